What follows belongs to an exercise in optimizing a design on an open flow for small area, a short achievable clock period and few clock cycles per item; a production flow would make more cautious choices.
Where RTL was checked, it was by simulation tests only, not by an equivalence proof against the original.
The runs stand in the order in which they began. Some may have run side by side, so a run need not build on the results above it, and the first need not be the original design.
The series may have gaps, and a smaller design here may also do less where the tests do not look.
Only the layout flow was run in runs 4, 5, 12 to 14, 20, 21, 24 and 27; the RTL was not checked for function there.

### design/flow/config.mk
export PLATFORM = sky130hd
export DESIGN_NAME = EC_TOP
export DESIGN_NICKNAME = EC_TOP
export VERILOG_FILES = /design/flow/design.v
export SDC_FILE = /design/flow/constraint.sdc
export NUM_CORES = 4
export LEC_CHECK = 0
export CAP_MARGIN = 20
export CORE_MARGIN = 2
export CORE_UTILIZATION = 40
export SLEW_MARGIN = 20
### design/flow/constraint.sdc
create_clock -name core_clock -period 44.0 [get_ports {clk}]
set_input_delay 8.8000 -clock core_clock [delete_from_list [all_inputs] [get_ports {clk}]]
set_output_delay 8.8000 -clock core_clock [all_outputs]
set_load 0.01 [all_outputs]
### design/flow/design.v
module INV_IP #(parameter IP_WIDTH = 6) (
    IN_1, IN_2,
    OUT_INV
);
	input  [IP_WIDTH-1:0] IN_1, IN_2;
	output reg [IP_WIDTH-1:0] OUT_INV;
		parameter LAYERS = (IP_WIDTH==7)? 9 : IP_WIDTH+1;
		parameter Q_LEN = IP_WIDTH-1;
		parameter T_LEN = IP_WIDTH;
		parameter NT_LEN = IP_WIDTH;
		parameter R_LEN = IP_WIDTH;
		parameter NR_LEN = IP_WIDTH-1;
	reg [IP_WIDTH-1 : 0] in_a, in_n;
	always@(*)begin
		if(IN_2 > IN_1)begin
			in_a = IN_1;
			in_n = IN_2;
		end else begin
			in_a = IN_2;
			in_n = IN_1;
		end
	end
	genvar layer_idx;
	genvar layer_idx2;
	generate
	if(IP_WIDTH == 6)begin:ii
			for(layer_idx = 1; layer_idx <= LAYERS-1; layer_idx = layer_idx+1)begin:gen_layer
				if(layer_idx == 1)begin:if_1
					wire [5-1 : 0] 			quotient;  
					wire 					t;
					wire signed [6-1 : 0] 	new_t;  
					wire [6-1 : 0] 			r;  
					wire [5-1 : 0]			new_r;  
					assign quotient = in_n / in_a;
					assign new_t = $signed({1'b0,quotient}) * -1;
					assign t = 1;
					assign new_r = in_n - quotient*in_a;
					assign r = in_a;
				end
				if(layer_idx == 2)begin:if_2
					wire 					l_t = ii.gen_layer[layer_idx-1].if_1.t;
					wire signed [6-1 : 0] 	l_new_t = ii.gen_layer[layer_idx-1].if_1.new_t;
					wire [6-1 : 0] 			l_r = ii.gen_layer[layer_idx-1].if_1.r;
					wire [5-1 : 0]			l_new_r = ii.gen_layer[layer_idx-1].if_1.new_r;
					wire [5-1 : 0] 			quotient;  
					wire signed [6-1 : 0] 	t;  
					wire [5-1 : 0] 			new_t;  
					wire [5-1 : 0] 			r;  
					wire [5-1 : 0] 			new_r;  
					assign quotient = l_r/l_new_r;
					assign new_t = $signed({1'd0, l_t}) -  $signed({1'b0, quotient}) * l_new_t;
					assign t = (l_new_r == 0)? {5'b0, l_t} : l_new_t;
					assign new_r = (l_new_r == 0)? l_new_r : ($signed({1'b0, l_r}) - $signed({1'b0, quotient}) * $signed({1'b0, l_new_r}));
					assign r = l_new_r;
				end
				if(layer_idx == 3)begin:if_3
					wire signed [6-1 : 0]	l_t = ii.gen_layer[layer_idx-1].if_2.t;
					wire [5-1 : 0] 			l_new_t = ii.gen_layer[layer_idx-1].if_2.new_t;
					wire [5-1 : 0] 			l_r = ii.gen_layer[layer_idx-1].if_2.r;
					wire [5-1 : 0]			l_new_r = ii.gen_layer[layer_idx-1].if_2.new_r;
					wire [4-1 : 0] 			quotient;  
					wire signed [6-1 : 0] 	t;  
					wire signed [6-1 : 0] 	new_t;  
					wire [5-1 : 0] 			r;  
					wire [4-1 : 0] 			new_r;  
					assign quotient = l_r/l_new_r;
					assign new_t = l_t - $signed({1'b0, quotient}) * $signed({1'b0,l_new_t});
					assign t = (l_new_r == 0)? l_t : {1'b0, l_new_t};
					assign new_r = (l_new_r == 0)? l_new_r : ($signed({1'b0, l_r}) - $signed({1'b0, quotient}) * $signed({1'b0, l_new_r}));
					assign r = l_new_r;
				end
				if(layer_idx == 4)begin:if_4
					wire signed [6-1 : 0]	l_t = ii.gen_layer[layer_idx-1].if_3.t;
					wire signed [6-1 : 0] 	l_new_t = ii.gen_layer[layer_idx-1].if_3.new_t;
					wire [5-1 : 0] 			l_r = ii.gen_layer[layer_idx-1].if_3.r;
					wire [5-1 : 0]			l_new_r = ii.gen_layer[layer_idx-1].if_3.new_r;
					wire [4-1 : 0] quotient;  
					wire signed [6-1 : 0] t;  
					wire [5-1 : 0] new_t;  
					wire [4-1 : 0] r;  
					wire [3-1 : 0] new_r;  
					assign quotient = l_r/l_new_r;
					assign new_t = l_t - $signed({1'b0, quotient}) * l_new_t;
					assign t = (l_new_r == 0)? l_t : l_new_t;
					assign new_r = (l_new_r == 0)? l_new_r : ($signed({1'b0, l_r}) - $signed({1'b0, quotient}) * $signed({1'b0, l_new_r}));
					assign r = l_new_r;
				end
				if(layer_idx == 5)begin:if_5
					wire signed [6-1 : 0]	l_t = ii.gen_layer[layer_idx-1].if_4.t;
					wire [5-1 : 0] 			l_new_t = ii.gen_layer[layer_idx-1].if_4.new_t;
					wire [4-1 : 0] 			l_r = ii.gen_layer[layer_idx-1].if_4.r;
					wire [3-1 : 0]			l_new_r = ii.gen_layer[layer_idx-1].if_4.new_r;
					wire [3-1 : 0] quotient;  
					wire signed [6-1 : 0] t;  
					wire signed [6-1 : 0] new_t;  
					wire [3-1 : 0] r;  
					wire [2-1 : 0] new_r;  
					assign quotient = l_r/l_new_r;
					assign new_t = l_t - $signed({1'b0, quotient}) * $signed({1'b0, l_new_t});
					assign t = (l_new_r == 0)? l_t : {1'b0,l_new_t};
					assign new_r = (l_new_r == 0)? l_new_r : ($signed({1'b0, l_r}) - $signed({1'b0, quotient}) * $signed({1'b0, l_new_r}));
					assign r = l_new_r;
				end
				if(layer_idx == 6)begin:if_6
					wire signed [6-1 : 0]	l_t = ii.gen_layer[layer_idx-1].if_5.t;
					wire signed [6-1 : 0] 	l_new_t = ii.gen_layer[layer_idx-1].if_5.new_t;
					wire [3-1 : 0] 			l_r = ii.gen_layer[layer_idx-1].if_5.r;
					wire [2-1 : 0]			l_new_r = ii.gen_layer[layer_idx-1].if_5.new_r;
					wire [2-1 : 0]quotient;  
					wire signed [6-1 : 0] t;  
					wire [5-1 : 0] new_t;  
					wire [2-1 : 0] r;  
					wire new_r;
					assign quotient = l_r/l_new_r;
					assign new_t = l_t - $signed({1'b0, quotient}) * $signed({1'b0, l_new_t});
					assign t = (l_new_r == 0)? l_t : l_new_t;
					assign new_r = (l_new_r == 0)? l_new_r : ($signed({1'b0, l_r}) - $signed({1'b0, quotient}) * $signed({1'b0, l_new_r}));
				end
			end
			wire signed [6-1 : 0] last_t = (ii.gen_layer[LAYERS-1].if_6.new_r == 0)? ii.gen_layer[LAYERS-1].if_6.t : {1'b0, ii.gen_layer[LAYERS-1].if_6.new_t}; 
			always @(*)begin
				if(in_a == 1)begin
					OUT_INV = 1;
				end
				else if(last_t < 0)begin
					OUT_INV = last_t + $signed({1'b0,in_n});
				end else begin
					OUT_INV = last_t;
				end
			end
	end 
	if (IP_WIDTH == 5 || IP_WIDTH == 7)begin:im
			for(layer_idx = 1; layer_idx <= LAYERS-1; layer_idx = layer_idx+1)begin:gen_layer
				wire [Q_LEN-1 : 0] quotient;
				wire signed [T_LEN-1 : 0] t;
				wire signed [NT_LEN-1 :0] new_t;
				wire [R_LEN-1 : 0] r;
				wire [NR_LEN-1 :0] new_r; 
				if(layer_idx == 1)begin
					assign quotient = in_n / in_a;
					assign new_t = $signed({1'b0, quotient})* -1;
					assign t = 1;
					assign new_r = $signed({1'b0, in_n}) - $signed({1'b0, quotient}) * $signed({1'b0, in_a});	
					assign r = in_a; 
				end else begin
					wire signed [T_LEN-1 : 0] l_t = im.gen_layer[layer_idx-1].t;
					wire signed [NT_LEN-1 :0] l_new_t = im.gen_layer[layer_idx-1].new_t;
					wire [R_LEN-1 : 0] l_r = im.gen_layer[layer_idx-1].r;
					wire [NR_LEN-1 :0] l_new_r = im.gen_layer[layer_idx-1].new_r; 
					assign quotient = l_r / l_new_r;				
					assign new_t = l_t - $signed({1'b0, quotient}) * l_new_t;
					assign t = (l_new_r == 0)? l_t : l_new_t;
					assign new_r = (l_new_r == 0)? l_new_r : $signed({1'b0, l_r}) - $signed({1'b0, quotient}) * $signed({1'b0, l_new_r});
					assign r = l_new_r;
				end 
		end
		wire signed [T_LEN-1 : 0] last_t = (im.gen_layer[LAYERS-1].new_r == 0)? im.gen_layer[LAYERS-1].t : im.gen_layer[LAYERS-1].new_t; 
		always @(*)begin
			if(in_a == 1)begin
				OUT_INV = 1;
			end
			else if(last_t < 0)begin
				OUT_INV = last_t + $signed({1'b0,in_n});
			end else begin
				OUT_INV = last_t;
			end
		end
	end
	endgenerate
endmodule
module EC_TOP(
    clk, rst_n, in_valid,
    in_Px, in_Py, in_Qx, in_Qy, in_prime, in_a,
    out_valid, out_Rx, out_Ry
);
	input clk, rst_n, in_valid;
	input [6-1:0] in_Px, in_Py, in_Qx, in_Qy, in_prime, in_a;
	output reg out_valid;
	output reg [6-1:0] out_Rx, out_Ry;
	reg [6-1 : 0] px, py;	
	reg [6-1 : 0] qx, qy;	
	reg [6-1 : 0] prime, a;	
	reg [6-1 : 0] s_down;
	reg [8-1 : 0] s_up; 
	wire [6-1 : 0] inv0_out;
	INV_IP #(.IP_WIDTH(6)) inv0 (.IN_1(s_down), .IN_2(prime), .OUT_INV(inv0_out));
	reg [8-1 : 0] Cmult_0;
	reg [6-1 : 0] Cmult_1;
	wire [14-1 : 0] Cmult_out;
	assign Cmult_out = Cmult_0 * Cmult_1;
	reg [14-1 : 0] Cas_add0;  
	reg [7-1 : 0] Cas_add1;
	reg [6-1 : 0] Cas_sub0;
	reg [6-1 : 0] Cas_sub1;
	wire [6-1 : 0] C_out;
	assign C_out = (Cas_add0 + Cas_add1 - Cas_sub0 - Cas_sub1) % prime;
	localparam S_INIT = 'd0;
	localparam S_DOWN = 'd1;
	localparam S_EEA  = 'd2;
	localparam S_ADJ  = 'd3;
	localparam S_P1   = 'd4;
	localparam S_P2   = 'd5;
	localparam S_OUTPUT = 'd6;
	reg [2 : 0] current_state, next_state;
	always@(posedge clk or negedge rst_n)begin
		if(!rst_n) current_state <= S_INIT;
		else current_state <= next_state;
	end
	always@(*)begin
		case(current_state)
			S_INIT: next_state = (in_valid)? S_DOWN : S_INIT;
			S_DOWN: next_state = S_EEA;
			S_EEA:  next_state = S_ADJ; 
			S_ADJ:  next_state = S_P1; 
			S_P1: next_state = S_P2;
			S_P2: next_state = S_OUTPUT;
			S_OUTPUT: next_state = S_INIT;
			default: next_state = S_INIT;
		endcase	
	end
	always@(posedge clk or negedge rst_n)begin
		if(!rst_n)begin
			px <= 0;
			py <= 0;
			qx <= 0;
			qy <= 0;
			prime <= 0;
			a <= 0;
		end else if(current_state == S_INIT && in_valid)begin
			px <= in_Px;
			py <= in_Py;
			qx <= in_Qx;
			qy <= in_Qy;
			prime <= in_prime;
			a <= in_a;
		end
	end
	always@(*)begin
		case(current_state)
			S_DOWN: begin
					Cmult_0 = px;
					Cmult_1 = 3;
				end
			S_EEA:  begin
					Cmult_0 = s_up;
					Cmult_1 = px;
				end
			S_ADJ:  begin
					Cmult_0 = s_up;
					Cmult_1 = s_down;
				end
			S_P1 :  begin
					Cmult_0 = s_down;
					Cmult_1 = s_down;
				end
			S_P2 :  begin
					Cmult_0 = (px > s_up[5:0])? (px - s_up[5:0]) : ((px + prime) - s_up[5:0]);
					Cmult_1 = s_down;
				end
			default:begin
					Cmult_0 = 0;
					Cmult_1 = 0;
				end
		endcase
	end
	always@(*)begin
		case(current_state)
		S_DOWN: begin
					if((px == qx) && (py == qy))begin
						Cas_add0 = {7'd0, py, 1'd0};
						Cas_add1 = 0;
						Cas_sub0 = 0;
						Cas_sub1 = 0;
					end else begin
						Cas_add0 = qx;
						Cas_add1 = prime;
						Cas_sub0 = px;
						Cas_sub1 = 0;
					end
				end
		S_EEA:  begin
					if((px == qx) && (py == qy))begin
						Cas_add0 = Cmult_out;
						Cas_add1 = a;
						Cas_sub0 = 0;
						Cas_sub1 = 0;
					end else begin
						Cas_add0 = qy;
						Cas_add1 = prime;
						Cas_sub0 = py;
						Cas_sub1 = 0;
					end
				end
		S_ADJ:  begin
					Cas_add0 = Cmult_out;
					Cas_add1 = 0;  
					Cas_sub0 = 0;
					Cas_sub1 = 0;
				end
		S_P1 :  begin
					Cas_add0 = Cmult_out;
					Cas_add1 = {prime,1'd0};
					Cas_sub0 = px;
					Cas_sub1 = qx;
				end
		S_P2 :  begin
					Cas_add0 = Cmult_out;
					Cas_add1 = prime;
					Cas_sub0 = py;
					Cas_sub1 = 0;
				end
		default:begin
				Cas_add0 = 0;
				Cas_add1 = 0;
				Cas_sub0 = 0;
				Cas_sub1 = 0;
			end
		endcase
	end	
	always@(posedge clk or negedge rst_n)begin
		if(!rst_n) s_up <= 0;
		else begin
			case (current_state)
				S_DOWN: s_up <= Cmult_out;
				S_EEA:  s_up <= C_out;
				S_P1:	s_up <= C_out;
			endcase
		end
	end
	always@(posedge clk or negedge rst_n)begin
		if(!rst_n) s_down <= 0;
		else begin
			case(current_state)
				S_DOWN: s_down <= C_out;
				S_EEA: s_down <= inv0_out;
				S_ADJ: s_down <= C_out;
			endcase
		end
	end
	always@(posedge clk or negedge rst_n)begin
		if(!rst_n)begin
			out_valid <= 0;
			out_Rx <= 0;
			out_Ry <= 0;
		end else if(current_state == S_P2)begin
			out_valid <= 1;
			out_Rx <= s_up[5:0];
			out_Ry <= C_out;
		end else begin
			out_valid <= 0;
			out_Rx <= 0;
			out_Ry <= 0;
		end
	end
endmodule
### design/flow/run.sh
#!/bin/bash
# synth_recipe.tcl (not shown) runs the flow's synth.tcl, then flattens the netlist and writes it again
# the make line also repeats each setting of config.mk as NAME=value (left out here)
make -C /OpenROAD-flow-scripts/flow DESIGN_CONFIG=/design/flow/config.mk WORK_HOME=/design/flow/orfs CLKGATE_MAP_FILE= SYNTH_SCRIPT=/design/flow/synth_recipe.tcl finish
==> summary.txt, run 1 <==
synthesized area per cell=7.667 um2; TritonCTS clock tree=done; fraction of registers with async set/reset=100.0%; total CTS buffers=9; largest delay contributor family on the critical path=compound AO/OA/AOI/OAI gates; WL per Instance=18.59 um; GPL Wtd Cong=between 0.9 and 1; Largest stage delay, worst path=about 0.67 ns; leading cell type in the layout, fill and taps excluded=ha_1; Setup crit start kind=flop; Ports=52; WL final=roughly 60 mm; first-pass GRT wire length=between 90 and 100 mm; Max FO, Critical Path=8; Ant. Diodes=0; most frequent cells in the layout=240 x ha_1, 235 x nor2_1, 228 x nand2_1, 219 x inv_1, 159 x buf_4; remaining antenna violation count after routing=0; syn nets=about 2800; CP bufs+invs=14; DR pass1 iterations=6; I/O Buffers=between 50 and 60; DP Worst Slack=-1.630 ns; CTS H-Tree Depth=3; Req. time, crit path=44.23 ns; Die Area=about 50000 um2; Slew Limit Fails=0; Hold Crit Class=flop to flop; post-synthesis sequential area ratio=8.753%; worst skew pair latency=about 0.34 ns; yosys synthesis warning count=2; Area growth syn-to-layout=19.12%; largest net degree at the start of global routing=67; Clock transition at path regs=approximately 0.07 ns; Remaining DRCs=0; grt met3 use=under 10%; chip width=roughly 220 um; Worst Tran Pin Value=approximately 1.2 ns; WP data arrival=between 40 and 50 ns; antenna violations before repair=0; Yosys cell types=108; vias in the first global route=between 15000 and 20000; clock root buffer=clkbuf_16; core footprint=46560 um2; clk sinks=66; Final Setup Violations=0; Synth Cell Area=18870 um2; Crit Path Category=flop to flop; GRT Total Usage=23.33%; Critical Path Sink Type=flop; vias post-DR=roughly 19000; Via density=a little under 6; Worst Slack Setup Final=between 1.5 and 2 ns; die height=~220 um; standard-cell rows=just under 80; GRT Max-Usage Layer=met2; Primary FF master, synth=dfrtp_1; Rel. slew slack=20.98%; share of cells above drive strength 1=between 10% and 20%; Mapped Cells=2461; initial detailed-routing violation count=1389; M1 GR Usage=about 33%; Post-synth EDFFs=0; clock skew=0.01147 ns; crit share post-route=between 90% and 100%; initial core utilization=40.53%; clock buffer depth=2; met2 usage=between 30% and 40%; status=timing/DRC/antenna clean; Final Hold Violating Endpoints=0; Final #Nets=a little over 3000; Top cell by count, worst path=ha_1; Worst path slowest cell=or4b_2; detailed-placement wirelength estimate=48.10 mm; Peak Freq=0.02363 GHz; max-cap viol count=0; #FFs+latches synth=66; fin crit period=42.32 ns; grt total ovfl=0
==> area by class of cell <==
cell class	instances	area, um2
clock buffer	9	225.2
clock inverter	7	53.80
fill	4570	24080
inverter	228	862.1
multi-input combinational	2109	17150
sequential	66	1653
tap	607	759.5
timing repair buffer	216	1775
==> through the flow <==
stage | setup TNS (ns) | cell area, um2 | instances | utilization, % | hold WS (ns)
finish | 0 | 22480 | 3242 | 48.28 | 0.5102
global route | -1.531 | 22480 | 3242 | 48.28 | 0.5351
CTS | 0 | 21340 | 3189 | 45.85 | 0.5038
detailed placement | -7.135 | 20750 | 3155 | 44.58 | 0.4875
global placement | -0.5390 | 20750 | 3155 | 44.58 | 0.4898
floorplan | 0 | 19020 | 2461 | - | 0.4657
==> registers in the layout, indices dropped and copies added (netlist names) <==
| signal | flops |
|---|---|
| a | 6 |
| current_state | 3 |
| out_Rx | 6 |
| out_Ry | 6 |
| out_valid | 1 |
| prime | 6 |
| px | 6 |
| py | 6 |
| qx | 6 |
| qy | 6 |
| s_down | 6 |
| s_up | 8 |
==> cell usage after synthesis, types with 7 or more instances <==
cell / n / share of area (%)
o31ai_1: 25 / 0.99
a211oi_1: 10 / 0.40
nand3_1: 34 / 0.90
xnor2_1: 127 / 5.9
nand4_1: 12 / 0.40
dfrtp_1: 66 / 8.8
and2_1: 29 / 0.96
o221ai_1: 12 / 0.56
nor4_1: 7 / 0.23
inv_1: 225 / 4.5
a21boi_0: 10 / 0.40
nor3_1: 84 / 2.2
o21ai_1: 11 / 0.29
nor2b_1: 33 / 1.1
clkbuf_1: 46 / 0.92
fa_1: 83 / 8.8
o21a_1: 60 / 2.4
o211ai_1: 21 / 0.84
mux2_2: 52 / 3.1
a31oi_1: 21 / 0.70
a221oi_1: 7 / 0.32
mux2i_1: 50 / 2.7
xor2_1: 49 / 2.3
nor2_1: 249 / 5.0
nand2b_1: 41 / 1.4
a21oi_1: 140 / 3.7
o22ai_1: 11 / 0.36
or3_1: 15 / 0.50
ha_1: 266 / 18
and3_1: 20 / 0.66
o21bai_1: 12 / 0.48
a22oi_1: 24 / 0.95
nand2_1: 240 / 4.8
or2_2: 15 / 0.50
a21o_1: 66 / 2.6
o21ai_0: 129 / 3.4
==> worst reg2reg max path: cells and delay by family, from the launching register on <==
kind | cells | cell delay, ns
XOR/XNOR | 19 | 2.93
AND/OR/NAND/NOR | 57 | 8.40
flip-flops | 1 | 0.39
buffers and inverters | 14 | 1.33
multiplexers | 7 | 1.40
AO/OA/AOI/OAI | 92 | 15.77
adder cells (fa/ha/maj) | 39 | 11.96
==> path summary, 6_finish.rpt <==
| path | from | depth (start not counted) | slack, ns | end |
|---|---|---|---|---|
| max in group asynchronous | rst_n | 2 | 34.76 | prime[0] |
| max reg2reg | s_down[1] | 228 | 1.68 | s_down[5] |
| min | s_up[6] | 1 | 0.51 | s_up[6] |
| min reg2reg | s_up[6] | 1 | 0.51 | s_up[6] |
| min in group asynchronous | rst_n | 2 | 8.65 | out_Ry[5] |
| max | s_down[1] | 228 | 1.68 | s_down[5] |
==> cells by family (layout without fill, tap and decap cells) <==
| logic type | Yosys count | in the layout | share of synthesized area [%] |
|---|---|---|---|
| compound gates | 659 | 659 | 24.08 |
| mux | 105 | 105 | 6.008 |
| flops | 66 | 66 | 8.753 |
| fa+ha+maj | 349 | 349 | 26.44 |
| xor+xnor | 179 | 179 | 8.521 |
| buf+inv | 286 | 460 | 5.789 |
| simple gates | 817 | 817 | 20.41 |
==> per-layer routing <==
metal,vias to the layer above,part of all wire [%]
met5,-,0
met4,0,2.4
met3,111,6.0
met2,595,46
met1,9055,46
li1,9121,-
==> repair_timing <==
item,in CTS,in global routing
pin swaps,17,133
setup endpoints to repair,6,6
setup buffers,18,53
gates resized for setup,43,151
hold buffers,0,0
Testbench counts, summed over its fixed seeds: cycles 111,992, items 16,000.
Power of run 1 is left out: the tool's default activity adds up to more than one toggle a clock period on the data nets, which glitch-free logic cannot reach.
==> inputs of run 2 (changes only) <==
==> design/flow/design.v (replaced) <==
module INV_IP(p, x, y);
  input [5:0] p;
  wire [5:0] p;
  input [4:0] x;
  wire [4:0] x;
  output [5:0] y;
  wire [5:0] y;
  wire _0000_;
  wire _0001_;
  wire _0002_;
  wire _0003_;
  wire _0004_;
  wire _0005_;
  wire _0006_;
  wire _0007_;
  wire _0008_;
  wire _0009_;
  wire _0010_;
  wire _0011_;
  wire _0012_;
  wire _0013_;
  wire _0014_;
  wire _0015_;
  wire _0016_;
  wire _0017_;
  wire _0018_;
  wire _0019_;
  wire _0020_;
  wire _0021_;
  wire _0022_;
  wire _0023_;
  wire _0024_;
  wire _0025_;
  wire _0026_;
  wire _0027_;
  wire _0028_;
  wire _0029_;
  wire _0030_;
  wire _0031_;
  wire _0032_;
  wire _0033_;
  wire _0034_;
  wire _0035_;
  wire _0036_;
  wire _0037_;
  wire _0038_;
  wire _0039_;
  wire _0040_;
  wire _0041_;
  wire _0042_;
  wire _0043_;
  wire _0044_;
  wire _0045_;
  wire _0046_;
  wire _0047_;
  wire _0048_;
  wire _0049_;
  wire _0050_;
  wire _0051_;
  wire _0052_;
  wire _0053_;
  wire _0054_;
  wire _0055_;
  wire _0056_;
  wire _0057_;
  wire _0058_;
  wire _0059_;
  wire _0060_;
  wire _0061_;
  wire _0062_;
  wire _0063_;
  wire _0064_;
  wire _0065_;
  wire _0066_;
  wire _0067_;
  wire _0068_;
  wire _0069_;
  wire _0070_;
  wire _0071_;
  wire _0072_;
  wire _0073_;
  wire _0074_;
  wire _0075_;
  wire _0076_;
  wire _0077_;
  wire _0078_;
  wire _0079_;
  wire _0080_;
  wire _0081_;
  wire _0082_;
  wire _0083_;
  wire _0084_;
  wire _0085_;
  wire _0086_;
  wire _0087_;
  wire _0088_;
  wire _0089_;
  wire _0090_;
  wire _0091_;
  wire _0092_;
  wire _0093_;
  wire _0094_;
  wire _0095_;
  wire _0096_;
  wire _0097_;
  wire _0098_;
  wire _0099_;
  wire _0100_;
  wire _0101_;
  wire _0102_;
  wire _0103_;
  wire _0104_;
  wire _0105_;
  wire _0106_;
  wire _0107_;
  wire _0108_;
  wire _0109_;
  wire _0110_;
  wire _0111_;
  wire _0112_;
  wire _0113_;
  wire _0114_;
  wire _0115_;
  wire _0116_;
  wire _0117_;
  wire _0118_;
  wire _0119_;
  wire _0120_;
  wire _0121_;
  wire _0122_;
  wire _0123_;
  wire _0124_;
  wire _0125_;
  wire _0126_;
  wire _0127_;
  wire _0128_;
  wire _0129_;
  wire _0130_;
  wire _0131_;
  wire _0132_;
  wire _0133_;
  wire _0134_;
  wire _0135_;
  wire _0136_;
  wire _0137_;
  wire _0138_;
  wire _0139_;
  wire _0140_;
  wire _0141_;
  wire _0142_;
  wire _0143_;
  wire _0144_;
  wire _0145_;
  wire _0146_;
  wire _0147_;
  wire _0148_;
  wire _0149_;
  wire _0150_;
  wire _0151_;
  wire _0152_;
  wire _0153_;
  wire _0154_;
  wire _0155_;
  wire _0156_;
  wire _0157_;
  wire _0158_;
  wire _0159_;
  wire _0160_;
  wire _0161_;
  wire _0162_;
  wire _0163_;
  wire _0164_;
  wire _0165_;
  wire _0166_;
  wire _0167_;
  wire _0168_;
  wire _0169_;
  wire _0170_;
  wire _0171_;
  wire _0172_;
  wire _0173_;
  wire _0174_;
  wire _0175_;
  wire _0176_;
  wire _0177_;
  wire _0178_;
  wire _0179_;
  wire _0180_;
  wire _0181_;
  wire _0182_;
  wire _0183_;
  wire _0184_;
  wire _0185_;
  wire _0186_;
  wire _0187_;
  wire _0188_;
  wire _0189_;
  wire _0190_;
  wire _0191_;
  wire _0192_;
  wire _0193_;
  wire _0194_;
  wire _0195_;
  wire _0196_;
  wire _0197_;
  wire _0198_;
  wire _0199_;
  wire _0200_;
  wire _0201_;
  wire _0202_;
  wire _0203_;
  wire _0204_;
  wire _0205_;
  wire _0206_;
  wire _0207_;
  wire _0208_;
  wire _0209_;
  wire _0210_;
  wire _0211_;
  wire _0212_;
  wire _0213_;
  wire _0214_;
  wire _0215_;
  wire _0216_;
  wire _0217_;
  wire _0218_;
  wire _0219_;
  wire _0220_;
  wire _0221_;
  wire _0222_;
  wire _0223_;
  wire _0224_;
  wire _0225_;
  wire _0226_;
  wire _0227_;
  wire _0228_;
  wire _0229_;
  wire _0230_;
  wire _0231_;
  wire _0232_;
  wire _0233_;
  wire _0234_;
  wire _0235_;
  wire _0236_;
  wire _0237_;
  wire _0238_;
  wire _0239_;
  wire _0240_;
  wire _0241_;
  wire _0242_;
  wire _0243_;
  wire _0244_;
  wire _0245_;
  wire _0246_;
  wire _0247_;
  wire _0248_;
  wire _0249_;
  wire _0250_;
  wire _0251_;
  wire _0252_;
  wire _0253_;
  wire _0254_;
  wire _0255_;
  wire _0256_;
  wire _0257_;
  wire _0258_;
  wire _0259_;
  wire _0260_;
  wire _0261_;
  wire _0262_;
  wire _0263_;
  wire _0264_;
  wire _0265_;
  wire _0266_;
  wire _0267_;
  wire _0268_;
  wire _0269_;
  wire _0270_;
  wire _0271_;
  wire _0272_;
  wire _0273_;
  wire _0274_;
  wire _0275_;
  wire _0276_;
  wire _0277_;
  wire _0278_;
  wire _0279_;
  wire _0280_;
  wire _0281_;
  wire _0282_;
  wire _0283_;
  wire _0284_;
  wire _0285_;
  wire _0286_;
  wire _0287_;
  wire _0288_;
  wire _0289_;
  wire _0290_;
  wire _0291_;
  wire _0292_;
  wire _0293_;
  wire _0294_;
  wire _0295_;
  wire _0296_;
  wire _0297_;
  wire _0298_;
  wire _0299_;
  wire _0300_;
  wire _0301_;
  wire _0302_;
  wire _0303_;
  wire _0304_;
  wire _0305_;
  wire _0306_;
  wire _0307_;
  wire _0308_;
  wire _0309_;
  wire _0310_;
  wire _0311_;
  wire _0312_;
  wire _0313_;
  wire _0314_;
  wire _0315_;
  wire _0316_;
  wire _0317_;
  wire _0318_;
  wire _0319_;
  wire _0320_;
  wire _0321_;
  wire _0322_;
  wire _0323_;
  wire _0324_;
  wire _0325_;
  wire _0326_;
  wire _0327_;
  wire _0328_;
  wire _0329_;
  wire _0330_;
  wire _0331_;
  wire _0332_;
  wire _0333_;
  wire _0334_;
  wire _0335_;
  wire _0336_;
  wire _0337_;
  wire _0338_;
  wire _0339_;
  wire _0340_;
  wire _0341_;
  wire _0342_;
  wire _0343_;
  wire _0344_;
  wire _0345_;
  wire _0346_;
  wire _0347_;
  wire _0348_;
  wire _0349_;
  wire _0350_;
  wire _0351_;
  wire _0352_;
  wire _0353_;
  wire _0354_;
  wire _0355_;
  wire _0356_;
  wire _0357_;
  wire _0358_;
  wire _0359_;
  wire _0360_;
  wire _0361_;
  wire _0362_;
  wire _0363_;
  wire _0364_;
  wire _0365_;
  wire _0366_;
  wire _0367_;
  wire _0368_;
  wire _0369_;
  wire _0370_;
  wire _0371_;
  wire _0372_;
  wire _0373_;
  wire _0374_;
  wire _0375_;
  wire _0376_;
  wire _0377_;
  wire _0378_;
  wire _0379_;
  wire _0380_;
  wire _0381_;
  wire _0382_;
  wire _0383_;
  wire _0384_;
  wire _0385_;
  wire _0386_;
  wire _0387_;
  wire _0388_;
  wire _0389_;
  wire _0390_;
  wire _0391_;
  wire _0392_;
  wire _0393_;
  wire _0394_;
  wire _0395_;
  wire _0396_;
  wire _0397_;
  wire _0398_;
  wire _0399_;
  wire _0400_;
  wire _0401_;
  wire _0402_;
  wire _0403_;
  wire _0404_;
  wire _0405_;
  wire _0406_;
  wire _0407_;
  wire _0408_;
  wire _0409_;
  wire _0410_;
  wire _0411_;
  wire _0412_;
  wire _0413_;
  wire _0414_;
  wire _0415_;
  wire _0416_;
  wire _0417_;
  wire _0418_;
  wire _0419_;
  wire _0420_;
  wire _0421_;
  wire _0422_;
  wire _0423_;
  wire _0424_;
  wire _0425_;
  wire _0426_;
  wire _0427_;
  wire _0428_;
  wire _0429_;
  wire _0430_;
  wire _0431_;
  wire _0432_;
  wire _0433_;
  wire _0434_;
  wire _0435_;
  wire _0436_;
  wire _0437_;
  wire _0438_;
  wire _0439_;
  wire _0440_;
  wire _0441_;
  wire _0442_;
  wire _0443_;
  wire _0444_;
  wire _0445_;
  wire _0446_;
  wire _0447_;
  wire _0448_;
  wire _0449_;
  wire _0450_;
  wire _0451_;
  wire _0452_;
  wire _0453_;
  wire _0454_;
  wire _0455_;
  wire _0456_;
  wire _0457_;
  wire _0458_;
  wire _0459_;
  wire _0460_;
  wire _0461_;
  wire _0462_;
  wire _0463_;
  wire _0464_;
  wire _0465_;
  wire _0466_;
  wire _0467_;
  wire _0468_;
  wire _0469_;
  wire _0470_;
  wire _0471_;
  wire _0472_;
  wire _0473_;
  wire _0474_;
  wire _0475_;
  wire _0476_;
  wire _0477_;
  wire _0478_;
  wire _0479_;
  wire _0480_;
  wire _0481_;
  wire _0482_;
  wire _0483_;
  wire _0484_;
  wire _0485_;
  wire _0486_;
  wire _0487_;
  wire _0488_;
  wire _0489_;
  wire _0490_;
  wire _0491_;
  wire _0492_;
  wire _0493_;
  wire _0494_;
  wire _0495_;
  wire _0496_;
  wire _0497_;
  wire _0498_;
  wire _0499_;
  wire _0500_;
  wire _0501_;
  wire _0502_;
  wire _0503_;
  wire _0504_;
  wire _0505_;
  wire _0506_;
  wire _0507_;
  wire _0508_;
  wire _0509_;
  wire _0510_;
  wire _0511_;
  wire _0512_;
  wire _0513_;
  wire _0514_;
  wire _0515_;
  wire _0516_;
  wire _0517_;
  wire _0518_;
  wire _0519_;
  wire _0520_;
  wire _0521_;
  wire _0522_;
  wire _0523_;
  wire _0524_;
  wire _0525_;
  wire _0526_;
  wire _0527_;
  wire _0528_;
  wire _0529_;
  wire _0530_;
  wire _0531_;
  wire _0532_;
  wire _0533_;
  wire _0534_;
  wire _0535_;
  wire _0536_;
  wire _0537_;
  wire _0538_;
  wire _0539_;
  wire _0540_;
  wire _0541_;
  wire _0542_;
  wire _0543_;
  wire _0544_;
  wire _0545_;
  wire _0546_;
  wire _0547_;
  wire _0548_;
  assign _0079_ = ~x[3];
  assign _0090_ = ~x[4];
  assign _0101_ = p[1] & p[0];
  assign _0112_ = _0101_ & ~(p[2]);
  assign _0123_ = p[3] & ~(p[2]);
  assign _0134_ = _0101_ & _0123_;
  assign _0145_ = x[2] | x[1];
  assign _0156_ = ~(x[2] | x[0]);
  assign _0167_ = x[0] | _0145_;
  assign _0178_ = x[2] & ~(x[0]);
  assign _0188_ = x[3] & ~(_0178_);
  assign _0199_ = ~(_0167_ & _0188_);
  assign _0210_ = x[1] & ~(x[0]);
  assign _0221_ = x[0] | ~(x[1]);
  assign _0232_ = _0079_ & _0221_;
  assign _0243_ = x[2] | ~(x[1]);
  assign _0254_ = ~(_0079_ & _0243_);
  assign _0265_ = _0210_ | _0254_;
  assign _0276_ = x[4] & _0199_;
  assign _0286_ = ~(_0265_ & _0276_);
  assign _0297_ = x[2] & x[0];
  assign _0308_ = x[2] ? x[0] : x[1];
  assign _0319_ = ~(_0079_ & _0308_);
  assign _0330_ = x[1] & x[0];
  assign _0341_ = _0090_ & ~(_0330_);
  assign _0352_ = ~(_0319_ & _0341_);
  assign _0363_ = ~(_0286_ & _0352_);
  assign _0374_ = ~(_0134_ & _0363_);
  assign _0384_ = p[4] & _0374_;
  assign _0395_ = x[0] & ~(x[1]);
  assign _0406_ = x[2] | ~(x[0]);
  assign _0417_ = x[2] | _0210_;
  assign _0428_ = x[1] ^ x[0];
  assign _0439_ = x[2] | _0428_;
  assign _0450_ = _0079_ | _0439_;
  assign _0461_ = ~(x[2] & x[1]);
  assign _0471_ = _0395_ | ~(x[2]);
  assign _0482_ = x[2] & x[3];
  assign _0493_ = _0395_ | ~(_0482_);
  assign _0504_ = ~(_0450_ & _0493_);
  assign _0507_ = ~(x[4] & _0504_);
  assign _0508_ = ~(x[1] & _0297_);
  assign _0509_ = x[4] & _0508_;
  assign _0510_ = x[4] & ~(x[3]);
  assign _0511_ = ~(_0508_ & _0510_);
  assign _0512_ = p[0] & ~(p[1]);
  assign _0513_ = p[2] & p[0];
  assign _0514_ = p[2] & _0512_;
  assign _0515_ = _0514_ & ~(p[3]);
  assign _0516_ = x[2] & ~(x[3]);
  assign _0517_ = ~(x[0] & x[3]);
  assign _0518_ = x[3] ? x[0] : x[2];
  assign _0519_ = _0330_ | ~(_0518_);
  assign _0520_ = ~(_0090_ & _0519_);
  assign _0521_ = _0515_ & _0520_;
  assign _0522_ = _0511_ & _0521_;
  assign _0523_ = ~(_0507_ & _0522_);
  assign _0524_ = x[3] & _0406_;
  assign _0525_ = x[1] | ~(x[2]);
  assign _0526_ = x[1] | ~(_0178_);
  assign _0527_ = ~(_0524_ & _0526_);
  assign _0528_ = _0210_ | _0471_;
  assign _0529_ = _0527_ | ~(_0508_);
  assign _0530_ = x[2] | _0221_;
  assign _0531_ = x[3] & ~(_0297_);
  assign _0532_ = ~(_0530_ & _0531_);
  assign _0533_ = _0090_ ? _0532_ : _0529_;
  assign _0534_ = _0079_ & ~(_0330_);
  assign _0535_ = _0090_ & _0525_;
  assign _0536_ = ~(_0534_ & _0535_);
  assign _0537_ = _0471_ & _0510_;
  assign _0538_ = p[3] & _0514_;
  assign _0539_ = _0538_ & ~(_0537_);
  assign _0540_ = _0536_ & _0539_;
  assign _0541_ = ~(_0533_ & _0540_);
  assign _0542_ = _0523_ & _0541_;
  assign _0543_ = ~(_0384_ & _0542_);
  assign _0544_ = x[1] | ~(_0297_);
  assign _0545_ = x[3] & _0544_;
  assign _0546_ = ~(x[3] & _0544_);
  assign _0547_ = ~(_0417_ & _0545_);
  assign _0548_ = _0510_ & ~(_0156_);
  assign _0000_ = ~(_0528_ & _0548_);
  assign _0001_ = p[2] & _0101_;
  assign _0002_ = p[2] & p[3];
  assign _0003_ = _0101_ & _0002_;
  assign _0004_ = ~(x[3] | x[4]);
  assign _0005_ = _0090_ & _0221_;
  assign _0006_ = _0221_ & _0004_;
  assign _0007_ = ~(_0544_ & _0006_);
  assign _0008_ = _0546_ & _0007_;
  assign _0009_ = _0003_ & _0008_;
  assign _0010_ = ~(_0000_ & _0009_);
  assign _0011_ = _0510_ & ~(x[1]);
  assign _0012_ = ~(_0516_ | _0011_);
  assign _0013_ = _0515_ & _0012_;
  assign _0014_ = x[4] & ~(_0395_);
  assign _0015_ = x[2] | _0395_;
  assign _0016_ = _0090_ | _0015_;
  assign _0017_ = ~(_0090_ & _0178_);
  assign _0018_ = ~(_0079_ & _0461_);
  assign _0019_ = _0017_ & ~(_0018_);
  assign _0020_ = ~(_0016_ & _0019_);
  assign _0021_ = ~(_0530_ & _0545_);
  assign _0022_ = _0134_ & _0021_;
  assign _0023_ = ~(_0020_ & _0022_);
  assign _0024_ = ~(x[4] & _0178_);
  assign _0025_ = ~(_0232_ & _0024_);
  assign _0026_ = _0512_ & ~(p[2]);
  assign _0027_ = _0123_ & _0512_;
  assign _0028_ = x[3] & _0461_;
  assign _0029_ = _0027_ & ~(_0028_);
  assign _0030_ = ~(_0025_ & _0029_);
  assign _0031_ = ~(_0547_ & _0013_);
  assign _0032_ = _0030_ & _0031_;
  assign _0033_ = _0023_ & _0032_;
  assign _0034_ = ~(_0010_ & _0033_);
  assign _0035_ = p[4] | _0034_;
  assign _0036_ = p[5] & _0543_;
  assign _0037_ = ~(_0035_ & _0036_);
  assign _0038_ = p[4] & ~(p[5]);
  assign _0039_ = ~(_0526_ & _0534_);
  assign _0040_ = _0145_ & _0461_;
  assign _0041_ = ~(x[3] & _0040_);
  assign _0042_ = x[0] | ~(_0145_);
  assign _0043_ = x[0] | _0041_;
  assign _0044_ = ~(_0039_ & _0043_);
  assign _0045_ = ~(_0514_ & _0044_);
  assign _0046_ = x[3] & ~(x[1]);
  assign _0047_ = _0428_ | ~(_0516_);
  assign _0048_ = _0079_ ? _0528_ : x[1];
  assign _0049_ = _0145_ & _0001_;
  assign _0050_ = ~(_0048_ & _0049_);
  assign _0051_ = ~(_0045_ & _0050_);
  assign _0052_ = _0079_ & ~(_0395_);
  assign _0053_ = ~(x[1] | _0178_);
  assign _0054_ = ~(_0040_ & _0052_);
  assign _0055_ = ~(_0221_ & _0531_);
  assign _0056_ = _0001_ & _0055_;
  assign _0057_ = ~(_0054_ & _0056_);
  assign _0058_ = _0156_ & _0046_;
  assign _0059_ = ~(_0026_ & _0058_);
  assign _0060_ = ~(x[1] & _0112_);
  assign _0061_ = _0112_ & ~(_0508_);
  assign _0062_ = _0059_ & ~(_0061_);
  assign _0063_ = ~(_0057_ & _0062_);
  assign _0064_ = p[3] ? _0051_ : _0063_;
  assign _0065_ = ~(_0038_ & _0064_);
  assign y[4] = ~(_0037_ & _0065_);
  assign _0066_ = ~(_0090_ & _0145_);
  assign _0067_ = _0145_ & _0004_;
  assign _0068_ = ~(x[1] & _0178_);
  assign _0069_ = x[0] ? x[2] : _0461_;
  assign _0070_ = ~(_0067_ & _0069_);
  assign _0071_ = ~(x[2] | x[3]);
  assign _0072_ = ~(_0014_ & _0071_);
  assign _0073_ = x[0] ? x[1] : x[2];
  assign _0074_ = x[3] & _0073_;
  assign _0075_ = ~(_0005_ & _0074_);
  assign _0076_ = _0072_ & _0075_;
  assign _0077_ = x[2] | ~(_0330_);
  assign _0078_ = _0243_ | _0517_;
  assign _0080_ = x[1] & ~(x[3]);
  assign _0081_ = ~(_0406_ & _0080_);
  assign _0082_ = ~(_0078_ & _0081_);
  assign _0083_ = ~(_0090_ & _0082_);
  assign _0084_ = x[3] & _0015_;
  assign _0085_ = ~(x[4] & _0221_);
  assign _0086_ = _0084_ | _0085_;
  assign _0087_ = x[1] | x[0];
  assign _0088_ = ~(x[2] & _0087_);
  assign _0089_ = ~(x[2] & _0428_);
  assign _0091_ = _0428_ & _0482_;
  assign _0092_ = p[3] & _0070_;
  assign _0093_ = _0076_ & _0092_;
  assign _0094_ = ~(_0507_ & _0093_);
  assign _0095_ = ~(p[3] | _0091_);
  assign _0096_ = _0086_ & _0095_;
  assign _0097_ = ~(_0083_ & _0096_);
  assign _0098_ = ~(_0094_ & _0097_);
  assign _0099_ = ~(p[4] & _0098_);
  assign _0100_ = ~(x[3] & _0439_);
  assign _0102_ = _0330_ | ~(x[2]);
  assign _0103_ = ~(_0548_ & _0102_);
  assign _0104_ = ~(_0232_ & _0535_);
  assign _0105_ = ~(p[3] | p[4]);
  assign _0106_ = _0104_ & _0105_;
  assign _0107_ = _0103_ & _0106_;
  assign _0108_ = ~(_0100_ & _0107_);
  assign _0109_ = ~(_0099_ & _0108_);
  assign _0110_ = ~(_0514_ & _0109_);
  assign _0111_ = p[3] & ~(p[4]);
  assign _0113_ = _0003_ & ~(p[4]);
  assign _0114_ = _0532_ & _0113_;
  assign _0115_ = ~(_0330_ & _0071_);
  assign _0116_ = x[3] | ~(x[0]);
  assign _0117_ = ~(_0395_ & _0516_);
  assign _0118_ = x[4] ? _0117_ : _0115_;
  assign _0119_ = ~(_0114_ & _0118_);
  assign _0120_ = ~(_0090_ & _0156_);
  assign _0121_ = _0052_ & ~(_0297_);
  assign _0122_ = ~(_0120_ & _0121_);
  assign _0124_ = ~(_0188_ & _0077_);
  assign _0125_ = _0512_ & _0124_;
  assign _0126_ = ~(_0122_ & _0125_);
  assign _0127_ = _0079_ & _0077_;
  assign _0128_ = ~(_0088_ & _0127_);
  assign _0129_ = _0090_ & _0101_;
  assign _0130_ = _0129_ & ~(_0084_);
  assign _0131_ = ~(_0128_ & _0130_);
  assign _0132_ = _0101_ & ~(_0482_);
  assign _0133_ = ~(_0014_ & _0132_);
  assign _0135_ = _0126_ & _0133_;
  assign _0136_ = _0131_ & _0135_;
  assign _0137_ = p[4] | _0136_;
  assign _0138_ = _0254_ | ~(_0544_);
  assign _0139_ = x[3] & _0525_;
  assign _0140_ = ~(_0439_ & _0139_);
  assign _0141_ = ~(_0138_ & _0140_);
  assign _0142_ = ~(_0090_ & _0141_);
  assign _0143_ = x[2] | _0330_;
  assign _0144_ = x[1] | ~(_0116_);
  assign _0146_ = _0143_ & _0144_;
  assign _0147_ = ~(x[4] & _0146_);
  assign _0148_ = p[4] & _0101_;
  assign _0149_ = _0147_ & _0148_;
  assign _0150_ = ~(_0142_ & _0149_);
  assign _0151_ = ~(_0137_ & _0150_);
  assign _0152_ = ~(_0123_ & _0151_);
  assign _0153_ = _0110_ & _0152_;
  assign _0154_ = ~(_0119_ & _0153_);
  assign _0155_ = ~(p[5] & _0154_);
  assign _0157_ = _0079_ ? _0077_ : _0439_;
  assign _0158_ = ~(_0026_ & _0157_);
  assign _0159_ = ~(_0112_ & _0053_);
  assign _0160_ = x[3] ? x[0] : x[1];
  assign _0161_ = _0001_ & ~(_0524_);
  assign _0162_ = ~(_0254_ & _0161_);
  assign _0163_ = _0158_ & _0162_;
  assign _0164_ = _0159_ & _0163_;
  assign _0165_ = p[3] | _0164_;
  assign _0166_ = _0330_ | ~(_0139_);
  assign _0168_ = ~(_0428_ & _0516_);
  assign _0169_ = _0512_ & _0168_;
  assign _0170_ = _0166_ & _0169_;
  assign _0171_ = ~(_0002_ & _0170_);
  assign _0172_ = x[3] & _0068_;
  assign _0173_ = ~(_0417_ & _0172_);
  assign _0174_ = _0516_ | ~(_0173_);
  assign _0175_ = ~(_0003_ & _0174_);
  assign _0176_ = _0171_ & _0175_;
  assign _0177_ = ~(_0165_ & _0176_);
  assign _0179_ = ~(_0038_ & _0177_);
  assign _0180_ = ~(x[1] | _0297_);
  assign _0181_ = ~(_0112_ & _0180_);
  assign _0182_ = _0053_ | ~(_0068_);
  assign _0183_ = ~(_0514_ & _0182_);
  assign _0184_ = ~(_0181_ & _0183_);
  assign _0185_ = _0111_ & ~(p[5]);
  assign _0186_ = ~(_0184_ & _0185_);
  assign _0187_ = _0179_ & _0186_;
  assign y[3] = ~(_0155_ & _0187_);
  assign _0189_ = x[2] | ~(_0395_);
  assign _0190_ = ~(_0471_ & _0189_);
  assign _0191_ = ~(x[3] & _0190_);
  assign _0192_ = ~(_0068_ & _0127_);
  assign _0193_ = x[4] & _0192_;
  assign _0194_ = ~(_0191_ & _0193_);
  assign _0195_ = _0079_ & _0530_;
  assign _0196_ = ~(_0535_ & _0195_);
  assign _0197_ = _0090_ & _0087_;
  assign _0198_ = ~(_0028_ & _0197_);
  assign _0200_ = _0196_ & _0198_;
  assign _0201_ = ~(_0194_ & _0200_);
  assign _0202_ = ~(_0134_ & _0201_);
  assign _0203_ = x[4] & _0102_;
  assign _0204_ = ~(_0127_ & _0203_);
  assign _0205_ = x[3] & _0167_;
  assign _0206_ = ~(x[4] & _0205_);
  assign _0207_ = ~(x[0] | _0482_);
  assign _0208_ = _0066_ | _0207_;
  assign _0209_ = _0515_ & _0208_;
  assign _0211_ = _0206_ & _0209_;
  assign _0212_ = ~(_0204_ & _0211_);
  assign _0213_ = _0145_ | ~(_0116_);
  assign _0214_ = ~(_0509_ & _0213_);
  assign _0215_ = x[3] ? _0525_ : _0221_;
  assign _0216_ = x[4] | _0215_;
  assign _0217_ = ~(_0214_ & _0216_);
  assign _0218_ = ~(_0538_ & _0217_);
  assign _0219_ = _0212_ & _0218_;
  assign _0220_ = ~(_0202_ & _0219_);
  assign _0222_ = x[2] ? _0395_ : _0330_;
  assign _0223_ = ~(_0510_ & _0222_);
  assign _0224_ = x[4] | _0018_;
  assign _0225_ = _0512_ & _0224_;
  assign _0226_ = _0191_ & _0225_;
  assign _0227_ = ~(_0223_ & _0226_);
  assign _0228_ = _0395_ | ~(_0188_);
  assign _0229_ = _0073_ | ~(_0004_);
  assign _0230_ = ~(x[4] & _0071_);
  assign _0231_ = _0228_ & _0230_;
  assign _0233_ = _0101_ & _0231_;
  assign _0234_ = ~(_0229_ & _0233_);
  assign _0235_ = ~(_0227_ & _0234_);
  assign _0236_ = ~(_0123_ & _0235_);
  assign _0237_ = ~(_0510_ & _0087_);
  assign _0238_ = _0040_ | _0237_;
  assign _0239_ = _0461_ | ~(_0004_);
  assign _0240_ = _0178_ | ~(_0046_);
  assign _0241_ = _0239_ & _0240_;
  assign _0242_ = _0238_ & _0241_;
  assign _0244_ = ~(_0515_ & _0242_);
  assign _0245_ = _0090_ | _0039_;
  assign _0246_ = _0517_ & _0003_;
  assign _0247_ = _0245_ & _0246_;
  assign _0248_ = ~(_0196_ & _0247_);
  assign _0249_ = _0244_ & _0248_;
  assign _0250_ = ~(_0236_ & _0249_);
  assign _0251_ = p[4] ? _0220_ : _0250_;
  assign _0252_ = ~(_0058_ | _0091_);
  assign _0253_ = _0001_ & _0252_;
  assign _0255_ = ~(_0039_ & _0253_);
  assign _0256_ = x[2] | ~(_0087_);
  assign _0257_ = _0071_ | ~(_0256_);
  assign _0258_ = ~(_0112_ & _0257_);
  assign _0259_ = _0026_ & _0040_;
  assign _0260_ = ~(_0406_ & _0259_);
  assign _0261_ = _0258_ & _0260_;
  assign _0262_ = _0255_ & _0261_;
  assign _0263_ = p[3] | _0262_;
  assign _0264_ = ~(_0068_ & _0084_);
  assign _0266_ = x[3] | _0040_;
  assign _0267_ = _0538_ & _0116_;
  assign _0268_ = _0266_ & _0267_;
  assign _0269_ = ~(_0264_ & _0268_);
  assign _0270_ = ~(_0003_ & _0078_);
  assign _0271_ = _0127_ | _0270_;
  assign _0272_ = _0269_ & _0271_;
  assign _0273_ = ~(_0263_ & _0272_);
  assign _0274_ = ~(p[4] & _0273_);
  assign _0275_ = p[1] | ~(x[0]);
  assign _0277_ = x[1] & _0275_;
  assign _0278_ = _0513_ & _0105_;
  assign _0279_ = ~(_0277_ & _0278_);
  assign _0280_ = ~(_0308_ & _0514_);
  assign _0281_ = ~(_0060_ & _0280_);
  assign _0282_ = ~(_0111_ & _0281_);
  assign _0283_ = _0279_ & _0282_;
  assign _0284_ = ~(_0274_ & _0283_);
  assign y[2] = p[5] ? _0251_ : _0284_;
  assign _0285_ = ~(_0450_ & _0461_);
  assign _0287_ = ~(_0001_ & _0285_);
  assign _0288_ = x[3] | _0145_;
  assign _0289_ = _0112_ & _0288_;
  assign _0290_ = ~(_0077_ & _0289_);
  assign _0291_ = ~(_0026_ & _0073_);
  assign _0292_ = _0290_ & _0291_;
  assign _0293_ = _0287_ & _0292_;
  assign _0294_ = p[3] | _0293_;
  assign _0295_ = ~(x[3] & _0189_);
  assign _0296_ = _0101_ & _0116_;
  assign _0298_ = _0018_ & _0296_;
  assign _0299_ = ~(_0295_ & _0298_);
  assign _0300_ = ~(_0319_ & _0512_);
  assign _0301_ = _0074_ | _0300_;
  assign _0302_ = ~(_0299_ & _0301_);
  assign _0303_ = ~(_0002_ & _0302_);
  assign _0304_ = ~(_0294_ & _0303_);
  assign _0305_ = ~(p[4] & _0304_);
  assign _0306_ = _0221_ & _0514_;
  assign _0307_ = _0112_ | _0306_;
  assign _0309_ = ~(_0105_ & _0307_);
  assign _0310_ = _0079_ & ~(_0042_);
  assign _0311_ = ~(_0461_ & _0310_);
  assign _0312_ = x[4] & _0311_;
  assign _0313_ = ~(_0173_ & _0312_);
  assign _0314_ = ~(_0178_ & _0046_);
  assign _0315_ = ~(_0265_ & _0314_);
  assign _0316_ = ~(_0090_ & _0315_);
  assign _0317_ = p[3] & _0316_;
  assign _0318_ = ~(_0313_ & _0317_);
  assign _0320_ = _0079_ & ~(_0156_);
  assign _0321_ = ~(_0087_ & _0320_);
  assign _0322_ = ~(_0524_ & _0525_);
  assign _0323_ = _0321_ & _0322_;
  assign _0324_ = ~(x[4] & _0323_);
  assign _0325_ = _0004_ & _0077_;
  assign _0326_ = ~(_0089_ & _0325_);
  assign _0327_ = _0005_ & _0028_;
  assign _0328_ = ~(p[3] | _0327_);
  assign _0329_ = _0326_ & _0328_;
  assign _0331_ = ~(_0324_ & _0329_);
  assign _0332_ = _0514_ & _0318_;
  assign _0333_ = ~(_0331_ & _0332_);
  assign _0334_ = _0090_ ? _0189_ : _0077_;
  assign _0335_ = ~(x[3] & _0334_);
  assign _0336_ = x[0] ? x[2] : x[1];
  assign _0337_ = ~(_0079_ & _0336_);
  assign _0338_ = _0134_ & _0337_;
  assign _0339_ = ~(_0335_ & _0338_);
  assign _0340_ = p[4] & _0339_;
  assign _0342_ = ~(_0333_ & _0340_);
  assign _0343_ = ~(_0510_ & _0256_);
  assign _0344_ = _0322_ & _0343_;
  assign _0345_ = _0178_ | _0344_;
  assign _0346_ = ~(_0007_ & _0345_);
  assign _0347_ = ~(_0134_ & _0346_);
  assign _0348_ = ~(_0188_ & _0535_);
  assign _0349_ = _0027_ & _0348_;
  assign _0350_ = x[2] | ~(_0232_);
  assign _0351_ = ~(_0203_ & _0350_);
  assign _0353_ = _0349_ & _0351_;
  assign _0354_ = ~(_0326_ & _0353_);
  assign _0355_ = ~(_0537_ & _0189_);
  assign _0356_ = ~(_0004_ & _0222_);
  assign _0357_ = ~(x[3] & _0143_);
  assign _0358_ = _0515_ & _0357_;
  assign _0359_ = _0356_ & _0358_;
  assign _0360_ = ~(_0355_ & _0359_);
  assign _0361_ = _0354_ & _0360_;
  assign _0362_ = ~(_0535_ & _0127_);
  assign _0364_ = ~(_0531_ & _0015_);
  assign _0365_ = ~(x[1] & _0510_);
  assign _0366_ = _0003_ & _0365_;
  assign _0367_ = _0364_ & _0366_;
  assign _0368_ = _0362_ & _0367_;
  assign _0369_ = ~(p[4] | _0368_);
  assign _0370_ = _0361_ & _0369_;
  assign _0371_ = ~(_0347_ & _0370_);
  assign _0372_ = p[5] & _0342_;
  assign _0373_ = ~(_0371_ & _0372_);
  assign _0375_ = ~(_0112_ & _0042_);
  assign _0376_ = ~(_0514_ & _0073_);
  assign _0377_ = ~(_0375_ & _0376_);
  assign _0378_ = ~(_0111_ & _0377_);
  assign _0379_ = _0309_ & _0378_;
  assign _0380_ = _0305_ & _0379_;
  assign _0381_ = p[5] | _0380_;
  assign y[1] = ~(_0373_ & _0381_);
  assign _0382_ = _0297_ | ~(_0288_);
  assign _0383_ = _0382_ | ~(_0450_);
  assign _0385_ = ~(_0090_ & _0383_);
  assign _0386_ = ~(_0312_ & _0314_);
  assign _0387_ = p[3] & _0386_;
  assign _0388_ = ~(_0385_ & _0387_);
  assign _0389_ = _0090_ & ~(_0195_);
  assign _0390_ = ~(_0173_ & _0389_);
  assign _0391_ = x[4] & ~(_0534_);
  assign _0392_ = ~(_0264_ & _0391_);
  assign _0393_ = _0390_ & _0392_;
  assign _0394_ = p[3] | ~(_0393_);
  assign _0396_ = _0514_ & _0394_;
  assign _0397_ = ~(_0388_ & _0396_);
  assign _0398_ = _0534_ | ~(_0297_);
  assign _0399_ = ~(_0428_ & _0071_);
  assign _0400_ = x[4] & _0399_;
  assign _0401_ = ~(_0398_ & _0400_);
  assign _0402_ = _0066_ | _0160_;
  assign _0403_ = _0134_ & _0402_;
  assign _0404_ = ~(_0401_ & _0403_);
  assign _0405_ = p[4] & _0404_;
  assign _0407_ = ~(_0397_ & _0405_);
  assign _0408_ = ~(_0210_ & _0071_);
  assign _0409_ = _0090_ | _0408_;
  assign _0410_ = _0041_ & _0409_;
  assign _0411_ = _0101_ & ~(_0004_);
  assign _0412_ = _0101_ & ~(_0180_);
  assign _0413_ = _0411_ | _0412_;
  assign _0414_ = ~(_0410_ & _0413_);
  assign _0415_ = ~(_0078_ & _0169_);
  assign _0416_ = ~(_0414_ & _0415_);
  assign _0418_ = ~(_0123_ & _0416_);
  assign _0419_ = ~(_0439_ & _0510_);
  assign _0420_ = ~(_0439_ & _0537_);
  assign _0421_ = _0003_ & ~(_0482_);
  assign _0422_ = _0070_ & _0421_;
  assign _0423_ = ~(_0420_ & _0422_);
  assign _0424_ = ~(_0528_ & _0067_);
  assign _0425_ = _0508_ & ~(_0237_);
  assign _0426_ = _0515_ & ~(_0425_);
  assign _0427_ = _0424_ & _0426_;
  assign _0429_ = _0527_ & _0427_;
  assign _0430_ = ~(p[4] | _0429_);
  assign _0431_ = _0423_ & _0430_;
  assign _0432_ = ~(_0418_ & _0431_);
  assign _0433_ = p[5] & _0432_;
  assign _0434_ = ~(_0407_ & _0433_);
  assign _0435_ = ~(_0330_ & _0514_);
  assign _0436_ = ~(_0060_ & _0435_);
  assign _0437_ = ~(_0111_ & _0436_);
  assign _0438_ = ~(_0221_ & _0278_);
  assign _0440_ = _0437_ & _0438_;
  assign _0441_ = p[5] | _0440_;
  assign _0442_ = _0026_ & _0168_;
  assign _0443_ = ~(_0252_ & _0442_);
  assign _0444_ = ~(_0071_ | _0087_);
  assign _0445_ = ~(_0112_ & _0444_);
  assign _0446_ = ~(_0544_ & _0115_);
  assign _0447_ = ~(_0001_ & _0446_);
  assign _0448_ = _0443_ & _0447_;
  assign _0449_ = _0445_ & _0448_;
  assign _0451_ = p[3] | _0449_;
  assign _0452_ = _0101_ & ~(_0310_);
  assign _0453_ = ~(_0529_ & _0452_);
  assign _0454_ = _0493_ & _0408_;
  assign _0455_ = _0512_ & _0047_;
  assign _0456_ = ~(_0454_ & _0455_);
  assign _0457_ = ~(_0453_ & _0456_);
  assign _0458_ = ~(_0002_ & _0457_);
  assign _0459_ = ~(_0451_ & _0458_);
  assign _0460_ = ~(_0038_ & _0459_);
  assign _0462_ = _0441_ & _0460_;
  assign y[0] = ~(_0434_ & _0462_);
  assign _0463_ = _0090_ | _0189_;
  assign _0464_ = _0079_ & _0508_;
  assign _0465_ = ~(_0463_ & _0464_);
  assign _0466_ = ~(_0105_ & _0465_);
  assign _0467_ = _0172_ | _0466_;
  assign _0468_ = x[0] ? _0525_ : _0145_;
  assign _0469_ = ~(_0510_ & _0468_);
  assign _0470_ = _0516_ ? _0395_ : _0210_;
  assign _0472_ = _0210_ | _0295_;
  assign _0473_ = x[4] ? _0472_ : _0470_;
  assign _0474_ = ~(_0469_ & _0473_);
  assign _0475_ = ~(p[3] & _0474_);
  assign _0476_ = _0079_ | _0222_;
  assign _0477_ = _0510_ & ~(_0526_);
  assign _0478_ = ~(_0325_ | _0477_);
  assign _0479_ = _0476_ & _0478_;
  assign _0480_ = p[3] | _0479_;
  assign _0481_ = p[4] & _0480_;
  assign _0483_ = ~(_0475_ & _0481_);
  assign _0484_ = ~(_0467_ & _0483_);
  assign _0485_ = ~(_0514_ & _0484_);
  assign _0486_ = _0524_ | ~(_0288_);
  assign _0487_ = ~(_0493_ & _0486_);
  assign _0488_ = _0090_ ? _0487_ : _0048_;
  assign _0489_ = ~(_0148_ & _0488_);
  assign _0490_ = _0512_ & ~(_0205_);
  assign _0491_ = ~(_0419_ & _0490_);
  assign _0492_ = _0079_ ? _0395_ : _0178_;
  assign _0494_ = ~(_0411_ & _0492_);
  assign _0495_ = ~(_0491_ & _0494_);
  assign _0496_ = _0526_ & _0004_;
  assign _0497_ = ~(p[4] | _0496_);
  assign _0498_ = ~(_0495_ & _0497_);
  assign _0499_ = ~(_0489_ & _0498_);
  assign _0500_ = ~(_0123_ & _0499_);
  assign _0501_ = _0357_ | ~(_0088_);
  assign _0502_ = ~(_0000_ & _0501_);
  assign _0503_ = ~(_0113_ & _0502_);
  assign _0505_ = _0500_ & _0503_;
  assign _0506_ = ~(_0485_ & _0505_);
  assign y[5] = p[5] & _0506_;
endmodule
module EC_TOP(
    clk, rst_n, in_valid,
    in_Px, in_Py, in_Qx, in_Qy, in_prime, in_a,
    out_valid, out_Rx, out_Ry
);
    input clk, rst_n, in_valid;
    input [6-1:0] in_Px, in_Py, in_Qx, in_Qy, in_prime, in_a;
    output reg out_valid;
    output reg [6-1:0] out_Rx, out_Ry;
    reg c1, c2, c3, c4;
    always @(posedge clk or negedge rst_n) begin
        if (!rst_n) begin
            c1 <= 1'b0; c2 <= 1'b0; c3 <= 1'b0; c4 <= 1'b0; out_valid <= 1'b0;
        end else begin
            c1 <= in_valid;
            c2 <= c1;
            c3 <= c2;
            c4 <= c3;
            out_valid <= c4;
        end
    end
    reg [5:0] p, px, py, qx, qy, ca;
    always @(posedge clk) begin
        if (in_valid) begin
            p  <= in_prime;
            px <= in_Px;
            py <= in_Py;
            qx <= in_Qx;
            qy <= in_Qy;
            ca <= in_a;
        end
    end
    wire dbl = (px == qx);
    wire [7:0] d    = dbl ? ({1'b0, py, 1'b0} - {2'b0, p}) : ({2'b0, qx} - {2'b0, px});
    wire       dneg = d[7];
    wire [5:0] dabs = dneg ? (6'd0 - d[5:0]) : d[5:0];
    wire [6:0] dcmp = {1'b0, p} - {dabs, 1'b0};         
    wire       fold = dcmp[6];
    wire [5:0] xh   = fold ? (p - dabs) : dabs;
    wire [5:0] jh;
    INV_IP u_inv (.p(p), .x(xh[4:0]), .y(jh));
    wire [5:0] jv   = (dneg ^ fold) ? (p - jh) : jh;
    reg  [5:0] ra, rb;           
    reg  [7:0] mx;
    reg  [5:0] my;
    reg  [6:0] mc;
    reg  [6:0] mk;
    always @(*) begin
        mx = 8'd0; my = 6'd0; mc = 7'd0; mk = 7'd0;
        if (c1) begin
            mx = dbl ? ({2'b0, px} + {1'b0, px, 1'b0}) : 8'd0;
            my = px;
            mc = dbl ? {1'b0, ca} : ({1'b0, qy} + {1'b0, p} - {1'b0, py});
        end
        if (c2) begin
            mx = {2'b0, ra};
            my = rb;
        end
        if (c3) begin
            mx = {2'b0, ra};
            my = ra;
            mk = {p, 1'b0} - {1'b0, px} - {1'b0, qx};
        end
        if (c4) begin
            mx = {2'b0, px} + {2'b0, p} - {2'b0, out_Rx};
            my = rb;
            mk = {1'b0, p} - {1'b0, py};
        end
    end
    wire [8:0] sa [0:6];
    wire [8:0] sb [0:6];
    assign sa[0] = {2'b0, mc};
    assign sb[0] = 9'd0;
    genvar i;
    generate
        for (i = 0; i < 6; i = i + 1) begin : it
            wire [8:0] v3 = my[i] ? {1'b0, mx} : 9'd0;
            wire       m  = sa[i][0] ^ sb[i][0] ^ v3[0];
            wire [8:0] v4 = m ? {3'b0, p} : 9'd0;
            wire [8:0] s1 = sa[i] ^ sb[i] ^ v3;
            wire [8:0] k1 = (sa[i] & sb[i]) | (sa[i] & v3) | (sb[i] & v3);
            wire [8:0] c1s = {k1[7:0], 1'b0};
            wire [8:0] s2 = s1 ^ c1s ^ v4;
            wire [8:0] k2 = (s1 & c1s) | (s1 & v4) | (c1s & v4);
            assign sa[i+1] = {1'b0, s2[8:1]};
            assign sb[i+1] = k2;
        end
    endgenerate
    wire [8:0] r   = sa[6] + sb[6] + {2'b0, mk};           
    wire [8:0] r1  = r - {3'b0, p};
    wire [8:0] r2  = r - {2'b0, p, 1'b0};
    wire [8:0] r3  = r - ({3'b0, p} + {2'b0, p, 1'b0});
    wire [5:0] res = !r3[8] ? r3[5:0] : !r2[8] ? r2[5:0] : !r1[8] ? r1[5:0] : r[5:0];
    wire [6:0] e1 = {ra, 1'b0};
    wire [5:0] f1 = (e1 >= {1'b0, p}) ? (e1 - {1'b0, p}) : e1[5:0];
    wire [6:0] e2 = {f1, 1'b0};
    wire [5:0] f2 = (e2 >= {1'b0, p}) ? (e2 - {1'b0, p}) : e2[5:0];
    wire [6:0] e3 = {f2, 1'b0};
    wire [5:0] f3 = (e3 >= {1'b0, p}) ? (e3 - {1'b0, p}) : e3[5:0];
    always @(posedge clk) begin
        if (c1) begin
            ra <= res;
            rb <= jv;
        end
        if (c2) ra <= res;
        if (c3) begin
            rb <= f3;
            out_Rx <= res;
        end
        if (c4) out_Ry <= res;
    end
endmodule
==> run 2 against run 1 <==
Against the previous run: still clean on timing, DRC and antenna; die area is 32% lower; design area is 38% lower; global-route usage is 2.6 points higher; via count is 39% lower; synthesized cell count is 40% lower; critical endpoint is now out_Rx[1].
==> summary.txt, run 2 <==
Hold Crit Class=flop to flop; Final #Nets=about 1800; Req. time, crit path=44.10 ns; Primary FF master, synth=edfxtp_1; Setup crit start kind=flop; first-pass GRT wire length=66.40 mm; I/O Buffers=51; status=timing/DRC/antenna clean; chip width=about 180 um; Clock transition at path regs=about 0.06 ns; Top cell by count, worst path=fa_1; Final TNS setup=0 ns; synthesized area per cell=8.656 um2; Critical Path Sink Type=flop; CTS H-Tree Depth=3; initial core utilization=roughly two fifths; number of fill cells=3105; yosys synthesis warning count=1; DR pass1 iterations=6; Gates resized, CTS repair=0; detailed-placement wirelength estimate=roughly 33 mm; Final Setup Violations=0; top cell type's share of synthesized area=17.12%; Ant. Diodes=0; Post-synth EDFFs=60; total CTS buffers=9; Yosys cell types=between 90 and 100; max-cap viol count=0; most frequent cells in the layout=176 x inv_1, 149 x ha_1, 129 x nand2_1, 109 x fa_1, 89 x a21oi_1; largest net degree at the start of global routing=46; antenna violations before repair=0; initial detailed-routing violation count=~1000; Ports=52; Worst Tran Pin Value=between 1 and 1.5 ns; Worst path slowest cell=o21ai_0; leading cell type in the layout, fill and taps excluded=inv_1; worst skew pair latency=0.35 ns; fin crit period=approximately 15 ns; top cell type by total area after synthesis=fa_1; Setup Fix Bufs, Post-CTS=0; Final Hold Violating Endpoints=0; most common cell in the netlist=inv_1; Via density=slightly above 6; syn nets=1769; vias post-DR=11570; Synth Cell Area=~13000 um2; crit share post-route=roughly a third; TritonCTS clock tree=done; dominant cells by area after synthesis=fa_1 17%, ha_1 15%, edfxtp_1 14%; share of cells above drive strength 1=approximately 5.9%; fraction of registers with async set/reset=just under 8%; #FFs+latches synth=between 60 and 70; clk sinks=between 60 and 70; vias in the first global route=between 10000 and 15000; Rel. slew slack=between 30% and 40%; Crit Path Category=flop to flop; Mapped Cells=around 1500; largest delay contributor family on the critical path=adder cells; Die Area=33300 um2; WL per Instance=about 22 um; post-synthesis sequential area ratio=between 10% and 20%; die height=between 150 and 200 um; WL final=about 43 mm; GPL Wtd Cong=between 1 and 1.5; RSZ-0062 raised after global routing=no; Peak Freq=0.06684 GHz; Remaining DRCs=0; Synth top cells by count=176 x inv_1, 149 x ha_1, 129 x nand2_1, 109 x fa_1, 89 x a21oi_1; core footprint=between 30000 and 40000 um2; remaining antenna violation count after routing=0; Largest stage delay, worst path=between 0.6 and 0.7 ns; Max FO, Critical Path=11; clock buffer depth=2; clock root buffer=clkbuf_16; WP data arrival=around 15 ns; Slew Limit Fails=0; Area growth syn-to-layout=10.03%; GRT Total Usage=about a quarter; Hold-fix buffers, CTS=0; clock skew=about 0.006 ns; grt total ovfl=0; standard-cell rows=between 60 and 70; CP bufs+invs=7
## run 2: cell count changes after synthesis, moves of 60 or more
| cell | before | now |
|---|---|---|
| dfrtp_1 | 66 | 5 |
| edfxtp_1 | 0 | 60 |
| ha_1 | 266 | 149 |
| nand2_1 | 240 | 129 |
| nor2_1 | 249 | 85 |
| o21ai_0 | 129 | 62 |
| xnor2_1 | 127 | 53 |
## run 2: kinds of logic (layout without fill, tap and decap cells)
kind of cell	after synthesis	after routing	share of synthesized area, %
AOI/OAI and AO/OA	406	406	22.37
xor gates and xnor gates	76	76	5.224
adders and majority gates	258	258	31.76
buffers and inverters	235	274	7.345
DFF	65	65	15.12
muxes	32	32	2.740
and+or+nand+nor	400	400	15.45
## run 2: worst reg2reg max path: cells and delay by family (launching register included)
| family | cells | cell delay [ns] |
|---|---|---|
| mux | 1 | 0.42 |
| fa+ha+maj | 18 | 8.64 |
| compound gates | 6 | 1.40 |
| buf+inv | 7 | 0.49 |
| simple gates | 14 | 2.75 |
| flops | 1 | 0.46 |
| xor+xnor | 1 | 0.53 |
## run 2: final cells by class
class	instances	area, um2	share of cell area (%)
clock inverter	6	91.34	0.6514
inverter	180	675.6	4.819
multi-input combinational	1172	9887	70.52
sequential	65	1927	13.74
timing repair buffer	78	708.2	5.051
clock buffer	10	229.0	1.633
tap	402	503.0	3.587
## run 2: through the flow
stage                     instances  utilization, %  hold slack, ns  cell area, um2  setup slack (ns)
final                          1913           44.55          0.5520           14020             29.04
after global routing           1913           44.55          0.5514           14020             28.10
after CTS                      1913           44.55          0.5389           14020             29.09
after detailed placement       1897           43.53          0.5215           13700             29.18
after global placement         1897           43.53          0.5224           13700             29.52
after floorplan                1472               -          0.3929           12740             30.40
## run 2: path summary, 6_finish.rpt
check                      cells after the start   endpoint   from  slack, ns
min                                            0         c3     c2       0.55
min in group asynchronous                      1  out_valid  rst_n       8.71
max in group asynchronous                      1         c4  rst_n      35.04
max reg2reg                                   47  out_Rx[1]  px[1]      29.04
max                                           47  out_Rx[1]  px[1]      29.04
min reg2reg                                    0         c3     c2       0.55
## run 2: layer usage
metal | global-route usage (%) | part of all wire (%)
met5 | 0 | 0
met4 | 8.097 | 3.1
met3 | 5.568 | 8.7
met2 | 40.33 | 44
met1 | 35.93 | 45
Testbench counts for the RTL of run 2, summed over its fixed seeds: cycles 95,992, items 16,000.
Power of run 2 is left out for the same reason.
==> inputs of run 3 (changes only) <==
==> design/flow/design.v (replaced) <==
module INV_IP (
    input  [5:0] p,
    input  [4:0] x,
    output [5:0] y
);
    wire n0;
    wire n1;
    wire n2;
    wire n3;
    wire n4;
    wire n5;
    wire n6;
    wire n7;
    wire n8;
    wire n9;
    wire n10;
    wire n11;
    wire n12;
    wire n13;
    wire n14;
    wire n15;
    wire n16;
    wire n17;
    wire n18;
    wire n19;
    wire n20;
    wire n21;
    wire n22;
    wire n23;
    wire n24;
    wire n25;
    wire n26;
    wire n27;
    wire n28;
    wire n29;
    wire n30;
    wire n31;
    wire n32;
    wire n33;
    wire n34;
    wire n35;
    wire n36;
    wire n37;
    wire n38;
    wire n39;
    wire n40;
    wire n41;
    wire n42;
    wire n43;
    wire n44;
    wire n45;
    wire n46;
    wire n47;
    wire n48;
    wire n49;
    wire n50;
    wire n51;
    wire n52;
    wire n53;
    wire n54;
    wire n55;
    wire n56;
    wire n57;
    wire n58;
    wire n59;
    wire n60;
    wire n61;
    wire n62;
    wire n63;
    wire n64;
    wire n65;
    wire n66;
    wire n67;
    wire n68;
    wire n69;
    wire n70;
    wire n71;
    wire n72;
    wire n73;
    wire n74;
    wire n75;
    wire n76;
    wire n77;
    wire n78;
    wire n79;
    wire n80;
    wire n81;
    wire n82;
    wire n83;
    wire n84;
    wire n85;
    wire n86;
    wire n87;
    wire n88;
    wire n89;
    wire n90;
    wire n91;
    wire n92;
    wire n93;
    wire n94;
    wire n95;
    wire n96;
    wire n97;
    wire n98;
    wire n99;
    wire n100;
    wire n101;
    wire n102;
    wire n103;
    wire n104;
    wire n105;
    wire n106;
    wire n107;
    wire n108;
    wire n109;
    wire n110;
    wire n111;
    wire n112;
    wire n113;
    wire n114;
    wire n115;
    wire n116;
    wire n117;
    wire n118;
    wire n119;
    wire n120;
    wire n121;
    wire n122;
    wire n123;
    wire n124;
    wire n125;
    wire n126;
    wire n127;
    wire n128;
    wire n129;
    wire n130;
    wire n131;
    wire n132;
    wire n133;
    wire n134;
    wire n135;
    wire n136;
    wire n137;
    wire n138;
    wire n139;
    wire n140;
    wire n141;
    wire n142;
    wire n143;
    wire n144;
    wire n145;
    wire n146;
    wire n147;
    wire n148;
    wire n149;
    wire n150;
    wire n151;
    wire n152;
    wire n153;
    wire n154;
    wire n155;
    wire n156;
    wire n157;
    wire n158;
    wire n159;
    wire n160;
    wire n161;
    wire n162;
    wire n163;
    wire n164;
    wire n165;
    wire n166;
    wire n167;
    wire n168;
    wire n169;
    wire n170;
    wire n171;
    wire n172;
    wire n173;
    wire n174;
    wire n175;
    wire n176;
    wire n177;
    wire n178;
    wire n179;
    wire n180;
    wire n181;
    wire n182;
    wire n183;
    wire n184;
    wire n185;
    wire n186;
    wire n187;
    wire n188;
    wire n189;
    wire n190;
    wire n191;
    wire n192;
    wire n193;
    wire n194;
    wire n195;
    wire n196;
    wire n197;
    wire n198;
    wire n199;
    wire n200;
    wire n201;
    wire n202;
    wire n203;
    wire n204;
    wire n205;
    wire n206;
    wire n207;
    wire n208;
    wire n209;
    wire n210;
    wire n211;
    wire n212;
    wire n213;
    wire n214;
    wire n215;
    wire n216;
    wire n217;
    wire n218;
    wire n219;
    wire n220;
    wire n221;
    wire n222;
    wire n223;
    wire n224;
    wire n225;
    wire n226;
    wire n227;
    wire n228;
    wire n229;
    wire n230;
    wire n231;
    wire n232;
    wire n233;
    wire n234;
    wire n235;
    wire n236;
    wire n237;
    wire n238;
    wire n239;
    wire n240;
    wire n241;
    wire n242;
    wire n243;
    wire n244;
    wire n245;
    wire n246;
    wire n247;
    wire n248;
    wire n249;
    wire n250;
    wire n251;
    wire n252;
    wire n253;
    wire n254;
    wire n255;
    wire n256;
    wire n257;
    wire n258;
    wire n259;
    wire n260;
    wire n261;
    wire n262;
    wire n263;
    wire n264;
    wire n265;
    wire n266;
    wire n267;
    wire n268;
    wire n269;
    wire n270;
    wire n271;
    wire n272;
    wire n273;
    wire n274;
    wire n275;
    wire n276;
    wire n277;
    wire n278;
    wire n279;
    wire n280;
    wire n281;
    wire n282;
    wire n283;
    wire n284;
    wire n285;
    wire n286;
    wire n287;
    wire n288;
    wire n289;
    wire n290;
    wire n291;
    wire n292;
    wire n293;
    wire n294;
    wire n295;
    wire n296;
    wire n297;
    wire n298;
    wire n299;
    wire n300;
    wire n301;
    wire n302;
    wire n303;
    wire n304;
    wire n305;
    wire n306;
    wire n307;
    wire n308;
    wire n309;
    wire n310;
    wire n311;
    wire n312;
    wire n313;
    wire n314;
    wire n315;
    wire n316;
    wire n317;
    wire n318;
    wire n319;
    wire n320;
    wire n321;
    wire n322;
    wire n323;
    wire n324;
    wire n325;
    wire n326;
    wire n327;
    wire n328;
    wire n329;
    wire n330;
    wire n331;
    wire n332;
    wire n333;
    wire n334;
    wire n335;
    wire n336;
    wire n337;
    wire n338;
    wire n339;
    wire n340;
    wire n341;
    wire n342;
    wire n343;
    wire n344;
    wire n345;
    wire n346;
    wire n347;
    wire n348;
    wire n349;
    wire n350;
    wire n351;
    wire n352;
    wire n353;
    wire n354;
    wire n355;
    wire n356;
    wire n357;
    wire n358;
    wire n359;
    wire n360;
    wire n361;
    wire n362;
    wire n363;
    wire n364;
    wire n365;
    wire n366;
    wire n367;
    wire n368;
    wire n369;
    wire n370;
    wire n371;
    wire n372;
    wire n373;
    wire n374;
    wire n375;
    wire n376;
    wire n377;
    wire n378;
    wire n379;
    wire n380;
    wire n381;
    wire n382;
    wire n383;
    wire n384;
    wire n385;
    wire n386;
    wire n387;
    wire n388;
    wire n389;
    wire n390;
    wire n391;
    wire n392;
    wire n393;
    wire n394;
    wire n395;
    wire n396;
    wire n397;
    wire n398;
    wire n399;
    wire n400;
    wire n401;
    wire n402;
    wire n403;
    wire n404;
    wire n405;
    wire n406;
    wire n407;
    wire n408;
    wire n409;
    wire n410;
    wire n411;
    wire n412;
    wire n413;
    wire n414;
    wire n415;
    wire n416;
    wire n417;
    wire n418;
    wire n419;
    wire n420;
    wire n421;
    wire n422;
    wire n423;
    wire n424;
    wire n425;
    wire n426;
    wire n427;
    wire n428;
    wire n429;
    wire n430;
    wire n431;
    wire n432;
    wire n433;
    wire n434;
    wire n435;
    wire n436;
    wire n437;
    wire n438;
    wire n439;
    wire n440;
    wire n441;
    wire n442;
    wire n443;
    wire n444;
    wire n445;
    wire n446;
    wire n447;
    wire n448;
    wire n449;
    wire n450;
    wire n451;
    wire n452;
    wire n453;
    wire n454;
    wire n455;
    wire n456;
    wire n457;
    wire n458;
    wire n459;
    wire n460;
    wire n461;
    wire n462;
    wire n463;
    wire n464;
    wire n465;
    wire n466;
    wire n467;
    wire n468;
    wire n469;
    wire n470;
    wire n471;
    wire n472;
    wire n473;
    wire n474;
    wire n475;
    wire n476;
    wire n477;
    wire n478;
    wire n479;
    wire n480;
    wire n481;
    wire n482;
    wire n483;
    wire n484;
    wire n485;
    wire n486;
    wire n487;
    wire n488;
    wire n489;
    wire n490;
    wire n491;
    wire n492;
    wire n493;
    wire n494;
    wire n495;
    wire n496;
    wire n497;
    wire n498;
    wire n499;
    wire n500;
    wire n501;
    wire n502;
    wire n503;
    assign n0 = (p[0] & p[1]);
    assign n1 = (~p[3] & n0);
    assign n2 = (~x[2] & ~x[3]);
    assign n3 = (~p[2] & ~n2);
    assign n4 = (~p[2] & x[1]);
    assign n5 = (~n3 & ~n4);
    assign n6 = (n1 & ~n5);
    assign n7 = (~x[0] & n6);
    assign n8 = (p[0] & p[2]);
    assign n9 = (p[3] & n8);
    assign n10 = (~x[0] & ~x[1]);
    assign n11 = (x[2] & n10);
    assign n12 = (n9 & n11);
    assign n13 = (x[0] & x[1]);
    assign n14 = (~x[0] & x[2]);
    assign n15 = (~n13 & ~n14);
    assign n16 = (~p[2] & n0);
    assign n17 = (~x[0] & x[1]);
    assign n18 = (~p[3] & ~n17);
    assign n19 = (n16 & n18);
    assign n20 = (n15 & n19);
    assign n21 = (~n12 & ~n20);
    assign n22 = (x[0] & x[2]);
    assign n23 = (n1 & n22);
    assign n24 = (n21 & n23);
    assign n25 = (~n7 & ~n24);
    assign n26 = (~x[1] & ~n25);
    assign n27 = (~p[1] & n9);
    assign n28 = (x[0] & ~x[2]);
    assign n29 = (~x[3] & n17);
    assign n30 = (x[2] & n29);
    assign n31 = (~n28 & ~n30);
    assign n32 = (x[0] & ~x[1]);
    assign n33 = (~x[2] & x[3]);
    assign n34 = (~n32 & ~n33);
    assign n35 = (n31 & n34);
    assign n36 = (n27 & ~n35);
    assign n37 = (~x[1] & ~x[3]);
    assign n38 = (~n14 & n37);
    assign n39 = (n9 & n38);
    assign n40 = (~n36 & ~n39);
    assign n41 = (p[4] & ~p[5]);
    assign n42 = (p[2] & n0);
    assign n43 = (n2 & n13);
    assign n44 = (n42 & n43);
    assign n45 = (n41 & ~n44);
    assign n46 = (p[0] & ~p[2]);
    assign n47 = (~p[1] & ~p[3]);
    assign n48 = (n46 & n47);
    assign n49 = (p[3] & n42);
    assign n50 = (~n48 & ~n49);
    assign n51 = (x[1] & x[2]);
    assign n52 = (x[0] & ~x[3]);
    assign n53 = (~n51 & ~n52);
    assign n54 = (x[2] & ~x[3]);
    assign n55 = (~x[1] & ~n54);
    assign n56 = (n53 & ~n55);
    assign n57 = (~n2 & ~n56);
    assign n58 = (~n9 & ~n57);
    assign n59 = (x[0] & x[3]);
    assign n60 = (~x[2] & n59);
    assign n61 = (n13 & n54);
    assign n62 = (~n60 & ~n61);
    assign n63 = (~n17 & ~n32);
    assign n64 = (x[2] & x[3]);
    assign n65 = (n63 & n64);
    assign n66 = (n62 & ~n65);
    assign n67 = (~n58 & n66);
    assign n68 = (~n50 & ~n67);
    assign n69 = (n45 & ~n68);
    assign n70 = (n40 & n69);
    assign n71 = (~n26 & n70);
    assign n72 = (~p[1] & n8);
    assign n73 = (~p[3] & n72);
    assign n74 = (~x[3] & x[4]);
    assign n75 = (~x[3] & ~x[4]);
    assign n76 = (x[2] & n75);
    assign n77 = (~x[2] & ~n75);
    assign n78 = (~n76 & ~n77);
    assign n79 = (~n74 & n78);
    assign n80 = (n17 & n79);
    assign n81 = (n13 & n74);
    assign n82 = (~x[4] & n17);
    assign n83 = (x[4] & n32);
    assign n84 = (n33 & ~n83);
    assign n85 = (~n82 & n84);
    assign n86 = (~n81 & ~n85);
    assign n87 = (~n80 & n86);
    assign n88 = (n73 & ~n87);
    assign n89 = (~x[2] & n17);
    assign n90 = (~x[3] & n89);
    assign n91 = (n27 & ~n90);
    assign n92 = (~x[4] & n32);
    assign n93 = (n33 & n92);
    assign n94 = (x[1] & ~x[4]);
    assign n95 = (n2 & n94);
    assign n96 = (~n11 & ~n82);
    assign n97 = (~n95 & n96);
    assign n98 = (~n93 & n97);
    assign n99 = (n91 & n98);
    assign n100 = (p[4] & p[5]);
    assign n101 = (p[3] & n16);
    assign n102 = (~n13 & n54);
    assign n103 = (~n43 & ~n102);
    assign n104 = (x[3] & ~n22);
    assign n105 = (~n10 & ~n104);
    assign n106 = (n103 & n105);
    assign n107 = (~x[1] & ~x[2]);
    assign n108 = (~n59 & ~n107);
    assign n109 = (~x[4] & ~n108);
    assign n110 = (x[1] & n75);
    assign n111 = (~n109 & ~n110);
    assign n112 = (~n106 & n111);
    assign n113 = (n101 & ~n112);
    assign n114 = (n100 & ~n113);
    assign n115 = (~n99 & n114);
    assign n116 = (~n88 & n115);
    assign n117 = (~x[3] & n83);
    assign n118 = (p[3] & ~n117);
    assign n119 = (x[2] & ~n74);
    assign n120 = (~n29 & n119);
    assign n121 = (n42 & ~n120);
    assign n122 = (~n90 & n121);
    assign n123 = (n118 & n122);
    assign n124 = (~p[4] & p[5]);
    assign n125 = (~n123 & n124);
    assign n126 = (~x[1] & n75);
    assign n127 = (~n22 & n126);
    assign n128 = (p[1] & ~n127);
    assign n129 = (x[4] & n89);
    assign n130 = (x[1] & n33);
    assign n131 = (p[3] & n46);
    assign n132 = (~x[1] & x[3]);
    assign n133 = (x[2] & n132);
    assign n134 = (n131 & ~n133);
    assign n135 = (~n130 & n134);
    assign n136 = (~n129 & n135);
    assign n137 = (n128 & n136);
    assign n138 = (~p[1] & n131);
    assign n139 = (n33 & n63);
    assign n140 = (~n102 & ~n139);
    assign n141 = (~n10 & ~n140);
    assign n142 = (n138 & ~n141);
    assign n143 = (n10 & ~n33);
    assign n144 = (n62 & ~n143);
    assign n145 = (~x[4] & n107);
    assign n146 = (~x[3] & n145);
    assign n147 = (n144 & ~n146);
    assign n148 = (n73 & ~n147);
    assign n149 = (~n142 & ~n148);
    assign n150 = (~n137 & n149);
    assign n151 = (n125 & n150);
    assign n152 = (~p[4] & ~p[5]);
    assign n153 = (p[3] & x[1]);
    assign n154 = (n16 & n153);
    assign n155 = (~n27 & ~n154);
    assign n156 = (p[2] & ~n13);
    assign n157 = (~n155 & ~n156);
    assign n158 = (n152 & ~n157);
    assign n159 = (n8 & n18);
    assign n160 = (n158 & ~n159);
    assign n161 = (~n151 & ~n160);
    assign n162 = (~n116 & n161);
    assign y[0] = (~n71 & n162);
    assign n163 = (p[3] & ~x[0]);
    assign n164 = (n13 & n49);
    assign n165 = (~n163 & ~n164);
    assign n166 = (n33 & ~n165);
    assign n167 = (~n138 & ~n166);
    assign n168 = (~n0 & n33);
    assign n169 = (x[2] & n13);
    assign n170 = (~n168 & ~n169);
    assign n171 = (~n90 & n170);
    assign n172 = (~n127 & n171);
    assign n173 = (~n167 & n172);
    assign n174 = (~x[0] & n74);
    assign n175 = (~x[2] & n174);
    assign n176 = (~x[2] & n13);
    assign n177 = (x[2] & n32);
    assign n178 = (~n64 & ~n177);
    assign n179 = (~n176 & n178);
    assign n180 = (n73 & n179);
    assign n181 = (~n175 & n180);
    assign n182 = (n124 & ~n181);
    assign n183 = (~x[4] & n176);
    assign n184 = (x[3] & n22);
    assign n185 = (~n54 & ~n74);
    assign n186 = (~x[1] & ~n185);
    assign n187 = (~n184 & ~n186);
    assign n188 = (~n183 & n187);
    assign n189 = (n49 & ~n188);
    assign n190 = (n54 & n83);
    assign n191 = (x[2] & ~n75);
    assign n192 = (n10 & ~n191);
    assign n193 = (n28 & n75);
    assign n194 = (~n169 & ~n193);
    assign n195 = (~n192 & n194);
    assign n196 = (~n190 & n195);
    assign n197 = (n101 & ~n196);
    assign n198 = (~n189 & ~n197);
    assign n199 = (n182 & n198);
    assign n200 = (~n173 & n199);
    assign n201 = (x[4] & ~n155);
    assign n202 = (n27 & n37);
    assign n203 = (x[3] & ~n92);
    assign n204 = (n101 & ~n203);
    assign n205 = (~n202 & ~n204);
    assign n206 = (~n201 & n205);
    assign n207 = (~x[2] & ~n17);
    assign n208 = (~n206 & n207);
    assign n209 = (x[2] & n72);
    assign n210 = (x[4] & n17);
    assign n211 = (~x[4] & n10);
    assign n212 = (~n52 & ~n211);
    assign n213 = (~n210 & n212);
    assign n214 = (p[3] & ~n213);
    assign n215 = (n13 & n75);
    assign n216 = (~n214 & ~n215);
    assign n217 = (n209 & ~n216);
    assign n218 = (n37 & n101);
    assign n219 = (~n73 & ~n218);
    assign n220 = (~x[0] & n33);
    assign n221 = (n53 & ~n220);
    assign n222 = (~n145 & ~n221);
    assign n223 = (~n219 & ~n222);
    assign n224 = (n100 & ~n223);
    assign n225 = (~n217 & n224);
    assign n226 = (~n208 & n225);
    assign n227 = (~n153 & ~n163);
    assign n228 = (~n18 & n227);
    assign n229 = (n72 & ~n228);
    assign n230 = (~n16 & ~n229);
    assign n231 = (n163 & ~n209);
    assign n232 = (~n230 & ~n231);
    assign n233 = (n101 & n107);
    assign n234 = (n152 & ~n233);
    assign n235 = (~n232 & n234);
    assign n236 = (~x[3] & n22);
    assign n237 = (~x[0] & n64);
    assign n238 = (~n236 & ~n237);
    assign n239 = (n91 & n238);
    assign n240 = (x[1] & n54);
    assign n241 = (~n60 & ~n240);
    assign n242 = (n9 & ~n241);
    assign n243 = (~n6 & ~n242);
    assign n244 = (~n239 & n243);
    assign n245 = (~n13 & ~n244);
    assign n246 = (p[2] & n139);
    assign n247 = (~n51 & ~n246);
    assign n248 = (n1 & ~n247);
    assign n249 = (~n15 & n48);
    assign n250 = (n41 & ~n249);
    assign n251 = (~n248 & n250);
    assign n252 = (~n245 & n251);
    assign n253 = (~n235 & ~n252);
    assign n254 = (~n226 & n253);
    assign y[1] = (~n200 & n254);
    assign n255 = (~n22 & n153);
    assign n256 = (n103 & ~n255);
    assign n257 = (~x[4] & ~n29);
    assign n258 = (~n256 & ~n257);
    assign n259 = (n118 & ~n133);
    assign n260 = (~x[1] & x[2]);
    assign n261 = (~n74 & ~n176);
    assign n262 = (~n260 & ~n261);
    assign n263 = (x[4] & n130);
    assign n264 = (~n83 & ~n236);
    assign n265 = (~n263 & n264);
    assign n266 = (~n191 & n265);
    assign n267 = (~n262 & n266);
    assign n268 = (~p[3] & ~n267);
    assign n269 = (~n259 & ~n268);
    assign n270 = (~n258 & ~n269);
    assign n271 = (n72 & ~n270);
    assign n272 = (~n31 & ~n83);
    assign n273 = (n32 & n64);
    assign n274 = (~n146 & ~n273);
    assign n275 = (~x[4] & n240);
    assign n276 = (n84 & ~n145);
    assign n277 = (~n275 & ~n276);
    assign n278 = (n274 & n277);
    assign n279 = (~n272 & n278);
    assign n280 = (n101 & ~n279);
    assign n281 = (n100 & ~n280);
    assign n282 = (~n271 & n281);
    assign n283 = (~n83 & ~n132);
    assign n284 = (~n108 & ~n283);
    assign n285 = (n73 & ~n284);
    assign n286 = (x[3] & n32);
    assign n287 = (x[2] & n74);
    assign n288 = (~n286 & ~n287);
    assign n289 = (~n2 & ~n13);
    assign n290 = (n288 & n289);
    assign n291 = (n96 & ~n290);
    assign n292 = (n49 & ~n291);
    assign n293 = (~n285 & ~n292);
    assign n294 = (~n240 & ~n293);
    assign n295 = (~n138 & ~n164);
    assign n296 = (~n54 & ~n130);
    assign n297 = (n4 & ~n296);
    assign n298 = (n5 & n74);
    assign n299 = (~n174 & ~n220);
    assign n300 = (~n273 & n299);
    assign n301 = (~n298 & n300);
    assign n302 = (~n297 & n301);
    assign n303 = (~n295 & ~n302);
    assign n304 = (~n14 & ~n215);
    assign n305 = (n288 & n304);
    assign n306 = (n101 & ~n305);
    assign n307 = (n124 & ~n306);
    assign n308 = (~n303 & n307);
    assign n309 = (~n294 & n308);
    assign n310 = (x[1] & n1);
    assign n311 = (n72 & ~n107);
    assign n312 = (~n310 & ~n311);
    assign n313 = (~n232 & ~n312);
    assign n314 = (n158 & ~n313);
    assign n315 = (~n64 & ~n132);
    assign n316 = (p[1] & ~n315);
    assign n317 = (n104 & n144);
    assign n318 = (~n316 & ~n317);
    assign n319 = (n9 & ~n318);
    assign n320 = (~n10 & n33);
    assign n321 = (~n11 & n156);
    assign n322 = (~n3 & ~n321);
    assign n323 = (~n320 & ~n322);
    assign n324 = (n1 & ~n323);
    assign n325 = (n27 & n56);
    assign n326 = (n48 & ~n51);
    assign n327 = (~n207 & n326);
    assign n328 = (n45 & ~n327);
    assign n329 = (~n325 & n328);
    assign n330 = (~n324 & n329);
    assign n331 = (~n319 & n330);
    assign n332 = (~n314 & ~n331);
    assign n333 = (~n309 & n332);
    assign y[2] = (~n282 & n333);
    assign n334 = (n128 & ~n190);
    assign n335 = (~x[0] & ~n79);
    assign n336 = (~p[4] & ~n43);
    assign n337 = (~n335 & n336);
    assign n338 = (~n334 & ~n337);
    assign n339 = (p[4] & x[4]);
    assign n340 = (n13 & n339);
    assign n341 = (n131 & ~n340);
    assign n342 = (~n338 & n341);
    assign n343 = (n33 & ~n63);
    assign n344 = (~x[4] & n343);
    assign n345 = (~n51 & ~n344);
    assign n346 = (n342 & n345);
    assign n347 = (~n65 & ~n126);
    assign n348 = (~p[3] & ~n347);
    assign n349 = (~n59 & ~n74);
    assign n350 = (n228 & ~n349);
    assign n351 = (~n74 & ~n82);
    assign n352 = (p[3] & x[2]);
    assign n353 = (~n351 & n352);
    assign n354 = (~n145 & ~n193);
    assign n355 = (~n343 & n354);
    assign n356 = (~n353 & n355);
    assign n357 = (~n350 & n356);
    assign n358 = (~n348 & n357);
    assign n359 = (n72 & ~n358);
    assign n360 = (n100 & ~n359);
    assign n361 = (~n346 & n360);
    assign n362 = (n79 & ~n176);
    assign n363 = (~n83 & ~n362);
    assign n364 = (p[1] & ~n363);
    assign n365 = (~n184 & ~n286);
    assign n366 = (~n364 & n365);
    assign n367 = (n342 & n366);
    assign n368 = (~n29 & ~n174);
    assign n369 = (n140 & n368);
    assign n370 = (n73 & ~n369);
    assign n371 = (n49 & ~n183);
    assign n372 = (~n89 & n104);
    assign n373 = (~n190 & ~n372);
    assign n374 = (n371 & n373);
    assign n375 = (n124 & ~n374);
    assign n376 = (~n370 & n375);
    assign n377 = (~n367 & n376);
    assign n378 = (~n48 & n296);
    assign n379 = (n10 & n33);
    assign n380 = (~n176 & ~n379);
    assign n381 = (~n50 & n380);
    assign n382 = (~n378 & n381);
    assign n383 = (x[1] & n2);
    assign n384 = (~n60 & ~n383);
    assign n385 = (~n49 & ~n384);
    assign n386 = (n42 & n385);
    assign n387 = (n27 & ~n289);
    assign n388 = (n9 & n184);
    assign n389 = (n41 & ~n388);
    assign n390 = (~n387 & n389);
    assign n391 = (n21 & n390);
    assign n392 = (~n386 & n391);
    assign n393 = (~n382 & n392);
    assign n394 = (~n89 & n321);
    assign n395 = (n27 & n394);
    assign n396 = (n10 & n101);
    assign n397 = (n234 & ~n396);
    assign n398 = (~n395 & n397);
    assign n399 = (~n393 & ~n398);
    assign n400 = (~n377 & n399);
    assign y[3] = (~n361 & n400);
    assign n401 = (n40 & ~n42);
    assign n402 = (~n61 & ~n132);
    assign n403 = (~n11 & n402);
    assign n404 = (n49 & n107);
    assign n405 = (~n385 & ~n404);
    assign n406 = (n403 & n405);
    assign n407 = (~n401 & n406);
    assign n408 = (~x[0] & ~n54);
    assign n409 = (n27 & n408);
    assign n410 = (~n394 & n409);
    assign n411 = (n48 & n379);
    assign n412 = (~p[5] & ~n411);
    assign n413 = (~n410 & n412);
    assign n414 = (~n24 & n413);
    assign n415 = (~n407 & n414);
    assign n416 = (~x[1] & ~n74);
    assign n417 = (x[1] & n74);
    assign n418 = (~n416 & ~n417);
    assign n419 = (n22 & ~n418);
    assign n420 = (~n132 & ~n417);
    assign n421 = (n14 & ~n420);
    assign n422 = (~n368 & ~n421);
    assign n423 = (~n419 & ~n422);
    assign n424 = (p[5] & n49);
    assign n425 = (~n423 & n424);
    assign n426 = (~x[0] & n76);
    assign n427 = (n17 & n33);
    assign n428 = (~n273 & ~n427);
    assign n429 = (~n175 & n428);
    assign n430 = (~n426 & n429);
    assign n431 = (n101 & ~n430);
    assign n432 = (~n33 & ~n55);
    assign n433 = (n138 & n432);
    assign n434 = (n212 & n433);
    assign n435 = (~n108 & n416);
    assign n436 = (n384 & ~n435);
    assign n437 = (n73 & ~n436);
    assign n438 = (n154 & ~n185);
    assign n439 = (~p[4] & ~n438);
    assign n440 = (~n437 & n439);
    assign n441 = (~n434 & n440);
    assign n442 = (~n431 & n441);
    assign n443 = (~n425 & n442);
    assign n444 = (~n11 & ~n240);
    assign n445 = (x[4] & ~n444);
    assign n446 = (~n215 & ~n445);
    assign n447 = (p[3] & ~n446);
    assign n448 = (~x[4] & ~n163);
    assign n449 = (x[4] & n163);
    assign n450 = (n320 & ~n449);
    assign n451 = (~n448 & n450);
    assign n452 = (n76 & ~n153);
    assign n453 = (~p[3] & n59);
    assign n454 = (n22 & ~n83);
    assign n455 = (~n453 & ~n454);
    assign n456 = (~n452 & n455);
    assign n457 = (~n451 & n456);
    assign n458 = (~n447 & n457);
    assign n459 = (n13 & ~n74);
    assign n460 = (~p[3] & n459);
    assign n461 = (n72 & ~n460);
    assign n462 = (~n458 & n461);
    assign n463 = (n63 & n418);
    assign n464 = (~n95 & n101);
    assign n465 = (n265 & n464);
    assign n466 = (~n463 & n465);
    assign n467 = (n100 & ~n466);
    assign n468 = (~n462 & n467);
    assign n469 = (~n443 & ~n468);
    assign y[4] = (~n415 & n469);
    assign n470 = (n408 & n418);
    assign n471 = (~n64 & n289);
    assign n472 = (~n264 & n471);
    assign n473 = (p[3] & ~n472);
    assign n474 = (~n470 & n473);
    assign n475 = (~p[3] & ~n273);
    assign n476 = (~n262 & n475);
    assign n477 = (~n474 & ~n476);
    assign n478 = (~n190 & ~n477);
    assign n479 = (n72 & ~n478);
    assign n480 = (x[4] & ~n403);
    assign n481 = (~x[4] & n220);
    assign n482 = (n101 & ~n481);
    assign n483 = (n274 & n482);
    assign n484 = (~n480 & n483);
    assign n485 = (p[4] & ~n484);
    assign n486 = (~n479 & n485);
    assign n487 = (~n88 & ~n101);
    assign n488 = (~n117 & ~n237);
    assign n489 = (~n487 & ~n488);
    assign n490 = (x[1] & ~n77);
    assign n491 = (n49 & ~n490);
    assign n492 = (~n180 & ~n491);
    assign n493 = (x[0] & ~n416);
    assign n494 = (~n492 & n493);
    assign n495 = (n63 & ~n459);
    assign n496 = (n138 & n495);
    assign n497 = (~n78 & n496);
    assign n498 = (n49 & n421);
    assign n499 = (~p[4] & ~n498);
    assign n500 = (~n497 & n499);
    assign n501 = (~n494 & n500);
    assign n502 = (~n489 & n501);
    assign n503 = (p[5] & ~n502);
    assign y[5] = (~n486 & n503);
endmodule
module EC_TOP(
    clk, rst_n, in_valid,
    in_Px, in_Py, in_Qx, in_Qy, in_prime, in_a,
    out_valid, out_Rx, out_Ry
);
    input clk, rst_n, in_valid;
    input [6-1:0] in_Px, in_Py, in_Qx, in_Qy, in_prime, in_a;
    output reg out_valid;
    output reg [6-1:0] out_Rx, out_Ry;
    reg c1, c2, c3, c4;
    always @(posedge clk or negedge rst_n) begin
        if (!rst_n) begin
            c1 <= 1'b0; c2 <= 1'b0; c3 <= 1'b0; c4 <= 1'b0; out_valid <= 1'b0;
        end else begin
            c1 <= in_valid;
            c2 <= c1;
            c3 <= c2;
            c4 <= c3;
            out_valid <= c4;
        end
    end
    wire      in_dbl = (in_Px == in_Qx);
    reg [5:0] p, px, qx, npy;
    always @(posedge clk) begin
        if (in_valid) begin
            p   <= in_prime;
            px  <= in_Px;
            qx  <= in_Qx;
            npy <= in_prime - in_Py;
        end
    end
    reg [5:0] cq;                
    reg       dbl, cadd;         
    always @(posedge clk) begin
        cq   <= !in_valid ? 6'd0 : in_dbl ? in_a : in_Qy;
        dbl  <= in_dbl;
        cadd <= in_valid & !in_dbl;
    end
    wire [7:0] d    = dbl ? ({2'b0, p} - {1'b0, npy, 1'b0}) : ({2'b0, qx} - {2'b0, px});
    wire       dneg = d[7];
    wire [5:0] dabs = dneg ? (6'd0 - d[5:0]) : d[5:0];
    wire [6:0] dcmp = {1'b0, p} - {dabs, 1'b0};         
    wire       fold = dcmp[6];
    wire [5:0] xh   = fold ? (p - dabs) : dabs;
    wire [5:0] jh;
    INV_IP u_inv (.p(p), .x(xh[4:0]), .y(jh));
    wire [5:0] jv   = (dneg ^ fold) ? (p - jh) : jh;
    reg  [7:0] ra;               
    reg  [5:0] rb;               
    wire [6:0] k3  = {p, 1'b0} - {1'b0, px} - {1'b0, qx};
    wire [6:0] mk  = c3 ? k3 : c4 ? {1'b0, npy} : 7'd0;
    wire [8:0] sa [0:6];
    wire [8:0] sb [0:6];
    assign sa[0] = {3'b0, cq};
    assign sb[0] = {3'b0, cadd ? npy : 6'd0};
    genvar i;
    generate
        for (i = 0; i < 6; i = i + 1) begin : it
            wire [8:0] v3 = rb[i] ? {1'b0, ra} : 9'd0;
            wire       m  = sa[i][0] ^ sb[i][0] ^ v3[0];
            wire [8:0] v4 = m ? {3'b0, p} : 9'd0;
            wire [8:0] s1 = sa[i] ^ sb[i] ^ v3;
            wire [8:0] k1 = (sa[i] & sb[i]) | (sa[i] & v3) | (sb[i] & v3);
            wire [8:0] c1s = {k1[7:0], 1'b0};
            wire [8:0] s2 = s1 ^ c1s ^ v4;
            wire [8:0] k2 = (s1 & c1s) | (s1 & v4) | (c1s & v4);
            assign sa[i+1] = {1'b0, s2[8:1]};
            assign sb[i+1] = k2;
        end
    endgenerate
    wire [8:0] u   = sa[6] + sb[6];
    wire [8:0] r   = sa[6] + sb[6] + {2'b0, mk};           
    wire [8:0] r1  = r - {3'b0, p};
    wire [8:0] r2  = r - {2'b0, p, 1'b0};
    wire [8:0] r3  = r - ({3'b0, p} + {2'b0, p, 1'b0});
    wire [5:0] res = !r3[8] ? r3[5:0] : !r2[8] ? r2[5:0] : !r1[8] ? r1[5:0] : r[5:0];
    wire [7:0] w0  = {1'b0, px, 1'b0} + {2'b0, qx};        
    wire [7:0] w1  = w0 - {2'b0, p};
    wire [7:0] w2  = w0 - {1'b0, p, 1'b0};
    wire [5:0] w   = !w2[7] ? w2[5:0] : !w1[7] ? w1[5:0] : w0[5:0];
    wire [8:0] x4a = {3'b0, w} + {2'b0, p, 1'b0} - u;      
    wire [8:0] x4b = x4a - {3'b0, p};
    wire [7:0] x4  = x4b[8] ? x4a[7:0] : x4b[7:0];         
    wire [6:0] e1 = {ra[5:0], 1'b0};
    wire [5:0] f1 = (e1 >= {1'b0, p}) ? (e1 - {1'b0, p}) : e1[5:0];
    wire [6:0] e2 = {f1, 1'b0};
    wire [5:0] f2 = (e2 >= {1'b0, p}) ? (e2 - {1'b0, p}) : e2[5:0];
    wire [6:0] e3 = {f2, 1'b0};
    wire [5:0] f3 = (e3 >= {1'b0, p}) ? (e3 - {1'b0, p}) : e3[5:0];
    wire [7:0] ra_o = in_valid ? ({2'b0, in_Px} + {1'b0, in_Px, 1'b0}) : x4;
    wire [5:0] rb_o = in_valid ? (in_dbl ? in_Px : 6'd0) : c1 ? jv : f3;
    always @(posedge clk) begin
        ra <= (c1 | c2) ? {2'b0, res} : ra_o;
        rb <= c2 ? res : rb_o;
        out_Ry <= res;
        if (c3) out_Rx <= res;
    end
endmodule
--- a/design/flow/config.mk
+++ b/design/flow/config.mk
@@ -6,4 +6,5 @@
 export NUM_CORES = 4
 export LEC_CHECK = 0
+export ABC_AREA = 1
 export CAP_MARGIN = 20
 export CORE_MARGIN = 2
==> run 3 against run 2 <==
Against the previous run: still clean; non-clock buffer count is 13 lower; utilization is 0.13 points higher; synthesized cell count grew 27%; maximum frequency rose by 14%; via count up 6.9%; cell count increased by 22%; count of clock-buffer cells in the layout is 2 higher; first-iteration DRC count grew 2.2%.
==> summary.txt, run 3 <==
Req. time, crit path=44.23 ns; total CTS buffers=9; vias in the first global route=approximately 12000; clk sinks=63; largest net degree at the start of global routing=42; I/O Buffers=between 50 and 60; fin crit period=approximately 13 ns; Top cell by count, worst path=fa_1; Rel. slew slack=between 30% and 40%; clock buffer depth=2; top cell type's share of synthesized area=16.31%; Hold Crit Class=flop to flop; CP bufs+invs=11; post-placement cell count=about 2300; GRT Total Usage=a little over a quarter; vias post-DR=12370; Slew Limit Fails=0; initial core utilization=40.74%; first-pass GRT wire length=between 60 and 70 mm; largest delay contributor family on the critical path=adder cells; Worst path slowest cell=clkinv_1; Remaining DRCs=0; Die Area=33670 um2; RSZ-0062 raised after global routing=no; standard-cell rows=65; yosys synthesis warning count=1; Crit Path Category=flop to flop; Via density=around 5.3; Hold-fix buffers, CTS=0; remaining antenna violation count after routing=0; Worst Tran Pin Value=between 1 and 1.5 ns; Post-synth EDFFs=30; die height=roughly 180 um; syn nets=roughly 2200; Final Hold Violating Endpoints=0; clock skew=between 0.01 and 0.015 ns; max reg flops=8; WP data arrival=between 10 and 15 ns; Final #Nets=about 2200; fraction of registers with async set/reset=just under 8%; Synth Cell Area=between 10000 and 15000 um2; Final TNS setup=0 ns; Critical Path Sink Type=flop; status=timing/DRC/antenna clean; crit share post-route=about 30%; max-cap viol count=0; number of fill cells=around 3200; Primary FF master, synth=edfxtp_1; post-synthesis sequential area ratio=about an eighth; Synth top cells by count=469 x nand2_1, 342 x inv_1, 160 x ha_1, 143 x nor2_1, 109 x nand3_1; Peak Freq=between 0.07 and 0.08 GHz; Top reg by flops=ra; Ports=52; TritonCTS clock tree=done; initial detailed-routing violation count=about 1000; Ant. Diodes=0; r2r setup slk=30.85 ns; dominant cells by area after synthesis=fa_1 16%, ha_1 16%, nand2_1 14%; Area growth syn-to-layout=9.679%; share of cells above drive strength 1=5.867%; Setup crit start kind=flop; core footprint=between 30000 and 40000 um2; Setup Fix Bufs, Post-CTS=0; Clock transition at path regs=0.06 ns; antenna violations before repair=0; chip width=roughly 180 um; CTS H-Tree Depth=3; WL per Instance=~18 um; synthesized area per cell=6.870 um2; most common cell in the netlist=nand2_1; grt total ovfl=0; DR pass1 iterations=6; detailed-placement wirelength estimate=34.16 mm; Yosys cell types=57; Largest stage delay, worst path=between 0.6 and 0.7 ns; Gates resized, CTS repair=0; most frequent cells in the layout=469 x nand2_1, 342 x inv_1, 160 x ha_1, 143 x nor2_1, 109 x nand3_1; clock root buffer=clkbuf_16; #FFs+latches synth=63; Max FO, Critical Path=19; leading cell type in the layout, fill and taps excluded=nand2_1; GPL Wtd Cong=0.9559; WL final=between 40 and 50 mm; top cell type by total area after synthesis=fa_1; Final Setup Violations=0; Mapped Cells=~1900; Non-Filler Instances=2328; worst skew pair latency=roughly 0.36 ns
## run 3: worst paths after layout
path                            startpoint         to  cells after the start
worst max-delay path                  p[2]      ra[5]                     46
worst min-delay path                    c2         c3                      0
worst max register to register        p[2]      ra[5]                     46
worst min register to register          c2         c3                      0
max in group asynchronous            rst_n  out_valid                      1
min in group asynchronous            rst_n         c1                      1
## run 3: logic make-up after synthesis
group / share of synthesized area [%]
flops: 12.31
mux: 0.08736
fa+ha+maj: 31.84
xor+xnor: 4.873
simple gates: 27.07
compound gates: 11.71
buf+inv: 12.12
## run 3: layout make-up
| class | instances | area, um2 | area share (%) |
|---|---|---|---|
| sequential | 63 | 1587 | 11.22 |
| multi-input combinational | 1415 | 9741 | 68.91 |
| tap | 402 | 503.0 | 3.558 |
| inverter | 367 | 1378 | 9.745 |
| timing repair buffer | 65 | 610.6 | 4.319 |
| clock buffer | 12 | 267.8 | 1.894 |
| clock inverter | 4 | 50.05 | 0.3540 |
## run 3: per-layer routing
layer  global-route usage, %  vias to the layer above  routed length (um)
met5                       0                        -                   0
met4                   8.768                        0                1374
met3                   3.823                      111                2837
met2                   45.09                      462               20210
met1                   33.71                     5784               18550
li1                        -                     6011                   -
## run 3: stage by stage
| step | util [%] | cell area, um2 | setup slack [ns] | hold slack, ns |
|---|---|---|---|---|
| 5_1_grt | 44.68 | 14140 | 29.95 | 0.5501 |
| 6_report | 44.68 | 14140 | 30.85 | 0.5468 |
| 3_3_place_gp | 43.68 | 13820 | 31.15 | 0.5279 |
| 2_1_floorplan | - | 12890 | 32.09 | 0.3904 |
| 3_5_place_dp | 43.68 | 13820 | 30.83 | 0.5334 |
| 4_1_cts | 44.68 | 14140 | 30.82 | 0.5430 |
Testbench counts for the RTL of run 3, summed over its fixed seeds: cycles 95,992, items 16,000.
Power of run 3 is left out for the same reason.
==> inputs of run 4 (changes only) <==
--- a/design/flow/design.v
+++ b/design/flow/design.v
@@ -1068,5 +1068,11 @@
     reg  [7:0] ra;               
     reg  [5:0] rb;               
-    wire [6:0] k3  = {p, 1'b0} - {1'b0, px} - {1'b0, qx};
+    wire [7:0] k3a = {1'b0, p, 1'b0};
+    wire [7:0] k3b = {2'b11, ~px};
+    wire [7:0] k3c = {2'b11, ~qx};
+    wire [7:0] k3s;
+    EC_RCA #(8) u_k3 (.a(k3a ^ k3b ^ k3c), .b({((k3a & k3b) | (k3a & k3c) | (k3b & k3c)), 1'b0}),
+                      .ci(1'b1), .s(k3s));
+    wire [6:0] k3  = k3s[6:0] + 7'd1;
     wire [6:0] mk  = c3 ? k3 : c4 ? {1'b0, npy} : 7'd0;
     wire [8:0] sa [0:6];
@@ -1089,23 +1095,36 @@
         end
     endgenerate
-    wire [8:0] u   = sa[6] + sb[6];
-    wire [8:0] r   = sa[6] + sb[6] + {2'b0, mk};           
-    wire [8:0] r1  = r - {3'b0, p};
-    wire [8:0] r2  = r - {2'b0, p, 1'b0};
-    wire [8:0] r3  = r - ({3'b0, p} + {2'b0, p, 1'b0});
-    wire [5:0] res = !r3[8] ? r3[5:0] : !r2[8] ? r2[5:0] : !r1[8] ? r1[5:0] : r[5:0];
+    wire [9:0] ua  = {1'b0, sa[6]};
+    wire [9:0] ub  = {1'b0, sb[6]};
+    wire [9:0] uk  = {3'b0, mk};
+    wire [9:0] np1, np3;                                    
+    EC_RCA #(10) u_np1 (.a(~{4'b0, p}), .b(10'd0), .ci(1'b1), .s(np1));
+    EC_RCA #(10) u_np3 (.a(np1), .b({np1[8:0], 1'b0}), .ci(1'b0), .s(np3));
+    wire [9:0] np2 = {np1[8:0], 1'b0};
+    wire [9:0] a1  = ua ^ ub ^ uk;
+    wire [9:0] b1  = {((ua & ub) | (ua & uk) | (ub & uk)), 1'b0};
+    wire [9:0] r0  = a1 + b1;
+    wire [9:0] r1  = (a1 ^ b1 ^ np1) + {((a1 & b1) | (a1 & np1) | (b1 & np1)), 1'b0};
+    wire [9:0] r2  = (a1 ^ b1 ^ np2) + {((a1 & b1) | (a1 & np2) | (b1 & np2)), 1'b0};
+    wire [9:0] r3  = (a1 ^ b1 ^ np3) + {((a1 & b1) | (a1 & np3) | (b1 & np3)), 1'b0};
+    wire [5:0] res = !r3[9] ? r3[5:0] : !r2[9] ? r2[5:0] : !r1[9] ? r1[5:0] : r0[5:0];
     wire [7:0] w0  = {1'b0, px, 1'b0} + {2'b0, qx};        
     wire [7:0] w1  = w0 - {2'b0, p};
     wire [7:0] w2  = w0 - {1'b0, p, 1'b0};
     wire [5:0] w   = !w2[7] ? w2[5:0] : !w1[7] ? w1[5:0] : w0[5:0];
-    wire [8:0] x4a = {3'b0, w} + {2'b0, p, 1'b0} - u;      
-    wire [8:0] x4b = x4a - {3'b0, p};
-    wire [7:0] x4  = x4b[8] ? x4a[7:0] : x4b[7:0];         
-    wire [6:0] e1 = {ra[5:0], 1'b0};
-    wire [5:0] f1 = (e1 >= {1'b0, p}) ? (e1 - {1'b0, p}) : e1[5:0];
-    wire [6:0] e2 = {f1, 1'b0};
-    wire [5:0] f2 = (e2 >= {1'b0, p}) ? (e2 - {1'b0, p}) : e2[5:0];
-    wire [6:0] e3 = {f2, 1'b0};
-    wire [5:0] f3 = (e3 >= {1'b0, p}) ? (e3 - {1'b0, p}) : e3[5:0];
+    wire [9:0] wc0 = {4'b0, w} + {3'b0, p, 1'b0} + 10'd2;   
+    wire [9:0] wc1 = {4'b0, w} + {4'b0, p} + 10'd2;         
+    wire [9:0] na  = ~ua;
+    wire [9:0] nb  = ~ub;
+    wire [9:0] x40 = (na ^ nb ^ wc0) + {((na & nb) | (na & wc0) | (nb & wc0)), 1'b0};
+    wire [9:0] x41 = (na ^ nb ^ wc1) + {((na & nb) | (na & wc1) | (nb & wc1)), 1'b0};
+    wire [7:0] x4  = x41[9] ? x40[7:0] : x41[7:0];         
+    wire [6:0] e1 = {1'b0, ra[5:0]};
+    wire [7:0] g1 = {e1, 1'b0} - {2'b0, p};
+    wire [5:0] f1 = g1[7] ? {e1[4:0], 1'b0} : g1[5:0];
+    wire [7:0] g2 = {1'b0, f1, 1'b0} - {2'b0, p};
+    wire [5:0] f2 = g2[7] ? {f1[4:0], 1'b0} : g2[5:0];
+    wire [7:0] g3 = {1'b0, f2, 1'b0} - {2'b0, p};
+    wire [5:0] f3 = g3[7] ? {f2[4:0], 1'b0} : g3[5:0];
     wire [7:0] ra_o = in_valid ? ({2'b0, in_Px} + {1'b0, in_Px, 1'b0}) : x4;
     wire [5:0] rb_o = in_valid ? (in_dbl ? in_Px : 6'd0) : c1 ? jv : f3;
@@ -1117,2 +1136,18 @@
     end
 endmodule
+module EC_RCA #(parameter W = 8) (
+    input  [W-1:0] a,
+    input  [W-1:0] b,
+    input          ci,
+    output [W-1:0] s
+);
+    wire [W:0] c;
+    assign c[0] = ci;
+    genvar k;
+    generate
+        for (k = 0; k < W; k = k + 1) begin : bit_
+            assign s[k]   = a[k] ^ b[k] ^ c[k];
+            assign c[k+1] = (a[k] & b[k]) | (a[k] & c[k]) | (b[k] & c[k]);
+        end
+    endgenerate
+endmodule
--- a/design/flow/config.mk
+++ b/design/flow/config.mk
@@ -9,4 +9,5 @@
 export CAP_MARGIN = 20
 export CORE_MARGIN = 2
-export CORE_UTILIZATION = 40
+export CORE_UTILIZATION = 70
+export PLACE_DENSITY = 0.85
 export SLEW_MARGIN = 20
==> run 4 against run 3 <==
Against the previous run: critical path type unchanged; sequential share of layout area is 0.56 points lower; design area is 5.3% higher; synthesized cell count is 2.6% higher; non-clock buffer count is 2 lower; register-to-register slack better by 0.99 ns; flip-flop and latch count stayed put.
==> summary.txt, run 4 <==
top cell type's share of synthesized area=between 20 and 25%; clk sinks=63; Final #Nets=roughly 2300; Setup Fix Bufs, Post-CTS=0; Hold Crit Class=flop to flop; Synth Area in Compound Gates=11.12%; clock root buffer=clkbuf_16; core footprint=between 15000 and 20000 um2; Slew Limit Fails=0; remaining antenna violation count after routing=0; standard-cell rows=a little over 50; hold_sp=c4; Final Hold Violating Endpoints=0; Clock transition at path regs=approximately 0.06 ns; CTS H-Tree Depth=3; Yosys cell types=62; largest net degree at the start of global routing=46; final core occ=between 70% and 80%; Peak Freq=about 0.082 GHz; Setup crit start kind=flop; dominant cells by area after synthesis=fa_1 21%, ha_1 15%, nand2_1 11%; Crit Path Category=flop to flop; Primary FF master, synth=edfxtp_1; Worst path slowest cell=fa_1; clock buffer depth=2; detailed-placement wirelength estimate=about 38 mm; FF-to-FF End=rb[2]; status=timing/DRC/antenna clean; Worst Tran Pin Value=between 0.9 and 1 ns; Req. time, crit path=approximately 44 ns; Critical Path Sink Type=flop; GPL Wtd Cong=1.022; synthesized area per cell=about 7.2 um2; max reg flops=8; Final Setup Violations=0; top cell type by total area after synthesis=fa_1; TritonCTS clock tree=done; Max FO, Critical Path=9; initial core utilization=approximately 71%; total CTS buffers=9; clock skew=between 0.01 and 0.015 ns; most common cell in the netlist=nand2_1; WP data arrival=12.44 ns; Die Area=between 20000 and 25000 um2; share of cells above drive strength 1=5.010%; Post-synth EDFFs=30; Rel. slew slack=about 35%; WL final=slightly below 50 mm; Top reg by flops=ra; R2R Path Start=ra[0]; RSZ-0062 raised after global routing=no; hold endpoint=out_valid; Remaining DRCs=0; DR pass1 iterations=6; Mapped Cells=~1900; vias in the first global route=approximately 14000; hold depth=0; grt total ovfl=0; first-pass GRT wire length=roughly 76 mm; GRT Total Usage=around half; max-cap viol count=0; die height=144.6 um; vias post-DR=14350; syn nets=2278; Synth top cells by count=421 x nand2_1, 389 x inv_1, 171 x ha_1, 168 x nor2_1, 143 x fa_1; number of fill cells=1308; I/O Buffers=51; mux share of post-synthesis cell area=less than 1%; chip width=144.6 um; Reg2Reg Depth=42; Synth Cell Area=13830 um2; simple-gate area share of the yosys netlist=24.12%; post-synthesis xor/xnor area fraction=between 4 and 5%; leading cell type in the layout, fill and taps excluded=nand2_1; worst skew pair latency=~0.36 ns; initial detailed-routing violation count=~1900; Area growth syn-to-layout=7.571%; most frequent cells in the layout=421 x nand2_1, 389 x inv_1, 171 x ha_1, 168 x nor2_1, 143 x fa_1; WHS=between 0.4 and 0.5 ns; Largest stage delay, worst path=between 0.6 and 0.7 ns; r2r setup slk=31.84 ns; WL per Instance=22.10 um; #FFs+latches synth=63; yosys synthesis warning count=2; largest family of logic cells by synthesized area=adder cells; Via density=approximately 6.4; Hold-fix buffers, CTS=0; adder-cell share of the synthesized area=between 30% and 40%; Final TNS setup=0 ns; Gates resized, CTS repair=0; post-synthesis sequential area ratio=about 11%; antenna violations before repair=0; fraction of registers with async set/reset=7.937%; crit share post-route=between 20% and 30%; Ant. Diodes=0; Top cell by count, worst path=fa_1; fin crit period=12.16 ns; Ports=52
-- run 4: cell type report --
class / instances / area (um2) / share of cell area, %
clock buffers: 10 / 239.0 / 1.606
clock inverters: 6 / 43.79 / 0.2943
inverters: 407 / 1531 / 10.29
multi-input cells: 1427 / 10550 / 70.91
flip-flops and latches: 63 / 1587 / 10.66
well taps: 265 / 331.6 / 2.228
repair buffers: 63 / 595.6 / 4.003
-- run 4: worst max path at each step --
stage                     startpoint   endpoint  slack, ns
after floorplan                ra[0]  out_Rx[0]      33.07
after global placement         ra[0]      rb[0]      32.58
after detailed placement       ra[0]      rb[0]      32.11
after CTS                      ra[0]      rb[0]      32.00
after global routing           ra[0]      rb[5]      31.27
final                          ra[0]      rb[2]      31.84
-- run 4: cell families (layout without fill, tap and decap cells) --
logic type | count (synthesis) | after routing
xor+xnor | 76 | 76
flops | 63 | 63
simple gates | 770 | 770
compound gates | 266 | 266
fa+ha+maj | 314 | 314
buf+inv | 435 | 486
mux | 1 | 1
-- run 4: metrics by stage --
stage	instances	setup WS [ns]	cell area, um2
after global placement	2225	32.58	14600
after CTS	2241	32.00	14880
after global routing	2241	31.27	14880
after floorplan	1925	33.07	13830
after detailed placement	2225	32.11	14600
final	2241	31.84	14880
-- run 4: routing by layer --
layer  routed length (um)  GRT usage, %  vias up
met1                16860         58.32     6519
met3                 7186         14.97      368
met4                 4095         33.73        0
met2                21380         74.46     1311
met5                    0             0        -
li1                     -             -     6152
-- run 4: critical path: cells and delay by family, from the launching register on --
| kind | cells | cell delay, ns |
|---|---|---|
| and+or+nand+nor | 14 | 1.63 |
| buffers and inverters | 8 | 0.98 |
| AOI/OAI and AO/OA | 4 | 0.82 |
| DFF | 1 | 0.52 |
| adders and majority gates | 16 | 8.12 |
Power of run 4 is left out for the same reason.
==> inputs of run 5 (changes only) <==
--- a/design/flow/config.mk
+++ b/design/flow/config.mk
@@ -9,5 +9,4 @@
 export CAP_MARGIN = 20
 export CORE_MARGIN = 2
-export CORE_UTILIZATION = 70
-export PLACE_DENSITY = 0.85
+export CORE_UTILIZATION = 40
 export SLEW_MARGIN = 20
==> run 5 against run 4 <==
Against the previous run: first-iteration DRC count is 42% lower; cell count is 8.4% higher; area after synthesis stayed put; utilization is 32 points lower; worst setup slack better by 0.28 ns; die area is 73% higher; global-route usage is 23 points lower; hold slack better by 0.022 ns.
==> summary.txt, run 5 <==
status=timing/DRC/antenna clean; Rel. slew slack=30.97%; worst skew pair latency=0.35 ns; leading cell type in the layout, fill and taps excluded=nand2_1; Worst Tran Pin Value=a little over 1 ns; clock buffer depth=2; syn nets=2278; Crit Path Category=flop to flop; I/O Buffers=slightly above 50; clk sinks=63; GRT Max-Usage Layer=met2; Hold-fix buffers, CTS=0; WL final=44.84 mm; GPL Wtd Cong=0.9683; Top cell by count, worst path=fa_1; Synth top cells by count=421 x nand2_1, 389 x inv_1, 171 x ha_1, 168 x nor2_1, 143 x fa_1; Mapped Cells=1925; CTS H-Tree Depth=3; Post-synth EDFFs=30; most common cell in the netlist=nand2_1; initial core utilization=between 40% and 50%; fin crit period=11.88 ns; max-cap viol count=0; met2 usage=a little over two fifths; DR pass1 iterations=6; fraction of registers with async set/reset=between 7 and 8%; first-pass GRT wire length=~70 mm; yosys synthesis warning count=2; Via density=roughly 5.2; Top reg by flops=ra; Final #Nets=2322; RSZ-0062 raised after global routing=no; Setup crit start kind=flop; dominant cells by area after synthesis=fa_1 21%, ha_1 15%, nand2_1 11%; Peak Freq=between 0.08 and 0.09 GHz; Final Hold Violating Endpoints=0; post-synthesis sequential area ratio=between 10% and 20%; Area growth syn-to-layout=9.688%; total CTS buffers=9; Setup Fix Bufs, Post-CTS=0; Clock transition at path regs=~0.06 ns; Die Area=about 36000 um2; WL per Instance=about 18 um; detailed-placement wirelength estimate=36.37 mm; chip width=190.0 um; core footprint=roughly 34000 um2; vias in the first global route=between 10000 and 15000; TritonCTS clock tree=done; #FFs+latches synth=63; die height=between 150 and 200 um; most frequent cells in the layout=421 x nand2_1, 389 x inv_1, 171 x ha_1, 168 x nor2_1, 143 x fa_1; remaining antenna violation count after routing=0; M1 GR Usage=about a third; grt met3 use=between 2 and 3%; clock root buffer=clkbuf_16; clock skew=0.01069 ns; Yosys cell types=62; crit share post-route=between 20 and 30%; synthesized area per cell=roughly 7 um2; top cell type's share of synthesized area=20.70%; GRT Total Usage=approximately a quarter; Primary FF master, synth=edfxtp_1; Remaining DRCs=0; Synth Cell Area=about 14000 um2; Largest stage delay, worst path=around 0.65 ns; top cell type by total area after synthesis=fa_1; Max FO, Critical Path=10; Gates resized, CTS repair=0; Final TNS setup=0 ns; Final Setup Violations=0; share of cells above drive strength 1=around 4.9%; antenna violations before repair=0; Req. time, crit path=~44 ns; Critical Path Sink Type=flop; WP data arrival=between 10 and 15 ns; standard-cell rows=roughly 70; Ports=52; initial detailed-routing violation count=roughly 1100; Slew Limit Fails=0; grt total ovfl=0; Ant. Diodes=0; Worst path slowest cell=fa_1; vias post-DR=12730; max reg flops=8; largest net degree at the start of global routing=between 40 and 50; Hold Crit Class=flop to flop
[run 5: worst max-delay path, delay by kind of cell, from the launching register on]
kind | cells | cell delay, ns
xor+xnor | 1 | 0.19
compound gates | 4 | 0.46
fa+ha+maj | 16 | 8.01
mux | 1 | 0.27
buf+inv | 10 | 1.22
simple gates | 11 | 1.09
flops | 1 | 0.51
[run 5: area by class of cell]
class / count / area (um2)
fill: 3491 / 19120
multi-input combinational: 1427 / 10550
sequential: 63 / 1587
inverter: 407 / 1531
timing repair buffer: 61 / 580.6
tap: 455 / 569.3
clock buffer: 9 / 225.2
clock inverter: 7 / 127.6
[run 5: worst paths after layout]
| kind | cells past startpoint | start | slack [ns] | end |
|---|---|---|---|---|
| setup / recovery | 43 | rb[0] | 32.12 | rb[0] |
| hold / removal | 0 | c4 | 0.43 | out_valid |
| setup reg to reg | 43 | rb[0] | 32.12 | rb[0] |
| hold reg to reg | 0 | c4 | 0.43 | out_valid |
| max in group asynchronous | 1 | rst_n | 35.08 | c2 |
| min in group asynchronous | 1 | rst_n | 8.70 | out_valid |
[run 5: per-layer routing]
| metal | routed length, um | share of wire [%] |
|---|---|---|
| met5 | 0 | 0 |
| met4 | 1978 | 4.4 |
| met3 | 2514 | 5.6 |
| met2 | 20620 | 46 |
| met1 | 19730 | 44 |
[run 5: per-stage QoR]
stage	cells	hold WS (ns)	setup slack, ns	area, um2	util [%]
2_1_floorplan	1925	0.3540	33.07	13830	-
3_3_place_gp	2413	0.4126	32.41	14820	43.22
3_5_place_dp	2413	0.4192	32.19	14820	43.22
4_1_cts	2429	0.4346	32.13	15170	44.25
5_1_grt	2429	0.4373	31.37	15170	44.25
6_report	2429	0.4307	32.12	15170	44.25
[run 5: cells by family (layout without fill, tap and decap cells)]
kind of cell	count (synthesis)	after routing	synth area share [%]
buf+inv	435	484	12.25
xor+xnor	76	76	4.812
simple gates	770	770	24.12
compound gates	266	266	11.12
flops	63	63	11.47
mux	1	1	0.07237
fa+ha+maj	314	314	36.16
Power of run 5 is left out for the same reason.
==> inputs of run 6 (changes only) <==
--- a/design/flow/design.v
+++ b/design/flow/design.v
@@ -1075,5 +1075,13 @@
                       .ci(1'b1), .s(k3s));
     wire [6:0] k3  = k3s[6:0] + 7'd1;
-    wire [6:0] mk  = c3 ? k3 : c4 ? {1'b0, npy} : 7'd0;
+    wire [7:0] k4  = {2'b0, npy} + (yq[6] ? ra : 8'd0);    
+    wire [7:0] mk  = c3 ? {1'b0, k3} : c4 ? k4 : 8'd0;
+    wire [7:0] ya  = {2'b0, px};
+    wire [7:0] yb  = {2'b0, p};
+    wire [7:0] yc  = {2'b11, ~out_Rx};
+    wire [7:0] yq;
+    EC_RCA #(8) u_yq (.a(ya ^ yb ^ yc), .b({((ya & yb) | (ya & yc) | (yb & yc)), 1'b0}),
+                      .ci(1'b1), .s(yq));
+    wire [5:0] my  = c4 ? {yq[5:1], ~(px[0] ^ out_Rx[0])} : rb;
     wire [8:0] sa [0:6];
     wire [8:0] sb [0:6];
@@ -1083,5 +1091,5 @@
     generate
         for (i = 0; i < 6; i = i + 1) begin : it
-            wire [8:0] v3 = rb[i] ? {1'b0, ra} : 9'd0;
+            wire [8:0] v3 = my[i] ? {1'b0, ra} : 9'd0;
             wire       m  = sa[i][0] ^ sb[i][0] ^ v3[0];
             wire [8:0] v4 = m ? {3'b0, p} : 9'd0;
@@ -1097,5 +1105,5 @@
     wire [9:0] ua  = {1'b0, sa[6]};
     wire [9:0] ub  = {1'b0, sb[6]};
-    wire [9:0] uk  = {3'b0, mk};
+    wire [9:0] uk  = {2'b0, mk};
     wire [9:0] np1, np3;                                    
     EC_RCA #(10) u_np1 (.a(~{4'b0, p}), .b(10'd0), .ci(1'b1), .s(np1));
@@ -1109,15 +1117,4 @@
     wire [9:0] r3  = (a1 ^ b1 ^ np3) + {((a1 & b1) | (a1 & np3) | (b1 & np3)), 1'b0};
     wire [5:0] res = !r3[9] ? r3[5:0] : !r2[9] ? r2[5:0] : !r1[9] ? r1[5:0] : r0[5:0];
-    wire [7:0] w0  = {1'b0, px, 1'b0} + {2'b0, qx};        
-    wire [7:0] w1  = w0 - {2'b0, p};
-    wire [7:0] w2  = w0 - {1'b0, p, 1'b0};
-    wire [5:0] w   = !w2[7] ? w2[5:0] : !w1[7] ? w1[5:0] : w0[5:0];
-    wire [9:0] wc0 = {4'b0, w} + {3'b0, p, 1'b0} + 10'd2;   
-    wire [9:0] wc1 = {4'b0, w} + {4'b0, p} + 10'd2;         
-    wire [9:0] na  = ~ua;
-    wire [9:0] nb  = ~ub;
-    wire [9:0] x40 = (na ^ nb ^ wc0) + {((na & nb) | (na & wc0) | (nb & wc0)), 1'b0};
-    wire [9:0] x41 = (na ^ nb ^ wc1) + {((na & nb) | (na & wc1) | (nb & wc1)), 1'b0};
-    wire [7:0] x4  = x41[9] ? x40[7:0] : x41[7:0];         
     wire [6:0] e1 = {1'b0, ra[5:0]};
     wire [7:0] g1 = {e1, 1'b0} - {2'b0, p};
@@ -1127,6 +1124,6 @@
     wire [7:0] g3 = {1'b0, f2, 1'b0} - {2'b0, p};
     wire [5:0] f3 = g3[7] ? {f2[4:0], 1'b0} : g3[5:0];
-    wire [7:0] ra_o = in_valid ? ({2'b0, in_Px} + {1'b0, in_Px, 1'b0}) : x4;
-    wire [5:0] rb_o = in_valid ? (in_dbl ? in_Px : 6'd0) : c1 ? jv : f3;
+    wire [7:0] ra_o = in_valid ? ({2'b0, in_Px} + {1'b0, in_Px, 1'b0}) : {2'b0, f3};
+    wire [5:0] rb_o = in_valid ? (in_dbl ? in_Px : 6'd0) : jv;
     always @(posedge clk) begin
         ra <= (c1 | c2) ? {2'b0, res} : ra_o;
==> run 6 against run 5 <==
Against the previous run: still clean; cell count shrank 13%; wire length shrank 10%; critical path depth grew 3; hold slack lost 0.053 ns; area after synthesis shrank 13%; die area shrank 12%; via count shrank 12%.
==> summary.txt, run 6 <==
adder-cell share of the synthesized area=approximately a third; simple-gate area share of the yosys netlist=around 25%; Area growth syn-to-layout=10.09%; R2R Path Start=p[0]; Final #Nets=around 2000; Critical Path Sink Type=flop; initial detailed-routing violation count=between 1000 and 1500; Reg2Reg Depth=46; #FFs+latches synth=63; WL per Instance=19.13 um; Die Area=~32000 um2; clock skew=~0.011 ns; chip width=177.8 um; GRT Total Usage=between 20% and 30%; Largest stage delay, worst path=around 0.57 ns; Ant. Diodes=0; CTS H-Tree Depth=3; most frequent cells in the layout=375 x nand2_1, 316 x inv_1, 145 x nor2_1, 134 x fa_1, 125 x ha_1; clock root buffer=clkbuf_16; max reg flops=8; Synth top cells by count=375 x nand2_1, 316 x inv_1, 145 x nor2_1, 134 x fa_1, 125 x ha_1; clock buffer depth=2; Max FO, Critical Path=16; post-synthesis xor/xnor area fraction=roughly 3.8%; Req. time, crit path=about 44 ns; WL final=around 40 mm; hold_sp=c1; Multi-input gate area=just over 9000 um2; Ports=52; Crit Path Category=flop to flop; antenna violations before repair=0; DR pass1 iterations=5; post-placement cell count=between 2000 and 2500; Top reg by flops=ra; worst skew pair latency=around 0.34 ns; grt total ovfl=0; leading cell type in the layout, fill and taps excluded=nand2_1; yosys synthesis warning count=3; GPL Wtd Cong=between 0.9 and 1; Synth Cell Area=roughly 12000 um2; Hold-fix buffers, CTS=0; vias in the first global route=around 11000; syn nets=around 2000; Via density=between 5 and 6; Clock transition at path regs=0.07 ns; max-cap viol count=0; largest net degree at the start of global routing=38; Setup crit start kind=flop; WP data arrival=between 10 and 15 ns; fraction of registers with async set/reset=between 7 and 8%; most common cell in the netlist=nand2_1; Peak Freq=0.08128 GHz; Non-Filler Instances=approximately 2100; standard-cell rows=63; Primary FF master, synth=edfxtp_1; vias post-DR=~11000; top cell type by total area after synthesis=fa_1; Worst path slowest cell=fa_1; Remaining DRCs=0; crit share post-route=roughly 28%; WHS=0.3779 ns; number of fill cells=3035; Top cell by count, worst path=fa_1; clk sinks=63; hold endpoint=c2; Final TNS setup=0 ns; Yosys cell types=53; post-synthesis sequential area ratio=13.13%; TritonCTS clock tree=done; Worst Tran Pin Value=around 0.9 ns; Mapped Cells=around 1700; RSZ-0062 raised after global routing=no; r2r setup slk=31.70 ns; fin crit period=about 12 ns; mux share of post-synthesis cell area=less than 1%; first-pass GRT wire length=63.51 mm; share of cells above drive strength 1=between 5 and 6%; Setup Fix Bufs, Post-CTS=0; remaining antenna violation count after routing=0; status=timing/DRC/antenna clean; initial core utilization=between 40% and 50%; total CTS buffers=9; dominant cells by area after synthesis=fa_1 22%, ha_1 13%, nand2_1 12%; Rel. slew slack=about 41%; I/O Buffers=51; Post-synth EDFFs=30; core footprint=29720 um2; Gates resized, CTS repair=0; Final Hold Violating Endpoints=0; detailed-placement wirelength estimate=32.28 mm; hold depth=0; die height=about 180 um; FF-to-FF End=ra[3]; Slew Limit Fails=0; largest family of logic cells by synthesized area=adder cells; Final Setup Violations=0; top cell type's share of synthesized area=around 22%; synthesized area per cell=between 7 and 8 um2; Synth Area in Compound Gates=11.32%; Register Area=1587 um2; Hold Crit Class=flop to flop
-- run 6: cell types whose count changed after synthesis, sizes merged, moves of 6 or more --
cell | previous run | this run
clkinv | 9 | 2
nand2 | 451 | 401
ha | 171 | 125
xnor2 | 36 | 18
a21oi | 93 | 87
inv | 398 | 325
nor2 | 174 | 152
o21ai | 109 | 98
nand3 | 101 | 108
fa | 143 | 134
xor2 | 40 | 34
a22o | 0 | 6
-- run 6: layer usage --
metal	share of wire [%]	track usage, %
met5	0	0
met4	3.7	10.14
met3	6.5	2.999
met2	46	43.51
met1	44	36.04
-- run 6: kinds of logic (layout without fill, tap and decap cells) --
kind of cell,after synthesis,in the layout
fa+ha+maj,259,259
compound gates,237,237
simple gates,694,694
flops,63,63
xor+xnor,52,52
mux,1,1
buf+inv,355,408
-- run 6: worst max path at each step --
| stage | from | slack, ns | to | depth (start not counted) |
|---|---|---|---|---|
| global placement | p[0] | 31.95 | ra[0] | 46 |
| finish | p[0] | 31.70 | ra[3] | 46 |
| detailed placement | p[0] | 31.81 | ra[0] | 46 |
| CTS | p[0] | 31.72 | ra[0] | 46 |
| global route | p[0] | 30.98 | ra[3] | 46 |
| floorplan | out_Rx[0] | 32.74 | out_Rx[0] | 45 |
-- run 6: worst max-delay path: cells and delay by family, from the launching register on --
family	cells	cell delay [ns]
AO/OA/AOI/OAI	7	1.42
XOR/XNOR	1	0.25
adder cells (fa/ha/maj)	16	7.63
buffers and inverters	13	1.70
flip-flops	1	0.35
AND/OR/NAND/NOR	9	0.85
-- run 6: layout make-up --
type                            count  area share, %
Timing Repair Buffer               65          4.591
Clock buffer                       14          2.145
Inverter                          327          9.267
Clock inverter                      2         0.1035
Sequential cell                    63          11.93
Multi-Input combinational cell   1243          68.29
Tap cell                          390          3.669
-- run 6: through the flow --
stage	utilization, %	worst slack (ns)	area (um2)
after detailed placement	43.75	31.81	13000
after global placement	43.75	31.95	13000
after CTS	44.75	31.72	13300
after floorplan	-	32.74	12080
after global routing	44.75	30.98	13300
final	44.75	31.70	13300
Testbench counts for the RTL of run 6, summed over its fixed seeds: cycles 95,992, items 16,000.
Power of run 6 is left out for the same reason.
==> inputs of run 7 (changes only) <==
==> design/flow/flow/run.sh (new file) <==
#!/bin/bash
set -euo pipefail
TARGET_NS=$(cat flow/target_ns)
MARGIN=$(python3 -c "print(round(${FLOW_PERIOD_NS} - ${TARGET_NS}, 3))")
echo "export SETUP_SLACK_MARGIN = ${MARGIN}" >> config.mk
bash standard.sh > standard_make.log 2>&1
==> design/flow/flow/target_ns (new file) <==
10.5
==> design/flow/standard.sh (new file) <==
#!/bin/bash
# synth_recipe.tcl (not shown) runs the flow's synth.tcl, then flattens the netlist and writes it again
# the make line also repeats each setting of config.mk as NAME=value (left out here)
make -C /OpenROAD-flow-scripts/flow DESIGN_CONFIG=/design/flow/config.mk WORK_HOME=/design/flow/orfs CLKGATE_MAP_FILE= SYNTH_SCRIPT=/design/flow/synth_recipe.tcl "${@:-finish}"
--- a/design/flow/config.mk
+++ b/design/flow/config.mk
@@ -11,2 +11,3 @@
 export CORE_UTILIZATION = 40
 export SLEW_MARGIN = 20
+export SETUP_SLACK_MARGIN = 33.5
removed: design/flow/run.sh
==> run 7 against run 6 <==
Against the previous run: flip-flop and latch count unchanged; hold slack worse by 0.0033 ns; register-to-register slack better by 0.96 ns; wire length down 0.96%; first-iteration DRC count down 7.8%; sequential share of layout area down 0.56 points; design area up 5.0%; still clean; area after synthesis unchanged; utilization up 2.2 points; worst setup slack better by 0.96 ns; maximum frequency up 8.4%.
==> summary.txt, run 7 <==
Yosys cell types=53; TritonCTS clock tree=done; WHS=between 0.3 and 0.4 ns; worst skew pair latency=~0.34 ns; Worst Tran Pin Value=approximately 0.96 ns; fraction of registers with async set/reset=under 10%; Req. time, crit path=around 44 ns; WP data arrival=around 12 ns; most common cell in the netlist=nand2_1; Primary FF master, synth=edfxtp_1; #FFs+latches synth=between 60 and 70; largest delay contributor family on the critical path=adder cells; Synth top cells by count=375 x nand2_1, 316 x inv_1, 145 x nor2_1, 134 x fa_1, 125 x ha_1; Final TNS setup=0 ns; CP endpoint=ra[3]; Reg2Reg Depth=between 40 and 50; remaining antenna violation count after routing=0; Via density=between 5 and 6; Top cell by count, worst path=fa_1; FF-to-FF End=ra[3]; Peak Freq=between 0.08 and 0.09 GHz; Area growth syn-to-layout=15.60%; vias in the first global route=around 11000; Ant. Diodes=0; clk sinks=63; dominant cells by area after synthesis=fa_1 22%, ha_1 13%, nand2_1 12%; max-cap viol count=0; die height=about 180 um; Final Setup Violations=0; clock root buffer=clkbuf_16; Ports=between 50 and 60; syn nets=slightly below 2000; I/O Buffers=51; Remaining DRCs=0; antenna violations before repair=0; Max FO, Critical Path=7; CP Depth=48; chip width=around 180 um; yosys synthesis warning count=3; total CTS buffers=9; detailed-placement wirelength estimate=about 31 mm; Cell Area, Placed=about 13000 um2; Slew Limit Fails=0; CP bufs+invs=12; WL per Instance=about 19 um; worst setup path startpoint=px[0]; Largest stage delay, worst path=~0.59 ns; max reg flops=8; Rel. slew slack=35.87%; number of fill cells=between 3000 and 4000; RSZ-0062 raised after global routing=yes; clock buffer depth=2; CTS H-Tree Depth=3; Post-synth EDFFs=30; clock skew=0.01347 ns; first-pass GRT wire length=about 62 mm; R2R Path Start=px[0]; top cell type by total area after synthesis=fa_1; leading cell type in the layout, fill and taps excluded=nand2_1; DR pass1 iterations=7; Clock transition at path regs=approximately 0.060 ns; share of cells above drive strength 1=12.16%; Mapped Cells=1661; top cell type's share of synthesized area=between 20% and 30%; grt total ovfl=0; most frequent cells in the layout=359 x nand2_1, 289 x inv_1, 134 x nor2_1, 128 x fa_1, 120 x ha_1; Top reg by flops=ra; status=timing/DRC/antenna clean; Worst path slowest cell=fa_1; Setup crit start kind=flop; post-synthesis sequential area ratio=about an eighth; standard-cell rows=63; Synth Cell Area=between 10000 and 15000 um2; core footprint=approximately 30000 um2; fin crit period=about 11 ns; Final Hold Violating Endpoints=0; Crit Path Category=flop to flop; initial detailed-routing violation count=about 970; Hold Crit Class=flop to flop; GPL Wtd Cong=1.025; GRT Total Usage=~26%; largest net degree at the start of global routing=38; initial core utilization=about two fifths; vias post-DR=11370; Final #Nets=between 2000 and 2500; r2r setup slk=around 33 ns; WL final=about 40 mm; Critical Path Sink Type=flop; crit share post-route=25.79%; fin area=13960 um2; Die Area=31610 um2; synthesized area per cell=7.273 um2
-- run 7: how the worst min path moves through the flow --
stage	startpoint	end	slack (ns)	depth (start not counted)
2_1_floorplan	c1	c2	0.35	0
3_3_place_gp	c1	c2	0.36	0
3_5_place_dp	c1	c2	0.36	0
4_1_cts	c1	c2	0.37	0
5_1_grt	c1	c2	0.38	0
6_report	c1	c2	0.37	0
-- run 7: area by class of cell --
cell class | instances | area (um2) | area share [%]
clock buffers | 9 | 225.2 | 1.613
clock inverters | 7 | 127.6 | 0.9139
inverters | 327 | 1257 | 9.005
multi-input cells | 1243 | 9349 | 66.95
flip-flops and latches | 63 | 1588 | 11.37
well taps | 390 | 488.0 | 3.494
repair buffers | 100 | 918.4 | 6.576
repair inverters | 2 | 11.26 | 0.08064
-- run 7: what timing repair did --
item / CTS / global route
endpoints found under the setup margin: 31 / 32
gates cloned: 2 / 0
pin swaps: 38 / 38
buffers inserted: 24 / 11
hold buffers: 0 / 0
gates resized for setup: 40 / 49
-- run 7: through the flow --
step / cells / util, % / worst slack, ns
after floorplan: 1661 / - / 33.36
after global placement: 2088 / 43.89 / 32.66
after detailed placement: 2088 / 43.89 / 32.53
after CTS: 2130 / 46.08 / 32.82
after global routing: 2141 / 46.99 / 32.29
final: 2141 / 46.99 / 32.65
-- run 7: cell families after synthesis --
| family | share of synthesized area (%) |
|---|---|
| XOR/XNOR | 3.770 |
| AND/OR/NAND/NOR | 24.86 |
| multiplexers | 0.08286 |
| buffers and inverters | 11.68 |
| adder cells (fa/ha/maj) | 35.15 |
| flip-flops | 13.13 |
| AO/OA/AOI/OAI | 11.32 |
-- run 7: layer usage --
| metal | vias to the layer above | wire, um | global-route usage [%] |
|---|---|---|---|
| met5 | - | 0 | 0 |
| met4 | 0 | 1921 | 11.44 |
| met3 | 115 | 2537 | 2.978 |
| met2 | 504 | 18180 | 42.41 |
| met1 | 5342 | 17220 | 34.32 |
| li1 | 5411 | - | - |
Power of run 7 is left out for the same reason.
==> inputs of run 8 (changes only) <==
==> design/flow/flow/target_ns (replaced) <==
11.2
--- a/design/flow/config.mk
+++ b/design/flow/config.mk
@@ -11,3 +11,3 @@
 export CORE_UTILIZATION = 40
 export SLEW_MARGIN = 20
-export SETUP_SLACK_MARGIN = 33.5
+export SETUP_SLACK_MARGIN = 32.8
==> run 8 against run 7 <==
Against the previous run: worst setup slack better by 0.21 ns; first-iteration DRC count up 9.0%; sequential share of layout area up 0.16 points; via count about the same; hold slack better by 0.0030 ns; design area down 1.4%; maximum frequency up 1.9%; utilization down 0.65 points; register-to-register slack better by 0.21 ns.
==> summary.txt, run 8 <==
status=timing/DRC/antenna clean; Top reg by flops=ra; most frequent cells in the layout=360 x nand2_1, 293 x inv_1, 142 x nor2_1, 130 x fa_1, 123 x ha_1; #FFs+latches synth=63; antenna violations before repair=0; Clock transition at path regs=approximately 0.060 ns; Req. time, crit path=between 40 and 50 ns; Final Hold Violating Endpoints=0; hold endpoint=c2; clock skew=between 0.01 and 0.015 ns; WP data arrival=about 11 ns; final core occ=approximately 46%; I/O Buffers=51; Worst path slowest cell=fa_1; fin crit period=11.14 ns; Hold-fix buffers, CTS=0; r2r setup slk=about 33 ns; initial detailed-routing violation count=around 1100; RSZ-0062 raised after global routing=yes; crit share post-route=about 25%; detailed-placement wirelength estimate=roughly 32 mm; largest net degree at the start of global routing=38; total CTS buffers=9; initial core utilization=between 40% and 50%; Remaining DRCs=0; Primary FF master, synth=edfxtp_1; max-cap viol count=0; dominant cells by area after synthesis=fa_1 22%, ha_1 13%, nand2_1 12%; Setup crit start kind=flop; share of cells above drive strength 1=10.93%; Largest stage delay, worst path=between 0.5 and 0.6 ns; chip width=around 180 um; Synth top cells by count=375 x nand2_1, 316 x inv_1, 145 x nor2_1, 134 x fa_1, 125 x ha_1; FF-to-FF End=ra[3]; GRT Total Usage=26.27%; Slew Limit Fails=0; grt total ovfl=0; Final #Nets=between 2000 and 2500; R2R Path Start=px[0]; fraction of registers with async set/reset=roughly 8%; hold_sp=c1; leading cell type in the layout, fill and taps excluded=nand2_1; Die Area=~32000 um2; post-synthesis sequential area ratio=around an eighth; worst skew pair latency=about 0.35 ns; GPL Wtd Cong=0.9761; Area growth syn-to-layout=13.99%; Reg2Reg Depth=44; Hold Crit Class=flop to flop; Final Setup Violations=0; Max FO, Critical Path=6; vias in the first global route=about 11000; CTS H-Tree Depth=3; clk sinks=63; WL final=between 40 and 50 mm; Ports=52; clock buffer depth=2; Worst Tran Pin Value=~0.83 ns; most common cell in the netlist=nand2_1; Synth Cell Area=~12000 um2; synthesized area per cell=~7.3 um2; max reg flops=8; standard-cell rows=63; Top cell by count, worst path=fa_1; Mapped Cells=roughly 1700; vias post-DR=~11000; remaining antenna violation count after routing=0; WL per Instance=between 15 and 20 um; Critical Path Sink Type=flop; top cell type's share of synthesized area=between 20% and 30%; Peak Freq=~0.09 GHz; hold depth=0; first-pass GRT wire length=62.97 mm; WHS=~0.38 ns; syn nets=1959; Post-synth EDFFs=30; Ant. Diodes=0; top cell type by total area after synthesis=fa_1; Crit Path Category=flop to flop; TritonCTS clock tree=done; Rel. slew slack=between 40 and 50%; DR pass1 iterations=8; yosys synthesis warning count=3; Via density=about 5.3; core footprint=29720 um2; die height=roughly 180 um; Final TNS setup=0 ns; Yosys cell types=53; clock root buffer=clkbuf_16
==> run 8: cell counts after synthesis <==
No cell type changed its count.
==> run 8: per-stage QoR <==
stage | cells | worst slack (ns) | area (um2)
6_report | 2138 | 32.86 | 13770
5_1_grt | 2138 | 32.36 | 13770
4_1_cts | 2117 | 32.81 | 13480
3_5_place_dp | 2088 | 31.75 | 13000
3_3_place_gp | 2088 | 32.01 | 13000
2_1_floorplan | 1661 | 32.82 | 12080
==> run 8: cell families after synthesis <==
| kind of cell | count (synthesis) | synth area share, % |
|---|---|---|
| adder cells (fa/ha/maj) | 259 | 35.15 |
| AND/OR/NAND/NOR | 694 | 24.86 |
| XOR/XNOR | 52 | 3.770 |
| AO/OA/AOI/OAI | 237 | 11.32 |
| buffers and inverters | 355 | 11.68 |
| multiplexers | 1 | 0.08286 |
| flip-flops | 63 | 13.13 |
==> run 8: repair_timing <==
item / in CTS / in global routing
setup endpoints to repair: 24 / 24
pin swaps: 15 / 45
setup buffers: 13 / 21
gates resized for setup: 35 / 50
cloned: 0 / 0
==> run 8: worst max path at each step <==
stage	startpoint	endpoint	slack, ns	cells past startpoint
6_report	px[0]	ra[3]	32.86	44
3_5_place_dp	p[1]	ra[0]	31.75	45
3_3_place_gp	p[1]	ra[0]	32.01	45
4_1_cts	px[0]	ra[3]	32.81	48
5_1_grt	px[0]	ra[3]	32.36	47
2_1_floorplan	out_Rx[0]	out_Rx[0]	32.82	45
==> run 8: routing by layer <==
layer  share of wire [%]  GRT usage [%]
met5                   0              0
met4                 4.0          9.631
met3                 6.7          3.320
met2                  46          43.30
met1                  43          35.27
==> run 8: critical path, delay by kind of cell, from the launching register on <==
kind	cells	cell delay (ns)
flip-flops	1	0.43
adder cells (fa/ha/maj)	17	8.06
AO/OA/AOI/OAI	6	0.95
AND/OR/NAND/NOR	12	0.89
buffers and inverters	9	0.73
==> run 8: final cells by class <==
type / instances / area, um2
multi-input combinational: 1243 / 9264
timing repair buffer: 99 / 875.8
fill: 2932 / 15950
inverter: 327 / 1250
sequential: 63 / 1588
tap: 390 / 488.0
clock inverter: 7 / 80.08
clock buffer: 9 / 225.2
Power of run 8 is left out for the same reason.
==> inputs of run 9 (changes only) <==
==> design/flow/flow/target_ns (replaced) <==
12.0
--- a/design/flow/config.mk
+++ b/design/flow/config.mk
@@ -11,3 +11,3 @@
 export CORE_UTILIZATION = 40
 export SLEW_MARGIN = 20
-export SETUP_SLACK_MARGIN = 32.8
+export SETUP_SLACK_MARGIN = 32.0
==> run 9 against run 8 <==
Against the previous run: global-route usage up 0.33 points; die area is the same; first-iteration DRC count down 7.5%; count of clock-buffer cells in the layout up 5; critical path depth rose by 6; wire length up 0.93%; largest cell class unchanged; highest routed layer unchanged.
==> summary.txt, run 9 <==
max-cap viol count=0; met2 usage=roughly 43%; crit share post-route=a little over a quarter; I/O Buffers=between 50 and 60; Final Setup Violations=0; die height=about 180 um; dominant cells by area after synthesis=fa_1 22%, ha_1 13%, nand2_1 12%; Final #Nets=about 2000; Top cell by count, worst path=fa_1; Remaining DRCs=0; DR pass1 iterations=12; Max FO, Critical Path=7; r2r setup slk=32.51 ns; max reg flops=8; R2R Path Start=out_Rx[0]; Reg2Reg Depth=50; vias post-DR=around 11000; Setup crit start kind=flop; Yosys cell types=between 50 and 60; grt total ovfl=0; standard-cell rows=63; status=timing/DRC/antenna clean; Post-synth EDFFs=30; Final Hold Violating Endpoints=0; RSZ-0062 raised after global routing=no; core footprint=29720 um2; top cell type by total area after synthesis=fa_1; #FFs+latches synth=63; hold_sp=c1; Worst Tran Pin Value=approximately 0.89 ns; share of cells above drive strength 1=between 7 and 8%; worst skew pair latency=0.34 ns; leading cell type in the layout, fill and taps excluded=nand2_1; Primary FF master, synth=edfxtp_1; WL per Instance=19.17 um; fraction of registers with async set/reset=7.937%; number of fill cells=between 3000 and 4000; post-synthesis sequential area ratio=13.13%; hold depth=0; GRT Total Usage=a little over a quarter; detailed-placement wirelength estimate=around 32 mm; first-pass GRT wire length=63.55 mm; clock root buffer=clkbuf_16; WL final=just over 40 mm; Slew Limit Fails=0; Die Area=roughly 32000 um2; Clock transition at path regs=about 0.060 ns; Top reg by flops=ra; Area growth syn-to-layout=11.16%; yosys synthesis warning count=3; Final TNS setup=0 ns; most frequent cells in the layout=372 x nand2_1, 306 x inv_1, 145 x nor2_1, 132 x fa_1, 124 x ha_1; Ant. Diodes=0; remaining antenna violation count after routing=0; most common cell in the netlist=nand2_1; GRT Max-Usage Layer=met2; Crit Path Category=flop to flop; chip width=roughly 180 um; hold endpoint=c2; fin crit period=about 11 ns; largest net degree at the start of global routing=38; Rel. slew slack=40.51%; Synth Cell Area=12080 um2; Peak Freq=between 0.08 and 0.09 GHz; WP data arrival=roughly 12 ns; clock buffer depth=2; Ports=52; Critical Path Sink Type=flop; total CTS buffers=9; M1 GR Usage=approximately 36%; clock skew=about 0.014 ns; clk sinks=63; Worst path slowest cell=fa_1; antenna violations before repair=0; Mapped Cells=1661; initial detailed-routing violation count=975; GPL Wtd Cong=between 0.9 and 1; initial core utilization=40.65%; Via density=about 5.3; CTS H-Tree Depth=3; synthesized area per cell=7.273 um2; syn nets=1959; Hold Crit Class=flop to flop; grt met3 use=3.128%; vias in the first global route=11240; FF-to-FF End=out_Rx[2]; Largest stage delay, worst path=~0.56 ns; TritonCTS clock tree=done; Synth top cells by count=375 x nand2_1, 316 x inv_1, 145 x nor2_1, 134 x fa_1, 125 x ha_1; Req. time, crit path=44.09 ns; top cell type's share of synthesized area=about 22%
[run 9: how the worst max path moves through the flow]
stage              start   endpoint  slack [ns]
2_1_floorplan  out_Rx[0]  out_Rx[0]       32.74
3_5_place_dp        p[0]      ra[0]       31.81
5_1_grt        out_Rx[0]      ra[3]       31.97
4_1_cts        out_Rx[0]      ra[5]       32.00
6_report       out_Rx[0]  out_Rx[2]       32.51
3_3_place_gp        p[0]      ra[0]       31.95
[run 9: kinds of logic (layout without fill, tap and decap cells)]
group / after synthesis / after routing / synth area share, %
AO/OA/AOI/OAI: 237 / 237 / 11.32
XOR/XNOR: 52 / 52 / 3.770
adder cells (fa/ha/maj): 259 / 259 / 35.15
buffers and inverters: 355 / 417 / 11.68
flip-flops: 63 / 63 / 13.13
multiplexers: 1 / 1 / 0.08286
AND/OR/NAND/NOR: 694 / 694 / 24.86
[run 9: cell type report]
type | instances | area [um2] | share of cell area [%]
clock inverters | 2 | 13.76 | 0.1025
well taps | 390 | 488.0 | 3.634
inverters | 327 | 1237 | 9.215
clock buffers | 14 | 285.3 | 2.124
flip-flops and latches | 63 | 1587 | 11.82
multi-input cells | 1243 | 9135 | 68.03
repair buffers | 74 | 681.9 | 5.078
[run 9: timing repair]
item                       4_1_cts  5_1_grt
setup endpoints to repair       23       24
pin swaps                        1       11
resized for setup                6       26
cloned                           0        0
hold buffers                     0        0
buffers inserted                 1        8
[run 9: through the flow]
| stage | cells | setup slack, ns | area [um2] | hold WS [ns] | utilization (%) |
|---|---|---|---|---|---|
| 2_1_floorplan | 1661 | 32.74 | 12080 | 0.3546 | - |
| 3_3_place_gp | 2088 | 31.95 | 13000 | 0.3563 | 43.75 |
| 3_5_place_dp | 2088 | 31.81 | 13000 | 0.3634 | 43.75 |
| 4_1_cts | 2105 | 32.00 | 13320 | 0.3758 | 44.82 |
| 5_1_grt | 2113 | 31.97 | 13430 | 0.3872 | 45.19 |
| 6_report | 2113 | 32.51 | 13430 | 0.3787 | 45.19 |
[run 9: worst max-delay path, delay by kind of cell (launching register included)]
family	cells	cell delay (ns)
AO/OA/AOI/OAI	4	0.43
adder cells (fa/ha/maj)	17	7.98
AND/OR/NAND/NOR	15	1.19
flip-flops	1	0.43
buffers and inverters	14	1.21
[run 9: routing by layer]
| layer | vias to the layer above | part of all wire (%) | wire length, um |
|---|---|---|---|
| met5 | - | 0 | 0 |
| met4 | 0 | 3.8 | 1530 |
| met3 | 109 | 7.3 | 2946 |
| met2 | 538 | 46 | 18530 |
| met1 | 5262 | 43 | 17490 |
| li1 | 5354 | - | - |
Power of run 9 is left out for the same reason.
==> inputs of run 10 (changes only) <==
==> design/flow/flow/run.sh (replaced) <==
#!/bin/bash
set -euo pipefail
TARGET_NS=$(cat flow/target_ns)
MARGIN=$(python3 -c "print(round(${FLOW_PERIOD_NS} - ${TARGET_NS}, 3))")
echo "export SETUP_SLACK_MARGIN = ${MARGIN}" >> config.mk
echo "export BUFFER_PORTS_ARGS = -buffer_cell sky130_fd_sc_hd__buf_2" >> config.mk
bash standard.sh > standard_make.log 2>&1
==> design/flow/flow/target_ns (replaced) <==
11.2
--- a/design/flow/config.mk
+++ b/design/flow/config.mk
@@ -11,3 +11,4 @@
 export CORE_UTILIZATION = 40
 export SLEW_MARGIN = 20
-export SETUP_SLACK_MARGIN = 32.0
+export SETUP_SLACK_MARGIN = 32.8
+export BUFFER_PORTS_ARGS = -buffer_cell sky130_fd_sc_hd__buf_2
==> run 10 against run 9 <==
Against the previous run: first-iteration DRC count down 4.7%; sequential share of layout area down 0.14 points; die area unchanged; utilization up 0.56 points; worst setup slack better by 0.30 ns; wire length up 0.94%; clock skew down 0.00095 ns; register-to-register slack better by 0.30 ns; critical path depth down 3; critical endpoint is now out_Rx[3]; highest routed layer is now met5.
==> summary.txt, run 10 <==
RSZ-0062 raised after global routing=yes; fin crit period=roughly 11 ns; Req. time, crit path=44.10 ns; vias in the first global route=between 10000 and 15000; Peak Freq=0.08938 GHz; first-pass GRT wire length=63.56 mm; Max FO, Critical Path=7; Mapped Cells=1661; clock root buffer=clkbuf_16; r2r setup slk=32.81 ns; Synth top cells by count=375 x nand2_1, 316 x inv_1, 145 x nor2_1, 134 x fa_1, 125 x ha_1; Setup crit start kind=flop; status=timing/DRC/antenna clean; Post-synth EDFFs=30; GPL Wtd Cong=just over 1; chip width=about 180 um; hold_sp=c1; hold depth=0; die height=about 180 um; clock skew=between 0.01 and 0.015 ns; post-placement cell count=2087; WL per Instance=roughly 19 um; Remaining DRCs=0; Non-Filler Instances=2142; Top reg by flops=ra; Final Setup Violations=0; R2R Path Start=px[0]; core footprint=roughly 30000 um2; most frequent cells in the layout=362 x nand2_1, 296 x inv_1, 142 x nor2_1, 129 x fa_1, 120 x ha_1; max reg flops=8; clk sinks=63; worst skew pair latency=~0.35 ns; hold endpoint=c2; DR pass1 iterations=5; total CTS buffers=9; number of fill cells=about 3000; Final #Nets=2044; Slew Limit Fails=0; Yosys cell types=between 50 and 60; standard-cell rows=between 60 and 70; Worst path slowest cell=fa_1; vias post-DR=between 10000 and 15000; dominant cells by area after synthesis=fa_1 22%, ha_1 13%, nand2_1 12%; clock buffer depth=2; Top cell by count, worst path=fa_1; detailed-placement wirelength estimate=about 32 mm; Clock transition at path regs=~0.06 ns; Hold Crit Class=flop to flop; Via density=approximately 5.3; Largest stage delay, worst path=around 0.6 ns; yosys synthesis warning count=3; initial core utilization=between 40 and 50%; Primary FF master, synth=edfxtp_1; post-synthesis sequential area ratio=13.13%; WL final=between 40 and 50 mm; Area growth syn-to-layout=12.54%; GRT Total Usage=about a quarter; synthesized area per cell=between 7 and 8 um2; FF-to-FF End=out_Rx[3]; Cell Area, Placed=12740 um2; top cell type by total area after synthesis=fa_1; I/O Buffers=51; leading cell type in the layout, fill and taps excluded=nand2_1; Rel. slew slack=37.39%; #FFs+latches synth=63; remaining antenna violation count after routing=0; syn nets=1959; Critical Path Sink Type=flop; largest net degree at the start of global routing=38; Die Area=approximately 32000 um2; initial detailed-routing violation count=between 900 and 1000; Synth Cell Area=between 10000 and 15000 um2; fraction of registers with async set/reset=under 10%; share of cells above drive strength 1=13.93%; most common cell in the netlist=nand2_1; fin area=13600 um2; crit share post-route=between 20% and 30%; Ports=52; Crit Path Category=flop to flop; CTS H-Tree Depth=3; Final TNS setup=0 ns; grt total ovfl=0; Worst Tran Pin Value=slightly above 0.9 ns; top cell type's share of synthesized area=22.21%; antenna violations before repair=1; WP data arrival=11.29 ns; Reg2Reg Depth=47; max-cap viol count=0; TritonCTS clock tree=done; Final Hold Violating Endpoints=0
## run 10: logic make-up after synthesis
| group | share of synthesized area, % |
|---|---|
| and+or+nand+nor | 24.86 |
| DFF | 13.13 |
| xor gates and xnor gates | 3.770 |
| muxes | 0.08286 |
| adders and majority gates | 35.15 |
| AOI/OAI and AO/OA | 11.32 |
| buffers and inverters | 11.68 |
## run 10: what timing repair did
item                       CTS  global route
setup buffers               22            15
setup endpoints to repair   24            24
pin swaps                   23            40
hold buffers                 0             0
gates resized for setup     38            55
gates cloned                 0             1
## run 10: worst max path at each step
| stage | from | endpoint | slack (ns) | depth (start not counted) |
|---|---|---|---|---|
| finish | px[0] | out_Rx[3] | 32.81 | 47 |
| global route | px[0] | rb[1] | 32.42 | 50 |
| CTS | px[0] | ra[3] | 32.80 | 46 |
| detailed placement | p[1] | ra[0] | 31.74 | 45 |
| global placement | p[1] | ra[0] | 31.99 | 45 |
| floorplan | out_Rx[0] | out_Rx[0] | 32.82 | 45 |
## run 10: layer usage
layer / part of all wire (%) / GRT usage (%) / up-vias
li1: - / - / 5424
met1: 43 / 35.34 / 5323
met2: 46 / 43.91 / 480
met3: 6.9 / 3.578 / 117
met4: 4.3 / 11.27 / 2
met5: 0.029 / 0 / -
## run 10: layout make-up
type	instances	area, um2	area share, %
Inverter	327	1250	9.194
Antenna cell	1	2.502	0.01841
Clock inverter	7	72.57	0.5338
Clock buffer	9	225.2	1.657
Tap cell	390	488.0	3.589
Sequential cell	63	1588	11.68
Timing Repair inverter	1	3.754	0.02761
Timing Repair Buffer	101	666.9	4.905
Multi-Input combinational cell	1243	9299	68.40
## run 10: worst max-delay path: cells and delay by family, from the launching register on
| family | cells | cell delay, ns |
|---|---|---|
| and+or+nand+nor | 12 | 0.90 |
| AOI/OAI and AO/OA | 5 | 0.58 |
| buffers and inverters | 13 | 0.98 |
| adders and majority gates | 17 | 8.02 |
| DFF | 1 | 0.45 |
## run 10: stage by stage
stage	setup WS [ns]	hold WS (ns)	util [%]
3_3_place_gp	31.99	0.3600	42.88
2_1_floorplan	32.82	0.3546	-
5_1_grt	32.42	0.4022	45.74
4_1_cts	32.80	0.3827	44.71
3_5_place_dp	31.74	0.3701	42.88
6_report	32.81	0.3795	45.75
Power of run 10 is left out for the same reason.
==> inputs of run 11 (changes only) <==
==> design/flow/flow/run.sh (replaced) <==
#!/bin/bash
set -euo pipefail
TARGET_NS=$(cat flow/target_ns)
MARGIN=$(python3 -c "print(round(${FLOW_PERIOD_NS} - ${TARGET_NS}, 3))")
echo "export SETUP_SLACK_MARGIN = ${MARGIN}" >> config.mk
echo "export BUFFER_PORTS_ARGS = -buffer_cell sky130_fd_sc_hd__buf_1" >> config.mk
bash standard.sh > standard_make.log 2>&1
--- a/design/flow/config.mk
+++ b/design/flow/config.mk
@@ -12,3 +12,3 @@
 export SLEW_MARGIN = 20
 export SETUP_SLACK_MARGIN = 32.8
-export BUFFER_PORTS_ARGS = -buffer_cell sky130_fd_sc_hd__buf_2
+export BUFFER_PORTS_ARGS = -buffer_cell sky130_fd_sc_hd__buf_1
==> run 11 against run 10 <==
Against the previous run: clock skew is 0.0030 ns lower; non-clock buffer count shrank 8; area after synthesis is the same; sequential share of layout area increased by 0.12 points; wire length decreased by 0.87%; critical endpoint is now rb[1]; largest cell class unchanged; highest routed layer is now met4.
==> summary.txt, run 11 <==
share of cells above drive strength 1=10.55%; Final TNS setup=0 ns; initial detailed-routing violation count=954; Top cell by count, worst path=fa_1; synthesized area per cell=7.273 um2; Setup crit start kind=flop; Final Hold Violating Endpoints=0; worst setup path startpoint=px[0]; I/O Buffers=a little over 50; first-pass GRT wire length=roughly 63 mm; WL per Instance=approximately 19 um; total CTS buffers=9; Top reg by flops=ra; TritonCTS clock tree=done; WP data arrival=11.34 ns; status=timing/DRC/antenna clean; clk sinks=63; CTS H-Tree Depth=3; WL final=between 40 and 50 mm; initial core utilization=about two fifths; Hold Crit Class=flop to flop; Rel. slew slack=40.94%; max-cap viol count=0; Die Area=about 32000 um2; #FFs+latches synth=63; Worst Slack Setup Final=between 30 and 40 ns; Ports=52; top cell type's share of synthesized area=22.21%; Remaining DRCs=0; most frequent cells in the layout=362 x nand2_1, 296 x inv_1, 140 x nor2_1, 130 x fa_1, 121 x ha_1; most common cell in the netlist=nand2_1; antenna violations before repair=0; syn nets=a little under 2000; worst skew pair latency=roughly 0.34 ns; Clock transition at path regs=0.06 ns; detailed-placement wirelength estimate=32.07 mm; Worst Tran Pin Value=slightly below 0.9 ns; Cell Area, Placed=~13000 um2; core footprint=about 30000 um2; Hold-fix buffers, CTS=0; R2R Path Start=px[0]; fin area=between 10000 and 15000 um2; Ant. Diodes=0; GPL Wtd Cong=around 1; Largest stage delay, worst path=0.58 ns; DRT met1 WL=17.64 mm; leading cell type in the layout, fill and taps excluded=nand2_1; chip width=177.8 um; vias in the first global route=between 10000 and 15000; Peak Freq=about 0.09 GHz; Final #Nets=around 2000; fraction of registers with async set/reset=under 10%; remaining antenna violation count after routing=0; yosys synthesis warning count=3; Crit Path Category=flop to flop; Req. time, crit path=~44 ns; Final Setup Violations=0; Top Layer Used=met4; Max FO, Critical Path=5; Worst path slowest cell=fa_1; largest net degree at the start of global routing=38; Yosys cell types=53; grt total ovfl=0; routed length on met2=around 19 mm; Mapped Cells=around 1700; DP Worst Slack=between 30 and 40 ns; Synth Cell Area=approximately 12000 um2; standard-cell rows=63; top cell type by total area after synthesis=fa_1; Critical Path Sink Type=flop; DR pass1 iterations=5; hold_sp=c1; clock skew=0.01017 ns; Post-synth EDFFs=30; met3 wire length=2.449 mm; Area growth syn-to-layout=11.35%; Slew Limit Fails=0; GRT Total Usage=26.58%; dominant cells by area after synthesis=fa_1 22%, ha_1 13%, nand2_1 12%; RSZ-0062 raised after global routing=yes; max reg flops=8; crit share post-route=25.27%; post-synthesis sequential area ratio=between 10% and 20%; r2r setup slk=approximately 33 ns; Primary FF master, synth=edfxtp_1; die height=between 150 and 200 um; fin crit period=between 10 and 15 ns; Via density=5.310; clock buffer depth=2; clock root buffer=clkbuf_16; vias post-DR=around 11000; Synth top cells by count=375 x nand2_1, 316 x inv_1, 145 x nor2_1, 134 x fa_1, 125 x ha_1
## run 11: cell counts after synthesis
Identical to the previous run, type by type.
## run 11: logic make-up (layout without fill, tap and decap cells)
family / count (synthesis) / in the layout / share of synthesized area (%)
and+or+nand+nor: 694 / 694 / 24.86
adders and majority gates: 259 / 259 / 35.15
DFF: 63 / 63 / 13.13
buffers and inverters: 355 / 438 / 11.68
muxes: 1 / 1 / 0.08286
xor gates and xnor gates: 52 / 52 / 3.770
AOI/OAI and AO/OA: 237 / 237 / 11.32
## run 11: final timing paths
kind                             end  cells after the start
setup / recovery               rb[1]                     46
setup reg to reg               rb[1]                     46
hold / removal                    c2                      0
max in group asynchronous         c3                      1
hold reg to reg                   c2                      0
min in group asynchronous  out_valid                      1
## run 11: per-layer routing
metal | GRT usage, % | vias to the layer above
met5 | 0 | -
met4 | 10.96 | 0
met3 | 3.256 | 107
met2 | 43.69 | 476
met1 | 35.36 | 5354
li1 | - | 5395
## run 11: final cells by class
cell class / count / area [um2]
clock buffers: 10 / 229.0
clock inverters: 6 / 85.08
fillers: 2971 / 16270
inverters: 327 / 1252
multi-input cells: 1243 / 9275
flip-flops and latches: 63 / 1587
well taps: 390 / 488.0
repair buffers: 93 / 523.0
repair inverters: 2 / 12.51
## run 11: worst max-delay path, delay by kind of cell, from the launching register on
kind            cells  cell delay (ns)
compound gates      5             0.59
xor+xnor            1             0.18
fa+ha+maj          17             7.92
buf+inv            15             1.26
flops               1             0.46
simple gates        8             0.57
## run 11: repair_timing
item                       CTS  global route
pin swaps                   26            31
setup endpoints to repair   24            24
gates resized for setup     43            47
buffers inserted            18            11
gates cloned                 2             0
## run 11: stage by stage
| step | hold slack (ns) | cells | util, % |
|---|---|---|---|
| 6_report | 0.3732 | 2134 | 45.27 |
| 2_1_floorplan | 0.3546 | 1661 | - |
| 3_3_place_gp | 0.3593 | 2087 | 42.67 |
| 3_5_place_dp | 0.3635 | 2087 | 42.67 |
| 5_1_grt | 0.3922 | 2134 | 45.27 |
| 4_1_cts | 0.3749 | 2123 | 44.54 |
Power of run 11 is left out for the same reason.
==> inputs of run 12 (changes only) <==
--- a/design/flow/design.v
+++ b/design/flow/design.v
@@ -1072,7 +1072,7 @@
     wire [7:0] k3c = {2'b11, ~qx};
     wire [7:0] k3s;
-    EC_RCA #(8) u_k3 (.a(k3a ^ k3b ^ k3c), .b({((k3a & k3b) | (k3a & k3c) | (k3b & k3c)), 1'b0}),
+    EC_RCA #(8) u_k3 (.a(k3a ^ k3b ^ k3c), .b({((k3a & k3b) | (k3a & k3c) | (k3b & k3c)), 1'b1}),
                       .ci(1'b1), .s(k3s));
-    wire [6:0] k3  = k3s[6:0] + 7'd1;
+    wire [6:0] k3  = k3s[6:0];
     wire [7:0] k4  = {2'b0, npy} + (yq[6] ? ra : 8'd0);    
     wire [7:0] mk  = c3 ? {1'b0, k3} : c4 ? k4 : 8'd0;
@@ -1083,5 +1083,5 @@
     EC_RCA #(8) u_yq (.a(ya ^ yb ^ yc), .b({((ya & yb) | (ya & yc) | (yb & yc)), 1'b0}),
                       .ci(1'b1), .s(yq));
-    wire [5:0] my  = c4 ? {yq[5:1], ~(px[0] ^ out_Rx[0])} : rb;
+    wire [5:0] my  = {c4 ? yq[5:1] : rb[5:1], rb[0]};
     wire [8:0] sa [0:6];
     wire [8:0] sb [0:6];
@@ -1128,5 +1128,6 @@
     always @(posedge clk) begin
         ra <= (c1 | c2) ? {2'b0, res} : ra_o;
-        rb <= c2 ? res : rb_o;
+        rb[5:1] <= c2 ? res[5:1] : rb_o[5:1];
+        rb[0]   <= c2 ? res[0] : c3 ? ~(px[0] ^ res[0]) : rb_o[0];
         out_Ry <= res;
         if (c3) out_Rx <= res;
==> run 12 against run 11 <==
Against the previous run: still clean on timing, DRC and antenna; area after synthesis decreased by 1.7%; design area is 1.1% lower; critical path depth is 1 higher; count of clock-buffer cells in the layout up 3; flip-flop and latch count unchanged; via count down 0.71%; largest cell class unchanged.
==> summary.txt, run 12 <==
Post-synth EDFFs=30; vias post-DR=between 10000 and 15000; Via density=approximately 5.3; leading cell type in the layout, fill and taps excluded=nand2_1; clock skew=0.01385 ns; GRT Total Usage=a little over a quarter; #FFs+latches synth=between 60 and 70; vias in the first global route=roughly 11000; CTS H-Tree Depth=3; Req. time, crit path=approximately 44 ns; R2R Path Start=p[1]; core footprint=around 29000 um2; hold_sp=c1; Die Area=between 30000 and 40000 um2; WL final=between 30 and 40 mm; clock buffer depth=2; max reg flops=8; post-synthesis sequential area ratio=between 10% and 20%; Area growth syn-to-layout=12.02%; Setup crit start kind=flop; r2r setup slk=between 30 and 40 ns; Worst Tran Pin Value=between 0.9 and 1 ns; syn nets=1932; most common cell in the netlist=nand2_1; grt total ovfl=0; Remaining DRCs=0; Final Setup Violations=0; Final Hold Violating Endpoints=0; Yosys cell types=between 50 and 60; fraction of registers with async set/reset=under 10%; die height=around 180 um; first-pass GRT wire length=about 63 mm; I/O Buffers=~50; Primary FF master, synth=edfxtp_1; top cell type by total area after synthesis=fa_1; Slew Limit Fails=0; Reg2Reg Depth=between 40 and 50; worst setup path startpoint=p[1]; WP data arrival=between 10 and 15 ns; antenna violations before repair=0; largest net degree at the start of global routing=37; Top reg by flops=ra; M1 GR Usage=between 30% and 40%; Mapped Cells=about 1600; Largest stage delay, worst path=slightly above 0.6 ns; chip width=between 150 and 200 um; GPL Wtd Cong=0.9708; Clock transition at path regs=approximately 0.070 ns; detailed-placement wirelength estimate=31.43 mm; initial core utilization=about two fifths; synthesized area per cell=slightly above 7 um2; GRT Max-Usage Layer=met2; Final TNS setup=0 ns; share of cells above drive strength 1=between 10% and 20%; Final #Nets=2010; Synth Cell Area=approximately 12000 um2; Crit Path Category=flop to flop; crit share post-route=25.39%; Peak Freq=just under 0.09 GHz; Max FO, Critical Path=4; met2 usage=between 40% and 50%; top cell type's share of synthesized area=between 20% and 30%; most frequent cells in the layout=367 x nand2_1, 281 x inv_1, 134 x nor2_1, 128 x fa_1, 120 x ha_1; DR pass1 iterations=6; hold depth=0; WL per Instance=approximately 19 um; max-cap viol count=0; Ant. Diodes=0; clock root buffer=clkbuf_16; fin crit period=between 10 and 15 ns; Ports=52; total CTS buffers=9; clk sinks=63; status=timing/DRC/antenna clean; Hold-fix buffers, CTS=0; yosys synthesis warning count=3; Rel. slew slack=roughly two fifths; Synth top cells by count=378 x nand2_1, 305 x inv_1, 139 x nor2_1, 133 x fa_1, 122 x ha_1; initial detailed-routing violation count=between 800 and 900; dominant cells by area after synthesis=fa_1 22%, ha_1 13%, nand2_1 12%; standard-cell rows=63; Worst path slowest cell=fa_2; grt met3 use=under 10%; RSZ-0062 raised after global routing=yes; worst skew pair latency=around 0.35 ns; Critical Path Sink Type=flop; remaining antenna violation count after routing=0; Top cell by count, worst path=fa_1; TritonCTS clock tree=done; Hold Crit Class=flop to flop
-- run 12: cell types whose count changed after synthesis, sizes merged, moves of 4 or more --
cell / previous run / this run
inv: 325 / 310
nor2: 152 / 146
o21ai: 98 / 104
o211ai: 12 / 7
o22ai: 0 / 4
-- run 12: worst paths after layout --
check / to
hold / removal: c2
setup reg to reg: rb[0]
hold reg to reg: c2
setup / recovery: rb[0]
min in group asynchronous: c4
max in group asynchronous: c2
-- run 12: kinds of logic after synthesis --
| kind of cell | count (synthesis) | share of synthesized area [%] |
|---|---|---|
| simple gates | 684 | 24.76 |
| compound gates | 243 | 11.61 |
| flops | 63 | 13.36 |
| fa+ha+maj | 255 | 35.27 |
| buf+inv | 344 | 11.40 |
| xor+xnor | 49 | 3.613 |
-- run 12: per-stage QoR --
stage          util, %  hold slack, ns  area [um2]  setup WS (ns)  cells
5_1_grt          45.25          0.4028       13310          32.44   2111
2_1_floorplan        -          0.3546       11900          32.81   1638
6_report         45.25          0.3808       13310          32.83   2111
3_5_place_dp     42.42          0.3702       12470          31.84   2059
4_1_cts          44.25          0.3829       13010          32.81   2092
3_3_place_gp     42.42          0.3625       12470          32.16   2059
-- run 12: metal layers --
layer / share of wire, % / vias to the layer above
li1: - / 5340
met1: 42 / 5382
met2: 49 / 424
met3: 4.9 / 105
met4: 4.3 / 0
met5: 0 / -
-- run 12: critical path: cells and delay by family, from the launching register on --
kind | cells | cell delay [ns]
XOR/XNOR | 1 | 0.23
AO/OA/AOI/OAI | 6 | 0.57
AND/OR/NAND/NOR | 10 | 0.99
flip-flops | 1 | 0.41
buffers and inverters | 14 | 1.18
adder cells (fa/ha/maj) | 16 | 7.66
-- run 12: area by class of cell --
class	count	area (um2)
Timing Repair Buffer	98	596.8
Clock inverter	3	47.55
Fill cell	3000	16100
Clock buffer	13	281.5
Sequential cell	63	1594
Multi-Input combinational cell	1231	9115
Inverter	313	1182
Tap cell	390	488.0
-- run 12: repair_timing --
action	4_1_cts	5_1_grt
pin swaps	12	39
resized for setup	31	56
setup endpoints to repair	24	24
buffers inserted	17	19
Power of run 12 is left out for the same reason.
==> inputs of run 13 (changes only) <==
--- a/design/flow/config.mk
+++ b/design/flow/config.mk
@@ -10,4 +10,5 @@
 export CORE_MARGIN = 2
 export CORE_UTILIZATION = 40
+export GPL_TIMING_DRIVEN = 1
 export SLEW_MARGIN = 20
 export SETUP_SLACK_MARGIN = 32.8
==> run 13 against run 12 <==
Against the previous run: sequential share of layout area stayed put; non-clock buffer count stayed put; synthesized cell count stayed put; first-iteration DRC count stayed put; die area stayed put; flip-flop and latch count stayed put; utilization stayed put; largest cell class unchanged.
==> summary.txt, run 13 <==
status=timing/DRC/antenna clean; Die Area=between 30000 and 40000 um2; Synth Cell Area=~12000 um2; grt total ovfl=0; RSZ-0062 raised after global routing=yes; #FFs+latches synth=63; DR pass1 iterations=6; I/O Buffers=between 50 and 60; largest net degree at the start of global routing=37; remaining antenna violation count after routing=0; Final Setup Violations=0; Top cell by count, worst path=fa_1; Cell Area, Placed=between 10000 and 15000 um2; Hold-fix buffers, CTS=0; Worst path slowest cell=fa_2; initial detailed-routing violation count=886; top cell type's share of synthesized area=22.42%; Final TNS setup=0 ns; Final Hold Violating Endpoints=0; Remaining DRCs=0; worst skew pair latency=approximately 0.35 ns; core footprint=29400 um2; Yosys cell types=55; vias in the first global route=~11000; crit share post-route=about a quarter; Primary FF master, synth=edfxtp_1; first-pass GRT wire length=around 63 mm; Mapped Cells=roughly 1600; CTS H-Tree Depth=3; Critical Path Sink Type=flop; Rel. slew slack=roughly 39%; Hold Crit Class=flop to flop; Slew Limit Fails=0; post-synthesis sequential area ratio=a little over an eighth; GRT Total Usage=approximately a quarter; Final #Nets=around 2000; clock skew=between 0.01 and 0.015 ns; initial core utilization=approximately two fifths; top cell type by total area after synthesis=fa_1; Req. time, crit path=44.25 ns; clock root buffer=clkbuf_16; syn nets=around 1900; total CTS buffers=9; Max FO, Critical Path=4; leading cell type in the layout, fill and taps excluded=nand2_1; Setup crit start kind=flop; fin crit period=11.17 ns; max-cap viol count=0; dominant cells by area after synthesis=fa_1 22%, ha_1 13%, nand2_1 12%; TritonCTS clock tree=done; post-placement cell count=around 2000; vias post-DR=around 11000; chip width=approximately 180 um; clock buffer depth=2; Crit Path Category=flop to flop; antenna violations before repair=0; clk sinks=between 60 and 70; fin area=about 13000 um2; Synth top cells by count=378 x nand2_1, 305 x inv_1, 139 x nor2_1, 133 x fa_1, 122 x ha_1; Top reg by flops=ra; max reg flops=8; fraction of registers with async set/reset=7.937%; die height=176.3 um; detailed-placement wirelength estimate=approximately 31 mm; standard-cell rows=63; Area growth syn-to-layout=12.02%; Largest stage delay, worst path=0.61 ns; GPL Wtd Cong=~0.97; share of cells above drive strength 1=10.52%; Ports=52; Peak Freq=between 0.08 and 0.09 GHz; most frequent cells in the layout=367 x nand2_1, 281 x inv_1, 134 x nor2_1, 128 x fa_1, 120 x ha_1; most common cell in the netlist=nand2_1; Worst Tran Pin Value=0.9174 ns; synthesized area per cell=between 7 and 8 um2; WL per Instance=approximately 19 um; Clock transition at path regs=about 0.070 ns; Ant. Diodes=0; WP data arrival=around 11 ns; Via density=5.330; Non-Filler Instances=between 2000 and 2500; yosys synthesis warning count=3; WL final=between 30 and 40 mm; Post-synth EDFFs=30
-- run 13: cell counts after synthesis --
No cell type changed its count.
-- run 13: worst max-delay path: cells and delay by family (launching register included) --
family	cells	cell delay (ns)
flip-flops	1	0.41
adder cells (fa/ha/maj)	16	7.66
AO/OA/AOI/OAI	6	0.57
XOR/XNOR	1	0.23
buffers and inverters	14	1.18
AND/OR/NAND/NOR	10	0.99
-- run 13: path summary, 6_finish.rpt --
check / startpoint / slack [ns] / endpoint / cells past startpoint
min: c1 / 0.38 / c2 / 0
min in group asynchronous: rst_n / 8.29 / c4 / 1
min reg2reg: c1 / 0.38 / c2 / 0
max reg2reg: p[1] / 32.83 / rb[0] / 47
max: p[1] / 32.83 / rb[0] / 47
max in group asynchronous: rst_n / 35.51 / c2 / 1
-- run 13: kinds of logic (layout without fill, tap and decap cells) --
kind of cell	after synthesis	in the layout	synth area share, %
AOI/OAI and AO/OA	243	243	11.61
xor gates and xnor gates	49	49	3.613
adders and majority gates	255	255	35.27
buffers and inverters	344	427	11.40
DFF	63	63	13.36
and+or+nand+nor	684	684	24.76
-- run 13: layout make-up --
| class | instances | area, um2 |
|---|---|---|
| Fill cell | 3000 | 16100 |
| Multi-Input combinational cell | 1231 | 9115 |
| Sequential cell | 63 | 1594 |
| Inverter | 313 | 1182 |
| Timing Repair Buffer | 98 | 596.8 |
| Tap cell | 390 | 488.0 |
| Clock buffer | 13 | 281.5 |
| Clock inverter | 3 | 47.55 |
-- run 13: metrics by stage --
stage          util, %  worst slack [ns]  hold slack [ns]
2_1_floorplan        -             32.81           0.3546
3_3_place_gp     42.42             32.16           0.3625
3_5_place_dp     42.42             31.84           0.3702
4_1_cts          44.25             32.81           0.3829
5_1_grt          45.25             32.44           0.4028
6_report         45.25             32.83           0.3808
-- run 13: routing by layer --
layer | global-route usage (%) | wire [um] | vias to the layer above
li1 | - | - | 5340
met1 | 34.37 | 16870 | 5382
met2 | 45.72 | 19440 | 424
met3 | 1.895 | 1951 | 105
met4 | 10.40 | 1704 | 0
met5 | 0 | 0 | -
-- run 13: timing repair --
action | 4_1_cts | 5_1_grt
buffers inserted | 17 | 19
gates cloned | 0 | 0
setup endpoints to repair | 24 | 24
resized for setup | 31 | 56
pin swaps | 12 | 39
Power of run 13 is left out for the same reason.
==> run 14: too many edits to list; what changed since run 13 <==
design/flow/design.v: 1151 -> 3706 lines; modules unchanged: 1
  INV_IP: edited, 1020 -> 3568 lines, shown in part
  EC_TOP: edited, 115 -> 122 lines
==> module INV_IP as of run 14, first 118 of 3568 lines <==
module INV_IP(p, x, y);
  input [5:0] p;
  wire [5:0] p;
  input [4:0] x;
  wire [4:0] x;
  output [5:0] y;
  wire [5:0] y;
  wire _0000_;
  wire _0001_;
  wire _0002_;
  wire _0003_;
  wire _0004_;
  wire _0005_;
  wire _0006_;
  wire _0007_;
  wire _0008_;
  wire _0009_;
  wire _0010_;
  wire _0011_;
  wire _0012_;
  wire _0013_;
  wire _0014_;
  wire _0015_;
  wire _0016_;
  wire _0017_;
  wire _0018_;
  wire _0019_;
  wire _0020_;
  wire _0021_;
  wire _0022_;
  wire _0023_;
  wire _0024_;
  wire _0025_;
  wire _0026_;
  wire _0027_;
  wire _0028_;
  wire _0029_;
  wire _0030_;
  wire _0031_;
  wire _0032_;
  wire _0033_;
  wire _0034_;
  wire _0035_;
  wire _0036_;
  wire _0037_;
  wire _0038_;
  wire _0039_;
  wire _0040_;
  wire _0041_;
  wire _0042_;
  wire _0043_;
  wire _0044_;
  wire _0045_;
  wire _0046_;
  wire _0047_;
  wire _0048_;
  wire _0049_;
  wire _0050_;
  wire _0051_;
  wire _0052_;
  wire _0053_;
  wire _0054_;
  wire _0055_;
  wire _0056_;
  wire _0057_;
  wire _0058_;
  wire _0059_;
  wire _0060_;
  wire _0061_;
  wire _0062_;
  wire _0063_;
  wire _0064_;
  wire _0065_;
  wire _0066_;
  wire _0067_;
  wire _0068_;
  wire _0069_;
  wire _0070_;
  wire _0071_;
  wire _0072_;
  wire _0073_;
  wire _0074_;
  wire _0075_;
  wire _0076_;
  wire _0077_;
  wire _0078_;
  wire _0079_;
  wire _0080_;
  wire _0081_;
  wire _0082_;
  wire _0083_;
  wire _0084_;
  wire _0085_;
  wire _0086_;
  wire _0087_;
  wire _0088_;
  wire _0089_;
  wire _0090_;
  wire _0091_;
  wire _0092_;
  wire _0093_;
  wire _0094_;
  wire _0095_;
  wire _0096_;
  wire _0097_;
  wire _0098_;
  wire _0099_;
  wire _0100_;
  wire _0101_;
  wire _0102_;
  wire _0103_;
  wire _0104_;
  wire _0105_;
  wire _0106_;
  wire _0107_;
  wire _0108_;
  wire _0109_;
  wire _0110_;
==> module EC_TOP, changes in run 14 <==
@@ -45,5 +45,12 @@
     wire [5:0] jh;
     INV_IP u_inv (.p(p), .x(xh[4:0]), .y(jh));
-    wire [5:0] jv   = (dneg ^ fold) ? (p - jh) : jh;
+    reg neg_p;
+    always @(*) begin
+        case (p)
+            6'd7, 6'd31, 6'd43: neg_p = 1'b1;
+            default:            neg_p = 1'b0;
+        endcase
+    end
+    wire [5:0] jv   = (dneg ^ fold ^ neg_p) ? (p - jh) : jh;
     reg  [7:0] ra;               
     reg  [5:0] rb;               
--- a/design/flow/config.mk
+++ b/design/flow/config.mk
@@ -10,5 +10,4 @@
 export CORE_MARGIN = 2
 export CORE_UTILIZATION = 40
-export GPL_TIMING_DRIVEN = 1
 export SLEW_MARGIN = 20
 export SETUP_SLACK_MARGIN = 32.8
==> run 14 against run 13 <==
Against the previous run: clock skew shrank 0.0066 ns; utilization shrank 0.38 points; design area grew 2.4%; largest cell class unchanged.
==> summary.txt, run 14 <==
Rel. slew slack=between 40% and 50%; final core occ=between 40 and 50%; Remaining DRCs=0; fraction of registers with async set/reset=7.937%; largest family of logic cells by synthesized area=adder cells; initial detailed-routing violation count=about 1200; most frequent cells in the layout=371 x nand2_1, 288 x inv_1, 131 x nor2_1, 127 x fa_1, 119 x ha_1; Max FO, Critical Path=9; Die Area=approximately 32000 um2; syn nets=1976; Synth Cell Area=~12000 um2; Final Hold Violating Endpoints=0; Yosys cell types=60; clock root buffer=clkbuf_16; synthesized area per cell=~7.3 um2; remaining antenna violation count after routing=0; GRT Total Usage=a little over a quarter; most common cell in the netlist=nand2_1; antenna violations before repair=0; Primary FF master, synth=edfxtp_1; DR pass1 iterations=6; Area growth syn-to-layout=11.20%; number of fill cells=approximately 3100; simple-gate area share of the yosys netlist=26.03%; Final Setup Violations=0; clock skew=0.007250 ns; post-synthesis sequential area ratio=about an eighth; worst skew pair latency=about 0.34 ns; first-pass GRT wire length=approximately 65 mm; vias in the first global route=roughly 11000; leading cell type in the layout, fill and taps excluded=nand2_1; CTS H-Tree Depth=3; Top cell by count, worst path=fa_1; WL per Instance=about 19 um; grt total ovfl=0; Hold-fix buffers, CTS=0; detailed-placement wirelength estimate=32.51 mm; vias post-DR=about 12000; top cell type by total area after synthesis=fa_1; Slew Limit Fails=0; top cell type's share of synthesized area=about 22%; Worst Tran Pin Value=about 0.85 ns; largest net degree at the start of global routing=46; Top reg by flops=ra; Post-synth EDFFs=30; Multi-input gate area=9424 um2; Ports=52; Crit Path Category=flop to flop; fin crit period=around 11 ns; Final #Nets=between 2000 and 2500; initial core utilization=40.35%; status=timing/DRC/antenna clean; Reg2Reg Depth=46; WP data arrival=11.29 ns; max-cap viol count=0; Via density=between 5 and 6; Hold Crit Class=flop to flop; GPL Wtd Cong=0.9802; post-synthesis xor/xnor area fraction=3.504%; Synth Area in Compound Gates=11.76%; adder-cell share of the synthesized area=approximately a third; Peak Freq=between 0.09 and 0.1 GHz; hold depth=0; Final TNS setup=0 ns; standard-cell rows=64; die height=179.0 um; DP Worst Slack=~32 ns; Worst path slowest cell=fa_1; core footprint=30350 um2; RSZ-0062 raised after global routing=yes; chip width=between 150 and 200 um; I/O Buffers=51; clock buffer depth=2; #FFs+latches synth=63; dominant cells by area after synthesis=fa_1 22%, ha_1 12%, nand2_1 12%; Critical Path Sink Type=flop; WHS=about 0.38 ns; yosys synthesis warning count=3; Mapped Cells=roughly 1700; Clock transition at path regs=around 0.06 ns; Synth top cells by count=383 x nand2_1, 304 x inv_1, 136 x nor2_1, 133 x fa_1, 121 x ha_1; Register Area=1589 um2; Largest stage delay, worst path=0.62 ns; crit share post-route=25.23%; Worst Slack Setup Final=32.90 ns; share of cells above drive strength 1=between 10 and 15%; Req. time, crit path=approximately 44 ns; max reg flops=8; total CTS buffers=9; Setup crit start kind=flop; TritonCTS clock tree=done; Ant. Diodes=0; clk sinks=between 60 and 70; mux share of post-synthesis cell area=0%; WL final=41.28 mm
==> run 14: stage by stage <==
step           cell area [um2]  std cells
2_1_floorplan            12250       1683
3_3_place_gp             12800       2108
3_5_place_dp             12800       2108
4_1_cts                  13330       2139
5_1_grt                  13620       2155
6_report                 13620       2155
==> run 14: metal layers <==
layer,track usage (%),part of all wire (%),up-vias
li1,-,-,5496
met1,37.12,43,5410
met2,42.31,45,587
met3,4.304,8.2,103
met4,8.537,3.1,0
met5,0,0,-
==> run 14: repair_timing <==
| item | in CTS | in global routing |
|---|---|---|
| endpoints found under the setup margin | 24 | 24 |
| resized for setup | 36 | 59 |
| buffers inserted | 15 | 16 |
| pin swaps | 18 | 32 |
==> run 14: layout make-up <==
type	count	area share (%)
repair buffers	94	4.024
clock buffers	10	1.838
well taps	396	3.638
multi-input cells	1268	69.20
clock inverters	6	0.5329
flip-flops and latches	63	11.67
inverters	318	9.096
==> run 14: kinds of logic after synthesis <==
| group | Yosys count |
|---|---|
| xor gates and xnor gates | 49 |
| AOI/OAI and AO/OA | 250 |
| adders and majority gates | 254 |
| and+or+nand+nor | 715 |
| DFF | 63 |
| buffers and inverters | 352 |
==> run 14: worst max-delay path, delay by kind of cell (launching register included) <==
family | cells | cell delay, ns
flops | 1 | 0.41
simple gates | 10 | 0.80
xor+xnor | 1 | 0.24
buf+inv | 14 | 1.19
fa+ha+maj | 16 | 7.54
compound gates | 5 | 0.73
==> run 14: worst paths after layout <==
kind	startpoint	slack, ns	endpoint
worst min-delay path	c1	0.38	c2
min in group asynchronous	rst_n	8.29	c1
worst max register to register	p[1]	32.90	ra[3]
worst max-delay path	p[1]	32.90	ra[3]
max in group asynchronous	rst_n	35.50	c3
worst min register to register	c1	0.38	c2
Power of run 14 is left out for the same reason.
==> inputs of run 15 (changes only) <==
==> design/flow/design.v (replaced) <==
module INV_IP (
    input  [5:0] p,
    input  [4:0] x,
    output [5:0] y
);
    wire n0;
    wire n1;
    wire n2;
    wire n3;
    wire n4;
    wire n5;
    wire n6;
    wire n7;
    wire n8;
    wire n9;
    wire n10;
    wire n11;
    wire n12;
    wire n13;
    wire n14;
    wire n15;
    wire n16;
    wire n17;
    wire n18;
    wire n19;
    wire n20;
    wire n21;
    wire n22;
    wire n23;
    wire n24;
    wire n25;
    wire n26;
    wire n27;
    wire n28;
    wire n29;
    wire n30;
    wire n31;
    wire n32;
    wire n33;
    wire n34;
    wire n35;
    wire n36;
    wire n37;
    wire n38;
    wire n39;
    wire n40;
    wire n41;
    wire n42;
    wire n43;
    wire n44;
    wire n45;
    wire n46;
    wire n47;
    wire n48;
    wire n49;
    wire n50;
    wire n51;
    wire n52;
    wire n53;
    wire n54;
    wire n55;
    wire n56;
    wire n57;
    wire n58;
    wire n59;
    wire n60;
    wire n61;
    wire n62;
    wire n63;
    wire n64;
    wire n65;
    wire n66;
    wire n67;
    wire n68;
    wire n69;
    wire n70;
    wire n71;
    wire n72;
    wire n73;
    wire n74;
    wire n75;
    wire n76;
    wire n77;
    wire n78;
    wire n79;
    wire n80;
    wire n81;
    wire n82;
    wire n83;
    wire n84;
    wire n85;
    wire n86;
    wire n87;
    wire n88;
    wire n89;
    wire n90;
    wire n91;
    wire n92;
    wire n93;
    wire n94;
    wire n95;
    wire n96;
    wire n97;
    wire n98;
    wire n99;
    wire n100;
    wire n101;
    wire n102;
    wire n103;
    wire n104;
    wire n105;
    wire n106;
    wire n107;
    wire n108;
    wire n109;
    wire n110;
    wire n111;
    wire n112;
    wire n113;
    wire n114;
    wire n115;
    wire n116;
    wire n117;
    wire n118;
    wire n119;
    wire n120;
    wire n121;
    wire n122;
    wire n123;
    wire n124;
    wire n125;
    wire n126;
    wire n127;
    wire n128;
    wire n129;
    wire n130;
    wire n131;
    wire n132;
    wire n133;
    wire n134;
    wire n135;
    wire n136;
    wire n137;
    wire n138;
    wire n139;
    wire n140;
    wire n141;
    wire n142;
    wire n143;
    wire n144;
    wire n145;
    wire n146;
    wire n147;
    wire n148;
    wire n149;
    wire n150;
    wire n151;
    wire n152;
    wire n153;
    wire n154;
    wire n155;
    wire n156;
    wire n157;
    wire n158;
    wire n159;
    wire n160;
    wire n161;
    wire n162;
    wire n163;
    wire n164;
    wire n165;
    wire n166;
    wire n167;
    wire n168;
    wire n169;
    wire n170;
    wire n171;
    wire n172;
    wire n173;
    wire n174;
    wire n175;
    wire n176;
    wire n177;
    wire n178;
    wire n179;
    wire n180;
    wire n181;
    wire n182;
    wire n183;
    wire n184;
    wire n185;
    wire n186;
    wire n187;
    wire n188;
    wire n189;
    wire n190;
    wire n191;
    wire n192;
    wire n193;
    wire n194;
    wire n195;
    wire n196;
    wire n197;
    wire n198;
    wire n199;
    wire n200;
    wire n201;
    wire n202;
    wire n203;
    wire n204;
    wire n205;
    wire n206;
    wire n207;
    wire n208;
    wire n209;
    wire n210;
    wire n211;
    wire n212;
    wire n213;
    wire n214;
    wire n215;
    wire n216;
    wire n217;
    wire n218;
    wire n219;
    wire n220;
    wire n221;
    wire n222;
    wire n223;
    wire n224;
    wire n225;
    wire n226;
    wire n227;
    wire n228;
    wire n229;
    wire n230;
    wire n231;
    wire n232;
    wire n233;
    wire n234;
    wire n235;
    wire n236;
    wire n237;
    wire n238;
    wire n239;
    wire n240;
    wire n241;
    wire n242;
    wire n243;
    wire n244;
    wire n245;
    wire n246;
    wire n247;
    wire n248;
    wire n249;
    wire n250;
    wire n251;
    wire n252;
    wire n253;
    wire n254;
    wire n255;
    wire n256;
    wire n257;
    wire n258;
    wire n259;
    wire n260;
    wire n261;
    wire n262;
    wire n263;
    wire n264;
    wire n265;
    wire n266;
    wire n267;
    wire n268;
    wire n269;
    wire n270;
    wire n271;
    wire n272;
    wire n273;
    wire n274;
    wire n275;
    wire n276;
    wire n277;
    wire n278;
    wire n279;
    wire n280;
    wire n281;
    wire n282;
    wire n283;
    wire n284;
    wire n285;
    wire n286;
    wire n287;
    wire n288;
    wire n289;
    wire n290;
    wire n291;
    wire n292;
    wire n293;
    wire n294;
    wire n295;
    wire n296;
    wire n297;
    wire n298;
    wire n299;
    wire n300;
    wire n301;
    wire n302;
    wire n303;
    wire n304;
    wire n305;
    wire n306;
    wire n307;
    wire n308;
    wire n309;
    wire n310;
    wire n311;
    wire n312;
    wire n313;
    wire n314;
    wire n315;
    wire n316;
    wire n317;
    wire n318;
    wire n319;
    wire n320;
    wire n321;
    wire n322;
    wire n323;
    wire n324;
    wire n325;
    wire n326;
    wire n327;
    wire n328;
    wire n329;
    wire n330;
    wire n331;
    wire n332;
    wire n333;
    wire n334;
    wire n335;
    wire n336;
    wire n337;
    wire n338;
    wire n339;
    wire n340;
    wire n341;
    wire n342;
    wire n343;
    wire n344;
    wire n345;
    wire n346;
    wire n347;
    wire n348;
    wire n349;
    wire n350;
    wire n351;
    wire n352;
    wire n353;
    wire n354;
    wire n355;
    wire n356;
    wire n357;
    wire n358;
    wire n359;
    wire n360;
    wire n361;
    wire n362;
    wire n363;
    wire n364;
    wire n365;
    wire n366;
    wire n367;
    wire n368;
    wire n369;
    wire n370;
    wire n371;
    wire n372;
    wire n373;
    wire n374;
    wire n375;
    wire n376;
    wire n377;
    wire n378;
    wire n379;
    wire n380;
    wire n381;
    wire n382;
    wire n383;
    wire n384;
    wire n385;
    wire n386;
    wire n387;
    wire n388;
    wire n389;
    wire n390;
    wire n391;
    wire n392;
    wire n393;
    wire n394;
    wire n395;
    wire n396;
    wire n397;
    wire n398;
    wire n399;
    wire n400;
    wire n401;
    wire n402;
    wire n403;
    wire n404;
    wire n405;
    wire n406;
    wire n407;
    wire n408;
    wire n409;
    wire n410;
    wire n411;
    wire n412;
    wire n413;
    wire n414;
    wire n415;
    wire n416;
    wire n417;
    wire n418;
    wire n419;
    wire n420;
    wire n421;
    wire n422;
    wire n423;
    wire n424;
    wire n425;
    wire n426;
    wire n427;
    wire n428;
    wire n429;
    wire n430;
    wire n431;
    wire n432;
    wire n433;
    wire n434;
    wire n435;
    wire n436;
    wire n437;
    wire n438;
    wire n439;
    wire n440;
    wire n441;
    wire n442;
    wire n443;
    wire n444;
    wire n445;
    wire n446;
    wire n447;
    wire n448;
    wire n449;
    wire n450;
    wire n451;
    wire n452;
    wire n453;
    wire n454;
    wire n455;
    wire n456;
    wire n457;
    wire n458;
    wire n459;
    wire n460;
    wire n461;
    wire n462;
    wire n463;
    wire n464;
    wire n465;
    wire n466;
    wire n467;
    wire n468;
    wire n469;
    wire n470;
    wire n471;
    wire n472;
    wire n473;
    wire n474;
    wire n475;
    wire n476;
    wire n477;
    wire n478;
    wire n479;
    wire n480;
    wire n481;
    wire n482;
    wire n483;
    wire n484;
    wire n485;
    wire n486;
    wire n487;
    wire n488;
    wire n489;
    wire n490;
    wire n491;
    wire n492;
    wire n493;
    wire n494;
    wire n495;
    wire n496;
    wire n497;
    wire n498;
    wire n499;
    wire n500;
    wire n501;
    wire n502;
    wire n503;
    assign n0 = (p[0] & p[1]);
    assign n1 = (~p[3] & n0);
    assign n2 = (~x[2] & ~x[3]);
    assign n3 = (~p[2] & ~n2);
    assign n4 = (~p[2] & x[1]);
    assign n5 = (~n3 & ~n4);
    assign n6 = (n1 & ~n5);
    assign n7 = (~x[0] & n6);
    assign n8 = (p[0] & p[2]);
    assign n9 = (p[3] & n8);
    assign n10 = (~x[0] & ~x[1]);
    assign n11 = (x[2] & n10);
    assign n12 = (n9 & n11);
    assign n13 = (x[0] & x[1]);
    assign n14 = (~x[0] & x[2]);
    assign n15 = (~n13 & ~n14);
    assign n16 = (~p[2] & n0);
    assign n17 = (~x[0] & x[1]);
    assign n18 = (~p[3] & ~n17);
    assign n19 = (n16 & n18);
    assign n20 = (n15 & n19);
    assign n21 = (~n12 & ~n20);
    assign n22 = (x[0] & x[2]);
    assign n23 = (n1 & n22);
    assign n24 = (n21 & n23);
    assign n25 = (~n7 & ~n24);
    assign n26 = (~x[1] & ~n25);
    assign n27 = (~p[1] & n9);
    assign n28 = (x[0] & ~x[2]);
    assign n29 = (~x[3] & n17);
    assign n30 = (x[2] & n29);
    assign n31 = (~n28 & ~n30);
    assign n32 = (x[0] & ~x[1]);
    assign n33 = (~x[2] & x[3]);
    assign n34 = (~n32 & ~n33);
    assign n35 = (n31 & n34);
    assign n36 = (n27 & ~n35);
    assign n37 = (~x[1] & ~x[3]);
    assign n38 = (~n14 & n37);
    assign n39 = (n9 & n38);
    assign n40 = (~n36 & ~n39);
    assign n41 = (p[4] & ~p[5]);
    assign n42 = (p[2] & n0);
    assign n43 = (n2 & n13);
    assign n44 = (n42 & n43);
    assign n45 = (n41 & ~n44);
    assign n46 = (p[0] & ~p[2]);
    assign n47 = (~p[1] & ~p[3]);
    assign n48 = (n46 & n47);
    assign n49 = (p[3] & n42);
    assign n50 = (~n48 & ~n49);
    assign n51 = (x[1] & x[2]);
    assign n52 = (x[0] & ~x[3]);
    assign n53 = (~n51 & ~n52);
    assign n54 = (x[2] & ~x[3]);
    assign n55 = (~x[1] & ~n54);
    assign n56 = (n53 & ~n55);
    assign n57 = (~n2 & ~n56);
    assign n58 = (~n9 & ~n57);
    assign n59 = (x[0] & x[3]);
    assign n60 = (~x[2] & n59);
    assign n61 = (n13 & n54);
    assign n62 = (~n60 & ~n61);
    assign n63 = (~n17 & ~n32);
    assign n64 = (x[2] & x[3]);
    assign n65 = (n63 & n64);
    assign n66 = (n62 & ~n65);
    assign n67 = (~n58 & n66);
    assign n68 = (~n50 & ~n67);
    assign n69 = (n45 & ~n68);
    assign n70 = (n40 & n69);
    assign n71 = (~n26 & n70);
    assign n72 = (~p[1] & n8);
    assign n73 = (~p[3] & n72);
    assign n74 = (~x[3] & x[4]);
    assign n75 = (~x[3] & ~x[4]);
    assign n76 = (x[2] & n75);
    assign n77 = (~x[2] & ~n75);
    assign n78 = (~n76 & ~n77);
    assign n79 = (~n74 & n78);
    assign n80 = (n17 & n79);
    assign n81 = (n13 & n74);
    assign n82 = (~x[4] & n17);
    assign n83 = (x[4] & n32);
    assign n84 = (n33 & ~n83);
    assign n85 = (~n82 & n84);
    assign n86 = (~n81 & ~n85);
    assign n87 = (~n80 & n86);
    assign n88 = (n73 & ~n87);
    assign n89 = (~x[2] & n17);
    assign n90 = (~x[3] & n89);
    assign n91 = (n27 & ~n90);
    assign n92 = (~x[4] & n32);
    assign n93 = (n33 & n92);
    assign n94 = (x[1] & ~x[4]);
    assign n95 = (n2 & n94);
    assign n96 = (~n11 & ~n82);
    assign n97 = (~n95 & n96);
    assign n98 = (~n93 & n97);
    assign n99 = (n91 & n98);
    assign n100 = (p[4] & p[5]);
    assign n101 = (p[3] & n16);
    assign n102 = (~n13 & n54);
    assign n103 = (~n43 & ~n102);
    assign n104 = (x[3] & ~n22);
    assign n105 = (~n10 & ~n104);
    assign n106 = (n103 & n105);
    assign n107 = (~x[1] & ~x[2]);
    assign n108 = (~n59 & ~n107);
    assign n109 = (~x[4] & ~n108);
    assign n110 = (x[1] & n75);
    assign n111 = (~n109 & ~n110);
    assign n112 = (~n106 & n111);
    assign n113 = (n101 & ~n112);
    assign n114 = (n100 & ~n113);
    assign n115 = (~n99 & n114);
    assign n116 = (~n88 & n115);
    assign n117 = (~x[3] & n83);
    assign n118 = (p[3] & ~n117);
    assign n119 = (x[2] & ~n74);
    assign n120 = (~n29 & n119);
    assign n121 = (n42 & ~n120);
    assign n122 = (~n90 & n121);
    assign n123 = (n118 & n122);
    assign n124 = (~p[4] & p[5]);
    assign n125 = (~n123 & n124);
    assign n126 = (~x[1] & n75);
    assign n127 = (~n22 & n126);
    assign n128 = (p[1] & ~n127);
    assign n129 = (x[4] & n89);
    assign n130 = (x[1] & n33);
    assign n131 = (p[3] & n46);
    assign n132 = (~x[1] & x[3]);
    assign n133 = (x[2] & n132);
    assign n134 = (n131 & ~n133);
    assign n135 = (~n130 & n134);
    assign n136 = (~n129 & n135);
    assign n137 = (n128 & n136);
    assign n138 = (~p[1] & n131);
    assign n139 = (n33 & n63);
    assign n140 = (~n102 & ~n139);
    assign n141 = (~n10 & ~n140);
    assign n142 = (n138 & ~n141);
    assign n143 = (n10 & ~n33);
    assign n144 = (n62 & ~n143);
    assign n145 = (~x[4] & n107);
    assign n146 = (~x[3] & n145);
    assign n147 = (n144 & ~n146);
    assign n148 = (n73 & ~n147);
    assign n149 = (~n142 & ~n148);
    assign n150 = (~n137 & n149);
    assign n151 = (n125 & n150);
    assign n152 = (~p[4] & ~p[5]);
    assign n153 = (p[3] & x[1]);
    assign n154 = (n16 & n153);
    assign n155 = (~n27 & ~n154);
    assign n156 = (p[2] & ~n13);
    assign n157 = (~n155 & ~n156);
    assign n158 = (n152 & ~n157);
    assign n159 = (n8 & n18);
    assign n160 = (n158 & ~n159);
    assign n161 = (~n151 & ~n160);
    assign n162 = (~n116 & n161);
    assign y[0] = (~n71 & n162);
    assign n163 = (p[3] & ~x[0]);
    assign n164 = (n13 & n49);
    assign n165 = (~n163 & ~n164);
    assign n166 = (n33 & ~n165);
    assign n167 = (~n138 & ~n166);
    assign n168 = (~n0 & n33);
    assign n169 = (x[2] & n13);
    assign n170 = (~n168 & ~n169);
    assign n171 = (~n90 & n170);
    assign n172 = (~n127 & n171);
    assign n173 = (~n167 & n172);
    assign n174 = (~x[0] & n74);
    assign n175 = (~x[2] & n174);
    assign n176 = (~x[2] & n13);
    assign n177 = (x[2] & n32);
    assign n178 = (~n64 & ~n177);
    assign n179 = (~n176 & n178);
    assign n180 = (n73 & n179);
    assign n181 = (~n175 & n180);
    assign n182 = (n124 & ~n181);
    assign n183 = (~x[4] & n176);
    assign n184 = (x[3] & n22);
    assign n185 = (~n54 & ~n74);
    assign n186 = (~x[1] & ~n185);
    assign n187 = (~n184 & ~n186);
    assign n188 = (~n183 & n187);
    assign n189 = (n49 & ~n188);
    assign n190 = (n54 & n83);
    assign n191 = (x[2] & ~n75);
    assign n192 = (n10 & ~n191);
    assign n193 = (n28 & n75);
    assign n194 = (~n169 & ~n193);
    assign n195 = (~n192 & n194);
    assign n196 = (~n190 & n195);
    assign n197 = (n101 & ~n196);
    assign n198 = (~n189 & ~n197);
    assign n199 = (n182 & n198);
    assign n200 = (~n173 & n199);
    assign n201 = (x[4] & ~n155);
    assign n202 = (n27 & n37);
    assign n203 = (x[3] & ~n92);
    assign n204 = (n101 & ~n203);
    assign n205 = (~n202 & ~n204);
    assign n206 = (~n201 & n205);
    assign n207 = (~x[2] & ~n17);
    assign n208 = (~n206 & n207);
    assign n209 = (x[2] & n72);
    assign n210 = (x[4] & n17);
    assign n211 = (~x[4] & n10);
    assign n212 = (~n52 & ~n211);
    assign n213 = (~n210 & n212);
    assign n214 = (p[3] & ~n213);
    assign n215 = (n13 & n75);
    assign n216 = (~n214 & ~n215);
    assign n217 = (n209 & ~n216);
    assign n218 = (n37 & n101);
    assign n219 = (~n73 & ~n218);
    assign n220 = (~x[0] & n33);
    assign n221 = (n53 & ~n220);
    assign n222 = (~n145 & ~n221);
    assign n223 = (~n219 & ~n222);
    assign n224 = (n100 & ~n223);
    assign n225 = (~n217 & n224);
    assign n226 = (~n208 & n225);
    assign n227 = (~n153 & ~n163);
    assign n228 = (~n18 & n227);
    assign n229 = (n72 & ~n228);
    assign n230 = (~n16 & ~n229);
    assign n231 = (n163 & ~n209);
    assign n232 = (~n230 & ~n231);
    assign n233 = (n101 & n107);
    assign n234 = (n152 & ~n233);
    assign n235 = (~n232 & n234);
    assign n236 = (~x[3] & n22);
    assign n237 = (~x[0] & n64);
    assign n238 = (~n236 & ~n237);
    assign n239 = (n91 & n238);
    assign n240 = (x[1] & n54);
    assign n241 = (~n60 & ~n240);
    assign n242 = (n9 & ~n241);
    assign n243 = (~n6 & ~n242);
    assign n244 = (~n239 & n243);
    assign n245 = (~n13 & ~n244);
    assign n246 = (p[2] & n139);
    assign n247 = (~n51 & ~n246);
    assign n248 = (n1 & ~n247);
    assign n249 = (~n15 & n48);
    assign n250 = (n41 & ~n249);
    assign n251 = (~n248 & n250);
    assign n252 = (~n245 & n251);
    assign n253 = (~n235 & ~n252);
    assign n254 = (~n226 & n253);
    assign y[1] = (~n200 & n254);
    assign n255 = (~n22 & n153);
    assign n256 = (n103 & ~n255);
    assign n257 = (~x[4] & ~n29);
    assign n258 = (~n256 & ~n257);
    assign n259 = (n118 & ~n133);
    assign n260 = (~x[1] & x[2]);
    assign n261 = (~n74 & ~n176);
    assign n262 = (~n260 & ~n261);
    assign n263 = (x[4] & n130);
    assign n264 = (~n83 & ~n236);
    assign n265 = (~n263 & n264);
    assign n266 = (~n191 & n265);
    assign n267 = (~n262 & n266);
    assign n268 = (~p[3] & ~n267);
    assign n269 = (~n259 & ~n268);
    assign n270 = (~n258 & ~n269);
    assign n271 = (n72 & ~n270);
    assign n272 = (~n31 & ~n83);
    assign n273 = (n32 & n64);
    assign n274 = (~n146 & ~n273);
    assign n275 = (~x[4] & n240);
    assign n276 = (n84 & ~n145);
    assign n277 = (~n275 & ~n276);
    assign n278 = (n274 & n277);
    assign n279 = (~n272 & n278);
    assign n280 = (n101 & ~n279);
    assign n281 = (n100 & ~n280);
    assign n282 = (~n271 & n281);
    assign n283 = (~n83 & ~n132);
    assign n284 = (~n108 & ~n283);
    assign n285 = (n73 & ~n284);
    assign n286 = (x[3] & n32);
    assign n287 = (x[2] & n74);
    assign n288 = (~n286 & ~n287);
    assign n289 = (~n2 & ~n13);
    assign n290 = (n288 & n289);
    assign n291 = (n96 & ~n290);
    assign n292 = (n49 & ~n291);
    assign n293 = (~n285 & ~n292);
    assign n294 = (~n240 & ~n293);
    assign n295 = (~n138 & ~n164);
    assign n296 = (~n54 & ~n130);
    assign n297 = (n4 & ~n296);
    assign n298 = (n5 & n74);
    assign n299 = (~n174 & ~n220);
    assign n300 = (~n273 & n299);
    assign n301 = (~n298 & n300);
    assign n302 = (~n297 & n301);
    assign n303 = (~n295 & ~n302);
    assign n304 = (~n14 & ~n215);
    assign n305 = (n288 & n304);
    assign n306 = (n101 & ~n305);
    assign n307 = (n124 & ~n306);
    assign n308 = (~n303 & n307);
    assign n309 = (~n294 & n308);
    assign n310 = (x[1] & n1);
    assign n311 = (n72 & ~n107);
    assign n312 = (~n310 & ~n311);
    assign n313 = (~n232 & ~n312);
    assign n314 = (n158 & ~n313);
    assign n315 = (~n64 & ~n132);
    assign n316 = (p[1] & ~n315);
    assign n317 = (n104 & n144);
    assign n318 = (~n316 & ~n317);
    assign n319 = (n9 & ~n318);
    assign n320 = (~n10 & n33);
    assign n321 = (~n11 & n156);
    assign n322 = (~n3 & ~n321);
    assign n323 = (~n320 & ~n322);
    assign n324 = (n1 & ~n323);
    assign n325 = (n27 & n56);
    assign n326 = (n48 & ~n51);
    assign n327 = (~n207 & n326);
    assign n328 = (n45 & ~n327);
    assign n329 = (~n325 & n328);
    assign n330 = (~n324 & n329);
    assign n331 = (~n319 & n330);
    assign n332 = (~n314 & ~n331);
    assign n333 = (~n309 & n332);
    assign y[2] = (~n282 & n333);
    assign n334 = (n128 & ~n190);
    assign n335 = (~x[0] & ~n79);
    assign n336 = (~p[4] & ~n43);
    assign n337 = (~n335 & n336);
    assign n338 = (~n334 & ~n337);
    assign n339 = (p[4] & x[4]);
    assign n340 = (n13 & n339);
    assign n341 = (n131 & ~n340);
    assign n342 = (~n338 & n341);
    assign n343 = (n33 & ~n63);
    assign n344 = (~x[4] & n343);
    assign n345 = (~n51 & ~n344);
    assign n346 = (n342 & n345);
    assign n347 = (~n65 & ~n126);
    assign n348 = (~p[3] & ~n347);
    assign n349 = (~n59 & ~n74);
    assign n350 = (n228 & ~n349);
    assign n351 = (~n74 & ~n82);
    assign n352 = (p[3] & x[2]);
    assign n353 = (~n351 & n352);
    assign n354 = (~n145 & ~n193);
    assign n355 = (~n343 & n354);
    assign n356 = (~n353 & n355);
    assign n357 = (~n350 & n356);
    assign n358 = (~n348 & n357);
    assign n359 = (n72 & ~n358);
    assign n360 = (n100 & ~n359);
    assign n361 = (~n346 & n360);
    assign n362 = (n79 & ~n176);
    assign n363 = (~n83 & ~n362);
    assign n364 = (p[1] & ~n363);
    assign n365 = (~n184 & ~n286);
    assign n366 = (~n364 & n365);
    assign n367 = (n342 & n366);
    assign n368 = (~n29 & ~n174);
    assign n369 = (n140 & n368);
    assign n370 = (n73 & ~n369);
    assign n371 = (n49 & ~n183);
    assign n372 = (~n89 & n104);
    assign n373 = (~n190 & ~n372);
    assign n374 = (n371 & n373);
    assign n375 = (n124 & ~n374);
    assign n376 = (~n370 & n375);
    assign n377 = (~n367 & n376);
    assign n378 = (~n48 & n296);
    assign n379 = (n10 & n33);
    assign n380 = (~n176 & ~n379);
    assign n381 = (~n50 & n380);
    assign n382 = (~n378 & n381);
    assign n383 = (x[1] & n2);
    assign n384 = (~n60 & ~n383);
    assign n385 = (~n49 & ~n384);
    assign n386 = (n42 & n385);
    assign n387 = (n27 & ~n289);
    assign n388 = (n9 & n184);
    assign n389 = (n41 & ~n388);
    assign n390 = (~n387 & n389);
    assign n391 = (n21 & n390);
    assign n392 = (~n386 & n391);
    assign n393 = (~n382 & n392);
    assign n394 = (~n89 & n321);
    assign n395 = (n27 & n394);
    assign n396 = (n10 & n101);
    assign n397 = (n234 & ~n396);
    assign n398 = (~n395 & n397);
    assign n399 = (~n393 & ~n398);
    assign n400 = (~n377 & n399);
    assign y[3] = (~n361 & n400);
    assign n401 = (n40 & ~n42);
    assign n402 = (~n61 & ~n132);
    assign n403 = (~n11 & n402);
    assign n404 = (n49 & n107);
    assign n405 = (~n385 & ~n404);
    assign n406 = (n403 & n405);
    assign n407 = (~n401 & n406);
    assign n408 = (~x[0] & ~n54);
    assign n409 = (n27 & n408);
    assign n410 = (~n394 & n409);
    assign n411 = (n48 & n379);
    assign n412 = (~p[5] & ~n411);
    assign n413 = (~n410 & n412);
    assign n414 = (~n24 & n413);
    assign n415 = (~n407 & n414);
    assign n416 = (~x[1] & ~n74);
    assign n417 = (x[1] & n74);
    assign n418 = (~n416 & ~n417);
    assign n419 = (n22 & ~n418);
    assign n420 = (~n132 & ~n417);
    assign n421 = (n14 & ~n420);
    assign n422 = (~n368 & ~n421);
    assign n423 = (~n419 & ~n422);
    assign n424 = (p[5] & n49);
    assign n425 = (~n423 & n424);
    assign n426 = (~x[0] & n76);
    assign n427 = (n17 & n33);
    assign n428 = (~n273 & ~n427);
    assign n429 = (~n175 & n428);
    assign n430 = (~n426 & n429);
    assign n431 = (n101 & ~n430);
    assign n432 = (~n33 & ~n55);
    assign n433 = (n138 & n432);
    assign n434 = (n212 & n433);
    assign n435 = (~n108 & n416);
    assign n436 = (n384 & ~n435);
    assign n437 = (n73 & ~n436);
    assign n438 = (n154 & ~n185);
    assign n439 = (~p[4] & ~n438);
    assign n440 = (~n437 & n439);
    assign n441 = (~n434 & n440);
    assign n442 = (~n431 & n441);
    assign n443 = (~n425 & n442);
    assign n444 = (~n11 & ~n240);
    assign n445 = (x[4] & ~n444);
    assign n446 = (~n215 & ~n445);
    assign n447 = (p[3] & ~n446);
    assign n448 = (~x[4] & ~n163);
    assign n449 = (x[4] & n163);
    assign n450 = (n320 & ~n449);
    assign n451 = (~n448 & n450);
    assign n452 = (n76 & ~n153);
    assign n453 = (~p[3] & n59);
    assign n454 = (n22 & ~n83);
    assign n455 = (~n453 & ~n454);
    assign n456 = (~n452 & n455);
    assign n457 = (~n451 & n456);
    assign n458 = (~n447 & n457);
    assign n459 = (n13 & ~n74);
    assign n460 = (~p[3] & n459);
    assign n461 = (n72 & ~n460);
    assign n462 = (~n458 & n461);
    assign n463 = (n63 & n418);
    assign n464 = (~n95 & n101);
    assign n465 = (n265 & n464);
    assign n466 = (~n463 & n465);
    assign n467 = (n100 & ~n466);
    assign n468 = (~n462 & n467);
    assign n469 = (~n443 & ~n468);
    assign y[4] = (~n415 & n469);
    assign n470 = (n408 & n418);
    assign n471 = (~n64 & n289);
    assign n472 = (~n264 & n471);
    assign n473 = (p[3] & ~n472);
    assign n474 = (~n470 & n473);
    assign n475 = (~p[3] & ~n273);
    assign n476 = (~n262 & n475);
    assign n477 = (~n474 & ~n476);
    assign n478 = (~n190 & ~n477);
    assign n479 = (n72 & ~n478);
    assign n480 = (x[4] & ~n403);
    assign n481 = (~x[4] & n220);
    assign n482 = (n101 & ~n481);
    assign n483 = (n274 & n482);
    assign n484 = (~n480 & n483);
    assign n485 = (p[4] & ~n484);
    assign n486 = (~n479 & n485);
    assign n487 = (~n88 & ~n101);
    assign n488 = (~n117 & ~n237);
    assign n489 = (~n487 & ~n488);
    assign n490 = (x[1] & ~n77);
    assign n491 = (n49 & ~n490);
    assign n492 = (~n180 & ~n491);
    assign n493 = (x[0] & ~n416);
    assign n494 = (~n492 & n493);
    assign n495 = (n63 & ~n459);
    assign n496 = (n138 & n495);
    assign n497 = (~n78 & n496);
    assign n498 = (n49 & n421);
    assign n499 = (~p[4] & ~n498);
    assign n500 = (~n497 & n499);
    assign n501 = (~n494 & n500);
    assign n502 = (~n489 & n501);
    assign n503 = (p[5] & ~n502);
    assign y[5] = (~n486 & n503);
endmodule
module EC_TOP(
    clk, rst_n, in_valid,
    in_Px, in_Py, in_Qx, in_Qy, in_prime, in_a,
    out_valid, out_Rx, out_Ry
);
    input clk, rst_n, in_valid;
    input [6-1:0] in_Px, in_Py, in_Qx, in_Qy, in_prime, in_a;
    output reg out_valid;
    output reg [6-1:0] out_Rx, out_Ry;
    reg c1, c2, c3, c4;
    always @(posedge clk or negedge rst_n) begin
        if (!rst_n) begin
            c1 <= 1'b0; c2 <= 1'b0; c3 <= 1'b0; c4 <= 1'b0; out_valid <= 1'b0;
        end else begin
            c1 <= in_valid;
            c2 <= c1;
            c3 <= c2;
            c4 <= c3;
            out_valid <= c4;
        end
    end
    wire      in_dbl = (in_Px == in_Qx);
    reg [5:0] p, px, qx, npy;
    always @(posedge clk) begin
        if (in_valid) begin
            p   <= in_prime;
            px  <= in_Px;
            qx  <= in_Qx;
            npy <= in_prime - in_Py;
        end
    end
    reg [5:0] cq;                
    reg       dbl, cadd;         
    always @(posedge clk) begin
        cq   <= !in_valid ? 6'd0 : in_dbl ? in_a : in_Qy;
        dbl  <= in_dbl;
        cadd <= in_valid & !in_dbl;
    end
    wire [7:0] d    = dbl ? ({2'b0, p} - {1'b0, npy, 1'b0}) : ({2'b0, qx} - {2'b0, px});
    wire       dneg = d[7];
    wire [5:0] dabs = dneg ? (6'd0 - d[5:0]) : d[5:0];
    wire [6:0] dcmp = {1'b0, p} - {dabs, 1'b0};         
    wire       fold = dcmp[6];
    wire [5:0] xh   = fold ? (p - dabs) : dabs;
    wire [5:0] jh;
    INV_IP u_inv (.p(p), .x(xh[4:0]), .y(jh));
    wire [5:0] jv   = (dneg ^ fold) ? (p - jh) : jh;
    reg  [7:0] ra;               
    reg  [5:0] rb;               
    wire [7:0] k3a = {1'b0, p, 1'b0};
    wire [7:0] k3b = {2'b11, ~px};
    wire [7:0] k3c = {2'b11, ~qx};
    wire [7:0] k3s;
    EC_RCA #(8) u_k3 (.a(k3a ^ k3b ^ k3c), .b({((k3a & k3b) | (k3a & k3c) | (k3b & k3c)), 1'b0}),
                      .ci(1'b1), .s(k3s));
    wire [6:0] k3  = k3s[6:0] + 7'd1;
    wire [7:0] k4  = {2'b0, npy} + (yq[6] ? ra : 8'd0);    
    wire [7:0] mk  = c3 ? {1'b0, k3} : c4 ? k4 : 8'd0;
    wire [7:0] ya  = {2'b0, px};
    wire [7:0] yb  = {2'b0, p};
    wire [7:0] yc  = {2'b11, ~out_Rx};
    wire [7:0] yq;
    EC_RCA #(8) u_yq (.a(ya ^ yb ^ yc), .b({((ya & yb) | (ya & yc) | (yb & yc)), 1'b0}),
                      .ci(1'b1), .s(yq));
    wire [5:0] my  = c4 ? {yq[5:1], ~(px[0] ^ out_Rx[0])} : rb;
    wire [8:0] sa [0:6];
    wire [8:0] sb [0:6];
    assign sa[0] = {3'b0, cq};
    assign sb[0] = {3'b0, cadd ? npy : 6'd0};
    genvar i;
    generate
        for (i = 0; i < 6; i = i + 1) begin : it
            wire [8:0] v3 = my[i] ? {1'b0, ra} : 9'd0;
            wire       m  = sa[i][0] ^ sb[i][0] ^ v3[0];
            wire [8:0] v4 = m ? {3'b0, p} : 9'd0;
            wire [8:0] s1 = sa[i] ^ sb[i] ^ v3;
            wire [8:0] k1 = (sa[i] & sb[i]) | (sa[i] & v3) | (sb[i] & v3);
            wire [8:0] c1s = {k1[7:0], 1'b0};
            wire [8:0] s2 = s1 ^ c1s ^ v4;
            wire [8:0] k2 = (s1 & c1s) | (s1 & v4) | (c1s & v4);
            assign sa[i+1] = {1'b0, s2[8:1]};
            assign sb[i+1] = k2;
        end
    endgenerate
    wire [8:0] ua  = sa[6];
    wire [8:0] ub  = sb[6];
    wire [8:0] uk  = {1'b0, mk};
    wire [8:0] np1, np3;                                    
    EC_RCA #(9) u_np1 (.a(~{3'b0, p}), .b(9'd0), .ci(1'b1), .s(np1));
    EC_RCA #(9) u_np3 (.a(np1), .b({np1[7:0], 1'b0}), .ci(1'b0), .s(np3));
    wire [8:0] np2 = {np1[7:0], 1'b0};
    wire [8:0] a1  = ua ^ ub ^ uk;
    wire [8:0] b1  = {((ua[7:0] & ub[7:0]) | (ua[7:0] & uk[7:0]) | (ub[7:0] & uk[7:0])), 1'b0};
    wire [8:0] r0  = a1 + b1;
    wire [8:0] r1  = (a1 ^ b1 ^ np1) + {((a1[7:0] & b1[7:0]) | (a1[7:0] & np1[7:0]) | (b1[7:0] & np1[7:0])), 1'b0};
    wire [8:0] r2  = (a1 ^ b1 ^ np2) + {((a1[7:0] & b1[7:0]) | (a1[7:0] & np2[7:0]) | (b1[7:0] & np2[7:0])), 1'b0};
    wire [8:0] r3  = (a1 ^ b1 ^ np3) + {((a1[7:0] & b1[7:0]) | (a1[7:0] & np3[7:0]) | (b1[7:0] & np3[7:0])), 1'b0};
    wire [5:0] res = !r3[8] ? r3[5:0] : !r2[8] ? r2[5:0] : !r1[8] ? r1[5:0] : r0[5:0];
    wire [6:0] e1 = {1'b0, ra[5:0]};
    wire [7:0] g1 = {e1, 1'b0} - {2'b0, p};
    wire [5:0] f1 = g1[7] ? {e1[4:0], 1'b0} : g1[5:0];
    wire [7:0] g2 = {1'b0, f1, 1'b0} - {2'b0, p};
    wire [5:0] f2 = g2[7] ? {f1[4:0], 1'b0} : g2[5:0];
    wire [7:0] g3 = {1'b0, f2, 1'b0} - {2'b0, p};
    wire [5:0] f3 = g3[7] ? {f2[4:0], 1'b0} : g3[5:0];
    wire [7:0] ra_o = in_valid ? ({2'b0, in_Px} + {1'b0, in_Px, 1'b0}) : {2'b0, f3};
    wire [5:0] rb_o = in_valid ? (in_dbl ? in_Px : 6'd0) : jv;
    always @(posedge clk) begin
        ra <= (c1 | c2) ? {2'b0, res} : ra_o;
        rb <= c2 ? res : rb_o;
        out_Ry <= res;
        if (c3) out_Rx <= res;
    end
endmodule
module EC_RCA #(parameter W = 8) (
    input  [W-1:0] a,
    input  [W-1:0] b,
    input          ci,
    output [W-1:0] s
);
    wire [W:0] c;
    assign c[0] = ci;
    genvar k;
    generate
        for (k = 0; k < W; k = k + 1) begin : bit_
            assign s[k]   = a[k] ^ b[k] ^ c[k];
            assign c[k+1] = (a[k] & b[k]) | (a[k] & c[k]) | (b[k] & c[k]);
        end
    endgenerate
endmodule
==> run 15 against run 14 <==
Against the previous run: non-clock buffer count decreased by 5; critical endpoint is now out_Rx[3]; worst setup slack got worse by 0.24 ns; count of clock-buffer cells in the layout rose by 4; area after synthesis fell by 1.9%; clock skew rose by 0.0019 ns; cell count down 0.88%; first-iteration DRC count is 8.2% lower; hold slack got worse by 0.0036 ns; via count shrank 1.7%; flip-flop and latch count stayed put; highest routed layer unchanged; still clean on timing, DRC and antenna; largest cell class unchanged.
==> summary.txt, run 15 <==
status=timing/DRC/antenna clean; DR pass1 iterations=5; dominant cells by area after synthesis=fa_1 22%, ha_1 13%, nand2_1 13%; Peak Freq=0.08820 GHz; Final TNS setup=0 ns; hold endpoint=c2; Max FO, Critical Path=5; max reg flops=8; RSZ-0062 raised after global routing=yes; Clock transition at path regs=~0.060 ns; Final Hold Violating Endpoints=0; vias in the first global route=around 12000; Worst Tran Pin Value=around 1.0 ns; share of cells above drive strength 1=9.794%; WP data arrival=approximately 11 ns; FF-to-FF End=out_Rx[3]; Crit Path Category=flop to flop; first-pass GRT wire length=around 63 mm; fin crit period=between 10 and 15 ns; Critical Path Sink Type=flop; clock buffer depth=2; I/O Buffers=51; CP bufs+invs=11; Synth Cell Area=roughly 12000 um2; yosys synthesis warning count=3; leading cell type in the layout, fill and taps excluded=nand2_1; WL per Instance=approximately 19 um; chip width=about 180 um; #FFs+latches synth=63; Reg2Reg Depth=between 40 and 50; Final Setup Violations=0; Setup crit start kind=flop; Via density=~5.3; core footprint=29640 um2; syn nets=between 1500 and 2000; Top cell by count, worst path=fa_1; r2r setup slk=between 30 and 40 ns; clk sinks=63; CTS H-Tree Depth=3; number of fill cells=between 3000 and 4000; largest net degree at the start of global routing=between 40 and 50; most common cell in the netlist=nand2_1; clock skew=0.009164 ns; Post-synth EDFFs=30; clock root buffer=clkbuf_16; worst skew pair latency=0.34 ns; grt total ovfl=0; top cell type by total area after synthesis=fa_1; Die Area=31450 um2; standard-cell rows=63; largest delay contributor family on the critical path=adder cells; Top reg by flops=ra; Largest stage delay, worst path=~0.6 ns; Remaining DRCs=0; die height=between 150 and 200 um; vias post-DR=between 10000 and 15000; most frequent cells in the layout=397 x nand2_1, 281 x inv_1, 152 x nor2_1, 130 x fa_1, 120 x ha_1; synthesized area per cell=between 7 and 8 um2; antenna violations before repair=0; hold_sp=c1; initial core utilization=40.55%; remaining antenna violation count after routing=0; Ports=between 50 and 60; TritonCTS clock tree=done; Synth top cells by count=402 x nand2_1, 296 x inv_1, 158 x nor2_1, 134 x fa_1, 122 x ha_1; Area growth syn-to-layout=10.72%; R2R Path Start=px[0]; GPL Wtd Cong=1.008; fraction of registers with async set/reset=roughly 8%; total CTS buffers=9; WL final=40.26 mm; hold depth=0; Yosys cell types=54; post-synthesis sequential area ratio=between 10% and 20%; max-cap viol count=0; Rel. slew slack=roughly a third; Final #Nets=2036; crit share post-route=25.77%; detailed-placement wirelength estimate=32.03 mm; GRT Total Usage=a little over a quarter; Slew Limit Fails=0; Worst path slowest cell=fa_2; Hold Crit Class=flop to flop; initial detailed-routing violation count=around 1100; Primary FF master, synth=edfxtp_1; Req. time, crit path=roughly 44 ns; Mapped Cells=roughly 1700; top cell type's share of synthesized area=between 20% and 30%; Ant. Diodes=0
==> run 15: changes by cell type after synthesis, sizes merged, moves of 7 or more <==
cell / change
xor2: +9
inv: -7
nand2: +12
nor2: +21
a21oi: -25
buf: -10
==> run 15: routing by layer <==
layer | wire length (um) | GRT usage [%] | vias to the layer above | part of all wire [%]
met3 | 2444 | 3.620 | 149 | 6.1
met2 | 18550 | 43.86 | 489 | 46
met1 | 16510 | 32.51 | 5377 | 41
li1 | - | - | 5382 | -
met5 | 0 | 0 | - | 0
met4 | 2755 | 16.63 | 0 | 6.8
==> run 15: worst max-delay path by stage <==
| stage | from | endpoint | slack, ns | depth (start not counted) |
|---|---|---|---|---|
| 3_3_place_gp | p[0] | out_Rx[4] | 31.81 | 46 |
| 4_1_cts | px[0] | ra[3] | 32.77 | 47 |
| 3_5_place_dp | p[0] | ra[3] | 31.56 | 47 |
| 2_1_floorplan | p[0] | out_Rx[4] | 32.81 | 46 |
| 6_report | px[0] | out_Rx[3] | 32.66 | 46 |
| 5_1_grt | px[0] | out_Rx[3] | 32.27 | 46 |
==> run 15: layout make-up <==
class                   count  area [um2]  area share, %
repair buffers             89       494.2          3.714
well taps                 390       488.0          3.667
flip-flops and latches     63        1588          11.93
multi-input cells        1267        9221          69.30
clock inverters             2       17.52         0.1316
inverters                 311        1191          8.952
clock buffers              14       306.5          2.304
==> run 15: worst register-to-register path: cells and delay by family, from the launching register on <==
family	cells	cell delay, ns
adders and majority gates	16	7.94
buffers and inverters	11	1.08
AOI/OAI and AO/OA	8	0.83
and+or+nand+nor	10	0.70
DFF	1	0.40
xor gates and xnor gates	1	0.19
==> run 15: kinds of logic (layout without fill, tap and decap cells) <==
group,Yosys count,count (layout),synth area share [%]
xor gates and xnor gates,61,61,4.446
buffers and inverters,337,416,11.15
and+or+nand+nor,736,736,26.22
adders and majority gates,256,256,35.02
muxes,1,1,0.08329
AOI/OAI and AO/OA,213,213,9.881
DFF,63,63,13.20
==> run 15: per-stage QoR <==
| step | cell area, um2 | utilization [%] | hold WS (ns) | setup WS, ns | instances |
|---|---|---|---|---|---|
| detailed placement | 12630 | 42.60 | 0.3679 | 31.56 | 2094 |
| global route | 13310 | 44.90 | 0.3963 | 32.27 | 2136 |
| finish | 13310 | 44.90 | 0.3780 | 32.66 | 2136 |
| floorplan | 12030 | - | 0.3546 | 32.81 | 1667 |
| global placement | 12630 | 42.60 | 0.3618 | 31.81 | 2094 |
| CTS | 13140 | 44.34 | 0.3813 | 32.77 | 2126 |
==> run 15: repair_timing <==
action,in CTS,in global routing
endpoints found under the setup margin,24,24
pin swaps,13,24
hold buffers,0,0
resized for setup,36,32
setup buffers,16,10
Testbench counts for the RTL of run 15, summed over its fixed seeds: cycles 95,992, items 16,000.
Power of run 15 is left out for the same reason.
==> inputs of run 16 (changes only) <==
--- a/design/flow/config.mk
+++ b/design/flow/config.mk
@@ -10,4 +10,5 @@
 export CORE_MARGIN = 2
 export CORE_UTILIZATION = 40
+export CTS_BUF_LIST = sky130_fd_sc_hd__clkbuf_8
 export SLEW_MARGIN = 20
 export SETUP_SLACK_MARGIN = 32.8
==> run 16 against run 15 <==
Against the previous run: still clean; first-iteration DRC count decreased by 3.1%; critical path depth unchanged; largest cell class unchanged; wire length decreased by 0.23%; register-to-register slack improved by 0.10 ns; non-clock buffer count increased by 3; area after synthesis unchanged; hold slack improved by 0.0038 ns; maximum frequency increased by 0.90%; worst setup slack improved by 0.10 ns; sequential share of layout area increased by 0.061 points; clock skew increased by 0.0056 ns; die area unchanged.
==> summary.txt, run 16 <==
detailed-placement wirelength estimate=approximately 32 mm; Critical Path Sink Type=flop; WL per Instance=around 19 um; RSZ-0062 raised after global routing=yes; status=timing/DRC/antenna clean; GRT Max-Usage Layer=met2; GRT Total Usage=26.43%; most frequent cells in the layout=395 x nand2_1, 280 x inv_1, 151 x nor2_1, 128 x fa_1, 120 x ha_1; met2 usage=between 40 and 50%; max-cap viol count=0; fraction of registers with async set/reset=just under 8%; Worst Tran Pin Value=0.9690 ns; top cell type's share of synthesized area=between 20% and 30%; Synth top cells by count=402 x nand2_1, 296 x inv_1, 158 x nor2_1, 134 x fa_1, 122 x ha_1; clock root buffer=clkbuf_8; standard-cell rows=63; Synth Area in Compound Gates=between 9 and 10%; WHS=around 0.38 ns; Reg2Reg Depth=46; Synth Cell Area=12020 um2; Top reg by flops=ra; Mapped Cells=between 1500 and 2000; dominant cells by area after synthesis=fa_1 22%, ha_1 13%, nand2_1 13%; Ant. Diodes=0; I/O Buffers=51; Final TNS setup=0 ns; #FFs+latches synth=63; Clock transition at path regs=0.08 ns; Hold Crit Class=flop to flop; worst skew pair latency=~0.37 ns; yosys synthesis warning count=3; Post-synth EDFFs=30; simple-gate area share of the yosys netlist=between 20% and 30%; Die Area=roughly 31000 um2; Largest stage delay, worst path=about 0.62 ns; Final Hold Violating Endpoints=0; share of cells above drive strength 1=10.23%; top cell type by total area after synthesis=fa_1; adder-cell share of the synthesized area=a little over a third; Final #Nets=slightly above 2000; vias post-DR=between 10000 and 15000; post-synthesis sequential area ratio=13.20%; Primary FF master, synth=edfxtp_1; syn nets=around 2000; leading cell type in the layout, fill and taps excluded=nand2_1; Slew Limit Fails=0; grt met3 use=under 10%; most common cell in the netlist=nand2_1; r2r setup slk=approximately 33 ns; Area growth syn-to-layout=10.16%; Max FO, Critical Path=7; grt total ovfl=0; Crit Path Category=flop to flop; R2R Path Start=px[0]; mux share of post-synthesis cell area=less than 1%; largest net degree at the start of global routing=between 40 and 50; Yosys cell types=54; core footprint=29640 um2; clock skew=0.01477 ns; Rel. slew slack=about a third; TritonCTS clock tree=done; initial core utilization=around two fifths; synthesized area per cell=7.209 um2; max reg flops=8; Via density=~5.3; crit share post-route=between 20% and 30%; WL final=around 40 mm; clk sinks=63; vias in the first global route=roughly 12000; DR pass1 iterations=6; post-synthesis xor/xnor area fraction=roughly 4.4%; M1 GR Usage=approximately a third; initial detailed-routing violation count=about 1000; largest family of logic cells by synthesized area=adder cells; first-pass GRT wire length=between 60 and 70 mm; total CTS buffers=9; Remaining DRCs=0; clock buffer depth=2; CTS H-Tree Depth=3; Ports=52; WP data arrival=11.46 ns; GPL Wtd Cong=1.008; antenna violations before repair=0; chip width=~180 um; Worst path slowest cell=fa_2; fin crit period=about 11 ns; Final Setup Violations=0; die height=roughly 180 um; CP endpoint=ra[0]; Top cell by count, worst path=fa_1; worst setup path startpoint=px[0]; Peak Freq=0.08899 GHz; Req. time, crit path=44.22 ns; remaining antenna violation count after routing=0; FF-to-FF End=ra[0]; Setup crit start kind=flop
==> run 16: changes by cell type in the layout (fill, tap and decap cells not counted), sizes merged <==
| cell | delta |
|---|---|
| clkbuf | -3 |
| bufinv | +1 |
| inv | +1 |
| clkinv | +1 |
| buf | +3 |
==> run 16: kinds of logic (layout without fill, tap and decap cells) <==
group / Yosys count / after routing
and+or+nand+nor: 736 / 736
buffers and inverters: 337 / 419
adders and majority gates: 256 / 256
AOI/OAI and AO/OA: 213 / 213
DFF: 63 / 63
xor gates and xnor gates: 61 / 61
muxes: 1 / 1
==> run 16: how the worst min path moves through the flow <==
stage	slack (ns)	cells past startpoint	startpoint	to
2_1_floorplan	0.35	0	c1	c2
3_3_place_gp	0.36	0	c1	c2
3_5_place_dp	0.37	0	c1	c2
4_1_cts	0.39	0	c1	c2
5_1_grt	0.40	0	c1	c2
6_report	0.38	0	c1	c2
==> run 16: critical path: cells and delay by family (launching register included) <==
family,cells,cell delay [ns]
compound gates,6,0.56
xor+xnor,1,0.14
fa+ha+maj,17,8.23
buf+inv,10,0.74
flops,1,0.41
mux,1,0.21
simple gates,11,0.78
==> run 16: timing repair <==
item | in CTS | in global routing
endpoints found under the setup margin | 24 | 24
resized for setup | 41 | 33
pin swaps | 16 | 32
hold buffers | 0 | 0
buffers inserted | 19 | 10
==> run 16: stage by stage <==
| step | cell area [um2] | cells | setup slack (ns) | util (%) |
|---|---|---|---|---|
| final | 13240 | 2139 | 32.76 | 44.67 |
| after global routing | 13240 | 2139 | 32.35 | 44.67 |
| after CTS | 13090 | 2129 | 32.80 | 44.18 |
| after detailed placement | 12630 | 2094 | 31.56 | 42.60 |
| after global placement | 12630 | 2094 | 31.81 | 42.60 |
| after floorplan | 12030 | 1667 | 32.81 | - |
==> run 16: metal layers <==
metal / wire, um / vias to the layer above
met5: 0 / -
met4: 2635 / 0
met3: 2715 / 139
met2: 18570 / 453
met1: 16250 / 5364
li1: - / 5388
==> run 16: layout make-up <==
class / instances / area (um2)
Fill cell: 3145 / 16400
Multi-Input combinational cell: 1267 / 9231
Sequential cell: 63 / 1588
Inverter: 311 / 1179
Timing Repair Buffer: 92 / 520.5
Tap cell: 390 / 488.0
Clock buffer: 11 / 151.4
Clock inverter: 5 / 81.33
Power of run 16 is left out for the same reason.
==> inputs of run 17 (changes only) <==
==> design/flow/flow/target_ns (replaced) <==
10.8
--- a/design/flow/config.mk
+++ b/design/flow/config.mk
@@ -12,4 +12,4 @@
 export CTS_BUF_LIST = sky130_fd_sc_hd__clkbuf_8
 export SLEW_MARGIN = 20
-export SETUP_SLACK_MARGIN = 32.8
+export SETUP_SLACK_MARGIN = 33.2
 export BUFFER_PORTS_ARGS = -buffer_cell sky130_fd_sc_hd__buf_1
==> run 17 against run 16 <==
Against the previous run: non-clock buffer count increased by 15; highest routed layer unchanged; count of clock-buffer cells in the layout decreased by 2; worst setup slack gained 0.16 ns; sequential share of layout area shrank 0.24 points; wire length is 2.6% higher; utilization rose by 0.89 points; via count increased by 1.5%; critical path depth fell by 1; die area did not move.
==> summary.txt, run 17 <==
status=timing/DRC/antenna clean; Final TNS setup=0 ns; number of fill cells=roughly 3100; worst skew pair latency=roughly 0.38 ns; Multi-input gate area=just over 9000 um2; clock root buffer=clkbuf_8; #FFs+latches synth=63; clock skew=0.01967 ns; WP data arrival=~11 ns; dominant cells by area after synthesis=fa_1 22%, ha_1 13%, nand2_1 13%; r2r setup slk=~33 ns; Ant. Diodes=0; GRT Total Usage=between 20% and 30%; max-cap viol count=0; Worst Tran Pin Value=0.8971 ns; top cell type by total area after synthesis=fa_1; die height=~180 um; GPL Wtd Cong=1.021; hold_sp=c1; clk sinks=63; Final #Nets=around 2100; Setup crit start kind=flop; CTS H-Tree Depth=3; largest net degree at the start of global routing=between 40 and 50; Top reg by flops=ra; hold depth=0; Worst path slowest cell=fa_2; Rel. slew slack=39.97%; largest delay contributor family on the critical path=adder cells; Req. time, crit path=~44 ns; Mapped Cells=between 1500 and 2000; Final Hold Violating Endpoints=0; I/O Buffers=51; CP bufs+invs=12; Via density=around 5.3; Post-synth EDFFs=30; Top cell by count, worst path=fa_1; top cell type's share of synthesized area=22.32%; Clock transition at path regs=about 0.09 ns; core footprint=roughly 30000 um2; fraction of registers with async set/reset=a little under 8%; post-synthesis sequential area ratio=about an eighth; DRT met1 WL=approximately 17 mm; initial detailed-routing violation count=approximately 1200; clock buffer depth=2; most frequent cells in the layout=391 x nand2_1, 272 x inv_1, 149 x nor2_1, 129 x fa_1, 119 x ha_1; Hold Crit Class=flop to flop; share of cells above drive strength 1=about 12%; crit share post-route=approximately a quarter; detailed-placement wirelength estimate=32.33 mm; Largest stage delay, worst path=between 0.6 and 0.7 ns; first-pass GRT wire length=between 60 and 70 mm; Area growth syn-to-layout=12.37%; Synth top cells by count=402 x nand2_1, 296 x inv_1, 158 x nor2_1, 134 x fa_1, 122 x ha_1; Reg2Reg Depth=between 40 and 50; Primary FF master, synth=edfxtp_1; TritonCTS clock tree=done; met3 wire length=approximately 2.5 mm; remaining antenna violation count after routing=0; syn nets=roughly 2000; Die Area=about 31000 um2; RSZ-0062 raised after global routing=yes; fin crit period=about 11 ns; Crit Path Category=flop to flop; initial core utilization=between 40% and 50%; hold endpoint=c2; Final Setup Violations=0; Max FO, Critical Path=8; Slew Limit Fails=0; Critical Path Sink Type=flop; synthesized area per cell=7.209 um2; Remaining DRCs=0; standard-cell rows=63; vias in the first global route=11380; FF-to-FF End=out_Rx[1]; Hold-fix buffers, CTS=0; routed length on met2=between 20 and 25 mm; Top Layer Used=met4; DR pass1 iterations=5; leading cell type in the layout, fill and taps excluded=nand2_1; WL per Instance=between 15 and 20 um; Register Area=between 1500 and 2000 um2; Yosys cell types=between 50 and 60; Synth Cell Area=12020 um2; Peak Freq=0.09028 GHz; Ports=between 50 and 60; max reg flops=8; total CTS buffers=9; vias post-DR=~12000; most common cell in the netlist=nand2_1; grt total ovfl=0; WL final=about 41 mm; chip width=~180 um; yosys synthesis warning count=3; antenna violations before repair=0; R2R Path Start=px[0]
## run 17: metrics by stage
stage,utilization [%],setup WS [ns],hold slack [ns],instances,instance area [um2]
after floorplan,-,33.20,0.3546,1667,12070
after global placement,42.73,32.55,0.3586,2094,12660
after detailed placement,42.73,32.25,0.3628,2094,12660
after CTS,44.95,33.01,0.3829,2140,13320
after global routing,45.56,32.58,0.3990,2154,13500
final,45.56,32.92,0.3793,2154,13500
## run 17: layout make-up
| class | count | area share, % |
|---|---|---|
| clock buffers | 9 | 0.9173 |
| clock inverters | 7 | 0.9451 |
| inverters | 311 | 8.821 |
| multi-input cells | 1267 | 69.09 |
| flip-flops and latches | 63 | 11.76 |
| well taps | 390 | 3.613 |
| repair buffers | 107 | 4.855 |
## run 17: worst max path at each step
stage	startpoint	to	slack (ns)	depth (start not counted)
2_1_floorplan	out_Rx[0]	out_Rx[4]	33.20	46
3_3_place_gp	p[1]	out_Rx[4]	32.55	47
3_5_place_dp	p[1]	ra[3]	32.25	48
4_1_cts	px[0]	ra[3]	33.01	48
5_1_grt	px[0]	ra[3]	32.58	48
6_report	px[0]	out_Rx[1]	32.92	45
## run 17: per-layer routing
layer / GRT usage [%] / vias up
li1: - / 5430
met1: 33.22 / 5486
met2: 46.24 / 471
met3: 3.256 / 126
met4: 12.16 / 0
met5: 0 / -
## run 17: cells by family (layout without fill, tap and decap cells)
logic type      after synthesis  count (layout)  synth area share [%]
compound gates              213             213                 9.881
xor+xnor                     61              61                 4.446
fa+ha+maj                   256             256                 35.02
buf+inv                     337             434                 11.15
flops                        63              63                 13.20
mux                           1               1               0.08329
simple gates                736             736                 26.22
## run 17: repair_timing
item                                    in CTS  in global routing
gates cloned                                 0                  0
endpoints found under the setup margin      24                 24
buffers inserted                            30                 14
pin swaps                                   40                 26
gates resized for setup                     59                 24
## run 17: worst reg2reg max path, delay by kind of cell (launching register included)
family | cells | cell delay, ns
adders and majority gates | 17 | 7.97
AOI/OAI and AO/OA | 4 | 0.55
xor gates and xnor gates | 1 | 0.16
DFF | 1 | 0.42
buffers and inverters | 12 | 1.01
and+or+nand+nor | 11 | 0.74
Power of run 17 is left out for the same reason.
==> inputs of run 18 (changes only) <==
==> design/flow/flow/target_ns (replaced) <==
11.2
--- a/design/flow/config.mk
+++ b/design/flow/config.mk
@@ -9,7 +9,7 @@
 export CAP_MARGIN = 20
 export CORE_MARGIN = 2
-export CORE_UTILIZATION = 40
+export CORE_UTILIZATION = 55
 export CTS_BUF_LIST = sky130_fd_sc_hd__clkbuf_8
 export SLEW_MARGIN = 20
-export SETUP_SLACK_MARGIN = 33.2
+export SETUP_SLACK_MARGIN = 32.8
 export BUFFER_PORTS_ARGS = -buffer_cell sky130_fd_sc_hd__buf_1
==> run 18 against run 17 <==
Against the previous run: still clean on timing, DRC and antenna; count of clock-buffer cells in the layout is the same; area after synthesis is the same; worst setup slack lost 0.072 ns; die area shrank 27%; register-to-register slack lost 0.07 ns; maximum frequency shrank 0.65%; cell count shrank 6.0%; via count shrank 1.3%; global-route usage grew 7.5 points; non-clock buffer count shrank 19; critical path depth grew 3; highest routed layer unchanged.
==> summary.txt, run 18 <==
Non-Filler Instances=~2000; clock buffer depth=2; Peak Freq=0.08969 GHz; most frequent cells in the layout=393 x nand2_1, 277 x inv_1, 151 x nor2_1, 128 x fa_1, 119 x ha_1; Critical Path Sink Type=flop; Clock transition at path regs=0.09 ns; Rel. slew slack=32.04%; Yosys cell types=between 50 and 60; post-placement cell count=approximately 2000; GPL Wtd Cong=~0.98; fraction of registers with async set/reset=between 7 and 8%; grt total ovfl=0; synthesized area per cell=7.209 um2; Post-synth EDFFs=30; vias post-DR=around 11000; top cell type by total area after synthesis=fa_1; Via density=about 5.6; Register Area=roughly 1600 um2; I/O Buffers=51; yosys synthesis warning count=3; Max FO, Critical Path=5; Final Hold Violating Endpoints=0; Final TNS setup=0 ns; Synth Cell Area=between 10000 and 15000 um2; Crit Path Category=flop to flop; max reg flops=8; RSZ-0062 raised after global routing=yes; crit share post-route=25.34%; first-pass GRT wire length=approximately 60 mm; die height=151.8 um; Largest stage delay, worst path=0.60 ns; total CTS buffers=9; Area growth syn-to-layout=8.839%; detailed-placement wirelength estimate=about 32 mm; GRT Total Usage=approximately a third; top cell type's share of synthesized area=approximately 22%; WL final=~40 mm; clock skew=between 0.015 and 0.02 ns; Ports=between 50 and 60; Final #Nets=just over 2000; chip width=approximately 150 um; Die Area=between 20000 and 25000 um2; dominant cells by area after synthesis=fa_1 22%, ha_1 13%, nand2_1 13%; Primary FF master, synth=edfxtp_1; leading cell type in the layout, fill and taps excluded=nand2_1; DR pass1 iterations=7; vias in the first global route=around 11000; Mapped Cells=~1700; standard-cell rows=54; fin crit period=roughly 11 ns; Synth top cells by count=402 x nand2_1, 296 x inv_1, 158 x nor2_1, 134 x fa_1, 122 x ha_1; clk sinks=63; Remaining DRCs=0; WP data arrival=11.37 ns; Slew Limit Fails=0; worst skew pair latency=0.36 ns; Top cell by count, worst path=fa_1; Worst Tran Pin Value=just over 1 ns; core footprint=between 20000 and 25000 um2; CTS H-Tree Depth=3; Setup crit start kind=flop; Final Setup Violations=0; Top reg by flops=ra; Worst path slowest cell=fa_2; initial core utilization=55.58%; syn nets=~2000; Req. time, crit path=roughly 44 ns; largest net degree at the start of global routing=47; antenna violations before repair=0; share of cells above drive strength 1=about a tenth; number of fill cells=around 2100; Multi-input gate area=slightly above 9000 um2; Hold-fix buffers, CTS=0; remaining antenna violation count after routing=0; post-synthesis sequential area ratio=between 10% and 20%; clock root buffer=clkbuf_8; max-cap viol count=0; Ant. Diodes=0; r2r setup slk=between 30 and 40 ns; WL per Instance=19.46 um; initial detailed-routing violation count=between 900 and 1000; status=timing/DRC/antenna clean; Hold Crit Class=flop to flop; most common cell in the netlist=nand2_1; TritonCTS clock tree=done; #FFs+latches synth=between 60 and 70
## run 18: cell counts after synthesis
Identical to the previous run, type by type.
## run 18: final timing paths
check	cells after the start	startpoint	to
setup / recovery	48	px[0]	ra[0]
hold / removal	0	c1	c2
setup reg to reg	48	px[0]	ra[0]
hold reg to reg	0	c1	c2
max in group asynchronous	1	rst_n	c4
min in group asynchronous	1	rst_n	c3
## run 18: kinds of logic after synthesis
family	count (synthesis)	synth area share, %
and+or+nand+nor	736	26.22
buffers and inverters	337	11.15
adders and majority gates	256	35.02
AOI/OAI and AO/OA	213	9.881
DFF	63	13.20
xor gates and xnor gates	61	4.446
muxes	1	0.08329
## run 18: through the flow
stage | hold slack, ns | area [um2] | worst slack [ns] | util (%)
final | 0.3951 | 13080 | 32.85 | 60.50
after global routing | 0.4065 | 13080 | 32.44 | 60.50
after CTS | 0.3944 | 12810 | 32.79 | 59.27
after detailed placement | 0.3735 | 12500 | 31.97 | 57.83
after global placement | 0.3671 | 12500 | 32.25 | 57.83
after floorplan | 0.3546 | 12030 | 32.81 | -
## run 18: final cells by class
type | count | share of cell area, %
clock buffer | 9 | 0.9470
clock inverter | 7 | 0.4113
inverter | 311 | 9.049
multi-input combinational | 1267 | 71.04
sequential | 63 | 12.14
tap | 280 | 2.678
timing repair buffer | 88 | 3.740
## run 18: what timing repair did
item / in CTS / in global routing
cloned: 0 / 0
endpoints found under the setup margin: 24 / 24
pin swaps: 12 / 23
hold endpoints to repair: 0 / 0
setup buffers: 9 / 14
gates resized for setup: 30 / 59
## run 18: metal layers
metal  global-route usage [%]  vias to the layer above  routed length (um)
met5                        0                        -                   0
met4                    18.74                        0                2531
met3                    4.820                      137                2743
met2                    57.74                      477               18900
met1                    42.57                     5356               15240
li1                         -                     5395                   -
## run 18: critical path, delay by kind of cell, from the launching register on
kind                       cells  cell delay (ns)
muxes                          1             0.19
xor gates and xnor gates       1             0.18
DFF                            1             0.44
adders and majority gates     17             7.99
AOI/OAI and AO/OA              6             0.52
and+or+nand+nor               11             0.74
buffers and inverters         12             0.94
Power of run 18 is left out for the same reason.
==> inputs of run 19 (changes only) <==
--- a/design/flow/config.mk
+++ b/design/flow/config.mk
@@ -9,5 +9,5 @@
 export CAP_MARGIN = 20
 export CORE_MARGIN = 2
-export CORE_UTILIZATION = 55
+export CORE_UTILIZATION = 62
 export CTS_BUF_LIST = sky130_fd_sc_hd__clkbuf_8
 export SLEW_MARGIN = 20
==> run 19 against run 18 <==
Against the previous run: wire length up 1.5%; still clean; via count up 3.7%; critical endpoint is now ra[3]; first-iteration DRC count up 44%; critical path type unchanged; worst setup slack worse by 0.076 ns; critical path depth down 1; global-route usage up 5.3 points; count of clock-buffer cells in the layout up 1.
==> summary.txt, run 19 <==
top cell type's share of synthesized area=around 22%; post-synthesis xor/xnor area fraction=under 10%; Crit Path Category=flop to flop; Synth Cell Area=approximately 12000 um2; DR pass1 iterations=6; Rel. slew slack=between 30% and 40%; #FFs+latches synth=between 60 and 70; syn nets=a little under 2000; clock root buffer=clkbuf_8; Slew Limit Fails=0; hold depth=0; chip width=approximately 140 um; r2r setup slk=approximately 33 ns; status=timing/DRC/antenna clean; worst setup path startpoint=out_Rx[0]; WL final=between 30 and 40 mm; Setup crit start kind=flop; CTS H-Tree Depth=3; fraction of registers with async set/reset=7.937%; DP Worst Slack=about 32 ns; Die Area=about 20000 um2; synthesized area per cell=~7.2 um2; first-pass GRT wire length=61.27 mm; hold endpoint=c2; Remaining DRCs=0; vias post-DR=around 12000; Reg2Reg Depth=47; number of fill cells=~1600; Worst path slowest cell=fa_2; share of cells above drive strength 1=between 10% and 20%; I/O Buffers=51; Final #Nets=around 2000; vias in the first global route=11730; WL per Instance=19.94 um; Non-Filler Instances=approximately 2000; Clock transition at path regs=0.08 ns; Synth top cells by count=402 x nand2_1, 296 x inv_1, 158 x nor2_1, 134 x fa_1, 122 x ha_1; max reg flops=8; Peak Freq=about 0.089 GHz; simple-gate area share of the yosys netlist=a little over a quarter; dominant cells by area after synthesis=fa_1 22%, ha_1 13%, nand2_1 13%; leading cell type in the layout, fill and taps excluded=nand2_1; R2R Path Start=out_Rx[0]; Post-synth EDFFs=30; Synth Area in Compound Gates=just under 10%; most frequent cells in the layout=392 x nand2_1, 277 x inv_1, 150 x nor2_1, 129 x fa_1, 118 x ha_1; FF-to-FF End=ra[3]; largest family of logic cells by synthesized area=adder cells; largest net degree at the start of global routing=47; GPL Wtd Cong=slightly above 1; Hold-fix buffers, CTS=0; Ports=52; fin crit period=~11 ns; Req. time, crit path=~44 ns; Yosys cell types=54; mux share of post-synthesis cell area=less than 1%; max-cap viol count=0; antenna violations before repair=1; TritonCTS clock tree=done; Top reg by flops=ra; Hold Crit Class=flop to flop; detailed-placement wirelength estimate=a little over 30 mm; Mapped Cells=1667; yosys synthesis warning count=3; Critical Path Sink Type=flop; Final TNS setup=0 ns; Area growth syn-to-layout=9.672%; core footprint=about 19000 um2; Worst Slack Setup Final=about 33 ns; RSZ-0062 raised after global routing=yes; initial detailed-routing violation count=1315; total CTS buffers=9; Max FO, Critical Path=8; Worst Tran Pin Value=roughly 0.97 ns; Final Setup Violations=0; Largest stage delay, worst path=between 0.6 and 0.7 ns; post-placement cell count=between 1500 and 2000; post-synthesis sequential area ratio=a little over an eighth; clock buffer depth=2; WP data arrival=11.50 ns; hold_sp=c1; Top cell by count, worst path=fa_1; GRT Total Usage=39.55%; worst skew pair latency=0.37 ns; clk sinks=63; Via density=between 5 and 6; Final Hold Violating Endpoints=0; most common cell in the netlist=nand2_1; die height=between 100 and 150 um; standard-cell rows=50; adder-cell share of the synthesized area=roughly a third; initial core utilization=63.61%; top cell type by total area after synthesis=fa_1; remaining antenna violation count after routing=0; clock skew=~0.015 ns; Primary FF master, synth=edfxtp_1; grt total ovfl=0; crit share post-route=between 20% and 30%
run 19: worst max path at each step:
stage | cells past startpoint | to | slack [ns]
final | 47 | ra[3] | 32.77
after global routing | 47 | ra[0] | 32.54
after CTS | 46 | rb[4] | 32.81
after detailed placement | 47 | out_Rx[4] | 31.76
after global placement | 47 | out_Rx[4] | 32.01
after floorplan | 46 | out_Rx[4] | 32.81
run 19: cells by family (layout without fill, tap and decap cells):
logic type | count (synthesis) | count (layout)
compound gates | 213 | 213
xor+xnor | 61 | 61
fa+ha+maj | 256 | 256
buf+inv | 337 | 414
flops | 63 | 63
mux | 1 | 1
other cells | 0 | 1
simple gates | 736 | 736
run 19: layer usage:
layer	routed length [um]	up-vias	GRT usage [%]	share of wire, %
li1	-	5386	-	-
met1	14800	5495	48.68	37
met2	18450	703	65.05	46
met3	4154	206	8.887	10
met4	2575	0	20.90	6.4
met5	0	-	0	0
run 19: what timing repair did:
action | in CTS | in global routing
pin swaps | 12 | 13
resized for setup | 33 | 63
endpoints found under the setup margin | 24 | 24
setup buffers | 14 | 9
run 19: worst max-delay path: cells and delay by family (launching register included):
kind                     cells  cell delay [ns]
adder cells (fa/ha/maj)     17             8.11
AND/OR/NAND/NOR             11             0.82
AO/OA/AOI/OAI                7             0.77
buffers and inverters       11             0.75
flip-flops                   1             0.42
XOR/XNOR                     1             0.27
run 19: area by class of cell:
cell class / instances / area (um2) / area share, %
Antenna cell: 1 / 2.502 / 0.01899
Clock buffer: 10 / 137.6 / 1.044
Clock inverter: 6 / 115.1 / 0.8734
Inverter: 311 / 1187 / 9.009
Multi-Input combinational cell: 1267 / 9341 / 70.88
Sequential cell: 63 / 1588 / 12.05
Tap cell: 260 / 325.3 / 2.468
Timing Repair Buffer: 87 / 483.0 / 3.664
run 19: metrics by stage:
step                      util (%)  hold slack [ns]  cell area [um2]
after floorplan                  -           0.3546            12030
after global placement       66.01           0.3637            12470
after detailed placement     66.01           0.3775            12470
after CTS                    68.34           0.3941            12910
after global routing         69.75           0.4159            13180
final                        69.76           0.4224            13180
Power of run 19 is left out for the same reason.
==> inputs of run 20 (changes only) <==
==> design/flow/design.v (replaced) <==
module INV_IP (
    input  [5:0] p,
    input  [4:0] k,
    output [5:0] y
);
    wire n0;
    wire n1;
    wire n2;
    wire n3;
    wire n4;
    wire n5;
    wire n6;
    wire n7;
    wire n8;
    wire n9;
    wire n10;
    wire n11;
    wire n12;
    wire n13;
    wire n14;
    wire n15;
    wire n16;
    wire n17;
    wire n18;
    wire n19;
    wire n20;
    wire n21;
    wire n22;
    wire n23;
    wire n24;
    wire n25;
    wire n26;
    wire n27;
    wire n28;
    wire n29;
    wire n30;
    wire n31;
    wire n32;
    wire n33;
    wire n34;
    wire n35;
    wire n36;
    wire n37;
    wire n38;
    wire n39;
    wire n40;
    wire n41;
    wire n42;
    wire n43;
    wire n44;
    wire n45;
    wire n46;
    wire n47;
    wire n48;
    wire n49;
    wire n50;
    wire n51;
    wire n52;
    wire n53;
    wire n54;
    wire n55;
    wire n56;
    wire n57;
    wire n58;
    wire n59;
    wire n60;
    wire n61;
    wire n62;
    wire n63;
    wire n64;
    wire n65;
    wire n66;
    wire n67;
    wire n68;
    wire n69;
    wire n70;
    wire n71;
    wire n72;
    wire n73;
    wire n74;
    wire n75;
    wire n76;
    wire n77;
    wire n78;
    wire n79;
    wire n80;
    wire n81;
    wire n82;
    wire n83;
    wire n84;
    wire n85;
    wire n86;
    wire n87;
    wire n88;
    wire n89;
    wire n90;
    wire n91;
    wire n92;
    wire n93;
    wire n94;
    wire n95;
    wire n96;
    wire n97;
    wire n98;
    wire n99;
    wire n100;
    wire n101;
    wire n102;
    wire n103;
    wire n104;
    wire n105;
    wire n106;
    wire n107;
    wire n108;
    wire n109;
    wire n110;
    wire n111;
    wire n112;
    wire n113;
    wire n114;
    wire n115;
    wire n116;
    wire n117;
    wire n118;
    wire n119;
    wire n120;
    wire n121;
    wire n122;
    wire n123;
    wire n124;
    wire n125;
    wire n126;
    wire n127;
    wire n128;
    wire n129;
    wire n130;
    wire n131;
    wire n132;
    wire n133;
    wire n134;
    wire n135;
    wire n136;
    wire n137;
    wire n138;
    wire n139;
    wire n140;
    wire n141;
    wire n142;
    wire n143;
    wire n144;
    wire n145;
    wire n146;
    wire n147;
    wire n148;
    wire n149;
    wire n150;
    wire n151;
    wire n152;
    wire n153;
    wire n154;
    wire n155;
    wire n156;
    wire n157;
    wire n158;
    wire n159;
    wire n160;
    wire n161;
    wire n162;
    wire n163;
    wire n164;
    wire n165;
    wire n166;
    wire n167;
    wire n168;
    wire n169;
    wire n170;
    wire n171;
    wire n172;
    wire n173;
    wire n174;
    wire n175;
    wire n176;
    wire n177;
    wire n178;
    wire n179;
    wire n180;
    wire n181;
    wire n182;
    wire n183;
    wire n184;
    wire n185;
    wire n186;
    wire n187;
    wire n188;
    wire n189;
    wire n190;
    wire n191;
    wire n192;
    wire n193;
    wire n194;
    wire n195;
    wire n196;
    wire n197;
    wire n198;
    wire n199;
    wire n200;
    wire n201;
    wire n202;
    wire n203;
    wire n204;
    wire n205;
    wire n206;
    wire n207;
    wire n208;
    wire n209;
    wire n210;
    wire n211;
    wire n212;
    wire n213;
    wire n214;
    wire n215;
    wire n216;
    wire n217;
    wire n218;
    wire n219;
    wire n220;
    wire n221;
    wire n222;
    wire n223;
    wire n224;
    wire n225;
    wire n226;
    wire n227;
    wire n228;
    wire n229;
    wire n230;
    wire n231;
    wire n232;
    wire n233;
    wire n234;
    wire n235;
    wire n236;
    wire n237;
    wire n238;
    wire n239;
    wire n240;
    wire n241;
    wire n242;
    wire n243;
    wire n244;
    wire n245;
    wire n246;
    wire n247;
    wire n248;
    wire n249;
    wire n250;
    wire n251;
    wire n252;
    wire n253;
    wire n254;
    wire n255;
    wire n256;
    wire n257;
    wire n258;
    wire n259;
    wire n260;
    wire n261;
    wire n262;
    wire n263;
    wire n264;
    wire n265;
    wire n266;
    wire n267;
    wire n268;
    wire n269;
    wire n270;
    wire n271;
    wire n272;
    wire n273;
    wire n274;
    wire n275;
    wire n276;
    wire n277;
    wire n278;
    wire n279;
    wire n280;
    wire n281;
    wire n282;
    wire n283;
    wire n284;
    wire n285;
    wire n286;
    wire n287;
    wire n288;
    wire n289;
    wire n290;
    wire n291;
    wire n292;
    wire n293;
    wire n294;
    wire n295;
    wire n296;
    wire n297;
    wire n298;
    wire n299;
    wire n300;
    wire n301;
    wire n302;
    wire n303;
    wire n304;
    wire n305;
    wire n306;
    wire n307;
    wire n308;
    wire n309;
    wire n310;
    wire n311;
    wire n312;
    wire n313;
    wire n314;
    wire n315;
    wire n316;
    wire n317;
    wire n318;
    wire n319;
    wire n320;
    wire n321;
    wire n322;
    wire n323;
    wire n324;
    wire n325;
    wire n326;
    wire n327;
    wire n328;
    wire n329;
    wire n330;
    wire n331;
    wire n332;
    wire n333;
    wire n334;
    wire n335;
    wire n336;
    wire n337;
    wire n338;
    wire n339;
    wire n340;
    wire n341;
    wire n342;
    wire n343;
    wire n344;
    wire n345;
    wire n346;
    wire n347;
    wire n348;
    wire n349;
    wire n350;
    wire n351;
    wire n352;
    wire n353;
    wire n354;
    wire n355;
    wire n356;
    wire n357;
    wire n358;
    wire n359;
    wire n360;
    wire n361;
    wire n362;
    wire n363;
    wire n364;
    wire n365;
    wire n366;
    wire n367;
    wire n368;
    wire n369;
    wire n370;
    wire n371;
    wire n372;
    wire n373;
    wire n374;
    wire n375;
    wire n376;
    wire n377;
    wire n378;
    wire n379;
    wire n380;
    wire n381;
    wire n382;
    wire n383;
    wire n384;
    wire n385;
    wire n386;
    wire n387;
    wire n388;
    wire n389;
    wire n390;
    wire n391;
    wire n392;
    wire n393;
    wire n394;
    wire n395;
    wire n396;
    wire n397;
    wire n398;
    wire n399;
    wire n400;
    wire n401;
    wire n402;
    wire n403;
    wire n404;
    wire n405;
    wire n406;
    wire n407;
    wire n408;
    wire n409;
    wire n410;
    wire n411;
    wire n412;
    wire n413;
    wire n414;
    wire n415;
    wire n416;
    wire n417;
    wire n418;
    wire n419;
    wire n420;
    wire n421;
    wire n422;
    wire n423;
    wire n424;
    wire n425;
    wire n426;
    wire n427;
    wire n428;
    wire n429;
    wire n430;
    wire n431;
    wire n432;
    wire n433;
    wire n434;
    wire n435;
    wire n436;
    wire n437;
    wire n438;
    wire n439;
    wire n440;
    wire n441;
    wire n442;
    wire n443;
    wire n444;
    wire n445;
    wire n446;
    wire n447;
    wire n448;
    wire n449;
    wire n450;
    wire n451;
    wire n452;
    wire n453;
    wire n454;
    wire n455;
    wire n456;
    wire n457;
    wire n458;
    wire n459;
    wire n460;
    wire n461;
    wire n462;
    wire n463;
    wire n464;
    wire n465;
    wire n466;
    wire n467;
    wire n468;
    wire n469;
    wire n470;
    wire n471;
    wire n472;
    wire n473;
    wire n474;
    wire n475;
    wire n476;
    wire n477;
    wire n478;
    wire n479;
    wire n480;
    wire n481;
    wire n482;
    wire n483;
    wire n484;
    wire n485;
    wire n486;
    wire n487;
    wire n488;
    wire n489;
    wire n490;
    wire n491;
    wire n492;
    wire n493;
    wire n494;
    wire n495;
    wire n496;
    wire n497;
    wire n498;
    wire n499;
    wire n500;
    wire n501;
    wire n502;
    wire n503;
    wire n504;
    wire n505;
    wire n506;
    wire n507;
    wire n508;
    wire n509;
    wire n510;
    wire n511;
    wire n512;
    wire n513;
    wire n514;
    wire n515;
    wire n516;
    wire n517;
    wire n518;
    wire n519;
    assign n0 = (p[0] & p[2]);
    assign n1 = (~p[1] & n0);
    assign n2 = (p[0] & p[1]);
    assign n3 = (~p[2] & n2);
    assign n4 = (p[3] & n3);
    assign n5 = (~k[2] & ~k[3]);
    assign n6 = (~k[4] & n5);
    assign n7 = (n4 & n6);
    assign n8 = (~n1 & ~n7);
    assign n9 = (~k[0] & n5);
    assign n10 = (~k[4] & n9);
    assign n11 = (~n8 & ~n10);
    assign n12 = (~p[3] & n0);
    assign n13 = (~p[4] & ~n12);
    assign n14 = (~n11 & n13);
    assign n15 = (~k[2] & k[3]);
    assign n16 = (~k[4] & n15);
    assign n17 = (~k[0] & ~k[1]);
    assign n18 = (n16 & ~n17);
    assign n19 = (n1 & ~n18);
    assign n20 = (k[0] & ~k[4]);
    assign n21 = (k[1] & ~k[2]);
    assign n22 = (n20 & n21);
    assign n23 = (n19 & ~n22);
    assign n24 = (~k[0] & k[1]);
    assign n25 = (k[2] & ~k[3]);
    assign n26 = (~k[4] & n25);
    assign n27 = (n24 & n26);
    assign n28 = (k[0] & ~k[1]);
    assign n29 = (n16 & n28);
    assign n30 = (~n27 & ~n29);
    assign n31 = (p[2] & n2);
    assign n32 = (n30 & n31);
    assign n33 = (p[3] & p[4]);
    assign n34 = (~n32 & n33);
    assign n35 = (~n23 & n34);
    assign n36 = (p[0] & ~p[2]);
    assign n37 = (~p[1] & n36);
    assign n38 = (~k[3] & ~k[4]);
    assign n39 = (~k[1] & n38);
    assign n40 = (~k[2] & ~k[4]);
    assign n41 = (k[0] & ~k[3]);
    assign n42 = (n40 & n41);
    assign n43 = (~n39 & ~n42);
    assign n44 = (n37 & ~n43);
    assign n45 = (~p[3] & p[4]);
    assign n46 = (~n37 & ~n45);
    assign n47 = (k[2] & ~k[4]);
    assign n48 = (~k[0] & n47);
    assign n49 = (~p[2] & n38);
    assign n50 = (~n48 & n49);
    assign n51 = (n2 & ~n50);
    assign n52 = (~n46 & ~n51);
    assign n53 = (~n44 & n52);
    assign n54 = (n2 & n45);
    assign n55 = (n5 & n28);
    assign n56 = (n54 & ~n55);
    assign n57 = (~n43 & n56);
    assign n58 = (~n53 & ~n57);
    assign n59 = (~n35 & n58);
    assign n60 = (~n14 & n59);
    assign n61 = (~p[5] & ~n60);
    assign n62 = (~p[4] & n4);
    assign n63 = (k[0] & k[1]);
    assign n64 = (~n17 & ~n63);
    assign n65 = (n47 & n64);
    assign n66 = (~n17 & n38);
    assign n67 = (~n47 & ~n66);
    assign n68 = (~n65 & ~n67);
    assign n69 = (~k[2] & ~n64);
    assign n70 = (~k[4] & n17);
    assign n71 = (~k[3] & ~n70);
    assign n72 = (n69 & n71);
    assign n73 = (n16 & ~n63);
    assign n74 = (~n72 & ~n73);
    assign n75 = (~n68 & n74);
    assign n76 = (n62 & ~n75);
    assign n77 = (p[4] & n4);
    assign n78 = (k[3] & k[4]);
    assign n79 = (k[1] & ~n40);
    assign n80 = (~n78 & n79);
    assign n81 = (~n26 & ~n41);
    assign n82 = (~n69 & n81);
    assign n83 = (~n80 & n82);
    assign n84 = (n77 & ~n83);
    assign n85 = (p[3] & ~p[4]);
    assign n86 = (n37 & n85);
    assign n87 = (n17 & n26);
    assign n88 = (~n42 & ~n87);
    assign n89 = (k[1] & k[2]);
    assign n90 = (n38 & n89);
    assign n91 = (~k[1] & n40);
    assign n92 = (~n55 & ~n91);
    assign n93 = (~n90 & n92);
    assign n94 = (n88 & n93);
    assign n95 = (n86 & ~n94);
    assign n96 = (p[5] & ~n95);
    assign n97 = (~n84 & n96);
    assign n98 = (~n76 & n97);
    assign n99 = (~k[3] & k[4]);
    assign n100 = (~n16 & ~n99);
    assign n101 = (k[0] & ~n100);
    assign n102 = (k[3] & ~k[4]);
    assign n103 = (n89 & n102);
    assign n104 = (k[0] & n103);
    assign n105 = (~k[0] & k[4]);
    assign n106 = (~k[2] & k[4]);
    assign n107 = (n105 & n106);
    assign n108 = (~k[1] & n25);
    assign n109 = (~p[3] & ~n108);
    assign n110 = (~n107 & n109);
    assign n111 = (~n104 & n110);
    assign n112 = (~n101 & n111);
    assign n113 = (n24 & n99);
    assign n114 = (~n55 & ~n113);
    assign n115 = (~n87 & n114);
    assign n116 = (~n104 & n115);
    assign n117 = (p[3] & ~n116);
    assign n118 = (p[4] & n1);
    assign n119 = (~k[2] & n24);
    assign n120 = (n21 & n99);
    assign n121 = (~n119 & ~n120);
    assign n122 = (k[0] & n102);
    assign n123 = (~k[0] & n40);
    assign n124 = (~n113 & ~n123);
    assign n125 = (~n122 & n124);
    assign n126 = (~n121 & n125);
    assign n127 = (n118 & ~n126);
    assign n128 = (~n117 & n127);
    assign n129 = (~n112 & n128);
    assign n130 = (k[4] & n108);
    assign n131 = (~k[0] & n130);
    assign n132 = (n31 & n85);
    assign n133 = (k[2] & n122);
    assign n134 = (~k[3] & n21);
    assign n135 = (~n133 & ~n134);
    assign n136 = (n132 & n135);
    assign n137 = (~n131 & n136);
    assign n138 = (~k[2] & n99);
    assign n139 = (~k[1] & n138);
    assign n140 = (~k[0] & n139);
    assign n141 = (~p[3] & n1);
    assign n142 = (~p[4] & n141);
    assign n143 = (n6 & n64);
    assign n144 = (n142 & ~n143);
    assign n145 = (~n140 & n144);
    assign n146 = (~n137 & ~n145);
    assign n147 = (k[3] & n17);
    assign n148 = (~k[4] & n147);
    assign n149 = (~k[0] & n16);
    assign n150 = (~n148 & ~n149);
    assign n151 = (~n90 & n150);
    assign n152 = (~n146 & n151);
    assign n153 = (~n129 & ~n152);
    assign n154 = (n98 & n153);
    assign y[0] = (~n61 & ~n154);
    assign n155 = (~n17 & ~n38);
    assign n156 = (n43 & ~n139);
    assign n157 = (k[0] & n156);
    assign n158 = (~n40 & ~n103);
    assign n159 = (~n157 & n158);
    assign n160 = (~p[4] & n17);
    assign n161 = (~n159 & n160);
    assign n162 = (p[4] & n159);
    assign n163 = (~k[3] & n22);
    assign n164 = (~k[3] & n70);
    assign n165 = (~n78 & ~n164);
    assign n166 = (~n163 & n165);
    assign n167 = (~n162 & n166);
    assign n168 = (~n161 & n167);
    assign n169 = (~n155 & n168);
    assign n170 = (n31 & ~n164);
    assign n171 = (~n169 & n170);
    assign n172 = (k[2] & n17);
    assign n173 = (~n21 & ~n172);
    assign n174 = (n3 & ~n173);
    assign n175 = (k[0] & ~n89);
    assign n176 = (~k[0] & n89);
    assign n177 = (~n175 & ~n176);
    assign n178 = (n37 & ~n177);
    assign n179 = (~n174 & ~n178);
    assign n180 = (n38 & ~n179);
    assign n181 = (n45 & ~n180);
    assign n182 = (~n171 & n181);
    assign n183 = (n1 & ~n88);
    assign n184 = (n85 & ~n183);
    assign n185 = (~k[3] & n91);
    assign n186 = (~n134 & ~n147);
    assign n187 = (n125 & n186);
    assign n188 = (n1 & ~n187);
    assign n189 = (n185 & n188);
    assign n190 = (~p[3] & ~p[4]);
    assign n191 = (n31 & ~n185);
    assign n192 = (n190 & ~n191);
    assign n193 = (~n189 & n192);
    assign n194 = (~n184 & ~n193);
    assign n195 = (~n3 & ~n194);
    assign n196 = (~n15 & n70);
    assign n197 = (~k[0] & n26);
    assign n198 = (~n18 & ~n197);
    assign n199 = (~n196 & n198);
    assign n200 = (n1 & ~n199);
    assign n201 = (~k[1] & n102);
    assign n202 = (k[2] & n201);
    assign n203 = (~k[0] & n202);
    assign n204 = (n38 & ~n172);
    assign n205 = (n31 & ~n204);
    assign n206 = (~n203 & n205);
    assign n207 = (n33 & ~n206);
    assign n208 = (~n200 & n207);
    assign n209 = (~n195 & ~n208);
    assign n210 = (~n182 & n209);
    assign n211 = (~p[5] & ~n210);
    assign n212 = (n141 & ~n168);
    assign n213 = (~k[4] & ~n39);
    assign n214 = (~n175 & ~n213);
    assign n215 = (~n24 & ~n25);
    assign n216 = (n173 & n215);
    assign n217 = (~n214 & ~n216);
    assign n218 = (n3 & ~n217);
    assign n219 = (~n188 & ~n218);
    assign n220 = (n33 & ~n219);
    assign n221 = (~n15 & ~n26);
    assign n222 = (~k[1] & ~n221);
    assign n223 = (~k[4] & n222);
    assign n224 = (~n24 & n138);
    assign n225 = (n28 & n102);
    assign n226 = (~n224 & ~n225);
    assign n227 = (n24 & n38);
    assign n228 = (n62 & ~n227);
    assign n229 = (n226 & n228);
    assign n230 = (~n223 & n229);
    assign n231 = (~n102 & ~n130);
    assign n232 = (k[0] & ~n231);
    assign n233 = (~n22 & ~n120);
    assign n234 = (n132 & n233);
    assign n235 = (~n164 & n234);
    assign n236 = (~n232 & n235);
    assign n237 = (~n148 & n190);
    assign n238 = (n19 & ~n38);
    assign n239 = (n237 & n238);
    assign n240 = (~k[4] & n24);
    assign n241 = (~n55 & ~n201);
    assign n242 = (~n240 & n241);
    assign n243 = (n86 & ~n242);
    assign n244 = (p[5] & ~n243);
    assign n245 = (~n239 & n244);
    assign n246 = (~n236 & n245);
    assign n247 = (~n230 & n246);
    assign n248 = (~n220 & n247);
    assign n249 = (~n212 & n248);
    assign y[1] = (~n211 & ~n249);
    assign n250 = (~n29 & ~n107);
    assign n251 = (~n65 & n250);
    assign n252 = (n156 & n251);
    assign n253 = (n77 & ~n252);
    assign n254 = (n63 & n99);
    assign n255 = (n15 & ~n63);
    assign n256 = (p[3] & ~n255);
    assign n257 = (~n254 & n256);
    assign n258 = (k[1] & n48);
    assign n259 = (~n133 & ~n258);
    assign n260 = (n257 & n259);
    assign n261 = (n118 & ~n260);
    assign n262 = (~n253 & ~n261);
    assign n263 = (~n130 & ~n148);
    assign n264 = (n25 & n63);
    assign n265 = (n5 & n24);
    assign n266 = (~n264 & ~n265);
    assign n267 = (n41 & ~n254);
    assign n268 = (~n20 & ~n47);
    assign n269 = (k[1] & ~n268);
    assign n270 = (~n267 & ~n269);
    assign n271 = (n266 & n270);
    assign n272 = (n263 & n271);
    assign n273 = (~p[3] & ~n272);
    assign n274 = (~n262 & ~n273);
    assign n275 = (k[0] & n16);
    assign n276 = (~n131 & ~n275);
    assign n277 = (n24 & n40);
    assign n278 = (~n103 & ~n277);
    assign n279 = (~n67 & ~n278);
    assign n280 = (~n203 & ~n279);
    assign n281 = (n276 & n280);
    assign n282 = (n132 & ~n281);
    assign n283 = (~n16 & ~n138);
    assign n284 = (n17 & ~n283);
    assign n285 = (~n22 & ~n103);
    assign n286 = (~n65 & n285);
    assign n287 = (~n284 & n286);
    assign n288 = (n86 & ~n287);
    assign n289 = (~n42 & ~n197);
    assign n290 = (~n102 & ~n138);
    assign n291 = (k[1] & ~n290);
    assign n292 = (n289 & ~n291);
    assign n293 = (n62 & ~n292);
    assign n294 = (~n16 & ~n48);
    assign n295 = (n285 & n294);
    assign n296 = (n142 & n295);
    assign n297 = (p[5] & ~n296);
    assign n298 = (~n293 & n297);
    assign n299 = (~n288 & n298);
    assign n300 = (~n282 & n299);
    assign n301 = (~n274 & n300);
    assign n302 = (~p[3] & ~n218);
    assign n303 = (n37 & n289);
    assign n304 = (~n185 & n303);
    assign n305 = (~n10 & n51);
    assign n306 = (n30 & n305);
    assign n307 = (~n304 & ~n306);
    assign n308 = (n302 & n307);
    assign n309 = (n20 & n222);
    assign n310 = (n150 & ~n309);
    assign n311 = (n1 & ~n310);
    assign n312 = (n26 & n28);
    assign n313 = (n5 & ~n28);
    assign n314 = (~k[4] & n313);
    assign n315 = (~n16 & n31);
    assign n316 = (~n314 & n315);
    assign n317 = (~n312 & n316);
    assign n318 = (~n45 & ~n317);
    assign n319 = (~n311 & n318);
    assign n320 = (~p[3] & n40);
    assign n321 = (~p[4] & ~n320);
    assign n322 = (~n319 & ~n321);
    assign n323 = (~n308 & n322);
    assign n324 = (n62 & ~n314);
    assign n325 = (n1 & n85);
    assign n326 = (n143 & n325);
    assign n327 = (~p[5] & ~n326);
    assign n328 = (~n324 & n327);
    assign n329 = (~n323 & n328);
    assign y[2] = (~n301 & ~n329);
    assign n330 = (p[1] & ~n25);
    assign n331 = (k[2] & n28);
    assign n332 = (~k[0] & ~n25);
    assign n333 = (n173 & n332);
    assign n334 = (~n331 & ~n333);
    assign n335 = (~n330 & ~n334);
    assign n336 = (p[1] & k[0]);
    assign n337 = (~k[2] & n336);
    assign n338 = (~k[4] & ~n134);
    assign n339 = (~n337 & n338);
    assign n340 = (~n335 & n339);
    assign n341 = (~p[1] & ~n9);
    assign n342 = (n226 & ~n341);
    assign n343 = (k[4] & ~n342);
    assign n344 = (n36 & ~n343);
    assign n345 = (~n340 & n344);
    assign n346 = (~n28 & n204);
    assign n347 = (n283 & ~n346);
    assign n348 = (n24 & ~n38);
    assign n349 = (n31 & ~n348);
    assign n350 = (~n347 & n349);
    assign n351 = (n85 & ~n350);
    assign n352 = (~n345 & n351);
    assign n353 = (~n225 & n278);
    assign n354 = (~n312 & n353);
    assign n355 = (n1 & ~n354);
    assign n356 = (n190 & ~n355);
    assign n357 = (p[3] & k[0]);
    assign n358 = (~k[4] & n357);
    assign n359 = (~n254 & ~n358);
    assign n360 = (k[2] & ~n359);
    assign n361 = (n1 & ~n163);
    assign n362 = (n106 & n147);
    assign n363 = (p[3] & k[1]);
    assign n364 = (n6 & n363);
    assign n365 = (~n362 & ~n364);
    assign n366 = (n361 & n365);
    assign n367 = (~n360 & n366);
    assign n368 = (~n309 & n367);
    assign n369 = (~k[1] & ~n15);
    assign n370 = (~n48 & n100);
    assign n371 = (~n369 & ~n370);
    assign n372 = (~p[3] & n371);
    assign n373 = (n106 & ~n313);
    assign n374 = (~n131 & ~n373);
    assign n375 = (p[3] & ~n374);
    assign n376 = (~n372 & ~n375);
    assign n377 = (n368 & n376);
    assign n378 = (~n139 & ~n148);
    assign n379 = (~n63 & n66);
    assign n380 = (n21 & n78);
    assign n381 = (k[0] & n380);
    assign n382 = (~n379 & ~n381);
    assign n383 = (n378 & n382);
    assign n384 = (n80 & n176);
    assign n385 = (~n203 & ~n384);
    assign n386 = (n383 & n385);
    assign n387 = (n4 & ~n386);
    assign n388 = (p[4] & ~n387);
    assign n389 = (~n377 & n388);
    assign n390 = (~n356 & ~n389);
    assign n391 = (~n352 & n390);
    assign n392 = (p[5] & ~n391);
    assign n393 = (~n41 & n91);
    assign n394 = (~n163 & ~n393);
    assign n395 = (~n3 & ~n394);
    assign n396 = (n306 & ~n395);
    assign n397 = (n3 & ~n42);
    assign n398 = (n37 & n314);
    assign n399 = (~n397 & ~n398);
    assign n400 = (~n396 & n399);
    assign n401 = (n45 & ~n90);
    assign n402 = (~n400 & n401);
    assign n403 = (n17 & n117);
    assign n404 = (~k[4] & ~n255);
    assign n405 = (n278 & n404);
    assign n406 = (~p[1] & ~n405);
    assign n407 = (p[1] & n369);
    assign n408 = (k[3] & ~n89);
    assign n409 = (n64 & n408);
    assign n410 = (~n407 & ~n409);
    assign n411 = (~k[4] & ~n410);
    assign n412 = (n0 & n33);
    assign n413 = (~n411 & n412);
    assign n414 = (~n406 & n413);
    assign n415 = (~n403 & n414);
    assign n416 = (n62 & n185);
    assign n417 = (~n325 & ~n416);
    assign n418 = (~n42 & ~n417);
    assign n419 = (~p[5] & ~n418);
    assign n420 = (~n415 & n419);
    assign n421 = (~n402 & n420);
    assign y[3] = (~n392 & ~n421);
    assign n422 = (n175 & ~n313);
    assign n423 = (p[1] & ~n422);
    assign n424 = (~n119 & n341);
    assign n425 = (~n423 & ~n424);
    assign n426 = (n266 & ~n425);
    assign n427 = (n412 & ~n426);
    assign n428 = (~p[2] & n89);
    assign n429 = (~n63 & ~n428);
    assign n430 = (~k[3] & ~n429);
    assign n431 = (k[3] & ~n28);
    assign n432 = (~k[2] & ~n41);
    assign n433 = (p[2] & n432);
    assign n434 = (~n431 & n433);
    assign n435 = (~n430 & ~n434);
    assign n436 = (n54 & ~n435);
    assign n437 = (~n427 & ~n436);
    assign n438 = (~k[4] & ~n437);
    assign n439 = (~p[5] & ~n438);
    assign n440 = (~n27 & ~n202);
    assign n441 = (~n275 & n440);
    assign n442 = (~n72 & n441);
    assign n443 = (n62 & ~n442);
    assign n444 = (n28 & ~n100);
    assign n445 = (k[4] & ~n25);
    assign n446 = (~n432 & n445);
    assign n447 = (~n164 & ~n197);
    assign n448 = (~n446 & n447);
    assign n449 = (~n444 & n448);
    assign n450 = (n77 & ~n449);
    assign n451 = (p[5] & ~n450);
    assign n452 = (~n443 & n451);
    assign n453 = (n31 & ~n138);
    assign n454 = (~n149 & n453);
    assign n455 = (~n267 & n454);
    assign n456 = (~n39 & ~n133);
    assign n457 = (~n9 & n456);
    assign n458 = (n303 & n457);
    assign n459 = (~n455 & ~n458);
    assign n460 = (~n70 & n85);
    assign n461 = (~n91 & n460);
    assign n462 = (~n459 & n461);
    assign n463 = (~n139 & n198);
    assign n464 = (~k[0] & ~n463);
    assign n465 = (n456 & ~n464);
    assign n466 = (n142 & ~n465);
    assign n467 = (n16 & n63);
    assign n468 = (~p[3] & n48);
    assign n469 = (~n362 & ~n468);
    assign n470 = (~n467 & n469);
    assign n471 = (n221 & n357);
    assign n472 = (~n240 & ~n363);
    assign n473 = (~n102 & ~n472);
    assign n474 = (~n120 & ~n202);
    assign n475 = (~n473 & n474);
    assign n476 = (~n471 & n475);
    assign n477 = (n470 & n476);
    assign n478 = (n118 & ~n477);
    assign n479 = (~n466 & ~n478);
    assign n480 = (~n462 & n479);
    assign n481 = (n452 & n480);
    assign y[4] = (~n439 & ~n481);
    assign n482 = (~n290 & ~n313);
    assign n483 = (~n371 & n482);
    assign n484 = (n38 & ~n64);
    assign n485 = (~n265 & ~n362);
    assign n486 = (~n484 & n485);
    assign n487 = (~n483 & n486);
    assign n488 = (n45 & ~n487);
    assign n489 = (~n163 & n237);
    assign n490 = (p[5] & ~n489);
    assign n491 = (~n488 & n490);
    assign n492 = (~n119 & ~n134);
    assign n493 = (~n105 & ~n492);
    assign n494 = (~n15 & n20);
    assign n495 = (~n222 & ~n494);
    assign n496 = (~n493 & n495);
    assign n497 = (n4 & ~n496);
    assign n498 = (p[3] & ~n119);
    assign n499 = (~n107 & ~n380);
    assign n500 = (n498 & n499);
    assign n501 = (k[2] & n147);
    assign n502 = (~n130 & ~n501);
    assign n503 = (n500 & n502);
    assign n504 = (n1 & ~n503);
    assign n505 = (~n85 & ~n504);
    assign n506 = (~n497 & n505);
    assign n507 = (n3 & n268);
    assign n508 = (~n29 & ~n104);
    assign n509 = (n37 & ~n508);
    assign n510 = (~n507 & ~n509);
    assign n511 = (~n313 & ~n510);
    assign n512 = (~n28 & n138);
    assign n513 = (n25 & n28);
    assign n514 = (~n73 & ~n513);
    assign n515 = (~n512 & n514);
    assign n516 = (n31 & ~n515);
    assign n517 = (n85 & ~n516);
    assign n518 = (~n511 & n517);
    assign n519 = (~n506 & ~n518);
    assign y[5] = (n491 & n519);
endmodule
module EC_TOP(
    clk, rst_n, in_valid,
    in_Px, in_Py, in_Qx, in_Qy, in_prime, in_a,
    out_valid, out_Rx, out_Ry
);
    input clk, rst_n, in_valid;
    input [6-1:0] in_Px, in_Py, in_Qx, in_Qy, in_prime, in_a;
    output reg out_valid;
    output reg [6-1:0] out_Rx, out_Ry;
    reg c1, c2, c3, c4;
    always @(posedge clk or negedge rst_n) begin
        if (!rst_n) begin
            c1 <= 1'b0; c2 <= 1'b0; c3 <= 1'b0; c4 <= 1'b0; out_valid <= 1'b0;
        end else begin
            c1 <= in_valid;
            c2 <= c1;
            c3 <= c2;
            c4 <= c3;
            out_valid <= c4;
        end
    end
    wire      in_dbl = (in_Px == in_Qx);
    reg [5:0] p, px, qx, npy;
    always @(posedge clk) begin
        if (in_valid) begin
            p   <= in_prime;
            px  <= in_Px;
            qx  <= in_Qx;
            npy <= in_prime - in_Py;
        end
    end
    reg [5:0] cq;                
    reg       dbl, cadd;         
    always @(posedge clk) begin
        cq   <= !in_valid ? 6'd0 : in_dbl ? in_a : in_Qy;
        dbl  <= in_dbl;
        cadd <= in_valid & !in_dbl;
    end
    wire [7:0] d    = dbl ? ({2'b0, p} - {1'b0, npy, 1'b0}) : ({2'b0, qx} - {2'b0, px});
    wire       dneg = d[7];
    wire [5:0] dabs = dneg ? (6'd0 - d[5:0]) : d[5:0];
    wire       dodd = d[0];
    wire [5:0] xo   = dodd ? dabs : (p - dabs);
    wire [5:0] jh;
    INV_IP u_inv (.p(p), .k(xo[5:1]), .y(jh));
    wire [5:0] jv   = (dneg ^ !dodd) ? (p - jh) : jh;
    reg  [7:0] ra;               
    reg  [5:0] rb;               
    wire [7:0] k3a = {1'b0, p, 1'b0};
    wire [7:0] k3b = {2'b11, ~px};
    wire [7:0] k3c = {2'b11, ~qx};
    wire [7:0] k3s;
    EC_RCA #(8) u_k3 (.a(k3a ^ k3b ^ k3c), .b({((k3a & k3b) | (k3a & k3c) | (k3b & k3c)), 1'b0}),
                      .ci(1'b1), .s(k3s));
    wire [6:0] k3  = k3s[6:0] + 7'd1;
    wire [7:0] k4  = {2'b0, npy} + (yq[6] ? ra : 8'd0);    
    wire [7:0] mk  = c3 ? {1'b0, k3} : c4 ? k4 : 8'd0;
    wire [7:0] ya  = {2'b0, px};
    wire [7:0] yb  = {2'b0, p};
    wire [7:0] yc  = {2'b11, ~out_Rx};
    wire [7:0] yq;
    EC_RCA #(8) u_yq (.a(ya ^ yb ^ yc), .b({((ya & yb) | (ya & yc) | (yb & yc)), 1'b0}),
                      .ci(1'b1), .s(yq));
    wire [5:0] my  = c4 ? {yq[5:1], ~(px[0] ^ out_Rx[0])} : rb;
    wire [8:0] sa [0:6];
    wire [8:0] sb [0:6];
    assign sa[0] = {3'b0, cq};
    assign sb[0] = {3'b0, cadd ? npy : 6'd0};
    genvar i;
    generate
        for (i = 0; i < 6; i = i + 1) begin : it
            wire [8:0] v3 = my[i] ? {1'b0, ra} : 9'd0;
            wire       m  = sa[i][0] ^ sb[i][0] ^ v3[0];
            wire [8:0] v4 = m ? {3'b0, p} : 9'd0;
            wire [8:0] s1 = sa[i] ^ sb[i] ^ v3;
            wire [8:0] k1 = (sa[i] & sb[i]) | (sa[i] & v3) | (sb[i] & v3);
            wire [8:0] c1s = {k1[7:0], 1'b0};
            wire [8:0] s2 = s1 ^ c1s ^ v4;
            wire [8:0] k2 = (s1 & c1s) | (s1 & v4) | (c1s & v4);
            assign sa[i+1] = {1'b0, s2[8:1]};
            assign sb[i+1] = k2;
        end
    endgenerate
    wire [8:0] ua  = sa[6];
    wire [8:0] ub  = sb[6];
    wire [8:0] uk  = {1'b0, mk};
    wire [8:0] np1, np3;                                    
    EC_RCA #(9) u_np1 (.a(~{3'b0, p}), .b(9'd0), .ci(1'b1), .s(np1));
    EC_RCA #(9) u_np3 (.a(np1), .b({np1[7:0], 1'b0}), .ci(1'b0), .s(np3));
    wire [8:0] np2 = {np1[7:0], 1'b0};
    wire [8:0] a1  = ua ^ ub ^ uk;
    wire [8:0] b1  = {((ua[7:0] & ub[7:0]) | (ua[7:0] & uk[7:0]) | (ub[7:0] & uk[7:0])), 1'b0};
    wire [8:0] r0  = a1 + b1;
    wire [8:0] r1  = (a1 ^ b1 ^ np1) + {((a1[7:0] & b1[7:0]) | (a1[7:0] & np1[7:0]) | (b1[7:0] & np1[7:0])), 1'b0};
    wire [8:0] r2  = (a1 ^ b1 ^ np2) + {((a1[7:0] & b1[7:0]) | (a1[7:0] & np2[7:0]) | (b1[7:0] & np2[7:0])), 1'b0};
    wire [8:0] r3  = (a1 ^ b1 ^ np3) + {((a1[7:0] & b1[7:0]) | (a1[7:0] & np3[7:0]) | (b1[7:0] & np3[7:0])), 1'b0};
    wire [5:0] res = !r3[8] ? r3[5:0] : !r2[8] ? r2[5:0] : !r1[8] ? r1[5:0] : r0[5:0];
    wire [6:0] e1 = {1'b0, ra[5:0]};
    wire [7:0] g1 = {e1, 1'b0} - {2'b0, p};
    wire [5:0] f1 = g1[7] ? {e1[4:0], 1'b0} : g1[5:0];
    wire [7:0] g2 = {1'b0, f1, 1'b0} - {2'b0, p};
    wire [5:0] f2 = g2[7] ? {f1[4:0], 1'b0} : g2[5:0];
    wire [7:0] g3 = {1'b0, f2, 1'b0} - {2'b0, p};
    wire [5:0] f3 = g3[7] ? {f2[4:0], 1'b0} : g3[5:0];
    wire [7:0] ra_o = in_valid ? ({2'b0, in_Px} + {1'b0, in_Px, 1'b0}) : {2'b0, f3};
    wire [5:0] rb_o = in_valid ? (in_dbl ? in_Px : 6'd0) : jv;
    always @(posedge clk) begin
        ra <= (c1 | c2) ? {2'b0, res} : ra_o;
        rb <= c2 ? res : rb_o;
        out_Ry <= res;
        if (c3) out_Rx <= res;
    end
endmodule
module EC_RCA #(parameter W = 8) (
    input  [W-1:0] a,
    input  [W-1:0] b,
    input          ci,
    output [W-1:0] s
);
    wire [W:0] c;
    assign c[0] = ci;
    genvar k;
    generate
        for (k = 0; k < W; k = k + 1) begin : bit_
            assign s[k]   = a[k] ^ b[k] ^ c[k];
            assign c[k+1] = (a[k] & b[k]) | (a[k] & c[k]) | (b[k] & c[k]);
        end
    endgenerate
endmodule
--- a/design/flow/config.mk
+++ b/design/flow/config.mk
@@ -9,5 +9,5 @@
 export CAP_MARGIN = 20
 export CORE_MARGIN = 2
-export CORE_UTILIZATION = 62
+export CORE_UTILIZATION = 55
 export CTS_BUF_LIST = sky130_fd_sc_hd__clkbuf_8
 export SLEW_MARGIN = 20
==> run 20 against run 19 <==
Against the previous run: flip-flop and latch count unchanged; design area decreased by 0.71%; critical endpoint is now out_Rx[3]; non-clock buffer count increased by 13; utilization decreased by 7.7 points; area after synthesis decreased by 1.5%; sequential share of layout area increased by 0.086 points; critical path type unchanged; synthesized cell count decreased by 3.3%.
==> summary.txt, run 20 <==
status=timing/DRC/antenna clean; remaining antenna violation count after routing=0; DR pass1 iterations=7; M1 GR Usage=a little under half; hold_sp=c1; WL per Instance=20.77 um; GRT Max-Usage Layer=met2; Top reg by flops=ra; Ant. Diodes=0; max reg flops=8; Yosys cell types=59; Mapped Cells=1612; max-cap viol count=0; Synth top cells by count=350 x nand2_1, 292 x inv_1, 153 x nor2_1, 134 x fa_1, 116 x ha_1; Final TNS setup=0 ns; Critical Path Sink Type=flop; vias in the first global route=11350; fraction of registers with async set/reset=roughly 8%; crit share post-route=between 20% and 30%; syn nets=roughly 1900; met2 usage=between 60% and 70%; Final #Nets=roughly 2000; R2R Path Start=px[0]; Via density=roughly 5.8; fin crit period=about 11 ns; initial core utilization=a little under three fifths; top cell type by total area after synthesis=fa_1; Max FO, Critical Path=4; clk sinks=63; Ports=between 50 and 60; worst skew pair latency=roughly 0.36 ns; Largest stage delay, worst path=0.60 ns; worst setup path startpoint=px[0]; core footprint=~21000 um2; Worst path slowest cell=fa_1; GRT Total Usage=a little under two fifths; clock buffer depth=2; synthesized area per cell=7.347 um2; Synth Cell Area=approximately 12000 um2; first-pass GRT wire length=between 60 and 70 mm; Setup crit start kind=flop; Rel. slew slack=between 30% and 40%; share of cells above drive strength 1=around an eighth; Remaining DRCs=0; Final Setup Violations=0; Die Area=~23000 um2; grt met3 use=5.182%; total CTS buffers=9; GPL Wtd Cong=slightly above 1; most common cell in the netlist=nand2_1; clock skew=roughly 0.014 ns; top cell type's share of synthesized area=between 20% and 30%; leading cell type in the layout, fill and taps excluded=nand2_1; I/O Buffers=51; CTS H-Tree Depth=3; antenna violations before repair=0; standard-cell rows=53; WP data arrival=between 10 and 15 ns; WL final=between 40 and 50 mm; Peak Freq=a little under 0.09 GHz; chip width=150.7 um; most frequent cells in the layout=338 x nand2_1, 271 x inv_1, 144 x nor2_1, 129 x fa_1, 112 x ha_1; Crit Path Category=flop to flop; TritonCTS clock tree=done; Hold Crit Class=flop to flop; yosys synthesis warning count=3; Top cell by count, worst path=fa_1; largest net degree at the start of global routing=36; Slew Limit Fails=0; Worst Tran Pin Value=~0.9 ns; dominant cells by area after synthesis=fa_1 23%, ha_1 12%, nand2_1 11%; post-synthesis sequential area ratio=between 10% and 20%; #FFs+latches synth=63; Primary FF master, synth=edfxtp_1; die height=about 150 um; Req. time, crit path=~44 ns; Post-synth EDFFs=30; detailed-placement wirelength estimate=around 33 mm; grt total ovfl=0; Area growth syn-to-layout=10.50%; Final Hold Violating Endpoints=0; clock root buffer=clkbuf_8; vias post-DR=between 10000 and 15000; Clock transition at path regs=approximately 0.080 ns; RSZ-0062 raised after global routing=yes; initial detailed-routing violation count=around 1100
==> run 20: critical path, delay by kind of cell, from the launching register on <==
family,cells,cell delay [ns]
fa+ha+maj,17,7.71
flops,1,0.44
compound gates,6,0.53
simple gates,11,1.03
buf+inv,16,1.43
==> run 20: cell type report <==
cell class | count | area [um2]
clock buffer | 9 | 123.9
clock inverter | 7 | 105.1
fill | 1916 | 8001
inverter | 308 | 1169
multi-input combinational | 1216 | 9181
sequential | 63 | 1588
tap | 275 | 344.1
timing repair buffer | 100 | 575.6
==> run 20: per-layer routing <==
metal  vias up  part of all wire (%)  routed length (um)
li1       5273                     -                   -
met1      5450                    38               15740
met2       598                    47               19410
met3       187                   8.1                3312
met4         0                   6.4                2610
met5         -                     0                   0
==> run 20: stage by stage <==
step                      hold slack (ns)  worst slack (ns)  util, %  cell area (um2)  instances
after global routing               0.4010             32.41    62.06            13090       1978
after CTS                          0.3911             32.78    60.73            12810       1965
after detailed placement           0.3769             31.81    58.39            12310       1925
after global placement             0.3661             32.19    58.39            12310       1925
after floorplan                    0.3546             32.80        -            11850       1612
final                              0.3874             32.64    62.06            13090       1978
==> run 20: worst paths after layout <==
path | endpoint | slack [ns] | depth (start not counted)
worst max register to register | out_Rx[3] | 32.64 | 50
worst min-delay path | c2 | 0.39 | 0
min in group asynchronous | c1 | 8.28 | 1
max in group asynchronous | c4 | 35.48 | 1
worst min register to register | c2 | 0.39 | 0
worst max-delay path | out_Rx[3] | 32.64 | 50
==> run 20: repair_timing <==
action | in CTS | in global routing
setup buffers | 24 | 13
hold buffers | 0 | 0
pin swaps | 28 | 42
resized for setup | 42 | 49
endpoints found under the setup margin | 24 | 24
==> run 20: cells by family after synthesis <==
kind of cell             synth area share, %
AND/OR/NAND/NOR                        24.73
buffers and inverters                  11.11
adder cells (fa/ha/maj)                34.91
AO/OA/AOI/OAI                          11.25
flip-flops                             13.40
XOR/XNOR                               4.511
multiplexers                         0.08453
Power of run 20 is left out for the same reason.
## Run 21: large edit since run 20, in outline
design/flow/design.v: 1181 -> 3829 lines; modules unchanged: 2
  INV_IP: edited, 1052 -> 3700 lines, shown in part
==> module INV_IP as of run 21, first 118 of 3700 lines <==
module INV_IP(p, k, y);
  input [5:0] p;
  wire [5:0] p;
  input [4:0] k;
  wire [4:0] k;
  output [5:0] y;
  wire [5:0] y;
  wire _0000_;
  wire _0001_;
  wire _0002_;
  wire _0003_;
  wire _0004_;
  wire _0005_;
  wire _0006_;
  wire _0007_;
  wire _0008_;
  wire _0009_;
  wire _0010_;
  wire _0011_;
  wire _0012_;
  wire _0013_;
  wire _0014_;
  wire _0015_;
  wire _0016_;
  wire _0017_;
  wire _0018_;
  wire _0019_;
  wire _0020_;
  wire _0021_;
  wire _0022_;
  wire _0023_;
  wire _0024_;
  wire _0025_;
  wire _0026_;
  wire _0027_;
  wire _0028_;
  wire _0029_;
  wire _0030_;
  wire _0031_;
  wire _0032_;
  wire _0033_;
  wire _0034_;
  wire _0035_;
  wire _0036_;
  wire _0037_;
  wire _0038_;
  wire _0039_;
  wire _0040_;
  wire _0041_;
  wire _0042_;
  wire _0043_;
  wire _0044_;
  wire _0045_;
  wire _0046_;
  wire _0047_;
  wire _0048_;
  wire _0049_;
  wire _0050_;
  wire _0051_;
  wire _0052_;
  wire _0053_;
  wire _0054_;
  wire _0055_;
  wire _0056_;
  wire _0057_;
  wire _0058_;
  wire _0059_;
  wire _0060_;
  wire _0061_;
  wire _0062_;
  wire _0063_;
  wire _0064_;
  wire _0065_;
  wire _0066_;
  wire _0067_;
  wire _0068_;
  wire _0069_;
  wire _0070_;
  wire _0071_;
  wire _0072_;
  wire _0073_;
  wire _0074_;
  wire _0075_;
  wire _0076_;
  wire _0077_;
  wire _0078_;
  wire _0079_;
  wire _0080_;
  wire _0081_;
  wire _0082_;
  wire _0083_;
  wire _0084_;
  wire _0085_;
  wire _0086_;
  wire _0087_;
  wire _0088_;
  wire _0089_;
  wire _0090_;
  wire _0091_;
  wire _0092_;
  wire _0093_;
  wire _0094_;
  wire _0095_;
  wire _0096_;
  wire _0097_;
  wire _0098_;
  wire _0099_;
  wire _0100_;
  wire _0101_;
  wire _0102_;
  wire _0103_;
  wire _0104_;
  wire _0105_;
  wire _0106_;
  wire _0107_;
  wire _0108_;
  wire _0109_;
  wire _0110_;
==> run 21 against run 20 <==
Against the previous run: still clean on timing, DRC and antenna; design area increased by 2.8%; register-to-register slack improved by 0.19 ns; clock skew increased by 0.0057 ns; maximum frequency increased by 1.7%; non-clock buffer count decreased by 1; cell count increased by 5.3%; wire length increased by 1.4%; first-iteration DRC count decreased by 12%.
==> summary.txt, run 21 <==
vias in the first global route=11570; GRT Max-Usage Layer=met2; Yosys cell types=54; Critical Path Sink Type=flop; fin crit period=approximately 11 ns; Setup crit start kind=flop; Rel. slew slack=approximately 27%; I/O Buffers=between 50 and 60; Primary FF master, synth=edfxtp_1; antenna violations before repair=0; Non-Filler Instances=~2100; syn nets=~2000; leading cell type in the layout, fill and taps excluded=nand2_1; largest net degree at the start of global routing=a little over 50; top cell type's share of synthesized area=between 20% and 30%; grt met3 use=approximately 4.8%; Top reg by flops=ra; top cell type by total area after synthesis=fa_1; worst setup path startpoint=px[0]; Ports=52; first-pass GRT wire length=about 64 mm; remaining antenna violation count after routing=0; number of fill cells=between 2000 and 2500; clock buffer depth=2; Via density=approximately 5.7; final core occ=approximately 60%; Synth Cell Area=roughly 12000 um2; Final TNS setup=0 ns; Cell Area, Placed=about 13000 um2; status=timing/DRC/antenna clean; clock skew=a little under 0.02 ns; Hold Crit Class=flop to flop; Ant. Diodes=0; initial detailed-routing violation count=977; Req. time, crit path=approximately 44 ns; Worst path slowest cell=fa_2; Slew Limit Fails=0; vias post-DR=about 12000; max reg flops=8; Final Setup Violations=0; most common cell in the netlist=nand2_1; Top cell by count, worst path=fa_1; detailed-placement wirelength estimate=~33 mm; standard-cell rows=54; #FFs+latches synth=63; met2 usage=about three fifths; Hold-fix buffers, CTS=0; post-synthesis sequential area ratio=around 13%; synthesized area per cell=approximately 7.1 um2; crit share post-route=25.37%; Worst Tran Pin Value=1.078 ns; Mapped Cells=about 1700; WL final=around 42 mm; WL per Instance=approximately 20 um; Peak Freq=about 0.09 GHz; RSZ-0062 raised after global routing=yes; die height=153.6 um; CTS H-Tree Depth=3; total CTS buffers=9; GPL Wtd Cong=0.9898; Post-synth EDFFs=30; M1 GR Usage=between 40% and 50%; initial core utilization=a little under three fifths; Die Area=23580 um2; dominant cells by area after synthesis=fa_1 22%, nand2_1 13%, ha_1 12%; fraction of registers with async set/reset=between 7 and 8%; share of cells above drive strength 1=10.99%; fin area=13450 um2; Crit Path Category=flop to flop; Final #Nets=2090; Max FO, Critical Path=6; Synth top cells by count=413 x nand2_1, 295 x inv_1, 147 x nor2_1, 134 x fa_1, 130 x nand3_1; Final Hold Violating Endpoints=0; R2R Path Start=px[0]; Clock transition at path regs=approximately 0.080 ns; yosys synthesis warning count=3; GRT Total Usage=35.23%; Area growth syn-to-layout=9.357%; post-placement cell count=~2000; max-cap viol count=0; most frequent cells in the layout=406 x nand2_1, 277 x inv_1, 139 x nor2_1, 130 x fa_1, 129 x nand3_1; Largest stage delay, worst path=around 0.6 ns; worst skew pair latency=about 0.37 ns; chip width=153.6 um; core footprint=between 20000 and 25000 um2; clk sinks=63; TritonCTS clock tree=done; grt total ovfl=0; hold_sp=c1; DR pass1 iterations=5; Remaining DRCs=0; WP data arrival=about 11 ns; clock root buffer=clkbuf_8
==> run 21: changes by cell type after synthesis, sizes merged, moves of 4 or more <==
cell    previous run  this run
inv              306       311
nand4             25        13
a22o               6         0
clkbuf            12         8
xor2              39        35
ha               116       120
nand3             92       140
o21ai             89       102
nand2            364       444
nor2             170       154
buf               13        28
==> run 21: kinds of logic (layout without fill, tap and decap cells) <==
group                    after synthesis  count (layout)  synth area share (%)
AO/OA/AOI/OAI                        225             225                 10.05
XOR/XNOR                              57              57                 4.058
adder cells (fa/ha/maj)              254             254                 34.01
buffers and inverters                351             430                 11.65
flip-flops                            63              63                 12.90
multiplexers                           1               1               0.08137
AND/OR/NAND/NOR                      772             772                 27.26
==> run 21: worst max-delay path, delay by kind of cell, from the launching register on <==
family                     cells  cell delay (ns)
buffers and inverters         12             1.03
adders and majority gates     17             7.77
muxes                          1             0.26
xor gates and xnor gates       1             0.18
AOI/OAI and AO/OA              6             0.54
DFF                            1             0.44
and+or+nand+nor               11             0.79
==> run 21: per-stage QoR <==
stage / hold WS (ns) / setup WS [ns]
floorplan: 0.3546 / 32.84
global placement: 0.3640 / 31.90
detailed placement: 0.3661 / 31.67
CTS: 0.3818 / 32.79
global route: 0.3893 / 32.47
finish: 0.3758 / 32.84
==> run 21: area by class of cell <==
| type | instances | area (um2) | share of cell area, % |
|---|---|---|---|
| clock buffer | 9 | 123.9 | 0.9208 |
| sequential | 63 | 1588 | 11.80 |
| multi-input combinational | 1309 | 9484 | 70.50 |
| timing repair buffer | 99 | 585.6 | 4.353 |
| inverter | 315 | 1201 | 8.929 |
| clock inverter | 7 | 120.1 | 0.8929 |
| tap | 280 | 350.3 | 2.604 |
==> run 21: worst paths after layout <==
kind / endpoint / slack, ns / cells past startpoint
setup / recovery: ra[0] / 32.84 / 48
hold / removal: c2 / 0.38 / 0
setup reg to reg: ra[0] / 32.84 / 48
hold reg to reg: c2 / 0.38 / 0
max in group asynchronous: c4 / 35.49 / 1
min in group asynchronous: c2 / 8.27 / 1
==> run 21: timing repair <==
action / in CTS / in global routing
pin swaps: 12 / 28
endpoints found under the setup margin: 24 / 24
setup buffers: 18 / 18
gates resized for setup: 40 / 48
==> run 21: metal layers <==
layer,part of all wire [%],wire [um]
met1,39,16320
met2,49,20220
met3,7.2,3010
met4,5.0,2087
met5,0,0
Power of run 21 is left out for the same reason.
==> inputs of run 22 (changes only) <==
==> design/flow/design.v (replaced) <==
module INV_IP (
    input  [5:0] p,
    input  [4:0] x,
    output [5:0] y
);
    wire n0;
    wire n1;
    wire n2;
    wire n3;
    wire n4;
    wire n5;
    wire n6;
    wire n7;
    wire n8;
    wire n9;
    wire n10;
    wire n11;
    wire n12;
    wire n13;
    wire n14;
    wire n15;
    wire n16;
    wire n17;
    wire n18;
    wire n19;
    wire n20;
    wire n21;
    wire n22;
    wire n23;
    wire n24;
    wire n25;
    wire n26;
    wire n27;
    wire n28;
    wire n29;
    wire n30;
    wire n31;
    wire n32;
    wire n33;
    wire n34;
    wire n35;
    wire n36;
    wire n37;
    wire n38;
    wire n39;
    wire n40;
    wire n41;
    wire n42;
    wire n43;
    wire n44;
    wire n45;
    wire n46;
    wire n47;
    wire n48;
    wire n49;
    wire n50;
    wire n51;
    wire n52;
    wire n53;
    wire n54;
    wire n55;
    wire n56;
    wire n57;
    wire n58;
    wire n59;
    wire n60;
    wire n61;
    wire n62;
    wire n63;
    wire n64;
    wire n65;
    wire n66;
    wire n67;
    wire n68;
    wire n69;
    wire n70;
    wire n71;
    wire n72;
    wire n73;
    wire n74;
    wire n75;
    wire n76;
    wire n77;
    wire n78;
    wire n79;
    wire n80;
    wire n81;
    wire n82;
    wire n83;
    wire n84;
    wire n85;
    wire n86;
    wire n87;
    wire n88;
    wire n89;
    wire n90;
    wire n91;
    wire n92;
    wire n93;
    wire n94;
    wire n95;
    wire n96;
    wire n97;
    wire n98;
    wire n99;
    wire n100;
    wire n101;
    wire n102;
    wire n103;
    wire n104;
    wire n105;
    wire n106;
    wire n107;
    wire n108;
    wire n109;
    wire n110;
    wire n111;
    wire n112;
    wire n113;
    wire n114;
    wire n115;
    wire n116;
    wire n117;
    wire n118;
    wire n119;
    wire n120;
    wire n121;
    wire n122;
    wire n123;
    wire n124;
    wire n125;
    wire n126;
    wire n127;
    wire n128;
    wire n129;
    wire n130;
    wire n131;
    wire n132;
    wire n133;
    wire n134;
    wire n135;
    wire n136;
    wire n137;
    wire n138;
    wire n139;
    wire n140;
    wire n141;
    wire n142;
    wire n143;
    wire n144;
    wire n145;
    wire n146;
    wire n147;
    wire n148;
    wire n149;
    wire n150;
    wire n151;
    wire n152;
    wire n153;
    wire n154;
    wire n155;
    wire n156;
    wire n157;
    wire n158;
    wire n159;
    wire n160;
    wire n161;
    wire n162;
    wire n163;
    wire n164;
    wire n165;
    wire n166;
    wire n167;
    wire n168;
    wire n169;
    wire n170;
    wire n171;
    wire n172;
    wire n173;
    wire n174;
    wire n175;
    wire n176;
    wire n177;
    wire n178;
    wire n179;
    wire n180;
    wire n181;
    wire n182;
    wire n183;
    wire n184;
    wire n185;
    wire n186;
    wire n187;
    wire n188;
    wire n189;
    wire n190;
    wire n191;
    wire n192;
    wire n193;
    wire n194;
    wire n195;
    wire n196;
    wire n197;
    wire n198;
    wire n199;
    wire n200;
    wire n201;
    wire n202;
    wire n203;
    wire n204;
    wire n205;
    wire n206;
    wire n207;
    wire n208;
    wire n209;
    wire n210;
    wire n211;
    wire n212;
    wire n213;
    wire n214;
    wire n215;
    wire n216;
    wire n217;
    wire n218;
    wire n219;
    wire n220;
    wire n221;
    wire n222;
    wire n223;
    wire n224;
    wire n225;
    wire n226;
    wire n227;
    wire n228;
    wire n229;
    wire n230;
    wire n231;
    wire n232;
    wire n233;
    wire n234;
    wire n235;
    wire n236;
    wire n237;
    wire n238;
    wire n239;
    wire n240;
    wire n241;
    wire n242;
    wire n243;
    wire n244;
    wire n245;
    wire n246;
    wire n247;
    wire n248;
    wire n249;
    wire n250;
    wire n251;
    wire n252;
    wire n253;
    wire n254;
    wire n255;
    wire n256;
    wire n257;
    wire n258;
    wire n259;
    wire n260;
    wire n261;
    wire n262;
    wire n263;
    wire n264;
    wire n265;
    wire n266;
    wire n267;
    wire n268;
    wire n269;
    wire n270;
    wire n271;
    wire n272;
    wire n273;
    wire n274;
    wire n275;
    wire n276;
    wire n277;
    wire n278;
    wire n279;
    wire n280;
    wire n281;
    wire n282;
    wire n283;
    wire n284;
    wire n285;
    wire n286;
    wire n287;
    wire n288;
    wire n289;
    wire n290;
    wire n291;
    wire n292;
    wire n293;
    wire n294;
    wire n295;
    wire n296;
    wire n297;
    wire n298;
    wire n299;
    wire n300;
    wire n301;
    wire n302;
    wire n303;
    wire n304;
    wire n305;
    wire n306;
    wire n307;
    wire n308;
    wire n309;
    wire n310;
    wire n311;
    wire n312;
    wire n313;
    wire n314;
    wire n315;
    wire n316;
    wire n317;
    wire n318;
    wire n319;
    wire n320;
    wire n321;
    wire n322;
    wire n323;
    wire n324;
    wire n325;
    wire n326;
    wire n327;
    wire n328;
    wire n329;
    wire n330;
    wire n331;
    wire n332;
    wire n333;
    wire n334;
    wire n335;
    wire n336;
    wire n337;
    wire n338;
    wire n339;
    wire n340;
    wire n341;
    wire n342;
    wire n343;
    wire n344;
    wire n345;
    wire n346;
    wire n347;
    wire n348;
    wire n349;
    wire n350;
    wire n351;
    wire n352;
    wire n353;
    wire n354;
    wire n355;
    wire n356;
    wire n357;
    wire n358;
    wire n359;
    wire n360;
    wire n361;
    wire n362;
    wire n363;
    wire n364;
    wire n365;
    wire n366;
    wire n367;
    wire n368;
    wire n369;
    wire n370;
    wire n371;
    wire n372;
    wire n373;
    wire n374;
    wire n375;
    wire n376;
    wire n377;
    wire n378;
    wire n379;
    wire n380;
    wire n381;
    wire n382;
    wire n383;
    wire n384;
    wire n385;
    wire n386;
    wire n387;
    wire n388;
    wire n389;
    wire n390;
    wire n391;
    wire n392;
    wire n393;
    wire n394;
    wire n395;
    wire n396;
    wire n397;
    wire n398;
    wire n399;
    wire n400;
    wire n401;
    wire n402;
    wire n403;
    wire n404;
    wire n405;
    wire n406;
    wire n407;
    wire n408;
    wire n409;
    wire n410;
    wire n411;
    wire n412;
    wire n413;
    wire n414;
    wire n415;
    wire n416;
    wire n417;
    wire n418;
    wire n419;
    wire n420;
    wire n421;
    wire n422;
    wire n423;
    wire n424;
    wire n425;
    wire n426;
    wire n427;
    wire n428;
    wire n429;
    wire n430;
    wire n431;
    wire n432;
    wire n433;
    wire n434;
    wire n435;
    wire n436;
    wire n437;
    wire n438;
    wire n439;
    wire n440;
    wire n441;
    wire n442;
    wire n443;
    wire n444;
    wire n445;
    wire n446;
    wire n447;
    wire n448;
    wire n449;
    wire n450;
    wire n451;
    wire n452;
    wire n453;
    wire n454;
    wire n455;
    wire n456;
    wire n457;
    wire n458;
    wire n459;
    wire n460;
    wire n461;
    wire n462;
    wire n463;
    wire n464;
    wire n465;
    wire n466;
    wire n467;
    wire n468;
    wire n469;
    wire n470;
    wire n471;
    wire n472;
    wire n473;
    wire n474;
    wire n475;
    wire n476;
    wire n477;
    wire n478;
    wire n479;
    wire n480;
    wire n481;
    wire n482;
    wire n483;
    wire n484;
    wire n485;
    wire n486;
    wire n487;
    wire n488;
    wire n489;
    wire n490;
    wire n491;
    wire n492;
    wire n493;
    wire n494;
    wire n495;
    wire n496;
    wire n497;
    wire n498;
    wire n499;
    wire n500;
    wire n501;
    wire n502;
    wire n503;
    assign n0 = (p[0] & p[1]);
    assign n1 = (~p[3] & n0);
    assign n2 = (~x[2] & ~x[3]);
    assign n3 = (~p[2] & ~n2);
    assign n4 = (~p[2] & x[1]);
    assign n5 = (~n3 & ~n4);
    assign n6 = (n1 & ~n5);
    assign n7 = (~x[0] & n6);
    assign n8 = (p[0] & p[2]);
    assign n9 = (p[3] & n8);
    assign n10 = (~x[0] & ~x[1]);
    assign n11 = (x[2] & n10);
    assign n12 = (n9 & n11);
    assign n13 = (x[0] & x[1]);
    assign n14 = (~x[0] & x[2]);
    assign n15 = (~n13 & ~n14);
    assign n16 = (~p[2] & n0);
    assign n17 = (~x[0] & x[1]);
    assign n18 = (~p[3] & ~n17);
    assign n19 = (n16 & n18);
    assign n20 = (n15 & n19);
    assign n21 = (~n12 & ~n20);
    assign n22 = (x[0] & x[2]);
    assign n23 = (n1 & n22);
    assign n24 = (n21 & n23);
    assign n25 = (~n7 & ~n24);
    assign n26 = (~x[1] & ~n25);
    assign n27 = (~p[1] & n9);
    assign n28 = (x[0] & ~x[2]);
    assign n29 = (~x[3] & n17);
    assign n30 = (x[2] & n29);
    assign n31 = (~n28 & ~n30);
    assign n32 = (x[0] & ~x[1]);
    assign n33 = (~x[2] & x[3]);
    assign n34 = (~n32 & ~n33);
    assign n35 = (n31 & n34);
    assign n36 = (n27 & ~n35);
    assign n37 = (~x[1] & ~x[3]);
    assign n38 = (~n14 & n37);
    assign n39 = (n9 & n38);
    assign n40 = (~n36 & ~n39);
    assign n41 = (p[4] & ~p[5]);
    assign n42 = (p[2] & n0);
    assign n43 = (n2 & n13);
    assign n44 = (n42 & n43);
    assign n45 = (n41 & ~n44);
    assign n46 = (p[0] & ~p[2]);
    assign n47 = (~p[1] & ~p[3]);
    assign n48 = (n46 & n47);
    assign n49 = (p[3] & n42);
    assign n50 = (~n48 & ~n49);
    assign n51 = (x[1] & x[2]);
    assign n52 = (x[0] & ~x[3]);
    assign n53 = (~n51 & ~n52);
    assign n54 = (x[2] & ~x[3]);
    assign n55 = (~x[1] & ~n54);
    assign n56 = (n53 & ~n55);
    assign n57 = (~n2 & ~n56);
    assign n58 = (~n9 & ~n57);
    assign n59 = (x[0] & x[3]);
    assign n60 = (~x[2] & n59);
    assign n61 = (n13 & n54);
    assign n62 = (~n60 & ~n61);
    assign n63 = (~n17 & ~n32);
    assign n64 = (x[2] & x[3]);
    assign n65 = (n63 & n64);
    assign n66 = (n62 & ~n65);
    assign n67 = (~n58 & n66);
    assign n68 = (~n50 & ~n67);
    assign n69 = (n45 & ~n68);
    assign n70 = (n40 & n69);
    assign n71 = (~n26 & n70);
    assign n72 = (~p[1] & n8);
    assign n73 = (~p[3] & n72);
    assign n74 = (~x[3] & x[4]);
    assign n75 = (~x[3] & ~x[4]);
    assign n76 = (x[2] & n75);
    assign n77 = (~x[2] & ~n75);
    assign n78 = (~n76 & ~n77);
    assign n79 = (~n74 & n78);
    assign n80 = (n17 & n79);
    assign n81 = (n13 & n74);
    assign n82 = (~x[4] & n17);
    assign n83 = (x[4] & n32);
    assign n84 = (n33 & ~n83);
    assign n85 = (~n82 & n84);
    assign n86 = (~n81 & ~n85);
    assign n87 = (~n80 & n86);
    assign n88 = (n73 & ~n87);
    assign n89 = (~x[2] & n17);
    assign n90 = (~x[3] & n89);
    assign n91 = (n27 & ~n90);
    assign n92 = (~x[4] & n32);
    assign n93 = (n33 & n92);
    assign n94 = (x[1] & ~x[4]);
    assign n95 = (n2 & n94);
    assign n96 = (~n11 & ~n82);
    assign n97 = (~n95 & n96);
    assign n98 = (~n93 & n97);
    assign n99 = (n91 & n98);
    assign n100 = (p[4] & p[5]);
    assign n101 = (p[3] & n16);
    assign n102 = (~n13 & n54);
    assign n103 = (~n43 & ~n102);
    assign n104 = (x[3] & ~n22);
    assign n105 = (~n10 & ~n104);
    assign n106 = (n103 & n105);
    assign n107 = (~x[1] & ~x[2]);
    assign n108 = (~n59 & ~n107);
    assign n109 = (~x[4] & ~n108);
    assign n110 = (x[1] & n75);
    assign n111 = (~n109 & ~n110);
    assign n112 = (~n106 & n111);
    assign n113 = (n101 & ~n112);
    assign n114 = (n100 & ~n113);
    assign n115 = (~n99 & n114);
    assign n116 = (~n88 & n115);
    assign n117 = (~x[3] & n83);
    assign n118 = (p[3] & ~n117);
    assign n119 = (x[2] & ~n74);
    assign n120 = (~n29 & n119);
    assign n121 = (n42 & ~n120);
    assign n122 = (~n90 & n121);
    assign n123 = (n118 & n122);
    assign n124 = (~p[4] & p[5]);
    assign n125 = (~n123 & n124);
    assign n126 = (~x[1] & n75);
    assign n127 = (~n22 & n126);
    assign n128 = (p[1] & ~n127);
    assign n129 = (x[4] & n89);
    assign n130 = (x[1] & n33);
    assign n131 = (p[3] & n46);
    assign n132 = (~x[1] & x[3]);
    assign n133 = (x[2] & n132);
    assign n134 = (n131 & ~n133);
    assign n135 = (~n130 & n134);
    assign n136 = (~n129 & n135);
    assign n137 = (n128 & n136);
    assign n138 = (~p[1] & n131);
    assign n139 = (n33 & n63);
    assign n140 = (~n102 & ~n139);
    assign n141 = (~n10 & ~n140);
    assign n142 = (n138 & ~n141);
    assign n143 = (n10 & ~n33);
    assign n144 = (n62 & ~n143);
    assign n145 = (~x[4] & n107);
    assign n146 = (~x[3] & n145);
    assign n147 = (n144 & ~n146);
    assign n148 = (n73 & ~n147);
    assign n149 = (~n142 & ~n148);
    assign n150 = (~n137 & n149);
    assign n151 = (n125 & n150);
    assign n152 = (~p[4] & ~p[5]);
    assign n153 = (p[3] & x[1]);
    assign n154 = (n16 & n153);
    assign n155 = (~n27 & ~n154);
    assign n156 = (p[2] & ~n13);
    assign n157 = (~n155 & ~n156);
    assign n158 = (n152 & ~n157);
    assign n159 = (n8 & n18);
    assign n160 = (n158 & ~n159);
    assign n161 = (~n151 & ~n160);
    assign n162 = (~n116 & n161);
    assign y[0] = (~n71 & n162);
    assign n163 = (p[3] & ~x[0]);
    assign n164 = (n13 & n49);
    assign n165 = (~n163 & ~n164);
    assign n166 = (n33 & ~n165);
    assign n167 = (~n138 & ~n166);
    assign n168 = (~n0 & n33);
    assign n169 = (x[2] & n13);
    assign n170 = (~n168 & ~n169);
    assign n171 = (~n90 & n170);
    assign n172 = (~n127 & n171);
    assign n173 = (~n167 & n172);
    assign n174 = (~x[0] & n74);
    assign n175 = (~x[2] & n174);
    assign n176 = (~x[2] & n13);
    assign n177 = (x[2] & n32);
    assign n178 = (~n64 & ~n177);
    assign n179 = (~n176 & n178);
    assign n180 = (n73 & n179);
    assign n181 = (~n175 & n180);
    assign n182 = (n124 & ~n181);
    assign n183 = (~x[4] & n176);
    assign n184 = (x[3] & n22);
    assign n185 = (~n54 & ~n74);
    assign n186 = (~x[1] & ~n185);
    assign n187 = (~n184 & ~n186);
    assign n188 = (~n183 & n187);
    assign n189 = (n49 & ~n188);
    assign n190 = (n54 & n83);
    assign n191 = (x[2] & ~n75);
    assign n192 = (n10 & ~n191);
    assign n193 = (n28 & n75);
    assign n194 = (~n169 & ~n193);
    assign n195 = (~n192 & n194);
    assign n196 = (~n190 & n195);
    assign n197 = (n101 & ~n196);
    assign n198 = (~n189 & ~n197);
    assign n199 = (n182 & n198);
    assign n200 = (~n173 & n199);
    assign n201 = (x[4] & ~n155);
    assign n202 = (n27 & n37);
    assign n203 = (x[3] & ~n92);
    assign n204 = (n101 & ~n203);
    assign n205 = (~n202 & ~n204);
    assign n206 = (~n201 & n205);
    assign n207 = (~x[2] & ~n17);
    assign n208 = (~n206 & n207);
    assign n209 = (x[2] & n72);
    assign n210 = (x[4] & n17);
    assign n211 = (~x[4] & n10);
    assign n212 = (~n52 & ~n211);
    assign n213 = (~n210 & n212);
    assign n214 = (p[3] & ~n213);
    assign n215 = (n13 & n75);
    assign n216 = (~n214 & ~n215);
    assign n217 = (n209 & ~n216);
    assign n218 = (n37 & n101);
    assign n219 = (~n73 & ~n218);
    assign n220 = (~x[0] & n33);
    assign n221 = (n53 & ~n220);
    assign n222 = (~n145 & ~n221);
    assign n223 = (~n219 & ~n222);
    assign n224 = (n100 & ~n223);
    assign n225 = (~n217 & n224);
    assign n226 = (~n208 & n225);
    assign n227 = (~n153 & ~n163);
    assign n228 = (~n18 & n227);
    assign n229 = (n72 & ~n228);
    assign n230 = (~n16 & ~n229);
    assign n231 = (n163 & ~n209);
    assign n232 = (~n230 & ~n231);
    assign n233 = (n101 & n107);
    assign n234 = (n152 & ~n233);
    assign n235 = (~n232 & n234);
    assign n236 = (~x[3] & n22);
    assign n237 = (~x[0] & n64);
    assign n238 = (~n236 & ~n237);
    assign n239 = (n91 & n238);
    assign n240 = (x[1] & n54);
    assign n241 = (~n60 & ~n240);
    assign n242 = (n9 & ~n241);
    assign n243 = (~n6 & ~n242);
    assign n244 = (~n239 & n243);
    assign n245 = (~n13 & ~n244);
    assign n246 = (p[2] & n139);
    assign n247 = (~n51 & ~n246);
    assign n248 = (n1 & ~n247);
    assign n249 = (~n15 & n48);
    assign n250 = (n41 & ~n249);
    assign n251 = (~n248 & n250);
    assign n252 = (~n245 & n251);
    assign n253 = (~n235 & ~n252);
    assign n254 = (~n226 & n253);
    assign y[1] = (~n200 & n254);
    assign n255 = (~n22 & n153);
    assign n256 = (n103 & ~n255);
    assign n257 = (~x[4] & ~n29);
    assign n258 = (~n256 & ~n257);
    assign n259 = (n118 & ~n133);
    assign n260 = (~x[1] & x[2]);
    assign n261 = (~n74 & ~n176);
    assign n262 = (~n260 & ~n261);
    assign n263 = (x[4] & n130);
    assign n264 = (~n83 & ~n236);
    assign n265 = (~n263 & n264);
    assign n266 = (~n191 & n265);
    assign n267 = (~n262 & n266);
    assign n268 = (~p[3] & ~n267);
    assign n269 = (~n259 & ~n268);
    assign n270 = (~n258 & ~n269);
    assign n271 = (n72 & ~n270);
    assign n272 = (~n31 & ~n83);
    assign n273 = (n32 & n64);
    assign n274 = (~n146 & ~n273);
    assign n275 = (~x[4] & n240);
    assign n276 = (n84 & ~n145);
    assign n277 = (~n275 & ~n276);
    assign n278 = (n274 & n277);
    assign n279 = (~n272 & n278);
    assign n280 = (n101 & ~n279);
    assign n281 = (n100 & ~n280);
    assign n282 = (~n271 & n281);
    assign n283 = (~n83 & ~n132);
    assign n284 = (~n108 & ~n283);
    assign n285 = (n73 & ~n284);
    assign n286 = (x[3] & n32);
    assign n287 = (x[2] & n74);
    assign n288 = (~n286 & ~n287);
    assign n289 = (~n2 & ~n13);
    assign n290 = (n288 & n289);
    assign n291 = (n96 & ~n290);
    assign n292 = (n49 & ~n291);
    assign n293 = (~n285 & ~n292);
    assign n294 = (~n240 & ~n293);
    assign n295 = (~n138 & ~n164);
    assign n296 = (~n54 & ~n130);
    assign n297 = (n4 & ~n296);
    assign n298 = (n5 & n74);
    assign n299 = (~n174 & ~n220);
    assign n300 = (~n273 & n299);
    assign n301 = (~n298 & n300);
    assign n302 = (~n297 & n301);
    assign n303 = (~n295 & ~n302);
    assign n304 = (~n14 & ~n215);
    assign n305 = (n288 & n304);
    assign n306 = (n101 & ~n305);
    assign n307 = (n124 & ~n306);
    assign n308 = (~n303 & n307);
    assign n309 = (~n294 & n308);
    assign n310 = (x[1] & n1);
    assign n311 = (n72 & ~n107);
    assign n312 = (~n310 & ~n311);
    assign n313 = (~n232 & ~n312);
    assign n314 = (n158 & ~n313);
    assign n315 = (~n64 & ~n132);
    assign n316 = (p[1] & ~n315);
    assign n317 = (n104 & n144);
    assign n318 = (~n316 & ~n317);
    assign n319 = (n9 & ~n318);
    assign n320 = (~n10 & n33);
    assign n321 = (~n11 & n156);
    assign n322 = (~n3 & ~n321);
    assign n323 = (~n320 & ~n322);
    assign n324 = (n1 & ~n323);
    assign n325 = (n27 & n56);
    assign n326 = (n48 & ~n51);
    assign n327 = (~n207 & n326);
    assign n328 = (n45 & ~n327);
    assign n329 = (~n325 & n328);
    assign n330 = (~n324 & n329);
    assign n331 = (~n319 & n330);
    assign n332 = (~n314 & ~n331);
    assign n333 = (~n309 & n332);
    assign y[2] = (~n282 & n333);
    assign n334 = (n128 & ~n190);
    assign n335 = (~x[0] & ~n79);
    assign n336 = (~p[4] & ~n43);
    assign n337 = (~n335 & n336);
    assign n338 = (~n334 & ~n337);
    assign n339 = (p[4] & x[4]);
    assign n340 = (n13 & n339);
    assign n341 = (n131 & ~n340);
    assign n342 = (~n338 & n341);
    assign n343 = (n33 & ~n63);
    assign n344 = (~x[4] & n343);
    assign n345 = (~n51 & ~n344);
    assign n346 = (n342 & n345);
    assign n347 = (~n65 & ~n126);
    assign n348 = (~p[3] & ~n347);
    assign n349 = (~n59 & ~n74);
    assign n350 = (n228 & ~n349);
    assign n351 = (~n74 & ~n82);
    assign n352 = (p[3] & x[2]);
    assign n353 = (~n351 & n352);
    assign n354 = (~n145 & ~n193);
    assign n355 = (~n343 & n354);
    assign n356 = (~n353 & n355);
    assign n357 = (~n350 & n356);
    assign n358 = (~n348 & n357);
    assign n359 = (n72 & ~n358);
    assign n360 = (n100 & ~n359);
    assign n361 = (~n346 & n360);
    assign n362 = (n79 & ~n176);
    assign n363 = (~n83 & ~n362);
    assign n364 = (p[1] & ~n363);
    assign n365 = (~n184 & ~n286);
    assign n366 = (~n364 & n365);
    assign n367 = (n342 & n366);
    assign n368 = (~n29 & ~n174);
    assign n369 = (n140 & n368);
    assign n370 = (n73 & ~n369);
    assign n371 = (n49 & ~n183);
    assign n372 = (~n89 & n104);
    assign n373 = (~n190 & ~n372);
    assign n374 = (n371 & n373);
    assign n375 = (n124 & ~n374);
    assign n376 = (~n370 & n375);
    assign n377 = (~n367 & n376);
    assign n378 = (~n48 & n296);
    assign n379 = (n10 & n33);
    assign n380 = (~n176 & ~n379);
    assign n381 = (~n50 & n380);
    assign n382 = (~n378 & n381);
    assign n383 = (x[1] & n2);
    assign n384 = (~n60 & ~n383);
    assign n385 = (~n49 & ~n384);
    assign n386 = (n42 & n385);
    assign n387 = (n27 & ~n289);
    assign n388 = (n9 & n184);
    assign n389 = (n41 & ~n388);
    assign n390 = (~n387 & n389);
    assign n391 = (n21 & n390);
    assign n392 = (~n386 & n391);
    assign n393 = (~n382 & n392);
    assign n394 = (~n89 & n321);
    assign n395 = (n27 & n394);
    assign n396 = (n10 & n101);
    assign n397 = (n234 & ~n396);
    assign n398 = (~n395 & n397);
    assign n399 = (~n393 & ~n398);
    assign n400 = (~n377 & n399);
    assign y[3] = (~n361 & n400);
    assign n401 = (n40 & ~n42);
    assign n402 = (~n61 & ~n132);
    assign n403 = (~n11 & n402);
    assign n404 = (n49 & n107);
    assign n405 = (~n385 & ~n404);
    assign n406 = (n403 & n405);
    assign n407 = (~n401 & n406);
    assign n408 = (~x[0] & ~n54);
    assign n409 = (n27 & n408);
    assign n410 = (~n394 & n409);
    assign n411 = (n48 & n379);
    assign n412 = (~p[5] & ~n411);
    assign n413 = (~n410 & n412);
    assign n414 = (~n24 & n413);
    assign n415 = (~n407 & n414);
    assign n416 = (~x[1] & ~n74);
    assign n417 = (x[1] & n74);
    assign n418 = (~n416 & ~n417);
    assign n419 = (n22 & ~n418);
    assign n420 = (~n132 & ~n417);
    assign n421 = (n14 & ~n420);
    assign n422 = (~n368 & ~n421);
    assign n423 = (~n419 & ~n422);
    assign n424 = (p[5] & n49);
    assign n425 = (~n423 & n424);
    assign n426 = (~x[0] & n76);
    assign n427 = (n17 & n33);
    assign n428 = (~n273 & ~n427);
    assign n429 = (~n175 & n428);
    assign n430 = (~n426 & n429);
    assign n431 = (n101 & ~n430);
    assign n432 = (~n33 & ~n55);
    assign n433 = (n138 & n432);
    assign n434 = (n212 & n433);
    assign n435 = (~n108 & n416);
    assign n436 = (n384 & ~n435);
    assign n437 = (n73 & ~n436);
    assign n438 = (n154 & ~n185);
    assign n439 = (~p[4] & ~n438);
    assign n440 = (~n437 & n439);
    assign n441 = (~n434 & n440);
    assign n442 = (~n431 & n441);
    assign n443 = (~n425 & n442);
    assign n444 = (~n11 & ~n240);
    assign n445 = (x[4] & ~n444);
    assign n446 = (~n215 & ~n445);
    assign n447 = (p[3] & ~n446);
    assign n448 = (~x[4] & ~n163);
    assign n449 = (x[4] & n163);
    assign n450 = (n320 & ~n449);
    assign n451 = (~n448 & n450);
    assign n452 = (n76 & ~n153);
    assign n453 = (~p[3] & n59);
    assign n454 = (n22 & ~n83);
    assign n455 = (~n453 & ~n454);
    assign n456 = (~n452 & n455);
    assign n457 = (~n451 & n456);
    assign n458 = (~n447 & n457);
    assign n459 = (n13 & ~n74);
    assign n460 = (~p[3] & n459);
    assign n461 = (n72 & ~n460);
    assign n462 = (~n458 & n461);
    assign n463 = (n63 & n418);
    assign n464 = (~n95 & n101);
    assign n465 = (n265 & n464);
    assign n466 = (~n463 & n465);
    assign n467 = (n100 & ~n466);
    assign n468 = (~n462 & n467);
    assign n469 = (~n443 & ~n468);
    assign y[4] = (~n415 & n469);
    assign n470 = (n408 & n418);
    assign n471 = (~n64 & n289);
    assign n472 = (~n264 & n471);
    assign n473 = (p[3] & ~n472);
    assign n474 = (~n470 & n473);
    assign n475 = (~p[3] & ~n273);
    assign n476 = (~n262 & n475);
    assign n477 = (~n474 & ~n476);
    assign n478 = (~n190 & ~n477);
    assign n479 = (n72 & ~n478);
    assign n480 = (x[4] & ~n403);
    assign n481 = (~x[4] & n220);
    assign n482 = (n101 & ~n481);
    assign n483 = (n274 & n482);
    assign n484 = (~n480 & n483);
    assign n485 = (p[4] & ~n484);
    assign n486 = (~n479 & n485);
    assign n487 = (~n88 & ~n101);
    assign n488 = (~n117 & ~n237);
    assign n489 = (~n487 & ~n488);
    assign n490 = (x[1] & ~n77);
    assign n491 = (n49 & ~n490);
    assign n492 = (~n180 & ~n491);
    assign n493 = (x[0] & ~n416);
    assign n494 = (~n492 & n493);
    assign n495 = (n63 & ~n459);
    assign n496 = (n138 & n495);
    assign n497 = (~n78 & n496);
    assign n498 = (n49 & n421);
    assign n499 = (~p[4] & ~n498);
    assign n500 = (~n497 & n499);
    assign n501 = (~n494 & n500);
    assign n502 = (~n489 & n501);
    assign n503 = (p[5] & ~n502);
    assign y[5] = (~n486 & n503);
endmodule
module EC_TOP(
    clk, rst_n, in_valid,
    in_Px, in_Py, in_Qx, in_Qy, in_prime, in_a,
    out_valid, out_Rx, out_Ry
);
    input clk, rst_n, in_valid;
    input [6-1:0] in_Px, in_Py, in_Qx, in_Qy, in_prime, in_a;
    output reg out_valid;
    output reg [6-1:0] out_Rx, out_Ry;
    reg c1, c2, c3, c4;
    always @(posedge clk or negedge rst_n) begin
        if (!rst_n) begin
            c1 <= 1'b0; c2 <= 1'b0; c3 <= 1'b0; c4 <= 1'b0; out_valid <= 1'b0;
        end else begin
            c1 <= in_valid;
            c2 <= c1;
            c3 <= c2;
            c4 <= c3;
            out_valid <= c4;
        end
    end
    wire      in_dbl = (in_Px == in_Qx);
    reg [5:0] p, px, qx, npy;
    always @(posedge clk) begin
        if (in_valid) begin
            p   <= in_prime;
            px  <= in_Px;
            qx  <= in_Qx;
            npy <= in_prime - in_Py;
        end
    end
    reg [5:0] cq;                
    reg       dbl, cadd;         
    always @(posedge clk) begin
        cq   <= !in_valid ? 6'd0 : in_dbl ? in_a : in_Qy;
        dbl  <= in_dbl;
        cadd <= in_valid & !in_dbl;
    end
    wire [7:0] d    = dbl ? ({2'b0, p} - {1'b0, npy, 1'b0}) : ({2'b0, qx} - {2'b0, px});
    wire       dneg = d[7];
    wire [5:0] dabs = dneg ? (6'd0 - d[5:0]) : d[5:0];
    wire [6:0] dcmp = {1'b0, p} - {dabs, 1'b0};         
    wire       fold = dcmp[6];
    wire [5:0] xh   = fold ? (p - dabs) : dabs;
    wire [5:0] jh;
    INV_IP u_inv (.p(p), .x(xh[4:0]), .y(jh));
    wire [5:0] jv   = (dneg ^ fold) ? (p - jh) : jh;
    reg  [7:0] ra;               
    reg  [5:0] rb;               
    wire [7:0] k3a = {1'b0, p, 1'b0};
    wire [7:0] k3b = {2'b11, ~px};
    wire [7:0] k3c = {2'b11, ~qx};
    wire [7:0] k3s;
    EC_RCA #(8) u_k3 (.a(k3a ^ k3b ^ k3c), .b({((k3a & k3b) | (k3a & k3c) | (k3b & k3c)), 1'b0}),
                      .ci(1'b1), .s(k3s));
    wire [6:0] k3  = k3s[6:0] + 7'd1;
    wire [7:0] k4  = {2'b0, npy} + (yq[6] ? ra : 8'd0);    
    wire [7:0] mk  = c3 ? {1'b0, k3} : c4 ? k4 : 8'd0;
    wire [7:0] ya  = {2'b0, px};
    wire [7:0] yb  = {2'b0, p};
    wire [5:0] rx  = {rb[5:1], ~(rb[0] ^ px[0])};        
    wire [7:0] yc  = {2'b11, ~rx};
    wire [7:0] yq;
    EC_RCA #(8) u_yq (.a(ya ^ yb ^ yc), .b({((ya & yb) | (ya & yc) | (yb & yc)), 1'b0}),
                      .ci(1'b1), .s(yq));
    wire [5:0] my  = {c4 ? yq[5:1] : rb[5:1], rb[0]};
    wire [8:0] sa [0:6];
    wire [8:0] sb [0:6];
    assign sa[0] = {3'b0, cq};
    assign sb[0] = {3'b0, cadd ? npy : 6'd0};
    genvar i;
    generate
        for (i = 0; i < 6; i = i + 1) begin : it
            wire [8:0] v3 = my[i] ? {1'b0, ra} : 9'd0;
            wire       m  = sa[i][0] ^ sb[i][0] ^ v3[0];
            wire [8:0] v4 = m ? {3'b0, p} : 9'd0;
            wire [8:0] s1 = sa[i] ^ sb[i] ^ v3;
            wire [8:0] k1 = (sa[i] & sb[i]) | (sa[i] & v3) | (sb[i] & v3);
            wire [8:0] c1s = {k1[7:0], 1'b0};
            wire [8:0] s2 = s1 ^ c1s ^ v4;
            wire [8:0] k2 = (s1 & c1s) | (s1 & v4) | (c1s & v4);
            assign sa[i+1] = {1'b0, s2[8:1]};
            assign sb[i+1] = k2;
        end
    endgenerate
    wire [8:0] ua  = sa[6];
    wire [8:0] ub  = sb[6];
    wire [8:0] uk  = {1'b0, mk};
    wire [8:0] np1, np3;                                    
    EC_RCA #(9) u_np1 (.a(~{3'b0, p}), .b(9'd0), .ci(1'b1), .s(np1));
    EC_RCA #(9) u_np3 (.a(np1), .b({np1[7:0], 1'b0}), .ci(1'b0), .s(np3));
    wire [8:0] np2 = {np1[7:0], 1'b0};
    wire [8:0] a1  = ua ^ ub ^ uk;
    wire [8:0] b1  = {((ua[7:0] & ub[7:0]) | (ua[7:0] & uk[7:0]) | (ub[7:0] & uk[7:0])), 1'b0};
    wire [8:0] r0  = a1 + b1;
    wire [8:0] r1  = (a1 ^ b1 ^ np1) + {((a1[7:0] & b1[7:0]) | (a1[7:0] & np1[7:0]) | (b1[7:0] & np1[7:0])), 1'b0};
    wire [8:0] r2  = (a1 ^ b1 ^ np2) + {((a1[7:0] & b1[7:0]) | (a1[7:0] & np2[7:0]) | (b1[7:0] & np2[7:0])), 1'b0};
    wire [8:0] r3  = (a1 ^ b1 ^ np3) + {((a1[7:0] & b1[7:0]) | (a1[7:0] & np3[7:0]) | (b1[7:0] & np3[7:0])), 1'b0};
    wire [5:0] res = !r3[8] ? r3[5:0] : !r2[8] ? r2[5:0] : !r1[8] ? r1[5:0] : r0[5:0];
    wire [6:0] e1 = {1'b0, ra[5:0]};
    wire [7:0] g1 = {e1, 1'b0} - {2'b0, p};
    wire [5:0] f1 = g1[7] ? {e1[4:0], 1'b0} : g1[5:0];
    wire [7:0] g2 = {1'b0, f1, 1'b0} - {2'b0, p};
    wire [5:0] f2 = g2[7] ? {f1[4:0], 1'b0} : g2[5:0];
    wire [7:0] g3 = {1'b0, f2, 1'b0} - {2'b0, p};
    wire [5:0] f3 = g3[7] ? {f2[4:0], 1'b0} : g3[5:0];
    wire [7:0] ra_o = in_valid ? ({2'b0, in_Px} + {1'b0, in_Px, 1'b0}) : {2'b0, f3};
    wire [5:0] rb_o = in_valid ? (in_dbl ? in_Px : 6'd0) : jv;
    always @(posedge clk) begin
        ra <= (c1 | c2) ? {2'b0, res} : ra_o;
        rb[5:1] <= (c2 | c3) ? res[5:1] : rb_o[5:1];
        rb[0]   <= c2 ? res[0] : c3 ? ~(px[0] ^ res[0]) : rb_o[0];
        out_Ry <= res;
        out_Rx <= rx;
    end
endmodule
module EC_RCA #(parameter W = 8) (
    input  [W-1:0] a,
    input  [W-1:0] b,
    input          ci,
    output [W-1:0] s
);
    wire [W:0] c;
    assign c[0] = ci;
    genvar k;
    generate
        for (k = 0; k < W; k = k + 1) begin : bit_
            assign s[k]   = a[k] ^ b[k] ^ c[k];
            assign c[k+1] = (a[k] & b[k]) | (a[k] & c[k]) | (b[k] & c[k]);
        end
    endgenerate
endmodule
==> run 22 against run 21 <==
Against the previous run: still clean; utilization shrank 0.84 points; flip-flop and latch count stayed put; cell count shrank 2.0%; hold slack better by 0.010 ns; area after synthesis shrank 0.81%; maximum frequency rose by 1.5%; non-clock buffer count fell by 14; die area decreased by 0.79%; clock skew fell by 0.0045 ns; global-route usage is 0.89 points lower; critical path type unchanged; largest cell class unchanged.
==> summary.txt, run 22 <==
Post-synth EDFFs=24; antenna violations before repair=0; Reg2Reg Depth=50; r2r setup slk=around 33 ns; CTS H-Tree Depth=3; Final Setup Violations=0; vias in the first global route=11460; WL final=around 40 mm; R2R Path Start=p[1]; post-placement cell count=between 1500 and 2000; clock root buffer=clkbuf_8; Slew Limit Fails=0; Max FO, Critical Path=4; Mapped Cells=about 1700; Synth top cells by count=409 x nand2_1, 298 x inv_1, 141 x nor2_1, 133 x fa_1, 121 x ha_1; TritonCTS clock tree=done; clock buffer depth=2; final core occ=roughly three fifths; remaining antenna violation count after routing=0; yosys synthesis warning count=3; die height=between 150 and 200 um; Final TNS setup=0 ns; Req. time, crit path=about 44 ns; total CTS buffers=9; Area growth syn-to-layout=8.409%; crit share post-route=about a quarter; initial detailed-routing violation count=approximately 870; #FFs+latches synth=between 60 and 70; most frequent cells in the layout=398 x nand2_1, 277 x inv_1, 136 x nor2_1, 125 x fa_1, 118 x ha_1; Primary FF master, synth=dfxtp_1; Hold-fix buffers, CTS=0; worst skew pair latency=0.38 ns; Ant. Diodes=0; FF-to-FF End=rb[0]; Clock transition at path regs=about 0.080 ns; most common cell in the netlist=nand2_1; Final #Nets=2048; clock skew=0.01508 ns; Synth Cell Area=approximately 12000 um2; fin crit period=around 11 ns; max-cap viol count=0; hold depth=0; RSZ-0062 raised after global routing=yes; Yosys cell types=between 50 and 60; vias post-DR=between 10000 and 15000; max reg flops=8; hold endpoint=c2; leading cell type in the layout, fill and taps excluded=nand2_1; Setup crit start kind=flop; post-synthesis sequential area ratio=12.51%; number of fill cells=approximately 2100; Via density=5.632; GPL Wtd Cong=around 1.0; Hold Crit Class=flop to flop; Top cell by count, worst path=fa_1; Crit Path Category=flop to flop; Worst Tran Pin Value=0.9363 ns; clk sinks=63; Critical Path Sink Type=flop; top cell type's share of synthesized area=between 20 and 25%; hold_sp=c1; Peak Freq=just over 0.09 GHz; synthesized area per cell=roughly 7.2 um2; grt total ovfl=0; DR pass1 iterations=5; largest net degree at the start of global routing=47; dominant cells by area after synthesis=fa_1 22%, nand2_1 13%, ha_1 12%; Top reg by flops=ra; Final Hold Violating Endpoints=0; Worst path slowest cell=fa_2; WL per Instance=~20 um; syn nets=1983; Largest stage delay, worst path=between 0.5 and 0.6 ns; WP data arrival=around 11 ns; Die Area=23390 um2; status=timing/DRC/antenna clean; Ports=52; share of cells above drive strength 1=between 10 and 15%; core footprint=about 22000 um2; GRT Total Usage=approximately a third; initial core utilization=between 50% and 60%; chip width=between 150 and 200 um; Non-Filler Instances=roughly 2000; detailed-placement wirelength estimate=around 32 mm; first-pass GRT wire length=approximately 62 mm; top cell type by total area after synthesis=fa_1; standard-cell rows=54; Rel. slew slack=37.35%; I/O Buffers=51; fraction of registers with async set/reset=about 8%; Remaining DRCs=0
run 22: changes by cell type after synthesis, moves of 6 or more:
cell      before  now
nand2_2       25   15
nand3_1      130   99
nor2_1       147  141
o21ai_1       10   28
buf_2         13    4
dfxtp_1       28   34
o21ai_0       90   76
edfxtp_1      30   24
run 22: worst max-delay path by stage:
| stage | startpoint | end | slack [ns] | depth (start not counted) |
|---|---|---|---|---|
| global route | p[1] | rb[0] | 32.58 | 48 |
| detailed placement | p[0] | rb[0] | 32.14 | 53 |
| floorplan | p[1] | rb[0] | 32.84 | 50 |
| finish | p[1] | rb[0] | 33.00 | 50 |
| global placement | p[1] | rb[0] | 32.34 | 51 |
| CTS | px[1] | rb[0] | 32.80 | 49 |
run 22: timing repair:
item	in CTS	in global routing
gates resized for setup	28	60
setup endpoints to repair	18	18
cloned	0	0
pin swaps	4	41
setup buffers	7	18
endpoints found under the hold margin	0	0
run 22: routing by layer:
metal | up-vias | share of wire (%) | global-route usage, %
met2 | 470 | 48 | 59.04
met1 | 5444 | 39 | 42.43
met3 | 132 | 7.1 | 5.018
met5 | - | 0 | 0
li1 | 5443 | - | -
met4 | 0 | 5.5 | 16.67
run 22: per-stage QoR:
step                      setup WS (ns)  hold WS (ns)  cell area [um2]
after floorplan                   32.84        0.3546            12210
after global placement            32.34        0.3677            12620
after detailed placement          32.14        0.3749            12620
after CTS                         32.80        0.3941            12930
after global routing              32.58        0.4046            13230
final                             33.00        0.3862            13230
run 22: logic make-up after synthesis:
family	after synthesis	synth area share, %
AO/OA/AOI/OAI	233	10.63
XOR/XNOR	64	4.655
adder cells (fa/ha/maj)	254	34.23
buffers and inverters	350	11.46
flip-flops	63	12.51
AND/OR/NAND/NOR	726	26.51
run 22: cell type report:
type,instances,area (um2),area share [%]
Timing Repair Buffer,85,462.9,3.500
Clock buffer,9,123.9,0.9364
Tap cell,280,350.3,2.649
Inverter,319,1216,9.194
Sequential cell,63,1536,11.62
Clock inverter,7,76.32,0.5770
Multi-Input combinational cell,1277,9462,71.53
run 22: worst max-delay path, delay by kind of cell (launching register included):
kind	cells	cell delay [ns]
AO/OA/AOI/OAI	7	0.92
XOR/XNOR	1	0.25
adder cells (fa/ha/maj)	15	7.34
buffers and inverters	13	0.94
flip-flops	1	0.40
AND/OR/NAND/NOR	14	1.02
Testbench counts for the RTL of run 22, summed over its fixed seeds: cycles 95,992, items 16,000.
Power of run 22 is left out for the same reason.
==> inputs of run 23 (changes only) <==
--- a/design/flow/config.mk
+++ b/design/flow/config.mk
@@ -7,9 +7,9 @@
 export LEC_CHECK = 0
 export ABC_AREA = 1
-export CAP_MARGIN = 20
+export CAP_MARGIN = 5
 export CORE_MARGIN = 2
 export CORE_UTILIZATION = 55
 export CTS_BUF_LIST = sky130_fd_sc_hd__clkbuf_8
-export SLEW_MARGIN = 20
+export SLEW_MARGIN = 5
 export SETUP_SLACK_MARGIN = 32.8
 export BUFFER_PORTS_ARGS = -buffer_cell sky130_fd_sc_hd__buf_1
==> run 23 against run 22 <==
Against the previous run: non-clock buffer count unchanged; hold slack unchanged; design area unchanged; flip-flop and latch count unchanged; die area unchanged; synthesized cell count unchanged; first-iteration DRC count unchanged; critical path type unchanged; clock skew unchanged; count of clock-buffer cells in the layout unchanged; cell count unchanged; area after synthesis unchanged.
==> summary.txt, run 23 <==
grt total ovfl=0; FF-to-FF End=rb[0]; Final TNS setup=0 ns; Mapped Cells=between 1500 and 2000; Setup crit start kind=flop; R2R Path Start=p[1]; post-placement cell count=1999; WP data arrival=around 11 ns; Synth top cells by count=409 x nand2_1, 298 x inv_1, 141 x nor2_1, 133 x fa_1, 121 x ha_1; Yosys cell types=55; clk sinks=63; clock root buffer=clkbuf_8; Via density=5.632; Top Layer Used=met4; syn nets=~2000; Final Setup Violations=0; fraction of registers with async set/reset=under 10%; Remaining DRCs=0; TritonCTS clock tree=done; Largest stage delay, worst path=approximately 0.59 ns; Rel. slew slack=a little under two fifths; Final Hold Violating Endpoints=0; Crit Path Category=flop to flop; chip width=152.9 um; clock buffer depth=2; max reg flops=8; GRT Total Usage=around a third; Worst path slowest cell=fa_2; antenna violations before repair=0; r2r setup slk=roughly 33 ns; Top cell by count, worst path=fa_1; Register Area=about 1500 um2; Ports=52; top cell type's share of synthesized area=a little over a fifth; Final #Nets=2048; DRT met1 WL=approximately 16 mm; Slew Limit Fails=0; Clock transition at path regs=about 0.080 ns; crit share post-route=about a quarter; Hold-fix buffers, CTS=0; remaining antenna violation count after routing=0; hold_sp=c1; WL per Instance=19.54 um; post-synthesis xor/xnor area fraction=4.655%; core footprint=about 22000 um2; Multi-input gate area=between 9000 and 10000 um2; Post-synth EDFFs=24; yosys synthesis warning count=3; Peak Freq=just over 0.09 GHz; simple-gate area share of the yosys netlist=between 20% and 30%; Ant. Diodes=0; first-pass GRT wire length=approximately 62 mm; met3 wire length=between 2 and 3 mm; initial detailed-routing violation count=869; post-synthesis sequential area ratio=roughly 13%; detailed-placement wirelength estimate=about 32 mm; WL final=approximately 40 mm; clock skew=roughly 0.015 ns; hold endpoint=c2; Req. time, crit path=~44 ns; Synth Area in Compound Gates=a little over a tenth; Synth Cell Area=around 12000 um2; fin crit period=around 11 ns; share of cells above drive strength 1=between 10% and 20%; most frequent cells in the layout=398 x nand2_1, 277 x inv_1, 136 x nor2_1, 125 x fa_1, 118 x ha_1; Hold Crit Class=flop to flop; status=timing/DRC/antenna clean; Max FO, Critical Path=4; RSZ-0062 raised after global routing=yes; I/O Buffers=51; dominant cells by area after synthesis=fa_1 22%, nand2_1 13%, ha_1 12%; number of fill cells=roughly 2100; mux share of post-synthesis cell area=0%; initial core utilization=approximately 56%; standard-cell rows=between 50 and 60; die height=152.9 um; GPL Wtd Cong=~1.0; leading cell type in the layout, fill and taps excluded=nand2_1; Primary FF master, synth=dfxtp_1; synthesized area per cell=slightly above 7 um2; largest family of logic cells by synthesized area=adder cells; top cell type by total area after synthesis=fa_1; vias in the first global route=approximately 11000; total CTS buffers=9; vias post-DR=11490; Non-Filler Instances=approximately 2000; hold depth=0; worst skew pair latency=0.38 ns; largest net degree at the start of global routing=47; max-cap viol count=0; DR pass1 iterations=5; Die Area=roughly 23000 um2; #FFs+latches synth=63; Area growth syn-to-layout=8.409%; CTS H-Tree Depth=3; Top reg by flops=ra; adder-cell share of the synthesized area=34.23%; Critical Path Sink Type=flop; routed length on met2=19.11 mm; Reg2Reg Depth=50; Worst Tran Pin Value=0.9363 ns; most common cell in the netlist=nand2_1
-- run 23: worst max path at each step --
stage               startpoint    end  slack [ns]  depth (start not counted)
global placement          p[1]  rb[0]       32.34                         51
floorplan                 p[1]  rb[0]       32.84                         50
finish                    p[1]  rb[0]       33.00                         50
global route              p[1]  rb[0]       32.58                         48
CTS                      px[1]  rb[0]       32.80                         49
detailed placement        p[0]  rb[0]       32.14                         53
-- run 23: per-stage QoR --
step	hold WS [ns]	setup slack (ns)	util, %	area, um2
after floorplan	0.3546	32.84	-	12210
after global placement	0.3677	32.34	57.83	12620
after detailed placement	0.3749	32.14	57.83	12620
after CTS	0.3941	32.80	59.23	12930
after global routing	0.4046	32.58	60.61	13230
final	0.3862	33.00	60.61	13230
-- run 23: what timing repair did --
item                       in CTS  in global routing
setup buffers                   7                 18
pin swaps                       4                 41
setup endpoints to repair      18                 18
gates resized for setup        28                 60
-- run 23: final cells by class --
cell class / instances / area share (%)
Multi-Input combinational cell: 1277 / 71.53
Sequential cell: 63 / 11.62
Inverter: 319 / 9.194
Timing Repair Buffer: 85 / 3.500
Tap cell: 280 / 2.649
Clock buffer: 9 / 0.9364
Clock inverter: 7 / 0.5770
-- run 23: routing by layer --
layer / vias to the layer above / GRT usage (%)
met5: - / 0
met4: 0 / 16.67
met3: 132 / 5.018
met2: 470 / 59.04
met1: 5444 / 42.43
li1: 5443 / -
-- run 23: cells by family (layout without fill, tap and decap cells) --
family	after synthesis	count (layout)
buffers and inverters	350	420
adder cells (fa/ha/maj)	254	254
XOR/XNOR	64	64
flip-flops	63	63
AND/OR/NAND/NOR	726	726
AO/OA/AOI/OAI	233	233
-- run 23: worst max-delay path, delay by kind of cell, from the launching register on --
family                     cells  cell delay (ns)
DFF                            1             0.40
buffers and inverters         13             0.94
and+or+nand+nor               14             1.02
xor gates and xnor gates       1             0.25
AOI/OAI and AO/OA              7             0.92
adders and majority gates     15             7.34
Power of run 23 is left out for the same reason.
==> inputs of run 24 (changes only) <==
==> design/flow/design.v (replaced) <==
module INV_IP (
    input  [5:0] p,
    input  [4:0] x,
    output [5:0] y
);
    wire n0;
    wire n1;
    wire n2;
    wire n3;
    wire n4;
    wire n5;
    wire n6;
    wire n7;
    wire n8;
    wire n9;
    wire n10;
    wire n11;
    wire n12;
    wire n13;
    wire n14;
    wire n15;
    wire n16;
    wire n17;
    wire n18;
    wire n19;
    wire n20;
    wire n21;
    wire n22;
    wire n23;
    wire n24;
    wire n25;
    wire n26;
    wire n27;
    wire n28;
    wire n29;
    wire n30;
    wire n31;
    wire n32;
    wire n33;
    wire n34;
    wire n35;
    wire n36;
    wire n37;
    wire n38;
    wire n39;
    wire n40;
    wire n41;
    wire n42;
    wire n43;
    wire n44;
    wire n45;
    wire n46;
    wire n47;
    wire n48;
    wire n49;
    wire n50;
    wire n51;
    wire n52;
    wire n53;
    wire n54;
    wire n55;
    wire n56;
    wire n57;
    wire n58;
    wire n59;
    wire n60;
    wire n61;
    wire n62;
    wire n63;
    wire n64;
    wire n65;
    wire n66;
    wire n67;
    wire n68;
    wire n69;
    wire n70;
    wire n71;
    wire n72;
    wire n73;
    wire n74;
    wire n75;
    wire n76;
    wire n77;
    wire n78;
    wire n79;
    wire n80;
    wire n81;
    wire n82;
    wire n83;
    wire n84;
    wire n85;
    wire n86;
    wire n87;
    wire n88;
    wire n89;
    wire n90;
    wire n91;
    wire n92;
    wire n93;
    wire n94;
    wire n95;
    wire n96;
    wire n97;
    wire n98;
    wire n99;
    wire n100;
    wire n101;
    wire n102;
    wire n103;
    wire n104;
    wire n105;
    wire n106;
    wire n107;
    wire n108;
    wire n109;
    wire n110;
    wire n111;
    wire n112;
    wire n113;
    wire n114;
    wire n115;
    wire n116;
    wire n117;
    wire n118;
    wire n119;
    wire n120;
    wire n121;
    wire n122;
    wire n123;
    wire n124;
    wire n125;
    wire n126;
    wire n127;
    wire n128;
    wire n129;
    wire n130;
    wire n131;
    wire n132;
    wire n133;
    wire n134;
    wire n135;
    wire n136;
    wire n137;
    wire n138;
    wire n139;
    wire n140;
    wire n141;
    wire n142;
    wire n143;
    wire n144;
    wire n145;
    wire n146;
    wire n147;
    wire n148;
    wire n149;
    wire n150;
    wire n151;
    wire n152;
    wire n153;
    wire n154;
    wire n155;
    wire n156;
    wire n157;
    wire n158;
    wire n159;
    wire n160;
    wire n161;
    wire n162;
    wire n163;
    wire n164;
    wire n165;
    wire n166;
    wire n167;
    wire n168;
    wire n169;
    wire n170;
    wire n171;
    wire n172;
    wire n173;
    wire n174;
    wire n175;
    wire n176;
    wire n177;
    wire n178;
    wire n179;
    wire n180;
    wire n181;
    wire n182;
    wire n183;
    wire n184;
    wire n185;
    wire n186;
    wire n187;
    wire n188;
    wire n189;
    wire n190;
    wire n191;
    wire n192;
    wire n193;
    wire n194;
    wire n195;
    wire n196;
    wire n197;
    wire n198;
    wire n199;
    wire n200;
    wire n201;
    wire n202;
    wire n203;
    wire n204;
    wire n205;
    wire n206;
    wire n207;
    wire n208;
    wire n209;
    wire n210;
    wire n211;
    wire n212;
    wire n213;
    wire n214;
    wire n215;
    wire n216;
    wire n217;
    wire n218;
    wire n219;
    wire n220;
    wire n221;
    wire n222;
    wire n223;
    wire n224;
    wire n225;
    wire n226;
    wire n227;
    wire n228;
    wire n229;
    wire n230;
    wire n231;
    wire n232;
    wire n233;
    wire n234;
    wire n235;
    wire n236;
    wire n237;
    wire n238;
    wire n239;
    wire n240;
    wire n241;
    wire n242;
    wire n243;
    wire n244;
    wire n245;
    wire n246;
    wire n247;
    wire n248;
    wire n249;
    wire n250;
    wire n251;
    wire n252;
    wire n253;
    wire n254;
    wire n255;
    wire n256;
    wire n257;
    wire n258;
    wire n259;
    wire n260;
    wire n261;
    wire n262;
    wire n263;
    wire n264;
    wire n265;
    wire n266;
    wire n267;
    wire n268;
    wire n269;
    wire n270;
    wire n271;
    wire n272;
    wire n273;
    wire n274;
    wire n275;
    wire n276;
    wire n277;
    wire n278;
    wire n279;
    wire n280;
    wire n281;
    wire n282;
    wire n283;
    wire n284;
    wire n285;
    wire n286;
    wire n287;
    wire n288;
    wire n289;
    wire n290;
    wire n291;
    wire n292;
    wire n293;
    wire n294;
    wire n295;
    wire n296;
    wire n297;
    wire n298;
    wire n299;
    wire n300;
    wire n301;
    wire n302;
    wire n303;
    wire n304;
    wire n305;
    wire n306;
    wire n307;
    wire n308;
    wire n309;
    wire n310;
    wire n311;
    wire n312;
    wire n313;
    wire n314;
    wire n315;
    wire n316;
    wire n317;
    wire n318;
    wire n319;
    wire n320;
    wire n321;
    wire n322;
    wire n323;
    wire n324;
    wire n325;
    wire n326;
    wire n327;
    wire n328;
    wire n329;
    wire n330;
    wire n331;
    wire n332;
    wire n333;
    wire n334;
    wire n335;
    wire n336;
    wire n337;
    wire n338;
    wire n339;
    wire n340;
    wire n341;
    wire n342;
    wire n343;
    wire n344;
    wire n345;
    wire n346;
    wire n347;
    wire n348;
    wire n349;
    wire n350;
    wire n351;
    wire n352;
    wire n353;
    wire n354;
    wire n355;
    wire n356;
    wire n357;
    wire n358;
    wire n359;
    wire n360;
    wire n361;
    wire n362;
    wire n363;
    wire n364;
    wire n365;
    wire n366;
    wire n367;
    wire n368;
    wire n369;
    wire n370;
    wire n371;
    wire n372;
    wire n373;
    wire n374;
    wire n375;
    wire n376;
    wire n377;
    wire n378;
    wire n379;
    wire n380;
    wire n381;
    assign n0 = (p[1] & p[2]);
    assign n1 = (p[0] & ~p[3]);
    assign n2 = (n0 & n1);
    assign n3 = (x[1] & x[3]);
    assign n4 = (~x[2] & n3);
    assign n5 = (x[0] & ~n4);
    assign n6 = (~x[1] & x[2]);
    assign n7 = (x[1] & ~x[2]);
    assign n8 = (~n6 & ~n7);
    assign n9 = (n5 & ~n8);
    assign n10 = (p[4] & ~n9);
    assign n11 = (n2 & ~n10);
    assign n12 = (p[0] & ~p[4]);
    assign n13 = (~p[1] & p[2]);
    assign n14 = (x[0] & x[1]);
    assign n15 = (p[3] & ~n14);
    assign n16 = (n13 & ~n15);
    assign n17 = (~x[0] & x[1]);
    assign n18 = (p[1] & ~p[2]);
    assign n19 = (~n17 & n18);
    assign n20 = (~n16 & ~n19);
    assign n21 = (n12 & ~n20);
    assign n22 = (~p[1] & n21);
    assign n23 = (~n11 & ~n22);
    assign n24 = (~p[1] & n14);
    assign n25 = (x[0] & ~x[3]);
    assign n26 = (p[1] & ~n14);
    assign n27 = (~n25 & n26);
    assign n28 = (~n24 & ~n27);
    assign n29 = (x[2] & ~n28);
    assign n30 = (p[3] & p[4]);
    assign n31 = (p[0] & n30);
    assign n32 = (p[2] & n31);
    assign n33 = (~x[0] & ~n8);
    assign n34 = (n32 & ~n33);
    assign n35 = (~n29 & n34);
    assign n36 = (p[3] & n12);
    assign n37 = (p[1] & n36);
    assign n38 = (~p[2] & x[1]);
    assign n39 = (n37 & n38);
    assign n40 = (~p[5] & ~n39);
    assign n41 = (p[4] & n1);
    assign n42 = (~p[2] & n41);
    assign n43 = (~x[0] & n6);
    assign n44 = (~p[1] & ~n6);
    assign n45 = (~n43 & ~n44);
    assign n46 = (n42 & ~n45);
    assign n47 = (n40 & ~n46);
    assign n48 = (~n35 & n47);
    assign n49 = (n23 & n48);
    assign n50 = (~x[0] & x[2]);
    assign n51 = (~x[2] & ~x[3]);
    assign n52 = (n17 & ~n51);
    assign n53 = (x[0] & x[4]);
    assign n54 = (~x[3] & n53);
    assign n55 = (~n52 & ~n54);
    assign n56 = (~n50 & n55);
    assign n57 = (x[3] & ~n56);
    assign n58 = (~x[1] & ~x[3]);
    assign n59 = (~x[2] & n58);
    assign n60 = (~x[2] & n53);
    assign n61 = (~n58 & ~n60);
    assign n62 = (~n59 & ~n61);
    assign n63 = (~n57 & ~n62);
    assign n64 = (~x[2] & x[3]);
    assign n65 = (x[2] & ~x[3]);
    assign n66 = (~n64 & ~n65);
    assign n67 = (~n63 & ~n66);
    assign n68 = (~x[3] & x[4]);
    assign n69 = (x[0] & ~x[1]);
    assign n70 = (n68 & n69);
    assign n71 = (x[2] & n69);
    assign n72 = (~n70 & ~n71);
    assign n73 = (~n67 & ~n72);
    assign n74 = (x[0] & x[3]);
    assign n75 = (x[1] & x[2]);
    assign n76 = (~n64 & ~n75);
    assign n77 = (~n74 & ~n76);
    assign n78 = (~n4 & ~n77);
    assign n79 = (~n73 & n78);
    assign n80 = (n63 & n79);
    assign n81 = (~x[3] & ~n7);
    assign n82 = (~n68 & ~n81);
    assign n83 = (~x[2] & n82);
    assign n84 = (n80 & n83);
    assign n85 = (~p[1] & n32);
    assign n86 = (~n17 & n85);
    assign n87 = (~n43 & n86);
    assign n88 = (~n84 & n87);
    assign n89 = (x[4] & n14);
    assign n90 = (~x[4] & n58);
    assign n91 = (~x[0] & ~n75);
    assign n92 = (~n90 & ~n91);
    assign n93 = (~n89 & n92);
    assign n94 = (p[2] & n93);
    assign n95 = (x[0] & ~n6);
    assign n96 = (~n66 & n95);
    assign n97 = (~n43 & ~n96);
    assign n98 = (~p[2] & ~n93);
    assign n99 = (n97 & n98);
    assign n100 = (~n94 & ~n99);
    assign n101 = (x[1] & n100);
    assign n102 = (p[4] & ~n101);
    assign n103 = (~x[2] & ~n17);
    assign n104 = (n55 & ~n103);
    assign n105 = (p[2] & n37);
    assign n106 = (~n104 & n105);
    assign n107 = (n1 & n13);
    assign n108 = (x[0] & x[2]);
    assign n109 = (~x[1] & ~n108);
    assign n110 = (~p[4] & ~n109);
    assign n111 = (~x[3] & ~n110);
    assign n112 = (n97 & ~n111);
    assign n113 = (n107 & ~n112);
    assign n114 = (~n106 & ~n113);
    assign n115 = (n58 & ~n100);
    assign n116 = (~n114 & ~n115);
    assign n117 = (~n102 & n116);
    assign n118 = (n5 & ~n58);
    assign n119 = (~n59 & ~n118);
    assign n120 = (~n75 & ~n108);
    assign n121 = (~p[1] & ~n120);
    assign n122 = (n119 & n121);
    assign n123 = (~n3 & ~n90);
    assign n124 = (p[1] & ~x[2]);
    assign n125 = (x[0] & ~x[2]);
    assign n126 = (n3 & n125);
    assign n127 = (~n124 & ~n126);
    assign n128 = (~n123 & ~n127);
    assign n129 = (~p[2] & n36);
    assign n130 = (~n25 & ~n64);
    assign n131 = (p[1] & ~x[1]);
    assign n132 = (n130 & n131);
    assign n133 = (n129 & ~n132);
    assign n134 = (~n128 & n133);
    assign n135 = (~n122 & n134);
    assign n136 = (n18 & n31);
    assign n137 = (p[4] & n64);
    assign n138 = (n107 & n137);
    assign n139 = (~n136 & ~n138);
    assign n140 = (n63 & ~n139);
    assign n141 = (p[5] & ~n140);
    assign n142 = (~n135 & n141);
    assign n143 = (~n117 & n142);
    assign n144 = (~n88 & n143);
    assign y[0] = (~n49 & ~n144);
    assign n145 = (~x[1] & ~n80);
    assign n146 = (p[2] & ~n82);
    assign n147 = (~n145 & n146);
    assign n148 = (x[2] & n68);
    assign n149 = (~n75 & ~n148);
    assign n150 = (~p[2] & n149);
    assign n151 = (~x[3] & ~x[4]);
    assign n152 = (~n75 & ~n151);
    assign n153 = (~n65 & ~n152);
    assign n154 = (x[0] & ~n153);
    assign n155 = (n150 & n154);
    assign n156 = (~x[1] & x[3]);
    assign n157 = (n125 & n156);
    assign n158 = (n17 & ~n64);
    assign n159 = (~n157 & ~n158);
    assign n160 = (n37 & n159);
    assign n161 = (~n155 & n160);
    assign n162 = (~n147 & n161);
    assign n163 = (n63 & ~n81);
    assign n164 = (n86 & ~n163);
    assign n165 = (x[3] & n14);
    assign n166 = (~n9 & ~n165);
    assign n167 = (p[4] & x[3]);
    assign n168 = (~n75 & n167);
    assign n169 = (~n166 & ~n168);
    assign n170 = (p[4] & ~n55);
    assign n171 = (n107 & ~n170);
    assign n172 = (~n169 & n171);
    assign n173 = (~n3 & ~n58);
    assign n174 = (n91 & n173);
    assign n175 = (n8 & n53);
    assign n176 = (~n174 & ~n175);
    assign n177 = (n109 & n176);
    assign n178 = (~x[1] & n74);
    assign n179 = (n103 & ~n178);
    assign n180 = (~x[3] & ~n50);
    assign n181 = (~n53 & ~n180);
    assign n182 = (n179 & ~n181);
    assign n183 = (~n177 & ~n182);
    assign n184 = (n136 & ~n183);
    assign n185 = (~p[1] & n129);
    assign n186 = (~x[2] & ~n25);
    assign n187 = (x[1] & ~n108);
    assign n188 = (~n186 & n187);
    assign n189 = (n72 & ~n188);
    assign n190 = (n185 & ~n189);
    assign n191 = (p[5] & ~n190);
    assign n192 = (~n184 & n191);
    assign n193 = (~n172 & n192);
    assign n194 = (~n164 & n193);
    assign n195 = (~n162 & n194);
    assign n196 = (~p[5] & ~n43);
    assign n197 = (~n14 & n196);
    assign n198 = (~n47 & ~n197);
    assign n199 = (~x[1] & ~n65);
    assign n200 = (~n50 & ~n199);
    assign n201 = (~n131 & ~n200);
    assign n202 = (~n157 & ~n201);
    assign n203 = (n32 & ~n202);
    assign n204 = (n2 & n14);
    assign n205 = (n10 & n204);
    assign n206 = (n1 & n18);
    assign n207 = (~n179 & n206);
    assign n208 = (~n21 & ~n207);
    assign n209 = (~n205 & n208);
    assign n210 = (~n203 & n209);
    assign n211 = (~n198 & n210);
    assign y[1] = (~n195 & ~n211);
    assign n212 = (p[1] & ~n81);
    assign n213 = (n5 & ~n212);
    assign n214 = (n5 & n32);
    assign n215 = (~n8 & n85);
    assign n216 = (~n214 & ~n215);
    assign n217 = (~n213 & ~n216);
    assign n218 = (n13 & n36);
    assign n219 = (n18 & n36);
    assign n220 = (~n108 & n219);
    assign n221 = (~n218 & ~n220);
    assign n222 = (~n109 & ~n221);
    assign n223 = (p[4] & n2);
    assign n224 = (~n97 & n223);
    assign n225 = (~p[1] & n6);
    assign n226 = (~n17 & ~n124);
    assign n227 = (~n225 & n226);
    assign n228 = (n42 & ~n227);
    assign n229 = (~n204 & ~n228);
    assign n230 = (n40 & n229);
    assign n231 = (~n224 & n230);
    assign n232 = (~n222 & n231);
    assign n233 = (~n217 & n232);
    assign n234 = (~n79 & n185);
    assign n235 = (~n59 & ~n165);
    assign n236 = (n37 & n235);
    assign n237 = (n100 & n236);
    assign n238 = (~p[4] & ~n76);
    assign n239 = (~n200 & n238);
    assign n240 = (p[4] & x[2]);
    assign n241 = (n156 & n240);
    assign n242 = (n107 & ~n241);
    assign n243 = (~n239 & n242);
    assign n244 = (n108 & n173);
    assign n245 = (~x[1] & n60);
    assign n246 = (~n244 & ~n245);
    assign n247 = (~x[4] & n108);
    assign n248 = (n14 & ~n68);
    assign n249 = (~n247 & ~n248);
    assign n250 = (p[4] & ~n249);
    assign n251 = (n246 & ~n250);
    assign n252 = (n243 & n251);
    assign n253 = (n130 & n173);
    assign n254 = (n53 & ~n75);
    assign n255 = (~n156 & n254);
    assign n256 = (~n253 & ~n255);
    assign n257 = (n85 & ~n256);
    assign n258 = (x[2] & ~n173);
    assign n259 = (n136 & ~n258);
    assign n260 = (n176 & n259);
    assign n261 = (p[5] & ~n260);
    assign n262 = (~n257 & n261);
    assign n263 = (~n252 & n262);
    assign n264 = (~n237 & n263);
    assign n265 = (~n234 & n264);
    assign y[2] = (~n233 & ~n265);
    assign n266 = (~p[2] & ~n77);
    assign n267 = (~n70 & ~n248);
    assign n268 = (~n8 & ~n267);
    assign n269 = (p[1] & ~n268);
    assign n270 = (~n266 & n269);
    assign n271 = (x[0] & ~n199);
    assign n272 = (n150 & n271);
    assign n273 = (~p[1] & ~p[2]);
    assign n274 = (n180 & n273);
    assign n275 = (~p[4] & ~n274);
    assign n276 = (~n272 & n275);
    assign n277 = (~n270 & n276);
    assign n278 = (n18 & ~n52);
    assign n279 = (~n89 & n278);
    assign n280 = (n149 & n279);
    assign n281 = (~n177 & n280);
    assign n282 = (~n74 & n104);
    assign n283 = (n13 & ~n165);
    assign n284 = (~n282 & n283);
    assign n285 = (n30 & ~n284);
    assign n286 = (~n281 & n285);
    assign n287 = (~n277 & ~n286);
    assign n288 = (~n154 & ~n158);
    assign n289 = (~x[2] & n156);
    assign n290 = (~n90 & ~n289);
    assign n291 = (~n288 & n290);
    assign n292 = (n13 & ~n291);
    assign n293 = (p[2] & n289);
    assign n294 = (n24 & n51);
    assign n295 = (p[3] & ~n294);
    assign n296 = (~n293 & n295);
    assign n297 = (~n292 & ~n296);
    assign n298 = (p[0] & ~n297);
    assign n299 = (n287 & n298);
    assign n300 = (n107 & n119);
    assign n301 = (~n287 & n300);
    assign n302 = (p[5] & ~n301);
    assign n303 = (~n299 & n302);
    assign n304 = (~n32 & n187);
    assign n305 = (~x[2] & n131);
    assign n306 = (n32 & n305);
    assign n307 = (~n157 & ~n306);
    assign n308 = (~n304 & n307);
    assign n309 = (n223 & ~n308);
    assign n310 = (~n125 & n273);
    assign n311 = (n41 & n310);
    assign n312 = (~p[5] & ~n311);
    assign n313 = (~n309 & n312);
    assign n314 = (~n124 & ~n157);
    assign n315 = (n32 & n314);
    assign n316 = (~n122 & n315);
    assign n317 = (n42 & ~n50);
    assign n318 = (n221 & ~n317);
    assign n319 = (~x[1] & ~n318);
    assign n320 = (~n316 & ~n319);
    assign n321 = (n313 & n320);
    assign y[3] = (~n303 & ~n321);
    assign n322 = (~n0 & ~n38);
    assign n323 = (n41 & ~n322);
    assign n324 = (n32 & ~n244);
    assign n325 = (~n323 & ~n324);
    assign n326 = (~n24 & n196);
    assign n327 = (~n325 & n326);
    assign n328 = (n308 & n327);
    assign n329 = (~n75 & n249);
    assign n330 = (n5 & ~n329);
    assign n331 = (~n67 & ~n330);
    assign n332 = (n85 & ~n331);
    assign n333 = (~n179 & ~n181);
    assign n334 = (n136 & ~n333);
    assign n335 = (~n108 & ~n158);
    assign n336 = (n105 & ~n335);
    assign n337 = (n240 & n242);
    assign n338 = (~n336 & ~n337);
    assign n339 = (~n334 & n338);
    assign n340 = (~n248 & ~n339);
    assign n341 = (n56 & ~n244);
    assign n342 = (n219 & ~n341);
    assign n343 = (~p[4] & ~x[2]);
    assign n344 = (~n178 & ~n343);
    assign n345 = (n107 & ~n344);
    assign n346 = (x[1] & n130);
    assign n347 = (n185 & n346);
    assign n348 = (~n345 & ~n347);
    assign n349 = (~n342 & n348);
    assign n350 = (~n340 & n349);
    assign n351 = (~n332 & n350);
    assign n352 = (p[5] & ~n70);
    assign n353 = (~n351 & n352);
    assign y[4] = ~((~n328 & ~n353));
    assign n354 = (n152 & ~n156);
    assign n355 = (n37 & n354);
    assign n356 = (~n150 & n355);
    assign n357 = (~n107 & ~n355);
    assign n358 = (~n65 & ~n68);
    assign n359 = (n8 & n358);
    assign n360 = (~p[4] & ~n8);
    assign n361 = (n151 & n240);
    assign n362 = (~n360 & ~n361);
    assign n363 = (~n359 & n362);
    assign n364 = (~n357 & n363);
    assign n365 = (~n356 & ~n364);
    assign n366 = (x[0] & ~n365);
    assign n367 = (~n7 & n63);
    assign n368 = (~n17 & ~n69);
    assign n369 = (n85 & ~n368);
    assign n370 = (~n367 & n369);
    assign n371 = (n235 & n246);
    assign n372 = (n267 & ~n371);
    assign n373 = (~x[0] & n64);
    assign n374 = (n136 & ~n373);
    assign n375 = (x[0] & ~n68);
    assign n376 = (n368 & ~n375);
    assign n377 = (n185 & n376);
    assign n378 = (~n374 & ~n377);
    assign n379 = (~n372 & ~n378);
    assign n380 = (~n370 & ~n379);
    assign n381 = (~n366 & n380);
    assign y[5] = (p[5] & ~n381);
endmodule
module EC_TOP(
    clk, rst_n, in_valid,
    in_Px, in_Py, in_Qx, in_Qy, in_prime, in_a,
    out_valid, out_Rx, out_Ry
);
    input clk, rst_n, in_valid;
    input [6-1:0] in_Px, in_Py, in_Qx, in_Qy, in_prime, in_a;
    output reg out_valid;
    output reg [6-1:0] out_Rx, out_Ry;
    reg c1, c2, c3, c4;
    always @(posedge clk or negedge rst_n) begin
        if (!rst_n) begin
            c1 <= 1'b0; c2 <= 1'b0; c3 <= 1'b0; c4 <= 1'b0; out_valid <= 1'b0;
        end else begin
            c1 <= in_valid;
            c2 <= c1;
            c3 <= c2;
            c4 <= c3;
            out_valid <= c4;
        end
    end
    wire      in_dbl = (in_Px == in_Qx);
    reg [5:0] p, px, qx, npy;
    always @(posedge clk) begin
        if (in_valid) begin
            p   <= in_prime;
            px  <= in_Px;
            qx  <= in_Qx;
            npy <= in_prime - in_Py;
        end
    end
    reg [5:0] cq;                
    reg       dbl, cadd;         
    always @(posedge clk) begin
        cq   <= !in_valid ? 6'd0 : in_dbl ? in_a : in_Qy;
        dbl  <= in_dbl;
        cadd <= in_valid & !in_dbl;
    end
    wire [7:0] d    = dbl ? ({2'b0, p} - {1'b0, npy, 1'b0}) : ({2'b0, qx} - {2'b0, px});
    wire       dneg = d[7];
    wire [5:0] dabs = dneg ? (6'd0 - d[5:0]) : d[5:0];
    wire [6:0] dcmp = {1'b0, p} - {dabs, 1'b0};         
    wire       fold = dcmp[6];
    wire [5:0] xh   = fold ? (p - dabs) : dabs;
    wire       xev  = !xh[0];
    wire [4:0] xl   = xev ? {1'b0, xh[4:1]} : xh[4:0];
    wire [5:0] jh;
    INV_IP u_inv (.p(p), .x(xl), .y(jh));
    wire [6:0] jhp  = {1'b0, jh} + (jh[0] ? {1'b0, p} : 7'd0);
    wire [5:0] jx   = xev ? jhp[6:1] : jh;
    wire [5:0] jv   = (dneg ^ fold) ? (p - jx) : jx;
    reg  [7:0] ra;               
    reg  [5:0] rb;               
    wire [7:0] k3a = {1'b0, p, 1'b0};
    wire [7:0] k3b = {2'b11, ~px};
    wire [7:0] k3c = {2'b11, ~qx};
    wire [7:0] k3s;
    EC_RCA #(8) u_k3 (.a(k3a ^ k3b ^ k3c), .b({((k3a & k3b) | (k3a & k3c) | (k3b & k3c)), 1'b0}),
                      .ci(1'b1), .s(k3s));
    wire [6:0] k3  = k3s[6:0] + 7'd1;
    wire [7:0] k4  = {2'b0, npy} + (yq[6] ? ra : 8'd0);    
    wire [7:0] mk  = c3 ? {1'b0, k3} : c4 ? k4 : 8'd0;
    wire [7:0] ya  = {2'b0, px};
    wire [7:0] yb  = {2'b0, p};
    wire [5:0] rx  = {rb[5:1], ~(rb[0] ^ px[0])};        
    wire [7:0] yc  = {2'b11, ~rx};
    wire [7:0] yq;
    EC_RCA #(8) u_yq (.a(ya ^ yb ^ yc), .b({((ya & yb) | (ya & yc) | (yb & yc)), 1'b0}),
                      .ci(1'b1), .s(yq));
    wire [5:0] my  = {c4 ? yq[5:1] : rb[5:1], rb[0]};
    wire [8:0] sa [0:6];
    wire [8:0] sb [0:6];
    assign sa[0] = {3'b0, cq};
    assign sb[0] = {3'b0, cadd ? npy : 6'd0};
    genvar i;
    generate
        for (i = 0; i < 6; i = i + 1) begin : it
            wire [8:0] v3 = my[i] ? {1'b0, ra} : 9'd0;
            wire       m  = sa[i][0] ^ sb[i][0] ^ v3[0];
            wire [8:0] v4 = m ? {3'b0, p} : 9'd0;
            wire [8:0] s1 = sa[i] ^ sb[i] ^ v3;
            wire [8:0] k1 = (sa[i] & sb[i]) | (sa[i] & v3) | (sb[i] & v3);
            wire [8:0] c1s = {k1[7:0], 1'b0};
            wire [8:0] s2 = s1 ^ c1s ^ v4;
            wire [8:0] k2 = (s1 & c1s) | (s1 & v4) | (c1s & v4);
            assign sa[i+1] = {1'b0, s2[8:1]};
            assign sb[i+1] = k2;
        end
    endgenerate
    wire [8:0] ua  = sa[6];
    wire [8:0] ub  = sb[6];
    wire [8:0] uk  = {1'b0, mk};
    wire [8:0] np1, np3;                                    
    EC_RCA #(9) u_np1 (.a(~{3'b0, p}), .b(9'd0), .ci(1'b1), .s(np1));
    EC_RCA #(9) u_np3 (.a(np1), .b({np1[7:0], 1'b0}), .ci(1'b0), .s(np3));
    wire [8:0] np2 = {np1[7:0], 1'b0};
    wire [8:0] a1  = ua ^ ub ^ uk;
    wire [8:0] b1  = {((ua[7:0] & ub[7:0]) | (ua[7:0] & uk[7:0]) | (ub[7:0] & uk[7:0])), 1'b0};
    wire [8:0] r0  = a1 + b1;
    wire [8:0] r1  = (a1 ^ b1 ^ np1) + {((a1[7:0] & b1[7:0]) | (a1[7:0] & np1[7:0]) | (b1[7:0] & np1[7:0])), 1'b0};
    wire [8:0] r2  = (a1 ^ b1 ^ np2) + {((a1[7:0] & b1[7:0]) | (a1[7:0] & np2[7:0]) | (b1[7:0] & np2[7:0])), 1'b0};
    wire [8:0] r3  = (a1 ^ b1 ^ np3) + {((a1[7:0] & b1[7:0]) | (a1[7:0] & np3[7:0]) | (b1[7:0] & np3[7:0])), 1'b0};
    wire [5:0] res = !r3[8] ? r3[5:0] : !r2[8] ? r2[5:0] : !r1[8] ? r1[5:0] : r0[5:0];
    wire [6:0] e1 = {1'b0, ra[5:0]};
    wire [7:0] g1 = {e1, 1'b0} - {2'b0, p};
    wire [5:0] f1 = g1[7] ? {e1[4:0], 1'b0} : g1[5:0];
    wire [7:0] g2 = {1'b0, f1, 1'b0} - {2'b0, p};
    wire [5:0] f2 = g2[7] ? {f1[4:0], 1'b0} : g2[5:0];
    wire [7:0] g3 = {1'b0, f2, 1'b0} - {2'b0, p};
    wire [5:0] f3 = g3[7] ? {f2[4:0], 1'b0} : g3[5:0];
    wire [7:0] ra_o = in_valid ? ({2'b0, in_Px} + {1'b0, in_Px, 1'b0}) : {2'b0, f3};
    wire [5:0] rb_o = in_valid ? (in_dbl ? in_Px : 6'd0) : jv;
    always @(posedge clk) begin
        ra <= (c1 | c2) ? {2'b0, res} : ra_o;
        rb[5:1] <= (c2 | c3) ? res[5:1] : rb_o[5:1];
        rb[0]   <= c2 ? res[0] : c3 ? ~(px[0] ^ res[0]) : rb_o[0];
        out_Ry <= res;
        out_Rx <= rx;
    end
endmodule
module EC_RCA #(parameter W = 8) (
    input  [W-1:0] a,
    input  [W-1:0] b,
    input          ci,
    output [W-1:0] s
);
    wire [W:0] c;
    assign c[0] = ci;
    genvar k;
    generate
        for (k = 0; k < W; k = k + 1) begin : bit_
            assign s[k]   = a[k] ^ b[k] ^ c[k];
            assign c[k+1] = (a[k] & b[k]) | (a[k] & c[k]) | (b[k] & c[k]);
        end
    endgenerate
endmodule
--- a/design/flow/config.mk
+++ b/design/flow/config.mk
@@ -7,9 +7,9 @@
 export LEC_CHECK = 0
 export ABC_AREA = 1
-export CAP_MARGIN = 5
+export CAP_MARGIN = 20
 export CORE_MARGIN = 2
 export CORE_UTILIZATION = 55
 export CTS_BUF_LIST = sky130_fd_sc_hd__clkbuf_8
-export SLEW_MARGIN = 5
+export SLEW_MARGIN = 20
 export SETUP_SLACK_MARGIN = 32.8
 export BUFFER_PORTS_ARGS = -buffer_cell sky130_fd_sc_hd__buf_1
==> run 24 against run 23 <==
Against the previous run: wire length decreased by 5.8%; clock skew decreased by 0.0012 ns; non-clock buffer count increased by 13; first-iteration DRC count increased by 11%; cell count decreased by 0.25%; critical path type unchanged.
==> summary.txt, run 24 <==
status=timing/DRC/antenna clean; Worst Tran Pin Value=0.8031 ns; initial core utilization=between 50% and 60%; max reg flops=8; total CTS buffers=9; most common cell in the netlist=nand2_1; Synth Area in Compound Gates=10.42%; largest family of logic cells by synthesized area=adder cells; post-synthesis sequential area ratio=about an eighth; Remaining DRCs=0; vias in the first global route=about 11000; vias post-DR=approximately 11000; DP Worst Slack=31.85 ns; max-cap viol count=0; Peak Freq=about 0.089 GHz; CTS H-Tree Depth=3; Hold Crit Class=flop to flop; Req. time, crit path=44.27 ns; largest net degree at the start of global routing=47; simple-gate area share of the yosys netlist=25.73%; syn nets=between 1500 and 2000; Final Setup Violations=0; Clock transition at path regs=around 0.09 ns; crit share post-route=between 20 and 30%; CP bufs+invs=11; detailed-placement wirelength estimate=approximately 30 mm; fraction of registers with async set/reset=slightly below 8%; standard-cell rows=54; adder-cell share of the synthesized area=35.41%; Top reg by flops=ra; top cell type's share of synthesized area=between 20% and 30%; core footprint=21760 um2; Via density=between 5 and 6; Ports=52; Setup crit start kind=flop; most frequent cells in the layout=363 x nand2_1, 291 x inv_1, 129 x nor2_1, 127 x fa_1, 124 x ha_1; Critical Path Sink Type=flop; GPL Wtd Cong=approximately 0.95; largest delay contributor family on the critical path=adder cells; Final #Nets=2052; leading cell type in the layout, fill and taps excluded=nand2_1; top cell type by total area after synthesis=fa_1; grt total ovfl=0; Top cell by count, worst path=fa_1; clk sinks=63; Largest stage delay, worst path=slightly below 0.6 ns; remaining antenna violation count after routing=0; Slew Limit Fails=0; mux share of post-synthesis cell area=0%; WHS=0.3890 ns; clock root buffer=clkbuf_8; Synth top cells by count=377 x nand2_1, 316 x inv_1, 137 x nor2_1, 134 x fa_1, 129 x ha_1; TritonCTS clock tree=done; die height=between 150 and 200 um; clock skew=between 0.01 and 0.015 ns; number of fill cells=2029; Area growth syn-to-layout=10.98%; Synth Cell Area=12140 um2; I/O Buffers=51; Worst Slack Setup Final=32.81 ns; Crit Path Category=flop to flop; worst skew pair latency=between 0.3 and 0.4 ns; post-synthesis xor/xnor area fraction=under 10%; fin crit period=11.19 ns; Mapped Cells=1663; dominant cells by area after synthesis=fa_1 22%, ha_1 13%, nand2_1 12%; Final Hold Violating Endpoints=0; Post-synth EDFFs=24; antenna violations before repair=0; #FFs+latches synth=63; Rel. slew slack=~46%; Final TNS setup=0 ns; chip width=~150 um; GRT Total Usage=roughly a third; yosys synthesis warning count=3; Yosys cell types=59; Primary FF master, synth=dfxtp_1; final core occ=slightly above 60%; WP data arrival=about 11 ns; DR pass1 iterations=5; WL per Instance=about 18 um; first-pass GRT wire length=a little under 60 mm; synthesized area per cell=around 7.3 um2; Die Area=approximately 23000 um2; Ant. Diodes=0; Worst path slowest cell=fa_2; Max FO, Critical Path=5; share of cells above drive strength 1=about 12%; clock buffer depth=2; WL final=between 30 and 40 mm; RSZ-0062 raised after global routing=yes; initial detailed-routing violation count=961
[run 24: cell types whose count changed in the layout (fill, tap and decap cells not counted), sizes merged, moves of 11 or more]
cell   before  now
o21ai     107   88
inv       318  329
buf        84   97
nand2     435  403
[run 24: layout make-up]
cell class	instances	area (um2)	area share, %
clock buffer	9	123.9	0.9197
timing repair inverter	1	8.758	0.06503
tap	280	350.3	2.601
multi-input combinational	1244	9502	70.55
inverter	333	1300	9.653
clock inverter	7	57.56	0.4274
timing repair buffer	98	591.8	4.394
sequential	63	1534	11.39
[run 24: cell families (layout without fill, tap and decap cells)]
group                      after synthesis  count (layout)
xor gates and xnor gates                62              62
buffers and inverters                  356             448
DFF                                     63              63
adders and majority gates              263             263
AOI/OAI and AO/OA                      221             221
and+or+nand+nor                        698             698
[run 24: per-stage QoR]
| stage | std cells | area (um2) |
|---|---|---|
| 2_1_floorplan | 1663 | 12150 |
| 3_3_place_gp | 1981 | 12640 |
| 3_5_place_dp | 1981 | 12640 |
| 4_1_cts | 2008 | 12980 |
| 5_1_grt | 2035 | 13470 |
| 6_report | 2035 | 13470 |
[run 24: metal layers]
| layer | vias to the layer above | GRT usage, % | wire (um) |
|---|---|---|---|
| li1 | 5395 | - | - |
| met2 | 441 | 49.94 | 16420 |
| met5 | - | 0 | 0 |
| met4 | 0 | 7.231 | 1072 |
| met1 | 5310 | 47.61 | 17260 |
| met3 | 71 | 4.238 | 2803 |
[run 24: path summary, 6_finish.rpt]
check                           start         to  slack [ns]  cells after the start
worst max-delay path             p[1]      rb[0]       32.81                     49
worst min-delay path               c1         c2        0.39                      0
worst max register to register   p[1]      rb[0]       32.81                     49
worst min register to register     c1         c2        0.39                      0
max in group asynchronous       rst_n         c3       35.53                      1
min in group asynchronous       rst_n  out_valid        8.26                      1
[run 24: timing repair]
| action | CTS | global route |
|---|---|---|
| gates resized for setup | 28 | 93 |
| pin swaps | 10 | 54 |
| hold endpoints to repair | 0 | 0 |
| endpoints found under the setup margin | 18 | 18 |
| gates cloned | 1 | 0 |
| hold buffers | 0 | 0 |
| buffers inserted | 10 | 27 |
Power of run 24 is left out for the same reason.
==> inputs of run 25 (changes only) <==
==> design/flow/design.v: back to that of run 22 <==
==> design/flow/flow/target_ns (replaced) <==
11.0
--- a/design/flow/config.mk
+++ b/design/flow/config.mk
@@ -12,4 +12,4 @@
 export CTS_BUF_LIST = sky130_fd_sc_hd__clkbuf_8
 export SLEW_MARGIN = 20
-export SETUP_SLACK_MARGIN = 32.8
+export SETUP_SLACK_MARGIN = 33.0
 export BUFFER_PORTS_ARGS = -buffer_cell sky130_fd_sc_hd__buf_1
==> run 25 against run 24 <==
Against the previous run: utilization about the same; maximum frequency is 1.3% higher; non-clock buffer count fell by 3; cell count increased by 0.74%; global-route usage up 2.6 points; via count up 2.9%; area after synthesis is 0.55% higher; still clean; flip-flop and latch count did not move; critical path depth did not move; worst setup slack better by 0.14 ns; count of clock-buffer cells in the layout did not move; design area increased by 0.36%.
==> summary.txt, run 25 <==
Rel. slew slack=a little over two fifths; DR pass1 iterations=5; Post-synth EDFFs=24; most common cell in the netlist=nand2_1; syn nets=1983; status=timing/DRC/antenna clean; Final TNS setup=0 ns; RSZ-0062 raised after global routing=yes; antenna violations before repair=0; Mapped Cells=1690; worst skew pair latency=~0.37 ns; Register Area=1534 um2; Primary FF master, synth=dfxtp_1; initial detailed-routing violation count=~940; clk sinks=63; Peak Freq=between 0.09 and 0.1 GHz; crit share post-route=25.12%; share of cells above drive strength 1=between 10% and 20%; max-cap viol count=0; first-pass GRT wire length=roughly 63 mm; dominant cells by area after synthesis=fa_1 22%, nand2_1 13%, ha_1 12%; vias in the first global route=about 11000; fin crit period=approximately 11 ns; post-synthesis sequential area ratio=12.51%; Multi-input gate area=9614 um2; Worst Tran Pin Value=around 0.84 ns; clock buffer depth=2; M1 GR Usage=roughly 44%; grt met3 use=~4.8%; yosys synthesis warning count=3; Top reg by flops=ra; Ports=52; largest net degree at the start of global routing=47; clock root buffer=clkbuf_8; die height=between 150 and 200 um; Hold Crit Class=flop to flop; Max FO, Critical Path=3; initial core utilization=55.91%; Critical Path Sink Type=flop; Top cell by count, worst path=fa_1; Via density=5.631; Final Setup Violations=0; standard-cell rows=54; total CTS buffers=9; synthesized area per cell=between 7 and 8 um2; Req. time, crit path=44.27 ns; GPL Wtd Cong=1.012; Die Area=23390 um2; top cell type by total area after synthesis=fa_1; vias post-DR=~12000; Synth Cell Area=12200 um2; fraction of registers with async set/reset=about 8%; Setup crit start kind=flop; GRT Total Usage=roughly a third; Crit Path Category=flop to flop; Clock transition at path regs=around 0.090 ns; Largest stage delay, worst path=between 0.5 and 0.6 ns; WL per Instance=19.64 um; Area growth syn-to-layout=10.78%; Worst path slowest cell=fa_2; TritonCTS clock tree=done; number of fill cells=about 2000; WP data arrival=roughly 11 ns; Final #Nets=just over 2000; most frequent cells in the layout=391 x nand2_1, 272 x inv_1, 134 x nor2_1, 123 x fa_1, 116 x ha_1; #FFs+latches synth=63; grt total ovfl=0; WL final=around 40 mm; chip width=about 150 um; met2 usage=between 50% and 60%; remaining antenna violation count after routing=0; I/O Buffers=51; Synth top cells by count=409 x nand2_1, 298 x inv_1, 141 x nor2_1, 133 x fa_1, 121 x ha_1; leading cell type in the layout, fill and taps excluded=nand2_1; detailed-placement wirelength estimate=approximately 31 mm; top cell type's share of synthesized area=21.82%; Remaining DRCs=0; max reg flops=8; Final Hold Violating Endpoints=0; Yosys cell types=between 50 and 60; Ant. Diodes=0; clock skew=roughly 0.017 ns; GRT Max-Usage Layer=met2; core footprint=roughly 22000 um2; CTS H-Tree Depth=3; Slew Limit Fails=0
[run 25: changes by cell type after synthesis, sizes merged, moves of 2 or more]
cell | before | now
nand3 | 114 | 110
a211oi | 5 | 3
inv | 328 | 315
xnor2 | 22 | 24
a21boi | 2 | 0
or2 | 14 | 6
o21bai | 7 | 5
ha | 129 | 121
nor2 | 143 | 151
a31oi | 8 | 12
buf | 8 | 17
o21ai | 88 | 107
nand2 | 403 | 435
a21oi | 80 | 77
[run 25: worst max-delay path, delay by kind of cell (launching register included)]
kind                     cells  cell delay, ns
AO/OA/AOI/OAI                7            0.96
XOR/XNOR                     1            0.20
adder cells (fa/ha/maj)     15            7.44
buffers and inverters       11            0.77
flip-flops                   1            0.42
AND/OR/NAND/NOR             15            1.17
[run 25: final timing paths]
kind | startpoint | depth (start not counted) | endpoint | slack [ns]
worst max-delay path | p[1] | 49 | rb[0] | 32.95
worst min-delay path | c1 | 0 | c2 | 0.40
worst max register to register | p[1] | 49 | rb[0] | 32.95
worst min register to register | c1 | 0 | c2 | 0.40
max in group asynchronous | rst_n | 1 | out_valid | 35.50
min in group asynchronous | rst_n | 1 | c4 | 8.27
[run 25: area by class of cell]
class                           instances  area share [%]
Clock buffer                            9          0.9164
Clock inverter                          7          0.5832
Inverter                              319           9.099
Multi-Input combinational cell       1277           71.13
Sequential cell                        63           11.35
Tap cell                              280           2.592
Timing Repair Buffer                   95           4.332
[run 25: kinds of logic (layout without fill, tap and decap cells)]
| family | after synthesis | count (layout) | synth area share [%] |
|---|---|---|---|
| AND/OR/NAND/NOR | 726 | 726 | 26.51 |
| flip-flops | 63 | 63 | 12.51 |
| AO/OA/AOI/OAI | 233 | 233 | 10.63 |
| buffers and inverters | 350 | 430 | 11.46 |
| XOR/XNOR | 64 | 64 | 4.655 |
| adder cells (fa/ha/maj) | 254 | 254 | 34.23 |
[run 25: routing by layer]
metal,vias to the layer above,part of all wire [%]
met4,0,5.5
met2,498,48
met5,-,0
met3,140,7.2
li1,5458,-
met1,5447,39
[run 25: timing repair]
item                       in CTS  in global routing
setup buffers                  21                 14
setup endpoints to repair      18                 18
gates resized for setup        52                 83
pin swaps                      29                 49
hold buffers                    0                  0
gates cloned                    0                  0
[run 25: through the flow]
stage	worst slack [ns]	utilization, %	cells	instance area, um2	hold WS [ns]
2_1_floorplan	33.03	-	1690	12230	0.3546
3_3_place_gp	32.49	57.87	1999	12630	0.3625
3_5_place_dp	32.26	57.87	1999	12630	0.3787
5_1_grt	32.60	61.94	2050	13520	0.4212
6_report	32.95	61.94	2050	13520	0.3996
4_1_cts	32.91	60.18	2036	13130	0.3978
Testbench counts for the RTL of run 25, summed over its fixed seeds: cycles 95,992, items 16,000.
Power of run 25 is left out for the same reason.
==> inputs of run 26 (changes only) <==
==> design/flow/flow/target_ns (replaced) <==
11.4
--- a/design/flow/config.mk
+++ b/design/flow/config.mk
@@ -12,4 +12,4 @@
 export CTS_BUF_LIST = sky130_fd_sc_hd__clkbuf_8
 export SLEW_MARGIN = 20
-export SETUP_SLACK_MARGIN = 33.0
+export SETUP_SLACK_MARGIN = 32.6
 export BUFFER_PORTS_ARGS = -buffer_cell sky130_fd_sc_hd__buf_1
==> run 26 against run 25 <==
Against the previous run: still clean on timing, DRC and antenna; via count up 0.84%; clock skew is essentially flat; area after synthesis did not move; cell count down 0.88%; register-to-register slack lost 0.07 ns; sequential share of layout area grew 0.33 points; worst setup slack got worse by 0.068 ns; die area did not move; critical path depth shrank 1; flip-flop and latch count stayed put; critical path type unchanged; largest cell class unchanged.
==> summary.txt, run 26 <==
status=timing/DRC/antenna clean; Worst Tran Pin Value=between 0.8 and 0.9 ns; Remaining DRCs=0; number of fill cells=2104; Top cell by count, worst path=fa_1; Final TNS setup=0 ns; Req. time, crit path=between 40 and 50 ns; Top reg by flops=ra; most common cell in the netlist=nand2_1; dominant cells by area after synthesis=fa_1 22%, nand2_1 13%, ha_1 12%; hold endpoint=c2; max reg flops=8; hold depth=0; Non-Filler Instances=~2000; vias post-DR=between 10000 and 15000; post-placement cell count=about 2000; Final #Nets=slightly above 2000; Ports=52; Area growth syn-to-layout=7.742%; CTS H-Tree Depth=3; Primary FF master, synth=dfxtp_1; Via density=approximately 5.7; Synth top cells by count=409 x nand2_1, 298 x inv_1, 141 x nor2_1, 133 x fa_1, 121 x ha_1; R2R Path Start=p[1]; max-cap viol count=0; #FFs+latches synth=63; vias in the first global route=approximately 11000; grt total ovfl=0; Final Hold Violating Endpoints=0; FF-to-FF End=ra[2]; Setup crit start kind=flop; share of cells above drive strength 1=about a tenth; Final Setup Violations=0; clk sinks=63; Ant. Diodes=0; first-pass GRT wire length=roughly 63 mm; r2r setup slk=around 33 ns; TritonCTS clock tree=done; leading cell type in the layout, fill and taps excluded=nand2_1; total CTS buffers=9; WL final=between 40 and 50 mm; largest net degree at the start of global routing=47; worst skew pair latency=around 0.38 ns; Mapped Cells=1690; GPL Wtd Cong=roughly 0.99; remaining antenna violation count after routing=0; top cell type by total area after synthesis=fa_1; WL per Instance=~20 um; core footprint=about 22000 um2; Critical Path Sink Type=flop; crit share post-route=around a quarter; top cell type's share of synthesized area=a little over a fifth; Yosys cell types=between 50 and 60; clock buffer depth=2; WP data arrival=about 11 ns; Worst path slowest cell=fa_1; clock skew=~0.017 ns; GRT Total Usage=approximately a third; most frequent cells in the layout=402 x nand2_1, 277 x inv_1, 136 x nor2_1, 128 x fa_1, 118 x ha_1; antenna violations before repair=0; chip width=roughly 150 um; Reg2Reg Depth=48; initial core utilization=between 50 and 60%; Slew Limit Fails=0; synthesized area per cell=7.220 um2; I/O Buffers=between 50 and 60; die height=roughly 150 um; standard-cell rows=54; Rel. slew slack=about two fifths; yosys synthesis warning count=3; Die Area=~23000 um2; fin crit period=~11 ns; DR pass1 iterations=5; Crit Path Category=flop to flop; Synth Cell Area=roughly 12000 um2; Largest stage delay, worst path=~0.57 ns; hold_sp=c1; post-synthesis sequential area ratio=between 10% and 20%; syn nets=just under 2000; initial detailed-routing violation count=a little over 900; Max FO, Critical Path=7; WHS=between 0.3 and 0.4 ns; Hold Crit Class=flop to flop; clock root buffer=clkbuf_8; Hold-fix buffers, CTS=0; Post-synth EDFFs=24; detailed-placement wirelength estimate=about 32 mm; Peak Freq=around 0.09 GHz; RSZ-0062 raised after global routing=yes; Clock transition at path regs=around 0.080 ns; fraction of registers with async set/reset=slightly below 8%
## run 26: cell counts after synthesis
Identical to the previous run, type by type.
## run 26: metrics by stage
step / util (%) / cell area [um2] / setup WS, ns
6_report: 60.24 / 13150 / 32.88
4_1_cts: 58.99 / 12870 / 32.60
3_5_place_dp: 57.79 / 12610 / 32.05
2_1_floorplan: - / 12200 / 32.68
5_1_grt: 60.24 / 13150 / 32.41
3_3_place_gp: 57.79 / 12610 / 32.32
## run 26: cell families after synthesis
kind of cell / synth area share (%)
compound gates: 10.63
xor+xnor: 4.655
fa+ha+maj: 34.23
buf+inv: 11.46
flops: 12.51
simple gates: 26.51
## run 26: repair_timing
action | CTS | global route
endpoints found under the setup margin | 18 | 18
resized for setup | 13 | 68
buffers inserted | 4 | 13
pin swaps | 2 | 36
## run 26: worst max-delay path: cells and delay by family, from the launching register on
| family | cells | cell delay [ns] |
|---|---|---|
| xor gates and xnor gates | 1 | 0.17 |
| DFF | 1 | 0.44 |
| buffers and inverters | 14 | 1.21 |
| adders and majority gates | 15 | 7.55 |
| and+or+nand+nor | 12 | 0.79 |
| AOI/OAI and AO/OA | 6 | 0.88 |
## run 26: worst max-delay path by stage
stage / startpoint / end / slack, ns
CTS: px[1] / rb[0] / 32.60
global placement: p[1] / rb[0] / 32.32
finish: p[1] / ra[2] / 32.88
detailed placement: p[1] / rb[0] / 32.05
floorplan: p[1] / rb[0] / 32.68
global route: px[1] / ra[5] / 32.41
## run 26: per-layer routing
layer / track usage (%) / vias up / routed length, um
met5: 0 / - / 0
met4: 18.39 / 0 / 2289
met3: 4.310 / 146 / 2774
li1: - / 5413 / -
met1: 42.06 / 5590 / 15630
met2: 60.13 / 491 / 19880
## run 26: final cells by class
type | count | area [um2] | area share (%)
clock inverter | 7 | 78.83 | 0.5996
multi-input combinational | 1277 | 9439 | 71.80
sequential | 63 | 1535 | 11.68
clock buffer | 9 | 123.9 | 0.9422
inverter | 319 | 1224 | 9.308
timing repair buffer | 77 | 395.4 | 3.008
tap | 280 | 350.3 | 2.665
Power of run 26 is left out for the same reason.
==> inputs of run 27 (changes only) <==
--- a/design/flow/design.v
+++ b/design/flow/design.v
@@ -1028,4 +1028,5 @@
     output reg out_valid;
     output reg [6-1:0] out_Rx, out_Ry;
+    reg [5:0] ry;                
     reg c1, c2, c3, c4;
     always @(posedge clk or negedge rst_n) begin
@@ -1053,5 +1054,5 @@
     reg       dbl, cadd;         
     always @(posedge clk) begin
-        cq   <= !in_valid ? 6'd0 : in_dbl ? in_a : in_Qy;
+        cq   <= in_valid ? (in_dbl ? in_a : in_Qy) : c4 ? (p - npy) : 6'd0;
         dbl  <= in_dbl;
         cadd <= in_valid & !in_dbl;
@@ -1072,9 +1073,10 @@
     wire [7:0] k3c = {2'b11, ~qx};
     wire [7:0] k3s;
-    EC_RCA #(8) u_k3 (.a(k3a ^ k3b ^ k3c), .b({((k3a & k3b) | (k3a & k3c) | (k3b & k3c)), 1'b0}),
+    EC_RCA #(8) u_k3 (.a(k3a ^ k3b ^ k3c), .b({((k3a & k3b) | (k3a & k3c) | (k3b & k3c)), 1'b1}),
                       .ci(1'b1), .s(k3s));
-    wire [6:0] k3  = k3s[6:0] + 7'd1;
-    wire [7:0] k4  = {2'b0, npy} + (yq[6] ? ra : 8'd0);    
-    wire [7:0] mk  = c3 ? {1'b0, k3} : c4 ? k4 : 8'd0;
+    wire [7:0] k3m;
+    EC_RCA #(8) u_k3m (.a(k3s), .b(~{2'b0, p}), .ci(1'b1), .s(k3m));
+    wire [6:0] k3  = k3m[7] ? k3s[6:0] : k3m[6:0];
+    wire [7:0] mk  = c3 ? {1'b0, k3} : (c4 & yq[6]) ? ra : 8'd0;
     wire [7:0] ya  = {2'b0, px};
     wire [7:0] yb  = {2'b0, p};
@@ -1107,7 +1109,6 @@
     wire [8:0] ub  = sb[6];
     wire [8:0] uk  = {1'b0, mk};
-    wire [8:0] np1, np3;                                    
+    wire [8:0] np1;                                         
     EC_RCA #(9) u_np1 (.a(~{3'b0, p}), .b(9'd0), .ci(1'b1), .s(np1));
-    EC_RCA #(9) u_np3 (.a(np1), .b({np1[7:0], 1'b0}), .ci(1'b0), .s(np3));
     wire [8:0] np2 = {np1[7:0], 1'b0};
     wire [8:0] a1  = ua ^ ub ^ uk;
@@ -1116,6 +1117,6 @@
     wire [8:0] r1  = (a1 ^ b1 ^ np1) + {((a1[7:0] & b1[7:0]) | (a1[7:0] & np1[7:0]) | (b1[7:0] & np1[7:0])), 1'b0};
     wire [8:0] r2  = (a1 ^ b1 ^ np2) + {((a1[7:0] & b1[7:0]) | (a1[7:0] & np2[7:0]) | (b1[7:0] & np2[7:0])), 1'b0};
-    wire [8:0] r3  = (a1 ^ b1 ^ np3) + {((a1[7:0] & b1[7:0]) | (a1[7:0] & np3[7:0]) | (b1[7:0] & np3[7:0])), 1'b0};
-    wire [5:0] res = !r3[8] ? r3[5:0] : !r2[8] ? r2[5:0] : !r1[8] ? r1[5:0] : r0[5:0];
+    wire [6:0] rsel = !r2[8] ? r2[6:0] : !r1[8] ? r1[6:0] : r0[6:0];    
+    wire [5:0] res = rsel[5:0];
     wire [6:0] e1 = {1'b0, ra[5:0]};
     wire [7:0] g1 = {e1, 1'b0} - {2'b0, p};
@@ -1128,10 +1129,13 @@
     wire [5:0] rb_o = in_valid ? (in_dbl ? in_Px : 6'd0) : jv;
     always @(posedge clk) begin
-        ra <= (c1 | c2) ? {2'b0, res} : ra_o;
+        ra <= (c1 | c2) ? {1'b0, rsel} : ra_o;
         rb[5:1] <= (c2 | c3) ? res[5:1] : rb_o[5:1];
         rb[0]   <= c2 ? res[0] : c3 ? ~(px[0] ^ res[0]) : rb_o[0];
-        out_Ry <= res;
+        ry <= res;
         out_Rx <= rx;
     end
+    wire [6:0] oy0 = {1'b0, ry} + {1'b0, npy};
+    wire [6:0] oy1 = {1'b0, ry} - {1'b0, cq};
+    always @(*) out_Ry = oy1[6] ? oy0[5:0] : oy1[5:0];
 endmodule
 module EC_RCA #(parameter W = 8) (
==> design/flow/flow/target_ns (replaced) <==
11.2
--- a/design/flow/config.mk
+++ b/design/flow/config.mk
@@ -12,4 +12,4 @@
 export CTS_BUF_LIST = sky130_fd_sc_hd__clkbuf_8
 export SLEW_MARGIN = 20
-export SETUP_SLACK_MARGIN = 32.6
+export SETUP_SLACK_MARGIN = 32.8
 export BUFFER_PORTS_ARGS = -buffer_cell sky130_fd_sc_hd__buf_1
==> run 27 against run 26 <==
Against the previous run: worst setup slack lost 0.52 ns; synthesized cell count shrank 1.0%; utilization grew 1.4 points.
==> summary.txt, run 27 <==
post-synthesis sequential area ratio=12.73%; share of cells above drive strength 1=around 13%; fraction of registers with async set/reset=7.937%; Hold-fix buffers, CTS=0; Peak Freq=around 0.086 GHz; Die Area=about 23000 um2; Non-Filler Instances=between 2000 and 2500; GPL Wtd Cong=0.9965; GRT Total Usage=between 30% and 40%; yosys synthesis warning count=3; worst skew pair latency=0.39 ns; I/O Buffers=51; total CTS buffers=9; die height=between 150 and 200 um; clock skew=0.01362 ns; antenna violations before repair=0; clock root buffer=clkbuf_8; Req. time, crit path=44.31 ns; Crit Path Category=flop to flop; Ports=between 50 and 60; Mapped Cells=~1700; WHS=between 0.3 and 0.4 ns; R2R Path Start=p[1]; FF-to-FF End=rb[0]; worst setup path startpoint=p[1]; Critical Path Sink Type=flop; post-placement cell count=1983; Synth top cells by count=380 x nand2_1, 317 x inv_1, 133 x nor2_1, 130 x fa_1, 121 x ha_1; Final #Nets=slightly above 2000; Worst Tran Pin Value=roughly 0.93 ns; most frequent cells in the layout=368 x nand2_1, 297 x inv_1, 125 x nor2_1, 125 x fa_1, 116 x ha_1; fin crit period=~12 ns; Synth Cell Area=around 12000 um2; Largest stage delay, worst path=about 0.6 ns; Max FO, Critical Path=4; vias post-DR=about 12000; crit share post-route=26.46%; vias in the first global route=between 10000 and 15000; Cell Area, Placed=~12000 um2; DRT met1 WL=17.43 mm; Top reg by flops=ra; Post-synth EDFFs=24; detailed-placement wirelength estimate=32.59 mm; grt total ovfl=0; routed length on met2=18.56 mm; first-pass GRT wire length=between 60 and 70 mm; Primary FF master, synth=dfxtp_1; most common cell in the netlist=nand2_1; leading cell type in the layout, fill and taps excluded=nand2_1; Area growth syn-to-layout=11.07%; Via density=around 5.7; WP data arrival=roughly 12 ns; CP Depth=between 50 and 60; largest net degree at the start of global routing=39; largest delay contributor family on the critical path=adder cells; Final Hold Violating Endpoints=0; Hold Crit Class=flop to flop; max-cap viol count=0; initial core utilization=between 50 and 60%; remaining antenna violation count after routing=0; initial detailed-routing violation count=1143; CP bufs+invs=20; RSZ-0062 raised after global routing=yes; dominant cells by area after synthesis=fa_1 22%, ha_1 13%, nand2_1 12%; WL final=42.18 mm; Worst path slowest cell=fa_1; Reg2Reg Depth=56; Slew Limit Fails=0; status=timing/DRC/antenna clean; r2r setup slk=approximately 32 ns; WL per Instance=~20 um; Final TNS setup=0 ns; top cell type by total area after synthesis=fa_1; clk sinks=63; clock buffer depth=2; fin area=around 13000 um2; top cell type's share of synthesized area=21.71%; #FFs+latches synth=63; Top cell by count, worst path=fa_1; CP endpoint=rb[0]; Ant. Diodes=0; Yosys cell types=59; Rel. slew slack=about 38%; TritonCTS clock tree=done; Clock transition at path regs=around 0.09 ns; Final Setup Violations=0; core footprint=21620 um2; chip width=151.6 um; standard-cell rows=54; met3 wire length=between 4 and 5 mm; CTS H-Tree Depth=3; DR pass1 iterations=6; max reg flops=8; Top Layer Used=met4; synthesized area per cell=between 7 and 8 um2; Remaining DRCs=0; Setup crit start kind=flop; syn nets=just under 2000
[run 27: cell count changes after synthesis, sizes merged, moves of 4 or more]
| cell | previous run | this run |
|---|---|---|
| nand2 | 435 | 405 |
| a21oi | 77 | 81 |
| o21ai | 107 | 101 |
| nor2 | 151 | 139 |
| xnor2 | 24 | 19 |
| nand3 | 110 | 114 |
| inv | 315 | 329 |
[run 27: worst min-delay path by stage]
stage	depth (start not counted)	startpoint	endpoint	slack (ns)
finish	0	c1	c2	0.38
global route	0	c1	c2	0.40
detailed placement	0	c1	c2	0.37
floorplan	0	c1	c2	0.35
CTS	0	c1	c2	0.39
global placement	0	c1	c2	0.37
[run 27: repair_timing]
item,4_1_cts,5_1_grt
cloned,1,1
setup endpoints to repair,25,25
hold endpoints to repair,0,0
pin swaps,16,47
resized for setup,49,64
setup buffers,22,26
[run 27: final cells by class]
cell class / instances / area [um2]
Clock buffer: 9 / 123.9
Clock inverter: 7 / 81.33
Fill cell: 2024 / 8304
Inverter: 332 / 1266
Multi-Input combinational cell: 1247 / 9269
Sequential cell: 63 / 1541
Tap cell: 280 / 350.3
Timing Repair Buffer: 111 / 684.4
[run 27: metrics by stage]
step                      worst slack, ns  util (%)
final                               32.36     61.59
after global routing                31.82     61.59
after detailed placement            31.55     57.59
after global placement              31.81     57.59
after CTS                           32.69     59.84
after floorplan                     32.82         -
[run 27: cell families after synthesis]
logic type	count (synthesis)	synth area share (%)
AO/OA/AOI/OAI	247	11.99
flip-flops	63	12.73
XOR/XNOR	57	4.164
buffers and inverters	364	11.94
adder cells (fa/ha/maj)	251	34.34
multiplexers	2	0.1670
AND/OR/NAND/NOR	689	24.67
[run 27: metal layers]
metal,vias to the layer above,GRT usage [%]
met5,-,0
met4,0,15.05
met3,131,9.701
met2,599,56.19
met1,5561,50.47
li1,5472,-
Power of run 27 is left out for the same reason.

-- port drivers added, routing unchanged --
The results above use ideal ports. As a check the final layouts listed here were re-extracted and re-timed, cells and wires unchanged.
Step 1, drivers: a clkbuf_16 drives clk and a buf_2 each remaining input, both assumed.
Step 2 adds t to the input delays and takes it off the output delays; t is the mean of the earliest and latest rising clock arrival at the registers after step 1. Input paths then give back, and output paths get back, about the clock's delay inside the block.
Three values: ideal, step 1, step 2; two values: the first two.
run | t, ns | slack for setup (ns) | clock arrival spread, ns | cell pins on the clock port's net
run 1 | 0.369 | 1.680 / 1.680 / 1.680 | 0.011 / 0.011 | 1
run 2 | 0.390 | 29.038 / 29.038 / 29.038 | 0.006 / 0.006 | 1
run 3 | 0.400 | 30.848 / 30.848 / 30.848 | 0.011 / 0.011 | 1
run 4 | 0.405 | 31.837 / 31.837 / 31.837 | 0.015 / 0.015 | 1
run 5 | 0.392 | 32.121 / 32.121 / 32.121 | 0.011 / 0.011 | 1
run 6 | 0.384 | 31.696 / 31.696 / 31.696 | 0.011 / 0.011 | 1
run 7 | 0.383 | 32.653 / 32.653 / 32.653 | 0.013 / 0.013 | 1
run 8 | 0.389 | 32.862 / 32.862 / 32.862 | 0.010 / 0.010 | 1
run 9 | 0.385 | 32.509 / 32.509 / 32.509 | 0.014 / 0.014 | 1
run 10 | 0.386 | 32.812 / 32.812 / 32.812 | 0.013 / 0.013 | 1
run 11 | 0.382 | 32.879 / 32.879 / 32.879 | 0.010 / 0.011 | 1
run 12 | 0.388 | 32.827 / 32.827 / 32.719 | 0.014 / 0.013 | 1
run 13 | 0.388 | 32.827 / 32.827 / 32.719 | 0.014 / 0.013 | 1
run 14 | 0.382 | 32.899 / 32.899 / 32.899 | 0.007 / 0.008 | 1
run 15 | 0.382 | 32.662 / 32.662 / 32.662 | 0.009 / 0.009 | 1
run 16 | 0.403 | 32.763 / 32.763 / 32.763 | 0.015 / 0.015 | 1
run 17 | 0.418 | 32.923 / 32.923 / 32.923 | 0.020 / 0.020 | 1
run 18 | 0.394 | 32.851 / 32.851 / 32.851 | 0.015 / 0.016 | 1
run 19 | 0.394 | 32.775 / 32.775 / 32.775 | 0.015 / 0.015 | 1
run 20 | 0.387 | 32.645 / 32.645 / 32.503 | 0.014 / 0.014 | 1
run 21 | 0.402 | 32.835 / 32.835 / 32.835 | 0.021 / 0.020 | 1
run 22 | 0.411 | 32.998 / 32.998 / 32.998 | 0.015 / 0.015 | 1
run 23 | 0.411 | 32.998 / 32.998 / 32.998 | 0.015 / 0.015 | 1
run 24 | 0.401 | 32.805 / 32.805 / 32.805 | 0.014 / 0.014 | 1
run 25 | 0.397 | 32.947 / 32.947 / 32.947 | 0.020 / 0.020 | 1
run 26 | 0.404 | 32.879 / 32.879 / 32.879 | 0.021 / 0.021 | 1
run 27 | 0.419 | 32.356 / 32.356 / 32.356 | 0.016 / 0.015 | 1
After both steps every run listed still meets setup and hold. For run 20, which loses most, drivers alone change the setup slack by 0.000 ns; drivers and shift together by -0.142 ns.
